Context: an optimization exercise on an open-source flow, tuned for small area, a short achievable clock period and few clock cycles per item. The choices shown serve that exercise and are no tape-out recipe.
At most, simulation tests tie the RTL to the original design; equivalence was not proved.
Order is by start time. A run may have started before the one above it ended, and the first run may already hold edits.
Some runs may be left out. An edit can pass the tests and still lose a function that they never use.
The RTL of runs 1 to 6, 20 and 21 was laid out without a check of its function.
Power is estimated from default activity; no workload was simulated.

File: design/flow/run.sh
#!/bin/bash
# synth_recipe.tcl (not shown) runs the flow's synth.tcl, then flattens the netlist and writes it again
# the make line also repeats each setting of config.mk as NAME=value (left out here)
make -C /OpenROAD-flow-scripts/flow DESIGN_CONFIG=/design/flow/config.mk WORK_HOME=/design/flow/orfs CLKGATE_MAP_FILE= SYNTH_SCRIPT=/design/flow/synth_recipe.tcl finish
File: design/flow/config.mk
export PLATFORM = sky130hd
export DESIGN_NAME = dot
export DESIGN_NICKNAME = dot
export VERILOG_FILES = /design/flow/design.v
export SDC_FILE = /design/flow/constraint.sdc
export NUM_CORES = 4
export LEC_CHECK = 0
export CAP_MARGIN = 20
export CORE_MARGIN = 2
export CORE_UTILIZATION = 40
export PLACE_DENSITY = 0.6
export SLEW_MARGIN = 20
File: design/flow/constraint.sdc
create_clock -name core_clock -period 11.0 [get_ports {clk}]
set_input_delay 2.2000 -clock core_clock [delete_from_list [all_inputs] [get_ports {clk}]]
set_output_delay 2.2000 -clock core_clock [all_outputs]
set_load 0.01 [all_outputs]
File: design/flow/design.v
module dot(input logic clk, input logic rst_n,
          output logic slave_waitrequest,
          input logic [3:0] slave_address,
          input logic slave_read, output logic [31:0] slave_readdata,
          input logic slave_write, input logic [31:0] slave_writedata,
          input logic master_waitrequest,
          output logic [31:0] master_address,
          output logic master_read, input logic [31:0] master_readdata, input logic master_readdatavalid,
          output logic master_write, output logic [31:0] master_writedata);
enum logic [2:0] {IDLE, WAIT_READ_WEIGHT, READ_WEIGHT, WAIT_READ_INPUT, READ_INPUT, COMPUTE, DONE} state;
logic [31:0] weight_address;
logic [31:0] input_address;
logic [31:0] input_length;
logic signed [31:0] total;
logic signed [63:0] product;
logic signed [31:0] weight_value, input_value;
logic [31:0] count;
assign product = weight_value * input_value;
always_ff @(posedge clk) begin
   if (!rst_n) begin
       state <= IDLE;
       total <= 0;
       count <= 0;
       weight_address <= 0;
       input_address <= 0;
       input_length <= 0;
   end else begin
       case (state)
           IDLE: begin
               if (slave_write) begin
                   case (slave_address)
                        4'd0: state <= WAIT_READ_WEIGHT;
                        4'd2: weight_address <= slave_writedata;
                        4'd3: input_address <= slave_writedata;
                        4'd5: input_length <= slave_writedata;
                   endcase
               end
               total <= 0;
               count <= 0;
           end
           WAIT_READ_WEIGHT: begin
               if (count < input_length) begin
                   if(master_waitrequest) state <= WAIT_READ_WEIGHT;
                   else state <= READ_WEIGHT;
               end else state <= DONE;
           end
           READ_WEIGHT: begin
               if (master_readdatavalid) begin
                   weight_value <= master_readdata;
                   state <= WAIT_READ_INPUT;
               end
           end
           WAIT_READ_INPUT: begin
               if(master_waitrequest) state <= WAIT_READ_INPUT;
               else state <= READ_INPUT;
           end
           READ_INPUT: begin
               if (master_readdatavalid) begin
                   input_value <= master_readdata;
                   state <= COMPUTE;
               end
           end
           COMPUTE: begin
               total <= total + product[47:16];
               count <= count + 1;
               state <= WAIT_READ_WEIGHT;
           end
           DONE: begin
               if (slave_read) begin
                   state <= IDLE;
               end
           end
       endcase
   end
end
   always_comb begin
       case(state)
           IDLE: begin
               slave_waitrequest = 1'b0;
               master_address = 32'd0;
               master_read = 1'd0;
               master_writedata = 32'd0;
               master_write = 1'd0;
               slave_readdata = 32'd0;
           end
           WAIT_READ_WEIGHT: begin
               slave_waitrequest = 1'b1;
               master_address = weight_address + (count << 2);
               master_read = (count < input_length);
               master_writedata = 32'd0;
               master_write = 1'b0;
               slave_readdata = 32'd0;
           end
           READ_WEIGHT: begin
               slave_waitrequest = 1'd1;
               master_address = weight_address + (count << 2);
               master_read = 1'b0;
               master_writedata = 32'd0;
               master_write = 1'b0;
               slave_readdata = 32'd0;
           end
           WAIT_READ_INPUT: begin
               slave_waitrequest = 1'b1;
               master_address = input_address + (count << 2);
               master_read = 1'b1;
               master_writedata = 32'd0;
               master_write = 1'b0;  
               slave_readdata = 32'd0;            
           end
           READ_INPUT: begin
               slave_waitrequest = 1'd1;
               master_address = input_address + (count << 2);
               master_read = 1'b0;
               master_writedata = 32'd0;
               master_write = 1'b0;
               slave_readdata = 32'd0;
           end
           COMPUTE: begin
               slave_waitrequest = 1'b1;
               master_address = 32'd0;
               master_read = 1'b0;
               master_writedata = 32'd0;
               master_write = 1'b0;  
               slave_readdata = 32'd0;            
           end
           DONE: begin
               slave_waitrequest = 1'd0;
               master_address = 32'd0;
               master_read = 1'b0;
               master_writedata = 32'd0;
               master_write = 1'b0;  
               if(slave_read) begin
                   slave_readdata = total;
               end
               else slave_readdata = 32'd0;            
           end
           default: begin
               slave_waitrequest = 1'b0;
               master_address = 32'd0;
               master_read = 1'b0;
               master_writedata = 32'd0;
               master_write = 1'b0;
               slave_readdata = 32'd0;
           end
       endcase
   end
endmodule
==> results.toml, run 1 <==
[clock_network]
clock_sinks = 227
hold_buffers = 0
clk_latency_ns = 0.63
cts_made_buffers = 31
cts_root_buf = "clkbuf_16"
htreeDepth = 1
cts_tree = "yes"
clkSlewWorstSetupHoldPaths_ns = 0.06
postCtsResizedCells = 0
cts_buffer_depth = 3
postCtsSetupBuffers = 0

[outcome]
status = "complete, no violations"

[final_layout]
fill_cells = 9959
design_area_mm2 = 0.04481
register_area_mm2 = 0.005185
final_layout_size_suffix_gt1_share_pct = 4.080
antenna_cells = 0
final_nets = 5706
multi_input_area_mm2 = 0.03168
area_growth_pct = 9.200

[routing]
wl_per_cell_um = 19.23
drt_iter0_drc = 1749
drc = 0
wl_um = 114000
via_per_inst = 5.040
dr.pass1.iters = 5
vias = 29870
final_antenna_net_count = 0

[place]
placed_area_mm2 = 0.04369
place_congestion = 0.8699
post-place-ws_ns = 0.7639
io_buffers = 139
post-dp-hpwl_um = 92760

[power_and_ir_drop]
ir_worst_vdd_mv = 0.4356
power.density_mw_per_mm2 = 236.3
leakage_nw = 20.93

[floorplan]
start_util_pct = 40.33
die_w_um = 324.3
num_rows = 117
die_area_mm2 = 0.1052
core-area_mm2 = 0.1017
io_pins = 173
die_h_um = 324.3

[worst_hold_path]
min_from = "input_address[8]$_SDFFE_PN0P_"
min_to = "input_address[8]$_SDFFE_PN0P_"
hold_path_class = "flip-flop to flip-flop"
hold_path_depth = 2

[global_route]
grt_pass1_vias = 31400
grtUsageTotal_pct = 22.40
grt_remaining_overflow = 0
grt_max_degree = 80
grt_first_pass_wirelength_um = 181400
antenna_found_initial = 0

[synth]
netlist_top_cells_count = "852 x inv_1, 840 x fa_1, 649 x nand2_1"
yosys_register_bits = 227
ys.flop_type = "dfxtp_1"
yosysUniqueCellTypes = 79
synth_seq_area_share_pct = 12.64
synth-edff-count = 64
netlist_area_mm2 = 0.04103
synthCells = 4523
yosysWarnings = 1
synth_top_area_cell = "fa_1"
synthTopCellsByArea = "fa_1 41%, and2_1 8.1%, dfxtp_1 8.0%"
synth_most_common_cell = "inv_1"
synth_top_area_share_pct = 40.98
avgSynthCellArea_um2 = 9.072
async_reset_ff_share_pct = 0

[critical_path]
worstPathRequired_ns = 11.49
start_kind = "flip-flop"
cp_max_fo = 32
crit_arrival_ns = 10.76
path_common_cell = "fa_1"
cp_slowest_cell = "edfxtp_1"
r2r_end = "total[31]$_SDFFE_PN0P_"
cp-end-kind = "flip-flop"
crit_type = "flip-flop to flip-flop"
r2r-start = "input_value[11]$_DFFE_PP_"
r2r_setup_slack_ns = 0.73
r2r_cells = 34
slowest_delay_ns = 0.82

[timing]
whs_ns = 0.4527
max_freq_ghz = 0.09739
rsz0062_at_grt = "no"
setup_viol = 0
slew_headroom_pct = 23.23
hold_viol = 0
tightest_slew_ns = 1.152
maxSlewViolCount = 0
clock_skew_ns = 0.03225
fin_crit_sh_pct = 93.34
finalCriticalPeriod_ns = 10.27
tns_ns = 0
fin_ws_ns = 0.7325

[job]
drv_cap = 0
==> sequential cells by signal, summed over array words and instances (netlist names) <==
name,flops
weight_address,32
state,3
count,32
total,32
input_length,32
weight_value,32
input_address,32
input_value,32
==> per-layer routing <==
metal	wire length [um]	track usage, %	vias to the layer above	part of all wire [%]
li1	-	-	13610	-
met1	47310	29.23	15370	42
met2	57590	39.04	718	51
met3	4902	2.179	176	4.3
met4	4156	7.366	0	3.6
met5	0	0	-	0
==> area by class of cell <==
| cell class | instances | area share (%) |
|---|---|---|
| Clock buffer | 39 | 1.888 |
| Clock inverter | 18 | 0.5026 |
| Inverter | 853 | 7.151 |
| Multi-Input combinational cell | 3211 | 70.71 |
| Sequential cell | 227 | 11.57 |
| Tap cell | 1368 | 3.820 |
| Timing Repair Buffer | 211 | 4.362 |
==> critical path: cells and delay by family (launching register included) <==
| family | cells | cell delay [ns] |
|---|---|---|
| xor gates and xnor gates | 3 | 0.44 |
| and+or+nand+nor | 5 | 0.99 |
| AOI/OAI and AO/OA | 14 | 2.97 |
| adders and majority gates | 10 | 4.80 |
| DFF | 1 | 0.82 |
| buffers and inverters | 2 | 0.10 |
==> metrics by stage <==
stage / power [mW] / util (%) / instances
6_report: 10.59 / 44.04 / 5927
2_1_floorplan: 7.483 / - / 4555
3_5_place_dp: 9.564 / 42.94 / 5867
3_3_place_gp: 9.485 / 42.94 / 5867
5_1_grt: 11.66 / 44.04 / 5927
4_1_cts: 10.70 / 44.00 / 5924
==> worst max path at each step <==
stage	from	end	cells past startpoint
5_1_grt	input_value[2]$_DFFE_PP_	total[31]$_SDFFE_PN0P_	35
4_1_cts	input_value[12]$_DFFE_PP_	total[31]$_SDFFE_PN0P_	34
2_1_floorplan	weight_value[19]$_DFFE_PP_	total[31]$_SDFFE_PN0P_	37
3_5_place_dp	input_value[12]$_DFFE_PP_	total[31]$_SDFFE_PN0P_	34
3_3_place_gp	input_value[11]$_DFFE_PP_	total[31]$_SDFFE_PN0P_	34
6_report	input_value[11]$_DFFE_PP_	total[31]$_SDFFE_PN0P_	34
==> logic make-up (layout without fill, tap and decap cells) <==
| kind of cell | count (synthesis) | count (layout) | share of synthesized area [%] |
|---|---|---|---|
| AND/OR/NAND/NOR | 1512 | 1512 | 18.16 |
| buffers and inverters | 1117 | 1121 | 10.52 |
| adder cells (fa/ha/maj) | 1097 | 1097 | 48.82 |
| AO/OA/AOI/OAI | 423 | 423 | 6.538 |
| flip-flops | 227 | 227 | 12.64 |
| XOR/XNOR | 110 | 110 | 2.348 |
| multiplexers | 36 | 36 | 0.9727 |
| other | 1 | 33 | 0.009139 |
==> placed cells by master (no fill, tap or decap), types with 5 or more instances in the layout <==
master and n:
nand2b_1 19, a311oi_1 5, o21bai_1 8, xor2_1 26
or2_2 10, dfxtp_1 163, edfxtp_1 64, and2_1 534
o211ai_1 6, ha_1 257, nor3_1 25, mux2_2 29
and3_1 26, a31oi_1 9, xnor2_1 84, nor2b_1 19
clkdlybuf4s50_1 139, fa_1 840, nand2_1 649, clkinv_2 5
o21a_1 21, a211oi_1 8, clkbuf_16 31, nand3_1 55
o21ai_1 19, buf_4 69, conb_1 33, o21ai_0 36
mux2i_1 5, nand4_1 13, a21o_1 49, nor2_1 126
inv_1 851, a21oi_1 191, a22oi_1 20
==> power by group <==
group          internal, mW  switching, mW  leakage (nW)
Clock                 0.640          0.430         0.517
Sequential            0.870         0.0206          1.89
Combinational          3.71           4.91          18.5
Total                  5.22           5.36          20.9
==> inputs of run 2 (changes only) <==
==> design/flow/design.v (replaced) <==
module dot(input logic clk, input logic rst_n,
          output logic slave_waitrequest,
          input logic [3:0] slave_address,
          input logic slave_read, output logic [31:0] slave_readdata,
          input logic slave_write, input logic [31:0] slave_writedata,
          input logic master_waitrequest,
          output logic [31:0] master_address,
          output logic master_read, input logic [31:0] master_readdata, input logic master_readdatavalid,
          output logic master_write, output logic [31:0] master_writedata);
logic [31:0] wbase, xbase;
logic [15:0] len;
logic        busy;       
logic        issuing;    
logic [15:0] nic;        
logic        nph;        
logic [2:0]  oc;         
logic        rph;        
logic        pa, pb;     
logic [31:0] wr, xr;
logic [15:0] hr;
logic [31:0] acc;
logic accept, load, start;
assign accept = master_read & ~master_waitrequest;
assign start  = slave_write & (slave_address == 4'd0) & ~busy;
assign load   = busy & issuing & (~master_read | accept) & (oc <= 3'd5);
logic [31:0] next_addr;
assign next_addr = (nph ? wbase : xbase) + {14'd0, nic, 2'b00};
always_ff @(posedge clk) begin
   if (!rst_n) begin
      wbase <= 0; xbase <= 0; len <= 0;
      busy <= 0; issuing <= 0; nic <= 0; nph <= 0; oc <= 0; rph <= 0;
      pa <= 0; pb <= 0;
      master_read <= 0; master_address <= 0;
   end else begin
      if (!busy && slave_write) begin
         case (slave_address)
            4'd2: wbase <= slave_writedata;
            4'd3: xbase <= slave_writedata;
            4'd5: len <= slave_writedata[15:0];
            default: ;
         endcase
      end
      if (start) begin
         busy <= 1;
         issuing <= (len != 0);
         nic <= 0; nph <= 0; rph <= 0;
      end else if (busy && slave_read && !slave_waitrequest) begin
         busy <= 0;
      end
      if (load) begin
         master_read <= 1;
         master_address <= next_addr;
         nph <= ~nph;
         if (nph) nic <= nic + 1'b1;
         if (nph && (nic + 1'b1 == len)) issuing <= 0;
      end else if (accept) begin
         master_read <= 0;
      end
      oc <= oc + {2'b0, accept} - {2'b0, master_readdatavalid};
      if (master_readdatavalid) rph <= ~rph;
      pa <= master_readdatavalid & rph;
      pb <= pa;
   end
end
always_ff @(posedge clk) begin
   if (master_readdatavalid & ~rph) xr <= master_readdata;
   if (master_readdatavalid &  rph) wr <= master_readdata;
   if (pa) hr <= xr[31:16];
end
logic signed [16:0] bsel;
logic signed [48:0] m;
logic [31:0] addend;
assign bsel = pa ? {1'b0, xr[15:0]} : pb ? {hr[15], hr} : 17'd0;
assign m = $signed(wr) * bsel;
assign addend = pa ? m[47:16] : m[31:0];
always_ff @(posedge clk) begin
   if (start) acc <= 0;
   else acc <= acc + addend;
end
assign slave_waitrequest = busy & (issuing | master_read | (oc != 0) | pa | pb);
assign slave_readdata = acc;
assign master_write = 1'b0;
assign master_writedata = 32'd0;
endmodule
==> results.toml, run 2 <==
[outcome]
status = "complete, no violations"

[place]
place_congestion = 0.8665
post-dp-hpwl_um = 64010
post-place-ws_ns = 0.6393
io_buffers = 139

[critical_path]
r2r_cells = 38
r2r_setup_slack_ns = 0.59
crit_arrival_ns = 10.90
cp_slowest_cell = "and2b_1"
crit_type = "flip-flop to flip-flop"
worstPathRequired_ns = 11.49
path_common_cell = "fa_1"
start_kind = "flip-flop"
cp_max_fo = 14
cp-end-kind = "flip-flop"
slowest_delay_ns = 0.75

[synth]
yosysWarnings = 1
synth_top_area_share_pct = 33.90
avgSynthCellArea_um2 = 9.105
yosys_register_bits = 250
synth_most_common_cell = "inv_1"
yosysUniqueCellTypes = 79
netlist_area_mm2 = 0.03059
netlist_top_cells_count = "565 x inv_1, 536 x nand2_1, 518 x fa_1"
ys.flop_type = "dfxtp_1"
synth_top_area_cell = "fa_1"
synth_seq_area_share_pct = 18.98
async_reset_ff_share_pct = 0
synth-edff-count = 80
synthCells = 3360
synthTopCellsByArea = "fa_1 34%, dfxtp_1 11%, edfxtp_1 7.9%"

[clock_network]
clock_sinks = 250
cts_made_buffers = 31
cts_tree = "yes"
clkSlewWorstSetupHoldPaths_ns = 0.07
postCtsResizedCells = 0
cts_root_buf = "clkbuf_16"
htreeDepth = 1
cts_buffer_depth = 3
postCtsSetupBuffers = 0
clk_latency_ns = 0.62
hold_buffers = 0

[global_route]
antenna_found_initial = 8
grt_pass1_vias = 23250
grt_first_pass_wirelength_um = 130100
grt_max_degree = 91
grt_remaining_overflow = 0
grtUsageTotal_pct = 21.13

[timing]
slew_headroom_pct = 31.96
fin_crit_sh_pct = 94.64
tns_ns = 0
tightest_slew_ns = 1.020
fin_ws_ns = 0.5894
finalCriticalPeriod_ns = 10.41
clock_skew_ns = 0.01363
hold_viol = 0
setup_viol = 0
max_freq_ghz = 0.09606
maxSlewViolCount = 0
rsz0062_at_grt = "no"

[power_and_ir_drop]
total_power_mw = 3.585
leakage_nw = 15.59
ir_worst_vdd_mv = 0.09731
power.density_mw_per_mm2 = 105.5

[floorplan]
die_w_um = 280.6
core-area_mm2 = 0.07582
io_pins = 173
start_util_pct = 40.35
die_area_mm2 = 0.07871
num_rows = 101
die_h_um = 280.6

[worst_hold_path]
hold_path_class = "flip-flop to flip-flop"
hold_path_depth = 0

[routing]
vias = 22250
wl_per_cell_um = 18.04
via_per_inst = 5.006
drt_iter0_drc = 1177
wl_um = 80190
dr.pass1.iters = 5
final_antenna_net_count = 0
drc = 0

[final_layout]
layout_common_cells = "565 x inv_1, 536 x nand2_1, 518 x fa_1, 180 x and2_1, 168 x dfxtp_1"
fill_cells = 7488
area_growth_pct = 11.09
final_layout_size_suffix_gt1_share_pct = 4.792
layout_commonest_cell = "inv_1"
multi_input_area_mm2 = 0.02202
register_area_mm2 = 0.005811
final_nets = 4197
utilization_pct = 44.82

[job]
drv_cap = 0
[run 2: cell types whose count changed in the layout (fill, tap and decap cells not counted), moves of 20 or more]
cell and delta:
a21oi_1 -24, a22oi_1 -20, and2_1 -354, fa_1 -322, ha_1 -91, inv_1 -286, mux2i_1 +25, nand2_1 -113
nand3_1 -28, nor2_1 +28, nor2b_1 +55, o21ai_0 +38, xor2_1 +20
[run 2: stage by stage]
stage | hold slack, ns | cell area, um2 | cells
finish | 0.4101 | 33980 | 4444
global route | 0.4171 | 33980 | 4442
CTS | 0.4109 | 33980 | 4442
detailed placement | 0.4045 | 32970 | 4384
global placement | 0.4027 | 32970 | 4384
floorplan | 0.4003 | 30710 | 3392
[run 2: per-layer routing]
| layer | part of all wire [%] | track usage (%) | vias up |
|---|---|---|---|
| met5 | 0.092 | 0 | - |
| met4 | 2.2 | 5.019 | 12 |
| met3 | 6.5 | 4.588 | 110 |
| met2 | 47 | 34.75 | 484 |
| met1 | 44 | 28.42 | 11110 |
| li1 | - | - | 10530 |
[run 2: final cells by class]
type | instances | area share [%]
clock inverter | 17 | 0.3608
antenna | 2 | 0.01473
tap | 978 | 3.601
timing repair buffer | 191 | 5.280
multi-input combinational | 2399 | 64.79
clock buffer | 41 | 2.599
sequential | 250 | 17.10
inverter | 566 | 6.255
[run 2: path summary, 6_finish.rpt]
| kind | from | end |
|---|---|---|
| max | pa$_SDFF_PN0_ | acc[31]$_SDFF_PP0_ |
| min | xr[30]$_DFFE_PP_ | hr[14]$_DFFE_PP_ |
| max reg2reg | pa$_SDFF_PN0_ | acc[31]$_SDFF_PP0_ |
| min reg2reg | xr[30]$_DFFE_PP_ | hr[14]$_DFFE_PP_ |
[run 2: power breakdown]
| group | leakage (nW) | switching (mW) | internal, mW |
|---|---|---|---|
| logic | 13.0 | 0.795 | 0.623 |
| clock network | 0.497 | 0.452 | 0.568 |
| registers | 2.13 | 0.0993 | 1.05 |
[run 2: critical path: cells and delay by family, from the launching register on]
kind                     cells  cell delay, ns
AND/OR/NAND/NOR              7            1.48
XOR/XNOR                     2            0.27
adder cells (fa/ha/maj)      8            3.74
buffers and inverters        6            0.55
multiplexers                 1            0.27
flip-flops                   1            0.35
AO/OA/AOI/OAI               14            3.59
[run 2: logic make-up (layout without fill, tap and decap cells)]
kind of cell	after synthesis	after routing	synth area share (%)
AND/OR/NAND/NOR	1077	1077	16.23
buffers and inverters	743	815	9.628
adder cells (fa/ha/maj)	684	684	40.69
AO/OA/AOI/OAI	418	418	8.663
flip-flops	250	250	18.98
XOR/XNOR	124	124	3.595
multiplexers	63	63	2.209
other	1	35	0.01226
## Run 3: large edit since run 2, in outline
design/flow/design.v: 84 -> 2428 lines; modules unchanged: 0
  dot: edited, 84 -> 2428 lines, shown in part
==> module dot, changes in run 3, first 51 of 2410 lines <==
@@ -16,20 +16,24 @@
 logic [2:0]  oc;         
 logic        rph;        
 logic        pa, pb;     
+logic        ready;      
 logic [31:0] wr, xr;
-logic [15:0] hr;
-logic [31:0] acc;
-logic accept, load, start;
+logic [15:0] br;         
+logic        xs;         
+logic        c16;
+logic [31:0] as_r, ac_r;
+logic accept, load, start, wvalid;
 assign accept = master_read & ~master_waitrequest;
 assign start  = slave_write & (slave_address == 4'd0) & ~busy;
 assign load   = busy & issuing & (~master_read | accept) & (oc <= 3'd5);
+assign wvalid = master_readdatavalid & rph;
 logic [31:0] next_addr;
 assign next_addr = (nph ? wbase : xbase) + {14'd0, nic, 2'b00};
 always_ff @(posedge clk) begin
    if (!rst_n) begin
       wbase <= 0; xbase <= 0; len <= 0;
       busy <= 0; issuing <= 0; nic <= 0; nph <= 0; oc <= 0; rph <= 0;
-      pa <= 0; pb <= 0;
+      pa <= 0; pb <= 0; ready <= 0;
       master_read <= 0; master_address <= 0;
    end else begin
       if (!busy && slave_write) begin
@@ -58,27 +62,2367 @@
       end
       oc <= oc + {2'b0, accept} - {2'b0, master_readdatavalid};
       if (master_readdatavalid) rph <= ~rph;
-      pa <= master_readdatavalid & rph;
+      pa <= wvalid;
       pb <= pa;
+      ready <= busy & ~start & ~issuing & ~master_read & (oc == 0) & ~pa & ~pb & ~wvalid
+               & ~(|(as_r & ac_r));
    end
 end
 always_ff @(posedge clk) begin
    if (master_readdatavalid & ~rph) xr <= master_readdata;
-   if (master_readdatavalid &  rph) wr <= master_readdata;
-   if (pa) hr <= xr[31:16];
+   if (wvalid) wr <= master_readdata;
+   br <= wvalid ? xr[15:0] : pa ? xr[31:16] : 16'd0;
 end
-logic signed [16:0] bsel;
-logic signed [48:0] m;
-logic [31:0] addend;
-assign bsel = pa ? {1'b0, xr[15:0]} : pb ? {hr[15], hr} : 17'd0;
==> results.toml, run 3 <==
[outcome]
status = "complete, no violations"

[floorplan]
start_util_pct = 40.36
core-area_mm2 = 0.07283
die_h_um = 275.1
die_area_mm2 = 0.07568
die_w_um = 275.1
num_rows = 99
io_pins = 173

[timing]
slew_headroom_pct = 20.88
maxSlewViolCount = 0
fin_ws_ns = 5.403
tns_ns = 0
fin_crit_sh_pct = 50.88
tightest_slew_ns = 1.187
max_freq_ghz = 0.1787
hold_viol = 0
setup_viol = 0
clock_skew_ns = 0.03705
rsz0062_at_grt = "no"
finalCriticalPeriod_ns = 5.597

[synth]
avgSynthCellArea_um2 = 9.432
yosysUniqueCellTypes = 73
synth_top_area_cell = "fa_1"
synth_top_area_share_pct = 35.96
netlist_area_mm2 = 0.02940
netlist_top_cells_count = "528 x fa_1, 474 x inv_1, 402 x nand2_1"
synthTopCellsByArea = "fa_1 36%, dfxtp_1 15%, and2_1 7.3%"
synthCells = 3117
ys.flop_type = "dfxtp_1"
yosys_register_bits = 284
synth_most_common_cell = "fa_1"
synth-edff-count = 64
synth_seq_area_share_pct = 21.52
async_reset_ff_share_pct = 0
yosysWarnings = 1

[critical_path]
start_kind = "flip-flop"
crit_arrival_ns = 6.03
crit_type = "flip-flop to flip-flop"
r2r_cells = 19
cp_max_fo = 123
cp-end-kind = "flip-flop"
worstPathRequired_ns = 11.43

[routing]
wl_per_cell_um = 23.25
final_antenna_net_count = 0
drc = 0
via_per_inst = 5.328
dr.pass1.iters = 5
drt_iter0_drc = 1925
wl_um = 96340
vias = 22080

[place]
dp.cells = 4082
place_congestion = 0.9249
placed_area_mm2 = 0.03155
post-dp-hpwl_um = 67580
post-place-ws_ns = 5.482
io_buffers = 139

[clock_network]
clkSlewWorstSetupHoldPaths_ns = 0.06
cts_buffer_depth = 3
cts_tree = "yes"
cts_made_buffers = 34
hold_buffers = 0
htreeDepth = 2
cts_root_buf = "clkbuf_16"
clock_sinks = 284
postCtsSetupBuffers = 0
clk_latency_ns = 0.57
postCtsResizedCells = 0

[final_layout]
utilization_pct = 44.94
final_cells = 4144
layout_common_cells = "528 x fa_1, 473 x inv_1, 402 x nand2_1, 340 x and2_1, 212 x dfxtp_1"
layout_commonest_cell = "fa_1"
area_growth_pct = 11.33
final_layout_size_suffix_gt1_share_pct = 6.566
design_area_mm2 = 0.03273
final_nets = 3828

[power_and_ir_drop]
p_comb_share_pct = 51.7
clockPowerShare_pct = 21.4
leakage_nw = 14.17
p_switching_mw = 2.398
p_seq_share_pct = 27.0
p_sw_share_pct = 43.59
power.density_mw_per_mm2 = 168.1
ir_worst_vdd_mv = 0.09210
p_int_mw = 3.104

[global_route]
grt_remaining_overflow = 0
antenna_found_initial = 7
grtUsageTotal_pct = 26.16
grt_pass1_vias = 23110
grt_first_pass_wirelength_um = 146100
grt_max_degree = 124

[worst_hold_path]
hold_path_class = "flip-flop to flip-flop"
hold_path_depth = 2

[job]
drv_cap = 0
==> run 3: cell count changes after synthesis, sizes merged, moves of 36 or more <==
cell | before | now
and2 | 181 | 341
nand2 | 536 | 403
a21o | 44 | 8
xnor2 | 77 | 26
dfxtp | 170 | 220
ha | 166 | 65
a21oi | 171 | 117
inv | 566 | 474
==> run 3: critical path, stage by stage (launching register included) <==
cell and delay (ns):
dfxtp_4 0.71, buf_12 0.41, nor2b_1 0.15, fa_1 0.45, inv_1 0.09, fa_1 0.42
fa_1 0.49, inv_1 0.05, fa_1 0.36, inv_1 0.07, fa_1 0.40, inv_1 0.08
fa_1 0.51, ha_1 0.36, a21o_1 0.16, a21oi_1 0.14, nor2b_1 0.06, o21ai_0 0.14
nand2_1 0.06, a31o_2 0.21
==> run 3: layout make-up <==
class                   instances  area [um2]
repair buffers                182        1742
clock buffers                  51        1026
inverters                     474        1780
clock inverters                 7       112.6
fillers                      7055       40110
diodes                          2       5.005
well taps                     959        1200
flip-flops and latches        284        6339
multi-input cells            2185       20520
==> run 3: power by group through the flow <==
stage                     logic (mW)  clock network, mW  registers (mW)
after floorplan                 1.83                  0            1.30
after global placement          2.78                  0            1.49
after detailed placement        2.81                  0            1.48
after CTS                       2.84               1.20            1.46
after global routing            3.20               1.24            1.48
final                           2.84               1.18            1.48
==> run 3: logic make-up after synthesis <==
family          Yosys count  share of synthesized area (%)
compound gates          295                          6.482
xor+xnor                 38                          1.132
fa+ha+maj               593                          38.72
buf+inv                 680                          9.159
flops                   284                          21.52
mux                      96                          3.494
other cells               1                        0.01276
simple gates           1130                          19.48
==> run 3: final timing paths <==
kind                          from              to  slack (ns)
setup / recovery     pa$_SDFF_PN0_     c16$_DFF_P_        5.40
hold / removal    xr[10]$_DFFE_PP_  br[10]$_DFF_P_        0.45
setup reg to reg     pa$_SDFF_PN0_     c16$_DFF_P_        5.40
hold reg to reg   xr[10]$_DFFE_PP_  br[10]$_DFF_P_        0.45
==> run 3: stage by stage <==
stage,total power [mW],hold slack (ns)
floorplan,3.136,0.4178
global placement,4.270,0.4235
detailed placement,4.294,0.4336
CTS,5.497,0.4475
global route,5.914,0.4568
finish,5.502,0.4456
==> run 3: metal layers <==
| layer | share of wire [%] | vias up | GRT usage (%) |
|---|---|---|---|
| met5 | 0.072 | - | 0 |
| met4 | 4.1 | 10 | 10.11 |
| met3 | 9.8 | 226 | 6.764 |
| met2 | 45 | 952 | 41.03 |
| met1 | 41 | 11240 | 34.72 |
| li1 | - | 9651 | - |
==> inputs of run 4 (changes only) <==
==> design/flow/design.v (replaced) <==
module dot(input logic clk, input logic rst_n,
          output logic slave_waitrequest,
          input logic [3:0] slave_address,
          input logic slave_read, output logic [31:0] slave_readdata,
          input logic slave_write, input logic [31:0] slave_writedata,
          input logic master_waitrequest,
          output logic [31:0] master_address,
          output logic master_read, input logic [31:0] master_readdata, input logic master_readdatavalid,
          output logic master_write, output logic [31:0] master_writedata);
logic [31:0] wbase, xbase;
logic [15:0] len;
logic        busy;       
logic        issuing;    
logic [15:0] nic;        
logic        nph;        
logic [2:0]  oc;         
logic        rph;        
logic        pa, pb;     
logic        ready;      
logic [31:0] wr, xr;
logic [15:0] br;         
logic        xs;         
logic        c16;
logic [3:0]  gq;         
logic [3:1]  pq;         
logic [31:0] as_r, ac_r;
logic accept, load, start, wvalid;
assign accept = master_read & ~master_waitrequest;
assign start  = slave_write & (slave_address == 4'd0) & ~busy;
assign load   = busy & issuing & (~master_read | accept) & (oc <= 3'd5);
assign wvalid = master_readdatavalid & rph;
logic [31:0] next_addr;
assign next_addr = (nph ? wbase : xbase) + {14'd0, nic, 2'b00};
always_ff @(posedge clk) begin
   if (!rst_n) begin
      wbase <= 0; xbase <= 0; len <= 0;
      busy <= 0; issuing <= 0; nic <= 0; nph <= 0; oc <= 0; rph <= 0;
      pa <= 0; pb <= 0; ready <= 0;
      master_read <= 0; master_address <= 0;
   end else begin
      if (!busy && slave_write) begin
         case (slave_address)
            4'd2: wbase <= slave_writedata;
            4'd3: xbase <= slave_writedata;
            4'd5: len <= slave_writedata[15:0];
            default: ;
         endcase
      end
      if (start) begin
         busy <= 1;
         issuing <= (len != 0);
         nic <= 0; nph <= 0; rph <= 0;
      end else if (busy && slave_read && !slave_waitrequest) begin
         busy <= 0;
      end
      if (load) begin
         master_read <= 1;
         master_address <= next_addr;
         nph <= ~nph;
         if (nph) nic <= nic + 1'b1;
         if (nph && (nic + 1'b1 == len)) issuing <= 0;
      end else if (accept) begin
         master_read <= 0;
      end
      oc <= oc + {2'b0, accept} - {2'b0, master_readdatavalid};
      if (master_readdatavalid) rph <= ~rph;
      pa <= wvalid;
      pb <= pa;
      ready <= busy & ~start & ~issuing & ~master_read & (oc == 0) & ~pa & ~pb & ~wvalid
               & ~(|(as_r & ac_r));
   end
end
always_ff @(posedge clk) begin
   if (master_readdatavalid & ~rph) xr <= master_readdata;
   if (wvalid) wr <= master_readdata;
   br <= wvalid ? xr[15:0] : pa ? xr[31:16] : 16'd0;
end
assign xs = xr[31];
logic [47:0] as_in_n, ac_in_n, ts_n, tc_n;
assign as_in_n = ~(pa ? {as_r, 16'd0} : {16'd0, as_r});
assign ac_in_n = ~(pa ? {ac_r, 16'd0} : {16'd0, ac_r});
logic t629;
logic t630;
logic t633;
logic t634;
logic t637;
logic t638;
logic t641;
logic t642;
logic t645;
logic t646;
logic t649;
logic t650;
logic t653;
logic t654;
logic t657;
logic t658;
logic t661;
logic t662;
logic t665;
logic t666;
logic t669;
logic t670;
logic t673;
logic t674;
logic t677;
logic t678;
logic t681;
logic t682;
logic t685;
logic t686;
logic t689;
logic t690;
logic t693;
logic t694;
logic t697;
logic t698;
logic t701;
logic t702;
logic t705;
logic t706;
logic t709;
logic t710;
logic t713;
logic t714;
logic t717;
logic t718;
logic t721;
logic t722;
logic t725;
logic t726;
logic t729;
logic t730;
logic t733;
logic t734;
logic t737;
logic t738;
logic t741;
logic t742;
logic t745;
logic t746;
logic t749;
logic t750;
logic t753;
logic t754;
logic t757;
logic t758;
logic t761;
logic t762;
logic t765;
logic t766;
logic t769;
logic t770;
logic t773;
logic t774;
logic t777;
logic t778;
logic t781;
logic t782;
logic t785;
logic t786;
logic t789;
logic t790;
logic t793;
logic t794;
logic t797;
logic t798;
logic t801;
logic t802;
logic t805;
logic t806;
logic t809;
logic t810;
logic t813;
logic t814;
logic t817;
logic t818;
logic t821;
logic t822;
logic t825;
logic t826;
logic t829;
logic t830;
logic t833;
logic t834;
logic t837;
logic t838;
logic t841;
logic t842;
logic t845;
logic t846;
logic t849;
logic t850;
logic t853;
logic t854;
logic t857;
logic t858;
logic t861;
logic t862;
logic t865;
logic t866;
logic t869;
logic t870;
logic t873;
logic t874;
logic t877;
logic t878;
logic t881;
logic t882;
logic t885;
logic t886;
logic t889;
logic t890;
logic t893;
logic t894;
logic t897;
logic t898;
logic t901;
logic t902;
logic t905;
logic t906;
logic t909;
logic t910;
logic t913;
logic t914;
logic t917;
logic t918;
logic t921;
logic t922;
logic t925;
logic t926;
logic t929;
logic t930;
logic t933;
logic t934;
logic t937;
logic t938;
logic t941;
logic t942;
logic t945;
logic t946;
logic t949;
logic t950;
logic t953;
logic t954;
logic t957;
logic t958;
logic t961;
logic t962;
logic t965;
logic t966;
logic t969;
logic t970;
logic t973;
logic t974;
logic t977;
logic t978;
logic t981;
logic t982;
logic t985;
logic t986;
logic t989;
logic t990;
logic t993;
logic t994;
logic t997;
logic t998;
logic t1001;
logic t1002;
logic t1005;
logic t1006;
logic t1009;
logic t1010;
logic t1013;
logic t1014;
logic t1017;
logic t1018;
logic t1021;
logic t1022;
logic t1025;
logic t1026;
logic t1029;
logic t1030;
logic t1033;
logic t1034;
logic t1037;
logic t1038;
logic t1041;
logic t1042;
logic t1045;
logic t1046;
logic t1049;
logic t1050;
logic t1053;
logic t1054;
logic t1057;
logic t1058;
logic t1061;
logic t1062;
logic t1065;
logic t1066;
logic t1069;
logic t1070;
logic t1073;
logic t1074;
logic t1077;
logic t1078;
logic t1081;
logic t1082;
logic t1085;
logic t1086;
logic t1089;
logic t1090;
logic t1093;
logic t1094;
logic t1097;
logic t1098;
logic t1101;
logic t1102;
logic t1105;
logic t1106;
logic t1109;
logic t1110;
logic t1113;
logic t1114;
logic t1117;
logic t1118;
logic t1121;
logic t1122;
logic t1125;
logic t1126;
logic t1129;
logic t1130;
logic t1133;
logic t1134;
logic t1137;
logic t1138;
logic t1141;
logic t1142;
logic t1145;
logic t1146;
logic t1149;
logic t1150;
logic t1153;
logic t1154;
logic t1157;
logic t1158;
logic t1161;
logic t1162;
logic t1165;
logic t1166;
logic t1169;
logic t1170;
logic t1173;
logic t1174;
logic t1177;
logic t1178;
logic t1181;
logic t1182;
logic t1185;
logic t1186;
logic t1189;
logic t1190;
logic t1193;
logic t1194;
logic t1197;
logic t1198;
logic t1201;
logic t1202;
logic t1205;
logic t1206;
logic t1209;
logic t1210;
logic t1213;
logic t1214;
logic t1217;
logic t1218;
logic t1221;
logic t1222;
logic t1225;
logic t1226;
logic t1229;
logic t1230;
logic t1233;
logic t1234;
logic t1237;
logic t1238;
logic t1241;
logic t1242;
logic t1245;
logic t1246;
logic t1249;
logic t1250;
logic t1253;
logic t1254;
logic t1257;
logic t1258;
logic t1261;
logic t1262;
logic t1265;
logic t1266;
logic t1269;
logic t1270;
logic t1273;
logic t1274;
logic t1277;
logic t1278;
logic t1281;
logic t1282;
logic t1285;
logic t1286;
logic t1289;
logic t1290;
logic t1293;
logic t1294;
logic t1297;
logic t1298;
logic t1301;
logic t1302;
logic t1305;
logic t1306;
logic t1309;
logic t1310;
logic t1313;
logic t1314;
logic t1317;
logic t1318;
logic t1321;
logic t1322;
logic t1325;
logic t1326;
logic t1329;
logic t1330;
logic t1333;
logic t1334;
logic t1337;
logic t1338;
logic t1341;
logic t1342;
logic t1345;
logic t1346;
logic t1349;
logic t1350;
logic t1353;
logic t1354;
logic t1357;
logic t1358;
logic t1361;
logic t1362;
logic t1365;
logic t1366;
logic t1369;
logic t1370;
logic t1373;
logic t1374;
logic t1377;
logic t1378;
logic t1381;
logic t1382;
logic t1385;
logic t1386;
logic t1389;
logic t1390;
logic t1393;
logic t1394;
logic t1397;
logic t1398;
logic t1401;
logic t1402;
logic t1405;
logic t1406;
logic t1409;
logic t1410;
logic t1413;
logic t1414;
logic t1417;
logic t1418;
logic t1421;
logic t1422;
logic t1425;
logic t1426;
logic t1429;
logic t1430;
logic t1433;
logic t1434;
logic t1437;
logic t1438;
logic t1441;
logic t1442;
logic t1445;
logic t1446;
logic t1449;
logic t1450;
logic t1453;
logic t1454;
logic t1457;
logic t1458;
logic t1461;
logic t1462;
logic t1465;
logic t1466;
logic t1469;
logic t1470;
logic t1473;
logic t1474;
logic t1477;
logic t1478;
logic t1481;
logic t1482;
logic t1485;
logic t1486;
logic t1489;
logic t1490;
logic t1493;
logic t1494;
logic t1497;
logic t1498;
logic t1501;
logic t1502;
logic t1505;
logic t1506;
logic t1509;
logic t1510;
logic t1513;
logic t1514;
logic t1517;
logic t1518;
logic t1521;
logic t1522;
logic t1525;
logic t1526;
logic t1529;
logic t1530;
logic t1533;
logic t1534;
logic t1537;
logic t1538;
logic t1541;
logic t1542;
logic t1545;
logic t1546;
logic t1549;
logic t1550;
logic t1553;
logic t1554;
logic t1557;
logic t1558;
logic t1561;
logic t1562;
logic t1565;
logic t1566;
logic t1569;
logic t1570;
logic t1573;
logic t1574;
logic t1577;
logic t1578;
logic t1581;
logic t1582;
logic t1585;
logic t1586;
logic t1589;
logic t1590;
logic t1593;
logic t1594;
logic t1597;
logic t1598;
logic t1601;
logic t1602;
logic t1605;
logic t1606;
logic t1609;
logic t1610;
logic t1613;
logic t1614;
logic t1617;
logic t1618;
logic t1621;
logic t1622;
logic t1625;
logic t1626;
logic t1629;
logic t1630;
logic t1633;
logic t1634;
logic t1637;
logic t1638;
logic t1641;
logic t1642;
logic t1645;
logic t1646;
logic t1649;
logic t1650;
logic t1653;
logic t1654;
logic t1657;
logic t1658;
logic t1661;
logic t1662;
logic t1665;
logic t1666;
logic t1669;
logic t1670;
logic t1673;
logic t1674;
logic t1677;
logic t1678;
logic t1681;
logic t1682;
logic t1685;
logic t1686;
logic t1689;
logic t1690;
logic t1693;
logic t1694;
logic t1697;
logic t1698;
logic t1701;
logic t1702;
logic t1705;
logic t1706;
logic t1709;
logic t1710;
logic t1713;
logic t1714;
logic t1717;
logic t1718;
logic t1721;
logic t1722;
logic t1725;
logic t1726;
logic t1729;
logic t1730;
logic t1733;
logic t1734;
logic t1737;
logic t1738;
logic t1741;
logic t1742;
logic t1745;
logic t1746;
logic t1749;
logic t1750;
logic t1753;
logic t1754;
logic t1757;
logic t1758;
logic t1761;
logic t1762;
logic t1765;
logic t1766;
logic t1769;
logic t1770;
logic t1773;
logic t1774;
logic t1777;
logic t1778;
logic t1781;
logic t1782;
logic t1785;
logic t1786;
logic t1789;
logic t1790;
logic t1793;
logic t1794;
logic t1797;
logic t1798;
logic t1801;
logic t1802;
logic t1805;
logic t1806;
logic t1809;
logic t1810;
logic t1813;
logic t1814;
logic t1817;
logic t1818;
logic t1821;
logic t1822;
logic t1825;
logic t1826;
logic t1829;
logic t1830;
logic t1833;
logic t1834;
logic t1837;
logic t1838;
logic t1841;
logic t1842;
logic t1845;
logic t1846;
logic t1849;
logic t1850;
logic t1853;
logic t1854;
logic t1857;
logic t1858;
logic t1861;
logic t1862;
logic t1865;
logic t1866;
logic t1869;
logic t1870;
logic t1873;
logic t1874;
logic t1877;
logic t1878;
logic t1881;
logic t1882;
logic t1885;
logic t1886;
logic t1889;
logic t1890;
logic t1893;
logic t1894;
logic t1897;
logic t1898;
logic t1901;
logic t1902;
logic t1905;
logic t1906;
logic t1909;
logic t1910;
logic t1913;
logic t1914;
logic t1917;
logic t1918;
logic t1921;
logic t1922;
logic t1925;
logic t1926;
logic t1929;
logic t1930;
logic t1933;
logic t1934;
logic t1937;
logic t1938;
logic t1941;
logic t1942;
logic t1945;
logic t1946;
logic t1949;
logic t1950;
logic t1953;
logic t1954;
logic t1957;
logic t1958;
logic t1961;
logic t1962;
logic t1965;
logic t1966;
logic t1969;
logic t1970;
logic t1973;
logic t1974;
logic t1977;
logic t1978;
logic t1981;
logic t1982;
logic t1985;
logic t1986;
logic t1989;
logic t1990;
logic t1993;
logic t1994;
logic t1997;
logic t1998;
logic t2001;
logic t2002;
logic t2005;
logic t2006;
logic t2009;
logic t2010;
logic t2013;
logic t2014;
logic t2017;
logic t2018;
logic t2021;
logic t2022;
logic t2025;
logic t2026;
logic t2029;
logic t2030;
logic t2033;
logic t2034;
logic t2037;
logic t2038;
logic t2041;
logic t2042;
logic t2045;
logic t2046;
logic t2049;
logic t2050;
logic t2053;
logic t2054;
logic t2057;
logic t2058;
logic t2061;
logic t2062;
logic t2065;
logic t2066;
logic t2069;
logic t2070;
logic t2073;
logic t2074;
logic t2077;
logic t2078;
logic t2081;
logic t2082;
logic t2085;
logic t2086;
logic t2089;
logic t2090;
logic t2093;
logic t2094;
logic t2097;
logic t2098;
logic t2101;
logic t2102;
logic t2105;
logic t2106;
logic t2109;
logic t2110;
logic t2113;
logic t2114;
logic t2117;
logic t2118;
logic t2121;
logic t2122;
logic t2125;
logic t2126;
logic t2129;
logic t2130;
logic t2133;
logic t2134;
logic t2137;
logic t2138;
logic t2141;
logic t2142;
logic t2145;
logic t2146;
logic t2149;
logic t2150;
logic t2153;
logic t2154;
logic t2157;
logic t2158;
logic t2161;
logic t2162;
logic t2165;
logic t2166;
logic t2169;
logic t2170;
logic t2173;
logic t2174;
logic t2177;
logic t2178;
logic t2181;
logic t2182;
logic t2185;
logic t2186;
logic t2189;
logic t2190;
logic t2193;
logic t2194;
logic t2197;
logic t2198;
logic t2201;
logic t2202;
logic t2205;
logic t2206;
logic t2209;
logic t2210;
logic t2213;
logic t2214;
logic t2217;
logic t2218;
logic t2221;
logic t2222;
logic t2225;
logic t2226;
logic t2229;
logic t2230;
logic t2233;
logic t2234;
logic t2237;
logic t2238;
logic t2241;
logic t2242;
logic t2245;
logic t2246;
logic t2249;
logic t2250;
logic t2253;
logic t2254;
logic t2257;
logic t2258;
logic t2261;
logic t2262;
logic t2265;
logic t2266;
logic t2269;
logic t2270;
logic t2273;
logic t2274;
logic t2277;
logic t2278;
logic t2281;
logic t2282;
logic t2285;
logic t2286;
logic t2289;
logic t2290;
logic t2293;
logic t2294;
logic t2297;
logic t2298;
logic t2301;
logic t2302;
logic t2305;
logic t2306;
logic t2309;
logic t2310;
logic t2313;
logic t2314;
logic t2317;
logic t2318;
logic t2321;
logic t2322;
logic t2325;
logic t2326;
logic t2329;
logic t2330;
logic t2333;
logic t2334;
logic t2337;
logic t2338;
logic t2341;
logic t2342;
logic t2345;
logic t2346;
logic t2349;
logic t2350;
logic t2353;
logic t2354;
logic t2357;
logic t2358;
logic t2361;
logic t2362;
logic t2365;
logic t2366;
logic t2369;
logic t2370;
logic t2373;
logic t2374;
logic t2377;
logic t2378;
logic t2381;
logic t2382;
logic t2385;
logic t2386;
logic t2389;
logic t2390;
logic t2393;
logic t2394;
logic t2397;
logic t2398;
logic t2401;
logic t2402;
logic t2405;
logic t2406;
logic t2409;
logic t2410;
logic t2413;
logic t2414;
logic t2417;
logic t2418;
logic t2421;
logic t2422;
logic t2425;
logic t2426;
logic t2429;
logic t2430;
logic t2433;
logic t2434;
logic t2437;
logic t2438;
logic t2441;
logic t2442;
logic t2445;
logic t2446;
logic t2449;
logic t2450;
logic t2453;
logic t2454;
logic t2457;
logic t2458;
logic t2461;
logic t2462;
logic t2465;
logic t2466;
logic t2469;
logic t2470;
logic t2473;
logic t2474;
logic t2477;
logic t2478;
logic t2481;
logic t2482;
logic t2485;
logic t2486;
logic t2489;
logic t2490;
logic t2493;
logic t2494;
logic t2497;
logic t2498;
logic t2501;
logic t2502;
logic t2505;
logic t2506;
logic t2509;
logic t2510;
logic t2513;
logic t2514;
logic t2517;
logic t2518;
logic t2521;
logic t2522;
logic t2525;
logic t2526;
logic t2529;
logic t2530;
logic t2533;
logic t2534;
logic t2537;
logic t2538;
logic t2541;
logic t2542;
logic t2545;
logic t2546;
logic t2549;
logic t2550;
logic t2553;
logic t2554;
logic t2557;
logic t2558;
logic t2561;
logic t2562;
logic t2565;
logic t2566;
logic t2569;
logic t2570;
logic t2573;
logic t2574;
logic t2577;
logic t2578;
logic t2581;
logic t2582;
logic t2585;
logic t2586;
logic t2589;
logic t2590;
logic t2593;
logic t2594;
logic t2597;
logic t2598;
logic t2601;
logic t2602;
logic t2605;
logic t2606;
logic t2609;
logic t2610;
logic t2613;
logic t2614;
logic t2617;
logic t2618;
logic t2621;
logic t2622;
logic t2625;
logic t2626;
logic t2629;
logic t2630;
logic t2633;
logic t2634;
logic t2637;
logic t2638;
logic t2641;
logic t2642;
logic t2645;
logic t2646;
logic t2649;
logic t2650;
logic t2653;
logic t2654;
logic t2657;
logic t2658;
logic t2661;
logic t2662;
logic t2665;
logic t2666;
logic t2669;
logic t2670;
logic t2673;
logic t2674;
logic t2677;
logic t2678;
logic t2681;
logic t2682;
logic t2685;
logic t2686;
logic t2689;
logic t2690;
logic t2693;
logic t2694;
logic t2697;
logic t2698;
logic t2701;
logic t2702;
logic t2705;
logic t2706;
logic t2709;
logic t2710;
logic t2713;
logic t2714;
logic t2717;
logic t2718;
logic t2721;
logic t2722;
logic t2725;
logic t2726;
logic t2729;
logic t2730;
logic t2733;
logic t2734;
logic t2737;
logic t2738;
logic t2741;
logic t2742;
logic t2745;
logic t2746;
logic t2749;
logic t2750;
logic t2753;
logic t2754;
logic t2757;
logic t2758;
logic t2761;
logic t2762;
logic t2765;
logic t2766;
logic t2769;
logic t2770;
logic t2773;
logic t2774;
logic t2777;
logic t2778;
logic t2781;
logic t2782;
logic t2785;
logic t2786;
logic t2789;
logic t2790;
logic t2793;
logic t2794;
logic t2797;
logic t2798;
logic t2801;
logic t2802;
logic t2805;
logic t2806;
logic t2809;
logic t2810;
logic t2813;
logic t2814;
logic t2817;
logic t2818;
logic t2821;
logic t2822;
logic t2825;
logic t2826;
logic t2829;
logic t2830;
logic t2833;
logic t2834;
logic t2837;
logic t2838;
logic t2841;
logic t2842;
logic t2845;
logic t2846;
logic t2849;
logic t2850;
logic t2853;
logic t2854;
logic t2857;
logic t2858;
logic t2861;
logic t2862;
dot_fa ut629 (.a(as_in_n[0]), .b(ac_in_n[0]), .c(~(wr[0] & br[0])), .s(t629), .co(t630));
dot_fa ut633 (.a(as_in_n[1]), .b(ac_in_n[1]), .c(~(wr[1] & br[0])), .s(t633), .co(t634));
dot_fa ut637 (.a(as_in_n[2]), .b(ac_in_n[2]), .c(~(wr[2] & br[0])), .s(t637), .co(t638));
dot_fa ut641 (.a(as_in_n[3]), .b(ac_in_n[3]), .c(~(wr[3] & br[0])), .s(t641), .co(t642));
dot_fa ut645 (.a(as_in_n[4]), .b(ac_in_n[4]), .c(~(wr[4] & br[0])), .s(t645), .co(t646));
dot_fa ut649 (.a(as_in_n[5]), .b(ac_in_n[5]), .c(~(wr[5] & br[0])), .s(t649), .co(t650));
dot_fa ut653 (.a(as_in_n[6]), .b(ac_in_n[6]), .c(~(wr[6] & br[0])), .s(t653), .co(t654));
dot_fa ut657 (.a(as_in_n[7]), .b(ac_in_n[7]), .c(~(wr[7] & br[0])), .s(t657), .co(t658));
dot_fa ut661 (.a(as_in_n[8]), .b(ac_in_n[8]), .c(~(wr[8] & br[0])), .s(t661), .co(t662));
dot_fa ut665 (.a(as_in_n[9]), .b(ac_in_n[9]), .c(~(wr[9] & br[0])), .s(t665), .co(t666));
dot_fa ut669 (.a(as_in_n[10]), .b(ac_in_n[10]), .c(~(wr[10] & br[0])), .s(t669), .co(t670));
dot_fa ut673 (.a(as_in_n[11]), .b(ac_in_n[11]), .c(~(wr[11] & br[0])), .s(t673), .co(t674));
dot_fa ut677 (.a(as_in_n[12]), .b(ac_in_n[12]), .c(~(wr[12] & br[0])), .s(t677), .co(t678));
assign t681 = ~((~(wr[11] & br[1])) ^ (~(wr[10] & br[2])));
assign t682 = (~(wr[11] & br[1])) | (~(wr[10] & br[2]));
dot_fa ut685 (.a(as_in_n[13]), .b(ac_in_n[13]), .c(~(wr[13] & br[0])), .s(t685), .co(t686));
dot_fa ut689 (.a(~(wr[12] & br[1])), .b(~(wr[11] & br[2])), .c(~(wr[10] & br[3])), .s(t689), .co(t690));
assign t693 = ~((~(wr[9] & br[4])) ^ (~(wr[8] & br[5])));
assign t694 = (~(wr[9] & br[4])) | (~(wr[8] & br[5]));
dot_fa ut697 (.a(as_in_n[14]), .b(ac_in_n[14]), .c(~(wr[14] & br[0])), .s(t697), .co(t698));
dot_fa ut701 (.a(~(wr[13] & br[1])), .b(~(wr[12] & br[2])), .c(~(wr[11] & br[3])), .s(t701), .co(t702));
dot_fa ut705 (.a(~(wr[10] & br[4])), .b(~(wr[9] & br[5])), .c(~(wr[8] & br[6])), .s(t705), .co(t706));
assign t709 = ~((~(wr[7] & br[7])) ^ (~(wr[6] & br[8])));
assign t710 = (~(wr[7] & br[7])) | (~(wr[6] & br[8]));
dot_fa ut713 (.a(as_in_n[15]), .b(ac_in_n[15]), .c(~(wr[15] & br[0])), .s(t713), .co(t714));
dot_fa ut717 (.a(~(wr[14] & br[1])), .b(~(wr[13] & br[2])), .c(~(wr[12] & br[3])), .s(t717), .co(t718));
dot_fa ut721 (.a(~(wr[11] & br[4])), .b(~(wr[10] & br[5])), .c(~(wr[9] & br[6])), .s(t721), .co(t722));
dot_fa ut725 (.a(~(wr[8] & br[7])), .b(~(wr[7] & br[8])), .c(~(wr[6] & br[9])), .s(t725), .co(t726));
assign t729 = ~((~(wr[5] & br[10])) ^ (~(wr[4] & br[11])));
assign t730 = (~(wr[5] & br[10])) | (~(wr[4] & br[11]));
dot_fa ut733 (.a(as_in_n[16]), .b(ac_in_n[16]), .c(~(wr[16] & br[0])), .s(t733), .co(t734));
dot_fa ut737 (.a(~(wr[15] & br[1])), .b(~(wr[14] & br[2])), .c(~(wr[13] & br[3])), .s(t737), .co(t738));
dot_fa ut741 (.a(~(wr[12] & br[4])), .b(~(wr[11] & br[5])), .c(~(wr[10] & br[6])), .s(t741), .co(t742));
dot_fa ut745 (.a(~(wr[9] & br[7])), .b(~(wr[8] & br[8])), .c(~(wr[7] & br[9])), .s(t745), .co(t746));
dot_fa ut749 (.a(~(wr[6] & br[10])), .b(~(wr[5] & br[11])), .c(~(wr[4] & br[12])), .s(t749), .co(t750));
dot_fa ut753 (.a(as_in_n[17]), .b(ac_in_n[17]), .c(~(wr[17] & br[0])), .s(t753), .co(t754));
dot_fa ut757 (.a(~(wr[16] & br[1])), .b(~(wr[15] & br[2])), .c(~(wr[14] & br[3])), .s(t757), .co(t758));
dot_fa ut761 (.a(~(wr[13] & br[4])), .b(~(wr[12] & br[5])), .c(~(wr[11] & br[6])), .s(t761), .co(t762));
dot_fa ut765 (.a(~(wr[10] & br[7])), .b(~(wr[9] & br[8])), .c(~(wr[8] & br[9])), .s(t765), .co(t766));
dot_fa ut769 (.a(~(wr[7] & br[10])), .b(~(wr[6] & br[11])), .c(~(wr[5] & br[12])), .s(t769), .co(t770));
dot_fa ut773 (.a(as_in_n[18]), .b(ac_in_n[18]), .c(~(wr[18] & br[0])), .s(t773), .co(t774));
dot_fa ut777 (.a(~(wr[17] & br[1])), .b(~(wr[16] & br[2])), .c(~(wr[15] & br[3])), .s(t777), .co(t778));
dot_fa ut781 (.a(~(wr[14] & br[4])), .b(~(wr[13] & br[5])), .c(~(wr[12] & br[6])), .s(t781), .co(t782));
dot_fa ut785 (.a(~(wr[11] & br[7])), .b(~(wr[10] & br[8])), .c(~(wr[9] & br[9])), .s(t785), .co(t786));
dot_fa ut789 (.a(~(wr[8] & br[10])), .b(~(wr[7] & br[11])), .c(~(wr[6] & br[12])), .s(t789), .co(t790));
dot_fa ut793 (.a(as_in_n[19]), .b(ac_in_n[19]), .c(~(wr[19] & br[0])), .s(t793), .co(t794));
dot_fa ut797 (.a(~(wr[18] & br[1])), .b(~(wr[17] & br[2])), .c(~(wr[16] & br[3])), .s(t797), .co(t798));
dot_fa ut801 (.a(~(wr[15] & br[4])), .b(~(wr[14] & br[5])), .c(~(wr[13] & br[6])), .s(t801), .co(t802));
dot_fa ut805 (.a(~(wr[12] & br[7])), .b(~(wr[11] & br[8])), .c(~(wr[10] & br[9])), .s(t805), .co(t806));
dot_fa ut809 (.a(~(wr[9] & br[10])), .b(~(wr[8] & br[11])), .c(~(wr[7] & br[12])), .s(t809), .co(t810));
dot_fa ut813 (.a(as_in_n[20]), .b(ac_in_n[20]), .c(~(wr[20] & br[0])), .s(t813), .co(t814));
dot_fa ut817 (.a(~(wr[19] & br[1])), .b(~(wr[18] & br[2])), .c(~(wr[17] & br[3])), .s(t817), .co(t818));
dot_fa ut821 (.a(~(wr[16] & br[4])), .b(~(wr[15] & br[5])), .c(~(wr[14] & br[6])), .s(t821), .co(t822));
dot_fa ut825 (.a(~(wr[13] & br[7])), .b(~(wr[12] & br[8])), .c(~(wr[11] & br[9])), .s(t825), .co(t826));
dot_fa ut829 (.a(~(wr[10] & br[10])), .b(~(wr[9] & br[11])), .c(~(wr[8] & br[12])), .s(t829), .co(t830));
dot_fa ut833 (.a(as_in_n[21]), .b(ac_in_n[21]), .c(~(wr[21] & br[0])), .s(t833), .co(t834));
dot_fa ut837 (.a(~(wr[20] & br[1])), .b(~(wr[19] & br[2])), .c(~(wr[18] & br[3])), .s(t837), .co(t838));
dot_fa ut841 (.a(~(wr[17] & br[4])), .b(~(wr[16] & br[5])), .c(~(wr[15] & br[6])), .s(t841), .co(t842));
dot_fa ut845 (.a(~(wr[14] & br[7])), .b(~(wr[13] & br[8])), .c(~(wr[12] & br[9])), .s(t845), .co(t846));
dot_fa ut849 (.a(~(wr[11] & br[10])), .b(~(wr[10] & br[11])), .c(~(wr[9] & br[12])), .s(t849), .co(t850));
dot_fa ut853 (.a(as_in_n[22]), .b(ac_in_n[22]), .c(~(wr[22] & br[0])), .s(t853), .co(t854));
dot_fa ut857 (.a(~(wr[21] & br[1])), .b(~(wr[20] & br[2])), .c(~(wr[19] & br[3])), .s(t857), .co(t858));
dot_fa ut861 (.a(~(wr[18] & br[4])), .b(~(wr[17] & br[5])), .c(~(wr[16] & br[6])), .s(t861), .co(t862));
dot_fa ut865 (.a(~(wr[15] & br[7])), .b(~(wr[14] & br[8])), .c(~(wr[13] & br[9])), .s(t865), .co(t866));
dot_fa ut869 (.a(~(wr[12] & br[10])), .b(~(wr[11] & br[11])), .c(~(wr[10] & br[12])), .s(t869), .co(t870));
dot_fa ut873 (.a(as_in_n[23]), .b(ac_in_n[23]), .c(~(wr[23] & br[0])), .s(t873), .co(t874));
dot_fa ut877 (.a(~(wr[22] & br[1])), .b(~(wr[21] & br[2])), .c(~(wr[20] & br[3])), .s(t877), .co(t878));
dot_fa ut881 (.a(~(wr[19] & br[4])), .b(~(wr[18] & br[5])), .c(~(wr[17] & br[6])), .s(t881), .co(t882));
dot_fa ut885 (.a(~(wr[16] & br[7])), .b(~(wr[15] & br[8])), .c(~(wr[14] & br[9])), .s(t885), .co(t886));
dot_fa ut889 (.a(~(wr[13] & br[10])), .b(~(wr[12] & br[11])), .c(~(wr[11] & br[12])), .s(t889), .co(t890));
dot_fa ut893 (.a(as_in_n[24]), .b(ac_in_n[24]), .c(~(wr[24] & br[0])), .s(t893), .co(t894));
dot_fa ut897 (.a(~(wr[23] & br[1])), .b(~(wr[22] & br[2])), .c(~(wr[21] & br[3])), .s(t897), .co(t898));
dot_fa ut901 (.a(~(wr[20] & br[4])), .b(~(wr[19] & br[5])), .c(~(wr[18] & br[6])), .s(t901), .co(t902));
dot_fa ut905 (.a(~(wr[17] & br[7])), .b(~(wr[16] & br[8])), .c(~(wr[15] & br[9])), .s(t905), .co(t906));
dot_fa ut909 (.a(~(wr[14] & br[10])), .b(~(wr[13] & br[11])), .c(~(wr[12] & br[12])), .s(t909), .co(t910));
dot_fa ut913 (.a(as_in_n[25]), .b(ac_in_n[25]), .c(~(wr[25] & br[0])), .s(t913), .co(t914));
dot_fa ut917 (.a(~(wr[24] & br[1])), .b(~(wr[23] & br[2])), .c(~(wr[22] & br[3])), .s(t917), .co(t918));
dot_fa ut921 (.a(~(wr[21] & br[4])), .b(~(wr[20] & br[5])), .c(~(wr[19] & br[6])), .s(t921), .co(t922));
dot_fa ut925 (.a(~(wr[18] & br[7])), .b(~(wr[17] & br[8])), .c(~(wr[16] & br[9])), .s(t925), .co(t926));
dot_fa ut929 (.a(~(wr[15] & br[10])), .b(~(wr[14] & br[11])), .c(~(wr[13] & br[12])), .s(t929), .co(t930));
dot_fa ut933 (.a(as_in_n[26]), .b(ac_in_n[26]), .c(~(wr[26] & br[0])), .s(t933), .co(t934));
dot_fa ut937 (.a(~(wr[25] & br[1])), .b(~(wr[24] & br[2])), .c(~(wr[23] & br[3])), .s(t937), .co(t938));
dot_fa ut941 (.a(~(wr[22] & br[4])), .b(~(wr[21] & br[5])), .c(~(wr[20] & br[6])), .s(t941), .co(t942));
dot_fa ut945 (.a(~(wr[19] & br[7])), .b(~(wr[18] & br[8])), .c(~(wr[17] & br[9])), .s(t945), .co(t946));
dot_fa ut949 (.a(~(wr[16] & br[10])), .b(~(wr[15] & br[11])), .c(~(wr[14] & br[12])), .s(t949), .co(t950));
dot_fa ut953 (.a(as_in_n[27]), .b(ac_in_n[27]), .c(~(wr[27] & br[0])), .s(t953), .co(t954));
dot_fa ut957 (.a(~(wr[26] & br[1])), .b(~(wr[25] & br[2])), .c(~(wr[24] & br[3])), .s(t957), .co(t958));
dot_fa ut961 (.a(~(wr[23] & br[4])), .b(~(wr[22] & br[5])), .c(~(wr[21] & br[6])), .s(t961), .co(t962));
dot_fa ut965 (.a(~(wr[20] & br[7])), .b(~(wr[19] & br[8])), .c(~(wr[18] & br[9])), .s(t965), .co(t966));
dot_fa ut969 (.a(~(wr[17] & br[10])), .b(~(wr[16] & br[11])), .c(~(wr[15] & br[12])), .s(t969), .co(t970));
dot_fa ut973 (.a(as_in_n[28]), .b(ac_in_n[28]), .c(~(wr[28] & br[0])), .s(t973), .co(t974));
dot_fa ut977 (.a(~(wr[27] & br[1])), .b(~(wr[26] & br[2])), .c(~(wr[25] & br[3])), .s(t977), .co(t978));
dot_fa ut981 (.a(~(wr[24] & br[4])), .b(~(wr[23] & br[5])), .c(~(wr[22] & br[6])), .s(t981), .co(t982));
dot_fa ut985 (.a(~(wr[21] & br[7])), .b(~(wr[20] & br[8])), .c(~(wr[19] & br[9])), .s(t985), .co(t986));
dot_fa ut989 (.a(~(wr[18] & br[10])), .b(~(wr[17] & br[11])), .c(~(wr[16] & br[12])), .s(t989), .co(t990));
dot_fa ut993 (.a(as_in_n[29]), .b(ac_in_n[29]), .c(~(wr[29] & br[0])), .s(t993), .co(t994));
dot_fa ut997 (.a(~(wr[28] & br[1])), .b(~(wr[27] & br[2])), .c(~(wr[26] & br[3])), .s(t997), .co(t998));
dot_fa ut1001 (.a(~(wr[25] & br[4])), .b(~(wr[24] & br[5])), .c(~(wr[23] & br[6])), .s(t1001), .co(t1002));
dot_fa ut1005 (.a(~(wr[22] & br[7])), .b(~(wr[21] & br[8])), .c(~(wr[20] & br[9])), .s(t1005), .co(t1006));
dot_fa ut1009 (.a(~(wr[19] & br[10])), .b(~(wr[18] & br[11])), .c(~(wr[17] & br[12])), .s(t1009), .co(t1010));
dot_fa ut1013 (.a(as_in_n[30]), .b(ac_in_n[30]), .c(~(wr[30] & br[0])), .s(t1013), .co(t1014));
dot_fa ut1017 (.a(~(wr[29] & br[1])), .b(~(wr[28] & br[2])), .c(~(wr[27] & br[3])), .s(t1017), .co(t1018));
dot_fa ut1021 (.a(~(wr[26] & br[4])), .b(~(wr[25] & br[5])), .c(~(wr[24] & br[6])), .s(t1021), .co(t1022));
dot_fa ut1025 (.a(~(wr[23] & br[7])), .b(~(wr[22] & br[8])), .c(~(wr[21] & br[9])), .s(t1025), .co(t1026));
dot_fa ut1029 (.a(~(wr[20] & br[10])), .b(~(wr[19] & br[11])), .c(~(wr[18] & br[12])), .s(t1029), .co(t1030));
dot_fa ut1033 (.a(as_in_n[31]), .b(ac_in_n[31]), .c(~(wr[30] & br[1])), .s(t1033), .co(t1034));
dot_fa ut1037 (.a(~(wr[29] & br[2])), .b(~(wr[28] & br[3])), .c(~(wr[27] & br[4])), .s(t1037), .co(t1038));
dot_fa ut1041 (.a(~(wr[26] & br[5])), .b(~(wr[25] & br[6])), .c(~(wr[24] & br[7])), .s(t1041), .co(t1042));
dot_fa ut1045 (.a(~(wr[23] & br[8])), .b(~(wr[22] & br[9])), .c(~(wr[21] & br[10])), .s(t1045), .co(t1046));
dot_fa ut1049 (.a(~(wr[20] & br[11])), .b(~(wr[19] & br[12])), .c(~(wr[18] & br[13])), .s(t1049), .co(t1050));
dot_fa ut1053 (.a(as_in_n[32]), .b(ac_in_n[32]), .c(~(wr[30] & br[2])), .s(t1053), .co(t1054));
dot_fa ut1057 (.a(~(wr[29] & br[3])), .b(~(wr[28] & br[4])), .c(~(wr[27] & br[5])), .s(t1057), .co(t1058));
dot_fa ut1061 (.a(~(wr[26] & br[6])), .b(~(wr[25] & br[7])), .c(~(wr[24] & br[8])), .s(t1061), .co(t1062));
dot_fa ut1065 (.a(~(wr[23] & br[9])), .b(~(wr[22] & br[10])), .c(~(wr[21] & br[11])), .s(t1065), .co(t1066));
dot_fa ut1069 (.a(~(wr[20] & br[12])), .b(~(wr[19] & br[13])), .c(~(wr[18] & br[14])), .s(t1069), .co(t1070));
assign t1073 = ~((~(wr[17] & br[15])) ^ (~(wr[31] & ~br[0])));
assign t1074 = (~(wr[17] & br[15])) | (~(wr[31] & ~br[0]));
dot_fa ut1077 (.a(as_in_n[33]), .b(ac_in_n[33]), .c(~(wr[30] & br[3])), .s(t1077), .co(t1078));
dot_fa ut1081 (.a(~(wr[29] & br[4])), .b(~(wr[28] & br[5])), .c(~(wr[27] & br[6])), .s(t1081), .co(t1082));
dot_fa ut1085 (.a(~(wr[26] & br[7])), .b(~(wr[25] & br[8])), .c(~(wr[24] & br[9])), .s(t1085), .co(t1086));
dot_fa ut1089 (.a(~(wr[23] & br[10])), .b(~(wr[22] & br[11])), .c(~(wr[21] & br[12])), .s(t1089), .co(t1090));
dot_fa ut1093 (.a(~(wr[20] & br[13])), .b(~(wr[19] & br[14])), .c(~(wr[18] & br[15])), .s(t1093), .co(t1094));
assign t1097 = ~((~(wr[31] & ~br[2])) ^ (~(xs & ~wr[0])));
assign t1098 = (~(wr[31] & ~br[2])) | (~(xs & ~wr[0]));
dot_fa ut1101 (.a(as_in_n[34]), .b(ac_in_n[34]), .c(~(wr[30] & br[4])), .s(t1101), .co(t1102));
dot_fa ut1105 (.a(~(wr[29] & br[5])), .b(~(wr[28] & br[6])), .c(~(wr[27] & br[7])), .s(t1105), .co(t1106));
dot_fa ut1109 (.a(~(wr[26] & br[8])), .b(~(wr[25] & br[9])), .c(~(wr[24] & br[10])), .s(t1109), .co(t1110));
dot_fa ut1113 (.a(~(wr[23] & br[11])), .b(~(wr[22] & br[12])), .c(~(wr[21] & br[13])), .s(t1113), .co(t1114));
assign t1117 = ~((~(wr[20] & br[14])) ^ (~(wr[19] & br[15])));
assign t1118 = (~(wr[20] & br[14])) | (~(wr[19] & br[15]));
dot_fa ut1121 (.a(as_in_n[35]), .b(ac_in_n[35]), .c(~(wr[30] & br[5])), .s(t1121), .co(t1122));
dot_fa ut1125 (.a(~(wr[29] & br[6])), .b(~(wr[28] & br[7])), .c(~(wr[27] & br[8])), .s(t1125), .co(t1126));
dot_fa ut1129 (.a(~(wr[26] & br[9])), .b(~(wr[25] & br[10])), .c(~(wr[24] & br[11])), .s(t1129), .co(t1130));
assign t1133 = ~((~(wr[23] & br[12])) ^ (~(wr[22] & br[13])));
assign t1134 = (~(wr[23] & br[12])) | (~(wr[22] & br[13]));
dot_fa ut1137 (.a(as_in_n[36]), .b(ac_in_n[36]), .c(~(wr[30] & br[6])), .s(t1137), .co(t1138));
dot_fa ut1141 (.a(~(wr[29] & br[7])), .b(~(wr[28] & br[8])), .c(~(wr[27] & br[9])), .s(t1141), .co(t1142));
assign t1145 = ~((~(wr[26] & br[10])) ^ (~(wr[25] & br[11])));
assign t1146 = (~(wr[26] & br[10])) | (~(wr[25] & br[11]));
dot_fa ut1149 (.a(as_in_n[37]), .b(ac_in_n[37]), .c(~(wr[30] & br[7])), .s(t1149), .co(t1150));
assign t1153 = ~((~(wr[29] & br[8])) ^ (~(wr[28] & br[9])));
assign t1154 = (~(wr[29] & br[8])) | (~(wr[28] & br[9]));
dot_fa ut1157 (.a(as_in_n[38]), .b(ac_in_n[38]), .c(~(wr[30] & br[8])), .s(t1157), .co(t1158));
dot_fa ut1161 (.a(as_in_n[39]), .b(ac_in_n[39]), .c(~(wr[30] & br[9])), .s(t1161), .co(t1162));
dot_fa ut1165 (.a(as_in_n[40]), .b(ac_in_n[40]), .c(~(wr[30] & br[10])), .s(t1165), .co(t1166));
dot_fa ut1169 (.a(as_in_n[41]), .b(ac_in_n[41]), .c(~(wr[30] & br[11])), .s(t1169), .co(t1170));
dot_fa ut1173 (.a(as_in_n[42]), .b(ac_in_n[42]), .c(~(wr[30] & br[12])), .s(t1173), .co(t1174));
dot_fa ut1177 (.a(as_in_n[43]), .b(ac_in_n[43]), .c(~(wr[30] & br[13])), .s(t1177), .co(t1178));
dot_fa ut1181 (.a(as_in_n[44]), .b(ac_in_n[44]), .c(~(wr[30] & br[14])), .s(t1181), .co(t1182));
dot_fa ut1185 (.a(as_in_n[45]), .b(ac_in_n[45]), .c(~(wr[30] & br[15])), .s(t1185), .co(t1186));
dot_fa ut1189 (.a(as_in_n[46]), .b(ac_in_n[46]), .c(~(wr[31] & ~br[15])), .s(t1189), .co(t1190));
dot_fa ut1193 (.a(as_in_n[47]), .b(ac_in_n[47]), .c(~wr[31]), .s(t1193), .co(t1194));
assign t1197 = ~((~(wr[7] & br[1])) ^ (~(wr[6] & br[2])));
assign t1198 = (~(wr[7] & br[1])) | (~(wr[6] & br[2]));
dot_fa ut1201 (.a(~(wr[8] & br[1])), .b(~(wr[7] & br[2])), .c(~(wr[6] & br[3])), .s(t1201), .co(t1202));
assign t1205 = ~((~(wr[5] & br[4])) ^ (~(wr[4] & br[5])));
assign t1206 = (~(wr[5] & br[4])) | (~(wr[4] & br[5]));
dot_fa ut1209 (.a(~(wr[9] & br[1])), .b(~(wr[8] & br[2])), .c(~(wr[7] & br[3])), .s(t1209), .co(t1210));
dot_fa ut1213 (.a(~(wr[6] & br[4])), .b(~(wr[5] & br[5])), .c(~(wr[4] & br[6])), .s(t1213), .co(t1214));
assign t1217 = ~((~(wr[3] & br[7])) ^ (~(wr[2] & br[8])));
assign t1218 = (~(wr[3] & br[7])) | (~(wr[2] & br[8]));
dot_fa ut1221 (.a(~(wr[10] & br[1])), .b(~(wr[9] & br[2])), .c(~(wr[8] & br[3])), .s(t1221), .co(t1222));
dot_fa ut1225 (.a(~(wr[7] & br[4])), .b(~(wr[6] & br[5])), .c(~(wr[5] & br[6])), .s(t1225), .co(t1226));
dot_fa ut1229 (.a(~(wr[4] & br[7])), .b(~(wr[3] & br[8])), .c(~(wr[2] & br[9])), .s(t1229), .co(t1230));
assign t1233 = ~((~(wr[1] & br[10])) ^ (~(wr[0] & br[11])));
assign t1234 = (~(wr[1] & br[10])) | (~(wr[0] & br[11]));
dot_fa ut1237 (.a(~(wr[9] & br[3])), .b(~(wr[8] & br[4])), .c(~(wr[7] & br[5])), .s(t1237), .co(t1238));
dot_fa ut1241 (.a(~(wr[6] & br[6])), .b(~(wr[5] & br[7])), .c(~(wr[4] & br[8])), .s(t1241), .co(t1242));
dot_fa ut1245 (.a(~(wr[3] & br[9])), .b(~(wr[2] & br[10])), .c(~(wr[1] & br[11])), .s(t1245), .co(t1246));
dot_fa ut1249 (.a(~(wr[0] & br[12])), .b(t681), .c(t674), .s(t1249), .co(t1250));
dot_fa ut1253 (.a(~(wr[7] & br[6])), .b(~(wr[6] & br[7])), .c(~(wr[5] & br[8])), .s(t1253), .co(t1254));
dot_fa ut1257 (.a(~(wr[4] & br[9])), .b(~(wr[3] & br[10])), .c(~(wr[2] & br[11])), .s(t1257), .co(t1258));
dot_fa ut1261 (.a(~(wr[1] & br[12])), .b(~(wr[0] & br[13])), .c(t682), .s(t1261), .co(t1262));
dot_fa ut1265 (.a(t693), .b(t678), .c(t685), .s(t1265), .co(t1266));
dot_fa ut1269 (.a(~(wr[5] & br[9])), .b(~(wr[4] & br[10])), .c(~(wr[3] & br[11])), .s(t1269), .co(t1270));
dot_fa ut1273 (.a(~(wr[2] & br[12])), .b(~(wr[1] & br[13])), .c(~(wr[0] & br[14])), .s(t1273), .co(t1274));
dot_fa ut1277 (.a(t694), .b(t709), .c(t686), .s(t1277), .co(t1278));
dot_fa ut1281 (.a(t690), .b(t697), .c(t701), .s(t1281), .co(t1282));
dot_fa ut1285 (.a(~(wr[3] & br[12])), .b(~(wr[2] & br[13])), .c(~(wr[1] & br[14])), .s(t1285), .co(t1286));
dot_fa ut1289 (.a(~(wr[0] & br[15])), .b(t710), .c(t729), .s(t1289), .co(t1290));
dot_fa ut1293 (.a(t698), .b(t702), .c(t706), .s(t1293), .co(t1294));
dot_fa ut1297 (.a(t713), .b(t717), .c(t721), .s(t1297), .co(t1298));
dot_fa ut1301 (.a(~(wr[3] & br[13])), .b(~(wr[2] & br[14])), .c(~(wr[1] & br[15])), .s(t1301), .co(t1302));
dot_fa ut1305 (.a(t730), .b(t714), .c(t718), .s(t1305), .co(t1306));
dot_fa ut1309 (.a(t722), .b(t726), .c(t733), .s(t1309), .co(t1310));
dot_fa ut1313 (.a(t737), .b(t741), .c(t745), .s(t1313), .co(t1314));
dot_fa ut1317 (.a(~(wr[4] & br[13])), .b(~(wr[3] & br[14])), .c(~(wr[2] & br[15])), .s(t1317), .co(t1318));
dot_fa ut1321 (.a(t734), .b(t738), .c(t742), .s(t1321), .co(t1322));
dot_fa ut1325 (.a(t746), .b(t750), .c(t753), .s(t1325), .co(t1326));
dot_fa ut1329 (.a(t757), .b(t761), .c(t765), .s(t1329), .co(t1330));
dot_fa ut1333 (.a(~(wr[5] & br[13])), .b(~(wr[4] & br[14])), .c(~(wr[3] & br[15])), .s(t1333), .co(t1334));
dot_fa ut1337 (.a(t754), .b(t758), .c(t762), .s(t1337), .co(t1338));
dot_fa ut1341 (.a(t766), .b(t770), .c(t773), .s(t1341), .co(t1342));
dot_fa ut1345 (.a(t777), .b(t781), .c(t785), .s(t1345), .co(t1346));
dot_fa ut1349 (.a(~(wr[6] & br[13])), .b(~(wr[5] & br[14])), .c(~(wr[4] & br[15])), .s(t1349), .co(t1350));
dot_fa ut1353 (.a(t774), .b(t778), .c(t782), .s(t1353), .co(t1354));
dot_fa ut1357 (.a(t786), .b(t790), .c(t793), .s(t1357), .co(t1358));
dot_fa ut1361 (.a(t797), .b(t801), .c(t805), .s(t1361), .co(t1362));
dot_fa ut1365 (.a(~(wr[7] & br[13])), .b(~(wr[6] & br[14])), .c(~(wr[5] & br[15])), .s(t1365), .co(t1366));
dot_fa ut1369 (.a(t794), .b(t798), .c(t802), .s(t1369), .co(t1370));
dot_fa ut1373 (.a(t806), .b(t810), .c(t813), .s(t1373), .co(t1374));
dot_fa ut1377 (.a(t817), .b(t821), .c(t825), .s(t1377), .co(t1378));
dot_fa ut1381 (.a(~(wr[8] & br[13])), .b(~(wr[7] & br[14])), .c(~(wr[6] & br[15])), .s(t1381), .co(t1382));
dot_fa ut1385 (.a(t814), .b(t818), .c(t822), .s(t1385), .co(t1386));
dot_fa ut1389 (.a(t826), .b(t830), .c(t833), .s(t1389), .co(t1390));
dot_fa ut1393 (.a(t837), .b(t841), .c(t845), .s(t1393), .co(t1394));
dot_fa ut1397 (.a(~(wr[9] & br[13])), .b(~(wr[8] & br[14])), .c(~(wr[7] & br[15])), .s(t1397), .co(t1398));
dot_fa ut1401 (.a(t834), .b(t838), .c(t842), .s(t1401), .co(t1402));
dot_fa ut1405 (.a(t846), .b(t850), .c(t853), .s(t1405), .co(t1406));
dot_fa ut1409 (.a(t857), .b(t861), .c(t865), .s(t1409), .co(t1410));
dot_fa ut1413 (.a(~(wr[10] & br[13])), .b(~(wr[9] & br[14])), .c(~(wr[8] & br[15])), .s(t1413), .co(t1414));
dot_fa ut1417 (.a(t854), .b(t858), .c(t862), .s(t1417), .co(t1418));
dot_fa ut1421 (.a(t866), .b(t870), .c(t873), .s(t1421), .co(t1422));
dot_fa ut1425 (.a(t877), .b(t881), .c(t885), .s(t1425), .co(t1426));
dot_fa ut1429 (.a(~(wr[11] & br[13])), .b(~(wr[10] & br[14])), .c(~(wr[9] & br[15])), .s(t1429), .co(t1430));
dot_fa ut1433 (.a(t874), .b(t878), .c(t882), .s(t1433), .co(t1434));
dot_fa ut1437 (.a(t886), .b(t890), .c(t893), .s(t1437), .co(t1438));
dot_fa ut1441 (.a(t897), .b(t901), .c(t905), .s(t1441), .co(t1442));
dot_fa ut1445 (.a(~(wr[12] & br[13])), .b(~(wr[11] & br[14])), .c(~(wr[10] & br[15])), .s(t1445), .co(t1446));
dot_fa ut1449 (.a(t894), .b(t898), .c(t902), .s(t1449), .co(t1450));
dot_fa ut1453 (.a(t906), .b(t910), .c(t913), .s(t1453), .co(t1454));
dot_fa ut1457 (.a(t917), .b(t921), .c(t925), .s(t1457), .co(t1458));
dot_fa ut1461 (.a(~(wr[13] & br[13])), .b(~(wr[12] & br[14])), .c(~(wr[11] & br[15])), .s(t1461), .co(t1462));
dot_fa ut1465 (.a(t914), .b(t918), .c(t922), .s(t1465), .co(t1466));
dot_fa ut1469 (.a(t926), .b(t930), .c(t933), .s(t1469), .co(t1470));
dot_fa ut1473 (.a(t937), .b(t941), .c(t945), .s(t1473), .co(t1474));
dot_fa ut1477 (.a(~(wr[14] & br[13])), .b(~(wr[13] & br[14])), .c(~(wr[12] & br[15])), .s(t1477), .co(t1478));
dot_fa ut1481 (.a(t934), .b(t938), .c(t942), .s(t1481), .co(t1482));
dot_fa ut1485 (.a(t946), .b(t950), .c(t953), .s(t1485), .co(t1486));
dot_fa ut1489 (.a(t957), .b(t961), .c(t965), .s(t1489), .co(t1490));
dot_fa ut1493 (.a(~(wr[15] & br[13])), .b(~(wr[14] & br[14])), .c(~(wr[13] & br[15])), .s(t1493), .co(t1494));
dot_fa ut1497 (.a(t954), .b(t958), .c(t962), .s(t1497), .co(t1498));
dot_fa ut1501 (.a(t966), .b(t970), .c(t973), .s(t1501), .co(t1502));
dot_fa ut1505 (.a(t977), .b(t981), .c(t985), .s(t1505), .co(t1506));
dot_fa ut1509 (.a(~(wr[16] & br[13])), .b(~(wr[15] & br[14])), .c(~(wr[14] & br[15])), .s(t1509), .co(t1510));
dot_fa ut1513 (.a(t974), .b(t978), .c(t982), .s(t1513), .co(t1514));
dot_fa ut1517 (.a(t986), .b(t990), .c(t993), .s(t1517), .co(t1518));
dot_fa ut1521 (.a(t997), .b(t1001), .c(t1005), .s(t1521), .co(t1522));
dot_fa ut1525 (.a(~(wr[17] & br[13])), .b(~(wr[16] & br[14])), .c(~(wr[15] & br[15])), .s(t1525), .co(t1526));
dot_fa ut1529 (.a(t994), .b(t998), .c(t1002), .s(t1529), .co(t1530));
dot_fa ut1533 (.a(t1006), .b(t1010), .c(t1013), .s(t1533), .co(t1534));
dot_fa ut1537 (.a(t1017), .b(t1021), .c(t1025), .s(t1537), .co(t1538));
dot_fa ut1541 (.a(~(wr[17] & br[14])), .b(~(wr[16] & br[15])), .c(~(wr[31] & br[0])), .s(t1541), .co(t1542));
dot_fa ut1545 (.a(t1014), .b(t1018), .c(t1022), .s(t1545), .co(t1546));
dot_fa ut1549 (.a(t1026), .b(t1030), .c(t1033), .s(t1549), .co(t1550));
dot_fa ut1553 (.a(t1037), .b(t1041), .c(t1045), .s(t1553), .co(t1554));
dot_fa ut1557 (.a(~(wr[31] & ~br[1])), .b(~(xs & wr[0])), .c(t1073), .s(t1557), .co(t1558));
dot_fa ut1561 (.a(t1034), .b(t1038), .c(t1042), .s(t1561), .co(t1562));
dot_fa ut1565 (.a(t1046), .b(t1050), .c(t1053), .s(t1565), .co(t1566));
dot_fa ut1569 (.a(t1057), .b(t1061), .c(t1065), .s(t1569), .co(t1570));
dot_fa ut1573 (.a(~(xs & ~wr[1])), .b(t1074), .c(t1097), .s(t1573), .co(t1574));
dot_fa ut1577 (.a(t1054), .b(t1058), .c(t1062), .s(t1577), .co(t1578));
dot_fa ut1581 (.a(t1066), .b(t1070), .c(t1077), .s(t1581), .co(t1582));
dot_fa ut1585 (.a(t1081), .b(t1085), .c(t1089), .s(t1585), .co(t1586));
dot_fa ut1589 (.a(~(wr[31] & ~br[3])), .b(~(xs & ~wr[2])), .c(t1098), .s(t1589), .co(t1590));
dot_fa ut1593 (.a(t1117), .b(t1078), .c(t1082), .s(t1593), .co(t1594));
dot_fa ut1597 (.a(t1086), .b(t1090), .c(t1094), .s(t1597), .co(t1598));
dot_fa ut1601 (.a(t1101), .b(t1105), .c(t1109), .s(t1601), .co(t1602));
dot_fa ut1605 (.a(~(wr[21] & br[14])), .b(~(wr[20] & br[15])), .c(~(wr[31] & ~br[4])), .s(t1605), .co(t1606));
dot_fa ut1609 (.a(~(xs & ~wr[3])), .b(t1118), .c(t1133), .s(t1609), .co(t1610));
dot_fa ut1613 (.a(t1102), .b(t1106), .c(t1110), .s(t1613), .co(t1614));
dot_fa ut1617 (.a(t1114), .b(t1121), .c(t1125), .s(t1617), .co(t1618));
dot_fa ut1621 (.a(~(wr[24] & br[12])), .b(~(wr[23] & br[13])), .c(~(wr[22] & br[14])), .s(t1621), .co(t1622));
dot_fa ut1625 (.a(~(wr[21] & br[15])), .b(~(wr[31] & ~br[5])), .c(~(xs & ~wr[4])), .s(t1625), .co(t1626));
dot_fa ut1629 (.a(t1134), .b(t1145), .c(t1122), .s(t1629), .co(t1630));
dot_fa ut1633 (.a(t1126), .b(t1130), .c(t1137), .s(t1633), .co(t1634));
dot_fa ut1637 (.a(~(wr[27] & br[10])), .b(~(wr[26] & br[11])), .c(~(wr[25] & br[12])), .s(t1637), .co(t1638));
dot_fa ut1641 (.a(~(wr[24] & br[13])), .b(~(wr[23] & br[14])), .c(~(wr[22] & br[15])), .s(t1641), .co(t1642));
dot_fa ut1645 (.a(~(wr[31] & ~br[6])), .b(~(xs & ~wr[5])), .c(t1146), .s(t1645), .co(t1646));
dot_fa ut1649 (.a(t1153), .b(t1138), .c(t1142), .s(t1649), .co(t1650));
dot_fa ut1653 (.a(~(wr[29] & br[9])), .b(~(wr[28] & br[10])), .c(~(wr[27] & br[11])), .s(t1653), .co(t1654));
dot_fa ut1657 (.a(~(wr[26] & br[12])), .b(~(wr[25] & br[13])), .c(~(wr[24] & br[14])), .s(t1657), .co(t1658));
dot_fa ut1661 (.a(~(wr[23] & br[15])), .b(~(wr[31] & ~br[7])), .c(~(xs & ~wr[6])), .s(t1661), .co(t1662));
assign t1665 = ~((t1154) ^ (t1150));
assign t1666 = (t1154) | (t1150);
dot_fa ut1669 (.a(~(wr[29] & br[10])), .b(~(wr[28] & br[11])), .c(~(wr[27] & br[12])), .s(t1669), .co(t1670));
dot_fa ut1673 (.a(~(wr[26] & br[13])), .b(~(wr[25] & br[14])), .c(~(wr[24] & br[15])), .s(t1673), .co(t1674));
assign t1677 = ~((~(wr[31] & ~br[8])) ^ (~(xs & ~wr[7])));
assign t1678 = (~(wr[31] & ~br[8])) | (~(xs & ~wr[7]));
dot_fa ut1681 (.a(~(wr[29] & br[11])), .b(~(wr[28] & br[12])), .c(~(wr[27] & br[13])), .s(t1681), .co(t1682));
assign t1685 = ~((~(wr[26] & br[14])) ^ (~(wr[25] & br[15])));
assign t1686 = (~(wr[26] & br[14])) | (~(wr[25] & br[15]));
assign t1689 = ~((~(wr[29] & br[12])) ^ (~(wr[28] & br[13])));
assign t1690 = (~(wr[29] & br[12])) | (~(wr[28] & br[13]));
assign t1693 = ~((~(wr[4] & br[1])) ^ (~(wr[3] & br[2])));
assign t1694 = (~(wr[4] & br[1])) | (~(wr[3] & br[2]));
dot_fa ut1697 (.a(~(wr[5] & br[1])), .b(~(wr[4] & br[2])), .c(~(wr[3] & br[3])), .s(t1697), .co(t1698));
assign t1701 = ~((~(wr[2] & br[4])) ^ (~(wr[1] & br[5])));
assign t1702 = (~(wr[2] & br[4])) | (~(wr[1] & br[5]));
dot_fa ut1705 (.a(~(wr[6] & br[1])), .b(~(wr[5] & br[2])), .c(~(wr[4] & br[3])), .s(t1705), .co(t1706));
dot_fa ut1709 (.a(~(wr[3] & br[4])), .b(~(wr[2] & br[5])), .c(~(wr[1] & br[6])), .s(t1709), .co(t1710));
assign t1713 = ~((~(wr[0] & br[7])) ^ (t654));
assign t1714 = (~(wr[0] & br[7])) | (t654);
dot_fa ut1717 (.a(~(wr[5] & br[3])), .b(~(wr[4] & br[4])), .c(~(wr[3] & br[5])), .s(t1717), .co(t1718));
dot_fa ut1721 (.a(~(wr[2] & br[6])), .b(~(wr[1] & br[7])), .c(~(wr[0] & br[8])), .s(t1721), .co(t1722));
dot_fa ut1725 (.a(t1197), .b(t658), .c(t661), .s(t1725), .co(t1726));
dot_fa ut1729 (.a(~(wr[3] & br[6])), .b(~(wr[2] & br[7])), .c(~(wr[1] & br[8])), .s(t1729), .co(t1730));
dot_fa ut1733 (.a(~(wr[0] & br[9])), .b(t1198), .c(t1205), .s(t1733), .co(t1734));
dot_fa ut1737 (.a(t662), .b(t665), .c(t1201), .s(t1737), .co(t1738));
dot_fa ut1741 (.a(~(wr[1] & br[9])), .b(~(wr[0] & br[10])), .c(t1206), .s(t1741), .co(t1742));
dot_fa ut1745 (.a(t1217), .b(t666), .c(t1202), .s(t1745), .co(t1746));
dot_fa ut1749 (.a(t669), .b(t1209), .c(t1213), .s(t1749), .co(t1750));
dot_fa ut1753 (.a(t1218), .b(t1233), .c(t670), .s(t1753), .co(t1754));
dot_fa ut1757 (.a(t1210), .b(t1214), .c(t673), .s(t1757), .co(t1758));
dot_fa ut1761 (.a(t1221), .b(t1225), .c(t1229), .s(t1761), .co(t1762));
dot_fa ut1765 (.a(t1234), .b(t1222), .c(t1226), .s(t1765), .co(t1766));
dot_fa ut1769 (.a(t1230), .b(t677), .c(t1237), .s(t1769), .co(t1770));
dot_fa ut1773 (.a(t1241), .b(t1245), .c(t1249), .s(t1773), .co(t1774));
dot_fa ut1777 (.a(t1238), .b(t1242), .c(t1246), .s(t1777), .co(t1778));
dot_fa ut1781 (.a(t689), .b(t1253), .c(t1257), .s(t1781), .co(t1782));
dot_fa ut1785 (.a(t1261), .b(t1250), .c(t1265), .s(t1785), .co(t1786));
dot_fa ut1789 (.a(t1254), .b(t1258), .c(t705), .s(t1789), .co(t1790));
dot_fa ut1793 (.a(t1269), .b(t1273), .c(t1262), .s(t1793), .co(t1794));
dot_fa ut1797 (.a(t1266), .b(t1277), .c(t1281), .s(t1797), .co(t1798));
dot_fa ut1801 (.a(t1270), .b(t1274), .c(t725), .s(t1801), .co(t1802));
dot_fa ut1805 (.a(t1285), .b(t1289), .c(t1278), .s(t1805), .co(t1806));
dot_fa ut1809 (.a(t1282), .b(t1293), .c(t1297), .s(t1809), .co(t1810));
dot_fa ut1813 (.a(t1286), .b(t749), .c(t1301), .s(t1813), .co(t1814));
dot_fa ut1817 (.a(t1290), .b(t1294), .c(t1298), .s(t1817), .co(t1818));
dot_fa ut1821 (.a(t1305), .b(t1309), .c(t1313), .s(t1821), .co(t1822));
dot_fa ut1825 (.a(t1302), .b(t769), .c(t1317), .s(t1825), .co(t1826));
dot_fa ut1829 (.a(t1306), .b(t1310), .c(t1314), .s(t1829), .co(t1830));
dot_fa ut1833 (.a(t1321), .b(t1325), .c(t1329), .s(t1833), .co(t1834));
dot_fa ut1837 (.a(t1318), .b(t789), .c(t1333), .s(t1837), .co(t1838));
dot_fa ut1841 (.a(t1322), .b(t1326), .c(t1330), .s(t1841), .co(t1842));
dot_fa ut1845 (.a(t1337), .b(t1341), .c(t1345), .s(t1845), .co(t1846));
dot_fa ut1849 (.a(t1334), .b(t809), .c(t1349), .s(t1849), .co(t1850));
dot_fa ut1853 (.a(t1338), .b(t1342), .c(t1346), .s(t1853), .co(t1854));
dot_fa ut1857 (.a(t1353), .b(t1357), .c(t1361), .s(t1857), .co(t1858));
dot_fa ut1861 (.a(t1350), .b(t829), .c(t1365), .s(t1861), .co(t1862));
dot_fa ut1865 (.a(t1354), .b(t1358), .c(t1362), .s(t1865), .co(t1866));
dot_fa ut1869 (.a(t1369), .b(t1373), .c(t1377), .s(t1869), .co(t1870));
dot_fa ut1873 (.a(t1366), .b(t849), .c(t1381), .s(t1873), .co(t1874));
dot_fa ut1877 (.a(t1370), .b(t1374), .c(t1378), .s(t1877), .co(t1878));
dot_fa ut1881 (.a(t1385), .b(t1389), .c(t1393), .s(t1881), .co(t1882));
dot_fa ut1885 (.a(t1382), .b(t869), .c(t1397), .s(t1885), .co(t1886));
dot_fa ut1889 (.a(t1386), .b(t1390), .c(t1394), .s(t1889), .co(t1890));
dot_fa ut1893 (.a(t1401), .b(t1405), .c(t1409), .s(t1893), .co(t1894));
dot_fa ut1897 (.a(t1398), .b(t889), .c(t1413), .s(t1897), .co(t1898));
dot_fa ut1901 (.a(t1402), .b(t1406), .c(t1410), .s(t1901), .co(t1902));
dot_fa ut1905 (.a(t1417), .b(t1421), .c(t1425), .s(t1905), .co(t1906));
dot_fa ut1909 (.a(t1414), .b(t909), .c(t1429), .s(t1909), .co(t1910));
dot_fa ut1913 (.a(t1418), .b(t1422), .c(t1426), .s(t1913), .co(t1914));
dot_fa ut1917 (.a(t1433), .b(t1437), .c(t1441), .s(t1917), .co(t1918));
dot_fa ut1921 (.a(t1430), .b(t929), .c(t1445), .s(t1921), .co(t1922));
dot_fa ut1925 (.a(t1434), .b(t1438), .c(t1442), .s(t1925), .co(t1926));
dot_fa ut1929 (.a(t1449), .b(t1453), .c(t1457), .s(t1929), .co(t1930));
dot_fa ut1933 (.a(t1446), .b(t949), .c(t1461), .s(t1933), .co(t1934));
dot_fa ut1937 (.a(t1450), .b(t1454), .c(t1458), .s(t1937), .co(t1938));
dot_fa ut1941 (.a(t1465), .b(t1469), .c(t1473), .s(t1941), .co(t1942));
dot_fa ut1945 (.a(t1462), .b(t969), .c(t1477), .s(t1945), .co(t1946));
dot_fa ut1949 (.a(t1466), .b(t1470), .c(t1474), .s(t1949), .co(t1950));
dot_fa ut1953 (.a(t1481), .b(t1485), .c(t1489), .s(t1953), .co(t1954));
dot_fa ut1957 (.a(t1478), .b(t989), .c(t1493), .s(t1957), .co(t1958));
dot_fa ut1961 (.a(t1482), .b(t1486), .c(t1490), .s(t1961), .co(t1962));
dot_fa ut1965 (.a(t1497), .b(t1501), .c(t1505), .s(t1965), .co(t1966));
dot_fa ut1969 (.a(t1494), .b(t1009), .c(t1509), .s(t1969), .co(t1970));
dot_fa ut1973 (.a(t1498), .b(t1502), .c(t1506), .s(t1973), .co(t1974));
dot_fa ut1977 (.a(t1513), .b(t1517), .c(t1521), .s(t1977), .co(t1978));
dot_fa ut1981 (.a(t1510), .b(t1029), .c(t1525), .s(t1981), .co(t1982));
dot_fa ut1985 (.a(t1514), .b(t1518), .c(t1522), .s(t1985), .co(t1986));
dot_fa ut1989 (.a(t1529), .b(t1533), .c(t1537), .s(t1989), .co(t1990));
dot_fa ut1993 (.a(t1526), .b(t1049), .c(t1541), .s(t1993), .co(t1994));
dot_fa ut1997 (.a(t1530), .b(t1534), .c(t1538), .s(t1997), .co(t1998));
dot_fa ut2001 (.a(t1545), .b(t1549), .c(t1553), .s(t2001), .co(t2002));
dot_fa ut2005 (.a(t1542), .b(t1069), .c(t1557), .s(t2005), .co(t2006));
dot_fa ut2009 (.a(t1546), .b(t1550), .c(t1554), .s(t2009), .co(t2010));
dot_fa ut2013 (.a(t1561), .b(t1565), .c(t1569), .s(t2013), .co(t2014));
dot_fa ut2017 (.a(t1093), .b(t1558), .c(t1573), .s(t2017), .co(t2018));
dot_fa ut2021 (.a(t1562), .b(t1566), .c(t1570), .s(t2021), .co(t2022));
dot_fa ut2025 (.a(t1577), .b(t1581), .c(t1585), .s(t2025), .co(t2026));
dot_fa ut2029 (.a(t1113), .b(t1574), .c(t1589), .s(t2029), .co(t2030));
dot_fa ut2033 (.a(t1578), .b(t1582), .c(t1586), .s(t2033), .co(t2034));
dot_fa ut2037 (.a(t1593), .b(t1597), .c(t1601), .s(t2037), .co(t2038));
dot_fa ut2041 (.a(t1129), .b(t1605), .c(t1590), .s(t2041), .co(t2042));
dot_fa ut2045 (.a(t1609), .b(t1594), .c(t1598), .s(t2045), .co(t2046));
dot_fa ut2049 (.a(t1602), .b(t1613), .c(t1617), .s(t2049), .co(t2050));
dot_fa ut2053 (.a(t1606), .b(t1141), .c(t1621), .s(t2053), .co(t2054));
dot_fa ut2057 (.a(t1625), .b(t1610), .c(t1614), .s(t2057), .co(t2058));
dot_fa ut2061 (.a(t1618), .b(t1629), .c(t1633), .s(t2061), .co(t2062));
dot_fa ut2065 (.a(t1622), .b(t1626), .c(t1149), .s(t2065), .co(t2066));
dot_fa ut2069 (.a(t1637), .b(t1641), .c(t1645), .s(t2069), .co(t2070));
dot_fa ut2073 (.a(t1630), .b(t1634), .c(t1649), .s(t2073), .co(t2074));
dot_fa ut2077 (.a(t1638), .b(t1642), .c(t1157), .s(t2077), .co(t2078));
dot_fa ut2081 (.a(t1653), .b(t1657), .c(t1661), .s(t2081), .co(t2082));
dot_fa ut2085 (.a(t1646), .b(t1665), .c(t1650), .s(t2085), .co(t2086));
dot_fa ut2089 (.a(t1677), .b(t1158), .c(t1654), .s(t2089), .co(t2090));
dot_fa ut2093 (.a(t1658), .b(t1662), .c(t1161), .s(t2093), .co(t2094));
dot_fa ut2097 (.a(t1669), .b(t1673), .c(t1666), .s(t2097), .co(t2098));
dot_fa ut2101 (.a(~(wr[31] & ~br[9])), .b(~(xs & ~wr[8])), .c(t1678), .s(t2101), .co(t2102));
dot_fa ut2105 (.a(t1685), .b(t1162), .c(t1670), .s(t2105), .co(t2106));
dot_fa ut2109 (.a(t1674), .b(t1165), .c(t1681), .s(t2109), .co(t2110));
dot_fa ut2113 (.a(~(wr[27] & br[14])), .b(~(wr[26] & br[15])), .c(~(wr[31] & ~br[10])), .s(t2113), .co(t2114));
dot_fa ut2117 (.a(~(xs & ~wr[9])), .b(t1686), .c(t1689), .s(t2117), .co(t2118));
dot_fa ut2121 (.a(t1166), .b(t1682), .c(t1169), .s(t2121), .co(t2122));
dot_fa ut2125 (.a(~(wr[29] & br[13])), .b(~(wr[28] & br[14])), .c(~(wr[27] & br[15])), .s(t2125), .co(t2126));
dot_fa ut2129 (.a(~(wr[31] & ~br[11])), .b(~(xs & ~wr[10])), .c(t1690), .s(t2129), .co(t2130));
assign t2133 = ~((t1170) ^ (t1173));
assign t2134 = (t1170) | (t1173);
dot_fa ut2137 (.a(~(wr[29] & br[14])), .b(~(wr[28] & br[15])), .c(~(wr[31] & ~br[12])), .s(t2137), .co(t2138));
assign t2141 = ~((~(xs & ~wr[11])) ^ (t1174));
assign t2142 = (~(xs & ~wr[11])) | (t1174);
assign t2145 = ~((~(wr[29] & br[15])) ^ (~(wr[31] & ~br[13])));
assign t2146 = (~(wr[29] & br[15])) | (~(wr[31] & ~br[13]));
assign t2149 = ~((~(wr[2] & br[1])) ^ (~(wr[1] & br[2])));
assign t2150 = (~(wr[2] & br[1])) | (~(wr[1] & br[2]));
dot_fa ut2153 (.a(~(wr[3] & br[1])), .b(~(wr[2] & br[2])), .c(~(wr[1] & br[3])), .s(t2153), .co(t2154));
assign t2157 = ~((~(wr[0] & br[4])) ^ (t642));
assign t2158 = (~(wr[0] & br[4])) | (t642);
dot_fa ut2161 (.a(~(wr[2] & br[3])), .b(~(wr[1] & br[4])), .c(~(wr[0] & br[5])), .s(t2161), .co(t2162));
dot_fa ut2165 (.a(t1693), .b(t646), .c(t649), .s(t2165), .co(t2166));
dot_fa ut2169 (.a(~(wr[0] & br[6])), .b(t1694), .c(t1701), .s(t2169), .co(t2170));
dot_fa ut2173 (.a(t650), .b(t653), .c(t1697), .s(t2173), .co(t2174));
dot_fa ut2177 (.a(t1702), .b(t1698), .c(t657), .s(t2177), .co(t2178));
dot_fa ut2181 (.a(t1705), .b(t1709), .c(t1713), .s(t2181), .co(t2182));
dot_fa ut2185 (.a(t1706), .b(t1710), .c(t1717), .s(t2185), .co(t2186));
dot_fa ut2189 (.a(t1721), .b(t1714), .c(t1725), .s(t2189), .co(t2190));
dot_fa ut2193 (.a(t1718), .b(t1722), .c(t1729), .s(t2193), .co(t2194));
dot_fa ut2197 (.a(t1733), .b(t1726), .c(t1737), .s(t2197), .co(t2198));
dot_fa ut2201 (.a(t1730), .b(t1734), .c(t1741), .s(t2201), .co(t2202));
dot_fa ut2205 (.a(t1738), .b(t1745), .c(t1749), .s(t2205), .co(t2206));
dot_fa ut2209 (.a(t1742), .b(t1746), .c(t1750), .s(t2209), .co(t2210));
dot_fa ut2213 (.a(t1753), .b(t1757), .c(t1761), .s(t2213), .co(t2214));
dot_fa ut2217 (.a(t1754), .b(t1758), .c(t1762), .s(t2217), .co(t2218));
dot_fa ut2221 (.a(t1765), .b(t1769), .c(t1773), .s(t2221), .co(t2222));
dot_fa ut2225 (.a(t1766), .b(t1770), .c(t1777), .s(t2225), .co(t2226));
dot_fa ut2229 (.a(t1781), .b(t1774), .c(t1785), .s(t2229), .co(t2230));
dot_fa ut2233 (.a(t1778), .b(t1782), .c(t1789), .s(t2233), .co(t2234));
dot_fa ut2237 (.a(t1793), .b(t1786), .c(t1797), .s(t2237), .co(t2238));
dot_fa ut2241 (.a(t1790), .b(t1801), .c(t1794), .s(t2241), .co(t2242));
dot_fa ut2245 (.a(t1805), .b(t1798), .c(t1809), .s(t2245), .co(t2246));
dot_fa ut2249 (.a(t1802), .b(t1813), .c(t1806), .s(t2249), .co(t2250));
dot_fa ut2253 (.a(t1810), .b(t1817), .c(t1821), .s(t2253), .co(t2254));
dot_fa ut2257 (.a(t1814), .b(t1825), .c(t1818), .s(t2257), .co(t2258));
dot_fa ut2261 (.a(t1822), .b(t1829), .c(t1833), .s(t2261), .co(t2262));
dot_fa ut2265 (.a(t1826), .b(t1837), .c(t1830), .s(t2265), .co(t2266));
dot_fa ut2269 (.a(t1834), .b(t1841), .c(t1845), .s(t2269), .co(t2270));
dot_fa ut2273 (.a(t1838), .b(t1849), .c(t1842), .s(t2273), .co(t2274));
dot_fa ut2277 (.a(t1846), .b(t1853), .c(t1857), .s(t2277), .co(t2278));
dot_fa ut2281 (.a(t1850), .b(t1861), .c(t1854), .s(t2281), .co(t2282));
dot_fa ut2285 (.a(t1858), .b(t1865), .c(t1869), .s(t2285), .co(t2286));
dot_fa ut2289 (.a(t1862), .b(t1873), .c(t1866), .s(t2289), .co(t2290));
dot_fa ut2293 (.a(t1870), .b(t1877), .c(t1881), .s(t2293), .co(t2294));
dot_fa ut2297 (.a(t1874), .b(t1885), .c(t1878), .s(t2297), .co(t2298));
dot_fa ut2301 (.a(t1882), .b(t1889), .c(t1893), .s(t2301), .co(t2302));
dot_fa ut2305 (.a(t1886), .b(t1897), .c(t1890), .s(t2305), .co(t2306));
dot_fa ut2309 (.a(t1894), .b(t1901), .c(t1905), .s(t2309), .co(t2310));
dot_fa ut2313 (.a(t1898), .b(t1909), .c(t1902), .s(t2313), .co(t2314));
dot_fa ut2317 (.a(t1906), .b(t1913), .c(t1917), .s(t2317), .co(t2318));
dot_fa ut2321 (.a(t1910), .b(t1921), .c(t1914), .s(t2321), .co(t2322));
dot_fa ut2325 (.a(t1918), .b(t1925), .c(t1929), .s(t2325), .co(t2326));
dot_fa ut2329 (.a(t1922), .b(t1933), .c(t1926), .s(t2329), .co(t2330));
dot_fa ut2333 (.a(t1930), .b(t1937), .c(t1941), .s(t2333), .co(t2334));
dot_fa ut2337 (.a(t1934), .b(t1945), .c(t1938), .s(t2337), .co(t2338));
dot_fa ut2341 (.a(t1942), .b(t1949), .c(t1953), .s(t2341), .co(t2342));
dot_fa ut2345 (.a(t1946), .b(t1957), .c(t1950), .s(t2345), .co(t2346));
dot_fa ut2349 (.a(t1954), .b(t1961), .c(t1965), .s(t2349), .co(t2350));
dot_fa ut2353 (.a(t1958), .b(t1969), .c(t1962), .s(t2353), .co(t2354));
dot_fa ut2357 (.a(t1966), .b(t1973), .c(t1977), .s(t2357), .co(t2358));
dot_fa ut2361 (.a(t1970), .b(t1981), .c(t1974), .s(t2361), .co(t2362));
dot_fa ut2365 (.a(t1978), .b(t1985), .c(t1989), .s(t2365), .co(t2366));
dot_fa ut2369 (.a(t1982), .b(t1993), .c(t1986), .s(t2369), .co(t2370));
dot_fa ut2373 (.a(t1990), .b(t1997), .c(t2001), .s(t2373), .co(t2374));
dot_fa ut2377 (.a(t1994), .b(t2005), .c(t1998), .s(t2377), .co(t2378));
dot_fa ut2381 (.a(t2002), .b(t2009), .c(t2013), .s(t2381), .co(t2382));
dot_fa ut2385 (.a(t2006), .b(t2017), .c(t2010), .s(t2385), .co(t2386));
dot_fa ut2389 (.a(t2014), .b(t2021), .c(t2025), .s(t2389), .co(t2390));
dot_fa ut2393 (.a(t2018), .b(t2029), .c(t2022), .s(t2393), .co(t2394));
dot_fa ut2397 (.a(t2026), .b(t2033), .c(t2037), .s(t2397), .co(t2398));
dot_fa ut2401 (.a(t2030), .b(t2041), .c(t2034), .s(t2401), .co(t2402));
dot_fa ut2405 (.a(t2045), .b(t2038), .c(t2049), .s(t2405), .co(t2406));
dot_fa ut2409 (.a(t2053), .b(t2042), .c(t2046), .s(t2409), .co(t2410));
dot_fa ut2413 (.a(t2057), .b(t2050), .c(t2061), .s(t2413), .co(t2414));
dot_fa ut2417 (.a(t2054), .b(t2065), .c(t2069), .s(t2417), .co(t2418));
dot_fa ut2421 (.a(t2058), .b(t2062), .c(t2073), .s(t2421), .co(t2422));
dot_fa ut2425 (.a(t2066), .b(t2077), .c(t2081), .s(t2425), .co(t2426));
dot_fa ut2429 (.a(t2070), .b(t2074), .c(t2085), .s(t2429), .co(t2430));
dot_fa ut2433 (.a(t2078), .b(t2082), .c(t2089), .s(t2433), .co(t2434));
dot_fa ut2437 (.a(t2093), .b(t2097), .c(t2086), .s(t2437), .co(t2438));
dot_fa ut2441 (.a(t2101), .b(t2090), .c(t2094), .s(t2441), .co(t2442));
dot_fa ut2445 (.a(t2105), .b(t2109), .c(t2098), .s(t2445), .co(t2446));
dot_fa ut2449 (.a(t2113), .b(t2102), .c(t2117), .s(t2449), .co(t2450));
dot_fa ut2453 (.a(t2106), .b(t2110), .c(t2121), .s(t2453), .co(t2454));
dot_fa ut2457 (.a(t2114), .b(t2125), .c(t2118), .s(t2457), .co(t2458));
dot_fa ut2461 (.a(t2129), .b(t2133), .c(t2122), .s(t2461), .co(t2462));
dot_fa ut2465 (.a(t2126), .b(t1177), .c(t2137), .s(t2465), .co(t2466));
dot_fa ut2469 (.a(t2130), .b(t2134), .c(t2141), .s(t2469), .co(t2470));
dot_fa ut2473 (.a(~(xs & ~wr[12])), .b(t2145), .c(t1178), .s(t2473), .co(t2474));
dot_fa ut2477 (.a(t2138), .b(t1181), .c(t2142), .s(t2477), .co(t2478));
dot_fa ut2481 (.a(~(wr[31] & ~br[14])), .b(~(xs & ~wr[13])), .c(t2146), .s(t2481), .co(t2482));
assign t2485 = ~((t1182) ^ (t1185));
assign t2486 = (t1182) | (t1185);
assign t2489 = ~((~(xs & ~wr[14])) ^ (t1186));
assign t2490 = (~(xs & ~wr[14])) | (t1186);
assign t2493 = ~((~(wr[1] & br[1])) ^ (~(wr[0] & br[2])));
assign t2494 = (~(wr[1] & br[1])) | (~(wr[0] & br[2]));
dot_fa ut2497 (.a(~(wr[0] & br[3])), .b(t2149), .c(t638), .s(t2497), .co(t2498));
dot_fa ut2501 (.a(t2150), .b(t645), .c(t2153), .s(t2501), .co(t2502));
dot_fa ut2505 (.a(t2154), .b(t2161), .c(t2158), .s(t2505), .co(t2506));
dot_fa ut2509 (.a(t2162), .b(t2169), .c(t2166), .s(t2509), .co(t2510));
dot_fa ut2513 (.a(t2170), .b(t2174), .c(t2177), .s(t2513), .co(t2514));
dot_fa ut2517 (.a(t2178), .b(t2185), .c(t2182), .s(t2517), .co(t2518));
dot_fa ut2521 (.a(t2186), .b(t2193), .c(t2190), .s(t2521), .co(t2522));
dot_fa ut2525 (.a(t2194), .b(t2201), .c(t2198), .s(t2525), .co(t2526));
dot_fa ut2529 (.a(t2202), .b(t2206), .c(t2209), .s(t2529), .co(t2530));
dot_fa ut2533 (.a(t2210), .b(t2214), .c(t2217), .s(t2533), .co(t2534));
dot_fa ut2537 (.a(t2218), .b(t2225), .c(t2222), .s(t2537), .co(t2538));
dot_fa ut2541 (.a(t2226), .b(t2233), .c(t2230), .s(t2541), .co(t2542));
dot_fa ut2545 (.a(t2234), .b(t2241), .c(t2238), .s(t2545), .co(t2546));
dot_fa ut2549 (.a(t2242), .b(t2249), .c(t2246), .s(t2549), .co(t2550));
dot_fa ut2553 (.a(t2250), .b(t2257), .c(t2254), .s(t2553), .co(t2554));
dot_fa ut2557 (.a(t2258), .b(t2265), .c(t2262), .s(t2557), .co(t2558));
dot_fa ut2561 (.a(t2266), .b(t2273), .c(t2270), .s(t2561), .co(t2562));
dot_fa ut2565 (.a(t2274), .b(t2281), .c(t2278), .s(t2565), .co(t2566));
dot_fa ut2569 (.a(t2282), .b(t2289), .c(t2286), .s(t2569), .co(t2570));
dot_fa ut2573 (.a(t2290), .b(t2297), .c(t2294), .s(t2573), .co(t2574));
dot_fa ut2577 (.a(t2298), .b(t2305), .c(t2302), .s(t2577), .co(t2578));
dot_fa ut2581 (.a(t2306), .b(t2313), .c(t2310), .s(t2581), .co(t2582));
dot_fa ut2585 (.a(t2314), .b(t2321), .c(t2318), .s(t2585), .co(t2586));
dot_fa ut2589 (.a(t2322), .b(t2329), .c(t2326), .s(t2589), .co(t2590));
dot_fa ut2593 (.a(t2330), .b(t2337), .c(t2334), .s(t2593), .co(t2594));
dot_fa ut2597 (.a(t2338), .b(t2345), .c(t2342), .s(t2597), .co(t2598));
dot_fa ut2601 (.a(t2346), .b(t2353), .c(t2350), .s(t2601), .co(t2602));
dot_fa ut2605 (.a(t2354), .b(t2361), .c(t2358), .s(t2605), .co(t2606));
dot_fa ut2609 (.a(t2362), .b(t2369), .c(t2366), .s(t2609), .co(t2610));
dot_fa ut2613 (.a(t2370), .b(t2377), .c(t2374), .s(t2613), .co(t2614));
dot_fa ut2617 (.a(t2378), .b(t2385), .c(t2382), .s(t2617), .co(t2618));
dot_fa ut2621 (.a(t2386), .b(t2393), .c(t2390), .s(t2621), .co(t2622));
dot_fa ut2625 (.a(t2394), .b(t2401), .c(t2398), .s(t2625), .co(t2626));
dot_fa ut2629 (.a(t2409), .b(t2402), .c(t2406), .s(t2629), .co(t2630));
dot_fa ut2633 (.a(t2417), .b(t2410), .c(t2414), .s(t2633), .co(t2634));
dot_fa ut2637 (.a(t2425), .b(t2418), .c(t2422), .s(t2637), .co(t2638));
dot_fa ut2641 (.a(t2426), .b(t2433), .c(t2437), .s(t2641), .co(t2642));
dot_fa ut2645 (.a(t2434), .b(t2441), .c(t2445), .s(t2645), .co(t2646));
dot_fa ut2649 (.a(t2449), .b(t2442), .c(t2453), .s(t2649), .co(t2650));
dot_fa ut2653 (.a(t2450), .b(t2457), .c(t2454), .s(t2653), .co(t2654));
dot_fa ut2657 (.a(t2465), .b(t2458), .c(t2469), .s(t2657), .co(t2658));
dot_fa ut2661 (.a(t2466), .b(t2473), .c(t2470), .s(t2661), .co(t2662));
dot_fa ut2665 (.a(t2481), .b(t2485), .c(t2474), .s(t2665), .co(t2666));
dot_fa ut2669 (.a(t1189), .b(t2482), .c(t2486), .s(t2669), .co(t2670));
dot_fa ut2673 (.a(~(xs & ~wr[15])), .b(t1193), .c(t1190), .s(t2673), .co(t2674));
assign t2677 = ~((~(wr[0] & br[1])) ^ (t630));
assign t2678 = (~(wr[0] & br[1])) | (t630);
dot_fa ut2681 (.a(t2493), .b(t634), .c(t637), .s(t2681), .co(t2682));
dot_fa ut2685 (.a(t2494), .b(t641), .c(t2497), .s(t2685), .co(t2686));
dot_fa ut2689 (.a(t2157), .b(t2498), .c(t2501), .s(t2689), .co(t2690));
dot_fa ut2693 (.a(t2502), .b(t2165), .c(t2505), .s(t2693), .co(t2694));
dot_fa ut2697 (.a(t2173), .b(t2506), .c(t2509), .s(t2697), .co(t2698));
dot_fa ut2701 (.a(t2181), .b(t2510), .c(t2513), .s(t2701), .co(t2702));
dot_fa ut2705 (.a(t2514), .b(t2189), .c(t2517), .s(t2705), .co(t2706));
dot_fa ut2709 (.a(t2197), .b(t2518), .c(t2521), .s(t2709), .co(t2710));
dot_fa ut2713 (.a(t2205), .b(t2522), .c(t2525), .s(t2713), .co(t2714));
dot_fa ut2717 (.a(t2213), .b(t2526), .c(t2529), .s(t2717), .co(t2718));
dot_fa ut2721 (.a(t2530), .b(t2221), .c(t2533), .s(t2721), .co(t2722));
dot_fa ut2725 (.a(t2534), .b(t2229), .c(t2537), .s(t2725), .co(t2726));
dot_fa ut2729 (.a(t2237), .b(t2538), .c(t2541), .s(t2729), .co(t2730));
dot_fa ut2733 (.a(t2245), .b(t2542), .c(t2545), .s(t2733), .co(t2734));
dot_fa ut2737 (.a(t2253), .b(t2546), .c(t2549), .s(t2737), .co(t2738));
dot_fa ut2741 (.a(t2261), .b(t2550), .c(t2553), .s(t2741), .co(t2742));
dot_fa ut2745 (.a(t2269), .b(t2554), .c(t2557), .s(t2745), .co(t2746));
dot_fa ut2749 (.a(t2277), .b(t2558), .c(t2561), .s(t2749), .co(t2750));
dot_fa ut2753 (.a(t2285), .b(t2562), .c(t2565), .s(t2753), .co(t2754));
dot_fa ut2757 (.a(t2293), .b(t2566), .c(t2569), .s(t2757), .co(t2758));
dot_fa ut2761 (.a(t2301), .b(t2570), .c(t2573), .s(t2761), .co(t2762));
dot_fa ut2765 (.a(t2309), .b(t2574), .c(t2577), .s(t2765), .co(t2766));
dot_fa ut2769 (.a(t2317), .b(t2578), .c(t2581), .s(t2769), .co(t2770));
dot_fa ut2773 (.a(t2325), .b(t2582), .c(t2585), .s(t2773), .co(t2774));
dot_fa ut2777 (.a(t2333), .b(t2586), .c(t2589), .s(t2777), .co(t2778));
dot_fa ut2781 (.a(t2341), .b(t2590), .c(t2593), .s(t2781), .co(t2782));
dot_fa ut2785 (.a(t2349), .b(t2594), .c(t2597), .s(t2785), .co(t2786));
dot_fa ut2789 (.a(t2357), .b(t2598), .c(t2601), .s(t2789), .co(t2790));
dot_fa ut2793 (.a(t2365), .b(t2602), .c(t2605), .s(t2793), .co(t2794));
dot_fa ut2797 (.a(t2373), .b(t2606), .c(t2609), .s(t2797), .co(t2798));
dot_fa ut2801 (.a(t2381), .b(t2610), .c(t2613), .s(t2801), .co(t2802));
dot_fa ut2805 (.a(t2389), .b(t2614), .c(t2617), .s(t2805), .co(t2806));
dot_fa ut2809 (.a(t2397), .b(t2618), .c(t2621), .s(t2809), .co(t2810));
dot_fa ut2813 (.a(t2405), .b(t2622), .c(t2625), .s(t2813), .co(t2814));
dot_fa ut2817 (.a(t2413), .b(t2626), .c(t2629), .s(t2817), .co(t2818));
dot_fa ut2821 (.a(t2421), .b(t2630), .c(t2633), .s(t2821), .co(t2822));
dot_fa ut2825 (.a(t2429), .b(t2637), .c(t2634), .s(t2825), .co(t2826));
dot_fa ut2829 (.a(t2430), .b(t2641), .c(t2638), .s(t2829), .co(t2830));
dot_fa ut2833 (.a(t2438), .b(t2645), .c(t2642), .s(t2833), .co(t2834));
dot_fa ut2837 (.a(t2446), .b(t2649), .c(t2646), .s(t2837), .co(t2838));
dot_fa ut2841 (.a(t2461), .b(t2650), .c(t2653), .s(t2841), .co(t2842));
dot_fa ut2845 (.a(t2462), .b(t2657), .c(t2654), .s(t2845), .co(t2846));
dot_fa ut2849 (.a(t2477), .b(t2658), .c(t2661), .s(t2849), .co(t2850));
dot_fa ut2853 (.a(t2478), .b(t2665), .c(t2662), .s(t2853), .co(t2854));
dot_fa ut2857 (.a(t2489), .b(t2669), .c(t2666), .s(t2857), .co(t2858));
dot_fa ut2861 (.a(t2490), .b(t2673), .c(t2670), .s(t2861), .co(t2862));
assign ts_n[0] = ~c16;
assign tc_n[0] = t629;
assign ts_n[1] = t633;
assign tc_n[1] = t2677;
assign ts_n[2] = t2678;
assign tc_n[2] = t2681;
assign ts_n[3] = t2682;
assign tc_n[3] = t2685;
assign ts_n[4] = t2686;
assign tc_n[4] = t2689;
assign ts_n[5] = t2690;
assign tc_n[5] = t2693;
assign ts_n[6] = t2694;
assign tc_n[6] = t2697;
assign ts_n[7] = t2698;
assign tc_n[7] = t2701;
assign ts_n[8] = t2702;
assign tc_n[8] = t2705;
assign ts_n[9] = t2706;
assign tc_n[9] = t2709;
assign ts_n[10] = t2710;
assign tc_n[10] = t2713;
assign ts_n[11] = t2714;
assign tc_n[11] = t2717;
assign ts_n[12] = t2718;
assign tc_n[12] = t2721;
assign ts_n[13] = t2722;
assign tc_n[13] = t2725;
assign ts_n[14] = t2726;
assign tc_n[14] = t2729;
assign ts_n[15] = t2730;
assign tc_n[15] = t2733;
assign ts_n[16] = t2734;
assign tc_n[16] = t2737;
assign ts_n[17] = t2738;
assign tc_n[17] = t2741;
assign ts_n[18] = t2742;
assign tc_n[18] = t2745;
assign ts_n[19] = t2746;
assign tc_n[19] = t2749;
assign ts_n[20] = t2750;
assign tc_n[20] = t2753;
assign ts_n[21] = t2754;
assign tc_n[21] = t2757;
assign ts_n[22] = t2758;
assign tc_n[22] = t2761;
assign ts_n[23] = t2762;
assign tc_n[23] = t2765;
assign ts_n[24] = t2766;
assign tc_n[24] = t2769;
assign ts_n[25] = t2770;
assign tc_n[25] = t2773;
assign ts_n[26] = t2774;
assign tc_n[26] = t2777;
assign ts_n[27] = t2778;
assign tc_n[27] = t2781;
assign ts_n[28] = t2782;
assign tc_n[28] = t2785;
assign ts_n[29] = t2786;
assign tc_n[29] = t2789;
assign ts_n[30] = t2790;
assign tc_n[30] = t2793;
assign ts_n[31] = t2794;
assign tc_n[31] = t2797;
assign ts_n[32] = t2798;
assign tc_n[32] = t2801;
assign ts_n[33] = t2802;
assign tc_n[33] = t2805;
assign ts_n[34] = t2806;
assign tc_n[34] = t2809;
assign ts_n[35] = t2810;
assign tc_n[35] = t2813;
assign ts_n[36] = t2814;
assign tc_n[36] = t2817;
assign ts_n[37] = t2818;
assign tc_n[37] = t2821;
assign ts_n[38] = t2822;
assign tc_n[38] = t2825;
assign ts_n[39] = t2829;
assign tc_n[39] = t2826;
assign ts_n[40] = t2833;
assign tc_n[40] = t2830;
assign ts_n[41] = t2837;
assign tc_n[41] = t2834;
assign ts_n[42] = t2841;
assign tc_n[42] = t2838;
assign ts_n[43] = t2845;
assign tc_n[43] = t2842;
assign ts_n[44] = t2849;
assign tc_n[44] = t2846;
assign ts_n[45] = t2850;
assign tc_n[45] = t2853;
assign ts_n[46] = t2857;
assign tc_n[46] = t2854;
assign ts_n[47] = t2861;
assign tc_n[47] = t2858;
logic [15:0] g, p;
logic [3:0] gg, pp;
assign g = ~(ts_n[15:0] | tc_n[15:0]);
assign p = ~(ts_n[15:0] & tc_n[15:0]);
genvar gi;
generate for (gi = 0; gi < 4; gi++) begin : grp
   assign gg[gi] = g[4*gi+3] | (p[4*gi+3] & g[4*gi+2]) | (p[4*gi+3] & p[4*gi+2] & g[4*gi+1])
                 | (p[4*gi+3] & p[4*gi+2] & p[4*gi+1] & g[4*gi]);
   assign pp[gi] = &p[4*gi +: 4];
end endgenerate
assign c16 = gq[3] | (pq[3] & gq[2]) | (pq[3] & pq[2] & gq[1]) | (pq[3] & pq[2] & pq[1] & gq[0]);
always_ff @(posedge clk) begin
   gq <= pa ? gg : 4'd0;
   pq <= pa ? pp[3:1] : 3'd0;
   if (start) begin
      as_r <= 0;
      ac_r <= 0;
   end else begin
      as_r <= ~(pa ? ts_n[47:16] : ts_n[31:0]);
      ac_r <= ~(pa ? tc_n[47:16] : tc_n[31:0]);
   end
end
assign slave_waitrequest = busy & ~ready;
assign slave_readdata = as_r | ac_r;
assign master_write = 1'b0;
assign master_writedata = 32'd0;
endmodule
module dot_fa(input logic a, input logic b, input logic c, output logic s, output logic co);
assign s = a ^ b ^ c;
assign co = (a & b) | (a & c) | (b & c);
endmodule
--- a/design/flow/config.mk
+++ b/design/flow/config.mk
@@ -10,3 +10,5 @@
 export CORE_UTILIZATION = 40
 export PLACE_DENSITY = 0.6
 export SLEW_MARGIN = 20
+export SYNTH_HIERARCHICAL = 1
+export SYNTH_MINIMUM_KEEP_SIZE = 0
==> results.toml, run 4 <==
[timing]
tightest_slew_ns = 1.169
max_freq_ghz = 0.1939
finalCriticalPeriod_ns = 5.157
slew_headroom_pct = 22.07
maxSlewViolCount = 0
tns_ns = 0
fin_crit_sh_pct = 46.89
whs_ns = 0.4291
setup_viol = 0
hold_viol = 0
rsz0062_at_grt = "no"
clock_skew_ns = 0.03721

[clock_network]
clock_sinks = 290
postCtsSetupBuffers = 0
cts_made_buffers = 37
cts_tree = "yes"
cts_root_buf = "clkbuf_16"
clk_latency_ns = 0.58
cts_buffer_depth = 3
clkSlewWorstSetupHoldPaths_ns = 0.06
htreeDepth = 2
postCtsResizedCells = 0
hold_buffers = 0

[worst_hold_path]
min_from = "xr[5]$_DFFE_PP_"
hold_path_class = "flip-flop to flip-flop"

[final_layout]
layout_common_cells = "699 x nand2_1, 531 x fa_1, 215 x dfxtp_1, 139 x clkdlybuf4s50_1, 120 x a21oi_1"
fill_cells = 6372
multi_input_area_mm2 = 0.01987
final_layout_size_suffix_gt1_share_pct = 7.084
register_area_mm2 = 0.006462
layout_commonest_cell = "nand2_1"
final_nets = 3436
area_growth_pct = 11.72
antenna_cells = 0
final_cells = 3691

[global_route]
grt_pass1_vias = 22680
grtUsageTotal_pct = 27.38
grt_first_pass_wirelength_um = 143700
grt_max_degree = 159
antenna_found_initial = 4
grt_remaining_overflow = 0

[job]
drv_cap = 0

[power_and_ir_drop]
clockPowerShare_pct = 22.4
ir_worst_vdd_mv = 0.1303
leakage_nw = 8.927
p_seq_share_pct = 26.6
total_power_mw = 5.628
p_sw_share_pct = 41.95
p_comb_share_pct = 51.0
p_switching_mw = 2.361
power.density_mw_per_mm2 = 183.1
p_int_mw = 3.267

[synth]
synth_top_area_share_pct = 38.64
async_reset_ff_share_pct = 0
netlist_top_cells_count = "699 x nand2_1, 531 x fa_1, 226 x dfxtp_1"
netlist_area_mm2 = 0.02751
avgSynthCellArea_um2 = 9.994
yosysUniqueCellTypes = 84
yosysWarnings = 7
ys.flop_type = "dfxtp_1"
synth_seq_area_share_pct = 23.43
synth-edff-count = 64
yosys_register_bits = 290
synth_most_common_cell = "nand2_1"
synthTopCellsByArea = "fa_1 39%, dfxtp_1 16%, nand2_1 9.5%"
synth_top_area_cell = "fa_1"
synthCells = 2753

[critical_path]
slowest_delay_ns = 0.62
r2r_cells = 11
worstPathRequired_ns = 11.49
crit_path_end = "gq[3]$_SDFF_PN0_"
r2r-start = "pa$_SDFF_PN0_"
crit_arrival_ns = 5.64
r2r_end = "gq[3]$_SDFF_PN0_"
startpoint = "pa$_SDFF_PN0_"
crit_type = "flip-flop to flip-flop"
cp_max_fo = 158
path_common_cell = "fa_1"
cp_slowest_cell = "dfxtp_4"
start_kind = "flip-flop"
r2r_setup_slack_ns = 5.84
cp-end-kind = "flip-flop"
path_cells = "buf_12 -> nand2b_1 -> fa_1 -> fa_1 -> fa_1 -> fa_1 -> fa_1 -> fa_1 -> a222oi_1 -> a21oi_1 -> a21boi_0"

[floorplan]
core-area_mm2 = 0.06835
die_area_mm2 = 0.07090
num_rows = 96
start_util_pct = 40.26
io_pins = 173
die_h_um = 266.3
die_w_um = 266.3

[routing]
via_per_inst = 5.759
dr.pass1.iters = 7
final_antenna_net_count = 0
drc = 0
wl_per_cell_um = 25.96
wl_um = 95810
vias = 21260
drt_iter0_drc = 2039

[place]
io_buffers = 139
place_congestion = 0.9498
post-dp-hpwl_um = 67140
dp.cells = 3623

[outcome]
status = "complete, no violations"
==> run 4: per-module statistics from Yosys (local to each module, per instance) <==
module | cells | flops+latches | cell area, um2
dot | 2224 | 290 | 16920
dot_fa | 1 | 0 | 20.02
==> run 4: worst min-delay path by stage <==
| stage | end | slack (ns) | cells past startpoint |
|---|---|---|---|
| CTS | br[5]$_DFF_P_ | 0.44 | 2 |
| detailed placement | br[13]$_DFF_P_ | 0.43 | 2 |
| finish | br[5]$_DFF_P_ | 0.43 | 2 |
| floorplan | br[0]$_DFF_P_ | 0.42 | 2 |
| global placement | br[8]$_DFF_P_ | 0.42 | 2 |
| global route | wbase[7]$_SDFFE_PN0P_ | 0.47 | 2 |
==> run 4: area by class of cell <==
type                       instances  share of cell area, %
multi-input combinational       2187                  64.64
sequential                       290                  21.02
timing repair buffer             184                  5.666
tap                              882                  3.590
clock buffer                      54                  3.480
inverter                          80                 0.9851
clock inverter                    14                 0.6106
==> run 4: kinds of logic (layout without fill, tap and decap cells) <==
| logic type | Yosys count | in the layout | synth area share (%) |
|---|---|---|---|
| xor+xnor | 33 | 33 | 1.050 |
| buf+inv | 308 | 332 | 4.916 |
| mux | 81 | 81 | 3.056 |
| other cells | 1 | 33 | 0.01363 |
| fa+ha+maj | 583 | 583 | 40.99 |
| flops | 290 | 290 | 23.43 |
| compound gates | 328 | 328 | 7.785 |
| simple gates | 1129 | 1129 | 18.76 |
==> run 4: layer usage <==
metal  vias to the layer above  track usage, %  part of all wire (%)
met3                       232           7.311                    11
met2                      1213           43.14                    46
met1                     10900           35.96                    39
met5                         -               0                 0.026
li1                       8907               -                     -
met4                         4           10.84                   4.0
==> run 4: through the flow <==
| stage | cell area (um2) | utilization [%] | setup slack [ns] |
|---|---|---|---|
| 2_1_floorplan | 27630 | - | 6.400 |
| 3_3_place_gp | 29480 | 43.13 | 5.995 |
| 3_5_place_dp | 29480 | 43.13 | 5.930 |
| 4_1_cts | 30740 | 44.97 | 5.930 |
| 5_1_grt | 30740 | 44.97 | 5.604 |
| 6_report | 30740 | 44.97 | 5.843 |
==> run 4: power groups by stage <==
stage	combinational, mW	clock (mW)	sequential [mW]
after floorplan	1.83	0	1.34
after global placement	2.79	0	1.51
after detailed placement	2.84	0	1.50
after CTS	2.85	1.29	1.48
after global routing	3.11	1.32	1.50
final	2.87	1.26	1.50
==> run 4: worst max-delay path, delay by kind of cell, from the launching register on <==
family | cells | cell delay [ns]
buffers and inverters | 1 | 0.55
AOI/OAI and AO/OA | 3 | 0.71
DFF | 1 | 0.62
and+or+nand+nor | 1 | 0.23
adders and majority gates | 6 | 2.81
==> inputs of run 5 (changes only) <==
--- a/design/flow/design.v
+++ b/design/flow/design.v
@@ -17,6 +17,7 @@
 logic        rph;        
 logic        pa, pb;     
 logic        ready;      
+logic        clr;        
 logic [31:0] wr, xr;
 logic [15:0] br;         
 logic        xs;         
@@ -35,7 +36,7 @@
    if (!rst_n) begin
       wbase <= 0; xbase <= 0; len <= 0;
       busy <= 0; issuing <= 0; nic <= 0; nph <= 0; oc <= 0; rph <= 0;
-      pa <= 0; pb <= 0; ready <= 0;
+      pa <= 0; pb <= 0; ready <= 0; clr <= 0;
       master_read <= 0; master_address <= 0;
    end else begin
       if (!busy && slave_write) begin
@@ -66,7 +67,8 @@
       if (master_readdatavalid) rph <= ~rph;
       pa <= wvalid;
       pb <= pa;
-      ready <= busy & ~start & ~issuing & ~master_read & (oc == 0) & ~pa & ~pb & ~wvalid
+      clr <= start;
+      ready <= busy & ~start & ~clr & ~issuing & ~master_read & (oc == 0) & ~pa & ~pb & ~wvalid
                & ~(|(as_r & ac_r));
    end
 end
@@ -77,8 +79,10 @@
 end
 assign xs = xr[31];
 logic [47:0] as_in_n, ac_in_n, ts_n, tc_n;
-assign as_in_n = ~(pa ? {as_r, 16'd0} : {16'd0, as_r});
-assign ac_in_n = ~(pa ? {ac_r, 16'd0} : {16'd0, ac_r});
+logic sel_lo;
+assign sel_lo = ~pa & ~clr;
+assign as_in_n = ~(({48{pa}} & {as_r, 16'd0}) | ({48{sel_lo}} & {16'd0, as_r}));
+assign ac_in_n = ~(({48{pa}} & {ac_r, 16'd0}) | ({48{sel_lo}} & {16'd0, ac_r}));
 logic t629;
 logic t630;
 logic t633;
@@ -1896,13 +1900,8 @@
 always_ff @(posedge clk) begin
    gq <= pa ? gg : 4'd0;
    pq <= pa ? pp[3:1] : 3'd0;
-   if (start) begin
-      as_r <= 0;
-      ac_r <= 0;
-   end else begin
-      as_r <= ~(pa ? ts_n[47:16] : ts_n[31:0]);
-      ac_r <= ~(pa ? tc_n[47:16] : tc_n[31:0]);
-   end
+   as_r <= ~(pa ? ts_n[47:16] : ts_n[31:0]);
+   ac_r <= ~(pa ? tc_n[47:16] : tc_n[31:0]);
 end
 assign slave_waitrequest = busy & ~ready;
 assign slave_readdata = as_r | ac_r;
==> results.toml, run 5 <==
[floorplan]
num_rows = 95
die_w_um = 263.9
die_area_mm2 = 0.06967
die_h_um = 263.9
core-area_mm2 = 0.06704
start_util_pct = 40.32
io_pins = 173

[place]
io_buffers = 139
place_congestion = 0.9716
post-dp-hpwl_um = 67660

[final_layout]
area_growth_pct = 11.53
register_area_mm2 = 0.006471
final_nets = 3382
multi_input_area_mm2 = 0.01944
layout_commonest_cell = "nand2_1"
layout_common_cells = "735 x nand2_1, 531 x fa_1, 225 x dfxtp_1, 151 x a21oi_1, 139 x clkdlybuf4s50_1"
fill_cells = 6295
final_layout_size_suffix_gt1_share_pct = 6.291

[timing]
max_freq_ghz = 0.1687
maxSlewViolCount = 0
tns_ns = 0
hold_viol = 0
tightest_slew_ns = 1.102
setup_viol = 0
slew_headroom_pct = 26.56
rsz0062_at_grt = "no"
finalCriticalPeriod_ns = 5.926
whs_ns = 0.4221
clock_skew_ns = 0.03478
fin_crit_sh_pct = 53.88

[power_and_ir_drop]
p_sw_share_pct = 41.89
p_int_mw = 2.998
ir_worst_vdd_mv = 0.1063
p_switching_mw = 2.162
p_comb_share_pct = 49.6
total_power_mw = 5.160
leakage_nw = 8.674
clockPowerShare_pct = 21.9
p_seq_share_pct = 28.5
power.density_mw_per_mm2 = 171.2

[clock_network]
cts_tree = "yes"
clock_sinks = 291
postCtsResizedCells = 0
hold_buffers = 0
postCtsSetupBuffers = 0
cts_buffer_depth = 3
htreeDepth = 2
cts_root_buf = "clkbuf_16"
clkSlewWorstSetupHoldPaths_ns = 0.06
clk_latency_ns = 0.58
cts_made_buffers = 34

[synth]
yosys_register_bits = 291
synth_seq_area_share_pct = 23.92
synth_top_area_cell = "fa_1"
synth-edff-count = 64
ys.flop_type = "dfxtp_1"
synthCells = 2697
synth_most_common_cell = "nand2_1"
avgSynthCellArea_um2 = 10.02
netlist_top_cells_count = "735 x nand2_1, 531 x fa_1, 227 x dfxtp_1"
netlist_area_mm2 = 0.02703
synthTopCellsByArea = "fa_1 39%, dfxtp_1 17%, nand2_1 10%"
yosysWarnings = 7
yosysUniqueCellTypes = 70
async_reset_ff_share_pct = 0
synth_top_area_share_pct = 39.33

[routing]
wl_um = 94570
wl_per_cell_um = 26.10
via_per_inst = 5.763
drt_iter0_drc = 2324
final_antenna_net_count = 0
dr.pass1.iters = 8
vias = 20890
drc = 0

[global_route]
antenna_found_initial = 7
grt_first_pass_wirelength_um = 141800
grt_max_degree = 87
grt_pass1_vias = 22440
grtUsageTotal_pct = 27.44
grt_remaining_overflow = 0

[critical_path]
r2r_cells = 11
start_kind = "flip-flop"
crit_arrival_ns = 6.32
cp-end-kind = "flip-flop"
crit_type = "flip-flop to flip-flop"
cp_max_fo = 70
worstPathRequired_ns = 11.40
r2r_setup_slack_ns = 5.07

[worst_hold_path]
hold_path_depth = 2
hold_path_class = "flip-flop to flip-flop"

[job]
drv_cap = 0

[outcome]
status = "complete, no violations"
-- run 5: metrics by stage --
stage | setup slack (ns) | instances | area, um2 | utilization [%]
6_report | 5.074 | 3624 | 30140 | 44.96
5_1_grt | 4.866 | 3623 | 30140 | 44.96
4_1_cts | 5.161 | 3623 | 30140 | 44.96
3_5_place_dp | 5.191 | 3563 | 29030 | 43.31
3_3_place_gp | 5.280 | 3563 | 29030 | 43.31
2_1_floorplan | 6.455 | 2729 | 27150 | -
-- run 5: power by group through the flow --
stage / Clock [mW] / Sequential (mW) / Combinational [mW]
detailed placement: 0 / 1.48 / 2.50
finish: 1.13 / 1.47 / 2.56
global placement: 0 / 1.48 / 2.45
CTS: 1.15 / 1.46 / 2.53
floorplan: 0 / 1.33 / 1.58
global route: 1.19 / 1.47 / 2.78
-- run 5: cell families after synthesis --
group	count (synthesis)	share of synthesized area, %
buffers and inverters	301	4.708
xor gates and xnor gates	41	1.329
other	1	0.01387
adders and majority gates	583	41.73
AOI/OAI and AO/OA	291	6.486
muxes	109	4.139
and+or+nand+nor	1080	17.67
DFF	291	23.92
-- run 5: per-layer routing --
metal | global-route usage, % | up-vias | share of wire [%]
met5 | 0 | - | 0.087
met3 | 8.650 | 289 | 12
met2 | 41.56 | 1267 | 44
met1 | 36.17 | 10630 | 39
met4 | 12.13 | 12 | 5.1
li1 | - | 8688 | -
-- run 5: layout make-up --
cell class,count,area share [%]
sequential,291,21.47
clock buffer,48,3.130
inverter,78,0.9754
tap,873,3.624
multi-input combinational,2137,64.51
antenna,1,0.008302
clock inverter,12,0.5521
timing repair buffer,184,5.736
-- run 5: critical path, stage by stage, from the launching register on --
cell and delay, ns:
dfxtp_4 0.83, buf_4 0.68, buf_4 0.79, nor3b_1 0.13, a21oi_1 0.21, fa_1 0.48, fa_1 0.52, fa_1 0.46
fa_1 0.42, fa_1 0.47, fa_1 0.58, mux2i_1 0.10
-- run 5: worst paths after layout --
check,to,from
worst max-delay path,ac_r[22]$_DFF_P_,pa$_SDFF_PN0_
worst min-delay path,br[2]$_DFF_P_,xr[2]$_DFFE_PP_
worst max register to register,ac_r[22]$_DFF_P_,pa$_SDFF_PN0_
worst min register to register,br[2]$_DFF_P_,xr[2]$_DFFE_PP_
-- run 5: Yosys stat by module (local to each module, per instance) --
module	flops+latches	times used	area, um2
dot	291	1	16440
dot_fa	0	529	20.02
==> inputs of run 6 (changes only) <==
--- a/design/flow/design.v
+++ b/design/flow/design.v
@@ -17,14 +17,16 @@
 logic        rph;        
 logic        pa, pb;     
 logic        ready;      
-logic        clr;        
 logic [31:0] wr, xr;
 logic [15:0] br;         
 logic        xs;         
 logic        c16;
-logic [3:0]  gq;         
-logic [3:1]  pq;         
-logic [31:0] as_r, ac_r;
+logic [7:0]  gq;         
+logic [7:1]  pq;         
+logic [47:0] as_q, ac_q;   
+logic [31:0] as_r, ac_r;   
+assign as_r = as_q[31:0];
+assign ac_r = ac_q[31:0];
 logic accept, load, start, wvalid;
 assign accept = master_read & ~master_waitrequest;
 assign start  = slave_write & (slave_address == 4'd0) & ~busy;
@@ -36,7 +38,7 @@
    if (!rst_n) begin
       wbase <= 0; xbase <= 0; len <= 0;
       busy <= 0; issuing <= 0; nic <= 0; nph <= 0; oc <= 0; rph <= 0;
-      pa <= 0; pb <= 0; ready <= 0; clr <= 0;
+      pa <= 0; pb <= 0; ready <= 0;
       master_read <= 0; master_address <= 0;
    end else begin
       if (!busy && slave_write) begin
@@ -67,8 +69,7 @@
       if (master_readdatavalid) rph <= ~rph;
       pa <= wvalid;
       pb <= pa;
-      clr <= start;
-      ready <= busy & ~start & ~clr & ~issuing & ~master_read & (oc == 0) & ~pa & ~pb & ~wvalid
+      ready <= busy & ~start & ~issuing & ~master_read & (oc == 0) & ~pa & ~pb & ~wvalid
                & ~(|(as_r & ac_r));
    end
 end
@@ -78,11 +79,10 @@
    br <= wvalid ? xr[15:0] : pa ? xr[31:16] : 16'd0;
 end
 assign xs = xr[31];
-logic [47:0] as_in_n, ac_in_n, ts_n, tc_n;
-logic sel_lo;
-assign sel_lo = ~pa & ~clr;
-assign as_in_n = ~(({48{pa}} & {as_r, 16'd0}) | ({48{sel_lo}} & {16'd0, as_r}));
-assign ac_in_n = ~(({48{pa}} & {ac_r, 16'd0}) | ({48{sel_lo}} & {16'd0, ac_r}));
+logic [47:0] ts_n, tc_n;
+logic [47:0] as_in_n, ac_in_n;
+assign as_in_n = ~as_q;
+assign ac_in_n = ~ac_q;
 logic t629;
 logic t630;
 logic t633;
@@ -1886,22 +1886,31 @@
 assign tc_n[46] = t2854;
 assign ts_n[47] = t2861;
 assign tc_n[47] = t2858;
+logic nxa, nxb;
+assign nxa = wvalid;
+assign nxb = ~pa & ~wvalid & ~start;
 logic [15:0] g, p;
-logic [3:0] gg, pp;
+logic [7:0] gg, pp;
 assign g = ~(ts_n[15:0] | tc_n[15:0]);
 assign p = ~(ts_n[15:0] & tc_n[15:0]);
 genvar gi;
-generate for (gi = 0; gi < 4; gi++) begin : grp
-   assign gg[gi] = g[4*gi+3] | (p[4*gi+3] & g[4*gi+2]) | (p[4*gi+3] & p[4*gi+2] & g[4*gi+1])
-                 | (p[4*gi+3] & p[4*gi+2] & p[4*gi+1] & g[4*gi]);
-   assign pp[gi] = &p[4*gi +: 4];
+generate for (gi = 0; gi < 8; gi++) begin : grp
+   assign gg[gi] = g[2*gi+1] | (p[2*gi+1] & g[2*gi]);
+   assign pp[gi] = p[2*gi+1] & p[2*gi];
 end endgenerate
-assign c16 = gq[3] | (pq[3] & gq[2]) | (pq[3] & pq[2] & gq[1]) | (pq[3] & pq[2] & pq[1] & gq[0]);
+logic [7:0] cg;    
+assign cg[0] = gq[0];
+generate for (gi = 1; gi < 8; gi++) begin : cch
+   assign cg[gi] = gq[gi] | (pq[gi] & cg[gi-1]);
+end endgenerate
+assign c16 = cg[7];
 always_ff @(posedge clk) begin
-   gq <= pa ? gg : 4'd0;
-   pq <= pa ? pp[3:1] : 3'd0;
-   as_r <= ~(pa ? ts_n[47:16] : ts_n[31:0]);
-   ac_r <= ~(pa ? tc_n[47:16] : tc_n[31:0]);
+   gq <= pa ? gg : 8'd0;
+   pq <= pa ? pp[7:1] : 7'd0;
+   as_q <= ({48{pa}} & {16'd0, ~ts_n[47:16]}) | ({48{nxa}} & {~ts_n[31:0], 16'd0})
+         | ({48{nxb}} & {16'd0, ~ts_n[31:0]});
+   ac_q <= ({48{pa}} & {16'd0, ~tc_n[47:16]}) | ({48{nxa}} & {~tc_n[31:0], 16'd0})
+         | ({48{nxb}} & {16'd0, ~tc_n[31:0]});
 end
 assign slave_waitrequest = busy & ~ready;
 assign slave_readdata = as_r | ac_r;
==> results.toml, run 6 <==
[timing]
fin_ws_ns = 6.140
max_freq_ghz = 0.2058
fin_crit_sh_pct = 44.18
hold_viol = 0
tightest_slew_ns = 1.179
setup_viol = 0
clock_skew_ns = 0.02788
rsz0062_at_grt = "no"
finalCriticalPeriod_ns = 4.860
maxSlewViolCount = 0
tns_ns = 0
slew_headroom_pct = 21.40

[routing]
via_per_inst = 5.615
final_antenna_net_count = 0
drc = 0
vias = 21160
wl_per_cell_um = 24.20
drt_iter0_drc = 2072
wl_um = 91200
dr.pass1.iters = 6

[synth]
yosysWarnings = 7
synthTopCellsByArea = "fa_1 38%, dfxtp_1 19%, nand2_1 9.6%"
async_reset_ff_share_pct = 0
synthCells = 2785
avgSynthCellArea_um2 = 9.941
yosysUniqueCellTypes = 72
synth_seq_area_share_pct = 26.17
synth_top_area_share_pct = 38.39
synth_most_common_cell = "nand2_1"
synth_top_area_cell = "fa_1"
synth-edff-count = 64
netlist_top_cells_count = "706 x nand2_1, 531 x fa_1, 266 x dfxtp_1"
ys.flop_type = "dfxtp_1"
netlist_area_mm2 = 0.02769
yosys_register_bits = 330

[power_and_ir_drop]
clockPowerShare_pct = 20.7
leakage_nw = 9.087
p_seq_share_pct = 26.1
p_sw_share_pct = 43.50
p_comb_share_pct = 53.1
power.density_mw_per_mm2 = 188.6
total_power_mw = 5.806
ir_worst_vdd_mv = 0.1446
p_switching_mw = 2.525
p_int_mw = 3.281

[clock_network]
cts_buffer_depth = 3
cts_made_buffers = 37
postCtsSetupBuffers = 0
clkSlewWorstSetupHoldPaths_ns = 0.06
cts_tree = "yes"
postCtsResizedCells = 0
hold_buffers = 0
clk_latency_ns = 0.55
clock_sinks = 330
cts_root_buf = "clkbuf_16"
htreeDepth = 2

[final_layout]
final_layout_size_suffix_gt1_share_pct = 4.621
layout_common_cells = "704 x nand2_1, 531 x fa_1, 259 x dfxtp_1, 177 x inv_1, 139 x clkdlybuf4s50_1"
final_nets = 3465
top_regs = "ac_q x48, as_q x48"
design_area_mm2 = 0.03079
layout_commonest_cell = "nand2_1"
area_growth_pct = 11.21
final_cells = 3768

[worst_hold_path]
hold_path_class = "flip-flop to flip-flop"
min_from = "xr[0]$_DFFE_PP_"

[place]
post-place-ws_ns = 5.968
io_buffers = 139
dp.cells = 3701
place_congestion = 1.006
post-dp-hpwl_um = 66780
placed_area_mm2 = 0.02965

[job]
drv_cap = 0

[floorplan]
num_rows = 96
io_pins = 173
die_area_mm2 = 0.07134
die_h_um = 267.1
core-area_mm2 = 0.06859
die_w_um = 267.1
start_util_pct = 40.37

[critical_path]
crit_type = "flip-flop to flip-flop"
startpoint = "wr[13]$_DFFE_PP_"
cp_slowest_cell = "edfxtp_1"
cp-end-kind = "flip-flop"
worstPathRequired_ns = 11.47
cp_max_fo = 17
slowest_delay_ns = 0.98
path_cells = "nand2_1 -> fa_1 -> fa_1 -> fa_1 -> fa_1 -> fa_1 -> fa_1 -> or2_2 -> maj3_1 -> nor2_1"
start_kind = "flip-flop"
r2r-start = "wr[13]$_DFFE_PP_"
path_common_cell = "fa_1"
crit_arrival_ns = 5.33

[global_route]
antenna_found_initial = 4
grt_remaining_overflow = 0
grt_max_degree = 82
grt_first_pass_wirelength_um = 138800
grtUsageTotal_pct = 26.03
grt_pass1_vias = 22700

[outcome]
status = "complete, no violations"
run 6: modules after synthesis, one instance, submodules excluded:
| module | flops+latches | cell area, um2 |
|---|---|---|
| dot | 330 | 17100 |
| dot_fa | 0 | 20.02 |
run 6: cell families after synthesis:
kind of cell / synth area share, %
XOR/XNOR: 1.297
other: 0.01354
adder cells (fa/ha/maj): 40.77
flip-flops: 26.17
multiplexers: 1.695
buffers and inverters: 6.128
AO/OA/AOI/OAI: 7.823
AND/OR/NAND/NOR: 16.10
run 6: worst max-delay path, delay by kind of cell, from the launching register on:
| kind | cells | cell delay, ns |
|---|---|---|
| fa+ha+maj | 7 | 3.23 |
| flops | 1 | 0.98 |
| simple gates | 3 | 0.59 |
run 6: routing by layer:
metal	share of wire, %	routed length, um	global-route usage, %
met3	9.2	8414	5.940
met4	3.5	3193	9.171
met2	48	43370	42.69
met5	0.039	36	0
met1	40	36190	33.90
run 6: path summary, 6_finish.rpt:
kind | cells after the start | slack, ns | to
worst max-delay path | 10 | 6.14 | gq[7]$_SDFF_PN0_
worst min register to register | 2 | 0.43 | br[0]$_DFF_P_
worst min-delay path | 2 | 0.43 | br[0]$_DFF_P_
worst max register to register | 10 | 6.14 | gq[7]$_SDFF_PN0_
run 6: stage by stage:
| stage | util, % | hold slack [ns] |
|---|---|---|
| floorplan | - | 0.4081 |
| global placement | 43.22 | 0.4116 |
| detailed placement | 43.23 | 0.4172 |
| CTS | 44.89 | 0.4354 |
| global route | 44.89 | 0.4489 |
| finish | 44.89 | 0.4330 |
run 6: area by class of cell:
type,count,area [um2]
inverter,180,678.2
tap,931,1165
timing repair buffer,173,1647
sequential,330,7256
fill,6431,37800
multi-input combinational,2087,18900
clock inverter,17,148.9
clock buffer,48,987.2
antenna,2,5.005
run 6: power groups by stage:
stage	logic (mW)	clock network [mW]	registers, mW
3_3_place_gp	2.95	0	1.54
6_report	3.09	1.20	1.52
4_1_cts	3.01	1.22	1.51
3_5_place_dp	2.98	0	1.54
5_1_grt	3.25	1.26	1.52
2_1_floorplan	1.71	0	1.46
==> inputs of run 7 (changes only) <==
==> design/flow/design.v (replaced) <==
module dot(input logic clk, input logic rst_n,
          output logic slave_waitrequest,
          input logic [3:0] slave_address,
          input logic slave_read, output logic [31:0] slave_readdata,
          input logic slave_write, input logic [31:0] slave_writedata,
          input logic master_waitrequest,
          output logic [31:0] master_address,
          output logic master_read, input logic [31:0] master_readdata, input logic master_readdatavalid,
          output logic master_write, output logic [31:0] master_writedata);
logic [31:0] wbase, xbase;
logic [15:0] len;
logic        busy;       
logic        issuing;    
logic [15:0] nic;        
logic        nph;        
logic [2:0]  oc;         
logic        rph;        
logic        pa, pb;     
logic        ready;      
logic [31:0] wr, xr;
logic [8:0]  bone, btwo, bneg;   
logic        c16;
logic [15:0] as_m_n, as_x_n, ac_m_n, ac_x_n;   
logic        lo_en;                             
logic [31:0] as_r, ac_r;                        
assign as_r = ~{as_m_n, as_x_n};
assign ac_r = ~{ac_m_n, ac_x_n};
logic accept, load, start, wvalid;
assign accept = master_read & ~master_waitrequest;
assign start  = slave_write & (slave_address == 4'd0) & ~busy;
assign load   = busy & issuing & (~master_read | accept) & (oc <= 3'd5);
assign wvalid = master_readdatavalid & rph;
logic [31:0] next_addr;
assign next_addr = (nph ? wbase : xbase) + {14'd0, nic, 2'b00};
always_ff @(posedge clk) begin
   if (!rst_n) begin
      wbase <= 0; xbase <= 0; len <= 0;
      busy <= 0; issuing <= 0; nic <= 0; nph <= 0; oc <= 0; rph <= 0;
      pa <= 0; pb <= 0; ready <= 0;
      master_read <= 0; master_address <= 0;
   end else begin
      if (!busy && slave_write) begin
         case (slave_address)
            4'd2: wbase <= slave_writedata;
            4'd3: xbase <= slave_writedata;
            4'd5: len <= slave_writedata[15:0];
            default: ;
         endcase
      end
      if (start) begin
         busy <= 1;
         issuing <= (len != 0);
         nic <= 0; nph <= 0; rph <= 0;
      end else if (busy && slave_read && !slave_waitrequest) begin
         busy <= 0;
      end
      if (load) begin
         master_read <= 1;
         master_address <= next_addr;
         nph <= ~nph;
         if (nph) nic <= nic + 1'b1;
         if (nph && (nic + 1'b1 == len)) issuing <= 0;
      end else if (accept) begin
         master_read <= 0;
      end
      oc <= oc + {2'b0, accept} - {2'b0, master_readdatavalid};
      if (master_readdatavalid) rph <= ~rph;
      pa <= wvalid;
      pb <= pa;
      ready <= busy & ~start & ~issuing & ~master_read & (oc == 0) & ~pa & ~pb & ~wvalid
               & ~(|(as_r & ac_r));
   end
end
always_ff @(posedge clk) begin
   if (master_readdatavalid & ~rph) xr <= master_readdata;
   if (wvalid) wr <= master_readdata;
   bone <= bd_one;
   btwo <= bd_two;
   bneg <= bd_neg;
end
logic [16:0] bnext;
logic [18:0] bx;
logic [8:0]  bd_one, bd_two, bd_neg;
assign bnext = wvalid ? {1'b0, xr[15:0]} : pa ? {xr[31], xr[31:16]} : 17'd0;
assign bx = {bnext[16], bnext, 1'b0};
genvar bi;
generate for (bi = 0; bi < 9; bi++) begin : benc
   assign bd_one[bi] = bx[2*bi+1] ^ bx[2*bi];
   assign bd_two[bi] = (bx[2*bi+2] & ~bx[2*bi+1] & ~bx[2*bi]) | (~bx[2*bi+2] & bx[2*bi+1] & bx[2*bi]);
   assign bd_neg[bi] = bx[2*bi+2];
end endgenerate
logic [47:0] ts_n, tc_n;
logic [47:0] as_in_n, ac_in_n;
assign as_in_n = {as_x_n, as_m_n, as_x_n | {16{~lo_en}}};
assign ac_in_n = {ac_x_n, ac_m_n, ac_x_n | {16{~lo_en}}};
logic t412;
logic t413;
logic t416;
logic t417;
logic t420;
logic t421;
logic t424;
logic t425;
logic t428;
logic t429;
logic t432;
logic t433;
logic t436;
logic t437;
logic t440;
logic t441;
logic t444;
logic t445;
logic t448;
logic t449;
logic t452;
logic t453;
logic t456;
logic t457;
logic t460;
logic t461;
logic t464;
logic t465;
logic t468;
logic t469;
logic t472;
logic t473;
logic t476;
logic t477;
logic t480;
logic t481;
logic t484;
logic t485;
logic t488;
logic t489;
logic t492;
logic t493;
logic t496;
logic t497;
logic t500;
logic t501;
logic t504;
logic t505;
logic t508;
logic t509;
logic t512;
logic t513;
logic t516;
logic t517;
logic t520;
logic t521;
logic t524;
logic t525;
logic t528;
logic t529;
logic t532;
logic t533;
logic t536;
logic t537;
logic t540;
logic t541;
logic t544;
logic t545;
logic t548;
logic t549;
logic t552;
logic t553;
logic t556;
logic t557;
logic t560;
logic t561;
logic t564;
logic t565;
logic t568;
logic t569;
logic t572;
logic t573;
logic t576;
logic t577;
logic t580;
logic t581;
logic t584;
logic t585;
logic t588;
logic t589;
logic t592;
logic t593;
logic t596;
logic t597;
logic t600;
logic t601;
logic t604;
logic t605;
logic t608;
logic t609;
logic t612;
logic t613;
logic t616;
logic t617;
logic t620;
logic t621;
logic t624;
logic t625;
logic t628;
logic t629;
logic t632;
logic t633;
logic t636;
logic t637;
logic t640;
logic t641;
logic t644;
logic t645;
logic t648;
logic t649;
logic t652;
logic t653;
logic t656;
logic t657;
logic t660;
logic t661;
logic t664;
logic t665;
logic t668;
logic t669;
logic t672;
logic t673;
logic t676;
logic t677;
logic t680;
logic t681;
logic t684;
logic t685;
logic t688;
logic t689;
logic t692;
logic t693;
logic t696;
logic t697;
logic t700;
logic t701;
logic t704;
logic t705;
logic t708;
logic t709;
logic t712;
logic t713;
logic t716;
logic t717;
logic t720;
logic t721;
logic t724;
logic t725;
logic t728;
logic t729;
logic t732;
logic t733;
logic t736;
logic t737;
logic t740;
logic t741;
logic t744;
logic t745;
logic t748;
logic t749;
logic t752;
logic t753;
logic t756;
logic t757;
logic t760;
logic t761;
logic t764;
logic t765;
logic t768;
logic t769;
logic t772;
logic t773;
logic t776;
logic t777;
logic t780;
logic t781;
logic t784;
logic t785;
logic t788;
logic t789;
logic t792;
logic t793;
logic t796;
logic t797;
logic t800;
logic t801;
logic t804;
logic t805;
logic t808;
logic t809;
logic t812;
logic t813;
logic t816;
logic t817;
logic t820;
logic t821;
logic t824;
logic t825;
logic t828;
logic t829;
logic t832;
logic t833;
logic t836;
logic t837;
logic t840;
logic t841;
logic t844;
logic t845;
logic t848;
logic t849;
logic t852;
logic t853;
logic t856;
logic t857;
logic t860;
logic t861;
logic t864;
logic t865;
logic t868;
logic t869;
logic t872;
logic t873;
logic t876;
logic t877;
logic t880;
logic t881;
logic t884;
logic t885;
logic t888;
logic t889;
logic t892;
logic t893;
logic t896;
logic t897;
logic t900;
logic t901;
logic t904;
logic t905;
logic t908;
logic t909;
logic t912;
logic t913;
logic t916;
logic t917;
logic t920;
logic t921;
logic t924;
logic t925;
logic t928;
logic t929;
logic t932;
logic t933;
logic t936;
logic t937;
logic t940;
logic t941;
logic t944;
logic t945;
logic t948;
logic t949;
logic t952;
logic t953;
logic t956;
logic t957;
logic t960;
logic t961;
logic t964;
logic t965;
logic t968;
logic t969;
logic t972;
logic t973;
logic t976;
logic t977;
logic t980;
logic t981;
logic t984;
logic t985;
logic t988;
logic t989;
logic t992;
logic t993;
logic t996;
logic t997;
logic t1000;
logic t1001;
logic t1004;
logic t1005;
logic t1008;
logic t1009;
logic t1012;
logic t1013;
logic t1016;
logic t1017;
logic t1020;
logic t1021;
logic t1024;
logic t1025;
logic t1028;
logic t1029;
logic t1032;
logic t1033;
logic t1036;
logic t1037;
logic t1040;
logic t1041;
logic t1044;
logic t1045;
logic t1048;
logic t1049;
logic t1052;
logic t1053;
logic t1056;
logic t1057;
logic t1060;
logic t1061;
logic t1064;
logic t1065;
logic t1068;
logic t1069;
logic t1072;
logic t1073;
logic t1076;
logic t1077;
logic t1080;
logic t1081;
logic t1084;
logic t1085;
logic t1088;
logic t1089;
logic t1092;
logic t1093;
logic t1096;
logic t1097;
logic t1100;
logic t1101;
logic t1104;
logic t1105;
logic t1108;
logic t1109;
logic t1112;
logic t1113;
logic t1116;
logic t1117;
logic t1120;
logic t1121;
logic t1124;
logic t1125;
logic t1128;
logic t1129;
logic t1132;
logic t1133;
logic t1136;
logic t1137;
logic t1140;
logic t1141;
logic t1144;
logic t1145;
logic t1148;
logic t1149;
logic t1152;
logic t1153;
logic t1156;
logic t1157;
logic t1160;
logic t1161;
logic t1164;
logic t1165;
logic t1168;
logic t1169;
logic t1172;
logic t1173;
logic t1176;
logic t1177;
logic t1180;
logic t1181;
logic t1184;
logic t1185;
logic t1188;
logic t1189;
logic t1192;
logic t1193;
logic t1196;
logic t1197;
logic t1200;
logic t1201;
logic t1204;
logic t1205;
logic t1208;
logic t1209;
logic t1212;
logic t1213;
logic t1216;
logic t1217;
logic t1220;
logic t1221;
logic t1224;
logic t1225;
logic t1228;
logic t1229;
logic t1232;
logic t1233;
logic t1236;
logic t1237;
logic t1240;
logic t1241;
logic t1244;
logic t1245;
logic t1248;
logic t1249;
logic t1252;
logic t1253;
logic t1256;
logic t1257;
logic t1260;
logic t1261;
logic t1264;
logic t1265;
logic t1268;
logic t1269;
logic t1272;
logic t1273;
logic t1276;
logic t1277;
logic t1280;
logic t1281;
logic t1284;
logic t1285;
logic t1288;
logic t1289;
logic t1292;
logic t1293;
logic t1296;
logic t1297;
logic t1300;
logic t1301;
logic t1304;
logic t1305;
logic t1308;
logic t1309;
logic t1312;
logic t1313;
logic t1316;
logic t1317;
logic t1320;
logic t1321;
logic t1324;
logic t1325;
logic t1328;
logic t1329;
logic t1332;
logic t1333;
logic t1336;
logic t1337;
logic t1340;
logic t1341;
logic t1344;
logic t1345;
logic t1348;
logic t1349;
logic t1352;
logic t1353;
logic t1356;
logic t1357;
logic t1360;
logic t1361;
logic t1364;
logic t1365;
logic t1368;
logic t1369;
logic t1372;
logic t1373;
logic t1376;
logic t1377;
logic t1380;
logic t1381;
logic t1384;
logic t1385;
logic t1388;
logic t1389;
logic t1392;
logic t1393;
logic t1396;
logic t1397;
logic t1400;
logic t1401;
logic t1404;
logic t1405;
logic t1408;
logic t1409;
logic t1412;
logic t1413;
logic t1416;
logic t1417;
logic t1420;
logic t1421;
logic t1424;
logic t1425;
logic t1428;
logic t1429;
logic t1432;
logic t1433;
logic t1436;
logic t1437;
logic t1440;
logic t1441;
logic t1444;
logic t1445;
logic t1448;
logic t1449;
logic t1452;
logic t1453;
logic t1456;
logic t1457;
logic t1460;
logic t1461;
logic t1464;
logic t1465;
logic t1468;
logic t1469;
logic t1472;
logic t1473;
logic t1476;
logic t1477;
logic t1480;
logic t1481;
logic t1484;
logic t1485;
logic t1488;
logic t1489;
logic t1492;
logic t1493;
logic t1496;
logic t1497;
logic t1500;
logic t1501;
logic t1504;
logic t1505;
logic t1508;
logic t1509;
logic t1512;
logic t1513;
logic t1516;
logic t1517;
logic t1520;
logic t1521;
logic t1524;
logic t1525;
logic t1528;
logic t1529;
logic t1532;
logic t1533;
logic t1536;
logic t1537;
logic t1540;
logic t1541;
logic t1544;
logic t1545;
logic t1548;
logic t1549;
logic t1552;
logic t1553;
logic t1556;
logic t1557;
logic t1560;
logic t1561;
logic t1564;
logic t1565;
logic t1568;
logic t1569;
logic t1572;
logic t1573;
logic t1576;
logic t1577;
logic t1580;
logic t1581;
logic t1584;
logic t1585;
logic t1588;
logic t1589;
logic t1592;
logic t1593;
logic t1596;
logic t1597;
logic t1600;
logic t1601;
logic t1604;
logic t1605;
logic t1608;
logic t1609;
logic t1612;
logic t1613;
logic t1616;
logic t1617;
logic t1620;
logic t1621;
logic t1624;
logic t1625;
logic t1628;
logic t1629;
logic t1632;
logic t1633;
logic t1636;
logic t1637;
logic t1640;
logic t1641;
logic t1644;
logic t1645;
logic t1648;
logic t1649;
logic t1652;
logic t1653;
logic t1656;
logic t1657;
logic t1660;
logic t1661;
logic t1664;
logic t1665;
logic t1668;
logic t1669;
logic t1672;
logic t1673;
logic t1676;
logic t1677;
logic t1680;
logic t1681;
logic t1684;
logic t1685;
logic t1688;
logic t1689;
logic t1692;
logic t1693;
logic t1696;
logic t1697;
logic t1700;
logic t1701;
logic t1704;
logic t1705;
logic t1708;
logic t1709;
logic t1712;
logic t1713;
logic t1716;
logic t1717;
logic t1720;
logic t1721;
logic t1724;
logic t1725;
logic t1728;
logic t1729;
logic t1732;
logic t1733;
logic t1736;
logic t1737;
logic t1740;
logic t1741;
logic t1744;
logic t1745;
logic t1748;
logic t1749;
logic t1752;
logic t1753;
logic t1756;
logic t1757;
logic t1760;
logic t1761;
logic t1764;
logic t1765;
logic t1768;
logic t1769;
logic t1772;
logic t1773;
logic t1776;
logic t1777;
logic t1780;
logic t1781;
logic t1784;
logic t1785;
logic t1788;
logic t1789;
logic t1792;
logic t1793;
logic t1796;
logic t1797;
logic t1800;
logic t1801;
logic t1804;
logic t1805;
logic t1808;
logic t1809;
logic t1812;
logic t1813;
logic t1816;
logic t1817;
dot_fa ut412 (.a(as_in_n[0]), .b(ac_in_n[0]), .c(~bneg[0]), .s(t412), .co(t413));
dot_fa ut416 (.a(as_in_n[1]), .b(ac_in_n[1]), .c(~(((bone[0] & wr[1]) | (btwo[0] & wr[0])) ^ bneg[0])), .s(t416), .co(t417));
dot_fa ut420 (.a(as_in_n[2]), .b(ac_in_n[2]), .c(~bneg[1]), .s(t420), .co(t421));
dot_fa ut424 (.a(as_in_n[3]), .b(ac_in_n[3]), .c(~(((bone[0] & wr[3]) | (btwo[0] & wr[2])) ^ bneg[0])), .s(t424), .co(t425));
dot_fa ut428 (.a(as_in_n[4]), .b(ac_in_n[4]), .c(~bneg[2]), .s(t428), .co(t429));
dot_fa ut432 (.a(as_in_n[5]), .b(ac_in_n[5]), .c(~(((bone[0] & wr[5]) | (btwo[0] & wr[4])) ^ bneg[0])), .s(t432), .co(t433));
dot_fa ut436 (.a(as_in_n[6]), .b(ac_in_n[6]), .c(~bneg[3]), .s(t436), .co(t437));
dot_fa ut440 (.a(as_in_n[7]), .b(ac_in_n[7]), .c(~(((bone[0] & wr[7]) | (btwo[0] & wr[6])) ^ bneg[0])), .s(t440), .co(t441));
dot_fa ut444 (.a(as_in_n[8]), .b(ac_in_n[8]), .c(~bneg[4]), .s(t444), .co(t445));
dot_fa ut448 (.a(as_in_n[9]), .b(ac_in_n[9]), .c(~(((bone[0] & wr[9]) | (btwo[0] & wr[8])) ^ bneg[0])), .s(t448), .co(t449));
dot_fa ut452 (.a(as_in_n[10]), .b(ac_in_n[10]), .c(~bneg[5]), .s(t452), .co(t453));
dot_fa ut456 (.a(as_in_n[11]), .b(ac_in_n[11]), .c(~(((bone[0] & wr[11]) | (btwo[0] & wr[10])) ^ bneg[0])), .s(t456), .co(t457));
dot_fa ut460 (.a(as_in_n[12]), .b(ac_in_n[12]), .c(~bneg[6]), .s(t460), .co(t461));
dot_fa ut464 (.a(as_in_n[13]), .b(ac_in_n[13]), .c(~(((bone[0] & wr[13]) | (btwo[0] & wr[12])) ^ bneg[0])), .s(t464), .co(t465));
dot_fa ut468 (.a(as_in_n[14]), .b(ac_in_n[14]), .c(~bneg[7]), .s(t468), .co(t469));
dot_fa ut472 (.a(~(((bone[0] & wr[14]) | (btwo[0] & wr[13])) ^ bneg[0])), .b(~(((bone[1] & wr[12]) | (btwo[1] & wr[11])) ^ bneg[1])), .c(1'b1), .s(t472), .co(t473));
dot_fa ut476 (.a(as_in_n[15]), .b(ac_in_n[15]), .c(~(((bone[0] & wr[15]) | (btwo[0] & wr[14])) ^ bneg[0])), .s(t476), .co(t477));
dot_fa ut480 (.a(~(((bone[1] & wr[13]) | (btwo[1] & wr[12])) ^ bneg[1])), .b(~(((bone[2] & wr[11]) | (btwo[2] & wr[10])) ^ bneg[2])), .c(1'b1), .s(t480), .co(t481));
dot_fa ut484 (.a(as_in_n[16]), .b(ac_in_n[16]), .c(~bneg[8]), .s(t484), .co(t485));
dot_fa ut488 (.a(~(((bone[0] & wr[16]) | (btwo[0] & wr[15])) ^ bneg[0])), .b(~(((bone[1] & wr[14]) | (btwo[1] & wr[13])) ^ bneg[1])), .c(~(((bone[2] & wr[12]) | (btwo[2] & wr[11])) ^ bneg[2])), .s(t488), .co(t489));
dot_fa ut492 (.a(~(((bone[3] & wr[10]) | (btwo[3] & wr[9])) ^ bneg[3])), .b(~(((bone[4] & wr[8]) | (btwo[4] & wr[7])) ^ bneg[4])), .c(1'b1), .s(t492), .co(t493));
dot_fa ut496 (.a(as_in_n[17]), .b(ac_in_n[17]), .c(~(((bone[0] & wr[17]) | (btwo[0] & wr[16])) ^ bneg[0])), .s(t496), .co(t497));
dot_fa ut500 (.a(~(((bone[1] & wr[15]) | (btwo[1] & wr[14])) ^ bneg[1])), .b(~(((bone[2] & wr[13]) | (btwo[2] & wr[12])) ^ bneg[2])), .c(~(((bone[3] & wr[11]) | (btwo[3] & wr[10])) ^ bneg[3])), .s(t500), .co(t501));
dot_fa ut504 (.a(~(((bone[4] & wr[9]) | (btwo[4] & wr[8])) ^ bneg[4])), .b(~(((bone[5] & wr[7]) | (btwo[5] & wr[6])) ^ bneg[5])), .c(1'b1), .s(t504), .co(t505));
dot_fa ut508 (.a(as_in_n[18]), .b(ac_in_n[18]), .c(~(((bone[0] & wr[18]) | (btwo[0] & wr[17])) ^ bneg[0])), .s(t508), .co(t509));
dot_fa ut512 (.a(~(((bone[1] & wr[16]) | (btwo[1] & wr[15])) ^ bneg[1])), .b(~(((bone[2] & wr[14]) | (btwo[2] & wr[13])) ^ bneg[2])), .c(~(((bone[3] & wr[12]) | (btwo[3] & wr[11])) ^ bneg[3])), .s(t512), .co(t513));
dot_fa ut516 (.a(~(((bone[4] & wr[10]) | (btwo[4] & wr[9])) ^ bneg[4])), .b(~(((bone[5] & wr[8]) | (btwo[5] & wr[7])) ^ bneg[5])), .c(1'b1), .s(t516), .co(t517));
dot_fa ut520 (.a(as_in_n[19]), .b(ac_in_n[19]), .c(~(((bone[0] & wr[19]) | (btwo[0] & wr[18])) ^ bneg[0])), .s(t520), .co(t521));
dot_fa ut524 (.a(~(((bone[1] & wr[17]) | (btwo[1] & wr[16])) ^ bneg[1])), .b(~(((bone[2] & wr[15]) | (btwo[2] & wr[14])) ^ bneg[2])), .c(~(((bone[3] & wr[13]) | (btwo[3] & wr[12])) ^ bneg[3])), .s(t524), .co(t525));
dot_fa ut528 (.a(~(((bone[4] & wr[11]) | (btwo[4] & wr[10])) ^ bneg[4])), .b(~(((bone[5] & wr[9]) | (btwo[5] & wr[8])) ^ bneg[5])), .c(1'b1), .s(t528), .co(t529));
dot_fa ut532 (.a(as_in_n[20]), .b(ac_in_n[20]), .c(~(((bone[0] & wr[20]) | (btwo[0] & wr[19])) ^ bneg[0])), .s(t532), .co(t533));
dot_fa ut536 (.a(~(((bone[1] & wr[18]) | (btwo[1] & wr[17])) ^ bneg[1])), .b(~(((bone[2] & wr[16]) | (btwo[2] & wr[15])) ^ bneg[2])), .c(~(((bone[3] & wr[14]) | (btwo[3] & wr[13])) ^ bneg[3])), .s(t536), .co(t537));
dot_fa ut540 (.a(~(((bone[4] & wr[12]) | (btwo[4] & wr[11])) ^ bneg[4])), .b(~(((bone[5] & wr[10]) | (btwo[5] & wr[9])) ^ bneg[5])), .c(1'b1), .s(t540), .co(t541));
dot_fa ut544 (.a(as_in_n[21]), .b(ac_in_n[21]), .c(~(((bone[0] & wr[21]) | (btwo[0] & wr[20])) ^ bneg[0])), .s(t544), .co(t545));
dot_fa ut548 (.a(~(((bone[1] & wr[19]) | (btwo[1] & wr[18])) ^ bneg[1])), .b(~(((bone[2] & wr[17]) | (btwo[2] & wr[16])) ^ bneg[2])), .c(~(((bone[3] & wr[15]) | (btwo[3] & wr[14])) ^ bneg[3])), .s(t548), .co(t549));
dot_fa ut552 (.a(~(((bone[4] & wr[13]) | (btwo[4] & wr[12])) ^ bneg[4])), .b(~(((bone[5] & wr[11]) | (btwo[5] & wr[10])) ^ bneg[5])), .c(1'b1), .s(t552), .co(t553));
dot_fa ut556 (.a(as_in_n[22]), .b(ac_in_n[22]), .c(~(((bone[0] & wr[22]) | (btwo[0] & wr[21])) ^ bneg[0])), .s(t556), .co(t557));
dot_fa ut560 (.a(~(((bone[1] & wr[20]) | (btwo[1] & wr[19])) ^ bneg[1])), .b(~(((bone[2] & wr[18]) | (btwo[2] & wr[17])) ^ bneg[2])), .c(~(((bone[3] & wr[16]) | (btwo[3] & wr[15])) ^ bneg[3])), .s(t560), .co(t561));
dot_fa ut564 (.a(~(((bone[4] & wr[14]) | (btwo[4] & wr[13])) ^ bneg[4])), .b(~(((bone[5] & wr[12]) | (btwo[5] & wr[11])) ^ bneg[5])), .c(1'b1), .s(t564), .co(t565));
dot_fa ut568 (.a(as_in_n[23]), .b(ac_in_n[23]), .c(~(((bone[0] & wr[23]) | (btwo[0] & wr[22])) ^ bneg[0])), .s(t568), .co(t569));
dot_fa ut572 (.a(~(((bone[1] & wr[21]) | (btwo[1] & wr[20])) ^ bneg[1])), .b(~(((bone[2] & wr[19]) | (btwo[2] & wr[18])) ^ bneg[2])), .c(~(((bone[3] & wr[17]) | (btwo[3] & wr[16])) ^ bneg[3])), .s(t572), .co(t573));
dot_fa ut576 (.a(~(((bone[4] & wr[15]) | (btwo[4] & wr[14])) ^ bneg[4])), .b(~(((bone[5] & wr[13]) | (btwo[5] & wr[12])) ^ bneg[5])), .c(1'b1), .s(t576), .co(t577));
dot_fa ut580 (.a(as_in_n[24]), .b(ac_in_n[24]), .c(~(((bone[0] & wr[24]) | (btwo[0] & wr[23])) ^ bneg[0])), .s(t580), .co(t581));
dot_fa ut584 (.a(~(((bone[1] & wr[22]) | (btwo[1] & wr[21])) ^ bneg[1])), .b(~(((bone[2] & wr[20]) | (btwo[2] & wr[19])) ^ bneg[2])), .c(~(((bone[3] & wr[18]) | (btwo[3] & wr[17])) ^ bneg[3])), .s(t584), .co(t585));
dot_fa ut588 (.a(~(((bone[4] & wr[16]) | (btwo[4] & wr[15])) ^ bneg[4])), .b(~(((bone[5] & wr[14]) | (btwo[5] & wr[13])) ^ bneg[5])), .c(1'b1), .s(t588), .co(t589));
dot_fa ut592 (.a(as_in_n[25]), .b(ac_in_n[25]), .c(~(((bone[0] & wr[25]) | (btwo[0] & wr[24])) ^ bneg[0])), .s(t592), .co(t593));
dot_fa ut596 (.a(~(((bone[1] & wr[23]) | (btwo[1] & wr[22])) ^ bneg[1])), .b(~(((bone[2] & wr[21]) | (btwo[2] & wr[20])) ^ bneg[2])), .c(~(((bone[3] & wr[19]) | (btwo[3] & wr[18])) ^ bneg[3])), .s(t596), .co(t597));
dot_fa ut600 (.a(~(((bone[4] & wr[17]) | (btwo[4] & wr[16])) ^ bneg[4])), .b(~(((bone[5] & wr[15]) | (btwo[5] & wr[14])) ^ bneg[5])), .c(1'b1), .s(t600), .co(t601));
dot_fa ut604 (.a(as_in_n[26]), .b(ac_in_n[26]), .c(~(((bone[0] & wr[26]) | (btwo[0] & wr[25])) ^ bneg[0])), .s(t604), .co(t605));
dot_fa ut608 (.a(~(((bone[1] & wr[24]) | (btwo[1] & wr[23])) ^ bneg[1])), .b(~(((bone[2] & wr[22]) | (btwo[2] & wr[21])) ^ bneg[2])), .c(~(((bone[3] & wr[20]) | (btwo[3] & wr[19])) ^ bneg[3])), .s(t608), .co(t609));
dot_fa ut612 (.a(~(((bone[4] & wr[18]) | (btwo[4] & wr[17])) ^ bneg[4])), .b(~(((bone[5] & wr[16]) | (btwo[5] & wr[15])) ^ bneg[5])), .c(1'b1), .s(t612), .co(t613));
dot_fa ut616 (.a(as_in_n[27]), .b(ac_in_n[27]), .c(~(((bone[0] & wr[27]) | (btwo[0] & wr[26])) ^ bneg[0])), .s(t616), .co(t617));
dot_fa ut620 (.a(~(((bone[1] & wr[25]) | (btwo[1] & wr[24])) ^ bneg[1])), .b(~(((bone[2] & wr[23]) | (btwo[2] & wr[22])) ^ bneg[2])), .c(~(((bone[3] & wr[21]) | (btwo[3] & wr[20])) ^ bneg[3])), .s(t620), .co(t621));
dot_fa ut624 (.a(~(((bone[4] & wr[19]) | (btwo[4] & wr[18])) ^ bneg[4])), .b(~(((bone[5] & wr[17]) | (btwo[5] & wr[16])) ^ bneg[5])), .c(1'b1), .s(t624), .co(t625));
dot_fa ut628 (.a(as_in_n[28]), .b(ac_in_n[28]), .c(~(((bone[0] & wr[28]) | (btwo[0] & wr[27])) ^ bneg[0])), .s(t628), .co(t629));
dot_fa ut632 (.a(~(((bone[1] & wr[26]) | (btwo[1] & wr[25])) ^ bneg[1])), .b(~(((bone[2] & wr[24]) | (btwo[2] & wr[23])) ^ bneg[2])), .c(~(((bone[3] & wr[22]) | (btwo[3] & wr[21])) ^ bneg[3])), .s(t632), .co(t633));
dot_fa ut636 (.a(~(((bone[4] & wr[20]) | (btwo[4] & wr[19])) ^ bneg[4])), .b(~(((bone[5] & wr[18]) | (btwo[5] & wr[17])) ^ bneg[5])), .c(1'b1), .s(t636), .co(t637));
dot_fa ut640 (.a(as_in_n[29]), .b(ac_in_n[29]), .c(~(((bone[0] & wr[29]) | (btwo[0] & wr[28])) ^ bneg[0])), .s(t640), .co(t641));
dot_fa ut644 (.a(~(((bone[1] & wr[27]) | (btwo[1] & wr[26])) ^ bneg[1])), .b(~(((bone[2] & wr[25]) | (btwo[2] & wr[24])) ^ bneg[2])), .c(~(((bone[3] & wr[23]) | (btwo[3] & wr[22])) ^ bneg[3])), .s(t644), .co(t645));
dot_fa ut648 (.a(~(((bone[4] & wr[21]) | (btwo[4] & wr[20])) ^ bneg[4])), .b(~(((bone[5] & wr[19]) | (btwo[5] & wr[18])) ^ bneg[5])), .c(1'b1), .s(t648), .co(t649));
dot_fa ut652 (.a(as_in_n[30]), .b(ac_in_n[30]), .c(~(((bone[0] & wr[30]) | (btwo[0] & wr[29])) ^ bneg[0])), .s(t652), .co(t653));
dot_fa ut656 (.a(~(((bone[1] & wr[28]) | (btwo[1] & wr[27])) ^ bneg[1])), .b(~(((bone[2] & wr[26]) | (btwo[2] & wr[25])) ^ bneg[2])), .c(~(((bone[3] & wr[24]) | (btwo[3] & wr[23])) ^ bneg[3])), .s(t656), .co(t657));
dot_fa ut660 (.a(~(((bone[4] & wr[22]) | (btwo[4] & wr[21])) ^ bneg[4])), .b(~(((bone[5] & wr[20]) | (btwo[5] & wr[19])) ^ bneg[5])), .c(1'b1), .s(t660), .co(t661));
dot_fa ut664 (.a(as_in_n[31]), .b(ac_in_n[31]), .c(~(((bone[0] & wr[31]) | (btwo[0] & wr[30])) ^ bneg[0])), .s(t664), .co(t665));
dot_fa ut668 (.a(~(((bone[1] & wr[29]) | (btwo[1] & wr[28])) ^ bneg[1])), .b(~(((bone[2] & wr[27]) | (btwo[2] & wr[26])) ^ bneg[2])), .c(~(((bone[3] & wr[25]) | (btwo[3] & wr[24])) ^ bneg[3])), .s(t668), .co(t669));
dot_fa ut672 (.a(~(((bone[4] & wr[23]) | (btwo[4] & wr[22])) ^ bneg[4])), .b(~(((bone[5] & wr[21]) | (btwo[5] & wr[20])) ^ bneg[5])), .c(1'b1), .s(t672), .co(t673));
dot_fa ut676 (.a(as_in_n[32]), .b(ac_in_n[32]), .c(~pa), .s(t676), .co(t677));
dot_fa ut680 (.a((((bone[0] | btwo[0]) & wr[31]) ^ bneg[0])), .b(~(((bone[1] & wr[30]) | (btwo[1] & wr[29])) ^ bneg[1])), .c(~(((bone[2] & wr[28]) | (btwo[2] & wr[27])) ^ bneg[2])), .s(t680), .co(t681));
dot_fa ut684 (.a(~(((bone[3] & wr[26]) | (btwo[3] & wr[25])) ^ bneg[3])), .b(~(((bone[4] & wr[24]) | (btwo[4] & wr[23])) ^ bneg[4])), .c(~(((bone[5] & wr[22]) | (btwo[5] & wr[21])) ^ bneg[5])), .s(t684), .co(t685));
dot_fa ut688 (.a(as_in_n[33]), .b(ac_in_n[33]), .c(~pa), .s(t688), .co(t689));
dot_fa ut692 (.a(~(((bone[1] & wr[31]) | (btwo[1] & wr[30])) ^ bneg[1])), .b(~(((bone[2] & wr[29]) | (btwo[2] & wr[28])) ^ bneg[2])), .c(~(((bone[3] & wr[27]) | (btwo[3] & wr[26])) ^ bneg[3])), .s(t692), .co(t693));
dot_fa ut696 (.a(~(((bone[4] & wr[25]) | (btwo[4] & wr[24])) ^ bneg[4])), .b(~(((bone[5] & wr[23]) | (btwo[5] & wr[22])) ^ bneg[5])), .c(1'b1), .s(t696), .co(t697));
dot_fa ut700 (.a(as_in_n[34]), .b(ac_in_n[34]), .c((((bone[1] | btwo[1]) & wr[31]) ^ bneg[1])), .s(t700), .co(t701));
dot_fa ut704 (.a(~(((bone[2] & wr[30]) | (btwo[2] & wr[29])) ^ bneg[2])), .b(~(((bone[3] & wr[28]) | (btwo[3] & wr[27])) ^ bneg[3])), .c(~(((bone[4] & wr[26]) | (btwo[4] & wr[25])) ^ bneg[4])), .s(t704), .co(t705));
dot_fa ut708 (.a(as_in_n[35]), .b(ac_in_n[35]), .c(~pa), .s(t708), .co(t709));
dot_fa ut712 (.a(~(((bone[2] & wr[31]) | (btwo[2] & wr[30])) ^ bneg[2])), .b(~(((bone[3] & wr[29]) | (btwo[3] & wr[28])) ^ bneg[3])), .c(1'b1), .s(t712), .co(t713));
dot_fa ut716 (.a(as_in_n[36]), .b(ac_in_n[36]), .c((((bone[2] | btwo[2]) & wr[31]) ^ bneg[2])), .s(t716), .co(t717));
dot_fa ut720 (.a(as_in_n[37]), .b(ac_in_n[37]), .c(~pa), .s(t720), .co(t721));
dot_fa ut724 (.a(as_in_n[38]), .b(ac_in_n[38]), .c((((bone[3] | btwo[3]) & wr[31]) ^ bneg[3])), .s(t724), .co(t725));
dot_fa ut728 (.a(as_in_n[39]), .b(ac_in_n[39]), .c(~pa), .s(t728), .co(t729));
dot_fa ut732 (.a(as_in_n[40]), .b(ac_in_n[40]), .c((((bone[4] | btwo[4]) & wr[31]) ^ bneg[4])), .s(t732), .co(t733));
dot_fa ut736 (.a(as_in_n[41]), .b(ac_in_n[41]), .c(~pa), .s(t736), .co(t737));
dot_fa ut740 (.a(as_in_n[42]), .b(ac_in_n[42]), .c((((bone[5] | btwo[5]) & wr[31]) ^ bneg[5])), .s(t740), .co(t741));
dot_fa ut744 (.a(as_in_n[43]), .b(ac_in_n[43]), .c(~pa), .s(t744), .co(t745));
dot_fa ut748 (.a(as_in_n[44]), .b(ac_in_n[44]), .c((((bone[6] | btwo[6]) & wr[31]) ^ bneg[6])), .s(t748), .co(t749));
dot_fa ut752 (.a(as_in_n[45]), .b(ac_in_n[45]), .c(~pa), .s(t752), .co(t753));
dot_fa ut756 (.a(as_in_n[46]), .b(ac_in_n[46]), .c((((bone[7] | btwo[7]) & wr[31]) ^ bneg[7])), .s(t756), .co(t757));
dot_fa ut760 (.a(as_in_n[47]), .b(ac_in_n[47]), .c(~pa), .s(t760), .co(t761));
dot_fa ut764 (.a(~(((bone[0] & wr[8]) | (btwo[0] & wr[7])) ^ bneg[0])), .b(~(((bone[1] & wr[6]) | (btwo[1] & wr[5])) ^ bneg[1])), .c(1'b1), .s(t764), .co(t765));
dot_fa ut768 (.a(~(((bone[1] & wr[7]) | (btwo[1] & wr[6])) ^ bneg[1])), .b(~(((bone[2] & wr[5]) | (btwo[2] & wr[4])) ^ bneg[2])), .c(1'b1), .s(t768), .co(t769));
dot_fa ut772 (.a(~(((bone[0] & wr[10]) | (btwo[0] & wr[9])) ^ bneg[0])), .b(~(((bone[1] & wr[8]) | (btwo[1] & wr[7])) ^ bneg[1])), .c(~(((bone[2] & wr[6]) | (btwo[2] & wr[5])) ^ bneg[2])), .s(t772), .co(t773));
dot_fa ut776 (.a(~(((bone[3] & wr[4]) | (btwo[3] & wr[3])) ^ bneg[3])), .b(~(((bone[4] & wr[2]) | (btwo[4] & wr[1])) ^ bneg[4])), .c(1'b1), .s(t776), .co(t777));
dot_fa ut780 (.a(~(((bone[1] & wr[9]) | (btwo[1] & wr[8])) ^ bneg[1])), .b(~(((bone[2] & wr[7]) | (btwo[2] & wr[6])) ^ bneg[2])), .c(~(((bone[3] & wr[5]) | (btwo[3] & wr[4])) ^ bneg[3])), .s(t780), .co(t781));
dot_fa ut784 (.a(~(((bone[4] & wr[3]) | (btwo[4] & wr[2])) ^ bneg[4])), .b(~(((bone[5] & wr[1]) | (btwo[5] & wr[0])) ^ bneg[5])), .c(1'b1), .s(t784), .co(t785));
dot_fa ut788 (.a(~(((bone[0] & wr[12]) | (btwo[0] & wr[11])) ^ bneg[0])), .b(~(((bone[1] & wr[10]) | (btwo[1] & wr[9])) ^ bneg[1])), .c(~(((bone[2] & wr[8]) | (btwo[2] & wr[7])) ^ bneg[2])), .s(t788), .co(t789));
dot_fa ut792 (.a(~(((bone[3] & wr[6]) | (btwo[3] & wr[5])) ^ bneg[3])), .b(~(((bone[4] & wr[4]) | (btwo[4] & wr[3])) ^ bneg[4])), .c(~(((bone[5] & wr[2]) | (btwo[5] & wr[1])) ^ bneg[5])), .s(t792), .co(t793));
dot_fa ut796 (.a(~((bone[6] & wr[0]) ^ bneg[6])), .b(t460), .c(1'b1), .s(t796), .co(t797));
dot_fa ut800 (.a(~(((bone[1] & wr[11]) | (btwo[1] & wr[10])) ^ bneg[1])), .b(~(((bone[2] & wr[9]) | (btwo[2] & wr[8])) ^ bneg[2])), .c(~(((bone[3] & wr[7]) | (btwo[3] & wr[6])) ^ bneg[3])), .s(t800), .co(t801));
dot_fa ut804 (.a(~(((bone[4] & wr[5]) | (btwo[4] & wr[4])) ^ bneg[4])), .b(~(((bone[5] & wr[3]) | (btwo[5] & wr[2])) ^ bneg[5])), .c(~(((bone[6] & wr[1]) | (btwo[6] & wr[0])) ^ bneg[6])), .s(t804), .co(t805));
dot_fa ut808 (.a(t461), .b(t464), .c(1'b1), .s(t808), .co(t809));
dot_fa ut812 (.a(~(((bone[2] & wr[10]) | (btwo[2] & wr[9])) ^ bneg[2])), .b(~(((bone[3] & wr[8]) | (btwo[3] & wr[7])) ^ bneg[3])), .c(~(((bone[4] & wr[6]) | (btwo[4] & wr[5])) ^ bneg[4])), .s(t812), .co(t813));
dot_fa ut816 (.a(~(((bone[5] & wr[4]) | (btwo[5] & wr[3])) ^ bneg[5])), .b(~(((bone[6] & wr[2]) | (btwo[6] & wr[1])) ^ bneg[6])), .c(~((bone[7] & wr[0]) ^ bneg[7])), .s(t816), .co(t817));
dot_fa ut820 (.a(t472), .b(t468), .c(t465), .s(t820), .co(t821));
dot_fa ut824 (.a(~(((bone[3] & wr[9]) | (btwo[3] & wr[8])) ^ bneg[3])), .b(~(((bone[4] & wr[7]) | (btwo[4] & wr[6])) ^ bneg[4])), .c(~(((bone[5] & wr[5]) | (btwo[5] & wr[4])) ^ bneg[5])), .s(t824), .co(t825));
dot_fa ut828 (.a(~(((bone[6] & wr[3]) | (btwo[6] & wr[2])) ^ bneg[6])), .b(~(((bone[7] & wr[1]) | (btwo[7] & wr[0])) ^ bneg[7])), .c(t469), .s(t828), .co(t829));
dot_fa ut832 (.a(t473), .b(t480), .c(t476), .s(t832), .co(t833));
dot_fa ut836 (.a(~(((bone[5] & wr[6]) | (btwo[5] & wr[5])) ^ bneg[5])), .b(~(((bone[6] & wr[4]) | (btwo[6] & wr[3])) ^ bneg[6])), .c(~(((bone[7] & wr[2]) | (btwo[7] & wr[1])) ^ bneg[7])), .s(t836), .co(t837));
dot_fa ut840 (.a(~((bone[8] & wr[0]) ^ bneg[8])), .b(t481), .c(t492), .s(t840), .co(t841));
dot_fa ut844 (.a(t484), .b(t477), .c(t488), .s(t844), .co(t845));
dot_fa ut848 (.a(~(((bone[6] & wr[5]) | (btwo[6] & wr[4])) ^ bneg[6])), .b(~(((bone[7] & wr[3]) | (btwo[7] & wr[2])) ^ bneg[7])), .c(~(((bone[8] & wr[1]) | (btwo[8] & wr[0])) ^ bneg[8])), .s(t848), .co(t849));
dot_fa ut852 (.a(t485), .b(t493), .c(t504), .s(t852), .co(t853));
dot_fa ut856 (.a(t489), .b(t496), .c(t500), .s(t856), .co(t857));
dot_fa ut860 (.a(~(((bone[6] & wr[6]) | (btwo[6] & wr[5])) ^ bneg[6])), .b(~(((bone[7] & wr[4]) | (btwo[7] & wr[3])) ^ bneg[7])), .c(~(((bone[8] & wr[2]) | (btwo[8] & wr[1])) ^ bneg[8])), .s(t860), .co(t861));
dot_fa ut864 (.a(t505), .b(t516), .c(t497), .s(t864), .co(t865));
dot_fa ut868 (.a(t501), .b(t508), .c(t512), .s(t868), .co(t869));
dot_fa ut872 (.a(~(((bone[6] & wr[7]) | (btwo[6] & wr[6])) ^ bneg[6])), .b(~(((bone[7] & wr[5]) | (btwo[7] & wr[4])) ^ bneg[7])), .c(~(((bone[8] & wr[3]) | (btwo[8] & wr[2])) ^ bneg[8])), .s(t872), .co(t873));
dot_fa ut876 (.a(t517), .b(t528), .c(t509), .s(t876), .co(t877));
dot_fa ut880 (.a(t513), .b(t520), .c(t524), .s(t880), .co(t881));
dot_fa ut884 (.a(~(((bone[6] & wr[8]) | (btwo[6] & wr[7])) ^ bneg[6])), .b(~(((bone[7] & wr[6]) | (btwo[7] & wr[5])) ^ bneg[7])), .c(~(((bone[8] & wr[4]) | (btwo[8] & wr[3])) ^ bneg[8])), .s(t884), .co(t885));
dot_fa ut888 (.a(t529), .b(t540), .c(t521), .s(t888), .co(t889));
dot_fa ut892 (.a(t525), .b(t532), .c(t536), .s(t892), .co(t893));
dot_fa ut896 (.a(~(((bone[6] & wr[9]) | (btwo[6] & wr[8])) ^ bneg[6])), .b(~(((bone[7] & wr[7]) | (btwo[7] & wr[6])) ^ bneg[7])), .c(~(((bone[8] & wr[5]) | (btwo[8] & wr[4])) ^ bneg[8])), .s(t896), .co(t897));
dot_fa ut900 (.a(t541), .b(t552), .c(t533), .s(t900), .co(t901));
dot_fa ut904 (.a(t537), .b(t544), .c(t548), .s(t904), .co(t905));
dot_fa ut908 (.a(~(((bone[6] & wr[10]) | (btwo[6] & wr[9])) ^ bneg[6])), .b(~(((bone[7] & wr[8]) | (btwo[7] & wr[7])) ^ bneg[7])), .c(~(((bone[8] & wr[6]) | (btwo[8] & wr[5])) ^ bneg[8])), .s(t908), .co(t909));
dot_fa ut912 (.a(t553), .b(t564), .c(t545), .s(t912), .co(t913));
dot_fa ut916 (.a(t549), .b(t556), .c(t560), .s(t916), .co(t917));
dot_fa ut920 (.a(~(((bone[6] & wr[11]) | (btwo[6] & wr[10])) ^ bneg[6])), .b(~(((bone[7] & wr[9]) | (btwo[7] & wr[8])) ^ bneg[7])), .c(~(((bone[8] & wr[7]) | (btwo[8] & wr[6])) ^ bneg[8])), .s(t920), .co(t921));
dot_fa ut924 (.a(t565), .b(t576), .c(t557), .s(t924), .co(t925));
dot_fa ut928 (.a(t561), .b(t568), .c(t572), .s(t928), .co(t929));
dot_fa ut932 (.a(~(((bone[6] & wr[12]) | (btwo[6] & wr[11])) ^ bneg[6])), .b(~(((bone[7] & wr[10]) | (btwo[7] & wr[9])) ^ bneg[7])), .c(~(((bone[8] & wr[8]) | (btwo[8] & wr[7])) ^ bneg[8])), .s(t932), .co(t933));
dot_fa ut936 (.a(t577), .b(t588), .c(t569), .s(t936), .co(t937));
dot_fa ut940 (.a(t573), .b(t580), .c(t584), .s(t940), .co(t941));
dot_fa ut944 (.a(~(((bone[6] & wr[13]) | (btwo[6] & wr[12])) ^ bneg[6])), .b(~(((bone[7] & wr[11]) | (btwo[7] & wr[10])) ^ bneg[7])), .c(~(((bone[8] & wr[9]) | (btwo[8] & wr[8])) ^ bneg[8])), .s(t944), .co(t945));
dot_fa ut948 (.a(t589), .b(t600), .c(t581), .s(t948), .co(t949));
dot_fa ut952 (.a(t585), .b(t592), .c(t596), .s(t952), .co(t953));
dot_fa ut956 (.a(~(((bone[6] & wr[14]) | (btwo[6] & wr[13])) ^ bneg[6])), .b(~(((bone[7] & wr[12]) | (btwo[7] & wr[11])) ^ bneg[7])), .c(~(((bone[8] & wr[10]) | (btwo[8] & wr[9])) ^ bneg[8])), .s(t956), .co(t957));
dot_fa ut960 (.a(t601), .b(t612), .c(t593), .s(t960), .co(t961));
dot_fa ut964 (.a(t597), .b(t604), .c(t608), .s(t964), .co(t965));
dot_fa ut968 (.a(~(((bone[6] & wr[15]) | (btwo[6] & wr[14])) ^ bneg[6])), .b(~(((bone[7] & wr[13]) | (btwo[7] & wr[12])) ^ bneg[7])), .c(~(((bone[8] & wr[11]) | (btwo[8] & wr[10])) ^ bneg[8])), .s(t968), .co(t969));
dot_fa ut972 (.a(t613), .b(t624), .c(t605), .s(t972), .co(t973));
dot_fa ut976 (.a(t609), .b(t616), .c(t620), .s(t976), .co(t977));
dot_fa ut980 (.a(~(((bone[6] & wr[16]) | (btwo[6] & wr[15])) ^ bneg[6])), .b(~(((bone[7] & wr[14]) | (btwo[7] & wr[13])) ^ bneg[7])), .c(~(((bone[8] & wr[12]) | (btwo[8] & wr[11])) ^ bneg[8])), .s(t980), .co(t981));
dot_fa ut984 (.a(t625), .b(t636), .c(t617), .s(t984), .co(t985));
dot_fa ut988 (.a(t621), .b(t628), .c(t632), .s(t988), .co(t989));
dot_fa ut992 (.a(~(((bone[6] & wr[17]) | (btwo[6] & wr[16])) ^ bneg[6])), .b(~(((bone[7] & wr[15]) | (btwo[7] & wr[14])) ^ bneg[7])), .c(~(((bone[8] & wr[13]) | (btwo[8] & wr[12])) ^ bneg[8])), .s(t992), .co(t993));
dot_fa ut996 (.a(t637), .b(t648), .c(t629), .s(t996), .co(t997));
dot_fa ut1000 (.a(t633), .b(t640), .c(t644), .s(t1000), .co(t1001));
dot_fa ut1004 (.a(~(((bone[6] & wr[18]) | (btwo[6] & wr[17])) ^ bneg[6])), .b(~(((bone[7] & wr[16]) | (btwo[7] & wr[15])) ^ bneg[7])), .c(~(((bone[8] & wr[14]) | (btwo[8] & wr[13])) ^ bneg[8])), .s(t1004), .co(t1005));
dot_fa ut1008 (.a(t649), .b(t660), .c(t641), .s(t1008), .co(t1009));
dot_fa ut1012 (.a(t645), .b(t652), .c(t656), .s(t1012), .co(t1013));
dot_fa ut1016 (.a(~(((bone[6] & wr[19]) | (btwo[6] & wr[18])) ^ bneg[6])), .b(~(((bone[7] & wr[17]) | (btwo[7] & wr[16])) ^ bneg[7])), .c(~(((bone[8] & wr[15]) | (btwo[8] & wr[14])) ^ bneg[8])), .s(t1016), .co(t1017));
dot_fa ut1020 (.a(t661), .b(t672), .c(t653), .s(t1020), .co(t1021));
dot_fa ut1024 (.a(t657), .b(t664), .c(t668), .s(t1024), .co(t1025));
dot_fa ut1028 (.a(~(((bone[6] & wr[20]) | (btwo[6] & wr[19])) ^ bneg[6])), .b(~(((bone[7] & wr[18]) | (btwo[7] & wr[17])) ^ bneg[7])), .c(~(((bone[8] & wr[16]) | (btwo[8] & wr[15])) ^ bneg[8])), .s(t1028), .co(t1029));
dot_fa ut1032 (.a(t673), .b(t676), .c(t665), .s(t1032), .co(t1033));
dot_fa ut1036 (.a(t669), .b(t680), .c(t684), .s(t1036), .co(t1037));
dot_fa ut1040 (.a(~(((bone[6] & wr[21]) | (btwo[6] & wr[20])) ^ bneg[6])), .b(~(((bone[7] & wr[19]) | (btwo[7] & wr[18])) ^ bneg[7])), .c(~(((bone[8] & wr[17]) | (btwo[8] & wr[16])) ^ bneg[8])), .s(t1040), .co(t1041));
dot_fa ut1044 (.a(t677), .b(t696), .c(t688), .s(t1044), .co(t1045));
dot_fa ut1048 (.a(t681), .b(t685), .c(t692), .s(t1048), .co(t1049));
dot_fa ut1052 (.a(~(((bone[5] & wr[24]) | (btwo[5] & wr[23])) ^ bneg[5])), .b(~(((bone[6] & wr[22]) | (btwo[6] & wr[21])) ^ bneg[6])), .c(~(((bone[7] & wr[20]) | (btwo[7] & wr[19])) ^ bneg[7])), .s(t1052), .co(t1053));
dot_fa ut1056 (.a(~(((bone[8] & wr[18]) | (btwo[8] & wr[17])) ^ bneg[8])), .b(t689), .c(t697), .s(t1056), .co(t1057));
dot_fa ut1060 (.a(t693), .b(t700), .c(t704), .s(t1060), .co(t1061));
dot_fa ut1064 (.a(~(((bone[4] & wr[27]) | (btwo[4] & wr[26])) ^ bneg[4])), .b(~(((bone[5] & wr[25]) | (btwo[5] & wr[24])) ^ bneg[5])), .c(~(((bone[6] & wr[23]) | (btwo[6] & wr[22])) ^ bneg[6])), .s(t1064), .co(t1065));
dot_fa ut1068 (.a(~(((bone[7] & wr[21]) | (btwo[7] & wr[20])) ^ bneg[7])), .b(~(((bone[8] & wr[19]) | (btwo[8] & wr[18])) ^ bneg[8])), .c(t712), .s(t1068), .co(t1069));
dot_fa ut1072 (.a(t708), .b(t701), .c(t705), .s(t1072), .co(t1073));
dot_fa ut1076 (.a(~(((bone[3] & wr[30]) | (btwo[3] & wr[29])) ^ bneg[3])), .b(~(((bone[4] & wr[28]) | (btwo[4] & wr[27])) ^ bneg[4])), .c(~(((bone[5] & wr[26]) | (btwo[5] & wr[25])) ^ bneg[5])), .s(t1076), .co(t1077));
dot_fa ut1080 (.a(~(((bone[6] & wr[24]) | (btwo[6] & wr[23])) ^ bneg[6])), .b(~(((bone[7] & wr[22]) | (btwo[7] & wr[21])) ^ bneg[7])), .c(~(((bone[8] & wr[20]) | (btwo[8] & wr[19])) ^ bneg[8])), .s(t1080), .co(t1081));
dot_fa ut1084 (.a(t709), .b(t713), .c(t716), .s(t1084), .co(t1085));
dot_fa ut1088 (.a(~(((bone[3] & wr[31]) | (btwo[3] & wr[30])) ^ bneg[3])), .b(~(((bone[4] & wr[29]) | (btwo[4] & wr[28])) ^ bneg[4])), .c(~(((bone[5] & wr[27]) | (btwo[5] & wr[26])) ^ bneg[5])), .s(t1088), .co(t1089));
dot_fa ut1092 (.a(~(((bone[6] & wr[25]) | (btwo[6] & wr[24])) ^ bneg[6])), .b(~(((bone[7] & wr[23]) | (btwo[7] & wr[22])) ^ bneg[7])), .c(~(((bone[8] & wr[21]) | (btwo[8] & wr[20])) ^ bneg[8])), .s(t1092), .co(t1093));
dot_fa ut1096 (.a(t720), .b(t717), .c(1'b1), .s(t1096), .co(t1097));
dot_fa ut1100 (.a(~(((bone[4] & wr[30]) | (btwo[4] & wr[29])) ^ bneg[4])), .b(~(((bone[5] & wr[28]) | (btwo[5] & wr[27])) ^ bneg[5])), .c(~(((bone[6] & wr[26]) | (btwo[6] & wr[25])) ^ bneg[6])), .s(t1100), .co(t1101));
dot_fa ut1104 (.a(~(((bone[7] & wr[24]) | (btwo[7] & wr[23])) ^ bneg[7])), .b(~(((bone[8] & wr[22]) | (btwo[8] & wr[21])) ^ bneg[8])), .c(t721), .s(t1104), .co(t1105));
dot_fa ut1108 (.a(~(((bone[4] & wr[31]) | (btwo[4] & wr[30])) ^ bneg[4])), .b(~(((bone[5] & wr[29]) | (btwo[5] & wr[28])) ^ bneg[5])), .c(~(((bone[6] & wr[27]) | (btwo[6] & wr[26])) ^ bneg[6])), .s(t1108), .co(t1109));
dot_fa ut1112 (.a(~(((bone[7] & wr[25]) | (btwo[7] & wr[24])) ^ bneg[7])), .b(~(((bone[8] & wr[23]) | (btwo[8] & wr[22])) ^ bneg[8])), .c(1'b1), .s(t1112), .co(t1113));
dot_fa ut1116 (.a(~(((bone[5] & wr[30]) | (btwo[5] & wr[29])) ^ bneg[5])), .b(~(((bone[6] & wr[28]) | (btwo[6] & wr[27])) ^ bneg[6])), .c(~(((bone[7] & wr[26]) | (btwo[7] & wr[25])) ^ bneg[7])), .s(t1116), .co(t1117));
dot_fa ut1120 (.a(~(((bone[5] & wr[31]) | (btwo[5] & wr[30])) ^ bneg[5])), .b(~(((bone[6] & wr[29]) | (btwo[6] & wr[28])) ^ bneg[6])), .c(1'b1), .s(t1120), .co(t1121));
dot_fa ut1124 (.a(~(((bone[0] & wr[4]) | (btwo[0] & wr[3])) ^ bneg[0])), .b(~(((bone[1] & wr[2]) | (btwo[1] & wr[1])) ^ bneg[1])), .c(1'b1), .s(t1124), .co(t1125));
dot_fa ut1128 (.a(~(((bone[1] & wr[3]) | (btwo[1] & wr[2])) ^ bneg[1])), .b(~(((bone[2] & wr[1]) | (btwo[2] & wr[0])) ^ bneg[2])), .c(1'b1), .s(t1128), .co(t1129));
dot_fa ut1132 (.a(~(((bone[0] & wr[6]) | (btwo[0] & wr[5])) ^ bneg[0])), .b(~(((bone[1] & wr[4]) | (btwo[1] & wr[3])) ^ bneg[1])), .c(~(((bone[2] & wr[2]) | (btwo[2] & wr[1])) ^ bneg[2])), .s(t1132), .co(t1133));
dot_fa ut1136 (.a(~((bone[3] & wr[0]) ^ bneg[3])), .b(t436), .c(1'b1), .s(t1136), .co(t1137));
dot_fa ut1140 (.a(~(((bone[1] & wr[5]) | (btwo[1] & wr[4])) ^ bneg[1])), .b(~(((bone[2] & wr[3]) | (btwo[2] & wr[2])) ^ bneg[2])), .c(~(((bone[3] & wr[1]) | (btwo[3] & wr[0])) ^ bneg[3])), .s(t1140), .co(t1141));
dot_fa ut1144 (.a(t437), .b(t440), .c(1'b1), .s(t1144), .co(t1145));
dot_fa ut1148 (.a(~(((bone[2] & wr[4]) | (btwo[2] & wr[3])) ^ bneg[2])), .b(~(((bone[3] & wr[2]) | (btwo[3] & wr[1])) ^ bneg[3])), .c(~((bone[4] & wr[0]) ^ bneg[4])), .s(t1148), .co(t1149));
dot_fa ut1152 (.a(t764), .b(t444), .c(t441), .s(t1152), .co(t1153));
dot_fa ut1156 (.a(~(((bone[3] & wr[3]) | (btwo[3] & wr[2])) ^ bneg[3])), .b(~(((bone[4] & wr[1]) | (btwo[4] & wr[0])) ^ bneg[4])), .c(t445), .s(t1156), .co(t1157));
dot_fa ut1160 (.a(t765), .b(t768), .c(t448), .s(t1160), .co(t1161));
dot_fa ut1164 (.a(~((bone[5] & wr[0]) ^ bneg[5])), .b(t769), .c(t776), .s(t1164), .co(t1165));
dot_fa ut1168 (.a(t452), .b(t449), .c(t772), .s(t1168), .co(t1169));
dot_fa ut1172 (.a(t453), .b(t777), .c(t784), .s(t1172), .co(t1173));
dot_fa ut1176 (.a(t773), .b(t456), .c(t780), .s(t1176), .co(t1177));
dot_fa ut1180 (.a(t785), .b(t457), .c(t781), .s(t1180), .co(t1181));
dot_fa ut1184 (.a(t788), .b(t792), .c(t796), .s(t1184), .co(t1185));
dot_fa ut1188 (.a(t789), .b(t793), .c(t800), .s(t1188), .co(t1189));
dot_fa ut1192 (.a(t804), .b(t797), .c(t808), .s(t1192), .co(t1193));
dot_fa ut1196 (.a(t801), .b(t805), .c(t812), .s(t1196), .co(t1197));
dot_fa ut1200 (.a(t816), .b(t809), .c(t820), .s(t1200), .co(t1201));
dot_fa ut1204 (.a(t813), .b(t817), .c(t824), .s(t1204), .co(t1205));
dot_fa ut1208 (.a(t828), .b(t821), .c(t832), .s(t1208), .co(t1209));
dot_fa ut1212 (.a(t825), .b(t836), .c(t829), .s(t1212), .co(t1213));
dot_fa ut1216 (.a(t840), .b(t833), .c(t844), .s(t1216), .co(t1217));
dot_fa ut1220 (.a(t837), .b(t848), .c(t841), .s(t1220), .co(t1221));
dot_fa ut1224 (.a(t852), .b(t845), .c(t856), .s(t1224), .co(t1225));
dot_fa ut1228 (.a(t849), .b(t860), .c(t853), .s(t1228), .co(t1229));
dot_fa ut1232 (.a(t857), .b(t864), .c(t868), .s(t1232), .co(t1233));
dot_fa ut1236 (.a(t861), .b(t872), .c(t865), .s(t1236), .co(t1237));
dot_fa ut1240 (.a(t869), .b(t876), .c(t880), .s(t1240), .co(t1241));
dot_fa ut1244 (.a(t873), .b(t884), .c(t877), .s(t1244), .co(t1245));
dot_fa ut1248 (.a(t881), .b(t888), .c(t892), .s(t1248), .co(t1249));
dot_fa ut1252 (.a(t885), .b(t896), .c(t889), .s(t1252), .co(t1253));
dot_fa ut1256 (.a(t893), .b(t900), .c(t904), .s(t1256), .co(t1257));
dot_fa ut1260 (.a(t897), .b(t908), .c(t901), .s(t1260), .co(t1261));
dot_fa ut1264 (.a(t905), .b(t912), .c(t916), .s(t1264), .co(t1265));
dot_fa ut1268 (.a(t909), .b(t920), .c(t913), .s(t1268), .co(t1269));
dot_fa ut1272 (.a(t917), .b(t924), .c(t928), .s(t1272), .co(t1273));
dot_fa ut1276 (.a(t921), .b(t932), .c(t925), .s(t1276), .co(t1277));
dot_fa ut1280 (.a(t929), .b(t936), .c(t940), .s(t1280), .co(t1281));
dot_fa ut1284 (.a(t933), .b(t944), .c(t937), .s(t1284), .co(t1285));
dot_fa ut1288 (.a(t941), .b(t948), .c(t952), .s(t1288), .co(t1289));
dot_fa ut1292 (.a(t945), .b(t956), .c(t949), .s(t1292), .co(t1293));
dot_fa ut1296 (.a(t953), .b(t960), .c(t964), .s(t1296), .co(t1297));
dot_fa ut1300 (.a(t957), .b(t968), .c(t961), .s(t1300), .co(t1301));
dot_fa ut1304 (.a(t965), .b(t972), .c(t976), .s(t1304), .co(t1305));
dot_fa ut1308 (.a(t969), .b(t980), .c(t973), .s(t1308), .co(t1309));
dot_fa ut1312 (.a(t977), .b(t984), .c(t988), .s(t1312), .co(t1313));
dot_fa ut1316 (.a(t981), .b(t992), .c(t985), .s(t1316), .co(t1317));
dot_fa ut1320 (.a(t989), .b(t996), .c(t1000), .s(t1320), .co(t1321));
dot_fa ut1324 (.a(t993), .b(t1004), .c(t997), .s(t1324), .co(t1325));
dot_fa ut1328 (.a(t1001), .b(t1008), .c(t1012), .s(t1328), .co(t1329));
dot_fa ut1332 (.a(t1005), .b(t1016), .c(t1009), .s(t1332), .co(t1333));
dot_fa ut1336 (.a(t1013), .b(t1020), .c(t1024), .s(t1336), .co(t1337));
dot_fa ut1340 (.a(t1017), .b(t1028), .c(t1021), .s(t1340), .co(t1341));
dot_fa ut1344 (.a(t1025), .b(t1032), .c(t1036), .s(t1344), .co(t1345));
dot_fa ut1348 (.a(t1029), .b(t1040), .c(t1044), .s(t1348), .co(t1349));
dot_fa ut1352 (.a(t1033), .b(t1037), .c(t1048), .s(t1352), .co(t1353));
dot_fa ut1356 (.a(t1041), .b(t1052), .c(t1045), .s(t1356), .co(t1357));
dot_fa ut1360 (.a(t1056), .b(t1049), .c(t1060), .s(t1360), .co(t1361));
dot_fa ut1364 (.a(t1053), .b(t1064), .c(t1057), .s(t1364), .co(t1365));
dot_fa ut1368 (.a(t1068), .b(t1061), .c(t1072), .s(t1368), .co(t1369));
dot_fa ut1372 (.a(t1065), .b(t1076), .c(t1080), .s(t1372), .co(t1373));
dot_fa ut1376 (.a(t1069), .b(t1073), .c(t1084), .s(t1376), .co(t1377));
dot_fa ut1380 (.a(t1077), .b(t1081), .c(t1088), .s(t1380), .co(t1381));
dot_fa ut1384 (.a(t1092), .b(t1096), .c(t1085), .s(t1384), .co(t1385));
dot_fa ut1388 (.a(t1089), .b(t1093), .c(t724), .s(t1388), .co(t1389));
dot_fa ut1392 (.a(t1100), .b(t1097), .c(t1104), .s(t1392), .co(t1393));
dot_fa ut1396 (.a(t1112), .b(t728), .c(t725), .s(t1396), .co(t1397));
dot_fa ut1400 (.a(t1101), .b(t1108), .c(t1105), .s(t1400), .co(t1401));
dot_fa ut1404 (.a(~(((bone[8] & wr[24]) | (btwo[8] & wr[23])) ^ bneg[8])), .b(t729), .c(t1113), .s(t1404), .co(t1405));
dot_fa ut1408 (.a(t1109), .b(t732), .c(t1116), .s(t1408), .co(t1409));
dot_fa ut1412 (.a(~(((bone[7] & wr[27]) | (btwo[7] & wr[26])) ^ bneg[7])), .b(~(((bone[8] & wr[25]) | (btwo[8] & wr[24])) ^ bneg[8])), .c(t1120), .s(t1412), .co(t1413));
dot_fa ut1416 (.a(t736), .b(t733), .c(t1117), .s(t1416), .co(t1417));
dot_fa ut1420 (.a(~(((bone[6] & wr[30]) | (btwo[6] & wr[29])) ^ bneg[6])), .b(~(((bone[7] & wr[28]) | (btwo[7] & wr[27])) ^ bneg[7])), .c(~(((bone[8] & wr[26]) | (btwo[8] & wr[25])) ^ bneg[8])), .s(t1420), .co(t1421));
dot_fa ut1424 (.a(t737), .b(t1121), .c(t740), .s(t1424), .co(t1425));
dot_fa ut1428 (.a(~(((bone[6] & wr[31]) | (btwo[6] & wr[30])) ^ bneg[6])), .b(~(((bone[7] & wr[29]) | (btwo[7] & wr[28])) ^ bneg[7])), .c(~(((bone[8] & wr[27]) | (btwo[8] & wr[26])) ^ bneg[8])), .s(t1428), .co(t1429));
dot_fa ut1432 (.a(t744), .b(t741), .c(1'b1), .s(t1432), .co(t1433));
dot_fa ut1436 (.a(~(((bone[7] & wr[30]) | (btwo[7] & wr[29])) ^ bneg[7])), .b(~(((bone[8] & wr[28]) | (btwo[8] & wr[27])) ^ bneg[8])), .c(t745), .s(t1436), .co(t1437));
dot_fa ut1440 (.a(~(((bone[7] & wr[31]) | (btwo[7] & wr[30])) ^ bneg[7])), .b(~(((bone[8] & wr[29]) | (btwo[8] & wr[28])) ^ bneg[8])), .c(1'b1), .s(t1440), .co(t1441));
dot_fa ut1444 (.a(~(((bone[0] & wr[2]) | (btwo[0] & wr[1])) ^ bneg[0])), .b(~((bone[1] & wr[0]) ^ bneg[1])), .c(1'b1), .s(t1444), .co(t1445));
dot_fa ut1448 (.a(~(((bone[1] & wr[1]) | (btwo[1] & wr[0])) ^ bneg[1])), .b(t421), .c(1'b1), .s(t1448), .co(t1449));
dot_fa ut1452 (.a(~((bone[2] & wr[0]) ^ bneg[2])), .b(t1124), .c(t428), .s(t1452), .co(t1453));
dot_fa ut1456 (.a(t429), .b(t1125), .c(t1128), .s(t1456), .co(t1457));
dot_fa ut1460 (.a(t1129), .b(t433), .c(t1132), .s(t1460), .co(t1461));
dot_fa ut1464 (.a(t1133), .b(t1140), .c(t1137), .s(t1464), .co(t1465));
dot_fa ut1468 (.a(t1141), .b(t1148), .c(t1145), .s(t1468), .co(t1469));
dot_fa ut1472 (.a(t1149), .b(t1156), .c(t1153), .s(t1472), .co(t1473));
dot_fa ut1476 (.a(t1157), .b(t1164), .c(t1161), .s(t1476), .co(t1477));
dot_fa ut1480 (.a(t1165), .b(t1172), .c(t1169), .s(t1480), .co(t1481));
dot_fa ut1484 (.a(t1173), .b(t1177), .c(t1180), .s(t1484), .co(t1485));
dot_fa ut1488 (.a(t1181), .b(t1188), .c(t1185), .s(t1488), .co(t1489));
dot_fa ut1492 (.a(t1189), .b(t1196), .c(t1193), .s(t1492), .co(t1493));
dot_fa ut1496 (.a(t1197), .b(t1204), .c(t1201), .s(t1496), .co(t1497));
dot_fa ut1500 (.a(t1205), .b(t1212), .c(t1209), .s(t1500), .co(t1501));
dot_fa ut1504 (.a(t1213), .b(t1220), .c(t1217), .s(t1504), .co(t1505));
dot_fa ut1508 (.a(t1221), .b(t1228), .c(t1225), .s(t1508), .co(t1509));
dot_fa ut1512 (.a(t1229), .b(t1236), .c(t1233), .s(t1512), .co(t1513));
dot_fa ut1516 (.a(t1237), .b(t1244), .c(t1241), .s(t1516), .co(t1517));
dot_fa ut1520 (.a(t1245), .b(t1252), .c(t1249), .s(t1520), .co(t1521));
dot_fa ut1524 (.a(t1253), .b(t1260), .c(t1257), .s(t1524), .co(t1525));
dot_fa ut1528 (.a(t1261), .b(t1268), .c(t1265), .s(t1528), .co(t1529));
dot_fa ut1532 (.a(t1269), .b(t1276), .c(t1273), .s(t1532), .co(t1533));
dot_fa ut1536 (.a(t1277), .b(t1284), .c(t1281), .s(t1536), .co(t1537));
dot_fa ut1540 (.a(t1285), .b(t1292), .c(t1289), .s(t1540), .co(t1541));
dot_fa ut1544 (.a(t1293), .b(t1300), .c(t1297), .s(t1544), .co(t1545));
dot_fa ut1548 (.a(t1301), .b(t1308), .c(t1305), .s(t1548), .co(t1549));
dot_fa ut1552 (.a(t1309), .b(t1316), .c(t1313), .s(t1552), .co(t1553));
dot_fa ut1556 (.a(t1317), .b(t1324), .c(t1321), .s(t1556), .co(t1557));
dot_fa ut1560 (.a(t1325), .b(t1332), .c(t1329), .s(t1560), .co(t1561));
dot_fa ut1564 (.a(t1333), .b(t1340), .c(t1337), .s(t1564), .co(t1565));
dot_fa ut1568 (.a(t1348), .b(t1341), .c(t1345), .s(t1568), .co(t1569));
dot_fa ut1572 (.a(t1349), .b(t1356), .c(t1353), .s(t1572), .co(t1573));
dot_fa ut1576 (.a(t1357), .b(t1364), .c(t1361), .s(t1576), .co(t1577));
dot_fa ut1580 (.a(t1372), .b(t1365), .c(t1369), .s(t1580), .co(t1581));
dot_fa ut1584 (.a(t1373), .b(t1380), .c(t1377), .s(t1584), .co(t1585));
dot_fa ut1588 (.a(t1381), .b(t1388), .c(t1392), .s(t1588), .co(t1589));
dot_fa ut1592 (.a(t1389), .b(t1396), .c(t1393), .s(t1592), .co(t1593));
dot_fa ut1596 (.a(t1404), .b(t1397), .c(t1408), .s(t1596), .co(t1597));
dot_fa ut1600 (.a(t1405), .b(t1412), .c(t1409), .s(t1600), .co(t1601));
dot_fa ut1604 (.a(t1420), .b(t1413), .c(t1417), .s(t1604), .co(t1605));
dot_fa ut1608 (.a(t1421), .b(t1428), .c(t1432), .s(t1608), .co(t1609));
dot_fa ut1612 (.a(t1429), .b(t748), .c(t1433), .s(t1612), .co(t1613));
dot_fa ut1616 (.a(t1440), .b(t752), .c(t749), .s(t1616), .co(t1617));
dot_fa ut1620 (.a(~(((bone[8] & wr[30]) | (btwo[8] & wr[29])) ^ bneg[8])), .b(t753), .c(t1441), .s(t1620), .co(t1621));
dot_fa ut1624 (.a(~(((bone[8] & wr[31]) | (btwo[8] & wr[30])) ^ bneg[8])), .b(t760), .c(1'b1), .s(t1624), .co(t1625));
dot_fa ut1628 (.a(~((bone[0] & wr[0]) ^ bneg[0])), .b(t412), .c(1'b1), .s(t1628), .co(t1629));
dot_fa ut1632 (.a(t413), .b(t416), .c(1'b1), .s(t1632), .co(t1633));
dot_fa ut1636 (.a(t1444), .b(t420), .c(t417), .s(t1636), .co(t1637));
dot_fa ut1640 (.a(t1445), .b(t424), .c(t1448), .s(t1640), .co(t1641));
dot_fa ut1644 (.a(t425), .b(t1449), .c(t1452), .s(t1644), .co(t1645));
dot_fa ut1648 (.a(t432), .b(t1453), .c(t1456), .s(t1648), .co(t1649));
dot_fa ut1652 (.a(t1136), .b(t1457), .c(t1460), .s(t1652), .co(t1653));
dot_fa ut1656 (.a(t1144), .b(t1461), .c(t1464), .s(t1656), .co(t1657));
dot_fa ut1660 (.a(t1152), .b(t1465), .c(t1468), .s(t1660), .co(t1661));
dot_fa ut1664 (.a(t1160), .b(t1469), .c(t1472), .s(t1664), .co(t1665));
dot_fa ut1668 (.a(t1168), .b(t1473), .c(t1476), .s(t1668), .co(t1669));
dot_fa ut1672 (.a(t1176), .b(t1477), .c(t1480), .s(t1672), .co(t1673));
dot_fa ut1676 (.a(t1184), .b(t1481), .c(t1484), .s(t1676), .co(t1677));
dot_fa ut1680 (.a(t1192), .b(t1485), .c(t1488), .s(t1680), .co(t1681));
dot_fa ut1684 (.a(t1200), .b(t1489), .c(t1492), .s(t1684), .co(t1685));
dot_fa ut1688 (.a(t1208), .b(t1493), .c(t1496), .s(t1688), .co(t1689));
dot_fa ut1692 (.a(t1216), .b(t1497), .c(t1500), .s(t1692), .co(t1693));
dot_fa ut1696 (.a(t1224), .b(t1501), .c(t1504), .s(t1696), .co(t1697));
dot_fa ut1700 (.a(t1232), .b(t1505), .c(t1508), .s(t1700), .co(t1701));
dot_fa ut1704 (.a(t1240), .b(t1509), .c(t1512), .s(t1704), .co(t1705));
dot_fa ut1708 (.a(t1248), .b(t1513), .c(t1516), .s(t1708), .co(t1709));
dot_fa ut1712 (.a(t1256), .b(t1517), .c(t1520), .s(t1712), .co(t1713));
dot_fa ut1716 (.a(t1264), .b(t1521), .c(t1524), .s(t1716), .co(t1717));
dot_fa ut1720 (.a(t1272), .b(t1525), .c(t1528), .s(t1720), .co(t1721));
dot_fa ut1724 (.a(t1280), .b(t1529), .c(t1532), .s(t1724), .co(t1725));
dot_fa ut1728 (.a(t1288), .b(t1533), .c(t1536), .s(t1728), .co(t1729));
dot_fa ut1732 (.a(t1296), .b(t1537), .c(t1540), .s(t1732), .co(t1733));
dot_fa ut1736 (.a(t1304), .b(t1541), .c(t1544), .s(t1736), .co(t1737));
dot_fa ut1740 (.a(t1312), .b(t1545), .c(t1548), .s(t1740), .co(t1741));
dot_fa ut1744 (.a(t1320), .b(t1549), .c(t1552), .s(t1744), .co(t1745));
dot_fa ut1748 (.a(t1328), .b(t1553), .c(t1556), .s(t1748), .co(t1749));
dot_fa ut1752 (.a(t1336), .b(t1557), .c(t1560), .s(t1752), .co(t1753));
dot_fa ut1756 (.a(t1344), .b(t1561), .c(t1564), .s(t1756), .co(t1757));
dot_fa ut1760 (.a(t1352), .b(t1565), .c(t1568), .s(t1760), .co(t1761));
dot_fa ut1764 (.a(t1360), .b(t1569), .c(t1572), .s(t1764), .co(t1765));
dot_fa ut1768 (.a(t1368), .b(t1573), .c(t1576), .s(t1768), .co(t1769));
dot_fa ut1772 (.a(t1376), .b(t1577), .c(t1580), .s(t1772), .co(t1773));
dot_fa ut1776 (.a(t1384), .b(t1581), .c(t1584), .s(t1776), .co(t1777));
dot_fa ut1780 (.a(t1385), .b(t1588), .c(t1585), .s(t1780), .co(t1781));
dot_fa ut1784 (.a(t1400), .b(t1592), .c(t1589), .s(t1784), .co(t1785));
dot_fa ut1788 (.a(t1401), .b(t1596), .c(t1593), .s(t1788), .co(t1789));
dot_fa ut1792 (.a(t1416), .b(t1597), .c(t1600), .s(t1792), .co(t1793));
dot_fa ut1796 (.a(t1424), .b(t1601), .c(t1604), .s(t1796), .co(t1797));
dot_fa ut1800 (.a(t1425), .b(t1608), .c(t1605), .s(t1800), .co(t1801));
dot_fa ut1804 (.a(t1436), .b(t1609), .c(t1612), .s(t1804), .co(t1805));
dot_fa ut1808 (.a(t1437), .b(t1616), .c(t1613), .s(t1808), .co(t1809));
dot_fa ut1812 (.a(t756), .b(t1620), .c(t1617), .s(t1812), .co(t1813));
dot_fa ut1816 (.a(t757), .b(t1624), .c(t1621), .s(t1816), .co(t1817));
assign ts_n[0] = ~c16;
assign tc_n[0] = t1628;
assign ts_n[1] = t1629;
assign tc_n[1] = t1632;
assign ts_n[2] = t1633;
assign tc_n[2] = t1636;
assign ts_n[3] = t1637;
assign tc_n[3] = t1640;
assign ts_n[4] = t1641;
assign tc_n[4] = t1644;
assign ts_n[5] = t1645;
assign tc_n[5] = t1648;
assign ts_n[6] = t1649;
assign tc_n[6] = t1652;
assign ts_n[7] = t1653;
assign tc_n[7] = t1656;
assign ts_n[8] = t1657;
assign tc_n[8] = t1660;
assign ts_n[9] = t1661;
assign tc_n[9] = t1664;
assign ts_n[10] = t1665;
assign tc_n[10] = t1668;
assign ts_n[11] = t1669;
assign tc_n[11] = t1672;
assign ts_n[12] = t1673;
assign tc_n[12] = t1676;
assign ts_n[13] = t1677;
assign tc_n[13] = t1680;
assign ts_n[14] = t1681;
assign tc_n[14] = t1684;
assign ts_n[15] = t1685;
assign tc_n[15] = t1688;
assign ts_n[16] = t1689;
assign tc_n[16] = t1692;
assign ts_n[17] = t1693;
assign tc_n[17] = t1696;
assign ts_n[18] = t1697;
assign tc_n[18] = t1700;
assign ts_n[19] = t1701;
assign tc_n[19] = t1704;
assign ts_n[20] = t1705;
assign tc_n[20] = t1708;
assign ts_n[21] = t1709;
assign tc_n[21] = t1712;
assign ts_n[22] = t1713;
assign tc_n[22] = t1716;
assign ts_n[23] = t1717;
assign tc_n[23] = t1720;
assign ts_n[24] = t1721;
assign tc_n[24] = t1724;
assign ts_n[25] = t1725;
assign tc_n[25] = t1728;
assign ts_n[26] = t1729;
assign tc_n[26] = t1732;
assign ts_n[27] = t1733;
assign tc_n[27] = t1736;
assign ts_n[28] = t1737;
assign tc_n[28] = t1740;
assign ts_n[29] = t1741;
assign tc_n[29] = t1744;
assign ts_n[30] = t1745;
assign tc_n[30] = t1748;
assign ts_n[31] = t1749;
assign tc_n[31] = t1752;
assign ts_n[32] = t1753;
assign tc_n[32] = t1756;
assign ts_n[33] = t1757;
assign tc_n[33] = t1760;
assign ts_n[34] = t1761;
assign tc_n[34] = t1764;
assign ts_n[35] = t1765;
assign tc_n[35] = t1768;
assign ts_n[36] = t1769;
assign tc_n[36] = t1772;
assign ts_n[37] = t1773;
assign tc_n[37] = t1776;
assign ts_n[38] = t1777;
assign tc_n[38] = t1780;
assign ts_n[39] = t1784;
assign tc_n[39] = t1781;
assign ts_n[40] = t1788;
assign tc_n[40] = t1785;
assign ts_n[41] = t1792;
assign tc_n[41] = t1789;
assign ts_n[42] = t1793;
assign tc_n[42] = t1796;
assign ts_n[43] = t1797;
assign tc_n[43] = t1800;
assign ts_n[44] = t1804;
assign tc_n[44] = t1801;
assign ts_n[45] = t1805;
assign tc_n[45] = t1808;
assign ts_n[46] = t1812;
assign tc_n[46] = t1809;
assign ts_n[47] = t1816;
assign tc_n[47] = t1813;
logic nxa, nxb;
assign nxa = wvalid;
assign nxb = ~pa & ~wvalid & ~start;
logic [15:0] lo_s_n, lo_c_n;
logic [16:0] lo_sum;
assign lo_sum = {1'b0, ~lo_s_n} + {1'b0, ~lo_c_n};
assign c16 = pb & lo_sum[16];
always_ff @(posedge clk) begin
   lo_s_n <= ts_n[15:0];
   lo_c_n <= tc_n[15:0];
   lo_en <= ~wvalid;
   as_m_n <= ~(({16{pa}} & ~ts_n[47:32]) | ({16{nxa}} & ~ts_n[15:0]) | ({16{nxb}} & ~ts_n[31:16]));
   as_x_n <= ~(({16{pa}} & ~ts_n[31:16]) | ({16{nxa}} & ~ts_n[31:16]) | ({16{nxb}} & ~ts_n[15:0]));
   ac_m_n <= ~(({16{pa}} & ~tc_n[47:32]) | ({16{nxa}} & ~tc_n[15:0]) | ({16{nxb}} & ~tc_n[31:16]));
   ac_x_n <= ~(({16{pa}} & ~tc_n[31:16]) | ({16{nxa}} & ~tc_n[31:16]) | ({16{nxb}} & ~tc_n[15:0]));
end
assign slave_waitrequest = busy & ~ready;
assign slave_readdata = as_r | ac_r;
assign master_write = 1'b0;
assign master_writedata = 32'd0;
endmodule
module dot_fa(input logic a, input logic b, input logic c, output logic s, output logic co);
assign s = a ^ b ^ c;
assign co = (a & b) | (a & c) | (b & c);
endmodule
==> results.toml, run 7 <==
[synth]
synth_seq_area_share_pct = 27.16
synth_most_common_cell = "fa_1"
synth-simple-area-share_pct = 11.27
synthCells = 2669
avgSynthCellArea_um2 = 9.886
synthAdderAreaFrac_pct = 28.57
yosys_register_bits = 326
synthTopCellsByArea = "fa_1 27%, dfxtp_1 20%, xnor2_1 11%"
netlist_area_mm2 = 0.02639
synth_top_family_by_area = "adder cells"
muxShareOfSynthArea_pct = 1.755
yosysWarnings = 7
synth_top_area_share_pct = 26.86
yosysUniqueCellTypes = 77
synth_xor_area_share_pct = 11.35
ys.flop_type = "dfxtp_1"
netlist_top_cells_count = "354 x fa_1, 325 x xnor2_1, 270 x nand2_1"
synth-edff-count = 64
synth_compound_area_share_pct = 14.61
async_reset_ff_share_pct = 0
synth_top_area_cell = "fa_1"

[routing]
via_per_inst = 5.923
drc = 0
wl_um = 92950
dr.pass1.iters = 8
wl_met1_um = 35880
final_antenna_net_count = 0
top_layer = "met5"
drt_iter0_drc = 2440
wl_met3_um = 9745
wl_met2_um = 42270
wl_per_cell_um = 25.87
vias = 21280

[worst_hold_path]
min_to = "wbase[15]$_SDFFE_PN0P_"
min_from = "wbase[15]$_SDFFE_PN0P_"
hold_path_class = "flip-flop to flip-flop"
hold_path_depth = 2

[timing]
setup_viol = 0
fin_ws_ns = 6.417
clock_skew_ns = 0.03730
tightest_slew_ns = 1.354
maxSlewViolCount = 0
finalCriticalPeriod_ns = 4.583
slew_headroom_pct = 9.704
max_freq_ghz = 0.2182
whs_ns = 0.4499
rsz0062_at_grt = "no"
fin_crit_sh_pct = 41.66
hold_viol = 0
tns_ns = 0

[floorplan]
io_pins = 173
die_w_um = 260.8
num_rows = 94
core-area_mm2 = 0.06551
die_area_mm2 = 0.06803
start_util_pct = 40.28
die_h_um = 260.8

[power_and_ir_drop]
ir_worst_vdd_mv = 0.2359
power.density_mw_per_mm2 = 296.7
leakage_nw = 9.993
total_power_mw = 8.823

[final_layout]
layout_common_cells = "354 x fa_1, 325 x xnor2_1, 269 x nand2_1, 249 x a22oi_1, 247 x dfxtp_1"
layout_commonest_cell = "fa_1"
final_layout_size_suffix_gt1_share_pct = 6.669
final_nets = 3164
final_cells = 3593
utilization_pct = 45.40
design_area_mm2 = 0.02974
antenna_cells = 0
area_growth_pct = 12.71

[critical_path]
path_cells = "clkdlybuf4s50_1 -> buf_4 -> clkinv_2 -> buf_4 -> nor2_1 -> a21o_1 -> nand2_1 -> o31ai_1"
crit_type = "input pin to flip-flop"
r2r_setup_slack_ns = 6.58
path_common_cell = "buf_4"
start_kind = "input pin"
r2r-start = "wr[19]$_DFFE_PP_"
crit_family = "buffers and inverters"
cp_max_fo = 64
r2r_end = "ac_m_n[0]$_DFF_P_"
crit_arrival_ns = 5.05
cp-end-kind = "flip-flop"
worstPathRequired_ns = 11.47
path_buf_inv = 4
cp_slowest_cell = "clkinv_2"
slowest_delay_ns = 0.65
r2r_cells = 9

[clock_network]
clock_sinks = 326
clk_latency_ns = 0.59
cts_tree = "yes"
cts_buffer_depth = 3
clkSlewWorstSetupHoldPaths_ns = 0.06
htreeDepth = 2
postCtsSetupBuffers = 0
cts_made_buffers = 40
cts_root_buf = "clkbuf_16"
hold_buffers = 0
postCtsResizedCells = 0

[place]
io_buffers = 139
place_congestion = 0.9657
post-place-ws_ns = 5.812
post-dp-hpwl_um = 63640
dp.cells = 3522
placed_area_mm2 = 0.02839

[global_route]
grt_remaining_overflow = 0
grt_first_pass_wirelength_um = 137700
grt_pass1_vias = 22090
antenna_found_initial = 1
grt_max_degree = 67
grtUsageTotal_pct = 27.24

[job]
drv_cap = 0

[outcome]
status = "complete, no violations"
[run 7: cell types whose count changed after synthesis, sizes merged, moves of 17 or more]
cell / before / now
clkbuf: 170 / 187
a22oi: 0 / 249
and2: 47 / 10
o22ai: 69 / 50
nand2: 706 / 270
a21oi: 120 / 148
inv: 180 / 58
nor2: 115 / 190
o21ai: 34 / 59
xnor2: 26 / 325
buf: 50 / 83
o21bai: 30 / 1
fa: 531 / 354
[run 7: area by class of cell]
cell class,count,area (um2)
repair buffers,188,1759
multi-input cells,2084,18140
clock buffers,52,1106
well taps,864,1081
inverters,60,226.5
flip-flops and latches,326,7186
clock inverters,19,240.2
fillers,6155,35770
[run 7: metal layers]
layer | up-vias | GRT usage [%]
met5 | - | 0
met4 | 2 | 13.54
met3 | 284 | 7.032
met2 | 1297 | 42.82
met1 | 10670 | 34.79
li1 | 9028 | -
[run 7: worst max path at each step]
stage / from / endpoint / slack (ns) / depth (start not counted)
finish: rst_n / nic[4]$_SDFF_PN0_ / 6.42 / 8
global route: rst_n / nic[14]$_SDFF_PN0_ / 6.15 / 7
CTS: rst_n / nic[4]$_SDFF_PN0_ / 6.42 / 8
detailed placement: rst_n / nic[14]$_SDFF_PN0_ / 5.81 / 7
global placement: rst_n / nic[4]$_SDFF_PN0_ / 5.91 / 8
floorplan: master_readdatavalid / btwo[7]$_DFF_P_ / 6.74 / 6
[run 7: power breakdown]
group          leakage [nW]  internal (mW)  switching (mW)
Sequential             2.76           1.50           0.331
Combinational          6.58           2.50            3.14
Clock                 0.661          0.789           0.560
Total                  9.99           4.79            4.03
[run 7: Yosys stat by module (local to each module, per instance)]
| module | cells | times used |
|---|---|---|
| dot | 2317 | 1 |
| dot_fa | 1 | 352 |
[run 7: kinds of logic (layout without fill, tap and decap cells)]
group                      count (synthesis)  count (layout)
muxes                                     44              44
AOI/OAI and AO/OA                        583             583
buffers and inverters                    330             319
other                                      2              73
DFF                                      326             326
and+or+nand+nor                          652             652
adders and majority gates                390             390
xor gates and xnor gates                 342             342
[run 7: worst min-delay path: stages, from the launching register on]
cell and delay [ns]:
dfxtp_1 0.30, nand2_1 0.05, a21oi_1 0.05
Testbench counts for the RTL of run 7, summed over its fixed seeds: cycles 91,785, items 45,420.
==> inputs of run 8 (changes only) <==
==> design/flow/config.mk (replaced) <==
export PLATFORM = sky130hd
export DESIGN_NAME = dot
export DESIGN_NICKNAME = dot
export VERILOG_FILES = /design/flow/design.v
export SDC_FILE = /design/flow/constraint.sdc
export NUM_CORES = 4
export LEC_CHECK = 0
export CAP_MARGIN = 50
export CORE_MARGIN = 2
export CORE_UTILIZATION = 40
export PLACE_DENSITY = 0.6
export SLEW_MARGIN = 75
export SYNTH_HIERARCHICAL = 1
export SYNTH_MINIMUM_KEEP_SIZE = 0
==> results.toml, run 8 <==
[floorplan]
num_rows = 94
die_h_um = 260.8
core-area_mm2 = 0.06551
die_area_mm2 = 0.06803
die_w_um = 260.8
io_pins = 173
start_util_pct = 40.28

[timing]
finalCriticalPeriod_ns = 4.303
rsz0062_at_grt = "no"
fin_crit_sh_pct = 39.12
maxSlewViolCount = 0
clock_skew_ns = 0.03788
tns_ns = 0
hold_viol = 0
setup_viol = 0
whs_ns = 0.4489
max_freq_ghz = 0.2324

[synth]
synth_most_common_cell = "fa_1"
ys.flop_type = "dfxtp_1"
avgSynthCellArea_um2 = 9.886
synthCells = 2669
yosys_register_bits = 326
netlist_area_mm2 = 0.02639
yosysUniqueCellTypes = 77
muxShareOfSynthArea_pct = 1.755
synth_top_area_share_pct = 26.86
synth-edff-count = 64
synth_top_family_by_area = "adder cells"
synthTopCellsByArea = "fa_1 27%, dfxtp_1 20%, xnor2_1 11%"
synthAdderAreaFrac_pct = 28.57
synth_compound_area_share_pct = 14.61
yosysWarnings = 7
synth_xor_area_share_pct = 11.35
netlist_top_cells_count = "354 x fa_1, 325 x xnor2_1, 270 x nand2_1"
synth_top_area_cell = "fa_1"
synth_seq_area_share_pct = 27.16
async_reset_ff_share_pct = 0
synth-simple-area-share_pct = 11.27

[clock_network]
cts_root_buf = "clkbuf_16"
cts_made_buffers = 40
htreeDepth = 2
postCtsSetupBuffers = 0
clkSlewWorstSetupHoldPaths_ns = 0.06
cts_buffer_depth = 3
clk_latency_ns = 0.58
cts_tree = "yes"
postCtsResizedCells = 0
clock_sinks = 326
hold_buffers = 0

[final_layout]
layout_common_cells = "354 x fa_1, 320 x xnor2_1, 268 x nand2_1, 249 x a22oi_1, 229 x dfxtp_1"
final_layout_size_suffix_gt1_share_pct = 11.12
utilization_pct = 47.42
register_area_mm2 = 0.007233
multi_input_area_mm2 = 0.01832
area_growth_pct = 17.73
layout_commonest_cell = "fa_1"
final_nets = 3257
fill_cells = 5979

[routing]
dr.pass1.iters = 6
wl_um = 94200
final_antenna_net_count = 0
via_per_inst = 5.876
drt_iter0_drc = 2534
drc = 0
wl_per_cell_um = 25.53
vias = 21680

[critical_path]
start_kind = "flip-flop"
worstPathRequired_ns = 11.45
cp-end-kind = "flip-flop"
cp_max_fo = 6
crit_arrival_ns = 4.76
crit_type = "flip-flop to flip-flop"

[global_route]
grt_max_degree = 54
grt_remaining_overflow = 0
grt_first_pass_wirelength_um = 139800
grtUsageTotal_pct = 27.57
grt_pass1_vias = 22460
antenna_found_initial = 0

[power_and_ir_drop]
power.density_mw_per_mm2 = 285.8
leakage_nw = 10.66
total_power_mw = 8.878
ir_worst_vdd_mv = 0.2191

[job]
drv_cap = 0

[outcome]
status = "complete, no violations"

[place]
post-dp-hpwl_um = 69000
io_buffers = 139
place_congestion = 0.9657

[worst_hold_path]
hold_path_class = "flip-flop to flip-flop"
## run 8: final cells by class
class | count | area share (%)
clock buffers | 57 | 3.686
well taps | 864 | 3.480
inverters | 60 | 0.7975
multi-input cells | 2084 | 58.98
flip-flops and latches | 326 | 23.29
diodes | 1 | 0.008056
repair buffers | 281 | 9.188
clock inverters | 17 | 0.5800
## run 8: final timing paths
kind	end	slack (ns)	cells past startpoint	startpoint
max	ac_x_n[3]$_DFF_P_	6.70	13	wr[17]$_DFFE_PP_
min reg2reg	wbase[15]$_SDFFE_PN0P_	0.45	2	wbase[15]$_SDFFE_PN0P_
min	wbase[15]$_SDFFE_PN0P_	0.45	2	wbase[15]$_SDFFE_PN0P_
max reg2reg	ac_x_n[3]$_DFF_P_	6.70	13	wr[17]$_DFFE_PP_
## run 8: metrics by stage
stage / cell area (um2) / instances / setup slack, ns
2_1_floorplan: 26650 / 2740 / 6.738
3_3_place_gp: 28390 / 3522 / 5.911
3_5_place_dp: 29570 / 3610 / 6.456
4_1_cts: 30900 / 3684 / 6.738
5_1_grt: 31060 / 3689 / 6.584
6_report: 31060 / 3690 / 6.697
## run 8: power by group
group          switching, mW  total (mW)  internal (mW)
registers              0.302        1.81           1.50
logic                   3.19        5.73           2.54
clock network          0.556        1.34          0.780
total                   4.05        8.88           4.83
## run 8: kinds of logic after synthesis
family          count (synthesis)
other cells                     2
fa+ha+maj                     390
mux                            44
simple gates                  652
flops                         326
xor+xnor                      342
compound gates                583
buf+inv                       330
## run 8: Yosys stat by module, one instance, submodules excluded
| module | cells inside | area (um2) | copies in the design | flip-flops and latches |
|---|---|---|---|---|
| dot | 2317 | 19340 | 1 | 326 |
| dot_fa | 1 | 20.02 | 352 | 0 |
## run 8: layer usage
metal,track usage [%],share of wire (%)
met4,13.89,5.7
met5,0,0
met2,42.48,45
met1,35.40,39
met3,7.828,11
## run 8: worst max-delay path: stages, from the launching register on
cell	delay (ns)
edfxtp_1	0.33
buf_2	0.21
buf_2	0.23
buf_2	0.20
buf_2	0.20
a22oi_1	0.10
xnor2_1	0.33
fa_1	0.50
fa_1	0.53
fa_1	0.42
fa_1	0.45
fa_1	0.50
nor2_1	0.14
a21oi_1	0.06
==> inputs of run 9 (changes only) <==
==> design/flow/flow/run.sh (new file) <==
#!/bin/bash
export SETUP_SLACK_MARGIN=7
bash standard.sh > standard.log 2>&1
==> design/flow/standard.sh (new file) <==
#!/bin/bash
# synth_recipe.tcl (not shown) runs the flow's synth.tcl, then flattens the netlist and writes it again
# the make line also repeats each setting of config.mk as NAME=value (left out here)
make -C /OpenROAD-flow-scripts/flow DESIGN_CONFIG=/design/flow/config.mk WORK_HOME=/design/flow/orfs CLKGATE_MAP_FILE= SYNTH_SCRIPT=/design/flow/synth_recipe.tcl "${@:-finish}"
removed: design/flow/run.sh
==> results.toml, run 9 <==
[outcome]
status = "complete, no violations"

[global_route]
grt_remaining_overflow = 0
antenna_found_initial = 1
grtUsageTotal_pct = 27.58
grt_first_pass_wirelength_um = 139600
grt_pass1_vias = 22020
grt_max_degree = 52

[floorplan]
die_area_mm2 = 0.06803
start_util_pct = 40.28
io_pins = 173
die_h_um = 260.8
num_rows = 94
die_w_um = 260.8
core-area_mm2 = 0.06551

[critical_path]
crit_arrival_ns = 4.49
cp_max_fo = 6
crit_path_end = "ac_m_n[1]$_DFF_P_"
r2r_setup_slack_ns = 6.99
worstPathRequired_ns = 11.47
r2r_cells = 12
crit_type = "flip-flop to flip-flop"
r2r_end = "ac_m_n[1]$_DFF_P_"
start_kind = "flip-flop"
r2r-start = "wr[27]$_DFFE_PP_"
cp-end-kind = "flip-flop"
startpoint = "wr[27]$_DFFE_PP_"

[job]
drv_cap = 0

[synth]
synth_top_area_share_pct = 26.86
yosysWarnings = 7
avgSynthCellArea_um2 = 9.886
async_reset_ff_share_pct = 0
netlist_top_cells_count = "354 x fa_1, 325 x xnor2_1, 270 x nand2_1"
yosysUniqueCellTypes = 77
synthCells = 2669
synth_top_area_cell = "fa_1"
synthTopCellsByArea = "fa_1 27%, dfxtp_1 20%, xnor2_1 11%"
synth_most_common_cell = "fa_1"
ys.flop_type = "dfxtp_1"
synth_seq_area_share_pct = 27.16
yosys_register_bits = 326
netlist_area_mm2 = 0.02639
synth-edff-count = 64

[timing]
maxSlewViolCount = 0
clock_skew_ns = 0.02370
setup_viol = 0
rsz0062_at_grt = "yes"
finalCriticalPeriod_ns = 4.015
max_freq_ghz = 0.2491
hold_viol = 0
fin_crit_sh_pct = 36.50
fin_ws_ns = 6.985
tns_ns = 0

[routing]
via_per_inst = 5.800
dr.pass1.iters = 7
vias = 21630
wl_um = 94390
drt_iter0_drc = 2382
final_antenna_net_count = 0
wl_per_cell_um = 25.31
drc = 0

[clock_network]
cts_made_buffers = 37
cts_root_buf = "clkbuf_16"
clkSlewWorstSetupHoldPaths_ns = 0.07
htreeDepth = 2
cts_tree = "yes"
hold_buffers = 0
cts_buffer_depth = 3
clock_sinks = 326
clk_latency_ns = 0.57

[power_and_ir_drop]
leakage_nw = 10.96
p_sw_share_pct = 46.18
p_int_mw = 4.943
p_seq_share_pct = 20.0
p_comb_share_pct = 66.9
power.density_mw_per_mm2 = 287.7
clockPowerShare_pct = 13.1
ir_worst_vdd_mv = 0.2168
p_switching_mw = 4.241

[final_layout]
layout_common_cells = "300 x fa_1, 297 x xnor2_1, 267 x nand2_1, 220 x dfxtp_1, 212 x a22oi_1"
final_layout_size_suffix_gt1_share_pct = 16.69
final_nets = 3300
final_cells = 3729
area_growth_pct = 20.96
layout_commonest_cell = "fa_1"

[worst_hold_path]
min_from = "master_address[7]$_SDFFE_PN0P_"
hold_path_depth = 2
hold_path_class = "flip-flop to flip-flop"

[place]
dp.cells = 3629
post-dp-hpwl_um = 71060
io_buffers = 139
place_congestion = 0.9681
post-place-ws_ns = 6.458
run 9: layer usage:
| metal | GRT usage, % | vias up | part of all wire [%] |
|---|---|---|---|
| met5 | 0 | - | 0 |
| met4 | 13.73 | 0 | 5.5 |
| met3 | 6.857 | 276 | 9.8 |
| met2 | 43.59 | 1259 | 46 |
| met1 | 35.18 | 10780 | 38 |
| li1 | - | 9316 | - |
run 9: how the worst min path moves through the flow:
| stage | slack (ns) | end |
|---|---|---|
| 5_1_grt | 0.47 | wbase[10]$_SDFFE_PN0P_ |
| 3_5_place_dp | 0.45 | wbase[9]$_SDFFE_PN0P_ |
| 6_report | 0.45 | master_address[7]$_SDFFE_PN0P_ |
| 4_1_cts | 0.45 | wbase[9]$_SDFFE_PN0P_ |
| 2_1_floorplan | 0.38 | lo_s_n[0]$_DFF_P_ |
| 3_3_place_gp | 0.44 | wbase[6]$_SDFFE_PN0P_ |
run 9: kinds of logic (layout without fill, tap and decap cells):
kind of cell,count (synthesis),in the layout,share of synthesized area [%]
AO/OA/AOI/OAI,583,583,14.61
XOR/XNOR,342,342,11.35
adder cells (fa/ha/maj),390,390,28.57
buffers and inverters,330,454,5.254
flip-flops,326,326,27.16
multiplexers,44,44,1.755
other,2,74,0.02846
AND/OR/NAND/NOR,652,652,11.27
run 9: worst max-delay path, cell delays in order, from the launching register on:
cell and delay, ns:
edfxtp_1 0.43, buf_6 0.16, buf_4 0.16, buf_4 0.16, a22oi_2 0.16, xnor2_2 0.10, fa_2 0.55, fa_2 0.44
fa_2 0.40, fa_2 0.58, fa_2 0.51, o22ai_2 0.19, nor2_1 0.06
run 9: modules after synthesis, one instance, submodules excluded:
module  cells inside  flip-flops and latches  cell area (um2)  times used
dot             2317                     326            19340           1
dot_fa             1                       0            20.02         352
run 9: final cells by class:
type                    count  area (um2)
fillers                  5956       33590
multi-input cells        2084       18830
flip-flops and latches    326        7244
repair buffers            327        3348
well taps                 864        1081
clock buffers              51        1010
inverters                  60       245.2
clock inverters            16       151.4
diodes                      1       2.502
run 9: through the flow:
| step | total power, mW | area, um2 | util (%) | hold WS, ns |
|---|---|---|---|---|
| after floorplan | 5.211 | 26660 | - | 0.3837 |
| after global placement | 7.529 | 28340 | 43.26 | 0.4381 |
| after detailed placement | 7.678 | 29700 | 45.33 | 0.4465 |
| after CTS | 9.022 | 31170 | 47.58 | 0.4539 |
| after global routing | 9.678 | 31910 | 48.72 | 0.4712 |
| final | 9.183 | 31920 | 48.72 | 0.4520 |
run 9: power by group through the flow:
| stage | registers (mW) | logic (mW) | clock network [mW] |
|---|---|---|---|
| after CTS | 1.82 | 5.97 | 1.23 |
| after floorplan | 1.65 | 3.56 | 0 |
| after detailed placement | 1.84 | 5.83 | 0 |
| final | 1.83 | 6.14 | 1.21 |
| after global routing | 1.85 | 6.56 | 1.28 |
| after global placement | 1.88 | 5.65 | 0 |
run 9: timing repair:
item,4_1_cts,5_1_grt
resized for setup,66,141
endpoints found under the setup margin,38,58
pin swaps,38,73
buffers inserted,11,18
==> inputs of run 10 (changes only) <==
==> design/flow/run.sh (new file) <==
#!/bin/bash
# synth_recipe.tcl (not shown) runs the flow's synth.tcl, then flattens the netlist and writes it again
# the make line also repeats each setting of config.mk as NAME=value (left out here)
make -C /OpenROAD-flow-scripts/flow DESIGN_CONFIG=/design/flow/config.mk WORK_HOME=/design/flow/orfs CLKGATE_MAP_FILE= SYNTH_SCRIPT=/design/flow/synth_recipe.tcl finish
==> design/flow/config.mk (replaced) <==
export PLATFORM = sky130hd
export DESIGN_NAME = dot
export DESIGN_NICKNAME = dot
export VERILOG_FILES = /design/flow/design.v
export SDC_FILE = /design/flow/constraint.sdc
export NUM_CORES = 4
export LEC_CHECK = 0
export CAP_MARGIN = 20
export CORE_MARGIN = 2
export CORE_UTILIZATION = 65
export PLACE_DENSITY = 0.8
export SLEW_MARGIN = 20
export SYNTH_HIERARCHICAL = 1
export SYNTH_MINIMUM_KEEP_SIZE = 0
removed: design/flow/flow/run.sh
removed: design/flow/standard.sh
==> results.toml, run 10 <==
[outcome]
status = "complete, no violations"

[timing]
finalCriticalPeriod_ns = 5.664
maxSlewViolCount = 0
hold_viol = 0
rsz0062_at_grt = "no"
tns_ns = 0
tightest_slew_ns = 1.157
clock_skew_ns = 0.03565
setup_viol = 0
slew_headroom_pct = 22.77
fin_crit_sh_pct = 51.49
max_freq_ghz = 0.1766

[global_route]
antenna_found_initial = 1
grt_pass1_vias = 21780
grt_first_pass_wirelength_um = 130900
grt_max_degree = 67
grtUsageTotal_pct = 42.00
grt_remaining_overflow = 0

[synth]
ys.flop_type = "dfxtp_1"
yosysWarnings = 7
yosysUniqueCellTypes = 77
synth_top_area_share_pct = 26.86
async_reset_ff_share_pct = 0
synthCells = 2669
synthTopCellsByArea = "fa_1 27%, dfxtp_1 20%, xnor2_1 11%"
avgSynthCellArea_um2 = 9.886
synth_seq_area_share_pct = 27.16
synth_top_area_cell = "fa_1"
synth-edff-count = 64
synth_most_common_cell = "fa_1"
yosys_register_bits = 326
netlist_top_cells_count = "354 x fa_1, 325 x xnor2_1, 270 x nand2_1"
netlist_area_mm2 = 0.02639

[routing]
final_antenna_net_count = 0
vias = 21790
dr.pass1.iters = 6
wl_um = 87940
via_per_inst = 6.729
wl_per_cell_um = 27.16
drc = 0
drt_iter0_drc = 2882

[clock_network]
postCtsResizedCells = 0
clkSlewWorstSetupHoldPaths_ns = 0.06
cts_tree = "yes"
cts_root_buf = "clkbuf_16"
postCtsSetupBuffers = 0
hold_buffers = 0
cts_made_buffers = 36
htreeDepth = 2
clk_latency_ns = 0.56
cts_buffer_depth = 3
clock_sinks = 326

[floorplan]
die_area_mm2 = 0.04222
start_util_pct = 66.10
core-area_mm2 = 0.03991
num_rows = 73
die_h_um = 205.5
die_w_um = 205.5
io_pins = 173

[critical_path]
crit_path_end = "as_m_n[8]$_DFF_P_"
startpoint = "master_readdatavalid"
r2r_setup_slack_ns = 6.27
r2r-start = "bone[1]$_DFF_P_"
worstPathRequired_ns = 11.43
r2r_cells = 9
r2r_end = "ac_m_n[3]$_DFF_P_"
crit_type = "input pin to flip-flop"
cp_max_fo = 66
crit_arrival_ns = 6.09
start_kind = "input pin"
cp-end-kind = "flip-flop"

[power_and_ir_drop]
ir_worst_vdd_mv = 0.2238
power.density_mw_per_mm2 = 303.6
leakage_nw = 9.834

[final_layout]
final_nets = 3153
design_area_mm2 = 0.02901
antenna_cells = 0
layout_commonest_cell = "fa_1"
layout_common_cells = "354 x fa_1, 325 x xnor2_1, 269 x nand2_1, 249 x a22oi_1, 246 x dfxtp_1"
area_growth_pct = 9.949
final_layout_size_suffix_gt1_share_pct = 5.934
fill_cells = 2935

[worst_hold_path]
hold_path_class = "flip-flop to flip-flop"
min_from = "xbase[21]$_SDFFE_PN0P_"

[place]
place_congestion = 0.9939
io_buffers = 139
placed_area_mm2 = 0.02791
post-dp-hpwl_um = 61280

[job]
drv_cap = 0
[run 10: cells by family (layout without fill, tap and decap cells)]
kind of cell	after synthesis	in the layout	synth area share, %
fa+ha+maj	390	390	28.57
compound gates	583	583	14.61
flops	326	326	27.16
buf+inv	330	303	5.254
simple gates	652	652	11.27
xor+xnor	342	342	11.35
mux	44	44	1.755
other cells	2	73	0.02846
[run 10: per-module statistics from Yosys (local to each module, per instance)]
module  copies in the design  area, um2  cells inside  flip-flops and latches
dot_fa                   352      20.02             1                       0
dot                        1      19340          2317                     326
[run 10: final cells by class]
type	instances	area, um2	area share (%)
Clock buffer	51	1002	3.455
Tap cell	525	656.9	2.264
Sequential cell	326	7187	24.77
Timing Repair Buffer	181	1707	5.883
Clock inverter	11	96.34	0.3321
Multi-Input combinational cell	2084	18130	62.51
Inverter	60	226.5	0.7806
[run 10: stage by stage]
stage	hold slack [ns]	total power [mW]	utilization, %	std cells	setup slack, ns
after CTS	0.4514	8.620	72.68	3238	5.442
after global placement	0.4380	7.327	69.93	3176	5.046
after global routing	0.4708	9.203	72.68	3238	5.149
after floorplan	0.3837	5.211	-	2740	6.738
final	0.4490	8.806	72.68	3238	5.336
after detailed placement	0.4435	7.456	69.93	3176	4.885
[run 10: how the worst min path moves through the flow]
| stage | to | slack (ns) | depth (start not counted) |
|---|---|---|---|
| 2_1_floorplan | lo_s_n[0]$_DFF_P_ | 0.38 | 1 |
| 3_3_place_gp | wbase[7]$_SDFFE_PN0P_ | 0.44 | 2 |
| 3_5_place_dp | xbase[21]$_SDFFE_PN0P_ | 0.44 | 2 |
| 4_1_cts | xbase[21]$_SDFFE_PN0P_ | 0.45 | 2 |
| 5_1_grt | xbase[13]$_SDFFE_PN0P_ | 0.47 | 2 |
| 6_report | xbase[21]$_SDFFE_PN0P_ | 0.45 | 2 |
[run 10: power breakdown]
group | switching, mW | internal [mW]
registers | 0.356 | 1.50
clock network | 0.489 | 0.661
logic | 3.25 | 2.55
[run 10: critical path, stage by stage]
cell and delay [ns]:
clkdlybuf4s50_1 0.50, nand2_2 0.86, inv_2 0.71, nor2_4 0.22, buf_4 0.59, nand2_1 0.40, buf_4 0.36, nor2_1 0.15
nor2_1 0.06
[run 10: layer usage]
layer	up-vias	part of all wire, %	wire [um]	track usage (%)
met4	2	5.2	4546	18.71
met1	10650	36	31810	56.16
li1	9003	-	-	-
met3	333	15	13030	14.19
met5	-	0.016	14	0.2381
met2	1797	44	38540	62.18
==> inputs of run 11 (changes only) <==
==> design/flow/flow/run.sh (new file) <==
#!/bin/bash
export SETUP_SLACK_MARGIN=8
bash standard.sh > standard.log 2>&1
==> design/flow/standard.sh (new file) <==
#!/bin/bash
# synth_recipe.tcl (not shown) runs the flow's synth.tcl, then flattens the netlist and writes it again
# the make line also repeats each setting of config.mk as NAME=value (left out here)
make -C /OpenROAD-flow-scripts/flow DESIGN_CONFIG=/design/flow/config.mk WORK_HOME=/design/flow/orfs CLKGATE_MAP_FILE= SYNTH_SCRIPT=/design/flow/synth_recipe.tcl "${@:-finish}"
==> design/flow/config.mk (replaced) <==
export PLATFORM = sky130hd
export DESIGN_NAME = dot
export DESIGN_NICKNAME = dot
export VERILOG_FILES = /design/flow/design.v
export SDC_FILE = /design/flow/constraint.sdc
export NUM_CORES = 4
export LEC_CHECK = 0
export CAP_MARGIN = 50
export CORE_MARGIN = 2
export CORE_UTILIZATION = 40
export PLACE_DENSITY = 0.6
export SLEW_MARGIN = 75
export SYNTH_HIERARCHICAL = 1
export SYNTH_MINIMUM_KEEP_SIZE = 0
removed: design/flow/run.sh
==> results.toml, run 11 <==
[routing]
wl_um = 106900
drc = 0
wl_per_cell_um = 27.11
dr.pass1.iters = 6
vias = 23440
final_antenna_net_count = 0
drt_iter0_drc = 2430
via_per_inst = 5.942

[final_layout]
layout_commonest_cell = "xnor2_1"
layout_common_cells = "296 x xnor2_1, 205 x fa_1, 186 x buf_4, 177 x nand2_1, 167 x nor2_1"
area_growth_pct = 39.35
final_cells = 3945
final_nets = 3512
final_layout_size_suffix_gt1_share_pct = 39.74

[clock_network]
cts_buffer_depth = 3
clk_latency_ns = 0.62
cts_tree = "yes"
clock_sinks = 326
cts_root_buf = "clkbuf_16"
clkSlewWorstSetupHoldPaths_ns = 0.06
hold_buffers = 0
htreeDepth = 2
cts_made_buffers = 40

[synth]
yosysUniqueCellTypes = 77
netlist_area_mm2 = 0.02639
yosys_register_bits = 326
synth_top_area_cell = "fa_1"
synthCells = 2669
synth-edff-count = 64
ys.flop_type = "dfxtp_1"
async_reset_ff_share_pct = 0
synth_seq_area_share_pct = 27.16
avgSynthCellArea_um2 = 9.886
synthTopCellsByArea = "fa_1 27%, dfxtp_1 20%, xnor2_1 11%"
synth_most_common_cell = "fa_1"
synth_top_area_share_pct = 26.86
netlist_top_cells_count = "354 x fa_1, 325 x xnor2_1, 270 x nand2_1"
yosysWarnings = 7

[place]
io_buffers = 139
dp.cells = 3639
place_congestion = 0.9443
post-dp-hpwl_um = 71680

[timing]
max_freq_ghz = 0.2482
slew_headroom_pct = 61.62
fin_crit_sh_pct = 36.62
clock_skew_ns = 0.05034
hold_viol = 0
tns_ns = 0
setup_viol = 0
maxSlewViolCount = 0
tightest_slew_ns = 0.5749
finalCriticalPeriod_ns = 4.028
rsz0062_at_grt = "yes"

[critical_path]
r2r_end = "ac_m_n[3]$_DFF_P_"
r2r_setup_slack_ns = 6.97
worstPathRequired_ns = 11.46
r2r_cells = 13
crit_type = "flip-flop to flip-flop"
start_kind = "flip-flop"
startpoint = "wr[26]$_DFFE_PP_"
r2r-start = "wr[26]$_DFFE_PP_"
cp-end-kind = "flip-flop"
crit_arrival_ns = 4.49
cp_max_fo = 4

[worst_hold_path]
min_from = "wbase[29]$_SDFFE_PN0P_"
hold_path_depth = 2
min_to = "wbase[29]$_SDFFE_PN0P_"
hold_path_class = "flip-flop to flip-flop"

[global_route]
grt_max_degree = 50
grt_pass1_vias = 23720
antenna_found_initial = 2
grtUsageTotal_pct = 30.03
grt_first_pass_wirelength_um = 151100
grt_remaining_overflow = 0

[floorplan]
num_rows = 94
die_w_um = 260.8
start_util_pct = 40.28
die_area_mm2 = 0.06803
io_pins = 173
core-area_mm2 = 0.06551
die_h_um = 260.8

[job]
drv_cap = 0

[outcome]
status = "complete, no violations"

[power_and_ir_drop]
leakage_nw = 12.81
power.density_mw_per_mm2 = 283.2
ir_worst_vdd_mv = 0.2399
-- run 11: cell counts after synthesis --
Identical to the previous run, type by type.
-- run 11: power breakdown --
part	switching, mW	total (mW)	internal, mW
Combinational	3.91	7.21	3.31
Sequential	0.230	1.80	1.57
Clock	0.600	1.40	0.800
Total	4.74	10.4	5.68
-- run 11: cells by family (layout without fill, tap and decap cells) --
family	after synthesis	in the layout	share of synthesized area (%)
XOR/XNOR	342	342	11.35
adder cells (fa/ha/maj)	390	390	28.57
AND/OR/NAND/NOR	652	655	11.27
multiplexers	44	44	1.755
other	2	74	0.02846
buffers and inverters	330	667	5.254
AO/OA/AOI/OAI	583	583	14.61
flip-flops	326	326	27.16
-- run 11: timing repair --
item,4_1_cts,5_1_grt
setup endpoints to repair,298,264
gates resized for setup,846,312
hold endpoints to repair,0,0
pin swaps,146,175
gates cloned,13,14
setup buffers,148,55
-- run 11: modules after synthesis (local to each module, per instance) --
module / flops+latches / area (um2)
dot: 326 / 19340
dot_fa: 0 / 20.02
-- run 11: metrics by stage --
| stage | total power, mW | setup WS [ns] | cell area (um2) | hold WS [ns] | utilization, % |
|---|---|---|---|---|---|
| 2_1_floorplan | 5.383 | 7.414 | 28200 | 0.3837 | - |
| 3_3_place_gp | 7.788 | 5.578 | 28980 | 0.4389 | 44.24 |
| 5_1_grt | 10.87 | 6.920 | 36770 | 0.4840 | 56.12 |
| 6_report | 10.41 | 6.972 | 36770 | 0.4563 | 56.13 |
| 3_5_place_dp | 7.907 | 6.454 | 30290 | 0.4447 | 46.23 |
| 4_1_cts | 9.958 | 6.964 | 34750 | 0.4532 | 53.05 |
-- run 11: how the worst max path moves through the flow --
stage / endpoint / slack, ns / cells after the start
after floorplan: ac_m_n[1]$_DFF_P_ / 7.41 / 11
after global placement: as_m_n[0]$_DFF_P_ / 5.58 / 9
after detailed placement: master_address[9]$_SDFFE_PN0P_ / 6.45 / 8
after CTS: ac_x_n[11]$_DFF_P_ / 6.96 / 12
after global routing: ac_m_n[3]$_DFF_P_ / 6.92 / 13
final: ac_m_n[3]$_DFF_P_ / 6.97 / 13
-- run 11: layer usage --
layer | routed length (um) | global-route usage (%)
met2 | 48370 | 46.87
met5 | 13 | 0
met4 | 6540 | 15.37
met1 | 41300 | 38.62
met3 | 10730 | 7.527
-- run 11: area by class of cell --
cell class / count / area [um2]
clock inverters: 23 / 282.8
multi-input cells: 2087 / 20630
fillers: 5399 / 28740
well taps: 864 / 1081
diodes: 1 / 2.502
repair inverters: 3 / 43.79
clock buffers: 51 / 1112
inverters: 60 / 291.5
flip-flops and latches: 326 / 7510
repair buffers: 530 / 5818
-- run 11: worst max-delay path, stage by stage (launching register included) --
cell and delay, ns:
edfxtp_1 0.53, buf_6 0.19, buf_6 0.11, buf_6 0.12, buf_6 0.12, a22oi_2 0.15
xnor2_1 0.10, fa_2 0.55, fa_2 0.44, fa_2 0.35, fa_2 0.54, fa_2 0.46
o22ai_1 0.17, nor2_1 0.05
==> inputs of run 12 (changes only) <==
==> design/flow/design.v (replaced) <==
module dot(input logic clk, input logic rst_n,
          output logic slave_waitrequest,
          input logic [3:0] slave_address,
          input logic slave_read, output logic [31:0] slave_readdata,
          input logic slave_write, input logic [31:0] slave_writedata,
          input logic master_waitrequest,
          output logic [31:0] master_address,
          output logic master_read, input logic [31:0] master_readdata, input logic master_readdatavalid,
          output logic master_write, output logic [31:0] master_writedata);
logic [31:0] wbase, xbase;
logic [15:0] len;
logic        busy;       
logic        issuing;    
logic [15:0] nic;        
logic        nph;        
logic [2:0]  oc;         
logic        rph;        
logic        pa, pb;     
logic        ready;      
logic [31:0] wr, xr;
logic [7:0]  bone, btwo, bneg;   
logic        c16;
logic [15:0] as_m_n, as_x_n, ac_m_n, ac_x_n;   
logic        lo_en;                             
logic [31:0] as_r, ac_r;                        
assign as_r = ~{as_m_n, as_x_n};
assign ac_r = ~{ac_m_n, ac_x_n};
logic accept, load, start, wvalid;
assign accept = master_read & ~master_waitrequest;
assign start  = slave_write & (slave_address == 4'd0) & ~busy;
assign load   = busy & issuing & (~master_read | accept) & (oc <= 3'd5);
assign wvalid = master_readdatavalid & rph;
logic [31:0] next_addr;
assign next_addr = (nph ? wbase : xbase) + {14'd0, nic, 2'b00};
always_ff @(posedge clk) begin
   if (!rst_n) begin
      wbase <= 0; xbase <= 0; len <= 0;
      busy <= 0; issuing <= 0; nic <= 0; nph <= 0; oc <= 0; rph <= 0;
      pa <= 0; pb <= 0; ready <= 0;
      master_read <= 0; master_address <= 0;
   end else begin
      if (!busy && slave_write) begin
         case (slave_address)
            4'd2: wbase <= slave_writedata;
            4'd3: xbase <= slave_writedata;
            4'd5: len <= slave_writedata[15:0];
            default: ;
         endcase
      end
      if (start) begin
         busy <= 1;
         issuing <= (len != 0);
         nic <= 0; nph <= 0; rph <= 0;
      end else if (busy && slave_read && !slave_waitrequest) begin
         busy <= 0;
      end
      if (load) begin
         master_read <= 1;
         master_address <= next_addr;
         nph <= ~nph;
         if (nph) nic <= nic + 1'b1;
         if (nph && (nic + 1'b1 == len)) issuing <= 0;
      end else if (accept) begin
         master_read <= 0;
      end
      oc <= oc + {2'b0, accept} - {2'b0, master_readdatavalid};
      if (master_readdatavalid) rph <= ~rph;
      pa <= wvalid;
      pb <= pa;
      ready <= busy & ~start & ~issuing & ~master_read & (oc == 0) & ~pa & ~pb & ~wvalid
               & ~(|(as_r & ac_r));
   end
end
always_ff @(posedge clk) begin
   if (master_readdatavalid & ~rph) xr <= master_readdata;
   if (wvalid) wr <= master_readdata;
   bone <= bd_one;
   btwo <= bd_two;
   bneg <= bd_neg;
end
logic [16:0] bx;    
logic [7:0]  bd_one, bd_two, bd_neg;
assign bx = wvalid ? {xr[15:0], 1'b0} : pa ? {xr[31:16], xr[15]} : 17'd0;
genvar bi;
generate for (bi = 0; bi < 8; bi++) begin : benc
   assign bd_one[bi] = bx[2*bi+1] ^ bx[2*bi];
   assign bd_two[bi] = (bx[2*bi+2] & ~bx[2*bi+1] & ~bx[2*bi]) | (~bx[2*bi+2] & bx[2*bi+1] & bx[2*bi]);
   assign bd_neg[bi] = bx[2*bi+2];
end endgenerate
logic [47:0] ts_n, tc_n;
logic [47:0] as_in_n, ac_in_n;
assign as_in_n = {as_x_n, as_m_n, as_x_n | {16{~lo_en}}};
assign ac_in_n = {ac_x_n, ac_m_n, ac_x_n | {16{~lo_en}}};
logic t379;
logic t380;
logic t383;
logic t384;
logic t387;
logic t388;
logic t391;
logic t392;
logic t395;
logic t396;
logic t399;
logic t400;
logic t403;
logic t404;
logic t407;
logic t408;
logic t411;
logic t412;
logic t415;
logic t416;
logic t419;
logic t420;
logic t423;
logic t424;
logic t427;
logic t428;
logic t431;
logic t432;
logic t435;
logic t436;
logic t439;
logic t440;
logic t443;
logic t444;
logic t447;
logic t448;
logic t451;
logic t452;
logic t455;
logic t456;
logic t459;
logic t460;
logic t463;
logic t464;
logic t467;
logic t468;
logic t471;
logic t472;
logic t475;
logic t476;
logic t479;
logic t480;
logic t483;
logic t484;
logic t487;
logic t488;
logic t491;
logic t492;
logic t495;
logic t496;
logic t499;
logic t500;
logic t503;
logic t504;
logic t507;
logic t508;
logic t511;
logic t512;
logic t515;
logic t516;
logic t519;
logic t520;
logic t523;
logic t524;
logic t527;
logic t528;
logic t531;
logic t532;
logic t535;
logic t536;
logic t539;
logic t540;
logic t543;
logic t544;
logic t547;
logic t548;
logic t551;
logic t552;
logic t555;
logic t556;
logic t559;
logic t560;
logic t563;
logic t564;
logic t567;
logic t568;
logic t571;
logic t572;
logic t575;
logic t576;
logic t579;
logic t580;
logic t583;
logic t584;
logic t587;
logic t588;
logic t591;
logic t592;
logic t595;
logic t596;
logic t599;
logic t600;
logic t603;
logic t604;
logic t607;
logic t608;
logic t611;
logic t612;
logic t615;
logic t616;
logic t619;
logic t620;
logic t623;
logic t624;
logic t627;
logic t628;
logic t631;
logic t632;
logic t635;
logic t636;
logic t639;
logic t640;
logic t643;
logic t644;
logic t647;
logic t648;
logic t651;
logic t652;
logic t655;
logic t656;
logic t659;
logic t660;
logic t663;
logic t664;
logic t667;
logic t668;
logic t671;
logic t672;
logic t675;
logic t676;
logic t679;
logic t680;
logic t683;
logic t684;
logic t687;
logic t688;
logic t691;
logic t692;
logic t695;
logic t696;
logic t699;
logic t700;
logic t703;
logic t704;
logic t707;
logic t708;
logic t711;
logic t712;
logic t715;
logic t716;
logic t719;
logic t720;
logic t723;
logic t724;
logic t727;
logic t728;
logic t731;
logic t732;
logic t735;
logic t736;
logic t739;
logic t740;
logic t743;
logic t744;
logic t747;
logic t748;
logic t751;
logic t752;
logic t755;
logic t756;
logic t759;
logic t760;
logic t763;
logic t764;
logic t767;
logic t768;
logic t771;
logic t772;
logic t775;
logic t776;
logic t779;
logic t780;
logic t783;
logic t784;
logic t787;
logic t788;
logic t791;
logic t792;
logic t795;
logic t796;
logic t799;
logic t800;
logic t803;
logic t804;
logic t807;
logic t808;
logic t811;
logic t812;
logic t815;
logic t816;
logic t819;
logic t820;
logic t823;
logic t824;
logic t827;
logic t828;
logic t831;
logic t832;
logic t835;
logic t836;
logic t839;
logic t840;
logic t843;
logic t844;
logic t847;
logic t848;
logic t851;
logic t852;
logic t855;
logic t856;
logic t859;
logic t860;
logic t863;
logic t864;
logic t867;
logic t868;
logic t871;
logic t872;
logic t875;
logic t876;
logic t879;
logic t880;
logic t883;
logic t884;
logic t887;
logic t888;
logic t891;
logic t892;
logic t895;
logic t896;
logic t899;
logic t900;
logic t903;
logic t904;
logic t907;
logic t908;
logic t911;
logic t912;
logic t915;
logic t916;
logic t919;
logic t920;
logic t923;
logic t924;
logic t927;
logic t928;
logic t931;
logic t932;
logic t935;
logic t936;
logic t939;
logic t940;
logic t943;
logic t944;
logic t947;
logic t948;
logic t951;
logic t952;
logic t955;
logic t956;
logic t959;
logic t960;
logic t963;
logic t964;
logic t967;
logic t968;
logic t971;
logic t972;
logic t975;
logic t976;
logic t979;
logic t980;
logic t983;
logic t984;
logic t987;
logic t988;
logic t991;
logic t992;
logic t995;
logic t996;
logic t999;
logic t1000;
logic t1003;
logic t1004;
logic t1007;
logic t1008;
logic t1011;
logic t1012;
logic t1015;
logic t1016;
logic t1019;
logic t1020;
logic t1023;
logic t1024;
logic t1027;
logic t1028;
logic t1031;
logic t1032;
logic t1035;
logic t1036;
logic t1039;
logic t1040;
logic t1043;
logic t1044;
logic t1047;
logic t1048;
logic t1051;
logic t1052;
logic t1055;
logic t1056;
logic t1059;
logic t1060;
logic t1063;
logic t1064;
logic t1067;
logic t1068;
logic t1071;
logic t1072;
logic t1075;
logic t1076;
logic t1079;
logic t1080;
logic t1083;
logic t1084;
logic t1087;
logic t1088;
logic t1091;
logic t1092;
logic t1095;
logic t1096;
logic t1099;
logic t1100;
logic t1103;
logic t1104;
logic t1107;
logic t1108;
logic t1111;
logic t1112;
logic t1115;
logic t1116;
logic t1119;
logic t1120;
logic t1123;
logic t1124;
logic t1127;
logic t1128;
logic t1131;
logic t1132;
logic t1135;
logic t1136;
logic t1139;
logic t1140;
logic t1143;
logic t1144;
logic t1147;
logic t1148;
logic t1151;
logic t1152;
logic t1155;
logic t1156;
logic t1159;
logic t1160;
logic t1163;
logic t1164;
logic t1167;
logic t1168;
logic t1171;
logic t1172;
logic t1175;
logic t1176;
logic t1179;
logic t1180;
logic t1183;
logic t1184;
logic t1187;
logic t1188;
logic t1191;
logic t1192;
logic t1195;
logic t1196;
logic t1199;
logic t1200;
logic t1203;
logic t1204;
logic t1207;
logic t1208;
logic t1211;
logic t1212;
logic t1215;
logic t1216;
logic t1219;
logic t1220;
logic t1223;
logic t1224;
logic t1227;
logic t1228;
logic t1231;
logic t1232;
logic t1235;
logic t1236;
logic t1239;
logic t1240;
logic t1243;
logic t1244;
logic t1247;
logic t1248;
logic t1251;
logic t1252;
logic t1255;
logic t1256;
logic t1259;
logic t1260;
logic t1263;
logic t1264;
logic t1267;
logic t1268;
logic t1271;
logic t1272;
logic t1275;
logic t1276;
logic t1279;
logic t1280;
logic t1283;
logic t1284;
logic t1287;
logic t1288;
logic t1291;
logic t1292;
logic t1295;
logic t1296;
logic t1299;
logic t1300;
logic t1303;
logic t1304;
logic t1307;
logic t1308;
logic t1311;
logic t1312;
logic t1315;
logic t1316;
logic t1319;
logic t1320;
logic t1323;
logic t1324;
logic t1327;
logic t1328;
logic t1331;
logic t1332;
logic t1335;
logic t1336;
logic t1339;
logic t1340;
logic t1343;
logic t1344;
logic t1347;
logic t1348;
logic t1351;
logic t1352;
logic t1355;
logic t1356;
logic t1359;
logic t1360;
logic t1363;
logic t1364;
logic t1367;
logic t1368;
logic t1371;
logic t1372;
logic t1375;
logic t1376;
logic t1379;
logic t1380;
logic t1383;
logic t1384;
logic t1387;
logic t1388;
logic t1391;
logic t1392;
logic t1395;
logic t1396;
logic t1399;
logic t1400;
logic t1403;
logic t1404;
logic t1407;
logic t1408;
logic t1411;
logic t1412;
logic t1415;
logic t1416;
logic t1419;
logic t1420;
logic t1423;
logic t1424;
logic t1427;
logic t1428;
logic t1431;
logic t1432;
logic t1435;
logic t1436;
logic t1439;
logic t1440;
logic t1443;
logic t1444;
logic t1447;
logic t1448;
logic t1451;
logic t1452;
logic t1455;
logic t1456;
logic t1459;
logic t1460;
logic t1463;
logic t1464;
logic t1467;
logic t1468;
logic t1471;
logic t1472;
logic t1475;
logic t1476;
logic t1479;
logic t1480;
logic t1483;
logic t1484;
logic t1487;
logic t1488;
logic t1491;
logic t1492;
logic t1495;
logic t1496;
logic t1499;
logic t1500;
logic t1503;
logic t1504;
logic t1507;
logic t1508;
logic t1511;
logic t1512;
logic t1515;
logic t1516;
logic t1519;
logic t1520;
logic t1523;
logic t1524;
logic t1527;
logic t1528;
logic t1531;
logic t1532;
logic t1535;
logic t1536;
logic t1539;
logic t1540;
logic t1543;
logic t1544;
logic t1547;
logic t1548;
logic t1551;
logic t1552;
logic t1555;
logic t1556;
logic t1559;
logic t1560;
logic t1563;
logic t1564;
logic t1567;
logic t1568;
logic t1571;
logic t1572;
logic t1575;
logic t1576;
logic t1579;
logic t1580;
logic t1583;
logic t1584;
logic t1587;
logic t1588;
logic t1591;
logic t1592;
logic t1595;
logic t1596;
logic t1599;
logic t1600;
logic t1603;
logic t1604;
logic t1607;
logic t1608;
logic t1611;
logic t1612;
logic t1615;
logic t1616;
logic t1619;
logic t1620;
logic t1623;
logic t1624;
logic t1627;
logic t1628;
logic t1631;
logic t1632;
logic t1635;
logic t1636;
logic t1639;
logic t1640;
logic t1643;
logic t1644;
logic t1647;
logic t1648;
logic t1651;
logic t1652;
logic t1655;
logic t1656;
dot_fa ut379 (.a(as_in_n[0]), .b(ac_in_n[0]), .c(~bneg[0]), .s(t379), .co(t380));
dot_fa ut383 (.a(as_in_n[1]), .b(ac_in_n[1]), .c(~(((bone[0] & wr[1]) | (btwo[0] & wr[0])) ^ bneg[0])), .s(t383), .co(t384));
dot_fa ut387 (.a(as_in_n[2]), .b(ac_in_n[2]), .c(~bneg[1]), .s(t387), .co(t388));
dot_fa ut391 (.a(as_in_n[3]), .b(ac_in_n[3]), .c(~(((bone[0] & wr[3]) | (btwo[0] & wr[2])) ^ bneg[0])), .s(t391), .co(t392));
dot_fa ut395 (.a(as_in_n[4]), .b(ac_in_n[4]), .c(~bneg[2]), .s(t395), .co(t396));
dot_fa ut399 (.a(as_in_n[5]), .b(ac_in_n[5]), .c(~(((bone[0] & wr[5]) | (btwo[0] & wr[4])) ^ bneg[0])), .s(t399), .co(t400));
dot_fa ut403 (.a(as_in_n[6]), .b(ac_in_n[6]), .c(~bneg[3]), .s(t403), .co(t404));
dot_fa ut407 (.a(as_in_n[7]), .b(ac_in_n[7]), .c(~(((bone[0] & wr[7]) | (btwo[0] & wr[6])) ^ bneg[0])), .s(t407), .co(t408));
dot_fa ut411 (.a(as_in_n[8]), .b(ac_in_n[8]), .c(~bneg[4]), .s(t411), .co(t412));
dot_fa ut415 (.a(as_in_n[9]), .b(ac_in_n[9]), .c(~(((bone[0] & wr[9]) | (btwo[0] & wr[8])) ^ bneg[0])), .s(t415), .co(t416));
dot_fa ut419 (.a(as_in_n[10]), .b(ac_in_n[10]), .c(~bneg[5]), .s(t419), .co(t420));
dot_fa ut423 (.a(as_in_n[11]), .b(ac_in_n[11]), .c(~(((bone[0] & wr[11]) | (btwo[0] & wr[10])) ^ bneg[0])), .s(t423), .co(t424));
dot_fa ut427 (.a(as_in_n[12]), .b(ac_in_n[12]), .c(~bneg[6]), .s(t427), .co(t428));
dot_fa ut431 (.a(as_in_n[13]), .b(ac_in_n[13]), .c(~(((bone[0] & wr[13]) | (btwo[0] & wr[12])) ^ bneg[0])), .s(t431), .co(t432));
dot_fa ut435 (.a(as_in_n[14]), .b(ac_in_n[14]), .c(~bneg[7]), .s(t435), .co(t436));
dot_fa ut439 (.a(~(((bone[0] & wr[14]) | (btwo[0] & wr[13])) ^ bneg[0])), .b(~(((bone[1] & wr[12]) | (btwo[1] & wr[11])) ^ bneg[1])), .c(1'b1), .s(t439), .co(t440));
dot_fa ut443 (.a(as_in_n[15]), .b(ac_in_n[15]), .c(~(((bone[0] & wr[15]) | (btwo[0] & wr[14])) ^ bneg[0])), .s(t443), .co(t444));
dot_fa ut447 (.a(~(((bone[1] & wr[13]) | (btwo[1] & wr[12])) ^ bneg[1])), .b(~(((bone[2] & wr[11]) | (btwo[2] & wr[10])) ^ bneg[2])), .c(1'b1), .s(t447), .co(t448));
dot_fa ut451 (.a(as_in_n[16]), .b(ac_in_n[16]), .c(~(((bone[0] & wr[16]) | (btwo[0] & wr[15])) ^ bneg[0])), .s(t451), .co(t452));
dot_fa ut455 (.a(~(((bone[1] & wr[14]) | (btwo[1] & wr[13])) ^ bneg[1])), .b(~(((bone[2] & wr[12]) | (btwo[2] & wr[11])) ^ bneg[2])), .c(1'b1), .s(t455), .co(t456));
dot_fa ut459 (.a(as_in_n[17]), .b(ac_in_n[17]), .c(~(((bone[0] & wr[17]) | (btwo[0] & wr[16])) ^ bneg[0])), .s(t459), .co(t460));
dot_fa ut463 (.a(~(((bone[1] & wr[15]) | (btwo[1] & wr[14])) ^ bneg[1])), .b(~(((bone[2] & wr[13]) | (btwo[2] & wr[12])) ^ bneg[2])), .c(1'b1), .s(t463), .co(t464));
dot_fa ut467 (.a(as_in_n[18]), .b(ac_in_n[18]), .c(~(((bone[0] & wr[18]) | (btwo[0] & wr[17])) ^ bneg[0])), .s(t467), .co(t468));
dot_fa ut471 (.a(~(((bone[1] & wr[16]) | (btwo[1] & wr[15])) ^ bneg[1])), .b(~(((bone[2] & wr[14]) | (btwo[2] & wr[13])) ^ bneg[2])), .c(1'b1), .s(t471), .co(t472));
dot_fa ut475 (.a(as_in_n[19]), .b(ac_in_n[19]), .c(~(((bone[0] & wr[19]) | (btwo[0] & wr[18])) ^ bneg[0])), .s(t475), .co(t476));
dot_fa ut479 (.a(~(((bone[1] & wr[17]) | (btwo[1] & wr[16])) ^ bneg[1])), .b(~(((bone[2] & wr[15]) | (btwo[2] & wr[14])) ^ bneg[2])), .c(1'b1), .s(t479), .co(t480));
dot_fa ut483 (.a(as_in_n[20]), .b(ac_in_n[20]), .c(~(((bone[0] & wr[20]) | (btwo[0] & wr[19])) ^ bneg[0])), .s(t483), .co(t484));
dot_fa ut487 (.a(~(((bone[1] & wr[18]) | (btwo[1] & wr[17])) ^ bneg[1])), .b(~(((bone[2] & wr[16]) | (btwo[2] & wr[15])) ^ bneg[2])), .c(1'b1), .s(t487), .co(t488));
dot_fa ut491 (.a(as_in_n[21]), .b(ac_in_n[21]), .c(~(((bone[0] & wr[21]) | (btwo[0] & wr[20])) ^ bneg[0])), .s(t491), .co(t492));
dot_fa ut495 (.a(~(((bone[1] & wr[19]) | (btwo[1] & wr[18])) ^ bneg[1])), .b(~(((bone[2] & wr[17]) | (btwo[2] & wr[16])) ^ bneg[2])), .c(1'b1), .s(t495), .co(t496));
dot_fa ut499 (.a(as_in_n[22]), .b(ac_in_n[22]), .c(~(((bone[0] & wr[22]) | (btwo[0] & wr[21])) ^ bneg[0])), .s(t499), .co(t500));
dot_fa ut503 (.a(~(((bone[1] & wr[20]) | (btwo[1] & wr[19])) ^ bneg[1])), .b(~(((bone[2] & wr[18]) | (btwo[2] & wr[17])) ^ bneg[2])), .c(1'b1), .s(t503), .co(t504));
dot_fa ut507 (.a(as_in_n[23]), .b(ac_in_n[23]), .c(~(((bone[0] & wr[23]) | (btwo[0] & wr[22])) ^ bneg[0])), .s(t507), .co(t508));
dot_fa ut511 (.a(~(((bone[1] & wr[21]) | (btwo[1] & wr[20])) ^ bneg[1])), .b(~(((bone[2] & wr[19]) | (btwo[2] & wr[18])) ^ bneg[2])), .c(1'b1), .s(t511), .co(t512));
dot_fa ut515 (.a(as_in_n[24]), .b(ac_in_n[24]), .c(~(((bone[0] & wr[24]) | (btwo[0] & wr[23])) ^ bneg[0])), .s(t515), .co(t516));
dot_fa ut519 (.a(~(((bone[1] & wr[22]) | (btwo[1] & wr[21])) ^ bneg[1])), .b(~(((bone[2] & wr[20]) | (btwo[2] & wr[19])) ^ bneg[2])), .c(1'b1), .s(t519), .co(t520));
dot_fa ut523 (.a(as_in_n[25]), .b(ac_in_n[25]), .c(~(((bone[0] & wr[25]) | (btwo[0] & wr[24])) ^ bneg[0])), .s(t523), .co(t524));
dot_fa ut527 (.a(~(((bone[1] & wr[23]) | (btwo[1] & wr[22])) ^ bneg[1])), .b(~(((bone[2] & wr[21]) | (btwo[2] & wr[20])) ^ bneg[2])), .c(1'b1), .s(t527), .co(t528));
dot_fa ut531 (.a(as_in_n[26]), .b(ac_in_n[26]), .c(~(((bone[0] & wr[26]) | (btwo[0] & wr[25])) ^ bneg[0])), .s(t531), .co(t532));
dot_fa ut535 (.a(~(((bone[1] & wr[24]) | (btwo[1] & wr[23])) ^ bneg[1])), .b(~(((bone[2] & wr[22]) | (btwo[2] & wr[21])) ^ bneg[2])), .c(1'b1), .s(t535), .co(t536));
dot_fa ut539 (.a(as_in_n[27]), .b(ac_in_n[27]), .c(~(((bone[0] & wr[27]) | (btwo[0] & wr[26])) ^ bneg[0])), .s(t539), .co(t540));
dot_fa ut543 (.a(~(((bone[1] & wr[25]) | (btwo[1] & wr[24])) ^ bneg[1])), .b(~(((bone[2] & wr[23]) | (btwo[2] & wr[22])) ^ bneg[2])), .c(1'b1), .s(t543), .co(t544));
dot_fa ut547 (.a(as_in_n[28]), .b(ac_in_n[28]), .c(~(((bone[0] & wr[28]) | (btwo[0] & wr[27])) ^ bneg[0])), .s(t547), .co(t548));
dot_fa ut551 (.a(~(((bone[1] & wr[26]) | (btwo[1] & wr[25])) ^ bneg[1])), .b(~(((bone[2] & wr[24]) | (btwo[2] & wr[23])) ^ bneg[2])), .c(1'b1), .s(t551), .co(t552));
dot_fa ut555 (.a(as_in_n[29]), .b(ac_in_n[29]), .c(~(((bone[0] & wr[29]) | (btwo[0] & wr[28])) ^ bneg[0])), .s(t555), .co(t556));
dot_fa ut559 (.a(~(((bone[1] & wr[27]) | (btwo[1] & wr[26])) ^ bneg[1])), .b(~(((bone[2] & wr[25]) | (btwo[2] & wr[24])) ^ bneg[2])), .c(1'b1), .s(t559), .co(t560));
dot_fa ut563 (.a(as_in_n[30]), .b(ac_in_n[30]), .c(~(((bone[0] & wr[30]) | (btwo[0] & wr[29])) ^ bneg[0])), .s(t563), .co(t564));
dot_fa ut567 (.a(~(((bone[1] & wr[28]) | (btwo[1] & wr[27])) ^ bneg[1])), .b(~(((bone[2] & wr[26]) | (btwo[2] & wr[25])) ^ bneg[2])), .c(1'b1), .s(t567), .co(t568));
dot_fa ut571 (.a(as_in_n[31]), .b(ac_in_n[31]), .c(~(((bone[0] & wr[31]) | (btwo[0] & wr[30])) ^ bneg[0])), .s(t571), .co(t572));
dot_fa ut575 (.a(~(((bone[1] & wr[29]) | (btwo[1] & wr[28])) ^ bneg[1])), .b(~(((bone[2] & wr[27]) | (btwo[2] & wr[26])) ^ bneg[2])), .c(1'b1), .s(t575), .co(t576));
dot_fa ut579 (.a(as_in_n[32]), .b(ac_in_n[32]), .c(1'b0), .s(t579), .co(t580));
dot_fa ut583 (.a((((bone[0] | btwo[0]) & wr[31]) ^ bneg[0])), .b(~(((bone[1] & wr[30]) | (btwo[1] & wr[29])) ^ bneg[1])), .c(~(((bone[2] & wr[28]) | (btwo[2] & wr[27])) ^ bneg[2])), .s(t583), .co(t584));
dot_fa ut587 (.a(as_in_n[33]), .b(ac_in_n[33]), .c(1'b0), .s(t587), .co(t588));
dot_fa ut591 (.a(~(((bone[1] & wr[31]) | (btwo[1] & wr[30])) ^ bneg[1])), .b(~(((bone[2] & wr[29]) | (btwo[2] & wr[28])) ^ bneg[2])), .c(1'b1), .s(t591), .co(t592));
dot_fa ut595 (.a(as_in_n[34]), .b(ac_in_n[34]), .c((((bone[1] | btwo[1]) & wr[31]) ^ bneg[1])), .s(t595), .co(t596));
dot_fa ut599 (.a(as_in_n[35]), .b(ac_in_n[35]), .c(1'b0), .s(t599), .co(t600));
dot_fa ut603 (.a(as_in_n[36]), .b(ac_in_n[36]), .c((((bone[2] | btwo[2]) & wr[31]) ^ bneg[2])), .s(t603), .co(t604));
dot_fa ut607 (.a(as_in_n[37]), .b(ac_in_n[37]), .c(1'b0), .s(t607), .co(t608));
dot_fa ut611 (.a(as_in_n[38]), .b(ac_in_n[38]), .c((((bone[3] | btwo[3]) & wr[31]) ^ bneg[3])), .s(t611), .co(t612));
dot_fa ut615 (.a(as_in_n[39]), .b(ac_in_n[39]), .c(1'b0), .s(t615), .co(t616));
dot_fa ut619 (.a(as_in_n[40]), .b(ac_in_n[40]), .c((((bone[4] | btwo[4]) & wr[31]) ^ bneg[4])), .s(t619), .co(t620));
dot_fa ut623 (.a(as_in_n[41]), .b(ac_in_n[41]), .c(1'b0), .s(t623), .co(t624));
dot_fa ut627 (.a(as_in_n[42]), .b(ac_in_n[42]), .c((((bone[5] | btwo[5]) & wr[31]) ^ bneg[5])), .s(t627), .co(t628));
dot_fa ut631 (.a(as_in_n[43]), .b(ac_in_n[43]), .c(1'b0), .s(t631), .co(t632));
dot_fa ut635 (.a(as_in_n[44]), .b(ac_in_n[44]), .c((((bone[6] | btwo[6]) & wr[31]) ^ bneg[6])), .s(t635), .co(t636));
dot_fa ut639 (.a(as_in_n[45]), .b(ac_in_n[45]), .c(1'b0), .s(t639), .co(t640));
dot_fa ut643 (.a(as_in_n[46]), .b(ac_in_n[46]), .c((((bone[7] | btwo[7]) & wr[31]) ^ bneg[7])), .s(t643), .co(t644));
dot_fa ut647 (.a(as_in_n[47]), .b(ac_in_n[47]), .c(1'b0), .s(t647), .co(t648));
dot_fa ut651 (.a(~(((bone[0] & wr[8]) | (btwo[0] & wr[7])) ^ bneg[0])), .b(~(((bone[1] & wr[6]) | (btwo[1] & wr[5])) ^ bneg[1])), .c(1'b1), .s(t651), .co(t652));
dot_fa ut655 (.a(~(((bone[1] & wr[7]) | (btwo[1] & wr[6])) ^ bneg[1])), .b(~(((bone[2] & wr[5]) | (btwo[2] & wr[4])) ^ bneg[2])), .c(1'b1), .s(t655), .co(t656));
dot_fa ut659 (.a(~(((bone[0] & wr[10]) | (btwo[0] & wr[9])) ^ bneg[0])), .b(~(((bone[1] & wr[8]) | (btwo[1] & wr[7])) ^ bneg[1])), .c(~(((bone[2] & wr[6]) | (btwo[2] & wr[5])) ^ bneg[2])), .s(t659), .co(t660));
dot_fa ut663 (.a(~(((bone[3] & wr[4]) | (btwo[3] & wr[3])) ^ bneg[3])), .b(~(((bone[4] & wr[2]) | (btwo[4] & wr[1])) ^ bneg[4])), .c(1'b1), .s(t663), .co(t664));
dot_fa ut667 (.a(~(((bone[1] & wr[9]) | (btwo[1] & wr[8])) ^ bneg[1])), .b(~(((bone[2] & wr[7]) | (btwo[2] & wr[6])) ^ bneg[2])), .c(~(((bone[3] & wr[5]) | (btwo[3] & wr[4])) ^ bneg[3])), .s(t667), .co(t668));
dot_fa ut671 (.a(~(((bone[4] & wr[3]) | (btwo[4] & wr[2])) ^ bneg[4])), .b(~(((bone[5] & wr[1]) | (btwo[5] & wr[0])) ^ bneg[5])), .c(1'b1), .s(t671), .co(t672));
dot_fa ut675 (.a(~(((bone[0] & wr[12]) | (btwo[0] & wr[11])) ^ bneg[0])), .b(~(((bone[1] & wr[10]) | (btwo[1] & wr[9])) ^ bneg[1])), .c(~(((bone[2] & wr[8]) | (btwo[2] & wr[7])) ^ bneg[2])), .s(t675), .co(t676));
dot_fa ut679 (.a(~(((bone[3] & wr[6]) | (btwo[3] & wr[5])) ^ bneg[3])), .b(~(((bone[4] & wr[4]) | (btwo[4] & wr[3])) ^ bneg[4])), .c(~(((bone[5] & wr[2]) | (btwo[5] & wr[1])) ^ bneg[5])), .s(t679), .co(t680));
dot_fa ut683 (.a(~((bone[6] & wr[0]) ^ bneg[6])), .b(t427), .c(1'b1), .s(t683), .co(t684));
dot_fa ut687 (.a(~(((bone[1] & wr[11]) | (btwo[1] & wr[10])) ^ bneg[1])), .b(~(((bone[2] & wr[9]) | (btwo[2] & wr[8])) ^ bneg[2])), .c(~(((bone[3] & wr[7]) | (btwo[3] & wr[6])) ^ bneg[3])), .s(t687), .co(t688));
dot_fa ut691 (.a(~(((bone[4] & wr[5]) | (btwo[4] & wr[4])) ^ bneg[4])), .b(~(((bone[5] & wr[3]) | (btwo[5] & wr[2])) ^ bneg[5])), .c(~(((bone[6] & wr[1]) | (btwo[6] & wr[0])) ^ bneg[6])), .s(t691), .co(t692));
dot_fa ut695 (.a(t428), .b(t431), .c(1'b1), .s(t695), .co(t696));
dot_fa ut699 (.a(~(((bone[2] & wr[10]) | (btwo[2] & wr[9])) ^ bneg[2])), .b(~(((bone[3] & wr[8]) | (btwo[3] & wr[7])) ^ bneg[3])), .c(~(((bone[4] & wr[6]) | (btwo[4] & wr[5])) ^ bneg[4])), .s(t699), .co(t700));
dot_fa ut703 (.a(~(((bone[5] & wr[4]) | (btwo[5] & wr[3])) ^ bneg[5])), .b(~(((bone[6] & wr[2]) | (btwo[6] & wr[1])) ^ bneg[6])), .c(~((bone[7] & wr[0]) ^ bneg[7])), .s(t703), .co(t704));
dot_fa ut707 (.a(t439), .b(t435), .c(t432), .s(t707), .co(t708));
dot_fa ut711 (.a(~(((bone[3] & wr[9]) | (btwo[3] & wr[8])) ^ bneg[3])), .b(~(((bone[4] & wr[7]) | (btwo[4] & wr[6])) ^ bneg[4])), .c(~(((bone[5] & wr[5]) | (btwo[5] & wr[4])) ^ bneg[5])), .s(t711), .co(t712));
dot_fa ut715 (.a(~(((bone[6] & wr[3]) | (btwo[6] & wr[2])) ^ bneg[6])), .b(~(((bone[7] & wr[1]) | (btwo[7] & wr[0])) ^ bneg[7])), .c(t436), .s(t715), .co(t716));
dot_fa ut719 (.a(t440), .b(t447), .c(t443), .s(t719), .co(t720));
dot_fa ut723 (.a(~(((bone[3] & wr[10]) | (btwo[3] & wr[9])) ^ bneg[3])), .b(~(((bone[4] & wr[8]) | (btwo[4] & wr[7])) ^ bneg[4])), .c(~(((bone[5] & wr[6]) | (btwo[5] & wr[5])) ^ bneg[5])), .s(t723), .co(t724));
dot_fa ut727 (.a(~(((bone[6] & wr[4]) | (btwo[6] & wr[3])) ^ bneg[6])), .b(~(((bone[7] & wr[2]) | (btwo[7] & wr[1])) ^ bneg[7])), .c(t448), .s(t727), .co(t728));
dot_fa ut731 (.a(t455), .b(t444), .c(t451), .s(t731), .co(t732));
dot_fa ut735 (.a(~(((bone[3] & wr[11]) | (btwo[3] & wr[10])) ^ bneg[3])), .b(~(((bone[4] & wr[9]) | (btwo[4] & wr[8])) ^ bneg[4])), .c(~(((bone[5] & wr[7]) | (btwo[5] & wr[6])) ^ bneg[5])), .s(t735), .co(t736));
dot_fa ut739 (.a(~(((bone[6] & wr[5]) | (btwo[6] & wr[4])) ^ bneg[6])), .b(~(((bone[7] & wr[3]) | (btwo[7] & wr[2])) ^ bneg[7])), .c(t456), .s(t739), .co(t740));
dot_fa ut743 (.a(t463), .b(t452), .c(t459), .s(t743), .co(t744));
dot_fa ut747 (.a(~(((bone[3] & wr[12]) | (btwo[3] & wr[11])) ^ bneg[3])), .b(~(((bone[4] & wr[10]) | (btwo[4] & wr[9])) ^ bneg[4])), .c(~(((bone[5] & wr[8]) | (btwo[5] & wr[7])) ^ bneg[5])), .s(t747), .co(t748));
dot_fa ut751 (.a(~(((bone[6] & wr[6]) | (btwo[6] & wr[5])) ^ bneg[6])), .b(~(((bone[7] & wr[4]) | (btwo[7] & wr[3])) ^ bneg[7])), .c(t464), .s(t751), .co(t752));
dot_fa ut755 (.a(t471), .b(t460), .c(t467), .s(t755), .co(t756));
dot_fa ut759 (.a(~(((bone[3] & wr[13]) | (btwo[3] & wr[12])) ^ bneg[3])), .b(~(((bone[4] & wr[11]) | (btwo[4] & wr[10])) ^ bneg[4])), .c(~(((bone[5] & wr[9]) | (btwo[5] & wr[8])) ^ bneg[5])), .s(t759), .co(t760));
dot_fa ut763 (.a(~(((bone[6] & wr[7]) | (btwo[6] & wr[6])) ^ bneg[6])), .b(~(((bone[7] & wr[5]) | (btwo[7] & wr[4])) ^ bneg[7])), .c(t472), .s(t763), .co(t764));
dot_fa ut767 (.a(t479), .b(t468), .c(t475), .s(t767), .co(t768));
dot_fa ut771 (.a(~(((bone[3] & wr[14]) | (btwo[3] & wr[13])) ^ bneg[3])), .b(~(((bone[4] & wr[12]) | (btwo[4] & wr[11])) ^ bneg[4])), .c(~(((bone[5] & wr[10]) | (btwo[5] & wr[9])) ^ bneg[5])), .s(t771), .co(t772));
dot_fa ut775 (.a(~(((bone[6] & wr[8]) | (btwo[6] & wr[7])) ^ bneg[6])), .b(~(((bone[7] & wr[6]) | (btwo[7] & wr[5])) ^ bneg[7])), .c(t480), .s(t775), .co(t776));
dot_fa ut779 (.a(t487), .b(t476), .c(t483), .s(t779), .co(t780));
dot_fa ut783 (.a(~(((bone[3] & wr[15]) | (btwo[3] & wr[14])) ^ bneg[3])), .b(~(((bone[4] & wr[13]) | (btwo[4] & wr[12])) ^ bneg[4])), .c(~(((bone[5] & wr[11]) | (btwo[5] & wr[10])) ^ bneg[5])), .s(t783), .co(t784));
dot_fa ut787 (.a(~(((bone[6] & wr[9]) | (btwo[6] & wr[8])) ^ bneg[6])), .b(~(((bone[7] & wr[7]) | (btwo[7] & wr[6])) ^ bneg[7])), .c(t488), .s(t787), .co(t788));
dot_fa ut791 (.a(t495), .b(t484), .c(t491), .s(t791), .co(t792));
dot_fa ut795 (.a(~(((bone[3] & wr[16]) | (btwo[3] & wr[15])) ^ bneg[3])), .b(~(((bone[4] & wr[14]) | (btwo[4] & wr[13])) ^ bneg[4])), .c(~(((bone[5] & wr[12]) | (btwo[5] & wr[11])) ^ bneg[5])), .s(t795), .co(t796));
dot_fa ut799 (.a(~(((bone[6] & wr[10]) | (btwo[6] & wr[9])) ^ bneg[6])), .b(~(((bone[7] & wr[8]) | (btwo[7] & wr[7])) ^ bneg[7])), .c(t496), .s(t799), .co(t800));
dot_fa ut803 (.a(t503), .b(t492), .c(t499), .s(t803), .co(t804));
dot_fa ut807 (.a(~(((bone[3] & wr[17]) | (btwo[3] & wr[16])) ^ bneg[3])), .b(~(((bone[4] & wr[15]) | (btwo[4] & wr[14])) ^ bneg[4])), .c(~(((bone[5] & wr[13]) | (btwo[5] & wr[12])) ^ bneg[5])), .s(t807), .co(t808));
dot_fa ut811 (.a(~(((bone[6] & wr[11]) | (btwo[6] & wr[10])) ^ bneg[6])), .b(~(((bone[7] & wr[9]) | (btwo[7] & wr[8])) ^ bneg[7])), .c(t504), .s(t811), .co(t812));
dot_fa ut815 (.a(t511), .b(t500), .c(t507), .s(t815), .co(t816));
dot_fa ut819 (.a(~(((bone[3] & wr[18]) | (btwo[3] & wr[17])) ^ bneg[3])), .b(~(((bone[4] & wr[16]) | (btwo[4] & wr[15])) ^ bneg[4])), .c(~(((bone[5] & wr[14]) | (btwo[5] & wr[13])) ^ bneg[5])), .s(t819), .co(t820));
dot_fa ut823 (.a(~(((bone[6] & wr[12]) | (btwo[6] & wr[11])) ^ bneg[6])), .b(~(((bone[7] & wr[10]) | (btwo[7] & wr[9])) ^ bneg[7])), .c(t512), .s(t823), .co(t824));
dot_fa ut827 (.a(t519), .b(t508), .c(t515), .s(t827), .co(t828));
dot_fa ut831 (.a(~(((bone[3] & wr[19]) | (btwo[3] & wr[18])) ^ bneg[3])), .b(~(((bone[4] & wr[17]) | (btwo[4] & wr[16])) ^ bneg[4])), .c(~(((bone[5] & wr[15]) | (btwo[5] & wr[14])) ^ bneg[5])), .s(t831), .co(t832));
dot_fa ut835 (.a(~(((bone[6] & wr[13]) | (btwo[6] & wr[12])) ^ bneg[6])), .b(~(((bone[7] & wr[11]) | (btwo[7] & wr[10])) ^ bneg[7])), .c(t520), .s(t835), .co(t836));
dot_fa ut839 (.a(t527), .b(t516), .c(t523), .s(t839), .co(t840));
dot_fa ut843 (.a(~(((bone[3] & wr[20]) | (btwo[3] & wr[19])) ^ bneg[3])), .b(~(((bone[4] & wr[18]) | (btwo[4] & wr[17])) ^ bneg[4])), .c(~(((bone[5] & wr[16]) | (btwo[5] & wr[15])) ^ bneg[5])), .s(t843), .co(t844));
dot_fa ut847 (.a(~(((bone[6] & wr[14]) | (btwo[6] & wr[13])) ^ bneg[6])), .b(~(((bone[7] & wr[12]) | (btwo[7] & wr[11])) ^ bneg[7])), .c(t528), .s(t847), .co(t848));
dot_fa ut851 (.a(t535), .b(t524), .c(t531), .s(t851), .co(t852));
dot_fa ut855 (.a(~(((bone[3] & wr[21]) | (btwo[3] & wr[20])) ^ bneg[3])), .b(~(((bone[4] & wr[19]) | (btwo[4] & wr[18])) ^ bneg[4])), .c(~(((bone[5] & wr[17]) | (btwo[5] & wr[16])) ^ bneg[5])), .s(t855), .co(t856));
dot_fa ut859 (.a(~(((bone[6] & wr[15]) | (btwo[6] & wr[14])) ^ bneg[6])), .b(~(((bone[7] & wr[13]) | (btwo[7] & wr[12])) ^ bneg[7])), .c(t536), .s(t859), .co(t860));
dot_fa ut863 (.a(t543), .b(t532), .c(t539), .s(t863), .co(t864));
dot_fa ut867 (.a(~(((bone[3] & wr[22]) | (btwo[3] & wr[21])) ^ bneg[3])), .b(~(((bone[4] & wr[20]) | (btwo[4] & wr[19])) ^ bneg[4])), .c(~(((bone[5] & wr[18]) | (btwo[5] & wr[17])) ^ bneg[5])), .s(t867), .co(t868));
dot_fa ut871 (.a(~(((bone[6] & wr[16]) | (btwo[6] & wr[15])) ^ bneg[6])), .b(~(((bone[7] & wr[14]) | (btwo[7] & wr[13])) ^ bneg[7])), .c(t544), .s(t871), .co(t872));
dot_fa ut875 (.a(t551), .b(t540), .c(t547), .s(t875), .co(t876));
dot_fa ut879 (.a(~(((bone[3] & wr[23]) | (btwo[3] & wr[22])) ^ bneg[3])), .b(~(((bone[4] & wr[21]) | (btwo[4] & wr[20])) ^ bneg[4])), .c(~(((bone[5] & wr[19]) | (btwo[5] & wr[18])) ^ bneg[5])), .s(t879), .co(t880));
dot_fa ut883 (.a(~(((bone[6] & wr[17]) | (btwo[6] & wr[16])) ^ bneg[6])), .b(~(((bone[7] & wr[15]) | (btwo[7] & wr[14])) ^ bneg[7])), .c(t552), .s(t883), .co(t884));
dot_fa ut887 (.a(t559), .b(t548), .c(t555), .s(t887), .co(t888));
dot_fa ut891 (.a(~(((bone[3] & wr[24]) | (btwo[3] & wr[23])) ^ bneg[3])), .b(~(((bone[4] & wr[22]) | (btwo[4] & wr[21])) ^ bneg[4])), .c(~(((bone[5] & wr[20]) | (btwo[5] & wr[19])) ^ bneg[5])), .s(t891), .co(t892));
dot_fa ut895 (.a(~(((bone[6] & wr[18]) | (btwo[6] & wr[17])) ^ bneg[6])), .b(~(((bone[7] & wr[16]) | (btwo[7] & wr[15])) ^ bneg[7])), .c(t560), .s(t895), .co(t896));
dot_fa ut899 (.a(t567), .b(t556), .c(t563), .s(t899), .co(t900));
dot_fa ut903 (.a(~(((bone[3] & wr[25]) | (btwo[3] & wr[24])) ^ bneg[3])), .b(~(((bone[4] & wr[23]) | (btwo[4] & wr[22])) ^ bneg[4])), .c(~(((bone[5] & wr[21]) | (btwo[5] & wr[20])) ^ bneg[5])), .s(t903), .co(t904));
dot_fa ut907 (.a(~(((bone[6] & wr[19]) | (btwo[6] & wr[18])) ^ bneg[6])), .b(~(((bone[7] & wr[17]) | (btwo[7] & wr[16])) ^ bneg[7])), .c(t568), .s(t907), .co(t908));
dot_fa ut911 (.a(t575), .b(t564), .c(t571), .s(t911), .co(t912));
dot_fa ut915 (.a(~(((bone[3] & wr[26]) | (btwo[3] & wr[25])) ^ bneg[3])), .b(~(((bone[4] & wr[24]) | (btwo[4] & wr[23])) ^ bneg[4])), .c(~(((bone[5] & wr[22]) | (btwo[5] & wr[21])) ^ bneg[5])), .s(t915), .co(t916));
dot_fa ut919 (.a(~(((bone[6] & wr[20]) | (btwo[6] & wr[19])) ^ bneg[6])), .b(~(((bone[7] & wr[18]) | (btwo[7] & wr[17])) ^ bneg[7])), .c(t579), .s(t919), .co(t920));
dot_fa ut923 (.a(t576), .b(t572), .c(t583), .s(t923), .co(t924));
dot_fa ut927 (.a(~(((bone[3] & wr[27]) | (btwo[3] & wr[26])) ^ bneg[3])), .b(~(((bone[4] & wr[25]) | (btwo[4] & wr[24])) ^ bneg[4])), .c(~(((bone[5] & wr[23]) | (btwo[5] & wr[22])) ^ bneg[5])), .s(t927), .co(t928));
dot_fa ut931 (.a(~(((bone[6] & wr[21]) | (btwo[6] & wr[20])) ^ bneg[6])), .b(~(((bone[7] & wr[19]) | (btwo[7] & wr[18])) ^ bneg[7])), .c(t580), .s(t931), .co(t932));
dot_fa ut935 (.a(t587), .b(t591), .c(t584), .s(t935), .co(t936));
dot_fa ut939 (.a(~(((bone[2] & wr[30]) | (btwo[2] & wr[29])) ^ bneg[2])), .b(~(((bone[3] & wr[28]) | (btwo[3] & wr[27])) ^ bneg[3])), .c(~(((bone[4] & wr[26]) | (btwo[4] & wr[25])) ^ bneg[4])), .s(t939), .co(t940));
dot_fa ut943 (.a(~(((bone[5] & wr[24]) | (btwo[5] & wr[23])) ^ bneg[5])), .b(~(((bone[6] & wr[22]) | (btwo[6] & wr[21])) ^ bneg[6])), .c(~(((bone[7] & wr[20]) | (btwo[7] & wr[19])) ^ bneg[7])), .s(t943), .co(t944));
dot_fa ut947 (.a(t588), .b(t592), .c(t595), .s(t947), .co(t948));
dot_fa ut951 (.a(~(((bone[2] & wr[31]) | (btwo[2] & wr[30])) ^ bneg[2])), .b(~(((bone[3] & wr[29]) | (btwo[3] & wr[28])) ^ bneg[3])), .c(~(((bone[4] & wr[27]) | (btwo[4] & wr[26])) ^ bneg[4])), .s(t951), .co(t952));
dot_fa ut955 (.a(~(((bone[5] & wr[25]) | (btwo[5] & wr[24])) ^ bneg[5])), .b(~(((bone[6] & wr[23]) | (btwo[6] & wr[22])) ^ bneg[6])), .c(~(((bone[7] & wr[21]) | (btwo[7] & wr[20])) ^ bneg[7])), .s(t955), .co(t956));
dot_fa ut959 (.a(t599), .b(t596), .c(1'b1), .s(t959), .co(t960));
dot_fa ut963 (.a(~(((bone[3] & wr[30]) | (btwo[3] & wr[29])) ^ bneg[3])), .b(~(((bone[4] & wr[28]) | (btwo[4] & wr[27])) ^ bneg[4])), .c(~(((bone[5] & wr[26]) | (btwo[5] & wr[25])) ^ bneg[5])), .s(t963), .co(t964));
dot_fa ut967 (.a(~(((bone[6] & wr[24]) | (btwo[6] & wr[23])) ^ bneg[6])), .b(~(((bone[7] & wr[22]) | (btwo[7] & wr[21])) ^ bneg[7])), .c(t600), .s(t967), .co(t968));
dot_fa ut971 (.a(~(((bone[3] & wr[31]) | (btwo[3] & wr[30])) ^ bneg[3])), .b(~(((bone[4] & wr[29]) | (btwo[4] & wr[28])) ^ bneg[4])), .c(~(((bone[5] & wr[27]) | (btwo[5] & wr[26])) ^ bneg[5])), .s(t971), .co(t972));
dot_fa ut975 (.a(~(((bone[6] & wr[25]) | (btwo[6] & wr[24])) ^ bneg[6])), .b(~(((bone[7] & wr[23]) | (btwo[7] & wr[22])) ^ bneg[7])), .c(1'b1), .s(t975), .co(t976));
dot_fa ut979 (.a(~(((bone[4] & wr[30]) | (btwo[4] & wr[29])) ^ bneg[4])), .b(~(((bone[5] & wr[28]) | (btwo[5] & wr[27])) ^ bneg[5])), .c(~(((bone[6] & wr[26]) | (btwo[6] & wr[25])) ^ bneg[6])), .s(t979), .co(t980));
dot_fa ut983 (.a(~(((bone[4] & wr[31]) | (btwo[4] & wr[30])) ^ bneg[4])), .b(~(((bone[5] & wr[29]) | (btwo[5] & wr[28])) ^ bneg[5])), .c(1'b1), .s(t983), .co(t984));
dot_fa ut987 (.a(~(((bone[0] & wr[4]) | (btwo[0] & wr[3])) ^ bneg[0])), .b(~(((bone[1] & wr[2]) | (btwo[1] & wr[1])) ^ bneg[1])), .c(1'b1), .s(t987), .co(t988));
dot_fa ut991 (.a(~(((bone[1] & wr[3]) | (btwo[1] & wr[2])) ^ bneg[1])), .b(~(((bone[2] & wr[1]) | (btwo[2] & wr[0])) ^ bneg[2])), .c(1'b1), .s(t991), .co(t992));
dot_fa ut995 (.a(~(((bone[0] & wr[6]) | (btwo[0] & wr[5])) ^ bneg[0])), .b(~(((bone[1] & wr[4]) | (btwo[1] & wr[3])) ^ bneg[1])), .c(~(((bone[2] & wr[2]) | (btwo[2] & wr[1])) ^ bneg[2])), .s(t995), .co(t996));
dot_fa ut999 (.a(~((bone[3] & wr[0]) ^ bneg[3])), .b(t403), .c(1'b1), .s(t999), .co(t1000));
dot_fa ut1003 (.a(~(((bone[1] & wr[5]) | (btwo[1] & wr[4])) ^ bneg[1])), .b(~(((bone[2] & wr[3]) | (btwo[2] & wr[2])) ^ bneg[2])), .c(~(((bone[3] & wr[1]) | (btwo[3] & wr[0])) ^ bneg[3])), .s(t1003), .co(t1004));
dot_fa ut1007 (.a(t404), .b(t407), .c(1'b1), .s(t1007), .co(t1008));
dot_fa ut1011 (.a(~(((bone[2] & wr[4]) | (btwo[2] & wr[3])) ^ bneg[2])), .b(~(((bone[3] & wr[2]) | (btwo[3] & wr[1])) ^ bneg[3])), .c(~((bone[4] & wr[0]) ^ bneg[4])), .s(t1011), .co(t1012));
dot_fa ut1015 (.a(t651), .b(t411), .c(t408), .s(t1015), .co(t1016));
dot_fa ut1019 (.a(~(((bone[3] & wr[3]) | (btwo[3] & wr[2])) ^ bneg[3])), .b(~(((bone[4] & wr[1]) | (btwo[4] & wr[0])) ^ bneg[4])), .c(t412), .s(t1019), .co(t1020));
dot_fa ut1023 (.a(t652), .b(t655), .c(t415), .s(t1023), .co(t1024));
dot_fa ut1027 (.a(~((bone[5] & wr[0]) ^ bneg[5])), .b(t656), .c(t663), .s(t1027), .co(t1028));
dot_fa ut1031 (.a(t419), .b(t416), .c(t659), .s(t1031), .co(t1032));
dot_fa ut1035 (.a(t420), .b(t664), .c(t671), .s(t1035), .co(t1036));
dot_fa ut1039 (.a(t660), .b(t423), .c(t667), .s(t1039), .co(t1040));
dot_fa ut1043 (.a(t672), .b(t424), .c(t668), .s(t1043), .co(t1044));
dot_fa ut1047 (.a(t675), .b(t679), .c(t683), .s(t1047), .co(t1048));
dot_fa ut1051 (.a(t676), .b(t680), .c(t687), .s(t1051), .co(t1052));
dot_fa ut1055 (.a(t691), .b(t684), .c(t695), .s(t1055), .co(t1056));
dot_fa ut1059 (.a(t688), .b(t692), .c(t699), .s(t1059), .co(t1060));
dot_fa ut1063 (.a(t703), .b(t696), .c(t707), .s(t1063), .co(t1064));
dot_fa ut1067 (.a(t700), .b(t704), .c(t711), .s(t1067), .co(t1068));
dot_fa ut1071 (.a(t715), .b(t708), .c(t719), .s(t1071), .co(t1072));
dot_fa ut1075 (.a(t712), .b(t723), .c(t716), .s(t1075), .co(t1076));
dot_fa ut1079 (.a(t727), .b(t720), .c(t731), .s(t1079), .co(t1080));
dot_fa ut1083 (.a(t724), .b(t735), .c(t728), .s(t1083), .co(t1084));
dot_fa ut1087 (.a(t739), .b(t732), .c(t743), .s(t1087), .co(t1088));
dot_fa ut1091 (.a(t736), .b(t747), .c(t740), .s(t1091), .co(t1092));
dot_fa ut1095 (.a(t751), .b(t744), .c(t755), .s(t1095), .co(t1096));
dot_fa ut1099 (.a(t748), .b(t759), .c(t752), .s(t1099), .co(t1100));
dot_fa ut1103 (.a(t763), .b(t756), .c(t767), .s(t1103), .co(t1104));
dot_fa ut1107 (.a(t760), .b(t771), .c(t764), .s(t1107), .co(t1108));
dot_fa ut1111 (.a(t775), .b(t768), .c(t779), .s(t1111), .co(t1112));
dot_fa ut1115 (.a(t772), .b(t783), .c(t776), .s(t1115), .co(t1116));
dot_fa ut1119 (.a(t787), .b(t780), .c(t791), .s(t1119), .co(t1120));
dot_fa ut1123 (.a(t784), .b(t795), .c(t788), .s(t1123), .co(t1124));
dot_fa ut1127 (.a(t799), .b(t792), .c(t803), .s(t1127), .co(t1128));
dot_fa ut1131 (.a(t796), .b(t807), .c(t800), .s(t1131), .co(t1132));
dot_fa ut1135 (.a(t811), .b(t804), .c(t815), .s(t1135), .co(t1136));
dot_fa ut1139 (.a(t808), .b(t819), .c(t812), .s(t1139), .co(t1140));
dot_fa ut1143 (.a(t823), .b(t816), .c(t827), .s(t1143), .co(t1144));
dot_fa ut1147 (.a(t820), .b(t831), .c(t824), .s(t1147), .co(t1148));
dot_fa ut1151 (.a(t835), .b(t828), .c(t839), .s(t1151), .co(t1152));
dot_fa ut1155 (.a(t832), .b(t843), .c(t836), .s(t1155), .co(t1156));
dot_fa ut1159 (.a(t847), .b(t840), .c(t851), .s(t1159), .co(t1160));
dot_fa ut1163 (.a(t844), .b(t855), .c(t848), .s(t1163), .co(t1164));
dot_fa ut1167 (.a(t859), .b(t852), .c(t863), .s(t1167), .co(t1168));
dot_fa ut1171 (.a(t856), .b(t867), .c(t860), .s(t1171), .co(t1172));
dot_fa ut1175 (.a(t871), .b(t864), .c(t875), .s(t1175), .co(t1176));
dot_fa ut1179 (.a(t868), .b(t879), .c(t872), .s(t1179), .co(t1180));
dot_fa ut1183 (.a(t883), .b(t876), .c(t887), .s(t1183), .co(t1184));
dot_fa ut1187 (.a(t880), .b(t891), .c(t884), .s(t1187), .co(t1188));
dot_fa ut1191 (.a(t895), .b(t888), .c(t899), .s(t1191), .co(t1192));
dot_fa ut1195 (.a(t892), .b(t903), .c(t896), .s(t1195), .co(t1196));
dot_fa ut1199 (.a(t907), .b(t900), .c(t911), .s(t1199), .co(t1200));
dot_fa ut1203 (.a(t904), .b(t915), .c(t919), .s(t1203), .co(t1204));
dot_fa ut1207 (.a(t908), .b(t912), .c(t923), .s(t1207), .co(t1208));
dot_fa ut1211 (.a(t916), .b(t927), .c(t920), .s(t1211), .co(t1212));
dot_fa ut1215 (.a(t931), .b(t924), .c(t935), .s(t1215), .co(t1216));
dot_fa ut1219 (.a(t928), .b(t939), .c(t943), .s(t1219), .co(t1220));
dot_fa ut1223 (.a(t932), .b(t936), .c(t947), .s(t1223), .co(t1224));
dot_fa ut1227 (.a(t940), .b(t944), .c(t951), .s(t1227), .co(t1228));
dot_fa ut1231 (.a(t955), .b(t959), .c(t948), .s(t1231), .co(t1232));
dot_fa ut1235 (.a(t952), .b(t956), .c(t603), .s(t1235), .co(t1236));
dot_fa ut1239 (.a(t963), .b(t967), .c(t960), .s(t1239), .co(t1240));
dot_fa ut1243 (.a(t607), .b(t975), .c(t604), .s(t1243), .co(t1244));
dot_fa ut1247 (.a(t964), .b(t971), .c(t968), .s(t1247), .co(t1248));
dot_fa ut1251 (.a(~(((bone[7] & wr[24]) | (btwo[7] & wr[23])) ^ bneg[7])), .b(t608), .c(t976), .s(t1251), .co(t1252));
dot_fa ut1255 (.a(t972), .b(t611), .c(t979), .s(t1255), .co(t1256));
dot_fa ut1259 (.a(~(((bone[6] & wr[27]) | (btwo[6] & wr[26])) ^ bneg[6])), .b(~(((bone[7] & wr[25]) | (btwo[7] & wr[24])) ^ bneg[7])), .c(t615), .s(t1259), .co(t1260));
dot_fa ut1263 (.a(t983), .b(t612), .c(t980), .s(t1263), .co(t1264));
dot_fa ut1267 (.a(~(((bone[5] & wr[30]) | (btwo[5] & wr[29])) ^ bneg[5])), .b(~(((bone[6] & wr[28]) | (btwo[6] & wr[27])) ^ bneg[6])), .c(~(((bone[7] & wr[26]) | (btwo[7] & wr[25])) ^ bneg[7])), .s(t1267), .co(t1268));
dot_fa ut1271 (.a(t616), .b(t984), .c(t619), .s(t1271), .co(t1272));
dot_fa ut1275 (.a(~(((bone[5] & wr[31]) | (btwo[5] & wr[30])) ^ bneg[5])), .b(~(((bone[6] & wr[29]) | (btwo[6] & wr[28])) ^ bneg[6])), .c(~(((bone[7] & wr[27]) | (btwo[7] & wr[26])) ^ bneg[7])), .s(t1275), .co(t1276));
dot_fa ut1279 (.a(t623), .b(t620), .c(1'b1), .s(t1279), .co(t1280));
dot_fa ut1283 (.a(~(((bone[6] & wr[30]) | (btwo[6] & wr[29])) ^ bneg[6])), .b(~(((bone[7] & wr[28]) | (btwo[7] & wr[27])) ^ bneg[7])), .c(t624), .s(t1283), .co(t1284));
dot_fa ut1287 (.a(~(((bone[6] & wr[31]) | (btwo[6] & wr[30])) ^ bneg[6])), .b(~(((bone[7] & wr[29]) | (btwo[7] & wr[28])) ^ bneg[7])), .c(1'b1), .s(t1287), .co(t1288));
dot_fa ut1291 (.a(~(((bone[0] & wr[2]) | (btwo[0] & wr[1])) ^ bneg[0])), .b(~((bone[1] & wr[0]) ^ bneg[1])), .c(1'b1), .s(t1291), .co(t1292));
dot_fa ut1295 (.a(~(((bone[1] & wr[1]) | (btwo[1] & wr[0])) ^ bneg[1])), .b(t388), .c(1'b1), .s(t1295), .co(t1296));
dot_fa ut1299 (.a(~((bone[2] & wr[0]) ^ bneg[2])), .b(t987), .c(t395), .s(t1299), .co(t1300));
dot_fa ut1303 (.a(t396), .b(t988), .c(t991), .s(t1303), .co(t1304));
dot_fa ut1307 (.a(t992), .b(t400), .c(t995), .s(t1307), .co(t1308));
dot_fa ut1311 (.a(t996), .b(t1003), .c(t1000), .s(t1311), .co(t1312));
dot_fa ut1315 (.a(t1004), .b(t1011), .c(t1008), .s(t1315), .co(t1316));
dot_fa ut1319 (.a(t1012), .b(t1019), .c(t1016), .s(t1319), .co(t1320));
dot_fa ut1323 (.a(t1020), .b(t1027), .c(t1024), .s(t1323), .co(t1324));
dot_fa ut1327 (.a(t1028), .b(t1035), .c(t1032), .s(t1327), .co(t1328));
dot_fa ut1331 (.a(t1036), .b(t1040), .c(t1043), .s(t1331), .co(t1332));
dot_fa ut1335 (.a(t1044), .b(t1051), .c(t1048), .s(t1335), .co(t1336));
dot_fa ut1339 (.a(t1052), .b(t1059), .c(t1056), .s(t1339), .co(t1340));
dot_fa ut1343 (.a(t1060), .b(t1067), .c(t1064), .s(t1343), .co(t1344));
dot_fa ut1347 (.a(t1068), .b(t1075), .c(t1072), .s(t1347), .co(t1348));
dot_fa ut1351 (.a(t1076), .b(t1083), .c(t1080), .s(t1351), .co(t1352));
dot_fa ut1355 (.a(t1084), .b(t1091), .c(t1088), .s(t1355), .co(t1356));
dot_fa ut1359 (.a(t1092), .b(t1099), .c(t1096), .s(t1359), .co(t1360));
dot_fa ut1363 (.a(t1100), .b(t1107), .c(t1104), .s(t1363), .co(t1364));
dot_fa ut1367 (.a(t1108), .b(t1115), .c(t1112), .s(t1367), .co(t1368));
dot_fa ut1371 (.a(t1116), .b(t1123), .c(t1120), .s(t1371), .co(t1372));
dot_fa ut1375 (.a(t1124), .b(t1131), .c(t1128), .s(t1375), .co(t1376));
dot_fa ut1379 (.a(t1132), .b(t1139), .c(t1136), .s(t1379), .co(t1380));
dot_fa ut1383 (.a(t1140), .b(t1147), .c(t1144), .s(t1383), .co(t1384));
dot_fa ut1387 (.a(t1148), .b(t1155), .c(t1152), .s(t1387), .co(t1388));
dot_fa ut1391 (.a(t1156), .b(t1163), .c(t1160), .s(t1391), .co(t1392));
dot_fa ut1395 (.a(t1164), .b(t1171), .c(t1168), .s(t1395), .co(t1396));
dot_fa ut1399 (.a(t1172), .b(t1179), .c(t1176), .s(t1399), .co(t1400));
dot_fa ut1403 (.a(t1180), .b(t1187), .c(t1184), .s(t1403), .co(t1404));
dot_fa ut1407 (.a(t1188), .b(t1195), .c(t1192), .s(t1407), .co(t1408));
dot_fa ut1411 (.a(t1196), .b(t1203), .c(t1200), .s(t1411), .co(t1412));
dot_fa ut1415 (.a(t1204), .b(t1211), .c(t1208), .s(t1415), .co(t1416));
dot_fa ut1419 (.a(t1219), .b(t1212), .c(t1216), .s(t1419), .co(t1420));
dot_fa ut1423 (.a(t1220), .b(t1227), .c(t1224), .s(t1423), .co(t1424));
dot_fa ut1427 (.a(t1228), .b(t1235), .c(t1239), .s(t1427), .co(t1428));
dot_fa ut1431 (.a(t1236), .b(t1243), .c(t1247), .s(t1431), .co(t1432));
dot_fa ut1435 (.a(t1251), .b(t1244), .c(t1248), .s(t1435), .co(t1436));
dot_fa ut1439 (.a(t1259), .b(t1252), .c(t1256), .s(t1439), .co(t1440));
dot_fa ut1443 (.a(t1267), .b(t1260), .c(t1264), .s(t1443), .co(t1444));
dot_fa ut1447 (.a(t1268), .b(t1275), .c(t1279), .s(t1447), .co(t1448));
dot_fa ut1451 (.a(t1276), .b(t627), .c(t1283), .s(t1451), .co(t1452));
dot_fa ut1455 (.a(t631), .b(t1287), .c(t628), .s(t1455), .co(t1456));
dot_fa ut1459 (.a(~(((bone[7] & wr[30]) | (btwo[7] & wr[29])) ^ bneg[7])), .b(t632), .c(t1288), .s(t1459), .co(t1460));
dot_fa ut1463 (.a(~(((bone[7] & wr[31]) | (btwo[7] & wr[30])) ^ bneg[7])), .b(t639), .c(1'b1), .s(t1463), .co(t1464));
dot_fa ut1467 (.a(~((bone[0] & wr[0]) ^ bneg[0])), .b(t379), .c(1'b1), .s(t1467), .co(t1468));
dot_fa ut1471 (.a(t380), .b(t383), .c(1'b1), .s(t1471), .co(t1472));
dot_fa ut1475 (.a(t1291), .b(t387), .c(t384), .s(t1475), .co(t1476));
dot_fa ut1479 (.a(t1292), .b(t391), .c(t1295), .s(t1479), .co(t1480));
dot_fa ut1483 (.a(t392), .b(t1296), .c(t1299), .s(t1483), .co(t1484));
dot_fa ut1487 (.a(t399), .b(t1300), .c(t1303), .s(t1487), .co(t1488));
dot_fa ut1491 (.a(t999), .b(t1304), .c(t1307), .s(t1491), .co(t1492));
dot_fa ut1495 (.a(t1007), .b(t1308), .c(t1311), .s(t1495), .co(t1496));
dot_fa ut1499 (.a(t1015), .b(t1312), .c(t1315), .s(t1499), .co(t1500));
dot_fa ut1503 (.a(t1023), .b(t1316), .c(t1319), .s(t1503), .co(t1504));
dot_fa ut1507 (.a(t1031), .b(t1320), .c(t1323), .s(t1507), .co(t1508));
dot_fa ut1511 (.a(t1039), .b(t1324), .c(t1327), .s(t1511), .co(t1512));
dot_fa ut1515 (.a(t1047), .b(t1328), .c(t1331), .s(t1515), .co(t1516));
dot_fa ut1519 (.a(t1055), .b(t1332), .c(t1335), .s(t1519), .co(t1520));
dot_fa ut1523 (.a(t1063), .b(t1336), .c(t1339), .s(t1523), .co(t1524));
dot_fa ut1527 (.a(t1071), .b(t1340), .c(t1343), .s(t1527), .co(t1528));
dot_fa ut1531 (.a(t1079), .b(t1344), .c(t1347), .s(t1531), .co(t1532));
dot_fa ut1535 (.a(t1087), .b(t1348), .c(t1351), .s(t1535), .co(t1536));
dot_fa ut1539 (.a(t1095), .b(t1352), .c(t1355), .s(t1539), .co(t1540));
dot_fa ut1543 (.a(t1103), .b(t1356), .c(t1359), .s(t1543), .co(t1544));
dot_fa ut1547 (.a(t1111), .b(t1360), .c(t1363), .s(t1547), .co(t1548));
dot_fa ut1551 (.a(t1119), .b(t1364), .c(t1367), .s(t1551), .co(t1552));
dot_fa ut1555 (.a(t1127), .b(t1368), .c(t1371), .s(t1555), .co(t1556));
dot_fa ut1559 (.a(t1135), .b(t1372), .c(t1375), .s(t1559), .co(t1560));
dot_fa ut1563 (.a(t1143), .b(t1376), .c(t1379), .s(t1563), .co(t1564));
dot_fa ut1567 (.a(t1151), .b(t1380), .c(t1383), .s(t1567), .co(t1568));
dot_fa ut1571 (.a(t1159), .b(t1384), .c(t1387), .s(t1571), .co(t1572));
dot_fa ut1575 (.a(t1167), .b(t1388), .c(t1391), .s(t1575), .co(t1576));
dot_fa ut1579 (.a(t1175), .b(t1392), .c(t1395), .s(t1579), .co(t1580));
dot_fa ut1583 (.a(t1183), .b(t1396), .c(t1399), .s(t1583), .co(t1584));
dot_fa ut1587 (.a(t1191), .b(t1400), .c(t1403), .s(t1587), .co(t1588));
dot_fa ut1591 (.a(t1199), .b(t1404), .c(t1407), .s(t1591), .co(t1592));
dot_fa ut1595 (.a(t1207), .b(t1408), .c(t1411), .s(t1595), .co(t1596));
dot_fa ut1599 (.a(t1215), .b(t1412), .c(t1415), .s(t1599), .co(t1600));
dot_fa ut1603 (.a(t1223), .b(t1416), .c(t1419), .s(t1603), .co(t1604));
dot_fa ut1607 (.a(t1231), .b(t1420), .c(t1423), .s(t1607), .co(t1608));
dot_fa ut1611 (.a(t1232), .b(t1427), .c(t1424), .s(t1611), .co(t1612));
dot_fa ut1615 (.a(t1240), .b(t1431), .c(t1428), .s(t1615), .co(t1616));
dot_fa ut1619 (.a(t1255), .b(t1432), .c(t1435), .s(t1619), .co(t1620));
dot_fa ut1623 (.a(t1263), .b(t1436), .c(t1439), .s(t1623), .co(t1624));
dot_fa ut1627 (.a(t1271), .b(t1440), .c(t1443), .s(t1627), .co(t1628));
dot_fa ut1631 (.a(t1272), .b(t1447), .c(t1444), .s(t1631), .co(t1632));
dot_fa ut1635 (.a(t1280), .b(t1451), .c(t1448), .s(t1635), .co(t1636));
dot_fa ut1639 (.a(t1284), .b(t1455), .c(t1452), .s(t1639), .co(t1640));
dot_fa ut1643 (.a(t635), .b(t1459), .c(t1456), .s(t1643), .co(t1644));
dot_fa ut1647 (.a(t636), .b(t1463), .c(t1460), .s(t1647), .co(t1648));
dot_fa ut1651 (.a(t640), .b(t1464), .c(t643), .s(t1651), .co(t1652));
dot_fa ut1655 (.a(t647), .b(t644), .c(1'b1), .s(t1655), .co(t1656));
assign ts_n[0] = ~c16;
assign tc_n[0] = t1467;
assign ts_n[1] = t1468;
assign tc_n[1] = t1471;
assign ts_n[2] = t1472;
assign tc_n[2] = t1475;
assign ts_n[3] = t1476;
assign tc_n[3] = t1479;
assign ts_n[4] = t1480;
assign tc_n[4] = t1483;
assign ts_n[5] = t1484;
assign tc_n[5] = t1487;
assign ts_n[6] = t1488;
assign tc_n[6] = t1491;
assign ts_n[7] = t1492;
assign tc_n[7] = t1495;
assign ts_n[8] = t1496;
assign tc_n[8] = t1499;
assign ts_n[9] = t1500;
assign tc_n[9] = t1503;
assign ts_n[10] = t1504;
assign tc_n[10] = t1507;
assign ts_n[11] = t1508;
assign tc_n[11] = t1511;
assign ts_n[12] = t1512;
assign tc_n[12] = t1515;
assign ts_n[13] = t1516;
assign tc_n[13] = t1519;
assign ts_n[14] = t1520;
assign tc_n[14] = t1523;
assign ts_n[15] = t1524;
assign tc_n[15] = t1527;
assign ts_n[16] = t1528;
assign tc_n[16] = t1531;
assign ts_n[17] = t1532;
assign tc_n[17] = t1535;
assign ts_n[18] = t1536;
assign tc_n[18] = t1539;
assign ts_n[19] = t1540;
assign tc_n[19] = t1543;
assign ts_n[20] = t1544;
assign tc_n[20] = t1547;
assign ts_n[21] = t1548;
assign tc_n[21] = t1551;
assign ts_n[22] = t1552;
assign tc_n[22] = t1555;
assign ts_n[23] = t1556;
assign tc_n[23] = t1559;
assign ts_n[24] = t1560;
assign tc_n[24] = t1563;
assign ts_n[25] = t1564;
assign tc_n[25] = t1567;
assign ts_n[26] = t1568;
assign tc_n[26] = t1571;
assign ts_n[27] = t1572;
assign tc_n[27] = t1575;
assign ts_n[28] = t1576;
assign tc_n[28] = t1579;
assign ts_n[29] = t1580;
assign tc_n[29] = t1583;
assign ts_n[30] = t1584;
assign tc_n[30] = t1587;
assign ts_n[31] = t1588;
assign tc_n[31] = t1591;
assign ts_n[32] = t1592;
assign tc_n[32] = t1595;
assign ts_n[33] = t1596;
assign tc_n[33] = t1599;
assign ts_n[34] = t1600;
assign tc_n[34] = t1603;
assign ts_n[35] = t1604;
assign tc_n[35] = t1607;
assign ts_n[36] = t1608;
assign tc_n[36] = t1611;
assign ts_n[37] = t1615;
assign tc_n[37] = t1612;
assign ts_n[38] = t1619;
assign tc_n[38] = t1616;
assign ts_n[39] = t1623;
assign tc_n[39] = t1620;
assign ts_n[40] = t1624;
assign tc_n[40] = t1627;
assign ts_n[41] = t1628;
assign tc_n[41] = t1631;
assign ts_n[42] = t1635;
assign tc_n[42] = t1632;
assign ts_n[43] = t1639;
assign tc_n[43] = t1636;
assign ts_n[44] = t1643;
assign tc_n[44] = t1640;
assign ts_n[45] = t1647;
assign tc_n[45] = t1644;
assign ts_n[46] = t1651;
assign tc_n[46] = t1648;
assign ts_n[47] = t1655;
assign tc_n[47] = t1652;
logic nxa, nxb;
assign nxa = wvalid;
assign nxb = ~pa & ~wvalid & ~start;
logic [15:0] lo_s_n, lo_c_n;
logic [16:0] lo_sum;
assign lo_sum = {1'b0, ~lo_s_n} + {1'b0, ~lo_c_n};
assign c16 = pb & lo_sum[16];
always_ff @(posedge clk) begin
   lo_s_n <= ts_n[15:0];
   lo_c_n <= tc_n[15:0];
   lo_en <= ~wvalid;
   as_m_n <= ~(({16{pa}} & ~ts_n[47:32]) | ({16{nxa}} & ~ts_n[15:0]) | ({16{nxb}} & ~ts_n[31:16]));
   as_x_n <= ~(({16{pa}} & ~ts_n[31:16]) | ({16{nxa}} & ~ts_n[31:16]) | ({16{nxb}} & ~ts_n[15:0]));
   ac_m_n <= ~(({16{pa}} & ~tc_n[47:32]) | ({16{nxa}} & ~tc_n[15:0]) | ({16{nxb}} & ~tc_n[31:16]));
   ac_x_n <= ~(({16{pa}} & ~tc_n[31:16]) | ({16{nxa}} & ~tc_n[31:16]) | ({16{nxb}} & ~tc_n[15:0]));
end
assign slave_waitrequest = busy & ~ready;
assign slave_readdata = as_r | ac_r;
assign master_write = 1'b0;
assign master_writedata = 32'd0;
endmodule
module dot_fa(input logic a, input logic b, input logic c, output logic s, output logic co);
assign s = a ^ b ^ c;
assign co = (a & b) | (a & c) | (b & c);
endmodule
==> design/flow/flow/run.sh (replaced) <==
#!/bin/bash
export SETUP_SLACK_MARGIN=7
bash standard.sh > standard.log 2>&1
==> results.toml, run 12 <==
[timing]
fin_crit_sh_pct = 36.42
finalCriticalPeriod_ns = 4.007
maxSlewViolCount = 0
max_freq_ghz = 0.2496
setup_viol = 0
rsz0062_at_grt = "yes"
tns_ns = 0
clock_skew_ns = 0.02194
hold_viol = 0

[synth]
synthCells = 2595
muxShareOfSynthArea_pct = 2.175
synth_xor_area_share_pct = 10.54
yosysWarnings = 7
synth-edff-count = 64
synth_top_area_share_pct = 25.35
synth_compound_area_share_pct = 15.14
yosys_register_bits = 324
synth_most_common_cell = "fa_1"
synthTopCellsByArea = "fa_1 25%, dfxtp_1 20%, xnor2_1 10%"
ys.flop_type = "dfxtp_1"
synth_top_area_cell = "fa_1"
netlist_area_mm2 = 0.02543
synth_seq_area_share_pct = 28.02
yosysUniqueCellTypes = 70
async_reset_ff_share_pct = 0
netlist_top_cells_count = "322 x fa_1, 290 x xnor2_1, 260 x dfxtp_1"
synth-simple-area-share_pct = 11.47
synthAdderAreaFrac_pct = 27.12
synth_top_family_by_area = "adder cells"
avgSynthCellArea_um2 = 9.800

[final_layout]
register_area_mm2 = 0.007198
area_growth_pct = 20.99
final_nets = 3193
fill_cells = 5651
multi_input_area_mm2 = 0.01773
layout_commonest_cell = "fa_1"
final_layout_size_suffix_gt1_share_pct = 14.91
utilization_pct = 48.87
final_cells = 3638
layout_common_cells = "286 x fa_1, 274 x xnor2_1, 244 x nand2_1, 229 x dfxtp_1, 223 x a22oi_1"

[place]
dp.cells = 3547
post-dp-hpwl_um = 67170
place_congestion = 0.9550
io_buffers = 139

[global_route]
grt_remaining_overflow = 0
grt_max_degree = 53
antenna_found_initial = 0
grt_first_pass_wirelength_um = 132000
grtUsageTotal_pct = 26.31
grt_pass1_vias = 21240

[clock_network]
cts_root_buf = "clkbuf_16"
cts_buffer_depth = 3
htreeDepth = 2
clkSlewWorstSetupHoldPaths_ns = 0.06
cts_made_buffers = 38
clock_sinks = 324
clk_latency_ns = 0.57
cts_tree = "yes"

[power_and_ir_drop]
clockPowerShare_pct = 14.2
p_comb_share_pct = 66.9
p_seq_share_pct = 18.8
leakage_nw = 10.66
power.density_mw_per_mm2 = 310.0
p_switching_mw = 4.423
ir_worst_vdd_mv = 0.2441
p_int_mw = 5.117
p_sw_share_pct = 46.36

[floorplan]
die_area_mm2 = 0.06561
core-area_mm2 = 0.06297
start_util_pct = 40.39
die_w_um = 256.1
num_rows = 92
die_h_um = 256.1
io_pins = 173

[routing]
drt_iter0_drc = 2327
dr.pass1.iters = 6
via_per_inst = 5.720
wl_per_cell_um = 24.18
wl_um = 87970
final_antenna_net_count = 0
vias = 20810
drc = 0

[critical_path]
worstPathRequired_ns = 11.44
r2r_setup_slack_ns = 6.99
cp-end-kind = "flip-flop"
startpoint = "wr[29]$_DFFE_PP_"
r2r-start = "wr[29]$_DFFE_PP_"
crit_type = "flip-flop to flip-flop"
crit_arrival_ns = 4.44
cp_max_fo = 7
start_kind = "flip-flop"

[job]
drv_cap = 0

[worst_hold_path]
min_from = "wbase[31]$_SDFFE_PN0P_"
hold_path_class = "flip-flop to flip-flop"

[outcome]
status = "complete, no violations"
-- run 12: cell count changes after synthesis, moves of 8 or more --
cell	change
a21o_1	-8
a21oi_1	+8
buf_1	-9
fa_1	-32
mux2i_1	+9
nand2_1	-25
xnor2_1	-35
-- run 12: Yosys stat by module, one instance, submodules excluded --
module,cell area [um2],times used
dot_fa,20.02,320
dot,19020,1
-- run 12: power groups by stage --
stage,logic [mW],clock network [mW],registers (mW)
6_report,6.39,1.36,1.79
5_1_grt,6.84,1.42,1.81
4_1_cts,6.07,1.38,1.78
3_5_place_dp,5.90,0,1.81
3_3_place_gp,5.73,0,1.85
2_1_floorplan,3.44,0,1.64
-- run 12: final timing paths --
path                             to  cells after the start
min reg2reg  wbase[31]$_SDFFE_PN0P_                      2
min          wbase[31]$_SDFFE_PN0P_                      2
max              ac_x_n[15]$_DFF_P_                     12
max reg2reg      ac_x_n[15]$_DFF_P_                     12
-- run 12: cells by family after synthesis --
logic type	count (synthesis)
AO/OA/AOI/OAI	585
XOR/XNOR	306
adder cells (fa/ha/maj)	358
buffers and inverters	325
flip-flops	324
multiplexers	53
other	2
AND/OR/NAND/NOR	642
-- run 12: routing by layer --
metal  share of wire [%]  up-vias  GRT usage (%)
met1                  40    10310          34.99
met3                  11      204          6.962
li1                    -     9095              -
met5                   0        -              0
met4                 4.6        0          11.18
met2                  45     1200          40.50
-- run 12: timing repair --
action	CTS	global route
pin swaps	27	68
setup buffers	5	11
setup endpoints to repair	21	46
hold buffers	0	0
resized for setup	46	80
cloned	1	0
-- run 12: per-stage QoR --
step	total power [mW]	cell area, um2	worst slack [ns]	hold slack [ns]
final	9.540	30770	6.993	0.4517
after global routing	10.07	30770	6.930	0.4687
after CTS	9.235	30270	6.973	0.4554
after detailed placement	7.706	28700	6.292	0.4469
after global placement	7.583	27280	5.663	0.4396
after floorplan	5.079	25730	7.229	0.4329
-- run 12: final cells by class --
cell class / instances / area share [%]
Multi-Input combinational cell: 2026 / 57.63
Clock inverter: 22 / 1.061
Tap cell: 846 / 3.440
Clock buffer: 48 / 3.343
Antenna cell: 1 / 0.008133
Sequential cell: 324 / 23.39
Timing Repair Buffer: 313 / 10.20
Inverter: 58 / 0.9272
-- run 12: critical path, stage by stage, from the launching register on --
cell,delay (ns)
edfxtp_1,0.50
buf_6,0.18
buf_2,0.15
buf_6,0.15
a22oi_2,0.19
xnor2_2,0.10
fa_2,0.59
fa_2,0.45
fa_2,0.36
fa_2,0.54
fa_2,0.51
nor2_1,0.12
a21oi_1,0.04
Testbench counts for the RTL of run 12, summed over its fixed seeds: cycles 91,778, items 45,420.
==> inputs of run 13 (changes only) <==
==> design/flow/flow/run.sh (replaced) <==
#!/bin/bash
export SETUP_SLACK_MARGIN=6.5
bash standard.sh > standard.log 2>&1
==> results.toml, run 13 <==
[power_and_ir_drop]
p_comb_share_pct = 66.1
p_switching_mw = 4.305
clockPowerShare_pct = 14.4
total_power_mw = 9.154
power.density_mw_per_mm2 = 303.9
ir_worst_vdd_mv = 0.2737
p_int_mw = 4.849
leakage_nw = 10.45
p_sw_share_pct = 47.03
p_seq_share_pct = 19.5

[outcome]
status = "complete, no violations"

[synth]
synth-edff-count = 64
ys.flop_type = "dfxtp_1"
synth-simple-area-share_pct = 11.47
synthTopCellsByArea = "fa_1 25%, dfxtp_1 20%, xnor2_1 10%"
synthAdderAreaFrac_pct = 27.12
muxShareOfSynthArea_pct = 2.175
yosysWarnings = 7
synth_top_area_cell = "fa_1"
yosysUniqueCellTypes = 70
netlist_top_cells_count = "322 x fa_1, 290 x xnor2_1, 260 x dfxtp_1"
synth_seq_area_share_pct = 28.02
synth_most_common_cell = "fa_1"
avgSynthCellArea_um2 = 9.800
netlist_area_mm2 = 0.02543
synth_xor_area_share_pct = 10.54
synth_top_area_share_pct = 25.35
synth_compound_area_share_pct = 15.14
synth_top_family_by_area = "adder cells"
yosys_register_bits = 324
async_reset_ff_share_pct = 0
synthCells = 2595

[critical_path]
cp_slowest_cell = "fa_1"
cp_max_fo = 6
r2r-start = "wr[29]$_DFFE_PP_"
crit_type = "flip-flop to flip-flop"
path_common_cell = "fa_1"
start_kind = "flip-flop"
cp-end-kind = "flip-flop"
worstPathRequired_ns = 11.45
path_cells = "buf_2 -> buf_2 -> buf_2 -> a22oi_1 -> xnor2_1 -> fa_1 -> fa_1 -> fa_1 -> fa_1 -> fa_1 -> o22ai_1 -> nor2_1"
crit_arrival_ns = 4.73
slowest_delay_ns = 0.53
startpoint = "wr[29]$_DFFE_PP_"

[timing]
max_freq_ghz = 0.2337
hold_viol = 0
maxSlewViolCount = 0
setup_viol = 0
clock_skew_ns = 0.02326
whs_ns = 0.4516
rsz0062_at_grt = "no"
fin_crit_sh_pct = 38.90
finalCriticalPeriod_ns = 4.279
tns_ns = 0

[final_layout]
design_area_mm2 = 0.03012
multi_input_area_mm2 = 0.01742
final_nets = 3177
antenna_cells = 0
area_growth_pct = 18.45
layout_common_cells = "322 x fa_1, 284 x xnor2_1, 248 x a22oi_1, 244 x nand2_1, 237 x dfxtp_1"
register_area_mm2 = 0.007186
final_cells = 3619
fill_cells = 5794
final_layout_size_suffix_gt1_share_pct = 11.22
layout_commonest_cell = "fa_1"

[routing]
dr.pass1.iters = 5
wl_per_cell_um = 23.94
vias = 20920
drt_iter0_drc = 2301
drc = 0
via_per_inst = 5.780
final_antenna_net_count = 0
wl_um = 86620

[clock_network]
cts_made_buffers = 38
postCtsSetupBuffers = 0
cts_tree = "yes"
postCtsResizedCells = 0
clkSlewWorstSetupHoldPaths_ns = 0.06
clk_latency_ns = 0.58
cts_buffer_depth = 3
cts_root_buf = "clkbuf_16"
clock_sinks = 324
htreeDepth = 2
hold_buffers = 0

[floorplan]
start_util_pct = 40.39
die_h_um = 256.1
core-area_mm2 = 0.06297
die_w_um = 256.1
num_rows = 92
die_area_mm2 = 0.06561
io_pins = 173

[global_route]
grt_first_pass_wirelength_um = 130900
grt_max_degree = 66
grt_pass1_vias = 21130
grt_remaining_overflow = 0
grtUsageTotal_pct = 26.02
antenna_found_initial = 0

[place]
post-dp-hpwl_um = 66600
place_congestion = 0.9740
io_buffers = 139
placed_area_mm2 = 0.02861
dp.cells = 3545

[worst_hold_path]
hold_path_class = "flip-flop to flip-flop"
min_from = "wbase[16]$_SDFFE_PN0P_"

[job]
drv_cap = 0
-- run 13: cell counts after synthesis --
No cell type changed its count.
-- run 13: per-module statistics from Yosys, one instance, submodules excluded --
module  cells  area (um2)
dot_fa      1       20.02
dot      2275       19020
-- run 13: metrics by stage --
| stage | setup slack, ns | util, % |
|---|---|---|
| final | 6.721 | 47.84 |
| after global routing | 6.591 | 47.84 |
| after CTS | 6.729 | 47.51 |
| after detailed placement | 6.283 | 45.43 |
| after global placement | 6.031 | 43.30 |
| after floorplan | 6.626 | - |
-- run 13: path summary, 6_finish.rpt --
check	end	slack (ns)	cells after the start
hold / removal	wbase[16]$_SDFFE_PN0P_	0.45	2
hold reg to reg	wbase[16]$_SDFFE_PN0P_	0.45	2
setup reg to reg	ac_m_n[0]$_DFF_P_	6.72	12
setup / recovery	ac_m_n[0]$_DFF_P_	6.72	12
-- run 13: power by group through the flow --
| stage | logic, mW | clock network, mW | registers, mW |
|---|---|---|---|
| after floorplan | 3.44 | 0 | 1.64 |
| after global placement | 5.71 | 0 | 1.84 |
| after global routing | 6.46 | 1.39 | 1.80 |
| after detailed placement | 5.87 | 0 | 1.80 |
| final | 6.05 | 1.32 | 1.78 |
| after CTS | 5.92 | 1.35 | 1.77 |
-- run 13: final cells by class --
cell class	instances	area share [%]
Tap cell	846	3.514
Multi-Input combinational cell	2026	57.83
Inverter	58	0.9180
Clock inverter	18	0.9263
Clock buffer	50	3.406
Sequential cell	324	23.86
Timing Repair Buffer	297	9.550
-- run 13: metal layers --
metal	up-vias	global-route usage (%)	wire (um)
met2	1204	40.19	38690
met5	-	0	0
met1	10440	35.53	35400
met3	192	5.516	8839
li1	9077	-	-
met4	0	10.66	3694
-- run 13: kinds of logic after synthesis --
family,count (synthesis)
buf+inv,325
fa+ha+maj,358
xor+xnor,306
other cells,2
flops,324
simple gates,642
mux,53
compound gates,585
-- run 13: critical path: cells and delay by family (launching register included) --
family / cells / cell delay (ns)
compound gates: 2 / 0.40
fa+ha+maj: 5 / 2.49
xor+xnor: 1 / 0.12
buf+inv: 3 / 0.58
simple gates: 1 / 0.06
flops: 1 / 0.52
==> inputs of run 14 (changes only) <==
==> design/flow/flow/run.sh (replaced) <==
#!/bin/bash
export SETUP_SLACK_MARGIN=7.3
bash standard.sh > standard.log 2>&1
==> results.toml, run 14 <==
[outcome]
status = "complete, no violations"

[global_route]
grtUsageTotal_pct = 26.67
antenna_found_initial = 3
grt_remaining_overflow = 0
grt_max_degree = 52
grt_first_pass_wirelength_um = 133100
grt_pass1_vias = 21190

[worst_hold_path]
min_to = "wbase[2]$_SDFFE_PN0P_"
min_from = "wbase[2]$_SDFFE_PN0P_"
hold_path_depth = 2
hold_path_class = "flip-flop to flip-flop"

[routing]
via_per_inst = 5.797
vias = 21320
final_antenna_net_count = 0
drt_iter0_drc = 2241
wl_um = 90880
dr.pass1.iters = 6
wl_per_cell_um = 24.71
drc = 0

[synth]
muxShareOfSynthArea_pct = 2.175
synth_xor_area_share_pct = 10.54
synth_top_area_share_pct = 25.35
synth-simple-area-share_pct = 11.47
synth-edff-count = 64
synth_top_area_cell = "fa_1"
synthAdderAreaFrac_pct = 27.12
yosysUniqueCellTypes = 70
synthCells = 2595
yosysWarnings = 7
synth_seq_area_share_pct = 28.02
yosys_register_bits = 324
avgSynthCellArea_um2 = 9.800
synth_top_family_by_area = "adder cells"
netlist_area_mm2 = 0.02543
async_reset_ff_share_pct = 0
netlist_top_cells_count = "322 x fa_1, 290 x xnor2_1, 260 x dfxtp_1"
synth_compound_area_share_pct = 15.14
synthTopCellsByArea = "fa_1 25%, dfxtp_1 20%, xnor2_1 10%"
synth_most_common_cell = "fa_1"
ys.flop_type = "dfxtp_1"

[power_and_ir_drop]
total_power_mw = 9.644
ir_worst_vdd_mv = 0.3807
power.density_mw_per_mm2 = 304.9
leakage_nw = 11.23

[timing]
fin_ws_ns = 7.085
hold_viol = 0
fin_crit_sh_pct = 35.59
clock_skew_ns = 0.03389
whs_ns = 0.4517
finalCriticalPeriod_ns = 3.915
setup_viol = 0
maxSlewViolCount = 0
rsz0062_at_grt = "yes"
max_freq_ghz = 0.2554
tns_ns = 0

[critical_path]
crit_type = "flip-flop to flip-flop"
r2r_setup_slack_ns = 7.09
cp_max_fo = 6
cp-end-kind = "flip-flop"
r2r_end = "ac_m_n[0]$_DFF_P_"
r2r-start = "wr[27]$_DFFE_PP_"
crit_arrival_ns = 4.37
worstPathRequired_ns = 11.45
r2r_cells = 11
start_kind = "flip-flop"
startpoint = "wr[27]$_DFFE_PP_"

[floorplan]
die_area_mm2 = 0.06561
io_pins = 173
num_rows = 92
core-area_mm2 = 0.06297
start_util_pct = 40.39
die_h_um = 256.1
die_w_um = 256.1

[final_layout]
final_cells = 3678
layout_commonest_cell = "xnor2_1"
layout_common_cells = "269 x xnor2_1, 257 x fa_1, 241 x nand2_1, 206 x a22oi_1, 185 x nor2_1"
area_growth_pct = 24.39
final_nets = 3233
antenna_cells = 0
final_layout_size_suffix_gt1_share_pct = 20.44

[clock_network]
cts_root_buf = "clkbuf_16"
clk_latency_ns = 0.59
clkSlewWorstSetupHoldPaths_ns = 0.06
cts_buffer_depth = 3
clock_sinks = 324
cts_made_buffers = 39
hold_buffers = 0
htreeDepth = 2
cts_tree = "yes"

[place]
dp.cells = 3536
post-place-ws_ns = 6.328
io_buffers = 139
post-dp-hpwl_um = 66470
place_congestion = 0.9548

[job]
drv_cap = 0
==> run 14: how the worst max path moves through the flow <==
stage / end / slack [ns]
2_1_floorplan: ac_m_n[0]$_DFF_P_ / 7.30
3_3_place_gp: as_m_n[0]$_DFF_P_ / 6.00
3_5_place_dp: as_m_n[0]$_DFF_P_ / 6.33
4_1_cts: ac_x_n[4]$_DFF_P_ / 7.08
5_1_grt: ac_x_n[5]$_DFF_P_ / 7.00
6_report: ac_m_n[0]$_DFF_P_ / 7.09
==> run 14: kinds of logic after synthesis <==
group / after synthesis
adder cells (fa/ha/maj): 358
XOR/XNOR: 306
AND/OR/NAND/NOR: 642
buffers and inverters: 325
multiplexers: 53
flip-flops: 324
other: 2
AO/OA/AOI/OAI: 585
==> run 14: timing repair <==
item                       in CTS  in global routing
gates resized for setup       250                109
setup buffers                  26                 34
gates cloned                    1                  6
pin swaps                     115                115
setup endpoints to repair     145                 78
==> run 14: critical path, stage by stage, from the launching register on <==
cell and delay (ns):
edfxtp_1 0.50, buf_6 0.18, buf_6 0.13, a22oi_2 0.13, xnor2_1 0.16, fa_1 0.47
fa_1 0.52, fa_2 0.41, fa_1 0.55, fa_2 0.52, o22ai_2 0.19, nor2_1 0.05
==> run 14: routing by layer <==
| layer | up-vias | GRT usage (%) | wire (um) |
|---|---|---|---|
| met5 | - | 0 | 23 |
| met4 | 4 | 10.45 | 3872 |
| met3 | 217 | 6.793 | 9818 |
| met2 | 1244 | 40.90 | 40490 |
| met1 | 10680 | 36.09 | 36670 |
| li1 | 9179 | - | - |
==> run 14: layout make-up <==
class                      count  area, um2
timing repair inverter         1      8.758
inverter                      58      321.6
multi-input combinational   2026      17990
clock inverter                22      274.0
fill                        5609      31330
tap                          846       1059
sequential                   324       7283
timing repair buffer         351       3623
clock buffer                  50       1077
==> run 14: per-module statistics from Yosys, one instance, submodules excluded <==
module | flops+latches | cells
dot_fa | 0 | 1
dot | 324 | 2275
==> run 14: through the flow <==
stage                     util, %  instance area [um2]
after detailed placement    45.42                28600
after floorplan                 -                25740
after global routing        50.24                31630
final                       50.24                31630
after CTS                   48.74                30690
after global placement      43.31                27270
==> run 14: power breakdown <==
group          switching, mW  internal [mW]  total (mW)
Clock                  0.554          0.798        1.35
Sequential             0.294           1.52        1.82
Combinational           3.65           2.82        6.47
==> inputs of run 15 (changes only) <==
==> design/flow/run.sh (new file) <==
#!/bin/bash
# synth_recipe.tcl (not shown) runs the flow's synth.tcl, then flattens the netlist and writes it again
# the make line also repeats each setting of config.mk as NAME=value (left out here)
make -C /OpenROAD-flow-scripts/flow DESIGN_CONFIG=/design/flow/config.mk WORK_HOME=/design/flow/orfs CLKGATE_MAP_FILE= SYNTH_SCRIPT=/design/flow/synth_recipe.tcl finish
removed: design/flow/flow/run.sh
removed: design/flow/standard.sh
==> results.toml, run 15 <==
[outcome]
status = "complete, no violations"

[clock_network]
postCtsResizedCells = 0
postCtsSetupBuffers = 0
clock_sinks = 324
clkSlewWorstSetupHoldPaths_ns = 0.06
cts_buffer_depth = 3
cts_tree = "yes"
hold_buffers = 0
clk_latency_ns = 0.58
htreeDepth = 2
cts_made_buffers = 38
cts_root_buf = "clkbuf_16"

[routing]
dr.pass1.iters = 5
drc = 0
vias = 20920
wl_per_cell_um = 23.94
drt_iter0_drc = 2301
wl_um = 86620
via_per_inst = 5.780
final_antenna_net_count = 0

[final_layout]
fill_cells = 5794
multi_input_area_mm2 = 0.01742
register_area_mm2 = 0.007186
final_nets = 3177
final_cells = 3619
layout_common_cells = "322 x fa_1, 284 x xnor2_1, 248 x a22oi_1, 244 x nand2_1, 237 x dfxtp_1"
layout_commonest_cell = "fa_1"
area_growth_pct = 18.45
final_layout_size_suffix_gt1_share_pct = 11.22
antenna_cells = 0

[power_and_ir_drop]
p_comb_share_pct = 66.1
p_sw_share_pct = 47.03
p_int_mw = 4.849
ir_worst_vdd_mv = 0.2737
p_switching_mw = 4.305
power.density_mw_per_mm2 = 303.9
leakage_nw = 10.45
total_power_mw = 9.154
clockPowerShare_pct = 14.4
p_seq_share_pct = 19.5

[critical_path]
cp_slowest_cell = "fa_1"
slowest_delay_ns = 0.53
cp-end-kind = "flip-flop"
path_common_cell = "fa_1"
cp_max_fo = 6
r2r-start = "wr[29]$_DFFE_PP_"
crit_type = "flip-flop to flip-flop"
start_kind = "flip-flop"
startpoint = "wr[29]$_DFFE_PP_"
r2r_setup_slack_ns = 6.72
r2r_cells = 12
crit_arrival_ns = 4.73
path_cells = "buf_2 -> buf_2 -> buf_2 -> a22oi_1 -> xnor2_1 -> fa_1 -> fa_1 -> fa_1 -> fa_1 -> fa_1 -> o22ai_1 -> nor2_1"
worstPathRequired_ns = 11.45
r2r_end = "ac_m_n[0]$_DFF_P_"
crit_path_end = "ac_m_n[0]$_DFF_P_"

[floorplan]
die_w_um = 256.1
io_pins = 173
num_rows = 92
core-area_mm2 = 0.06297
start_util_pct = 40.39
die_area_mm2 = 0.06561
die_h_um = 256.1

[timing]
maxSlewViolCount = 0
whs_ns = 0.4516
hold_viol = 0
clock_skew_ns = 0.02326
finalCriticalPeriod_ns = 4.279
setup_viol = 0
tns_ns = 0
fin_crit_sh_pct = 38.90
rsz0062_at_grt = "no"
max_freq_ghz = 0.2337

[synth]
synth_seq_area_share_pct = 28.02
synth_top_area_cell = "fa_1"
ys.flop_type = "dfxtp_1"
netlist_top_cells_count = "322 x fa_1, 290 x xnor2_1, 260 x dfxtp_1"
yosys_register_bits = 324
synth_most_common_cell = "fa_1"
synthTopCellsByArea = "fa_1 25%, dfxtp_1 20%, xnor2_1 10%"
yosysWarnings = 7
async_reset_ff_share_pct = 0
yosysUniqueCellTypes = 70
synth-edff-count = 64
netlist_area_mm2 = 0.02543
avgSynthCellArea_um2 = 9.800
synth_top_area_share_pct = 25.35
synthCells = 2595

[place]
post-dp-hpwl_um = 66600
dp.cells = 3545
place_congestion = 0.9740
io_buffers = 139

[global_route]
antenna_found_initial = 0
grt_remaining_overflow = 0
grt_max_degree = 66
grt_pass1_vias = 21130
grtUsageTotal_pct = 26.02
grt_first_pass_wirelength_um = 130900

[job]
drv_cap = 0

[worst_hold_path]
hold_path_class = "flip-flop to flip-flop"
==> run 15: cell count changes in the layout (fill, tap and decap cells not counted), sizes merged, moves of 7 or more <==
cell / change
clkdlybuf4s50: +63
dlygate4sd2: -54
buf: -48
dlymetal6s2s: -8
clkbuf: -7
==> run 15: layer usage <==
layer | routed length, um | vias up | global-route usage, %
met4 | 3694 | 0 | 10.66
met5 | 0 | - | 0
met2 | 38690 | 1204 | 40.19
met3 | 8839 | 192 | 5.516
met1 | 35400 | 10440 | 35.53
li1 | - | 9077 | -
==> run 15: worst max-delay path: cells and delay by family (launching register included) <==
| kind | cells | cell delay [ns] |
|---|---|---|
| adder cells (fa/ha/maj) | 5 | 2.49 |
| buffers and inverters | 3 | 0.58 |
| flip-flops | 1 | 0.52 |
| AO/OA/AOI/OAI | 2 | 0.40 |
| XOR/XNOR | 1 | 0.12 |
| AND/OR/NAND/NOR | 1 | 0.06 |
==> run 15: modules after synthesis (local to each module, per instance) <==
module / area (um2) / cells inside
dot: 19020 / 2275
dot_fa: 20.02 / 1
==> run 15: kinds of logic after synthesis <==
logic type | share of synthesized area, %
other cells | 0.02953
fa+ha+maj | 27.12
buf+inv | 5.505
flops | 28.02
simple gates | 11.47
mux | 2.175
compound gates | 15.14
xor+xnor | 10.54
==> run 15: cell type report <==
| class | count | area share (%) |
|---|---|---|
| Inverter | 58 | 0.9180 |
| Clock inverter | 18 | 0.9263 |
| Tap cell | 846 | 3.514 |
| Sequential cell | 324 | 23.86 |
| Multi-Input combinational cell | 2026 | 57.83 |
| Timing Repair Buffer | 297 | 9.550 |
| Clock buffer | 50 | 3.406 |
==> run 15: worst min path at each step <==
stage,cells past startpoint,slack (ns),startpoint,to
after floorplan,2,0.43,wbase[10]$_SDFFE_PN0P_,wbase[10]$_SDFFE_PN0P_
after global placement,2,0.44,xbase[7]$_SDFFE_PN0P_,xbase[7]$_SDFFE_PN0P_
final,2,0.45,wbase[16]$_SDFFE_PN0P_,wbase[16]$_SDFFE_PN0P_
after detailed placement,2,0.45,wbase[16]$_SDFFE_PN0P_,wbase[16]$_SDFFE_PN0P_
after CTS,2,0.45,wbase[16]$_SDFFE_PN0P_,wbase[16]$_SDFFE_PN0P_
after global routing,2,0.47,xbase[13]$_SDFFE_PN0P_,xbase[13]$_SDFFE_PN0P_
==> run 15: power groups by stage <==
stage,sequential (mW),clock (mW),combinational [mW]
after CTS,1.77,1.35,5.92
after detailed placement,1.80,0,5.87
after floorplan,1.64,0,3.44
after global placement,1.84,0,5.71
final,1.78,1.32,6.05
after global routing,1.80,1.39,6.46
==> run 15: through the flow <==
| step | util [%] | setup slack (ns) | cell area, um2 |
|---|---|---|---|
| 2_1_floorplan | - | 6.626 | 25730 |
| 3_3_place_gp | 43.30 | 6.031 | 27260 |
| 3_5_place_dp | 45.43 | 6.283 | 28610 |
| 4_1_cts | 47.51 | 6.729 | 29910 |
| 5_1_grt | 47.84 | 6.591 | 30120 |
| 6_report | 47.84 | 6.721 | 30120 |
==> inputs of run 16 (changes only) <==
==> design/flow/flow/run.sh (new file) <==
#!/bin/bash
export SETUP_SLACK_MARGIN=7
bash standard.sh > standard.log 2>&1
==> design/flow/standard.sh (new file) <==
#!/bin/bash
# synth_recipe.tcl (not shown) runs the flow's synth.tcl, then flattens the netlist and writes it again
# the make line also repeats each setting of config.mk as NAME=value (left out here)
make -C /OpenROAD-flow-scripts/flow DESIGN_CONFIG=/design/flow/config.mk WORK_HOME=/design/flow/orfs CLKGATE_MAP_FILE= SYNTH_SCRIPT=/design/flow/synth_recipe.tcl "${@:-finish}"
--- a/design/flow/config.mk
+++ b/design/flow/config.mk
@@ -7,8 +7,8 @@
 export LEC_CHECK = 0
 export CAP_MARGIN = 50
 export CORE_MARGIN = 2
-export CORE_UTILIZATION = 40
-export PLACE_DENSITY = 0.6
+export CORE_UTILIZATION = 55
+export PLACE_DENSITY = 0.7
 export SLEW_MARGIN = 75
 export SYNTH_HIERARCHICAL = 1
 export SYNTH_MINIMUM_KEEP_SIZE = 0
removed: design/flow/run.sh
==> results.toml, run 16 <==
[outcome]
status = "complete, no violations"

[timing]
tns_ns = 0
whs_ns = 0.4527
max_freq_ghz = 0.2479
rsz0062_at_grt = "yes"
clock_skew_ns = 0.02662
hold_viol = 0
finalCriticalPeriod_ns = 4.033
maxSlewViolCount = 0
fin_crit_sh_pct = 36.66
setup_viol = 0
fin_ws_ns = 6.967

[global_route]
grt_remaining_overflow = 0
grtUsageTotal_pct = 35.97
antenna_found_initial = 0
grt_max_degree = 62
grt_pass1_vias = 21520
grt_first_pass_wirelength_um = 129300

[place]
post-dp-hpwl_um = 64700
io_buffers = 139
dp.cells = 3302
place_congestion = 0.9735
placed_area_mm2 = 0.02831
post-place-ws_ns = 6.492

[synth]
yosysWarnings = 7
avgSynthCellArea_um2 = 9.800
synth_top_area_share_pct = 25.35
async_reset_ff_share_pct = 0
yosysUniqueCellTypes = 70
synth-edff-count = 64
synth_seq_area_share_pct = 28.02
ys.flop_type = "dfxtp_1"
yosys_register_bits = 324
synth_top_area_cell = "fa_1"
netlist_top_cells_count = "322 x fa_1, 290 x xnor2_1, 260 x dfxtp_1"
netlist_area_mm2 = 0.02543
synth_most_common_cell = "fa_1"
synthTopCellsByArea = "fa_1 25%, dfxtp_1 20%, xnor2_1 10%"
synthCells = 2595

[clock_network]
cts_buffer_depth = 3
cts_tree = "yes"
clkSlewWorstSetupHoldPaths_ns = 0.06
clk_latency_ns = 0.57
clock_sinks = 324
htreeDepth = 2
cts_made_buffers = 38
cts_root_buf = "clkbuf_16"
hold_buffers = 0

[power_and_ir_drop]
p_seq_share_pct = 19.2
p_sw_share_pct = 46.53
leakage_nw = 10.51
ir_worst_vdd_mv = 0.2386
total_power_mw = 9.244
p_switching_mw = 4.301
power.density_mw_per_mm2 = 307.1
p_comb_share_pct = 67.6
clockPowerShare_pct = 13.2
p_int_mw = 4.943

[final_layout]
layout_common_cells = "292 x fa_1, 279 x xnor2_1, 242 x nand2_1, 236 x dfxtp_1, 230 x a22oi_1"
fill_cells = 3613
final_layout_size_suffix_gt1_share_pct = 13.74
area_growth_pct = 18.38
final_nets = 3191
utilization_pct = 66.20
final_cells = 3389
design_area_mm2 = 0.03011
layout_commonest_cell = "fa_1"

[worst_hold_path]
hold_path_class = "flip-flop to flip-flop"
hold_path_depth = 2

[floorplan]
core-area_mm2 = 0.04548
die_area_mm2 = 0.04797
die_w_um = 219.0
die_h_um = 219.0
io_pins = 173
start_util_pct = 55.92
num_rows = 78

[critical_path]
start_kind = "flip-flop"
r2r_cells = 12
worstPathRequired_ns = 11.46
cp_max_fo = 4
crit_arrival_ns = 4.49
crit_type = "flip-flop to flip-flop"
cp-end-kind = "flip-flop"

[job]
drv_cap = 0

[routing]
vias = 21520
drc = 0
final_antenna_net_count = 0
dr.pass1.iters = 7
wl_um = 85990
via_per_inst = 6.350
wl_per_cell_um = 25.37
drt_iter0_drc = 2612
==> run 16: cell families after synthesis <==
logic type | count (synthesis) | share of synthesized area (%)
compound gates | 585 | 15.14
xor+xnor | 306 | 10.54
fa+ha+maj | 358 | 27.12
buf+inv | 325 | 5.505
flops | 324 | 28.02
mux | 53 | 2.175
other cells | 2 | 0.02953
simple gates | 642 | 11.47
==> run 16: path summary, 6_finish.rpt <==
kind                            slack [ns]             startpoint                     to
worst max-delay path                  6.97       wr[31]$_DFFE_PP_      ac_m_n[0]$_DFF_P_
worst min-delay path                  0.45  wbase[3]$_SDFFE_PN0P_  wbase[3]$_SDFFE_PN0P_
worst max register to register        6.97       wr[31]$_DFFE_PP_      ac_m_n[0]$_DFF_P_
worst min register to register        0.45  wbase[3]$_SDFFE_PN0P_  wbase[3]$_SDFFE_PN0P_
==> run 16: Yosys stat by module, one instance, submodules excluded <==
module  cells  times used
dot      2275           1
dot_fa      1         320
==> run 16: metal layers <==
metal / global-route usage (%) / part of all wire (%) / vias up
li1: - / - / 9101
met2: 53.08 / 44 / 1499
met5: 0 / 0 / -
met4: 13.99 / 4.4 / 0
met1: 49.54 / 39 / 10660
met3: 11.25 / 13 / 259
==> run 16: layout make-up <==
class | count | area (um2) | share of cell area [%]
clock inverter | 11 | 113.9 | 0.3782
timing repair buffer | 311 | 3013 | 10.01
tap | 600 | 750.7 | 2.494
clock buffer | 57 | 1072 | 3.562
antenna | 2 | 5.005 | 0.01662
multi-input combinational | 2026 | 17670 | 58.71
sequential | 324 | 7187 | 23.87
inverter | 58 | 289.0 | 0.9601
==> run 16: worst max-delay path, cell delays in order (launching register included) <==
cell and delay, ns:
edfxtp_1 0.46, buf_6 0.17, buf_6 0.13, buf_4 0.13
a22oi_1 0.20, xnor2_1 0.17, fa_2 0.52, fa_1 0.54
fa_2 0.38, fa_1 0.51, fa_2 0.50, o22ai_1 0.18
nor2_1 0.05
==> run 16: power by group through the flow <==
stage / Clock (mW) / Sequential (mW) / Combinational [mW]
2_1_floorplan: 0 / 1.64 / 3.44
3_3_place_gp: 0 / 1.83 / 5.55
3_5_place_dp: 0 / 1.78 / 5.75
4_1_cts: 1.23 / 1.76 / 5.88
5_1_grt: 1.28 / 1.79 / 6.61
6_report: 1.22 / 1.77 / 6.25
==> run 16: what timing repair did <==
item	in CTS	in global routing
pin swaps	11	40
buffers inserted	3	9
setup endpoints to repair	16	54
gates resized for setup	20	78
==> inputs of run 17 (changes only) <==
==> design/flow/config.mk (replaced) <==
export PLATFORM = sky130hd
export DESIGN_NAME = dot
export DESIGN_NICKNAME = dot
export VERILOG_FILES = /design/flow/design.v
export SDC_FILE = /design/flow/constraint.sdc
export NUM_CORES = 4
export LEC_CHECK = 0
export CAP_MARGIN = 20
export CORE_MARGIN = 2
export CORE_UTILIZATION = 55
export PLACE_DENSITY = 0.7
export SLEW_MARGIN = 20
export SYNTH_HIERARCHICAL = 1
export SYNTH_MINIMUM_KEEP_SIZE = 0
==> results.toml, run 17 <==
[timing]
finalCriticalPeriod_ns = 4.028
clock_skew_ns = 0.03022
whs_ns = 0.4515
fin_crit_sh_pct = 36.62
rsz0062_at_grt = "yes"
tns_ns = 0
setup_viol = 0
hold_viol = 0
maxSlewViolCount = 0
max_freq_ghz = 0.2483
slew_headroom_pct = 34.13
tightest_slew_ns = 0.9880

[synth]
yosys_register_bits = 324
netlist_area_mm2 = 0.02543
avgSynthCellArea_um2 = 9.800
async_reset_ff_share_pct = 0
synth_most_common_cell = "fa_1"
synth_top_area_share_pct = 25.35
synthTopCellsByArea = "fa_1 25%, dfxtp_1 20%, xnor2_1 10%"
synth_seq_area_share_pct = 28.02
yosysUniqueCellTypes = 70
synth_top_area_cell = "fa_1"
ys.flop_type = "dfxtp_1"
synthCells = 2595
synth-edff-count = 64
netlist_top_cells_count = "322 x fa_1, 290 x xnor2_1, 260 x dfxtp_1"
yosysWarnings = 7

[critical_path]
cp_max_fo = 32
cp-end-kind = "flip-flop"
worstPathRequired_ns = 11.45
cp_slowest_cell = "fa_1"
path_common_cell = "fa_1"
start_kind = "flip-flop"
path_cells = "buf_12 -> o21ai_0 -> xnor2_2 -> fa_1 -> fa_1 -> fa_1 -> fa_1 -> fa_1 -> o22ai_1 -> nor2_1"
slowest_delay_ns = 0.51
crit_arrival_ns = 4.47
crit_type = "flip-flop to flip-flop"

[outcome]
status = "complete, no violations"

[routing]
drt_iter0_drc = 2970
vias = 21510
via_per_inst = 6.501
dr.pass1.iters = 7
wl_um = 87870
wl_per_cell_um = 26.56
final_antenna_net_count = 0
drc = 0

[final_layout]
multi_input_area_mm2 = 0.01729
final_nets = 3115
final_layout_size_suffix_gt1_share_pct = 8.124
register_area_mm2 = 0.007171
antenna_cells = 0
layout_common_cells = "320 x fa_1, 287 x xnor2_1, 248 x a22oi_1, 245 x dfxtp_1, 243 x nand2_1"
fill_cells = 3726
layout_commonest_cell = "fa_1"
area_growth_pct = 14.78

[floorplan]
num_rows = 78
core-area_mm2 = 0.04548
start_util_pct = 55.92
die_h_um = 219.0
die_area_mm2 = 0.04797
die_w_um = 219.0
io_pins = 173

[place]
post-dp-hpwl_um = 59250
place_congestion = 0.9735
io_buffers = 139

[global_route]
antenna_found_initial = 1
grt_max_degree = 66
grt_first_pass_wirelength_um = 128500
grtUsageTotal_pct = 35.93
grt_remaining_overflow = 0
grt_pass1_vias = 21270

[clock_network]
clk_latency_ns = 0.57
clkSlewWorstSetupHoldPaths_ns = 0.06
htreeDepth = 2
cts_buffer_depth = 3
cts_tree = "yes"
hold_buffers = 0
cts_root_buf = "clkbuf_16"
cts_made_buffers = 38
clock_sinks = 324

[worst_hold_path]
hold_path_class = "flip-flop to flip-flop"

[power_and_ir_drop]
ir_worst_vdd_mv = 0.2385
leakage_nw = 10.09
power.density_mw_per_mm2 = 311.6

[job]
drv_cap = 0
==> run 17: cell counts after synthesis <==
Identical to the previous run, type by type.
==> run 17: repair_timing <==
action                                  CTS  global route
pin swaps                                 0             3
buffers inserted                         53            12
gates resized for setup                  26            37
endpoints found under the setup margin  145            83
cloned                                    0             2
endpoints found under the hold margin     0             0
==> run 17: worst max-delay path, delay by kind of cell (launching register included) <==
family                     cells  cell delay, ns
adders and majority gates      5            2.38
AOI/OAI and AO/OA              2            0.41
xor gates and xnor gates       1            0.41
DFF                            1            0.40
buffers and inverters          1            0.24
and+or+nand+nor                1            0.05
==> run 17: final timing paths <==
check / start / endpoint / slack, ns / depth (start not counted)
setup reg to reg: btwo[0]$_DFF_P_ / ac_m_n[1]$_DFF_P_ / 6.97 / 10
hold reg to reg: xbase[11]$_SDFFE_PN0P_ / xbase[11]$_SDFFE_PN0P_ / 0.45 / 2
hold / removal: xbase[11]$_SDFFE_PN0P_ / xbase[11]$_SDFFE_PN0P_ / 0.45 / 2
setup / recovery: btwo[0]$_DFF_P_ / ac_m_n[1]$_DFF_P_ / 6.97 / 10
==> run 17: modules after synthesis, one instance, submodules excluded <==
module | cells | times used | flops+latches | area [um2]
dot | 2275 | 1 | 324 | 19020
dot_fa | 1 | 320 | 0 | 20.02
==> run 17: through the flow <==
stage | util (%) | power, mW | instances | setup WS, ns | instance area, um2
4_1_cts | 63.48 | 8.795 | 3293 | 6.940 | 28870
3_3_place_gp | 59.27 | 7.376 | 3175 | 5.490 | 26950
2_1_floorplan | - | 5.079 | 2675 | 7.229 | 25730
5_1_grt | 64.18 | 9.465 | 3308 | 6.905 | 29190
3_5_place_dp | 59.27 | 7.493 | 3175 | 5.424 | 26950
6_report | 64.18 | 9.094 | 3308 | 6.972 | 29190
==> run 17: layer usage <==
metal	track usage (%)	share of wire (%)	vias up	routed length (um)
met1	49.22	38	10660	33830
li1	-	-	8924	-
met4	16.08	5.1	2	4457
met3	12.10	14	317	12240
met2	51.67	42	1605	37320
met5	0	0.020	-	18
==> run 17: cell families (layout without fill, tap and decap cells) <==
family	count (synthesis)	in the layout	synth area share [%]
compound gates	585	585	15.14
xor+xnor	306	306	10.54
fa+ha+maj	358	358	27.12
buf+inv	325	358	5.505
flops	324	324	28.02
mux	53	53	2.175
other cells	2	82	0.02953
simple gates	642	642	11.47
==> run 17: layout make-up <==
type | count | share of cell area [%]
multi-input combinational | 2026 | 59.24
sequential | 324 | 24.57
timing repair buffer | 235 | 8.534
clock buffer | 56 | 3.695
tap | 600 | 2.572
inverter | 58 | 0.8745
clock inverter | 9 | 0.5230
==> run 17: report_power, final <==
| group | switching (mW) | internal [mW] |
|---|---|---|
| logic | 3.46 | 2.57 |
| registers | 0.310 | 1.49 |
| clock network | 0.513 | 0.752 |
| total | 4.28 | 4.81 |
==> inputs of run 18 (changes only) <==
==> design/flow/flow/run.sh (replaced) <==
#!/bin/bash
export SETUP_SLACK_MARGIN=7.2
bash standard.sh > standard.log 2>&1
==> design/flow/config.mk (replaced) <==
export PLATFORM = sky130hd
export DESIGN_NAME = dot
export DESIGN_NICKNAME = dot
export VERILOG_FILES = /design/flow/design.v
export SDC_FILE = /design/flow/constraint.sdc
export NUM_CORES = 4
export LEC_CHECK = 0
export CAP_MARGIN = 50
export CORE_MARGIN = 2
export CORE_UTILIZATION = 55
export PLACE_DENSITY = 0.7
export SLEW_MARGIN = 75
export SYNTH_HIERARCHICAL = 1
export SYNTH_MINIMUM_KEEP_SIZE = 0
==> results.toml, run 18 <==
[outcome]
status = "complete, no violations"

[routing]
via_per_inst = 6.469
drt_iter0_drc = 2829
wl_um = 90250
wl_per_cell_um = 26.40
final_antenna_net_count = 0
dr.pass1.iters = 10
vias = 22110
drc = 0

[clock_network]
clkSlewWorstSetupHoldPaths_ns = 0.06
htreeDepth = 2
cts_buffer_depth = 3
hold_buffers = 0
cts_made_buffers = 38
clock_sinks = 324
clk_latency_ns = 0.58
cts_root_buf = "clkbuf_16"
cts_tree = "yes"

[final_layout]
layout_commonest_cell = "xnor2_1"
layout_common_cells = "268 x xnor2_1, 253 x fa_1, 241 x nand2_1, 204 x a22oi_1, 186 x nor2_1"
final_nets = 3222
final_layout_size_suffix_gt1_share_pct = 19.98
register_area_mm2 = 0.007277
fill_cells = 3449
area_growth_pct = 22.05
final_cells = 3418
multi_input_area_mm2 = 0.01806
antenna_cells = 0

[synth]
synth_seq_area_share_pct = 28.02
netlist_area_mm2 = 0.02543
synth-edff-count = 64
avgSynthCellArea_um2 = 9.800
synthAdderAreaFrac_pct = 27.12
synth_most_common_cell = "fa_1"
yosysUniqueCellTypes = 70
muxShareOfSynthArea_pct = 2.175
ys.flop_type = "dfxtp_1"
synthCells = 2595
synthTopCellsByArea = "fa_1 25%, dfxtp_1 20%, xnor2_1 10%"
synth_top_family_by_area = "adder cells"
synth_xor_area_share_pct = 10.54
synth_compound_area_share_pct = 15.14
yosys_register_bits = 324
synth_top_area_cell = "fa_1"
netlist_top_cells_count = "322 x fa_1, 290 x xnor2_1, 260 x dfxtp_1"
async_reset_ff_share_pct = 0
yosysWarnings = 7
synth-simple-area-share_pct = 11.47
synth_top_area_share_pct = 25.35

[timing]
hold_viol = 0
setup_viol = 0
clock_skew_ns = 0.02524
fin_crit_sh_pct = 35.90
max_freq_ghz = 0.2532
maxSlewViolCount = 0
rsz0062_at_grt = "yes"
finalCriticalPeriod_ns = 3.949
tns_ns = 0

[global_route]
antenna_found_initial = 0
grtUsageTotal_pct = 36.51
use_met1_pct = 49.78
met3_usage_pct = 11.91
grt_pass1_vias = 21910
grt_first_pass_wirelength_um = 131100
busiest_layer = "met2"
grt_remaining_overflow = 0
met2_usage_pct = 53.69
grt_max_degree = 62

[critical_path]
worstPathRequired_ns = 11.46
cp-end-kind = "flip-flop"
cp_max_fo = 6
r2r_cells = 12
start_kind = "flip-flop"
crit_type = "flip-flop to flip-flop"
crit_arrival_ns = 4.41

[floorplan]
io_pins = 173
core-area_mm2 = 0.04548
die_h_um = 219.0
start_util_pct = 55.92
num_rows = 78
die_area_mm2 = 0.04797
die_w_um = 219.0

[place]
io_buffers = 139
dp.cells = 3302
post-dp-hpwl_um = 64700
place_congestion = 0.9735

[power_and_ir_drop]
power.density_mw_per_mm2 = 305.3
total_power_mw = 9.476
leakage_nw = 10.86
ir_worst_vdd_mv = 0.2428

[job]
drv_cap = 0

[worst_hold_path]
hold_path_class = "flip-flop to flip-flop"
hold_path_depth = 2
[run 18: cell counts after synthesis]
No cell type changed its count.
[run 18: timing repair]
| item | 4_1_cts | 5_1_grt |
|---|---|---|
| pin swaps | 105 | 103 |
| cloned | 0 | 2 |
| setup buffers | 24 | 16 |
| endpoints found under the setup margin | 97 | 90 |
| gates resized for setup | 204 | 115 |
| hold endpoints to repair | 0 | 0 |
[run 18: critical path: stages (launching register included)]
cell,delay (ns)
edfxtp_1,0.49
buf_6,0.18
buf_6,0.12
buf_6,0.13
a22oi_2,0.16
xnor2_2,0.11
fa_2,0.58
fa_2,0.46
fa_2,0.36
fa_1,0.50
fa_2,0.50
o22ai_2,0.19
nor2_1,0.05
[run 18: path summary, 6_finish.rpt]
| path | from | endpoint | slack [ns] |
|---|---|---|---|
| worst max register to register | wr[28]$_DFFE_PP_ | ac_m_n[1]$_DFF_P_ | 7.05 |
| worst min register to register | xbase[27]$_SDFFE_PN0P_ | xbase[27]$_SDFFE_PN0P_ | 0.45 |
| worst min-delay path | xbase[27]$_SDFFE_PN0P_ | xbase[27]$_SDFFE_PN0P_ | 0.45 |
| worst max-delay path | wr[28]$_DFFE_PP_ | ac_m_n[1]$_DFF_P_ | 7.05 |
[run 18: cell families (layout without fill, tap and decap cells)]
family	after synthesis	after routing
xor+xnor	306	306
simple gates	642	642
buf+inv	325	468
other cells	2	82
fa+ha+maj	358	358
flops	324	324
mux	53	53
compound gates	585	585
[run 18: where the power goes]
part	switching [mW]	internal (mW)
registers	0.280	1.52
logic	3.60	2.84
clock network	0.524	0.702
total	4.41	5.07
[run 18: final cells by class]
cell class | count | area share, %
sequential | 324 | 23.45
clock inverter | 11 | 0.3668
timing repair buffer | 342 | 11.19
multi-input combinational | 2026 | 58.19
inverter | 58 | 0.9312
clock buffer | 57 | 3.455
tap | 600 | 2.419
[run 18: routing by layer]
layer	wire length (um)	share of wire, %
met1	34350	38
met2	38760	43
met3	12160	13
met4	4969	5.5
met5	0	0
[run 18: Yosys stat by module, one instance, submodules excluded]
module / copies in the design / area (um2)
dot: 1 / 19020
dot_fa: 320 / 20.02
[run 18: stage by stage]
| stage | cell area [um2] | hold WS [ns] | util (%) | setup slack, ns |
|---|---|---|---|---|
| final | 31040 | 0.4517 | 68.25 | 7.051 |
| after global routing | 31040 | 0.4744 | 68.25 | 7.021 |
| after CTS | 30240 | 0.4536 | 66.49 | 7.056 |
| after detailed placement | 28310 | 0.4461 | 62.24 | 6.492 |
| after global placement | 26950 | 0.4395 | 59.27 | 5.490 |
| after floorplan | 25730 | 0.4329 | - | 7.229 |
==> inputs of run 19 (changes only) <==
==> design/flow/config.mk (replaced) <==
export PLATFORM = sky130hd
export DESIGN_NAME = dot
export DESIGN_NICKNAME = dot
export VERILOG_FILES = /design/flow/design.v
export SDC_FILE = /design/flow/constraint.sdc
export NUM_CORES = 4
export LEC_CHECK = 0
export CAP_MARGIN = 20
export CORE_MARGIN = 2
export CORE_UTILIZATION = 55
export PLACE_DENSITY = 0.7
export SLEW_MARGIN = 20
export SYNTH_HIERARCHICAL = 1
export SYNTH_MINIMUM_KEEP_SIZE = 0
==> results.toml, run 19 <==
[timing]
tightest_slew_ns = 0.9667
tns_ns = 0
max_freq_ghz = 0.2603
maxSlewViolCount = 0
clock_skew_ns = 0.02107
hold_viol = 0
whs_ns = 0.4533
fin_ws_ns = 7.158
slew_headroom_pct = 35.42
finalCriticalPeriod_ns = 3.842
rsz0062_at_grt = "yes"
setup_viol = 0
fin_crit_sh_pct = 34.93

[routing]
drc = 0
wl_um = 90410
wl_per_cell_um = 26.98
final_antenna_net_count = 0
vias = 21940
dr.pass1.iters = 9
drt_iter0_drc = 2893
via_per_inst = 6.548

[worst_hold_path]
min_to = "xbase[27]$_SDFFE_PN0P_"
hold_path_class = "flip-flop to flip-flop"
min_from = "xbase[27]$_SDFFE_PN0P_"
hold_path_depth = 2

[global_route]
grt_pass1_vias = 21770
grtUsageTotal_pct = 37.09
grt_max_degree = 62
grt_remaining_overflow = 0
antenna_found_initial = 0
grt_first_pass_wirelength_um = 132100

[critical_path]
r2r_cells = 9
cp_max_fo = 5
start_kind = "flip-flop"
r2r-start = "wr[23]$_DFFE_PP_"
r2r_end = "ac_x_n[12]$_DFF_P_"
r2r_setup_slack_ns = 7.16
worstPathRequired_ns = 11.49
crit_arrival_ns = 4.34
cp-end-kind = "flip-flop"
crit_type = "flip-flop to flip-flop"

[synth]
yosys_register_bits = 324
netlist_top_cells_count = "322 x fa_1, 290 x xnor2_1, 260 x dfxtp_1"
synth-edff-count = 64
yosysUniqueCellTypes = 70
yosysWarnings = 7
netlist_area_mm2 = 0.02543
async_reset_ff_share_pct = 0
synth_seq_area_share_pct = 28.02
synth_top_area_share_pct = 25.35
synthTopCellsByArea = "fa_1 25%, dfxtp_1 20%, xnor2_1 10%"
ys.flop_type = "dfxtp_1"
synth_most_common_cell = "fa_1"
synthCells = 2595
synth_top_area_cell = "fa_1"
avgSynthCellArea_um2 = 9.800

[outcome]
status = "complete, no violations"

[final_layout]
layout_common_cells = "289 x fa_1, 283 x xnor2_1, 242 x nand2_1, 222 x a22oi_1, 194 x nor2_1"
antenna_cells = 0
final_cells = 3351
final_nets = 3158
layout_commonest_cell = "fa_1"
fill_cells = 3555
final_layout_size_suffix_gt1_share_pct = 14.21
area_growth_pct = 18.83

[floorplan]
start_util_pct = 55.92
io_pins = 173
core-area_mm2 = 0.04548
die_h_um = 219.0
die_area_mm2 = 0.04797
die_w_um = 219.0
num_rows = 78

[power_and_ir_drop]
ir_worst_vdd_mv = 0.2585
power.density_mw_per_mm2 = 311.7
leakage_nw = 10.52

[place]
post-place-ws_ns = 5.424
io_buffers = 139
place_congestion = 0.9735
post-dp-hpwl_um = 59250
dp.cells = 3175

[clock_network]
clock_sinks = 324
clkSlewWorstSetupHoldPaths_ns = 0.06
cts_buffer_depth = 3
hold_buffers = 0
clk_latency_ns = 0.57
cts_made_buffers = 38
cts_root_buf = "clkbuf_16"
cts_tree = "yes"
htreeDepth = 2

[job]
drv_cap = 0
-- run 19: cell families (layout without fill, tap and decap cells) --
group | count (synthesis) | after routing | share of synthesized area [%]
and+or+nand+nor | 642 | 642 | 11.47
AOI/OAI and AO/OA | 585 | 585 | 15.14
adders and majority gates | 358 | 358 | 27.12
buffers and inverters | 325 | 401 | 5.505
DFF | 324 | 324 | 28.02
xor gates and xnor gates | 306 | 306 | 10.54
muxes | 53 | 53 | 2.175
other | 2 | 82 | 0.02953
-- run 19: worst max-delay path by stage --
| stage | from | endpoint | depth (start not counted) |
|---|---|---|---|
| 6_report | wr[23]$_DFFE_PP_ | ac_x_n[12]$_DFF_P_ | 9 |
| 5_1_grt | btwo[2]$_DFF_P_ | ac_x_n[4]$_DFF_P_ | 11 |
| 4_1_cts | slave_address[3] | issuing$_SDFF_PN0_ | 8 |
| 3_5_place_dp | master_readdatavalid | as_m_n[0]$_DFF_P_ | 10 |
| 3_3_place_gp | master_readdatavalid | as_m_n[0]$_DFF_P_ | 10 |
| 2_1_floorplan | master_readdatavalid | btwo[2]$_DFF_P_ | 7 |
-- run 19: final cells by class --
cell class | count | area [um2] | area share, %
inverter | 58 | 266.5 | 0.8819
multi-input combinational | 2026 | 17550 | 58.09
clock inverter | 9 | 152.6 | 0.5051
timing repair buffer | 278 | 3146 | 10.41
tap | 600 | 750.7 | 2.484
clock buffer | 56 | 1079 | 3.569
sequential | 324 | 7272 | 24.06
-- run 19: what timing repair did --
item                       CTS  global route
hold endpoints to repair     0             0
buffers inserted            74            30
resized for setup          134           104
gates cloned                 5             2
setup endpoints to repair  234           119
pin swaps                    5            66
-- run 19: per-stage QoR --
step	area [um2]	power [mW]	util [%]
global placement	26950	7.376	59.27
CTS	29460	8.893	64.78
finish	30220	9.418	66.45
floorplan	25730	5.079	-
global route	30220	9.718	66.45
detailed placement	26950	7.493	59.27
-- run 19: layer usage --
metal | GRT usage (%) | routed length, um | vias up
met5 | 0 | 0 | -
met1 | 50.24 | 34040 | 10830
met2 | 53.01 | 38350 | 1736
met3 | 13.53 | 12960 | 364
li1 | - | - | 9017
met4 | 16.98 | 5052 | 0
-- run 19: modules after synthesis, one instance, submodules excluded --
module | times used | area (um2) | flops+latches
dot_fa | 320 | 20.02 | 0
dot | 1 | 19020 | 324
-- run 19: power breakdown --
part           switching, mW  total (mW)  internal [mW]
clock                  0.518        1.27          0.752
combinational           3.56        6.32           2.76
sequential             0.306        1.83           1.52
total                   4.38        9.42           5.04
-- run 19: worst max-delay path: stages (launching register included) --
cell and delay (ns):
edfxtp_1 0.57, a22oi_1 0.32, xnor2_1 0.14, fa_1 0.45, fa_1 0.50, fa_2 0.42
fa_1 0.52, fa_2 0.67, nor2_1 0.07, a21oi_1 0.11
==> inputs of run 20 (changes only) <==
--- a/design/flow/design.v
+++ b/design/flow/design.v
@@ -1150,13 +1150,25 @@
 logic nxa, nxb;
 assign nxa = wvalid;
 assign nxb = ~pa & ~wvalid & ~start;
-logic [15:0] lo_s_n, lo_c_n;
-logic [16:0] lo_sum;
-assign lo_sum = {1'b0, ~lo_s_n} + {1'b0, ~lo_c_n};
-assign c16 = pb & lo_sum[16];
+logic [15:0] g, p;
+logic [7:0] gg, pp, gq;
+logic [7:1] pq;
+assign g = ~(ts_n[15:0] | tc_n[15:0]);
+assign p = ~(ts_n[15:0] & tc_n[15:0]);
+genvar gi;
+generate for (gi = 0; gi < 8; gi++) begin : grp
+   assign gg[gi] = g[2*gi+1] | (p[2*gi+1] & g[2*gi]);
+   assign pp[gi] = p[2*gi+1] & p[2*gi];
+end endgenerate
+logic [7:0] cg;
+assign cg[0] = gq[0];
+generate for (gi = 1; gi < 8; gi++) begin : cch
+   assign cg[gi] = gq[gi] | (pq[gi] & cg[gi-1]);
+end endgenerate
+assign c16 = cg[7];
 always_ff @(posedge clk) begin
-   lo_s_n <= ts_n[15:0];
-   lo_c_n <= tc_n[15:0];
+   gq <= pa ? gg : 8'd0;
+   pq <= pa ? pp[7:1] : 7'd0;
    lo_en <= ~wvalid;
    as_m_n <= ~(({16{pa}} & ~ts_n[47:32]) | ({16{nxa}} & ~ts_n[15:0]) | ({16{nxb}} & ~ts_n[31:16]));
    as_x_n <= ~(({16{pa}} & ~ts_n[31:16]) | ({16{nxa}} & ~ts_n[31:16]) | ({16{nxb}} & ~ts_n[15:0]));
==> design/flow/flow/run.sh (replaced) <==
#!/bin/bash
export SETUP_SLACK_MARGIN=7
bash standard.sh > standard.log 2>&1
==> results.toml, run 20 <==
[synth]
yosys_register_bits = 307
synth_top_area_cell = "fa_1"
netlist_top_cells_count = "322 x fa_1, 296 x xnor2_1, 251 x a22oi_1"
synthCells = 2560
ys.flop_type = "dfxtp_1"
synth-edff-count = 64
synthTopCellsByArea = "fa_1 26%, dfxtp_1 20%, xnor2_1 10%"
netlist_area_mm2 = 0.02494
synth_top_area_share_pct = 25.85
yosysWarnings = 7
yosysUniqueCellTypes = 70
synth_most_common_cell = "fa_1"
avgSynthCellArea_um2 = 9.741
async_reset_ff_share_pct = 0
synth_seq_area_share_pct = 27.21

[floorplan]
num_rows = 78
die_w_um = 216.9
start_util_pct = 55.31
die_area_mm2 = 0.04706
core-area_mm2 = 0.04509
io_pins = 173
die_h_um = 216.9

[clock_network]
cts_made_buffers = 37
cts_tree = "yes"
cts_root_buf = "clkbuf_16"
htreeDepth = 2
hold_buffers = 0
clk_latency_ns = 0.56
clock_sinks = 307
clkSlewWorstSetupHoldPaths_ns = 0.06
cts_buffer_depth = 3

[place]
place_congestion = 0.9923
io_buffers = 139
placed_area_mm2 = 0.02658
post-dp-hpwl_um = 63250

[critical_path]
cp_max_fo = 33
cp-end-kind = "flip-flop"
r2r-start = "bneg[2]$_DFF_P_"
r2r_cells = 10
start_kind = "flip-flop"
crit_arrival_ns = 4.50
startpoint = "bneg[2]$_DFF_P_"
worstPathRequired_ns = 11.47
crit_type = "flip-flop to flip-flop"
r2r_end = "ac_x_n[9]$_DFF_P_"
r2r_setup_slack_ns = 6.97

[worst_hold_path]
min_to = "wbase[16]$_SDFFE_PN0P_"
hold_path_class = "flip-flop to flip-flop"
hold_path_depth = 2
min_from = "wbase[16]$_SDFFE_PN0P_"

[final_layout]
layout_common_cells = "316 x fa_1, 294 x xnor2_1, 248 x a22oi_1, 241 x nand2_1, 231 x dfxtp_1"
final_nets = 3101
final_layout_size_suffix_gt1_share_pct = 9.735
area_growth_pct = 16.30
layout_commonest_cell = "fa_1"
antenna_cells = 0
utilization_pct = 64.32
design_area_mm2 = 0.02900

[global_route]
grt_first_pass_wirelength_um = 136300
grt_max_degree = 67
grtUsageTotal_pct = 38.91
grt_pass1_vias = 21770
grt_remaining_overflow = 0
antenna_found_initial = 0

[routing]
drt_iter0_drc = 2650
dr.pass1.iters = 6
wl_per_cell_um = 27.58
drc = 0
final_antenna_net_count = 0
wl_um = 91350
vias = 21470
via_per_inst = 6.482

[timing]
rsz0062_at_grt = "yes"
fin_crit_sh_pct = 36.65
maxSlewViolCount = 0
hold_viol = 0
tightest_slew_ns = 0.8801
setup_viol = 0
clock_skew_ns = 0.01855
max_freq_ghz = 0.2481
slew_headroom_pct = 40.83
tns_ns = 0
finalCriticalPeriod_ns = 4.031

[job]
drv_cap = 0

[power_and_ir_drop]
total_power_mw = 9.280
power.density_mw_per_mm2 = 320.0
leakage_nw = 9.861
ir_worst_vdd_mv = 0.2946

[outcome]
status = "complete, no violations"
[run 20: cell types whose count changed after synthesis, moves of 7 or more]
cell	change
clkbuf_1	-7
a211oi_1	+9
ha_1	-16
buf_2	+8
dfxtp_1	-17
nor2_1	+21
a221oi_1	+7
inv_1	-29
nand3_1	-7
[run 20: through the flow]
step                      hold WS [ns]  worst slack, ns  instances
after floorplan                 0.4329            7.042       2640
after global placement          0.4388            6.265       3157
after detailed placement        0.4444            6.238       3157
after CTS                       0.4526            7.002       3307
after global routing            0.4685            6.916       3312
final                           0.4498            6.969       3312
[run 20: layout make-up]
class / count / area, um2
Inverter: 29 / 121.4
Multi-Input combinational cell: 2042 / 17290
Sequential cell: 307 / 6817
Clock inverter: 16 / 226.5
Clock buffer: 50 / 1046
Tap cell: 600 / 750.7
Fill cell: 3650 / 16090
Timing Repair Buffer: 268 / 2746
[run 20: power by group]
| part | internal [mW] | switching, mW | total (mW) |
|---|---|---|---|
| Clock | 0.787 | 0.508 | 1.30 |
| Combinational | 2.63 | 3.69 | 6.32 |
| Sequential | 1.37 | 0.297 | 1.66 |
[run 20: kinds of logic after synthesis]
kind of cell	synth area share (%)
AO/OA/AOI/OAI	15.77
adder cells (fa/ha/maj)	26.89
other	0.03012
buffers and inverters	5.002
AND/OR/NAND/NOR	12.08
flip-flops	27.21
multiplexers	2.263
XOR/XNOR	10.75
[run 20: how the worst max path moves through the flow]
stage | end | slack [ns] | depth (start not counted)
2_1_floorplan | gq[7]$_SDFF_PN0_ | 7.04 | 10
3_3_place_gp | master_address[28]$_SDFFE_PN0P_ | 6.26 | 6
3_5_place_dp | master_address[28]$_SDFFE_PN0P_ | 6.24 | 6
4_1_cts | slave_readdata[25] | 7.00 | 2
5_1_grt | ac_x_n[7]$_DFF_P_ | 6.92 | 10
6_report | ac_x_n[9]$_DFF_P_ | 6.97 | 10
[run 20: worst max-delay path, cell delays in order (launching register included)]
cell and delay [ns]:
dfxtp_1 0.34, inv_2 0.06, buf_6 0.42, xnor2_1 0.24, fa_1 0.50, fa_1 0.50
fa_1 0.39, fa_1 0.45, fa_1 0.77, nor2_1 0.10, a21oi_1 0.16
[run 20: layer usage]
layer / track usage [%] / part of all wire (%) / up-vias
li1: - / - / 8956
met4: 20.02 / 6.4 / 0
met3: 9.043 / 10 / 332
met5: 0 / 0 / -
met2: 63.30 / 47 / 1434
met1: 48.66 / 37 / 10750
[run 20: Yosys stat by module, one instance, submodules excluded]
module / cells / cell area, um2
dot_fa: 1 / 20.02
dot: 2240 / 18530
[run 20: repair_timing]
| item | 4_1_cts | 5_1_grt |
|---|---|---|
| endpoints found under the setup margin | 93 | 74 |
| setup buffers | 84 | 3 |
| cloned | 0 | 1 |
| pin swaps | 2 | 15 |
| gates resized for setup | 32 | 27 |
==> inputs of run 21 (changes only) <==
==> design/flow/flow/run.sh (replaced) <==
#!/bin/bash
export SETUP_SLACK_MARGIN=7.2
bash standard.sh > standard.log 2>&1
--- a/design/flow/config.mk
+++ b/design/flow/config.mk
@@ -8,6 +8,8 @@
 export CAP_MARGIN = 20
 export CORE_MARGIN = 2
 export CORE_UTILIZATION = 55
+export CTS_CLUSTER_DIAMETER = 70
+export CTS_CLUSTER_SIZE = 22
 export PLACE_DENSITY = 0.7
 export SLEW_MARGIN = 20
 export SYNTH_HIERARCHICAL = 1
==> results.toml, run 21 <==
[synth]
yosys_register_bits = 307
yosysUniqueCellTypes = 70
synth_seq_area_share_pct = 27.21
synth_top_area_share_pct = 25.85
synthTopCellsByArea = "fa_1 26%, dfxtp_1 20%, xnor2_1 10%"
avgSynthCellArea_um2 = 9.741
synth-edff-count = 64
synthCells = 2560
netlist_top_cells_count = "322 x fa_1, 296 x xnor2_1, 251 x a22oi_1"
synth_top_area_cell = "fa_1"
synth_most_common_cell = "fa_1"
yosysWarnings = 7
async_reset_ff_share_pct = 0
ys.flop_type = "dfxtp_1"
netlist_area_mm2 = 0.02494

[place]
place_congestion = 0.9766
io_buffers = 139
post-dp-hpwl_um = 63940

[power_and_ir_drop]
ir_worst_vdd_mv = 0.3217
total_power_mw = 9.193
power.density_mw_per_mm2 = 311.3
leakage_nw = 9.948

[critical_path]
crit_family = "adder cells"
cp_max_fo = 3
path_depth = 11
cp_slowest_cell = "fa_1"
path_cells = "buf_12 -> a22oi_2 -> xnor2_2 -> fa_1 -> fa_1 -> fa_2 -> fa_1 -> fa_2 -> or2_4 -> maj3_2 -> nor2_1"
startpoint = "wr[13]$_DFFE_PP_"
path_common_cell = "fa_1"
crit_arrival_ns = 4.51
worstPathRequired_ns = 11.52
crit_type = "flip-flop to flip-flop"
cp-end-kind = "flip-flop"
r2r_cells = 11
r2r_end = "gq[7]$_SDFF_PN0_"
r2r_setup_slack_ns = 7.01
start_kind = "flip-flop"
path_buf_inv = 1
crit_path_end = "gq[7]$_SDFF_PN0_"
slowest_delay_ns = 0.54
r2r-start = "wr[13]$_DFFE_PP_"

[floorplan]
die_area_mm2 = 0.04706
start_util_pct = 55.31
core-area_mm2 = 0.04509
die_h_um = 216.9
io_pins = 173
num_rows = 78
die_w_um = 216.9

[global_route]
antenna_found_initial = 0
use_met1_pct = 53.22
grt_max_degree = 72
met2_usage_pct = 60.03
grtUsageTotal_pct = 38.76
met3_usage_pct = 8.218
busiest_layer = "met2"
grt_first_pass_wirelength_um = 135600
grt_remaining_overflow = 0
grt_pass1_vias = 21210

[final_layout]
layout_common_cells = "281 x xnor2_1, 266 x fa_1, 238 x nand2_1, 217 x a22oi_1, 210 x nor2_1"
final_layout_size_suffix_gt1_share_pct = 16.35
layout_commonest_cell = "xnor2_1"
area_growth_pct = 18.41
final_nets = 3106

[timing]
max_freq_ghz = 0.2504
setup_viol = 0
hold_viol = 0
fin_crit_sh_pct = 36.30
slew_headroom_pct = 27.80
finalCriticalPeriod_ns = 3.993
rsz0062_at_grt = "yes"
maxSlewViolCount = 0
tightest_slew_ns = 1.083
clock_skew_ns = 0.02029
tns_ns = 0

[clock_network]
clk_latency_ns = 0.60
clkSlewWorstSetupHoldPaths_ns = 0.08
cts_buffer_depth = 3
htreeDepth = 1
cts_made_buffers = 25
clock_sinks = 307
cts_tree = "yes"
cts_root_buf = "clkbuf_16"

[routing]
wl_per_cell_um = 28.19
drc = 0
dr.pass1.iters = 7
via_per_inst = 6.469
vias = 21410
wl_um = 93300
drt_iter0_drc = 2647
final_antenna_net_count = 0

[outcome]
status = "complete, no violations"

[worst_hold_path]
hold_path_class = "flip-flop to flip-flop"

[job]
drv_cap = 0
[run 21: cell types whose count changed in the layout (fill, tap and decap cells not counted), sizes merged]
cell,before,now
buf,126,141
bufinv,5,1
clkbuf,53,32
clkdlybuf4s15,0,1
clkdlybuf4s50,139,104
clkinv,9,7
clkinvlp,2,4
diode,0,1
dlygate4sd2,0,34
inv,29,36
[run 21: timing repair]
action / 4_1_cts / 5_1_grt
cloned: 0 / 4
endpoints found under the hold margin: 0 / 0
resized for setup: 182 / 136
hold buffers: 0 / 0
pin swaps: 23 / 77
buffers inserted: 84 / 18
setup endpoints to repair: 220 / 95
[run 21: through the flow]
step	worst slack [ns]	std cells	hold slack, ns	area (um2)	utilization (%)
6_report	7.007	3310	0.4541	29530	65.49
5_1_grt	6.916	3309	0.4780	29530	65.48
4_1_cts	7.012	3287	0.4558	28730	63.72
3_5_place_dp	5.880	3157	0.4439	26590	58.97
3_3_place_gp	6.004	3157	0.4376	26590	58.97
2_1_floorplan	7.201	2640	0.4329	25290	-
[run 21: metal layers]
| metal | vias to the layer above | routed length (um) |
|---|---|---|
| li1 | 8973 | - |
| met1 | 10790 | 36980 |
| met2 | 1384 | 41620 |
| met3 | 267 | 9920 |
| met4 | 0 | 4790 |
| met5 | - | 0 |
[run 21: power breakdown]
part           internal (mW)  leakage, nW  total, mW  switching [mW]
clock                  0.476        0.419      0.991           0.515
sequential              1.40         2.59       1.69           0.294
combinational           2.80         6.94       6.51            3.71
total                   4.67         9.95       9.19            4.52
[run 21: layout make-up]
class,instances,area (um2)
multi-input combinational,2042,17730
fill,3628,15560
sequential,307,6937
timing repair buffer,285,3099
tap,600,750.7
clock buffer,27,633.1
clock inverter,19,252.7
inverter,29,121.4
antenna,1,2.502
[run 21: how the worst min path moves through the flow]
stage | startpoint | endpoint | slack (ns) | cells after the start
2_1_floorplan | wbase[10]$_SDFFE_PN0P_ | wbase[10]$_SDFFE_PN0P_ | 0.43 | 2
5_1_grt | xbase[10]$_SDFFE_PN0P_ | xbase[10]$_SDFFE_PN0P_ | 0.48 | 2
3_5_place_dp | xbase[9]$_SDFFE_PN0P_ | xbase[9]$_SDFFE_PN0P_ | 0.44 | 2
4_1_cts | xbase[9]$_SDFFE_PN0P_ | xbase[9]$_SDFFE_PN0P_ | 0.46 | 2
6_report | xbase[9]$_SDFFE_PN0P_ | xbase[9]$_SDFFE_PN0P_ | 0.45 | 2
3_3_place_gp | wbase[2]$_SDFFE_PN0P_ | wbase[2]$_SDFFE_PN0P_ | 0.44 | 2
[run 21: cells by family (layout without fill, tap and decap cells)]
kind of cell / Yosys count / in the layout / synth area share, %
compound gates: 594 / 594 / 15.77
xor+xnor: 306 / 306 / 10.75
fa+ha+maj: 343 / 343 / 26.89
buf+inv: 291 / 360 / 5.002
flops: 307 / 307 / 27.21
mux: 54 / 54 / 2.263
other cells: 2 / 83 / 0.03012
simple gates: 663 / 663 / 12.08
[run 21: modules after synthesis (local to each module, per instance)]
module  flip-flops and latches  copies in the design  cells inside
dot                        307                     1          2240
dot_fa                       0                   320             1
[run 21: tightest hold or removal path, cell delays in order, from the launching register on]
cell     delay (ns)
dfxtp_1        0.31
nand2_1        0.05
a21oi_1        0.05
==> inputs of run 22 (changes only) <==
--- a/design/flow/design.v
+++ b/design/flow/design.v
@@ -1150,25 +1150,13 @@
 logic nxa, nxb;
 assign nxa = wvalid;
 assign nxb = ~pa & ~wvalid & ~start;
-logic [15:0] g, p;
-logic [7:0] gg, pp, gq;
-logic [7:1] pq;
-assign g = ~(ts_n[15:0] | tc_n[15:0]);
-assign p = ~(ts_n[15:0] & tc_n[15:0]);
-genvar gi;
-generate for (gi = 0; gi < 8; gi++) begin : grp
-   assign gg[gi] = g[2*gi+1] | (p[2*gi+1] & g[2*gi]);
-   assign pp[gi] = p[2*gi+1] & p[2*gi];
-end endgenerate
-logic [7:0] cg;
-assign cg[0] = gq[0];
-generate for (gi = 1; gi < 8; gi++) begin : cch
-   assign cg[gi] = gq[gi] | (pq[gi] & cg[gi-1]);
-end endgenerate
-assign c16 = cg[7];
+logic [15:0] lo_s_n, lo_c_n;
+logic [16:0] lo_sum;
+assign lo_sum = {1'b0, ~lo_s_n} + {1'b0, ~lo_c_n};
+assign c16 = pb & lo_sum[16];
 always_ff @(posedge clk) begin
-   gq <= pa ? gg : 8'd0;
-   pq <= pa ? pp[7:1] : 7'd0;
+   lo_s_n <= ts_n[15:0];
+   lo_c_n <= tc_n[15:0];
    lo_en <= ~wvalid;
    as_m_n <= ~(({16{pa}} & ~ts_n[47:32]) | ({16{nxa}} & ~ts_n[15:0]) | ({16{nxb}} & ~ts_n[31:16]));
    as_x_n <= ~(({16{pa}} & ~ts_n[31:16]) | ({16{nxa}} & ~ts_n[31:16]) | ({16{nxb}} & ~ts_n[15:0]));
==> results.toml, run 22 <==
[timing]
rsz0062_at_grt = "yes"
setup_viol = 0
hold_viol = 0
fin_ws_ns = 7.149
finalCriticalPeriod_ns = 3.851
fin_crit_sh_pct = 35.01
maxSlewViolCount = 0
tightest_slew_ns = 0.9952
clock_skew_ns = 0.03057
slew_headroom_pct = 33.51
tns_ns = 0
max_freq_ghz = 0.2596

[synth]
netlist_area_mm2 = 0.02543
synth_seq_area_share_pct = 28.02
synth_top_area_share_pct = 25.35
synth_most_common_cell = "fa_1"
yosys_register_bits = 324
synth-edff-count = 64
avgSynthCellArea_um2 = 9.800
yosysUniqueCellTypes = 70
synthTopCellsByArea = "fa_1 25%, dfxtp_1 20%, xnor2_1 10%"
synthCells = 2595
netlist_top_cells_count = "322 x fa_1, 290 x xnor2_1, 260 x dfxtp_1"
ys.flop_type = "dfxtp_1"
async_reset_ff_share_pct = 0
yosysWarnings = 7
synth_top_area_cell = "fa_1"

[final_layout]
utilization_pct = 65.97
antenna_cells = 0
final_cells = 3331
multi_input_area_mm2 = 0.01768
register_area_mm2 = 0.007271
layout_common_cells = "281 x fa_1, 275 x xnor2_1, 242 x nand2_1, 215 x a22oi_1, 192 x nor2_1"
final_nets = 3145
layout_commonest_cell = "fa_1"
area_growth_pct = 17.97
fill_cells = 3566
final_layout_size_suffix_gt1_share_pct = 14.94

[routing]
drc = 0
via_per_inst = 6.535
vias = 21770
drt_iter0_drc = 2909
dr.pass1.iters = 7
wl_per_cell_um = 26.82
wl_um = 89340
final_antenna_net_count = 0

[floorplan]
start_util_pct = 55.92
die_area_mm2 = 0.04797
die_h_um = 219.0
core-area_mm2 = 0.04548
num_rows = 78
io_pins = 173
die_w_um = 219.0

[clock_network]
cts_tree = "yes"
clock_sinks = 324
cts_made_buffers = 24
hold_buffers = 0
clk_latency_ns = 0.58
clkSlewWorstSetupHoldPaths_ns = 0.09
htreeDepth = 1
cts_root_buf = "clkbuf_16"
cts_buffer_depth = 3

[critical_path]
crit_type = "flip-flop to flip-flop"
r2r_setup_slack_ns = 7.15
cp_slowest_cell = "fa_1"
crit_arrival_ns = 4.33
cp_max_fo = 17
r2r_end = "ac_m_n[1]$_DFF_P_"
cp-end-kind = "flip-flop"
start_kind = "flip-flop"
path_cells = "buf_12 -> o21ai_1 -> xnor2_2 -> fa_1 -> fa_1 -> fa_1 -> fa_1 -> fa_2 -> o22ai_2 -> nor2_1"
slowest_delay_ns = 0.52
r2r-start = "bone[0]$_DFF_P_"
path_common_cell = "fa_1"
r2r_cells = 10
worstPathRequired_ns = 11.48

[worst_hold_path]
hold_path_depth = 2
min_from = "wbase[17]$_SDFFE_PN0P_"
hold_path_class = "flip-flop to flip-flop"
min_to = "wbase[17]$_SDFFE_PN0P_"

[global_route]
grtUsageTotal_pct = 36.50
antenna_found_initial = 3
grt_max_degree = 62
grt_remaining_overflow = 0
grt_pass1_vias = 21550
grt_first_pass_wirelength_um = 130900

[power_and_ir_drop]
power.density_mw_per_mm2 = 303.7
leakage_nw = 10.42
ir_worst_vdd_mv = 0.2659

[place]
place_congestion = 0.9735
post-dp-hpwl_um = 59250
post-place-ws_ns = 5.424
dp.cells = 3175
io_buffers = 139

[outcome]
status = "complete, no violations"

[job]
drv_cap = 0
==> run 22: logic make-up after synthesis <==
group / count (synthesis) / synth area share [%]
AND/OR/NAND/NOR: 642 / 11.47
AO/OA/AOI/OAI: 585 / 15.14
adder cells (fa/ha/maj): 358 / 27.12
buffers and inverters: 325 / 5.505
flip-flops: 324 / 28.02
XOR/XNOR: 306 / 10.54
multiplexers: 53 / 2.175
other: 2 / 0.02953
==> run 22: Yosys stat by module (local to each module, per instance) <==
module / flops+latches / times used / cells
dot: 324 / 1 / 2275
dot_fa: 0 / 320 / 1
==> run 22: worst max-delay path, delay by kind of cell (launching register included) <==
kind,cells,cell delay (ns)
flops,1,0.41
xor+xnor,1,0.41
buf+inv,1,0.19
simple gates,1,0.05
fa+ha+maj,5,2.38
compound gates,2,0.31
==> run 22: timing repair <==
action / in CTS / in global routing
pin swaps: 6 / 76
setup buffers: 79 / 27
gates cloned: 4 / 2
resized for setup: 138 / 134
endpoints found under the setup margin: 233 / 117
==> run 22: per-layer routing <==
metal / track usage (%) / vias to the layer above / wire length (um)
met5: 0 / - / 26
met4: 16.24 / 4 / 4559
met3: 12.22 / 313 / 12960
met2: 52.76 / 1725 / 38080
met1: 49.84 / 10730 / 33720
li1: - / 8992 / -
==> run 22: worst max-delay path by stage <==
stage               slack, ns                  to  cells after the start                 start
global route             7.11   ac_x_n[4]$_DFF_P_                     10      wr[13]$_DFFE_PP_
finish                   7.15   ac_m_n[1]$_DFF_P_                     10       bone[0]$_DFF_P_
detailed placement       5.42   as_m_n[0]$_DFF_P_                     10  master_readdatavalid
CTS                      7.13  issuing$_SDFF_PN0_                      8      slave_address[3]
floorplan                7.23     btwo[2]$_DFF_P_                      7  master_readdatavalid
global placement         5.49   as_m_n[0]$_DFF_P_                     10  master_readdatavalid
==> run 22: where the power goes <==
| group | internal, mW | leakage [nW] | total [mW] | switching [mW] |
|---|---|---|---|---|
| combinational | 2.77 | 7.25 | 6.31 | 3.54 |
| sequential | 1.52 | 2.74 | 1.82 | 0.300 |
| clock | 0.484 | 0.421 | 0.977 | 0.493 |
| total | 4.77 | 10.4 | 9.11 | 4.34 |
==> run 22: per-stage QoR <==
stage | area [um2] | power [mW] | hold slack [ns]
final | 30000 | 9.111 | 0.4564
after global routing | 30000 | 9.441 | 0.4710
after CTS | 29110 | 8.558 | 0.4579
after detailed placement | 26950 | 7.493 | 0.4461
after global placement | 26950 | 7.376 | 0.4395
after floorplan | 25730 | 5.079 | 0.4329
==> run 22: layout make-up <==
cell class,count,area share (%)
multi-input combinational,2026,58.93
inverter,58,0.8884
clock inverter,14,0.7174
clock buffer,30,2.215
timing repair buffer,279,10.51
sequential,324,24.24
tap,600,2.502
Testbench counts for the RTL of run 22, summed over its fixed seeds: cycles 91,778, items 45,420.
==> inputs of run 23 (changes only) <==
==> design/flow/flow/run.sh (replaced) <==
#!/bin/bash
export SETUP_SLACK_MARGIN=7
bash standard.sh > standard.log 2>&1
==> results.toml, run 23 <==
[outcome]
status = "complete, no violations"

[global_route]
grt_remaining_overflow = 0
grtUsageTotal_pct = 35.26
grt_max_degree = 66
antenna_found_initial = 0
grt_first_pass_wirelength_um = 127100
grt_pass1_vias = 21030

[synth]
ys.flop_type = "dfxtp_1"
synthTopCellsByArea = "fa_1 25%, dfxtp_1 20%, xnor2_1 10%"
yosysUniqueCellTypes = 70
netlist_area_mm2 = 0.02543
avgSynthCellArea_um2 = 9.800
synth_top_area_cell = "fa_1"
yosys_register_bits = 324
async_reset_ff_share_pct = 0
netlist_top_cells_count = "322 x fa_1, 290 x xnor2_1, 260 x dfxtp_1"
synth_seq_area_share_pct = 28.02
synthCells = 2595
synth_top_area_share_pct = 25.35
synth-edff-count = 64
synth_most_common_cell = "fa_1"
yosysWarnings = 7

[clock_network]
cts_tree = "yes"
clk_latency_ns = 0.58
cts_buffer_depth = 3
cts_made_buffers = 24
clkSlewWorstSetupHoldPaths_ns = 0.09
clock_sinks = 324
cts_root_buf = "clkbuf_16"
htreeDepth = 1

[timing]
max_freq_ghz = 0.2497
tns_ns = 0
clock_skew_ns = 0.03284
tightest_slew_ns = 0.9786
rsz0062_at_grt = "yes"
setup_viol = 0
hold_viol = 0
maxSlewViolCount = 0
slew_headroom_pct = 34.76
finalCriticalPeriod_ns = 4.005
fin_crit_sh_pct = 36.41
fin_ws_ns = 6.995

[floorplan]
die_h_um = 219.0
die_w_um = 219.0
die_area_mm2 = 0.04797
io_pins = 173
core-area_mm2 = 0.04548
start_util_pct = 55.92
num_rows = 78

[job]
drv_cap = 0

[routing]
via_per_inst = 6.452
final_antenna_net_count = 0
vias = 21220
drt_iter0_drc = 2804
wl_per_cell_um = 26.21
dr.pass1.iters = 8
wl_um = 86180
drc = 0

[critical_path]
cp-end-kind = "flip-flop"
start_kind = "flip-flop"
startpoint = "btwo[0]$_DFF_P_"
worstPathRequired_ns = 11.48
cp_max_fo = 32
r2r_cells = 10
crit_type = "flip-flop to flip-flop"
crit_arrival_ns = 4.48
r2r-start = "btwo[0]$_DFF_P_"

[power_and_ir_drop]
power.density_mw_per_mm2 = 302.6
leakage_nw = 9.906
ir_worst_vdd_mv = 0.2371

[worst_hold_path]
min_from = "wbase[17]$_SDFFE_PN0P_"
hold_path_depth = 2
hold_path_class = "flip-flop to flip-flop"

[final_layout]
antenna_cells = 0
final_layout_size_suffix_gt1_share_pct = 7.813
final_nets = 3102
area_growth_pct = 13.36
layout_commonest_cell = "fa_1"
layout_common_cells = "320 x fa_1, 287 x xnor2_1, 248 x a22oi_1, 244 x dfxtp_1, 243 x nand2_1"

[place]
post-dp-hpwl_um = 59250
post-place-ws_ns = 5.424
place_congestion = 0.9735
io_buffers = 139
[run 23: critical path, stage by stage, from the launching register on]
cell	delay, ns
dfxtp_1	0.37
buf_8	0.28
o21ai_0	0.19
xnor2_2	0.42
fa_1	0.49
fa_1	0.48
fa_1	0.40
fa_1	0.51
fa_1	0.49
o22ai_1	0.23
nor2_1	0.06
[run 23: worst paths after layout]
| check | to | slack (ns) |
|---|---|---|
| worst max-delay path | ac_m_n[1]$_DFF_P_ | 6.99 |
| worst min-delay path | wbase[17]$_SDFFE_PN0P_ | 0.46 |
| worst max register to register | ac_m_n[1]$_DFF_P_ | 6.99 |
| worst min register to register | wbase[17]$_SDFFE_PN0P_ | 0.46 |
[run 23: kinds of logic after synthesis]
logic type,count (synthesis),synth area share [%]
compound gates,585,15.14
xor+xnor,306,10.54
fa+ha+maj,358,27.12
buf+inv,325,5.505
flops,324,28.02
mux,53,2.175
other cells,2,0.02953
simple gates,642,11.47
[run 23: per-layer routing]
layer  part of all wire (%)  routed length (um)  global-route usage [%]
met4                    4.6                3952                   14.46
met1                     39               33630                   49.47
met3                     14               11840                   10.01
met5                  0.089                  77                       0
met2                     43               36680                   51.38
[run 23: final cells by class]
cell class,count,area (um2)
multi-input combinational,2026,17290
clock buffer,30,664.4
sequential,324,7172
inverter,58,257.7
timing repair buffer,236,2479
tap,600,750.7
fill,3765,16650
clock inverter,14,215.2
[run 23: what timing repair did]
action	CTS	global route
setup endpoints to repair	137	85
pin swaps	0	3
resized for setup	24	38
setup buffers	54	12
hold buffers	0	0
cloned	0	2
[run 23: per-stage QoR]
| stage | cell area (um2) | std cells | hold slack, ns | util, % | power, mW |
|---|---|---|---|---|---|
| 2_1_floorplan | 25730 | 2675 | 0.4329 | - | 5.079 |
| 3_3_place_gp | 26950 | 3175 | 0.4395 | 59.27 | 7.376 |
| 3_5_place_dp | 26950 | 3175 | 0.4461 | 59.27 | 7.493 |
| 4_1_cts | 28520 | 3273 | 0.4579 | 62.72 | 8.503 |
| 5_1_grt | 28830 | 3288 | 0.4711 | 63.39 | 9.139 |
| 6_report | 28830 | 3288 | 0.4563 | 63.39 | 8.724 |
[run 23: modules after synthesis (local to each module, per instance)]
module	cells inside	times used	flops+latches
dot_fa	1	320	0
dot	2275	1	324
[run 23: power by group]
| group | total [mW] | switching (mW) | internal [mW] |
|---|---|---|---|
| Combinational | 5.95 | 3.39 | 2.55 |
| Clock | 0.976 | 0.492 | 0.484 |
| Sequential | 1.80 | 0.308 | 1.49 |
| Total | 8.72 | 4.19 | 4.53 |
==> inputs of run 24 (changes only) <==
--- a/design/flow/config.mk
+++ b/design/flow/config.mk
@@ -7,10 +7,10 @@
 export LEC_CHECK = 0
 export CAP_MARGIN = 20
 export CORE_MARGIN = 2
-export CORE_UTILIZATION = 55
+export CORE_UTILIZATION = 65
 export CTS_CLUSTER_DIAMETER = 70
 export CTS_CLUSTER_SIZE = 22
-export PLACE_DENSITY = 0.7
+export PLACE_DENSITY = 0.8
 export SLEW_MARGIN = 20
 export SYNTH_HIERARCHICAL = 1
 export SYNTH_MINIMUM_KEEP_SIZE = 0
==> results.toml, run 24 <==
[floorplan]
num_rows = 72
core-area_mm2 = 0.03865
io_pins = 173
start_util_pct = 65.80
die_h_um = 201.8
die_w_um = 201.8
die_area_mm2 = 0.04072

[clock_network]
cts_made_buffers = 23
cts_tree = "yes"
clock_sinks = 324
clk_latency_ns = 0.56
cts_root_buf = "clkbuf_16"
cts_buffer_depth = 3
htreeDepth = 1
clkSlewWorstSetupHoldPaths_ns = 0.09

[final_layout]
utilization_pct = 74.62
final_layout_size_suffix_gt1_share_pct = 8.506
layout_commonest_cell = "fa_1"
register_area_mm2 = 0.007172
multi_input_area_mm2 = 0.01730
antenna_cells = 0
area_growth_pct = 13.41
final_nets = 3120
fill_cells = 2659
layout_common_cells = "315 x fa_1, 286 x xnor2_1, 248 x a22oi_1, 244 x dfxtp_1, 243 x nand2_1"

[timing]
max_freq_ghz = 0.2461
fin_crit_sh_pct = 36.94
tns_ns = 0
rsz0062_at_grt = "yes"
tightest_slew_ns = 0.9406
maxSlewViolCount = 0
slew_headroom_pct = 37.30
finalCriticalPeriod_ns = 4.063
clock_skew_ns = 0.02152
setup_viol = 0
fin_ws_ns = 6.937
hold_viol = 0

[global_route]
grt_max_degree = 66
grt_pass1_vias = 21420
grtUsageTotal_pct = 40.76
grt_remaining_overflow = 0
antenna_found_initial = 2
grt_first_pass_wirelength_um = 126300

[synth]
ys.flop_type = "dfxtp_1"
synth_seq_area_share_pct = 28.02
yosysWarnings = 7
synthCells = 2595
synthTopCellsByArea = "fa_1 25%, dfxtp_1 20%, xnor2_1 10%"
async_reset_ff_share_pct = 0
avgSynthCellArea_um2 = 9.800
netlist_area_mm2 = 0.02543
yosys_register_bits = 324
synth_most_common_cell = "fa_1"
netlist_top_cells_count = "322 x fa_1, 290 x xnor2_1, 260 x dfxtp_1"
synth_top_area_cell = "fa_1"
yosysUniqueCellTypes = 70
synth_top_area_share_pct = 25.35
synth-edff-count = 64

[power_and_ir_drop]
ir_worst_vdd_mv = 0.2538
leakage_nw = 9.971
power.density_mw_per_mm2 = 300.6

[place]
post-place-ws_ns = 5.436
post-dp-hpwl_um = 57580
io_buffers = 139
place_congestion = 0.9937

[routing]
wl_um = 86430
dr.pass1.iters = 8
drt_iter0_drc = 3265
drc = 0
vias = 21880
via_per_inst = 6.791
wl_per_cell_um = 26.82
final_antenna_net_count = 0

[critical_path]
crit_type = "flip-flop to flip-flop"
crit_arrival_ns = 4.52
r2r-start = "wr[31]$_DFFE_PP_"
start_kind = "flip-flop"
r2r_setup_slack_ns = 6.94
r2r_end = "ac_m_n[3]$_DFF_P_"
r2r_cells = 10
cp_max_fo = 16
worstPathRequired_ns = 11.46
cp-end-kind = "flip-flop"

[job]
drv_cap = 0

[outcome]
status = "complete, no violations"

[worst_hold_path]
min_to = "wbase[31]$_SDFFE_PN0P_"
min_from = "wbase[31]$_SDFFE_PN0P_"
hold_path_depth = 2
hold_path_class = "flip-flop to flip-flop"
run 24: per-module statistics from Yosys (local to each module, per instance):
| module | times used | area (um2) | cells inside |
|---|---|---|---|
| dot_fa | 320 | 20.02 | 1 |
| dot | 1 | 19020 | 2275 |
run 24: per-layer routing:
metal / vias to the layer above / wire, um / global-route usage, %
met5: - / 28 / 0
met4: 4 / 5833 / 18.25
met3: 463 / 13280 / 13.96
met2: 1937 / 36020 / 58.65
met1: 10540 / 31270 / 56.00
li1: 8934 / - / -
run 24: cell families (layout without fill, tap and decap cells):
| group | count (synthesis) | in the layout | synth area share, % |
|---|---|---|---|
| XOR/XNOR | 306 | 306 | 10.54 |
| other | 2 | 82 | 0.02953 |
| buffers and inverters | 325 | 354 | 5.505 |
| AND/OR/NAND/NOR | 642 | 642 | 11.47 |
| flip-flops | 324 | 324 | 28.02 |
| AO/OA/AOI/OAI | 585 | 585 | 15.14 |
| adder cells (fa/ha/maj) | 358 | 358 | 27.12 |
| multiplexers | 53 | 53 | 2.175 |
run 24: layout make-up:
cell class | count | share of cell area [%]
sequential | 324 | 24.87
tap | 518 | 2.247
clock inverter | 13 | 0.5076
multi-input combinational | 2026 | 59.99
timing repair buffer | 255 | 9.423
inverter | 58 | 0.9024
clock buffer | 28 | 2.061
run 24: worst max path at each step:
stage / from / to / slack (ns) / cells after the start
5_1_grt: master_readdatavalid / as_m_n[0]$_DFF_P_ / 6.88 / 10
2_1_floorplan: master_readdatavalid / btwo[2]$_DFF_P_ / 7.23 / 7
6_report: wr[31]$_DFFE_PP_ / ac_m_n[3]$_DFF_P_ / 6.94 / 10
4_1_cts: master_readdatavalid / as_m_n[0]$_DFF_P_ / 6.90 / 10
3_5_place_dp: master_readdatavalid / as_m_n[0]$_DFF_P_ / 5.44 / 10
3_3_place_gp: master_readdatavalid / as_m_n[0]$_DFF_P_ / 5.50 / 10
run 24: what timing repair did:
item	in CTS	in global routing
pin swaps	0	4
endpoints found under the setup margin	129	122
cloned	0	2
setup buffers	60	25
hold buffers	0	0
gates resized for setup	27	36
run 24: worst max-delay path, stage by stage (launching register included):
cell and delay [ns]:
edfxtp_1 0.33, buf_4 0.28, o21ai_0 0.22, xnor2_2 0.49, fa_1 0.54, fa_1 0.48, fa_1 0.40, fa_1 0.51
fa_1 0.47, o22ai_1 0.18, nor2_1 0.06
run 24: report_power, final:
group          switching, mW  total [mW]  internal, mW
registers              0.323        1.82          1.49
logic                   3.40        5.98          2.58
clock network          0.464       0.874         0.410
run 24: per-stage QoR:
stage	total power [mW]	instance area (um2)	instances	hold slack [ns]
final	8.670	28840	3222	0.4560
after global routing	8.965	28840	3222	0.4743
after CTS	8.278	28350	3194	0.4579
after detailed placement	7.372	26850	3093	0.4452
after global placement	7.217	26850	3093	0.4388
after floorplan	5.079	25730	2675	0.4329
==> inputs of run 25 (changes only) <==
==> design/flow/config.mk (replaced) <==
export PLATFORM = sky130hd
export DESIGN_NAME = dot
export DESIGN_NICKNAME = dot
export VERILOG_FILES = /design/flow/design.v
export SDC_FILE = /design/flow/constraint.sdc
export NUM_CORES = 4
export LEC_CHECK = 0
export CAP_MARGIN = 20
export CORE_MARGIN = 2
export CORE_UTILIZATION = 55
export CTS_CLUSTER_DIAMETER = 60
export CTS_CLUSTER_SIZE = 28
export PLACE_DENSITY = 0.7
export SLEW_MARGIN = 20
export SYNTH_HIERARCHICAL = 1
export SYNTH_MINIMUM_KEEP_SIZE = 0
==> results.toml, run 25 <==
[place]
post-dp-hpwl_um = 59250
io_buffers = 139
post-place-ws_ns = 5.424
place_congestion = 0.9735

[global_route]
grt_max_degree = 66
grt_remaining_overflow = 0
grtUsageTotal_pct = 35.45
antenna_found_initial = 1
grt_pass1_vias = 21190
grt_first_pass_wirelength_um = 127800

[critical_path]
worstPathRequired_ns = 8.80
startpoint = "as_m_n[0]$_DFF_P_"
r2r-start = "btwo[0]$_DFF_P_"
r2r_end = "ac_m_n[1]$_DFF_P_"
cp_max_fo = 3
r2r_cells = 10
r2r_setup_slack_ns = 7.02
crit_type = "flip-flop to primary output"
start_kind = "flip-flop"
crit_arrival_ns = 1.86
cp-end-kind = "primary output"

[clock_network]
clk_latency_ns = 0.63
clock_sinks = 324
clkSlewWorstSetupHoldPaths_ns = 0.08
cts_buffer_depth = 3
htreeDepth = 1
cts_tree = "yes"
cts_made_buffers = 28
cts_root_buf = "clkbuf_16"

[timing]
max_freq_ghz = 0.2463
setup_viol = 0
clock_skew_ns = 0.03724
rsz0062_at_grt = "yes"
fin_ws_ns = 6.939
finalCriticalPeriod_ns = 4.061
slew_headroom_pct = 34.60
tns_ns = 0
fin_crit_sh_pct = 36.92
maxSlewViolCount = 0
tightest_slew_ns = 0.9789
hold_viol = 0

[power_and_ir_drop]
power.density_mw_per_mm2 = 306.8
ir_worst_vdd_mv = 0.2394
leakage_nw = 9.966

[synth]
netlist_top_cells_count = "322 x fa_1, 290 x xnor2_1, 260 x dfxtp_1"
async_reset_ff_share_pct = 0
synthTopCellsByArea = "fa_1 25%, dfxtp_1 20%, xnor2_1 10%"
ys.flop_type = "dfxtp_1"
yosys_register_bits = 324
avgSynthCellArea_um2 = 9.800
netlist_area_mm2 = 0.02543
synth_top_area_cell = "fa_1"
synth_top_area_share_pct = 25.35
yosysUniqueCellTypes = 70
synth_most_common_cell = "fa_1"
yosysWarnings = 7
synth-edff-count = 64
synthCells = 2595
synth_seq_area_share_pct = 28.02

[floorplan]
start_util_pct = 55.92
die_w_um = 219.0
die_area_mm2 = 0.04797
io_pins = 173
die_h_um = 219.0
core-area_mm2 = 0.04548
num_rows = 78

[final_layout]
layout_commonest_cell = "fa_1"
register_area_mm2 = 0.007192
multi_input_area_mm2 = 0.01729
final_nets = 3109
final_layout_size_suffix_gt1_share_pct = 8.781
fill_cells = 3728
layout_common_cells = "321 x fa_1, 287 x xnor2_1, 248 x a22oi_1, 244 x nand2_1, 228 x dfxtp_1"
area_growth_pct = 13.84

[outcome]
status = "complete, no violations"

[worst_hold_path]
hold_path_depth = 2
hold_path_class = "flip-flop to flip-flop"
min_from = "xbase[15]$_SDFFE_PN0P_"
min_to = "xbase[15]$_SDFFE_PN0P_"

[routing]
wl_um = 85860
drt_iter0_drc = 2791
dr.pass1.iters = 6
vias = 21230
wl_per_cell_um = 26.02
final_antenna_net_count = 0
drc = 0
via_per_inst = 6.433

[job]
drv_cap = 0
run 25: changes by cell type in the layout (fill, tap and decap cells not counted), moves of 6 or more:
cell	change
fa_1	+6
dfxtp_1	-16
dfxtp_2	+16
buf_4	-6
fa_2	-6
run 25: kinds of logic after synthesis:
kind of cell / after synthesis / share of synthesized area, %
simple gates: 642 / 11.47
compound gates: 585 / 15.14
fa+ha+maj: 358 / 27.12
buf+inv: 325 / 5.505
flops: 324 / 28.02
xor+xnor: 306 / 10.54
mux: 53 / 2.175
other cells: 2 / 0.02953
run 25: metrics by stage:
stage	area, um2	util (%)	hold WS [ns]	instances	power, mW
final	28950	63.66	0.4531	3300	8.883
after global routing	28950	63.65	0.4692	3299	9.271
after CTS	28690	63.09	0.4562	3288	8.628
after detailed placement	26950	59.27	0.4461	3175	7.493
after global placement	26950	59.27	0.4395	3175	7.376
after floorplan	25730	-	0.4329	2675	5.079
run 25: metal layers:
| layer | GRT usage (%) | part of all wire [%] | vias to the layer above |
|---|---|---|---|
| li1 | - | - | 8921 |
| met1 | 49.04 | 39 | 10490 |
| met2 | 51.58 | 43 | 1541 |
| met3 | 10.70 | 13 | 276 |
| met4 | 15.41 | 4.6 | 2 |
| met5 | 0 | 0.012 | - |
run 25: cell type report:
class	count	share of cell area, %
diodes	1	0.008643
repair buffers	239	8.458
well taps	600	2.593
clock inverters	22	1.059
flip-flops and latches	324	24.84
inverters	58	0.8557
clock buffers	30	2.481
multi-input cells	2026	59.70
run 25: worst max-delay path by stage:
stage	to	slack [ns]	cells past startpoint
floorplan	btwo[2]$_DFF_P_	7.23	7
global placement	as_m_n[0]$_DFF_P_	5.49	10
detailed placement	as_m_n[0]$_DFF_P_	5.42	10
CTS	as_m_n[0]$_DFF_P_	6.95	10
global route	as_m_n[0]$_DFF_P_	6.93	10
finish	slave_readdata[16]	6.94	2
run 25: worst max-delay path, stage by stage, from the launching register on:
cell and delay [ns]:
dfxtp_1 0.59, nand2_1 0.13, clkdlybuf4s50_1 0.51
run 25: power by group:
| group | leakage [nW] | switching [mW] | internal, mW |
|---|---|---|---|
| clock | 0.495 | 0.558 | 0.542 |
| sequential | 2.74 | 0.305 | 1.50 |
| combinational | 6.73 | 3.43 | 2.55 |
| total | 9.97 | 4.29 | 4.59 |
run 25: timing repair:
| item | in CTS | in global routing |
|---|---|---|
| setup endpoints to repair | 105 | 85 |
| resized for setup | 28 | 44 |
| pin swaps | 0 | 3 |
| buffers inserted | 61 | 10 |
| hold buffers | 0 | 0 |
run 25: per-module statistics from Yosys, one instance, submodules excluded:
| module | copies in the design | flops+latches | cell area [um2] | cells |
|---|---|---|---|---|
| dot | 1 | 324 | 19020 | 2275 |
| dot_fa | 320 | 0 | 20.02 | 1 |
==> inputs of run 26 (changes only) <==
--- a/design/flow/config.mk
+++ b/design/flow/config.mk
@@ -5,11 +5,12 @@
 export SDC_FILE = /design/flow/constraint.sdc
 export NUM_CORES = 4
 export LEC_CHECK = 0
+export ABC_AREA = 1
 export CAP_MARGIN = 20
 export CORE_MARGIN = 2
 export CORE_UTILIZATION = 55
-export CTS_CLUSTER_DIAMETER = 60
-export CTS_CLUSTER_SIZE = 28
+export CTS_CLUSTER_DIAMETER = 70
+export CTS_CLUSTER_SIZE = 22
 export PLACE_DENSITY = 0.7
 export SLEW_MARGIN = 20
 export SYNTH_HIERARCHICAL = 1
==> results.toml, run 26 <==
[synth]
yosysUniqueCellTypes = 46
netlist_area_mm2 = 0.02553
netlist_top_cells_count = "371 x nand2_1, 340 x o22ai_1, 322 x fa_1"
synth_top_area_share_pct = 25.25
async_reset_ff_share_pct = 0
synthCells = 2875
ys.flop_type = "dfxtp_1"
synth-simple-area-share_pct = 12.34
avgSynthCellArea_um2 = 8.880
yosysWarnings = 7
synth_most_common_cell = "nand2_1"
synthTopCellsByArea = "fa_1 25%, dfxtp_1 20%, xor2_1 9.5%"
muxShareOfSynthArea_pct = 0.03921
synth_compound_area_share_pct = 14.45
yosys_register_bits = 324
synth_top_area_cell = "fa_1"
synthAdderAreaFrac_pct = 27.01
synth_xor_area_share_pct = 9.640
synth-edff-count = 64
synth_seq_area_share_pct = 27.91
synth_top_family_by_area = "adder cells"

[floorplan]
die_h_um = 219.5
die_w_um = 219.5
num_rows = 78
core-area_mm2 = 0.04558
start_util_pct = 56.02
die_area_mm2 = 0.04816
io_pins = 173

[global_route]
grt_max_degree = 65
grt_remaining_overflow = 0
grtUsageTotal_pct = 37.72
grt_pass1_vias = 22380
grt_first_pass_wirelength_um = 135500
antenna_found_initial = 1

[clock_network]
cts_tree = "yes"
htreeDepth = 1
cts_made_buffers = 28
clkSlewWorstSetupHoldPaths_ns = 0.09
cts_root_buf = "clkbuf_16"
clk_latency_ns = 0.60
cts_buffer_depth = 3
hold_buffers = 0
clock_sinks = 324

[routing]
via_per_inst = 6.210
dr.pass1.iters = 8
drc = 0
drt_iter0_drc = 2950
wl_per_cell_um = 25.02
wl_um = 91420
final_antenna_net_count = 0
vias = 22690

[power_and_ir_drop]
p_seq_share_pct = 18.0
p_switching_mw = 4.710
clockPowerShare_pct = 11.2
p_comb_share_pct = 70.8
power.density_mw_per_mm2 = 333.8
ir_worst_vdd_mv = 0.3112
leakage_nw = 11.37
p_int_mw = 5.217
p_sw_share_pct = 47.45

[final_layout]
area_growth_pct = 16.47
final_layout_size_suffix_gt1_share_pct = 10.90
design_area_mm2 = 0.02974
layout_commonest_cell = "nand2_1"
final_nets = 3464
antenna_cells = 0
layout_common_cells = "370 x nand2_1, 307 x o22ai_1, 282 x fa_1, 279 x inv_1, 265 x xor2_1"
utilization_pct = 65.24

[timing]
hold_viol = 0
finalCriticalPeriod_ns = 4.156
tns_ns = 0
rsz0062_at_grt = "yes"
fin_crit_sh_pct = 37.78
clock_skew_ns = 0.01990
tightest_slew_ns = 0.8594
max_freq_ghz = 0.2406
setup_viol = 0
maxSlewViolCount = 0
slew_headroom_pct = 42.64

[critical_path]
path_cells = "inv_1 -> buf_8 -> o22ai_1 -> xor2_1 -> fa_1 -> fa_1 -> fa_1 -> fa_1 -> fa_2 -> o22ai_1 -> o21bai_1 -> inv_1"
path_common_cell = "fa_1"
cp_max_fo = 31
worstPathRequired_ns = 11.55
crit_arrival_ns = 4.70
crit_type = "flip-flop to flip-flop"
start_kind = "flip-flop"
slowest_delay_ns = 0.64
cp_slowest_cell = "fa_2"
cp-end-kind = "flip-flop"

[worst_hold_path]
hold_path_class = "flip-flop to flip-flop"

[place]
io_buffers = 139
post-dp-hpwl_um = 63730
placed_area_mm2 = 0.02723
place_congestion = 1.019

[job]
drv_cap = 0

[outcome]
status = "complete, no violations"
==> run 26: cell types whose count changed after synthesis, sizes merged, moves of 34 or more <==
| cell | previous run | this run |
|---|---|---|
| a21oi | 156 | 64 |
| a22oi | 248 | 14 |
| clkbuf | 191 | 123 |
| inv | 57 | 327 |
| mux2i | 35 | 1 |
| nand2 | 245 | 376 |
| nand2b | 38 | 0 |
| nand3 | 51 | 87 |
| nor2 | 196 | 247 |
| o21ai | 54 | 156 |
| o22ai | 50 | 340 |
| xnor2 | 290 | 3 |
| xor2 | 16 | 278 |
==> run 26: repair_timing <==
action                     CTS  global route
setup endpoints to repair   67            79
gates resized for setup     46           126
setup buffers               63            21
pin swaps                    6            39
gates cloned                 0             0
==> run 26: kinds of logic (layout without fill, tap and decap cells) <==
kind of cell | after synthesis | count (layout)
AO/OA/AOI/OAI | 615 | 615
buffers and inverters | 534 | 633
multiplexers | 1 | 1
XOR/XNOR | 281 | 281
AND/OR/NAND/NOR | 760 | 760
adder cells (fa/ha/maj) | 358 | 358
flip-flops | 324 | 324
other | 2 | 82
==> run 26: metrics by stage <==
stage	worst slack, ns	std cells	hold slack [ns]	power [mW]
2_1_floorplan	7.230	2955	0.3923	5.735
3_3_place_gp	6.464	3516	0.4448	7.994
3_5_place_dp	6.408	3516	0.4451	8.144
4_1_cts	6.960	3631	0.4583	9.381
5_1_grt	6.779	3654	0.4945	10.40
6_report	6.844	3654	0.4563	9.927
==> run 26: path summary, 6_finish.rpt <==
| kind | startpoint | endpoint | slack [ns] | cells after the start |
|---|---|---|---|---|
| setup / recovery | btwo[2]$_DFF_P_ | ac_m_n[4]$_DFF_P_ | 6.84 | 12 |
| hold / removal | wbase[30]$_SDFFE_PN0P_ | wbase[30]$_SDFFE_PN0P_ | 0.46 | 2 |
| setup reg to reg | btwo[2]$_DFF_P_ | ac_m_n[4]$_DFF_P_ | 6.84 | 12 |
| hold reg to reg | wbase[30]$_SDFFE_PN0P_ | wbase[30]$_SDFFE_PN0P_ | 0.46 | 2 |
==> run 26: power groups by stage <==
stage                     sequential (mW)  combinational (mW)  clock, mW
after global placement               1.79                6.20          0
after global routing                 1.80                7.44       1.16
after floorplan                      1.67                4.07          0
after detailed placement             1.79                6.35          0
after CTS                            1.77                6.49       1.12
final                                1.78                7.03       1.12
==> run 26: critical path: cells and delay by family (launching register included) <==
kind                     cells  cell delay (ns)
AO/OA/AOI/OAI                3             0.52
XOR/XNOR                     1             0.22
adder cells (fa/ha/maj)      5             2.61
buffers and inverters        3             0.34
flip-flops                   1             0.36
==> run 26: cell type report <==
type / instances / area, um2
clock buffers: 32 / 737.0
clock inverters: 20 / 289.0
fillers: 3686 / 15840
inverters: 329 / 1373
multi-input cells: 2097 / 16960
flip-flops and latches: 324 / 7136
well taps: 600 / 750.7
repair buffers: 252 / 2496
==> run 26: Yosys stat by module (local to each module, per instance) <==
module	times used	cell area, um2	cells inside
dot	1	19120	2555
dot_fa	320	20.02	1
==> run 26: per-layer routing <==
layer	vias to the layer above	global-route usage [%]	routed length [um]
li1	9644	-	-
met1	10980	49.99	34730
met2	1662	57.38	39880
met3	411	11.26	11480
met4	0	16.55	5328
met5	-	0.2083	0
==> inputs of run 27 (changes only) <==
--- a/design/flow/config.mk
+++ b/design/flow/config.mk
@@ -5,10 +5,10 @@
 export SDC_FILE = /design/flow/constraint.sdc
 export NUM_CORES = 4
 export LEC_CHECK = 0
-export ABC_AREA = 1
 export CAP_MARGIN = 20
 export CORE_MARGIN = 2
 export CORE_UTILIZATION = 55
+export CTS_BUF_LIST = sky130_fd_sc_hd__clkbuf_8 sky130_fd_sc_hd__clkbuf_16
 export CTS_CLUSTER_DIAMETER = 70
 export CTS_CLUSTER_SIZE = 22
 export PLACE_DENSITY = 0.7
==> results.toml, run 27 <==
[outcome]
status = "complete, no violations"

[place]
post-place-ws_ns = 5.424
place_congestion = 0.9735
post-dp-hpwl_um = 59250
io_buffers = 139

[clock_network]
clock_sinks = 324
cts_root_buf = "clkbuf_16"
cts_buffer_depth = 3
cts_tree = "yes"
cts_made_buffers = 24
clk_latency_ns = 0.58
clkSlewWorstSetupHoldPaths_ns = 0.09
htreeDepth = 1

[worst_hold_path]
hold_path_depth = 2
hold_path_class = "flip-flop to flip-flop"

[synth]
async_reset_ff_share_pct = 0
synth-edff-count = 64
muxShareOfSynthArea_pct = 2.175
netlist_top_cells_count = "322 x fa_1, 290 x xnor2_1, 260 x dfxtp_1"
synth_top_family_by_area = "adder cells"
synth_compound_area_share_pct = 15.14
synthAdderAreaFrac_pct = 27.12
synth_seq_area_share_pct = 28.02
synth-simple-area-share_pct = 11.47
avgSynthCellArea_um2 = 9.800
synth_top_area_share_pct = 25.35
yosysUniqueCellTypes = 70
synth_xor_area_share_pct = 10.54
synthTopCellsByArea = "fa_1 25%, dfxtp_1 20%, xnor2_1 10%"
synth_top_area_cell = "fa_1"
yosys_register_bits = 324
yosysWarnings = 7
netlist_area_mm2 = 0.02543
synth_most_common_cell = "fa_1"
ys.flop_type = "dfxtp_1"
synthCells = 2595

[job]
drv_cap = 0

[routing]
final_antenna_net_count = 0
dr.pass1.iters = 8
wl_per_cell_um = 26.21
wl_um = 86180
drt_iter0_drc = 2804
via_per_inst = 6.450
drc = 0
vias = 21210

[critical_path]
start_kind = "flip-flop"
r2r_cells = 10
crit_type = "flip-flop to flip-flop"
worstPathRequired_ns = 11.48
cp-end-kind = "flip-flop"
cp_max_fo = 32
crit_arrival_ns = 4.50

[power_and_ir_drop]
power.density_mw_per_mm2 = 302.6
clockPowerShare_pct = 11.2
p_comb_share_pct = 68.2
leakage_nw = 9.918
p_sw_share_pct = 48.10
p_int_mw = 4.528
p_switching_mw = 4.196
ir_worst_vdd_mv = 0.2363
p_seq_share_pct = 20.6

[timing]
hold_viol = 0
clock_skew_ns = 0.03167
slew_headroom_pct = 33.77
max_freq_ghz = 0.2487
fin_ws_ns = 6.980
fin_crit_sh_pct = 36.55
finalCriticalPeriod_ns = 4.020
maxSlewViolCount = 0
tightest_slew_ns = 0.9934
rsz0062_at_grt = "yes"
tns_ns = 0
setup_viol = 0

[final_layout]
multi_input_area_mm2 = 0.01729
final_layout_size_suffix_gt1_share_pct = 7.813
utilization_pct = 63.39
fill_cells = 3765
antenna_cells = 0
register_area_mm2 = 0.007172
area_growth_pct = 13.36
layout_common_cells = "320 x fa_1, 287 x xnor2_1, 248 x a22oi_1, 244 x dfxtp_1, 243 x nand2_1"
final_nets = 3102
layout_commonest_cell = "fa_1"

[floorplan]
num_rows = 78
io_pins = 173
core-area_mm2 = 0.04548
die_w_um = 219.0
die_h_um = 219.0
die_area_mm2 = 0.04797
start_util_pct = 55.92

[global_route]
grt_first_pass_wirelength_um = 127100
grtUsageTotal_pct = 35.26
antenna_found_initial = 0
grt_max_degree = 66
grt_pass1_vias = 21030
grt_remaining_overflow = 0
[run 27: layer usage]
metal  GRT usage (%)  up-vias  wire length, um
met5               0        -               77
met4           14.46        2             4008
met3           10.01      264            11560
met2           51.38     1551            36700
met1           49.47    10490            33830
li1                -     8905                -
[run 27: final timing paths]
kind / startpoint / endpoint / slack (ns)
setup / recovery: btwo[0]$_DFF_P_ / ac_m_n[1]$_DFF_P_ / 6.98
hold / removal: wbase[17]$_SDFFE_PN0P_ / wbase[17]$_SDFFE_PN0P_ / 0.46
setup reg to reg: btwo[0]$_DFF_P_ / ac_m_n[1]$_DFF_P_ / 6.98
hold reg to reg: wbase[17]$_SDFFE_PN0P_ / wbase[17]$_SDFFE_PN0P_ / 0.46
[run 27: worst max-delay path: stages, from the launching register on]
cell and delay [ns]:
dfxtp_1 0.37, buf_8 0.28, o21ai_0 0.19, xnor2_2 0.42, fa_1 0.49, fa_1 0.48, fa_1 0.40, fa_1 0.51
fa_1 0.49, o22ai_1 0.23, nor2_1 0.06
[run 27: stage by stage]
stage	total power, mW	hold WS [ns]	cells	instance area [um2]
2_1_floorplan	5.079	0.4329	2675	25730
3_3_place_gp	7.376	0.4395	3175	26950
3_5_place_dp	7.493	0.4461	3175	26950
4_1_cts	8.501	0.4579	3273	28520
5_1_grt	9.137	0.4711	3288	28830
6_report	8.724	0.4561	3288	28830
[run 27: repair_timing]
action / in CTS / in global routing
pin swaps: 0 / 3
endpoints found under the setup margin: 137 / 85
cloned: 0 / 2
endpoints found under the hold margin: 0 / 0
hold buffers: 0 / 0
buffers inserted: 54 / 12
resized for setup: 24 / 38
[run 27: cell families after synthesis]
group,after synthesis
AND/OR/NAND/NOR,642
AO/OA/AOI/OAI,585
adder cells (fa/ha/maj),358
buffers and inverters,325
flip-flops,324
XOR/XNOR,306
multiplexers,53
other,2
[run 27: area by class of cell]
class                           instances  share of cell area [%]
Multi-Input combinational cell       2026                   59.98
Sequential cell                       324                   24.88
Timing Repair Buffer                  236                   8.598
Tap cell                              600                   2.604
Clock buffer                           27                   2.266
Inverter                               58                  0.8941
Clock inverter                         17                  0.7856
[run 27: modules after synthesis (local to each module, per instance)]
module,flip-flops and latches,copies in the design,cells
dot_fa,0,320,1
dot,324,1,2275
[run 27: power by group through the flow]
stage,sequential (mW),clock [mW],combinational [mW]
detailed placement,1.83,0,5.66
global placement,1.83,0,5.55
global route,1.81,1.02,6.30
CTS,1.79,0.980,5.73
floorplan,1.64,0,3.44
finish,1.80,0.974,5.95

static timing again, ports no longer ideal:
Ports are ideal in the flow. The routed layouts listed here were re-timed in OpenROAD. Step 1 (the two cells are an assumption about what drives the block):
set clk [get_ports {clk}]
set_driving_cell -lib_cell sky130_fd_sc_hd__clkbuf_16 $clk
set_driving_cell -lib_cell sky130_fd_sc_hd__buf_2 [delete_from_list [all_inputs] $clk]
Step 2 adds t to the input delays and takes it off the output delays; t is the mean of the earliest and latest rising clock arrival at the registers after step 1. Input paths then give back, and output paths get back, about the clock's delay inside the block. Slacks: ideal / step 1 / step 2; pairs: ideal / step 1.
run | shift t [ns] | setup slack, ns | worst setup path after step 2 | worst data-port slew with drivers (ns)
run 1 | 0.677 | 0.732 / 0.732 / 0.732 | register to register | 0.07
run 2 | 0.667 | 0.589 / 0.589 / 0.589 | register to register | 0.14
run 3 | 0.613 | 5.403 / 5.403 / 5.403 | register to register | 0.09
run 4 | 0.633 | 5.843 / 5.843 / 5.843 | register to register | 0.07
run 5 | 0.625 | 5.074 / 5.074 / 5.074 | register to register | 0.07
run 6 | 0.599 | 6.140 / 6.140 / 5.908 | input to register | 0.08
run 7 | 0.637 | 6.417 / 6.456 / 5.818 | input to register | 0.07
run 8 | 0.625 | 6.697 / 6.697 / 6.399 | input to register | 0.06
run 9 | 0.623 | 6.985 / 6.949 / 6.540 | input to register | 0.06
run 10 | 0.597 | 5.336 / 5.372 / 4.774 | input to register | 0.09
run 11 | 0.665 | 6.972 / 6.972 / 6.972 | register to register | 0.08
run 12 | 0.623 | 6.993 / 6.967 / 6.528 | input to register | 0.05
run 13 | 0.629 | 6.721 / 6.721 / 6.363 | input to register | 0.05
run 14 | 0.631 | 7.085 / 7.085 / 6.688 | input to register | 0.05
run 15 | 0.629 | 6.721 / 6.721 / 6.363 | input to register | 0.05
run 16 | 0.614 | 6.967 / 6.955 / 6.531 | input to register | 0.08
run 17 | 0.611 | 6.972 / 6.949 / 6.425 | input to register | 0.08
run 18 | 0.622 | 7.051 / 7.051 / 6.637 | input to register | 0.08
run 19 | 0.617 | 7.158 / 7.133 / 6.632 | input to register | 0.08
run 20 | 0.611 | 6.969 / 6.959 / 6.508 | input to register | 0.06
run 21 | 0.645 | 7.007 / 7.007 / 6.641 | input to register | 0.11
run 22 | 0.626 | 7.149 / 7.149 / 6.654 | input to register | 0.08
run 23 | 0.623 | 6.995 / 6.944 / 6.425 | input to register | 0.08
run 24 | 0.605 | 6.937 / 6.937 / 6.374 | input to register | 0.07
run 25 | 0.670 | 6.939 / 6.882 / 6.428 | input to register | 0.08
run 26 | 0.653 | 6.844 / 6.844 / 6.580 | input to register | 0.07
run 27 | 0.623 | 6.980 / 6.934 / 6.421 | input to register | 0.08
After both steps setup and hold are still met in every run listed. The setup slack of run 7, which loses most, moves by +0.039 ns with the drivers and by -0.599 ns with both steps.
